Source: an optimization exercise on an open RTL-to-GDS flow (aim: small area, a short achievable clock period and few clock cycles). Production flows keep margins and buffers that such runs may drop.
Where RTL was checked, it was by simulation tests only, not by an equivalence proof against the original.
Runs are listed by start time; runs that overlapped did not see each other's results, and the first one shown may already differ from the original design.
Some runs may be left out. An edit can pass the tests and still lose a function that they never use.
Only the layout flow was run in runs 1, 7, 10 to 13, 18 to 22, 24, 25, 30, 31, 35, 38, 39, 49 and 50; the RTL was not checked for function there.
In runs 13 to 15, 17, 19 to 21, 24 and 28 to 50 the design's own scripts or RTL, not TritonCTS, make the clock network.
The clock input has no modelled driver; a real chip could not lean on it and would need a root buffer or a full tree.

**flow/config.mk**
```make
export PLATFORM = sky130hd
export DESIGN_NAME = top_axi_lite
export DESIGN_NICKNAME = top_axi_lite
export VERILOG_FILES = /design/flow/design.v
export SDC_FILE = /design/flow/constraint.sdc
export NUM_CORES = 4
export LEC_CHECK = 0
export CAP_MARGIN = 20
export CORE_MARGIN = 2
export CORE_UTILIZATION = 45
export SLEW_MARGIN = 20
```
**flow/constraint.sdc**
```tcl
create_clock -name core_clock -period 3.5 [get_ports {clk}]
set_input_delay 0.7000 -clock core_clock [delete_from_list [all_inputs] [get_ports {clk}]]
set_output_delay 0.7000 -clock core_clock [all_outputs]
set_load 0.01 [all_outputs]
```
**flow/design.v**
```verilog
`timescale 1ns / 1ps
module axi_lite_master (
    input logic clk,
    input logic rstn,
    input logic        start,     
    input logic        mode,      
    input logic [31:0] addr,      
    input logic [31:0] wdata_in,  
    input  logic        arready,   
    output logic        arvalid,   
    output logic [31:0] araddr,    
    input  logic        rvalid,   
    input  logic [31:0] rdata,    
    output logic        rready,   
    input  logic        awready,   
    output logic        awvalid,   
    output logic [31:0] awaddr,    
    input  logic        wready,   
    output logic        wvalid,   
    output logic [31:0] wdata,    
    input  logic bvalid,   
    output logic bready,   
    output logic [31:0] rdata_out,   
    output logic        done         
);
  typedef enum logic [2:0] {
    IDLE,         
    WRITE_ADDR,   
    WRITE_DATA,   
    WRITE_RESP,   
    READ_ADDR,    
    READ_DATA,    
    DONE          
  } state_t;
  state_t state, next_state;
  logic aw_handshake, w_handshake, b_handshake;
  logic ar_handshake, r_handshake;
  assign aw_handshake = awvalid && awready;
  assign w_handshake  = wvalid && wready;
  assign b_handshake  = bvalid && bready;
  assign ar_handshake = arvalid && arready;
  assign r_handshake  = rvalid && rready;
  always_ff @(posedge clk or negedge rstn) begin
    if (!rstn) state <= IDLE;
    else state <= next_state;
  end
  always_comb begin
    next_state = state;
    case (state)
      IDLE: if (start) next_state = (mode) ? WRITE_ADDR : READ_ADDR;
      WRITE_ADDR: if (aw_handshake) next_state = WRITE_DATA;
      WRITE_DATA: if (w_handshake) next_state = WRITE_RESP;
      WRITE_RESP: if (b_handshake) next_state = DONE;
      READ_ADDR: if (ar_handshake) next_state = READ_DATA;
      READ_DATA: if (r_handshake) next_state = DONE;
      DONE:
      if (start) next_state = (mode) ? WRITE_ADDR : READ_ADDR;
      else next_state = IDLE;
    endcase
  end
  assign awvalid = (state == WRITE_ADDR);
  assign awaddr  = addr;
  assign wvalid  = (state == WRITE_DATA);
  assign wdata   = wdata_in;
  assign bready  = (state == WRITE_RESP);
  assign arvalid = (state == READ_ADDR);
  assign araddr  = addr;
  assign rready  = (state == READ_DATA);
  assign done    = (state == DONE);
  always_ff @(posedge clk or negedge rstn) begin
    if (!rstn) rdata_out <= 32'b0;
    else if (state == READ_DATA && rvalid) rdata_out <= rdata;
  end
endmodule
`timescale 1ns / 1ps
module axi_lite_slave (
    input  logic        clk,
    input  logic        rstn,
    input  logic        awvalid,
    input  logic [31:0] awaddr,
    output logic        awready,
    input  logic        wvalid,
    input  logic [31:0] wdata,
    output logic        wready,
    output logic        bvalid,
    input  logic        bready,
    input  logic        arvalid,
    input  logic [31:0] araddr,
    output logic        arready,
    output logic        rvalid,
    output logic [31:0] rdata,
    input  logic        rready
);
    logic [31:0] mem [0:15];
    logic [31:0] awaddr_reg, araddr_reg;
    always_ff @(posedge clk or negedge rstn) begin
        if (!rstn) begin
            awready    <= 0;
            awaddr_reg <= 0;
        end else begin
            if (!awready && awvalid) begin
                awready <= 1;
                awaddr_reg <= awaddr;
            end else begin
                awready <= 0;
            end
        end
    end
    always_ff @(posedge clk or negedge rstn) begin
        if (!rstn) begin
            wready <= 0;
        end else begin
            if (!wready && wvalid) begin
                wready <= 1;
                mem[awaddr_reg[5:2]] <= wdata;  
            end else begin
                wready <= 0;
            end
        end
    end
    always_ff @(posedge clk or negedge rstn) begin
        if (!rstn) begin
            bvalid <= 0;
        end else begin
            if (wvalid && wready)
                bvalid <= 1;
            else if (bvalid && bready)
                bvalid <= 0;
        end
    end
    always_ff @(posedge clk or negedge rstn) begin
        if (!rstn) begin
            arready    <= 0;
            araddr_reg <= 0;
        end else begin
            if (!arready && arvalid) begin
                arready <= 1;
                araddr_reg <= araddr;
            end else begin
                arready <= 0;
            end
        end
    end
    always_ff @(posedge clk or negedge rstn) begin
        if (!rstn) begin
            rvalid <= 0;
            rdata  <= 0;
        end else begin
            if (arvalid && arready) begin
                rdata  <= mem[araddr_reg[5:2]];
                rvalid <= 1;
            end else if (rvalid && rready) begin
                rvalid <= 0;
            end
        end
    end
endmodule
module top_axi_lite (
    input  logic clk,
    input  logic rstn,
    input  logic start,
    input  logic mode,            
    input  logic [31:0] addr,
    input  logic [31:0] wdata_in,
    output logic [31:0] rdata_out,
    output logic done
);
    logic        awvalid, awready;
    logic [31:0] awaddr;
    logic        wvalid, wready;
    logic [31:0] wdata;
    logic        bvalid, bready;
    logic        arvalid, arready;
    logic [31:0] araddr;
    logic        rvalid, rready;
    logic [31:0] rdata;
    logic [1:0]  bresp;   
    axi_lite_master master_inst (
        .clk(clk),
        .rstn(rstn),
        .start(start),
        .mode(mode),
        .addr(addr),
        .wdata_in(wdata_in),
        .arready(arready),
        .rvalid(rvalid),
        .rdata(rdata),
        .arvalid(arvalid),
        .araddr(araddr),
        .rready(rready),
        .awready(awready),
        .wready(wready),
        .bvalid(bvalid),
        .awvalid(awvalid),
        .awaddr(awaddr),
        .wvalid(wvalid),
        .wdata(wdata),
        .bready(bready),
        .rdata_out(rdata_out),
        .done(done)
    );
    axi_lite_slave slave_inst (
        .clk(clk),
        .rstn(rstn),
        .awvalid(awvalid),
        .awaddr(awaddr),
        .awready(awready),
        .wvalid(wvalid),
        .wdata(wdata),
        .wready(wready),
        .bvalid(bvalid),
        .bready(bready),
        .arvalid(arvalid),
        .araddr(araddr),
        .arready(arready),
        .rvalid(rvalid),
        .rdata(rdata),
        .rready(rready)
    );
endmodule
```
**flow/run.sh**
```bash
#!/bin/bash
# synth_recipe.tcl (not shown) runs the flow's synth.tcl, then flattens the netlist and writes it again
# the make line also repeats each setting of config.mk as NAME=value (left out here)
make -C /OpenROAD-flow-scripts/flow DESIGN_CONFIG=/design/flow/config.mk WORK_HOME=/design/flow/orfs CLKGATE_MAP_FILE= SYNTH_SCRIPT=/design/flow/synth_recipe.tcl finish
```
==> results.sh, run 1 <==
export IMPL_status="complete, no violations"
export IMPL_post_place_ws_ps=825
export IMPL_fin_tns_setup_ps=0
export IMPL_synthesis_area_mm2=0.0225
export IMPL_hold_path_class="in -> async"
export IMPL_synth_net_count=1431
export IMPL_synth_async_sr_flop_share_pct=13.5
export IMPL_cts_htree_levels=2
export IMPL_cap_violations=0
export IMPL_ys_seq_area_share_pct=77.1
export IMPL_num_vias=13000
export IMPL_timing_slew_headroom_pct=41.5
export IMPL_yosys_warnings=3
export IMPL_worst_setup_path_type="reg -> out"
export IMPL_firstDrtPassIters=5
export IMPL_wl_per_cell_um=26.1
export IMPL_grt_util_all_layers_pct=22.1
export IMPL_routabilityCongestion=0.748
export IMPL_grt_pass1_vias=13200
export IMPL_largest_reg_flops=512
export IMPL_netlist_top_cells_count="edfxtp_1 (512), a22oi_1 (186), o22ai_1 (93)"
export IMPL_initial_core_util_pct=45.3
export IMPL_insertion_delay_ps=620
export IMPL_avgSynthCellArea_um2=16.5
export IMPL_max_freq_ghz=0.332
export IMPL_cts_root_buf="clkbuf_16"
export IMPL_via_per_inst=5.92
export IMPL_period_share_pct=86.1
export IMPL_chipHeight_um=228
export IMPL_cp_required_ps=2800
export IMPL_syn2layout_area_growth_pct=17.8
export IMPL_drt_iter0_drc=1216
export IMPL_period_minus_slack_ps=3010
export IMPL_critPathMaxStageDelay_ps=590
export IMPL_fin_nets=1535
export IMPL_hold_violations=0
export IMPL_final_area_mm2=0.0266
export IMPL_pin_count=101
export IMPL_finalWorstSetupSlack_ps=487
export IMPL_synthFlopType="edfxtp_1"
export IMPL_clk_pin_slew_worst_paths_ps=60
export IMPL_clkSinkCount=592
export IMPL_cts_tree="built"
export IMPL_tightest_slew_ps=875
export IMPL_drt_wl_total_mm=57.1
export IMPL_ys_top_cells_by_area="edfxtp_1 (68%), dfrtp_1 (8.9%), a22oi_1 (6.2%)"
export IMPL_antenna_found_initial=1
export IMPL_dp_hpwl_mm=32.6
export IMPL_worstSetupEndpointType="output pin"
export IMPL_synth_edf_count=512
export IMPL_clk_path_buf_depth=3
export IMPL_io_buffers=72
export IMPL_netlist_instances=1363
export IMPL_synth_most_common_cell="edfxtp_1"
export IMPL_place_area_mm2=0.0245
export IMPL_dieArea_mm2=0.0519
export IMPL_post_synth_top_area_fraction_pct=68.2
export IMPL_post_route_util_pct=53.4
export IMPL_yosysTopAreaCell="edfxtp_1"
export IMPL_rsz0062_at_grt="false"
export IMPL_grt_max_degree=43
export IMPL_gr_total_overflow=0
export IMPL_cts_hold_buffers=0
export IMPL_fin_skew_ps=16.1
export IMPL_critical_path_slowest_cell="dfrtp_1"
export IMPL_numCtsBuffers=59
export IMPL_yosysUniqueCellTypes=48
export IMPL_num_fill_cells=3944
export IMPL_num_rows=82
export IMPL_core_area_mm2=0.0498
export IMPL_crit_arrival_ps=2310
export IMPL_drc=0
export IMPL_ys_ff_latch=592
export IMPL_ant_nets=0
export IMPL_post_cts_setup_buffers=0
export IMPL_crit_chain="clkinv_1, and3_1, clkdlybuf4s50_1"
export IMPL_cp_start_kind="register"
export IMPL_crit_fanout=11
export IMPL_setup_viol=0
export IMPL_cts_repair_resized=0
export IMPL_grt_pass1_wl_mm=85.3
export IMPL_drive_gt1_share_pct=17.7
export IMPL_drv_slew=0
export IMPL_die_w_um=228
## cell usage in the layout (no fill, tap or decap), drive strengths merged, types with 41 or more instances in the layout
master / count
a21oi: 41
a22oi: 186
buf: 65
clkbuf: 80
clkdlybuf4s50: 71
dfrtp: 80
edfxtp: 512
nor2: 53
nor2b: 41
o22ai: 93
## routing by layer
layer,global-route usage (%),up-vias,share of wire [%]
li1,-,5712,-
met1,30.0,6670,42
met2,36.0,494,48
met3,3.86,96,7.2
met4,7.64,0,2.9
met5,0,-,0
## cells by family after synthesis
kind of cell    count (synthesis)  share of synthesized area (%)
flops                         592                           77.1
compound gates                431                           14.3
simple gates                  168                           4.12
buf+inv                       130                           2.40
mux                            42                           2.08
## layout make-up
| class | instances | area [um^2] | share of cell area, % |
|---|---|---|---|
| multi-input cells | 641 | 4830 | 18.2 |
| clock buffers | 80 | 1680 | 6.31 |
| well taps | 672 | 841 | 3.17 |
| flip-flops and latches | 592 | 17400 | 65.4 |
| diodes | 1 | 2.50 | 0.00942 |
| clock inverters | 32 | 385 | 1.45 |
| inverters | 37 | 139 | 0.523 |
| repair buffers | 136 | 1310 | 4.92 |
## metrics by stage
step | hold WS [ps] | std cells
after floorplan | 404 | 1363
final | 232 | 2191
after global routing | 274 | 2191
after global placement | 470 | 2077
after detailed placement | 477 | 2078
after CTS | 246 | 2190
## critical path: cells and delay by family (launching register included)
kind | cells | cell delay (ps)
DFF | 1 | 590
buffers and inverters | 2 | 850
and+or+nand+nor | 1 | 250
## path summary, 6_finish.rpt
kind / from / endpoint / slack [ps] / depth (start not counted)
max: master_inst.state[0]$_DFFE_PN0P_ / done / 490 / 3
min in group core_clock: slave_inst.awready$_DFF_PN0_ / slave_inst.awready$_DFF_PN0_ / 480 / 1
min: rstn / slave_inst.awaddr_reg[5]$_DFFE_PN0P_ / 230 / 2
max in group asynchronous: rstn / master_inst.rdata_out[10]$_DFFE_PN0P_ / 2230 / 3
min reg2reg: slave_inst.awready$_DFF_PN0_ / slave_inst.awready$_DFF_PN0_ / 480 / 1
max reg2reg: slave_inst.araddr_reg[3]$_DFFE_PN0P_ / slave_inst.rdata[30]$_DFFE_PN0P_ / 770 / 6
Power of run 1 is not shown: the default activity estimate is doubtful for this run.
==> inputs of run 2 (changes only) <==
==> flow/design.v (replaced) <==
module top_axi_lite (
    input  logic        clk,
    input  logic        rstn,
    input  logic        start,
    input  logic        mode,        
    input  logic [31:0] addr,
    input  logic [31:0] wdata_in,
    output logic [31:0] rdata_out,
    output logic        done
);
    logic [31:0] mem [0:15];
    always_ff @(posedge clk) begin
        if (start && mode) mem[addr[5:2]] <= wdata_in;
    end
    always_ff @(posedge clk) begin
        rdata_out <= mem[addr[5:2]];
    end
    always_ff @(posedge clk or negedge rstn) begin
        if (!rstn) done <= 1'b0;
        else       done <= start;
    end
endmodule
==> run 2 against run 1 <==
Against the previous run:
- still clean on timing, DRC and antenna
- synthesized cell count fell by 38%
- clock skew fell by 1.9 ps
- global-route usage down 4.3 points
- via count is 31% lower
- worst setup slack improved by 800 ps
- critical path depth is 2 lower
- highest routed layer is now met5
==> results.sh, run 2 <==
export IMPL_cts_hold_buffers=0
export IMPL_pin_count=101
export IMPL_ys_ff_latch=545
export IMPL_num_fill_cells=3381
export IMPL_layout_cells_non_filler=1612
export IMPL_ant_nets=0
export IMPL_numCtsBuffers=55
export IMPL_cap_violations=0
export IMPL_rsz0062_at_grt="false"
export IMPL_gr_total_overflow=0
export IMPL_chipHeight_um=214
export IMPL_grt_util_all_layers_pct=17.8
export IMPL_post_synth_top_area_fraction_pct=77.2
export IMPL_multiInputGateArea_mm2=0.00378
export IMPL_synth_most_common_cell="edfxtp_1"
export IMPL_synthesis_area_mm2=0.0199
export IMPL_clkSinkCount=545
export IMPL_synth_async_sr_flop_share_pct=0.183
export IMPL_crit_fanout=1
export IMPL_cts_htree_levels=2
export IMPL_dieArea_mm2=0.0460
export IMPL_num_vias=8925
export IMPL_fin_skew_ps=14.3
export IMPL_netlist_top_cells_count="edfxtp_1 (512), mux4_2 (128), a22oi_1 (64)"
export IMPL_critPathMaxStageDelay_ps=550
export IMPL_period_share_pct=63.2
export IMPL_firstDrtPassIters=5
export IMPL_wl_per_cell_um=24.9
export IMPL_grt_pass1_wl_mm=60.1
export IMPL_drc=0
export IMPL_placed_cells_incl_taps=1508
export IMPL_num_rows=77
export IMPL_initial_core_util_pct=45.3
export IMPL_drt_iter0_drc=726
export IMPL_timing_slew_headroom_pct=58.3
export IMPL_cts_repair_resized=0
export IMPL_max_freq_ghz=0.452
export IMPL_core_area_mm2=0.0439
export IMPL_via_per_inst=5.54
export IMPL_cp_start_kind="register"
export IMPL_worstSetupEndpointType="output pin"
export IMPL_die_w_um=214
export IMPL_fin_tns_setup_ps=0
export IMPL_io_buffers=72
export IMPL_syn2layout_area_growth_pct=18.6
export IMPL_post_route_util_pct=53.8
export IMPL_period_minus_slack_ps=2210
export IMPL_drive_gt1_share_pct=27.7
export IMPL_yosys_warnings=1
export IMPL_critPathBufInv=1
export IMPL_ys_seq_area_share_pct=80.5
export IMPL_status="complete, no violations"
export IMPL_cts_tree="built"
export IMPL_insertion_delay_ps=600
export IMPL_clk_pin_slew_worst_paths_ps=60
export IMPL_final_common_cell="edfxtp_1"
export IMPL_dp_hpwl_mm=21.7
export IMPL_clk_path_buf_depth=3
export IMPL_fin_nets=1041
export IMPL_critical_path_slowest_cell="clkdlybuf4s50_1"
export IMPL_final_cell_mix="edfxtp_1 (512), mux4_2 (128), clkdlybuf4s50_1 (70), a22oi_1 (64), clkbuf_16 (56)"
export IMPL_grt_max_degree=65
export IMPL_register_area_mm2=0.0160
export IMPL_netlist_instances=844
export IMPL_yosysUniqueCellTypes=19
export IMPL_setup_viol=0
export IMPL_crit_family="buffers and inverters"
export IMPL_synth_net_count=912
export IMPL_antenna_found_initial=1
export IMPL_crit_arrival_ps=1510
export IMPL_finalWorstSetupSlack_ps=1290
export IMPL_grt_pass1_vias=9436
export IMPL_post_place_ws_ps=705
export IMPL_hold_violations=0
export IMPL_post_cts_setup_buffers=0
export IMPL_largest_reg_flops=512
export IMPL_drv_slew=0
export IMPL_routabilityCongestion=0.691
export IMPL_cp_required_ps=2800
export IMPL_drt_wl_total_mm=40.2
export IMPL_yosysTopAreaCell="edfxtp_1"
export IMPL_ys_top_cells_by_area="edfxtp_1 (77%), mux4_2 (14%), dfxtp_1 (3.2%)"
export IMPL_worst_setup_path_type="reg -> out"
export IMPL_crit_chain="clkdlybuf4s50_1"
export IMPL_cts_root_buf="clkbuf_16"
export IMPL_hold_path_class="in -> async"
export IMPL_tightest_slew_ps=623
export IMPL_synthFlopType="edfxtp_1"
export IMPL_synth_edf_count=512
export IMPL_avgSynthCellArea_um2=23.6
export IMPL_antennaDiodeCount=0
==> run 2: cell types whose count changed after synthesis, sizes merged, moves of 40 or more <==
| cell | before | now |
|---|---|---|
| nor2 | 53 | 13 |
| mux4 | 0 | 128 |
| a21oi | 41 | 0 |
| dfrtp | 80 | 1 |
| a22oi | 186 | 64 |
| o22ai | 93 | 0 |
| clkbuf | 65 | 25 |
==> run 2: worst paths after layout <==
check,end,slack (ps),cells after the start,start
worst min register to register,rdata_out[6]$_DFF_P_,670,3,mem[12][6]$_DFFE_PP_
max in group asynchronous,done$_DFF_PN0_,3170,1,rstn
min in group core_clock,rdata_out[6]$_DFF_P_,670,3,mem[12][6]$_DFFE_PP_
worst min-delay path,done$_DFF_PN0_,230,1,rstn
worst max register to register,rdata_out[15]$_DFF_P_,2100,3,mem[11][15]$_DFFE_PP_
worst max-delay path,rdata_out[31],1290,1,rdata_out[31]$_DFF_P_
==> run 2: cell families (layout without fill, tap and decap cells) <==
family,Yosys count,in the layout,synth area share [%]
compound gates,64,64,2.41
buf+inv,47,223,1.28
flops,545,545,80.5
mux,128,128,14.5
simple gates,60,60,1.29
==> run 2: final cells by class <==
type | count | area share (%)
Sequential cell | 545 | 67.9
Timing Repair Buffer | 119 | 4.99
Clock inverter | 33 | 1.48
Tap cell | 592 | 3.14
Multi-Input combinational cell | 252 | 16.0
Clock buffer | 71 | 6.47
==> run 2: metal layers <==
metal | routed length [um] | global-route usage (%) | up-vias
met5 | 13 | 0 | -
met4 | 654 | 5.14 | 2
met3 | 2020 | 3.05 | 56
met2 | 20700 | 30.3 | 223
met1 | 16800 | 23.9 | 4787
li1 | - | - | 3857
==> run 2: per-stage QoR <==
stage,hold slack [ps],cell area (um^2)
floorplan,404,19900
global placement,651,21700
detailed placement,652,21700
CTS,211,23600
global route,212,23600
finish,234,23600
Testbench counts for the RTL of run 2, summed over its fixed seeds: cycles 8,000.
Power of run 2 is not shown: the default activity estimate is doubtful for this run.
==> inputs of run 3 (changes only) <==
--- a/flow/config.mk
+++ b/flow/config.mk
@@ -7,5 +7,6 @@
 export LEC_CHECK = 0
 export CAP_MARGIN = 20
 export CORE_MARGIN = 2
-export CORE_UTILIZATION = 45
+export CORE_UTILIZATION = 55
+export SETUP_SLACK_MARGIN = 1.9
 export SLEW_MARGIN = 20
==> run 3 against run 2 <==
Against the previous run:
- still clean
- wire length grew 16%
- first-iteration DRC count up 32%
- worst setup slack better by 440 ps
- synthesized cell count is the same
- non-clock buffer count increased by 55
- utilization is 15 points higher
- die area decreased by 18%
- register-to-register slack better by 60 ps
- clock-buffer cell count up 5
- cell count down 5.0%
- sequential share of layout area fell by 2.7 points
- critical endpoint is now mem[12][5]$_DFFE_PP_
- highest routed layer is now met4
==> results.sh, run 3 <==
export IMPL_period_minus_slack_ps=1770
export IMPL_clk_path_buf_depth=3
export IMPL_worst_setup_path_type="in -> reg"
export IMPL_largest_reg_flops=512
export IMPL_post_synth_top_area_fraction_pct=77.2
export IMPL_tightest_slew_ps=536
export IMPL_yosysTopAreaCell="edfxtp_1"
export IMPL_numCtsBuffers=53
export IMPL_grt_util_all_layers_pct=24.9
export IMPL_antennaDiodeCount=0
export IMPL_worstSetupEndpointType="register"
export IMPL_fin_tns_setup_ps=0
export IMPL_num_fill_cells=2153
export IMPL_netlist_instances=844
export IMPL_hold_path_class="in -> async"
export IMPL_multiInputGateArea_mm2=0.00382
export IMPL_ys_ff_latch=545
export IMPL_register_area_mm2=0.0161
export IMPL_fin_skew_ps=14.0
export IMPL_yosysUniqueCellTypes=19
export IMPL_crit_chain="buf_8, nand2_4, or3_4, buf_6, buf_12, buf_6, nor2_4, buf_12, buf_6, buf_16"
export IMPL_cts_tree="built"
export IMPL_core_area_mm2=0.0357
export IMPL_final_cell_mix="edfxtp_1 (512), mux4_2 (128), clkbuf_16 (63), a22oi_1 (61), buf_6 (37)"
export IMPL_die_w_um=194
export IMPL_cp_required_ps=3790
export IMPL_avgSynthCellArea_um2=23.6
export IMPL_num_vias=9586
export IMPL_crit_arrival_ps=2060
export IMPL_yosys_warnings=1
export IMPL_synth_net_count=912
export IMPL_firstDrtPassIters=24
export IMPL_ys_seq_area_share_pct=80.5
export IMPL_clk_pin_slew_worst_paths_ps=60
export IMPL_drive_gt1_share_pct=36.4
export IMPL_antenna_found_initial=0
export IMPL_final_common_cell="edfxtp_1"
export IMPL_initial_core_util_pct=55.9
export IMPL_netlist_top_cells_count="edfxtp_1 (512), mux4_2 (128), a22oi_1 (64)"
export IMPL_period_share_pct=50.5
export IMPL_crit_top_cell="buf_6"
export IMPL_hold_violations=0
export IMPL_dp_hpwl_mm=20.5
export IMPL_drt_iter0_drc=957
export IMPL_critical_path_slowest_cell="or3_4"
export IMPL_dieArea_mm2=0.0378
export IMPL_critPathMaxStageDelay_ps=390
export IMPL_via_per_inst=6.26
export IMPL_ys_top_cells_by_area="edfxtp_1 (77%), mux4_2 (14%), dfxtp_1 (3.2%)"
export IMPL_syn2layout_area_growth_pct=23.6
export IMPL_clkSinkCount=545
export IMPL_insertion_delay_ps=590
export IMPL_cts_htree_levels=2
export IMPL_routabilityCongestion=0.753
export IMPL_timing_rr_start="mem[10][3]$_DFFE_PP_"
export IMPL_fin_hold_ws_ps=259
export IMPL_wl_per_cell_um=30.4
export IMPL_timing_slew_headroom_pct=64.1
export IMPL_cts_hold_buffers=0
export IMPL_num_rows=69
export IMPL_synth_async_sr_flop_share_pct=0.183
export IMPL_post_route_util_pct=69.0
export IMPL_synthesis_area_mm2=0.0199
export IMPL_crit_fanout=8
export IMPL_synthFlopType="edfxtp_1"
export IMPL_chipHeight_um=194
export IMPL_drc=0
export IMPL_pin_count=101
export IMPL_rsz0062_at_grt="true"
export IMPL_gr_total_overflow=0
export IMPL_grt_max_degree=88
export IMPL_cp_start_kind="input port"
export IMPL_io_buffers=72
export IMPL_ant_nets=0
export IMPL_max_freq_ghz=0.565
export IMPL_setup_viol=0
export IMPL_cap_violations=0
export IMPL_drv_slew=0
export IMPL_synth_most_common_cell="edfxtp_1"
export IMPL_fin_nets=1094
export IMPL_grt_pass1_vias=9809
export IMPL_cts_root_buf="clkbuf_16"
export IMPL_drt_wl_total_mm=46.6
export IMPL_synth_edf_count=512
export IMPL_grt_pass1_wl_mm=66.0
export IMPL_cp_startpoint="mode"
export IMPL_r2r_slack_ps=2160
export IMPL_status="complete, no violations"
==> run 3: cell counts after synthesis <==
Identical to the previous run, type by type.
==> run 3: area by class of cell <==
cell class,count,share of cell area (%)
clock buffer,76,6.15
multi-input combinational,252,15.5
timing repair buffer,174,9.67
tap,461,2.34
sequential,545,65.2
clock inverter,24,1.08
==> run 3: worst paths after layout <==
check,end,cells past startpoint
worst max-delay path,mem[12][5]$_DFFE_PP_,10
worst min-delay path,done$_DFF_PN0_,1
worst max register to register,rdata_out[3]$_DFF_P_,3
worst min register to register,rdata_out[24]$_DFF_P_,3
max in group asynchronous,done$_DFF_PN0_,1
min in group core_clock,done$_DFF_PN0_,2
==> run 3: layer usage <==
layer	part of all wire, %	vias to the layer above	routed length (um)	track usage [%]
li1	-	3989	-	-
met1	43	5114	19900	38.4
met2	47	430	22100	37.9
met3	8.3	53	3850	4.79
met4	1.6	0	756	5.73
met5	0	-	0	0
==> run 3: metrics by stage <==
| step | std cells | setup WS, ps | area (um^2) |
|---|---|---|---|
| floorplan | 844 | 685 | 20100 |
| global placement | 1365 | 720 | 21500 |
| detailed placement | 1365 | 651 | 21500 |
| CTS | 1514 | 1710 | 24200 |
| global route | 1532 | 1700 | 24600 |
| finish | 1532 | 1730 | 24600 |
==> run 3: cell families after synthesis <==
| kind of cell | share of synthesized area, % |
|---|---|
| flops | 80.5 |
| mux | 14.5 |
| compound gates | 2.41 |
| simple gates | 1.29 |
| buf+inv | 1.28 |
==> run 3: what timing repair did <==
item,4_1_cts,5_1_grt
pin swaps,9,5
buffers inserted,33,11
cloned,16,7
resized for setup,237,38
setup endpoints to repair,577,217
==> run 3: critical path, delay by kind of cell <==
kind	cells	cell delay (ps)
buffers and inverters	7	820
AND/OR/NAND/NOR	3	520
Power of run 3 is not shown: the default activity estimate is doubtful for this run.
==> inputs of run 4 (changes only) <==
--- a/flow/config.mk
+++ b/flow/config.mk
@@ -8,5 +8,5 @@
 export CAP_MARGIN = 20
 export CORE_MARGIN = 2
 export CORE_UTILIZATION = 55
-export SETUP_SLACK_MARGIN = 1.9
+export SETUP_SLACK_MARGIN = 1.4
 export SLEW_MARGIN = 20
==> run 4 against run 3 <==
Against the previous run:
- sequential cell count did not move
- critical endpoint is now rdata_out[24]$_DFF_P_
- first-iteration DRC count fell by 5.6%
- hold slack improved by 11 ps
- synthesized cell count did not move
- register-to-register slack barely moved
- critical path type unchanged
- wire length fell by 10%
- final area fell by 5.1%
- cell count fell by 3.7%
- clock-buffer cell count rose by 5
- largest cell class unchanged
- maximum frequency fell by 13%
- sequential share of layout area rose by 3.4 points
- via count fell by 5.4%
==> results.sh, run 4 <==
export IMPL_avgSynthCellArea_um2=23.6
export IMPL_setup_viol=0
export IMPL_firstDrtPassIters=7
export IMPL_ys_seq_area_share_pct=80.5
export IMPL_period_share_pct=58.2
export IMPL_cts_hold_buffers=0
export IMPL_ys_ff_latch=545
export IMPL_num_vias=9070
export IMPL_cp_start_kind="input port"
export IMPL_synth_compound_area_share_pct=2.41
export IMPL_status="complete, no violations"
export IMPL_timing_rr_start="mem[11][24]$_DFFE_PP_"
export IMPL_chipHeight_um=194
export IMPL_netlist_instances=844
export IMPL_final_common_cell="edfxtp_1"
export IMPL_pin_count=101
export IMPL_placed_cells_incl_taps=1368
export IMPL_synth_most_common_cell="edfxtp_1"
export IMPL_cts_htree_levels=2
export IMPL_largest_reg_flops=512
export IMPL_fin_skew_ps=10.3
export IMPL_grt_max_degree=129
export IMPL_antennaDiodeCount=0
export IMPL_routabilityCongestion=0.711
export IMPL_hold_violations=0
export IMPL_die_w_um=194
export IMPL_insertion_delay_ps=570
export IMPL_syn2layout_area_growth_pct=17.3
export IMPL_muxShareOfSynthArea_pct=14.5
export IMPL_initial_core_util_pct=55.9
export IMPL_tightest_slew_ps=817
export IMPL_yosys_warnings=1
export IMPL_drive_gt1_share_pct=26.7
export IMPL_worstSetupEndpointType="register"
export IMPL_fin_tns_setup_ps=0
export IMPL_grt_pass1_vias=9563
export IMPL_netlist_top_cells_count="edfxtp_1 (512), mux4_2 (128), a22oi_1 (64)"
export IMPL_synthAdderAreaFrac_pct=0
export IMPL_yosysUniqueCellTypes=19
export IMPL_crit_arrival_ps=2540
export IMPL_gr_total_overflow=0
export IMPL_period_minus_slack_ps=2040
export IMPL_synthXorXnorAreaFrac_pct=0
export IMPL_core_area_mm2=0.0357
export IMPL_num_rows=69
export IMPL_grt_pass1_wl_mm=61.0
export IMPL_synth_net_count=912
export IMPL_grt_util_all_layers_pct=22.5
export IMPL_via_per_inst=6.14
export IMPL_synth_top_family_by_area="multiplexers"
export IMPL_cp_startpoint="addr[5]"
export IMPL_cts_root_buf="clkbuf_16"
export IMPL_synth_simple_gate_area_share_pct=1.29
export IMPL_clkSinkCount=545
export IMPL_post_route_util_pct=65.5
export IMPL_clk_pin_slew_worst_paths_ps=60
export IMPL_fin_nets=1044
export IMPL_cp_required_ps=4000
export IMPL_crit_fanout=32
export IMPL_ant_nets=0
export IMPL_drv_slew=0
export IMPL_wl_per_cell_um=28.3
export IMPL_synthesis_area_mm2=0.0199
export IMPL_rsz0062_at_grt="false"
export IMPL_cts_tree="built"
export IMPL_drc=0
export IMPL_yosysTopAreaCell="edfxtp_1"
export IMPL_timing_slew_headroom_pct=45.5
export IMPL_clk_path_buf_depth=3
export IMPL_io_buffers=72
export IMPL_synthFlopType="edfxtp_1"
export IMPL_antenna_found_initial=0
export IMPL_final_cell_mix="edfxtp_1 (512), mux4_2 (128), a22oi_1 (64), clkbuf_16 (55), clkdlybuf4s50_1 (37)"
export IMPL_ys_top_cells_by_area="edfxtp_1 (77%), mux4_2 (14%), dfxtp_1 (3.2%)"
export IMPL_hold_path_class="in -> async"
export IMPL_dieArea_mm2=0.0378
export IMPL_post_synth_top_area_fraction_pct=77.2
export IMPL_max_freq_ghz=0.491
export IMPL_layout_cells_non_filler=1476
export IMPL_synth_edf_count=512
export IMPL_worst_setup_path_type="in -> reg"
export IMPL_numCtsBuffers=53
export IMPL_drt_iter0_drc=903
export IMPL_synth_async_sr_flop_share_pct=0.183
export IMPL_drt_wl_total_mm=41.8
export IMPL_cap_violations=0
export IMPL_dp_hpwl_mm=21.2
run 4: cell counts after synthesis:
Identical to the previous run, type by type.
run 4: cells by family after synthesis:
group / Yosys count
DFF: 545
muxes: 128
AOI/OAI and AO/OA: 64
and+or+nand+nor: 60
buffers and inverters: 47
run 4: timing repair:
item | 4_1_cts | 5_1_grt
gates resized for setup | 35 | 8
cloned | 0 | 3
setup buffers | 6 | 5
pin swaps | 3 | 3
setup endpoints to repair | 185 | 164
run 4: worst paths after layout:
kind	end	slack, ps	depth (start not counted)
worst max-delay path	rdata_out[24]$_DFF_P_	1460	6
worst min-delay path	done$_DFF_PN0_	270	1
worst max register to register	rdata_out[24]$_DFF_P_	2150	3
worst min register to register	rdata_out[30]$_DFF_P_	670	3
max in group asynchronous	done$_DFF_PN0_	3130	1
min in group core_clock	rdata_out[30]$_DFF_P_	670	3
run 4: area by class of cell:
cell class,instances,area (um^2)
Tap cell,461,577
Sequential cell,545,16000
Multi-Input combinational cell,252,3780
Timing Repair Buffer,124,1370
Fill cell,2340,12300
Clock inverter,13,82.6
Clock buffer,81,1510
run 4: stage by stage:
stage	hold slack (ps)	worst slack [ps]	area [um^2]
2_1_floorplan	404	682	20100
3_3_place_gp	658	652	21600
3_5_place_dp	660	624	21600
4_1_cts	242	1420	23200
5_1_grt	251	1390	23400
6_report	271	1460	23400
run 4: worst max-delay path, cell delays in order:
cell and delay, ps:
clkdlybuf4s50_1 520, buf_4 250, nor2b_4 170, buf_4 500
a22oi_1 230, nand2_1 160
run 4: per-layer routing:
metal	GRT usage, %	share of wire (%)	vias up
met5	0	0	-
met4	6.24	1.6	0
met3	3.56	5.8	53
met2	35.2	48	285
met1	33.7	44	4879
li1	-	-	3853
Power of run 4 is not shown: the default activity estimate is doubtful for this run.
==> inputs of run 5 (changes only) <==
--- a/flow/config.mk
+++ b/flow/config.mk
@@ -7,6 +7,8 @@
 export LEC_CHECK = 0
 export CAP_MARGIN = 20
 export CORE_MARGIN = 2
-export CORE_UTILIZATION = 55
-export SETUP_SLACK_MARGIN = 1.4
+export CORE_UTILIZATION = 65
+export CTS_CLUSTER_DIAMETER = 60
+export CTS_CLUSTER_SIZE = 25
+export SETUP_SLACK_MARGIN = 1.8
 export SLEW_MARGIN = 20
==> run 5 against run 4 <==
Against the previous run:
- via count is 5.1% higher
- hold slack better by 42 ps
- first-iteration DRC count is 54% higher
- synthesized cell count stayed put
- worst setup slack better by 300 ps
- register-to-register slack worse by 30 ps
- sequential cell count stayed put
- critical endpoint is now done
- highest routed layer is now met5
- area after synthesis stayed put
- final area is 1.2% higher
- utilization is 12 points higher
- non-clock buffer count is 34 higher
- largest cell class unchanged
- maximum frequency is 17% higher
==> results.sh, run 5 <==
export IMPL_crit_chain="buf_2"
export IMPL_critPathBufInv=1
export IMPL_fin_tns_setup_ps=0
export IMPL_synth_edf_count=512
export IMPL_cts_root_buf="clkbuf_16"
export IMPL_r2r_slack_ps=2120
export IMPL_ys_ff_latch=545
export IMPL_synthXorXnorAreaFrac_pct=0
export IMPL_crit_family="flip-flops"
export IMPL_tightest_slew_ps=559
export IMPL_firstDrtPassIters=5
export IMPL_layout_cells_non_filler=1415
export IMPL_ant_nets=0
export IMPL_ys_top_cells_by_area="edfxtp_1 (77%), mux4_2 (14%), dfxtp_1 (3.2%)"
export IMPL_synth_async_sr_flop_share_pct=0.183
export IMPL_insertion_delay_ps=540
export IMPL_fin_skew_ps=12.4
export IMPL_avgSynthCellArea_um2=23.6
export IMPL_clk_pin_slew_worst_paths_ps=80
export IMPL_num_vias=9534
export IMPL_dp_hpwl_mm=20.6
export IMPL_timing_slew_headroom_pct=62.6
export IMPL_syn2layout_area_growth_pct=18.8
export IMPL_clkSinkCount=545
export IMPL_cts_htree_levels=2
export IMPL_largest_reg_flops=512
export IMPL_cp_start_kind="register"
export IMPL_synthAdderAreaFrac_pct=0
export IMPL_pin_count=101
export IMPL_num_rows=64
export IMPL_setup_viol=0
export IMPL_r2r_end="rdata_out[30]$_DFF_P_"
export IMPL_finalWorstSetupSlack_ps=1760
export IMPL_yosysUniqueCellTypes=19
export IMPL_placed_cells_incl_taps=1298
export IMPL_yosys_warnings=1
export IMPL_chipHeight_um=179
export IMPL_antenna_found_initial=3
export IMPL_grt_pass1_vias=9696
export IMPL_synthFlopType="edfxtp_1"
export IMPL_netlist_top_cells_count="edfxtp_1 (512), mux4_2 (128), a22oi_1 (64)"
export IMPL_crit_fanout=1
export IMPL_final_cell_mix="edfxtp_1 (512), mux4_2 (128), a22oi_1 (63), clkbuf_16 (44)"
export IMPL_synth_simple_gate_area_share_pct=1.29
export IMPL_initial_core_util_pct=65.6
export IMPL_cts_hold_buffers=0
export IMPL_cap_violations=0
export IMPL_post_route_util_pct=77.9
export IMPL_fin_nets=1061
export IMPL_io_buffers=72
export IMPL_drive_gt1_share_pct=34.3
export IMPL_via_per_inst=6.74
export IMPL_hold_violations=0
export IMPL_routabilityCongestion=0.749
export IMPL_numCtsBuffers=36
export IMPL_grt_pass1_wl_mm=63.1
export IMPL_synth_most_common_cell="edfxtp_1"
export IMPL_max_freq_ghz=0.575
export IMPL_clk_path_buf_depth=3
export IMPL_grt_util_all_layers_pct=28.6
export IMPL_grt_max_degree=65
export IMPL_muxShareOfSynthArea_pct=14.5
export IMPL_critical_path_slowest_cell="dfrtp_1"
export IMPL_crit_arrival_ps=1040
export IMPL_hold_path_class="in -> async"
export IMPL_wl_per_cell_um=32.7
export IMPL_post_place_ws_ps=602
export IMPL_synth_compound_area_share_pct=2.41
export IMPL_dieArea_mm2=0.0321
export IMPL_drc=0
export IMPL_synth_net_count=912
export IMPL_post_synth_top_area_fraction_pct=77.2
export IMPL_core_area_mm2=0.0303
export IMPL_netlist_instances=844
export IMPL_drt_iter0_drc=1388
export IMPL_cp_required_ps=2800
export IMPL_ff2ff_path_depth=3
export IMPL_period_share_pct=49.7
export IMPL_final_common_cell="edfxtp_1"
export IMPL_period_minus_slack_ps=1740
export IMPL_drt_wl_total_mm=46.2
export IMPL_synthesis_area_mm2=0.0199
export IMPL_ys_seq_area_share_pct=80.5
export IMPL_critPathMaxStageDelay_ps=380
export IMPL_gr_total_overflow=0
export IMPL_timing_rr_start="mem[3][30]$_DFFE_PP_"
export IMPL_yosysTopAreaCell="edfxtp_1"
export IMPL_drv_slew=0
export IMPL_synth_top_family_by_area="multiplexers"
export IMPL_rsz0062_at_grt="true"
export IMPL_worst_setup_path_type="reg -> out"
export IMPL_status="complete, no violations"
export IMPL_worstSetupEndpointType="output pin"
export IMPL_cts_tree="built"
export IMPL_die_w_um=179
[run 5: cell counts after synthesis]
No cell type changed its count.
[run 5: per-layer routing]
layer | part of all wire, % | vias up | GRT usage [%]
li1 | - | 3888 | -
met1 | 37 | 5031 | 39.2
met3 | 9.6 | 81 | 5.45
met2 | 51 | 528 | 48.5
met4 | 2.5 | 6 | 7.38
met5 | 0.082 | - | 0
[run 5: metrics by stage]
step | cell area, um^2 | hold WS, ps
final | 23700 | 313
after global routing | 23700 | 307
after CTS | 23400 | 307
after detailed placement | 21500 | 654
after global placement | 21500 | 650
after floorplan | 20100 | 404
[run 5: worst max-delay path by stage]
| stage | startpoint | to | slack, ps | depth (start not counted) |
|---|---|---|---|---|
| 3_3_place_gp | start | mem[3][10]$_DFFE_PP_ | 660 | 4 |
| 2_1_floorplan | addr[2] | mem[3][0]$_DFFE_PP_ | 680 | 5 |
| 6_report | done$_DFF_PN0_ | done | 1760 | 1 |
| 4_1_cts | done$_DFF_PN0_ | done | 1750 | 1 |
| 5_1_grt | done$_DFF_PN0_ | done | 1740 | 1 |
| 3_5_place_dp | start | mem[3][12]$_DFFE_PP_ | 600 | 4 |
[run 5: logic make-up (layout without fill, tap and decap cells)]
| group | after synthesis | count (layout) |
|---|---|---|
| other | 0 | 1 |
| and+or+nand+nor | 60 | 60 |
| AOI/OAI and AO/OA | 64 | 64 |
| DFF | 545 | 545 |
| buffers and inverters | 47 | 221 |
| muxes | 128 | 128 |
[run 5: final cells by class]
class                      instances  area, um^2
antenna                            1        2.50
clock buffer                      44         952
clock inverter                    19         234
fill                            1487        6700
multi-input combinational        252        3810
sequential                       545       16100
tap                              396         495
timing repair buffer             158        2090
[run 5: what timing repair did]
| action | 4_1_cts | 5_1_grt |
|---|---|---|
| pin swaps | 12 | 7 |
| setup endpoints to repair | 577 | 227 |
| resized for setup | 208 | 18 |
| gates cloned | 13 | 9 |
| setup buffers | 28 | 3 |
Power of run 5 is not shown: the default activity estimate is doubtful for this run.
==> inputs of run 6 (changes only) <==
--- a/flow/config.mk
+++ b/flow/config.mk
@@ -7,8 +7,8 @@
 export LEC_CHECK = 0
 export CAP_MARGIN = 20
 export CORE_MARGIN = 2
-export CORE_UTILIZATION = 65
-export CTS_CLUSTER_DIAMETER = 60
-export CTS_CLUSTER_SIZE = 25
+export CORE_UTILIZATION = 55
+export CTS_CLUSTER_DIAMETER = 100
+export CTS_CLUSTER_SIZE = 30
 export SETUP_SLACK_MARGIN = 1.8
 export SLEW_MARGIN = 20
==> run 6 against run 5 <==
Against the previous run:
- still clean
- final area fell by 3.8%
- utilization fell by 14 points
- maximum frequency fell by 0.81%
- hold slack got worse by 38 ps
- die area rose by 18%
- area after synthesis did not move
- first-iteration DRC count fell by 51%
- critical path depth rose by 5
- clock skew rose by 14 ps
- clock-buffer cell count fell by 5
- cell count rose by 0.99%
- sequential share of layout area rose by 2.7 points
- critical path type is now in -> reg
==> results.sh, run 6 <==
export IMPL_yosysTopAreaCell="edfxtp_1"
export IMPL_ys_ff_latch=545
export IMPL_netlist_instances=844
export IMPL_crit_fanout=22
export IMPL_timing_slew_headroom_pct=63.5
export IMPL_crit_arrival_ps=2010
export IMPL_cts_hold_buffers=0
export IMPL_cts_tree="built"
export IMPL_final_cell_mix="edfxtp_1 (512), mux4_2 (128), a22oi_1 (64), nand2_1 (33), clkdlybuf4s50_1 (33)"
export IMPL_io_buffers=72
export IMPL_synth_most_common_cell="edfxtp_1"
export IMPL_dieArea_mm2=0.0378
export IMPL_ys_seq_area_share_pct=80.5
export IMPL_period_share_pct=50.1
export IMPL_crit_chain="clkbuf_16, or3_4, buf_12, nor2_4, buf_4, buf_16"
export IMPL_clk_pin_slew_worst_paths_ps=110
export IMPL_syn2layout_area_growth_pct=14.2
export IMPL_fin_tns_setup_ps=0
export IMPL_placed_cells_incl_taps=1365
export IMPL_period_minus_slack_ps=1750
export IMPL_hold_path_class="in -> async"
export IMPL_antennaDiodeCount=0
export IMPL_wl_per_cell_um=29.7
export IMPL_grt_util_all_layers_pct=22.8
export IMPL_r2r_slack_ps=2180
export IMPL_critPathMaxStageDelay_ps=400
export IMPL_ff2ff_path_depth=3
export IMPL_drt_wl_total_mm=42.4
export IMPL_fin_skew_ps=26.5
export IMPL_cp_start_kind="input port"
export IMPL_crit_family="buffers and inverters"
export IMPL_antenna_found_initial=0
export IMPL_cts_root_buf="clkbuf_16"
export IMPL_max_freq_ghz=0.570
export IMPL_synthesis_area_mm2=0.0199
export IMPL_cp_startpoint="addr[2]"
export IMPL_clk_path_buf_depth=3
export IMPL_netlist_top_cells_count="edfxtp_1 (512), mux4_2 (128), a22oi_1 (64)"
export IMPL_rsz0062_at_grt="true"
export IMPL_synth_edf_count=512
export IMPL_critical_path_slowest_cell="or3_4"
export IMPL_register_area_mm2=0.0161
export IMPL_grt_max_degree=88
export IMPL_grt_pass1_vias=9277
export IMPL_status="complete, no violations"
export IMPL_numCtsBuffers=22
export IMPL_num_fill_cells=2373
export IMPL_via_per_inst=6.27
export IMPL_drive_gt1_share_pct=30.1
export IMPL_drv_slew=0
export IMPL_grt_pass1_wl_mm=61.6
export IMPL_place_area_mm2=0.0215
export IMPL_worstSetupEndpointType="register"
export IMPL_routabilityCongestion=0.753
export IMPL_fin_nets=1020
export IMPL_num_vias=8955
export IMPL_ant_nets=0
export IMPL_cap_violations=0
export IMPL_pin_count=101
export IMPL_cp_required_ps=3760
export IMPL_insertion_delay_ps=540
export IMPL_dp_hpwl_mm=20.5
export IMPL_chipHeight_um=194
export IMPL_core_area_mm2=0.0357
export IMPL_largest_reg_flops=512
export IMPL_timing_rr_start="mem[10][0]$_DFFE_PP_"
export IMPL_worst_setup_path_type="in -> reg"
export IMPL_firstDrtPassIters=15
export IMPL_r2r_end="rdata_out[0]$_DFF_P_"
export IMPL_final_area_mm2=0.0228
export IMPL_die_w_um=194
export IMPL_hold_violations=0
export IMPL_avgSynthCellArea_um2=23.6
export IMPL_clkSinkCount=545
export IMPL_cts_htree_levels=1
export IMPL_num_rows=69
export IMPL_final_common_cell="edfxtp_1"
export IMPL_yosys_warnings=1
export IMPL_tightest_slew_ps=545
export IMPL_yosysUniqueCellTypes=19
export IMPL_multiInputGateArea_mm2=0.00380
export IMPL_drt_iter0_drc=682
export IMPL_synth_net_count=912
export IMPL_gr_total_overflow=0
export IMPL_drc=0
export IMPL_initial_core_util_pct=55.9
export IMPL_setup_viol=0
export IMPL_post_synth_top_area_fraction_pct=77.2
export IMPL_synth_async_sr_flop_share_pct=0.183
export IMPL_critPathBufInv=4
export IMPL_layout_cells_non_filler=1429
export IMPL_ys_top_cells_by_area="edfxtp_1 (77%), mux4_2 (14%), dfxtp_1 (3.2%)"
export IMPL_synthFlopType="edfxtp_1"
[run 6: cell count changes in the layout (fill, tap and decap cells not counted), moves of 7 or more]
cell	previous run	this run
buf_6	20	29
clkbuf_16	44	27
buf_12	25	15
buf_16	15	8
clkbuf_1	7	16
buf_4	28	16
[run 6: how the worst max path moves through the flow]
stage | endpoint | cells past startpoint
4_1_cts | mem[12][26]$_DFFE_PP_ | 5
3_3_place_gp | mem[3][18]$_DFFE_PP_ | 4
3_5_place_dp | mem[1][9]$_DFFE_PP_ | 4
5_1_grt | done | 1
2_1_floorplan | mem[3][0]$_DFFE_PP_ | 5
6_report | mem[12][5]$_DFFE_PP_ | 6
[run 6: repair_timing]
item	CTS	global route
pin swaps	8	2
buffers inserted	12	1
cloned	8	3
setup endpoints to repair	577	73
resized for setup	205	20
[run 6: worst reg2reg max path: cells and delay by family (launching register included)]
family             cells  cell delay (ps)
muxes                  1              470
DFF                    1              400
AOI/OAI and AO/OA      1              240
and+or+nand+nor        1              100
[run 6: cells by family after synthesis]
logic type	Yosys count	synth area share, %
buffers and inverters	47	1.28
AO/OA/AOI/OAI	64	2.41
flip-flops	545	80.5
multiplexers	128	14.5
AND/OR/NAND/NOR	60	1.29
[run 6: layer usage]
metal	share of wire, %	GRT usage, %
met5	0	0
met4	1.1	3.65
met3	6.0	2.69
met2	48	36.3
met1	45	35.6
[run 6: final cells by class]
cell class              count  area share (%)
flip-flops and latches    545            70.6
well taps                 461            2.54
clock inverters             1           0.132
clock buffers              39            2.79
repair buffers            131            7.23
multi-input cells         252            16.7
[run 6: stage by stage]
stage / hold slack, ps / setup WS [ps] / util [%]
after floorplan: 404 / 685 / -
final: 274 / 1750 / 63.8
after global routing: 268 / 1710 / 63.8
after detailed placement: 654 / 651 / 60.4
after global placement: 650 / 720 / 60.4
after CTS: 265 / 1710 / 63.4
Power of run 6 is not shown: the default activity estimate is doubtful for this run.
==> inputs of run 7 (changes only) <==
--- a/flow/design.v
+++ b/flow/design.v
@@ -9,8 +9,18 @@
     output logic        done
 );
     logic [31:0] mem [0:15];
+    logic [3:0] lo, hi;
+    logic [15:0] we;
+    always_comb begin
+        for (int j = 0; j < 4; j++) begin
+            lo[j] = (addr[3:2] == 2'(j));
+            hi[j] = start && mode && (addr[5:4] == 2'(j));
+        end
+        for (int i = 0; i < 16; i++) we[i] = hi[i/4] && lo[i%4];
+    end
     always_ff @(posedge clk) begin
-        if (start && mode) mem[addr[5:2]] <= wdata_in;
+        for (int i = 0; i < 16; i++)
+            if (we[i]) mem[i] <= wdata_in;
     end
     always_ff @(posedge clk) begin
         rdata_out <= mem[addr[5:2]];
==> run 7 against run 6 <==
Against the previous run:
- still clean
- global-route usage grew 5.2 points
- synthesized cell count is 47% higher
- cell count up 33%
- wire length increased by 30%
- maximum frequency fell by 0.60%
- worst setup slack worse by 11 ps
- critical endpoint is now done
- largest cell class unchanged
==> results.sh, run 7 <==
export IMPL_status="complete, no violations"
export IMPL_drt_iter0_drc=1325
export IMPL_setup_viol=0
export IMPL_period_minus_slack_ps=1760
export IMPL_num_fill_cells=2600
export IMPL_synth_edf_count=512
export IMPL_timing_slew_headroom_pct=58.2
export IMPL_worst_setup_path_type="reg -> out"
export IMPL_tightest_slew_ps=625
export IMPL_fin_nets=1436
export IMPL_drv_slew=0
export IMPL_avgSynthCellArea_um2=16.8
export IMPL_final_common_cell="edfxtp_1"
export IMPL_register_area_mm2=0.0161
export IMPL_pin_count=101
export IMPL_drive_gt1_share_pct=22.2
export IMPL_ys_top_cells_by_area="edfxtp_1 (74%), a22oi_1 (4.1%), dfxtp_1 (3.1%)"
export IMPL_dieArea_mm2=0.0396
export IMPL_cp_start_kind="register"
export IMPL_grt_pass1_vias=11900
export IMPL_r2r_end="rdata_out[2]$_DFF_P_"
export IMPL_clk_pin_slew_worst_paths_ps=110
export IMPL_cts_htree_levels=1
export IMPL_hold_violations=0
export IMPL_syn2layout_area_growth_pct=18.1
export IMPL_ff2ff_path_depth=4
export IMPL_initial_core_util_pct=55.6
export IMPL_antenna_found_initial=1
export IMPL_fin_hold_ws_ps=267
export IMPL_largest_reg_flops=512
export IMPL_hold_path_class="in -> async"
export IMPL_ant_nets=0
export IMPL_clkSinkCount=545
export IMPL_die_w_um=199
export IMPL_synth_async_sr_flop_share_pct=0.183
export IMPL_routabilityCongestion=0.747
export IMPL_cap_violations=0
export IMPL_num_rows=71
export IMPL_wl_per_cell_um=29.1
export IMPL_gr_total_overflow=0
export IMPL_fin_skew_ps=28.9
export IMPL_cts_root_buf="clkbuf_16"
export IMPL_netlist_top_cells_count="edfxtp_1 (512), a22oi_1 (113), nand3b_1 (58)"
export IMPL_multiInputGateArea_mm2=0.00487
export IMPL_synthFlopType="edfxtp_1"
export IMPL_drc=0
export IMPL_num_vias=12300
export IMPL_max_freq_ghz=0.567
export IMPL_grt_pass1_wl_mm=79.2
export IMPL_fin_tns_setup_ps=0
export IMPL_numCtsBuffers=22
export IMPL_cp_required_ps=2800
export IMPL_grt_util_all_layers_pct=28.0
export IMPL_crit_fanout=1
export IMPL_dp_hpwl_mm=29.7
export IMPL_yosysTopAreaCell="edfxtp_1"
export IMPL_via_per_inst=6.47
export IMPL_crit_family="flip-flops"
export IMPL_post_synth_top_area_fraction_pct=73.5
export IMPL_r2r_slack_ps=1960
export IMPL_grt_max_degree=35
export IMPL_ys_ff_latch=545
export IMPL_insertion_delay_ps=570
export IMPL_synth_most_common_cell="edfxtp_1"
export IMPL_crit_arrival_ps=1060
export IMPL_timing_rr_start="mem[1][2]$_DFFE_PP_"
export IMPL_io_buffers=72
export IMPL_netlist_instances=1244
export IMPL_synth_net_count=1312
export IMPL_yosysUniqueCellTypes=59
export IMPL_crit_chain="buf_2"
export IMPL_critPathMaxStageDelay_ps=370
export IMPL_chipHeight_um=199
export IMPL_critPathBufInv=1
export IMPL_core_area_mm2=0.0376
export IMPL_place_area_mm2=0.0226
export IMPL_firstDrtPassIters=5
export IMPL_worstSetupEndpointType="output pin"
export IMPL_synthesis_area_mm2=0.0209
export IMPL_period_share_pct=50.4
export IMPL_final_area_mm2=0.0247
export IMPL_critical_path_slowest_cell="dfrtp_1"
export IMPL_final_cell_mix="edfxtp_1 (512), a22oi_1 (99), buf_4 (60), nand3b_1 (58), and3b_1 (43)"
export IMPL_ys_seq_area_share_pct=76.7
export IMPL_drt_wl_total_mm=55.1
export IMPL_yosys_warnings=2
export IMPL_clk_path_buf_depth=3
export IMPL_cts_tree="built"
export IMPL_rsz0062_at_grt="true"
[run 7: what timing repair did]
action,4_1_cts,5_1_grt
endpoints found under the setup margin,577,238
gates resized for setup,293,55
cloned,16,5
pin swaps,20,18
hold buffers,0,0
buffers inserted,28,7
[run 7: area by class of cell]
class                   count  share of cell area [%]
inverters                   9                   0.152
clock inverters             1                   0.122
flip-flops and latches    545                    65.1
well taps                 511                    2.59
diodes                      1                  0.0101
multi-input cells         591                    19.7
clock buffers              37                    2.54
repair buffers            199                    9.79
[run 7: worst max path at each step]
| stage | start | end | cells past startpoint |
|---|---|---|---|
| after floorplan | addr[3] | mem[12][0]$_DFFE_PP_ | 5 |
| after global placement | addr[4] | rdata_out[10]$_DFF_P_ | 6 |
| after detailed placement | addr[4] | rdata_out[7]$_DFF_P_ | 6 |
| after CTS | done$_DFF_PN0_ | done | 1 |
| after global routing | done$_DFF_PN0_ | done | 1 |
| final | done$_DFF_PN0_ | done | 1 |
[run 7: cell families (layout without fill, tap and decap cells)]
logic type             count (synthesis)  in the layout  share of synthesized area (%)
DFF                                  545            545                           76.7
and+or+nand+nor                      241            245                           7.52
other                                  0              1                              0
AOI/OAI and AO/OA                    332            332                           12.2
buffers and inverters                112            246                           2.81
muxes                                 14             14                          0.718
[run 7: stage by stage]
step                      worst slack (ps)  cells  util [%]
after floorplan                        892   1244         -
after global placement                 241   1799      60.1
after detailed placement               194   1799      60.1
after CTS                             1710   1881      64.8
after global routing                  1690   1893      65.7
final                                 1740   1894      65.7
[run 7: per-layer routing]
metal	wire [um]	global-route usage [%]	vias to the layer above
li1	-	-	5319
met1	23100	40.0	6295
met2	26100	45.5	565
met3	4540	4.73	79
met4	1410	6.58	0
met5	0	0	-
Power of run 7 is not shown: the default activity estimate is doubtful for this run.
==> inputs of run 8 (changes only) <==
==> flow/design.v (replaced) <==
module top_axi_lite (
    input  logic        clk,
    input  logic        rstn,
    input  logic        start,
    input  logic        mode,        
    input  logic [31:0] addr,
    input  logic [31:0] wdata_in,
    output logic [31:0] rdata_out,
    output logic        done
);
    logic [31:0] mem [0:15];
    always_ff @(posedge clk) begin
        if (start && mode) mem[addr[5:2]] <= wdata_in;
    end
    always_ff @(posedge clk) begin
        rdata_out <= mem[addr[5:2]];
    end
    always_ff @(posedge clk or negedge rstn) begin
        if (!rstn) done <= 1'b0;
        else       done <= start;
    end
endmodule
==> flow/flow/run.sh (new file) <==
#!/bin/bash
# The standard layout, with the ports buffered by buf_4 cells instead of the
# cell buffer_ports picks by itself. Full output in standard.log.
set -euo pipefail
bash standard.sh "BUFFER_PORTS_ARGS=-buffer_cell sky130_fd_sc_hd__buf_4" finish > standard.log 2>&1
==> flow/standard.sh (new file) <==
#!/bin/bash
# synth_recipe.tcl (not shown) runs the flow's synth.tcl, then flattens the netlist and writes it again
# the make line also repeats each setting of config.mk as NAME=value (left out here)
make -C /OpenROAD-flow-scripts/flow DESIGN_CONFIG=/design/flow/config.mk WORK_HOME=/design/flow/orfs CLKGATE_MAP_FILE= SYNTH_SCRIPT=/design/flow/synth_recipe.tcl "${@:-finish}"
removed: flow/run.sh
==> run 8 against run 7 <==
Against the previous run:
- area after synthesis fell by 4.7%
- die area fell by 4.6%
- hold slack improved by 14 ps
- cell count fell by 26%
- clock skew rose by 0.77 ps
- utilization fell by 2.9 points
- still clean on timing, DRC and antenna
- highest routed layer unchanged
- final area fell by 9.3%
==> results.sh, run 8 <==
export IMPL_status="complete, no violations"
export IMPL_clk_path_buf_depth=3
export IMPL_via_per_inst=6.31
export IMPL_crit_chain="buf_6"
export IMPL_num_fill_cells=2414
export IMPL_grt_util_all_layers_pct=23.4
export IMPL_timing_rr_start="mem[8][29]$_DFFE_PP_"
export IMPL_ff2ff_path_depth=3
export IMPL_critical_path_slowest_cell="dfrtp_1"
export IMPL_multiInputGateArea_mm2=0.00378
export IMPL_yosys_warnings=1
export IMPL_drt_wl_total_mm=43.0
export IMPL_setup_viol=0
export IMPL_grt_max_degree=65
export IMPL_fin_tns_setup_ps=0
export IMPL_io_buffers=72
export IMPL_synth_edf_count=512
export IMPL_avgSynthCellArea_um2=23.6
export IMPL_dieArea_mm2=0.0378
export IMPL_final_cell_mix="edfxtp_1 (512), mux4_2 (128), a22oi_1 (64), buf_4 (54), buf_6 (37)"
export IMPL_routabilityCongestion=0.720
export IMPL_chipHeight_um=194
export IMPL_drt_iter0_drc=831
export IMPL_cp_required_ps=2800
export IMPL_cts_root_buf="clkbuf_16"
export IMPL_rsz0062_at_grt="true"
export IMPL_hold_path_class="in -> reg"
export IMPL_crit_fanout=1
export IMPL_netlist_top_cells_count="edfxtp_1 (512), mux4_2 (128), a22oi_1 (64)"
export IMPL_crit_family="flip-flops"
export IMPL_ys_ff_latch=545
export IMPL_synthesis_area_mm2=0.0199
export IMPL_wl_per_cell_um=30.6
export IMPL_tightest_slew_ps=658
export IMPL_register_area_mm2=0.0161
export IMPL_post_place_ws_ps=707
export IMPL_largest_reg_flops=512
export IMPL_cap_violations=0
export IMPL_syn2layout_area_growth_pct=12.4
export IMPL_insertion_delay_ps=560
export IMPL_timing_slew_headroom_pct=56.2
export IMPL_place_area_mm2=0.0213
export IMPL_finalWorstSetupSlack_ps=1720
export IMPL_dp_hpwl_mm=20.6
export IMPL_ys_seq_area_share_pct=80.5
export IMPL_cp_start_kind="register"
export IMPL_period_minus_slack_ps=1780
export IMPL_fin_hold_ws_ps=281
export IMPL_critPathMaxStageDelay_ps=400
export IMPL_synthFlopType="edfxtp_1"
export IMPL_antenna_found_initial=0
export IMPL_antennaDiodeCount=0
export IMPL_cp_startpoint="done$_DFF_PN0_"
export IMPL_clkSinkCount=545
export IMPL_whs_path_depth=1
export IMPL_critPathBufInv=1
export IMPL_fin_skew_ps=29.7
export IMPL_synth_most_common_cell="edfxtp_1"
export IMPL_final_area_mm2=0.0224
export IMPL_post_synth_top_area_fraction_pct=77.2
export IMPL_cts_htree_levels=1
export IMPL_r2r_slack_ps=2180
export IMPL_max_freq_ghz=0.563
export IMPL_worstSetupEndpointType="output pin"
export IMPL_gr_total_overflow=0
export IMPL_core_area_mm2=0.0357
export IMPL_clk_pin_slew_worst_paths_ps=110
export IMPL_synth_net_count=912
export IMPL_timing_critical_path_to="done"
export IMPL_crit_arrival_ps=1080
export IMPL_drive_gt1_share_pct=33.4
export IMPL_pin_count=101
export IMPL_cts_tree="built"
export IMPL_num_rows=69
export IMPL_drc=0
export IMPL_yosysTopAreaCell="edfxtp_1"
export IMPL_period_share_pct=50.8
export IMPL_num_vias=8869
export IMPL_grt_pass1_vias=9356
export IMPL_initial_core_util_pct=55.9
export IMPL_numCtsBuffers=22
export IMPL_drv_slew=0
export IMPL_r2r_end="rdata_out[29]$_DFF_P_"
export IMPL_ant_nets=0
export IMPL_hold_violations=0
export IMPL_yosysUniqueCellTypes=19
export IMPL_netlist_instances=844
export IMPL_final_common_cell="edfxtp_1"
export IMPL_fin_nets=1002
export IMPL_grt_pass1_wl_mm=62.4
export IMPL_worst_setup_path_type="reg -> out"
export IMPL_die_w_um=194
export IMPL_ys_top_cells_by_area="edfxtp_1 (77%), mux4_2 (14%), dfxtp_1 (3.2%)"
export IMPL_crit_cells=1
export IMPL_firstDrtPassIters=20
export IMPL_synth_async_sr_flop_share_pct=0.183
==> run 8: how the worst min path moves through the flow <==
stage,start,to
2_1_floorplan,rstn,done$_DFF_PN0_
3_3_place_gp,rstn,done$_DFF_PN0_
3_5_place_dp,rstn,done$_DFF_PN0_
4_1_cts,start,done$_DFF_PN0_
5_1_grt,start,done$_DFF_PN0_
6_report,start,done$_DFF_PN0_
==> run 8: timing repair <==
item,in CTS,in global routing
endpoints found under the setup margin,399,53
cloned,5,0
pin swaps,4,0
gates resized for setup,73,5
hold endpoints to repair,1,0
hold buffers,1,0
buffers inserted,6,0
==> run 8: metal layers <==
layer	GRT usage, %	wire length [um]
met5	0	0
met4	3.82	668
met3	2.97	2520
met2	40.0	21900
met1	33.5	18000
==> run 8: logic make-up (layout without fill, tap and decap cells) <==
logic type             count (synthesis)  count (layout)  share of synthesized area (%)
AO/OA/AOI/OAI                         64              64                           2.41
buffers and inverters                 47             148                           1.28
flip-flops                           545             545                           80.5
multiplexers                         128             128                           14.5
AND/OR/NAND/NOR                       60              60                           1.29
==> run 8: layout make-up <==
cell class	instances	share of cell area (%)
Sequential cell	545	71.8
Multi-Input combinational cell	252	16.9
Tap cell	461	2.58
Timing Repair Buffer	113	5.82
Clock buffer	34	2.75
Clock inverter	1	0.134
==> run 8: worst register-to-register path: stages, from the launching register on <==
cell	delay (ps)
edfxtp_1	400
mux4_2	470
a22oi_1	250
nand2_1	90
==> run 8: through the flow <==
step	util [%]	instances
floorplan	-	844
global placement	59.9	1359
detailed placement	59.9	1359
CTS	62.8	1406
global route	62.8	1406
finish	62.8	1406
Testbench counts for the RTL of run 8, summed over its fixed seeds: cycles 8,000.
Power of run 8 is not shown: the default activity estimate is doubtful for this run.
==> inputs of run 9 (changes only) <==
==> flow/flow/run.sh (replaced) <==
#!/bin/bash
# The standard layout, with the ports buffered by buf_2 cells instead of the
# cell buffer_ports picks by itself. Full output in standard.log.
set -euo pipefail
bash standard.sh "BUFFER_PORTS_ARGS=-buffer_cell sky130_fd_sc_hd__buf_2" finish > standard.log 2>&1
==> run 9 against run 8 <==
Against the previous run:
- still clean on timing, DRC and antenna
- maximum frequency is 0.11% higher
- wire length is 0.17% higher
- clock skew increased by 1.5 ps
- final area up 0.93%
- critical path type unchanged
==> results.sh, run 9 <==
export IMPL_min_from="start"
export IMPL_fin_skew_ps=31.2
export IMPL_firstDrtPassIters=20
export IMPL_fin_nets=1020
export IMPL_avgSynthCellArea_um2=23.6
export IMPL_drc=0
export IMPL_netlist_instances=844
export IMPL_drt_wl_total_mm=43.1
export IMPL_critPathMaxStageDelay_ps=380
export IMPL_status="complete, no violations"
export IMPL_ff2ff_path_depth=3
export IMPL_chipHeight_um=194
export IMPL_synth_net_count=912
export IMPL_io_buffers=72
export IMPL_r2r_end="rdata_out[0]$_DFF_P_"
export IMPL_synthFlopType="edfxtp_1"
export IMPL_die_w_um=194
export IMPL_yosysTopAreaCell="edfxtp_1"
export IMPL_tightest_slew_ps=624
export IMPL_cts_htree_levels=1
export IMPL_synthXorXnorAreaFrac_pct=0
export IMPL_drive_gt1_share_pct=33.1
export IMPL_crit_family="flip-flops"
export IMPL_period_share_pct=50.7
export IMPL_whs_endpoint="done$_DFF_PN0_"
export IMPL_cp_required_ps=2800
export IMPL_yosysUniqueCellTypes=19
export IMPL_routabilityCongestion=0.715
export IMPL_crit_arrival_ps=1080
export IMPL_grt_util_all_layers_pct=22.6
export IMPL_hold_violations=0
export IMPL_register_area_mm2=0.0161
export IMPL_clk_pin_slew_worst_paths_ps=120
export IMPL_clkSinkCount=545
export IMPL_crit_chain="buf_2"
export IMPL_hold_path_class="in -> reg"
export IMPL_cap_violations=0
export IMPL_num_rows=69
export IMPL_num_fill_cells=2380
export IMPL_insertion_delay_ps=550
export IMPL_synthesis_area_mm2=0.0199
export IMPL_r2r_slack_ps=2190
export IMPL_post_route_util_pct=63.4
export IMPL_core_area_mm2=0.0357
export IMPL_worst_setup_path_type="reg -> out"
export IMPL_placed_cells_incl_taps=1359
export IMPL_drv_slew=0
export IMPL_muxShareOfSynthArea_pct=14.5
export IMPL_period_minus_slack_ps=1780
export IMPL_timing_rr_start="mem[10][0]$_DFFE_PP_"
export IMPL_critical_path_slowest_cell="dfrtp_1"
export IMPL_largest_reg_flops=512
export IMPL_synth_edf_count=512
export IMPL_max_freq_ghz=0.563
export IMPL_multiInputGateArea_mm2=0.00379
export IMPL_post_synth_top_area_fraction_pct=77.2
export IMPL_synth_top_family_by_area="multiplexers"
export IMPL_yosys_warnings=1
export IMPL_final_cell_mix="edfxtp_1 (512), mux4_2 (128), a22oi_1 (64), buf_2 (55), nand2_1 (33)"
export IMPL_grt_max_degree=65
export IMPL_gr_total_overflow=0
export IMPL_wl_per_cell_um=30.1
export IMPL_grt_pass1_vias=9176
export IMPL_numCtsBuffers=22
export IMPL_setup_viol=0
export IMPL_syn2layout_area_growth_pct=13.5
export IMPL_rsz0062_at_grt="true"
export IMPL_via_per_inst=6.25
export IMPL_crit_fanout=1
export IMPL_critPathBufInv=1
export IMPL_synth_simple_gate_area_share_pct=1.29
export IMPL_initial_core_util_pct=55.9
export IMPL_cts_root_buf="clkbuf_16"
export IMPL_ys_seq_area_share_pct=80.5
export IMPL_grt_pass1_wl_mm=60.9
export IMPL_cts_tree="built"
export IMPL_fin_tns_setup_ps=0
export IMPL_layout_cells_non_filler=1430
export IMPL_ys_ff_latch=545
export IMPL_dp_hpwl_mm=20.3
export IMPL_netlist_top_cells_count="edfxtp_1 (512), mux4_2 (128), a22oi_1 (64)"
export IMPL_whs_path_depth=1
export IMPL_antenna_found_initial=2
export IMPL_ant_nets=0
export IMPL_clk_path_buf_depth=3
export IMPL_synthAdderAreaFrac_pct=0
export IMPL_pin_count=101
export IMPL_synth_compound_area_share_pct=2.41
export IMPL_num_vias=8939
export IMPL_dieArea_mm2=0.0378
export IMPL_drt_iter0_drc=770
export IMPL_ys_top_cells_by_area="edfxtp_1 (77%), mux4_2 (14%), dfxtp_1 (3.2%)"
export IMPL_synth_most_common_cell="edfxtp_1"
export IMPL_cp_start_kind="register"
export IMPL_timing_slew_headroom_pct=58.3
export IMPL_worstSetupEndpointType="output pin"
export IMPL_final_common_cell="edfxtp_1"
export IMPL_synth_async_sr_flop_share_pct=0.183
run 9: cell families after synthesis:
| family | count (synthesis) |
|---|---|
| compound gates | 64 |
| buf+inv | 47 |
| simple gates | 60 |
| flops | 545 |
| mux | 128 |
run 9: metrics by stage:
stage	setup WS, ps	instance area [um^2]	hold slack, ps
floorplan	685	20100	404
global placement	680	21200	476
detailed placement	627	21200	479
CTS	1700	22200	274
global route	1680	22600	279
finish	1720	22600	297
run 9: worst max-delay path by stage:
stage	cells past startpoint	to	startpoint	slack (ps)
2_1_floorplan	5	mem[3][0]$_DFFE_PP_	addr[2]	680
3_3_place_gp	4	mem[1][18]$_DFFE_PP_	addr[2]	680
3_5_place_dp	4	mem[1][18]$_DFFE_PP_	addr[2]	630
4_1_cts	1	done	done$_DFF_PN0_	1700
5_1_grt	1	done	done$_DFF_PN0_	1680
6_report	1	done	done$_DFF_PN0_	1720
run 9: what timing repair did:
item                       in CTS  in global routing
setup endpoints to repair     563                233
hold buffers                    1                  0
resized for setup              28                 23
pin swaps                       4                  5
cloned                          4                  7
buffers inserted                5                 13
hold endpoints to repair        1                  0
run 9: routing by layer:
layer,up-vias,global-route usage [%],share of wire (%)
li1,3782,-,-
met1,4842,32.7,42
met5,-,0,0.030
met2,267,37.9,51
met4,2,4.93,1.7
met3,46,2.67,5.5
run 9: final cells by class:
class / count / share of cell area [%]
well taps: 461 / 2.55
diodes: 1 / 0.0111
clock buffers: 39 / 2.81
flip-flops and latches: 545 / 71.1
repair buffers: 131 / 6.65
clock inverters: 1 / 0.133
multi-input cells: 252 / 16.8
Power of run 9 is not shown: the default activity estimate is doubtful for this run.
==> inputs of run 10 (changes only) <==
==> flow/design.v (replaced) <==
module rf_ao22 (
    input  logic a1, a2, b1, b2,
    output logic y
);
    assign y = (a1 & a2) | (b1 & b2);
endmodule
module rf_aoi222 (
    input  logic a1, a2, b1, b2, c1, c2,
    output logic y
);
    assign y = !((a1 & a2) | (b1 & b2) | (c1 & c2));
endmodule
module top_axi_lite (
    input  logic        clk,
    input  logic        rstn,
    input  logic        start,
    input  logic        mode,        
    input  logic [31:0] addr,
    input  logic [31:0] wdata_in,
    output logic [31:0] rdata_out,
    output logic        done
);
    logic [31:0] mem [0:15];
    logic [31:0] mem_d [0:15];
    logic [15:0] we, hold, sel;
    logic [5:0]  part [0:31];
    logic [31:0] rd;
    always_comb begin
        for (int i = 0; i < 16; i++) begin
            we[i]   = start && mode && (addr[5:2] == 4'(i));
            hold[i] = !we[i];
            sel[i]  = (addr[5:2] == 4'(i));
        end
    end
    for (genvar i = 0; i < 16; i++) begin : g_word
        for (genvar b = 0; b < 32; b++) begin : g_bit
            rf_ao22 u_next (
                .a1(we[i]), .a2(wdata_in[b]), .b1(hold[i]), .b2(mem[i][b]),
                .y(mem_d[i][b])
            );
        end
    end
    always_ff @(posedge clk) begin
        for (int i = 0; i < 16; i++) mem[i] <= mem_d[i];
    end
    for (genvar b = 0; b < 32; b++) begin : g_rd
        for (genvar k = 0; k < 5; k++) begin : g_aoi222
            rf_aoi222 u_part (
                .a1(sel[3*k]),   .a2(mem[3*k][b]),
                .b1(sel[3*k+1]), .b2(mem[3*k+1][b]),
                .c1(sel[3*k+2]), .c2(mem[3*k+2][b]),
                .y(part[b][k])
            );
        end
        assign part[b][5] = !(sel[15] && mem[15][b]);
        assign rd[b] = !(&part[b]);
    end
    always_ff @(posedge clk) begin
        rdata_out <= rd;
    end
    always_ff @(posedge clk or negedge rstn) begin
        if (!rstn) done <= 1'b0;
        else       done <= start;
    end
endmodule
==> flow/run.sh (new file) <==
#!/bin/bash
# synth_recipe.tcl (not shown) runs the flow's synth.tcl, then flattens the netlist and writes it again
# the make line also repeats each setting of config.mk as NAME=value (left out here)
make -C /OpenROAD-flow-scripts/flow DESIGN_CONFIG=/design/flow/config.mk WORK_HOME=/design/flow/orfs CLKGATE_MAP_FILE= SYNTH_SCRIPT=/design/flow/synth_recipe.tcl finish
--- a/flow/config.mk
+++ b/flow/config.mk
@@ -12,3 +12,5 @@
 export CTS_CLUSTER_SIZE = 30
 export SETUP_SLACK_MARGIN = 1.8
 export SLEW_MARGIN = 20
+export SYNTH_HIERARCHICAL = 1
+export SYNTH_MINIMUM_KEEP_SIZE = 0
removed: flow/flow/run.sh
removed: flow/standard.sh
==> run 10 against run 9 <==
Against the previous run:
- still clean on timing, DRC and antenna
- global-route usage grew 18 points
- sequential share of layout area is 22 points lower
- synthesized cell count up 65%
- critical path depth grew 9
- maximum frequency shrank 9.8%
- final area decreased by 1.0%
- sequential cell count did not move
- non-clock buffer count increased by 80
==> results.sh, run 10 <==
export IMPL_status="complete, no violations"
export IMPL_tightest_slew_ps=751
export IMPL_numCtsBuffers=22
export IMPL_antenna_found_initial=2
export IMPL_yosys_warnings=12
export IMPL_drv_slew=0
export IMPL_synthFlopType="dfxtp_1"
export IMPL_synth_net_count=1460
export IMPL_hold_violations=0
export IMPL_place_area_mm2=0.0200
export IMPL_fin_tns_setup_ps=0
export IMPL_fin_skew_ps=26.1
export IMPL_synth_most_common_cell="dfxtp_1"
export IMPL_drt_iter0_drc=2764
export IMPL_critPathMaxStageDelay_ps=530
export IMPL_final_common_cell="dfxtp_1"
export IMPL_cts_root_buf="clkbuf_16"
export IMPL_placed_cells_incl_taps=1943
export IMPL_yosysTopAreaCell="dfxtp_1"
export IMPL_core_area_mm2=0.0324
export IMPL_drive_gt1_share_pct=17.3
export IMPL_io_buffers=72
export IMPL_hold_path_class="in -> async"
export IMPL_initial_core_util_pct=55.5
export IMPL_final_area_mm2=0.0224
export IMPL_netlist_top_cells_count="dfxtp_1 (544), a22o_1 (512), a222oi_1 (160)"
export IMPL_cap_violations=0
export IMPL_wl_per_cell_um=34.0
export IMPL_synth_edf_count=0
export IMPL_final_cell_mix="dfxtp_1 (528), a22o_1 (512), a222oi_1 (160), buf_12 (47), buf_4 (46)"
export IMPL_die_w_um=185
export IMPL_chipHeight_um=185
export IMPL_insertion_delay_ps=580
export IMPL_timing_rr_start="mem[6][0]$_DFF_P_"
export IMPL_ff2ff_path_depth=3
export IMPL_cp_required_ps=3980
export IMPL_post_synth_top_area_fraction_pct=60.6
export IMPL_timing_slew_headroom_pct=49.8
export IMPL_grt_max_degree=34
export IMPL_crit_arrival_ps=2450
export IMPL_clkSinkCount=545
export IMPL_dp_hpwl_mm=30.6
export IMPL_cts_hold_buffers=0
export IMPL_num_vias=15700
export IMPL_period_minus_slack_ps=1970
export IMPL_via_per_inst=7.57
export IMPL_crit_fanout=6
export IMPL_period_share_pct=56.2
export IMPL_pin_count=101
export IMPL_worst_setup_path_type="in -> reg"
export IMPL_finalWorstSetupSlack_ps=1530
export IMPL_setup_viol=0
export IMPL_gr_total_overflow=0
export IMPL_grt_pass1_vias=15100
export IMPL_synth_async_sr_flop_share_pct=0.183
export IMPL_ys_ff_latch=545
export IMPL_routabilityCongestion=0.770
export IMPL_post_place_ws_ps=103
export IMPL_ys_seq_area_share_pct=60.7
export IMPL_critical_path_slowest_cell="a222oi_1"
export IMPL_ant_nets=0
export IMPL_r2r_slack_ps=2080
export IMPL_crit_family="compound AO/OA/AOI/OAI gates"
export IMPL_cp_start_kind="input port"
export IMPL_synthesis_area_mm2=0.0180
export IMPL_yosysUniqueCellTypes=22
export IMPL_critPathBufInv=5
export IMPL_worstSetupEndpointType="register"
export IMPL_dieArea_mm2=0.0341
export IMPL_rsz0062_at_grt="true"
export IMPL_grt_util_all_layers_pct=40.1
export IMPL_fin_nets=1694
export IMPL_clk_path_buf_depth=3
export IMPL_firstDrtPassIters=7
export IMPL_cts_htree_levels=1
export IMPL_netlist_instances=1392
export IMPL_max_freq_ghz=0.508
export IMPL_clk_pin_slew_worst_paths_ps=110
export IMPL_layout_cells_non_filler=2070
export IMPL_largest_reg_flops=512
export IMPL_drt_wl_total_mm=70.4
export IMPL_ys_top_cells_by_area="dfxtp_1 (61%), a22o_1 (25%), a222oi_1 (8.9%)"
export IMPL_drc=0
export IMPL_cts_tree="built"
export IMPL_syn2layout_area_growth_pct=24.5
export IMPL_grt_pass1_wl_mm=101
export IMPL_r2r_end="rdata_out[0]$_DFF_P_"
export IMPL_num_rows=66
export IMPL_crit_chain="buf_6, buf_6, nand2b_4, buf_12, buf_12, nor2_4, buf_4, a222oi_1, nand3_1, a211o_1"
export IMPL_avgSynthCellArea_um2=12.9
-- run 10: cell types whose count changed in the layout (fill, tap and decap cells not counted), moves of 28 or more --
cell and change:
dfxtp_1 +511, edfxtp_1 -512, nand3_1 +34, buf_2 -38, a22oi_1 -64, mux4_2 -128, a222oi_1 +160, clkdlybuf4s50_1 +33
a22o_1 +512, a211o_1 +32, buf_4 +28
-- run 10: logic make-up (layout without fill, tap and decap cells) --
group | after synthesis | after routing | share of synthesized area [%]
other | 0 | 2 | 0
and+or+nand+nor | 130 | 142 | 3.39
DFF | 545 | 545 | 60.7
AOI/OAI and AO/OA | 704 | 704 | 35.4
buffers and inverters | 13 | 235 | 0.473
-- run 10: Yosys stat by module, one instance, submodules excluded --
| module | area [um^2] | flops+latches | cells inside |
|---|---|---|---|
| top_axi_lite | 11900 | 545 | 720 |
| rf_ao22 | 8.76 | 0 | 1 |
| rf_aoi222 | 10.0 | 0 | 1 |
-- run 10: routing by layer --
| metal | routed length, um | global-route usage (%) | vias up |
|---|---|---|---|
| li1 | - | - | 6497 |
| met3 | 8790 | 9.83 | 262 |
| met5 | 0 | 0 | - |
| met4 | 4390 | 20.8 | 0 |
| met2 | 30400 | 61.3 | 1138 |
| met1 | 26800 | 52.9 | 7783 |
-- run 10: worst max-delay path by stage --
| stage | start | to | depth (start not counted) |
|---|---|---|---|
| floorplan | addr[4] | rdata_out[0]$_DFF_P_ | 7 |
| global placement | addr[4] | rdata_out[25]$_DFF_P_ | 6 |
| finish | addr[3] | rdata_out[0]$_DFF_P_ | 10 |
| CTS | addr[3] | rdata_out[2]$_DFF_P_ | 9 |
| global route | addr[3] | rdata_out[0]$_DFF_P_ | 10 |
| detailed placement | addr[4] | rdata_out[26]$_DFF_P_ | 6 |
-- run 10: worst reg2reg max path: cells and delay by family, from the launching register on --
kind	cells	cell delay (ps)
compound gates	2	780
flops	1	380
simple gates	1	160
-- run 10: per-stage QoR --
step           util [%]  hold slack, ps
4_1_cts            68.4             270
3_5_place_dp       61.7             449
6_report           69.1             271
3_3_place_gp       61.3             449
2_1_floorplan         -             404
5_1_grt            69.1             279
-- run 10: cell type report --
class / instances / area [um^2]
antenna: 2 / 5.00
clock buffer: 23 / 576
clock inverter: 1 / 30.0
fill: 2392 / 10000
multi-input combinational: 846 / 7520
sequential: 545 / 10900
tap: 442 / 553
timing repair buffer: 211 / 2750
-- run 10: repair_timing --
item                       in CTS  in global routing
setup endpoints to repair     577                395
buffers inserted               72                  4
gates cloned                   22                  3
pin swaps                      92                 40
resized for setup             266                 43
hold endpoints to repair        0                  0
Power of run 10 is not shown: the default activity estimate is doubtful for this run.
==> inputs of run 11 (changes only) <==
--- a/flow/design.v
+++ b/flow/design.v
@@ -3,12 +3,6 @@
     output logic y
 );
     assign y = (a1 & a2) | (b1 & b2);
-endmodule
-module rf_aoi222 (
-    input  logic a1, a2, b1, b2, c1, c2,
-    output logic y
-);
-    assign y = !((a1 & a2) | (b1 & b2) | (c1 & c2));
 endmodule
 module top_axi_lite (
     input  logic        clk,
@@ -23,7 +17,7 @@
     logic [31:0] mem [0:15];
     logic [31:0] mem_d [0:15];
     logic [15:0] we, hold, sel;
-    logic [5:0]  part [0:31];
+    logic [7:0]  part [0:31];   
     logic [31:0] rd;
     always_comb begin
         for (int i = 0; i < 16; i++) begin
@@ -44,16 +38,14 @@
         for (int i = 0; i < 16; i++) mem[i] <= mem_d[i];
     end
     for (genvar b = 0; b < 32; b++) begin : g_rd
-        for (genvar k = 0; k < 5; k++) begin : g_aoi222
-            rf_aoi222 u_part (
-                .a1(sel[3*k]),   .a2(mem[3*k][b]),
-                .b1(sel[3*k+1]), .b2(mem[3*k+1][b]),
-                .c1(sel[3*k+2]), .c2(mem[3*k+2][b]),
+        for (genvar k = 0; k < 8; k++) begin : g_ao22
+            rf_ao22 u_part (
+                .a1(sel[2*k]),   .a2(mem[2*k][b]),
+                .b1(sel[2*k+1]), .b2(mem[2*k+1][b]),
                 .y(part[b][k])
             );
         end
-        assign part[b][5] = !(sel[15] && mem[15][b]);
-        assign rd[b] = !(&part[b]);
+        assign rd[b] = |part[b];
     end
     always_ff @(posedge clk) begin
         rdata_out <= rd;
==> run 11 against run 10 <==
Against the previous run:
- register-to-register slack gained 200 ps
- area after synthesis grew 3.2%
- utilization grew 0.28 points
- wire length shrank 1.0%
- clock skew shrank 8.5 ps
- die area grew 3.2%
- final area grew 3.5%
- clock-buffer cell count is the same
- hold slack lost 0.80 ps
- sequential cell count is the same
- cell count grew 5.2%
- sequential share of layout area shrank 1.7 points
- highest routed layer unchanged
- still clean
==> results.sh, run 11 <==
export IMPL_cap_violations=0
export IMPL_critical_path_slowest_cell="nor4_2"
export IMPL_grt_max_degree=33
export IMPL_worstSetupEndpointType="register"
export IMPL_ys_seq_area_share_pct=58.8
export IMPL_dp_hpwl_mm=33.1
export IMPL_clk_path_buf_depth=3
export IMPL_num_rows=67
export IMPL_crit_top_cell="buf_6"
export IMPL_num_vias=16100
export IMPL_period_share_pct=52.8
export IMPL_synth_most_common_cell="a22o_1"
export IMPL_setup_viol=0
export IMPL_yosys_warnings=11
export IMPL_crit_arrival_ps=2270
export IMPL_max_freq_ghz=0.542
export IMPL_ys_top_cells_by_area="dfxtp_1 (59%), a22o_1 (36%), nor4_1 (2.2%)"
export IMPL_routabilityCongestion=0.796
export IMPL_final_common_cell="a22o_1"
export IMPL_cts_root_buf="clkbuf_16"
export IMPL_core_area_mm2=0.0334
export IMPL_r2r_slack_ps=2280
export IMPL_crit_fanout=8
export IMPL_period_minus_slack_ps=1850
export IMPL_numCtsBuffers=22
export IMPL_drt_wl_total_mm=69.7
export IMPL_die_w_um=188
export IMPL_final_cell_mix="a22o_1 (766), dfxtp_1 (532), buf_4 (68), nor4_2 (46), buf_12 (42)"
export IMPL_hold_violations=0
export IMPL_avgSynthCellArea_um2=12.5
export IMPL_drc=0
export IMPL_grt_util_all_layers_pct=38.1
export IMPL_hold_path_class="in -> async"
export IMPL_cp_start_kind="input port"
export IMPL_gr_total_overflow=0
export IMPL_ys_ff_latch=545
export IMPL_tightest_slew_ps=665
export IMPL_chipHeight_um=188
export IMPL_insertion_delay_ps=570
export IMPL_netlist_instances=1482
export IMPL_timing_slew_headroom_pct=55.6
export IMPL_ant_nets=0
export IMPL_dieArea_mm2=0.0352
export IMPL_grt_pass1_vias=15500
export IMPL_synth_net_count=1550
export IMPL_synth_edf_count=0
export IMPL_drive_gt1_share_pct=19.8
export IMPL_antenna_found_initial=0
export IMPL_synthesis_area_mm2=0.0186
export IMPL_wl_per_cell_um=32.0
export IMPL_crit_family="simple AND/OR/NAND/NOR gates"
export IMPL_pin_count=101
export IMPL_io_buffers=72
export IMPL_fin_tns_setup_ps=0
export IMPL_fin_nets=1795
export IMPL_largest_reg_flops=512
export IMPL_netlist_top_cells_count="a22o_1 (768), dfxtp_1 (544), nor4_1 (64)"
export IMPL_firstDrtPassIters=5
export IMPL_critPathMaxStageDelay_ps=290
export IMPL_status="complete, no violations"
export IMPL_synth_async_sr_flop_share_pct=0.183
export IMPL_yosysUniqueCellTypes=22
export IMPL_syn2layout_area_growth_pct=24.8
export IMPL_drv_slew=0
export IMPL_critPathBufInv=5
export IMPL_via_per_inst=7.38
export IMPL_synthFlopType="dfxtp_1"
export IMPL_grt_pass1_wl_mm=101
export IMPL_drt_iter0_drc=2081
export IMPL_rsz0062_at_grt="true"
export IMPL_fin_skew_ps=17.6
export IMPL_cts_tree="built"
export IMPL_post_synth_top_area_fraction_pct=58.7
export IMPL_crit_chain="buf_6, buf_6, buf_12, nand2b_4, buf_6, nor2_4, buf_12, a22o_1, nor4_2, nand2_1"
export IMPL_clkSinkCount=545
export IMPL_clk_pin_slew_worst_paths_ps=100
export IMPL_cp_required_ps=3920
export IMPL_worst_setup_path_type="in -> reg"
export IMPL_initial_core_util_pct=55.6
export IMPL_yosysTopAreaCell="dfxtp_1"
export IMPL_cts_htree_levels=1
## run 11: changes by cell type after synthesis, moves of 2 or more
cell      delta
buf_6        -3
clkbuf_1     -4
a222oi_1   -160
buf_4        +2
nand3_1     -32
nor2_1       -5
nor4_1      +64
a211o_1     -32
a22o_1     +256
nor2_2       +7
## run 11: area by class of cell
cell class                 instances  area (um^2)
clock inverter                     2         28.8
multi-input combinational        940         8530
timing repair buffer             218         2530
clock buffer                      23          576
tap                              448          561
fill                            2407        10200
sequential                       545        10900
antenna                            1         2.50
## run 11: worst register-to-register path, cell delays in order (launching register included)
cell	delay, ps
dfxtp_1	340
a22o_1	250
nor4_2	300
nand2_1	180
## run 11: path summary, 6_finish.rpt
kind | from | endpoint | depth (start not counted)
max | addr[4] | rdata_out[29]$_DFF_P_ | 10
min in group core_clock | mem[15][12]$_DFF_P_ | mem[15][12]$_DFF_P_ | 1
min reg2reg | mem[15][12]$_DFF_P_ | mem[15][12]$_DFF_P_ | 1
min | rstn | done$_DFF_PN0_ | 1
max in group asynchronous | rstn | done$_DFF_PN0_ | 1
max reg2reg | mem[0][29]$_DFF_P_ | rdata_out[29]$_DFF_P_ | 3
## run 11: what timing repair did
item	CTS	global route
cloned	12	2
gates resized for setup	282	52
setup endpoints to repair	577	176
buffers inserted	77	3
pin swaps	60	29
hold buffers	0	0
## run 11: per-module statistics from Yosys (local to each module, per instance)
| module | flops+latches | copies in the design |
|---|---|---|
| rf_ao22 | 0 | 768 |
| top_axi_lite | 545 | 1 |
## run 11: kinds of logic after synthesis
group                  Yosys count  share of synthesized area (%)
flip-flops                     545                           58.8
AND/OR/NAND/NOR                162                           4.69
AO/OA/AOI/OAI                  768                           36.2
buffers and inverters            7                          0.249
## run 11: through the flow
step | setup WS [ps] | hold WS, ps | area, um^2 | util [%] | instances
after floorplan | 1270 | 404 | 18800 | - | 1482
after global placement | 251 | 452 | 20700 | 61.9 | 2051
after detailed placement | 250 | 453 | 20800 | 62.3 | 2057
after CTS | 1730 | 267 | 22800 | 68.4 | 2171
after global routing | 1640 | 277 | 23200 | 69.4 | 2176
final | 1650 | 270 | 23200 | 69.4 | 2177
## run 11: metal layers
layer / GRT usage (%) / wire length (um)
met5: 0 / 0
met4: 18.6 / 4280
met3: 7.28 / 7370
met2: 59.0 / 30800
met1: 51.4 / 27200
Power of run 11 is not shown: the default activity estimate is doubtful for this run.
==> inputs of run 12 (changes only) <==
==> flow/flow/run.sh (new file) <==
#!/bin/bash
# The standard layout, with the ports buffered by buf_4 cells instead of the
# cell buffer_ports picks by itself. Full output in standard.log.
set -euo pipefail
bash standard.sh "BUFFER_PORTS_ARGS=-buffer_cell sky130_fd_sc_hd__buf_4" finish > standard.log 2>&1
==> flow/standard.sh (new file) <==
#!/bin/bash
# synth_recipe.tcl (not shown) runs the flow's synth.tcl, then flattens the netlist and writes it again
# the make line also repeats each setting of config.mk as NAME=value (left out here)
make -C /OpenROAD-flow-scripts/flow DESIGN_CONFIG=/design/flow/config.mk WORK_HOME=/design/flow/orfs CLKGATE_MAP_FILE= SYNTH_SCRIPT=/design/flow/synth_recipe.tcl "${@:-finish}"
removed: flow/run.sh
==> run 12 against run 11 <==
Against the previous run:
- sequential share of layout area increased by 1.6 points
- first-iteration DRC count shrank 19%
- highest routed layer unchanged
- critical path depth shrank 9
- global-route usage down 1.7 points
- die area stayed put
- sequential cell count did not move
- clock skew grew 8.0 ps
- area after synthesis is the same
- maximum frequency up 4.6%
- utilization decreased by 2.1 points
==> results.sh, run 12 <==
export IMPL_synth_most_common_cell="a22o_1"
export IMPL_clk_path_buf_depth=3
export IMPL_antennaDiodeCount=0
export IMPL_yosysUniqueCellTypes=22
export IMPL_synth_async_sr_flop_share_pct=0.183
export IMPL_cts_root_buf="clkbuf_16"
export IMPL_crit_fanout=1
export IMPL_status="complete, no violations"
export IMPL_gr_total_overflow=0
export IMPL_grt_max_degree=33
export IMPL_clkSinkCount=545
export IMPL_cts_tree="built"
export IMPL_critPathMaxStageDelay_ps=380
export IMPL_numCtsBuffers=22
export IMPL_crit_chain="buf_6"
export IMPL_synthFlopType="dfxtp_1"
export IMPL_num_rows=67
export IMPL_drv_slew=0
export IMPL_synth_edf_count=0
export IMPL_dp_hpwl_mm=32.4
export IMPL_insertion_delay_ps=580
export IMPL_critical_path_slowest_cell="dfxtp_2"
export IMPL_yosysTopAreaCell="dfxtp_1"
export IMPL_antenna_found_initial=0
export IMPL_ys_top_cells_by_area="dfxtp_1 (59%), a22o_1 (36%), nor4_1 (2.2%)"
export IMPL_synthesis_area_mm2=0.0186
export IMPL_io_buffers=72
export IMPL_synth_net_count=1550
export IMPL_crit_arrival_ps=1070
export IMPL_via_per_inst=7.33
export IMPL_period_minus_slack_ps=1770
export IMPL_grt_util_all_layers_pct=36.5
export IMPL_max_freq_ghz=0.566
export IMPL_netlist_top_cells_count="a22o_1 (768), dfxtp_1 (544), nor4_1 (64)"
export IMPL_cts_htree_levels=1
export IMPL_ys_ff_latch=545
export IMPL_tightest_slew_ps=743
export IMPL_timing_slew_headroom_pct=50.3
export IMPL_grt_pass1_wl_mm=97.6
export IMPL_setup_viol=0
export IMPL_chipHeight_um=188
export IMPL_drive_gt1_share_pct=19.5
export IMPL_hold_path_class="in -> reg"
export IMPL_syn2layout_area_growth_pct=21.0
export IMPL_critPathBufInv=1
export IMPL_rsz0062_at_grt="true"
export IMPL_die_w_um=188
export IMPL_firstDrtPassIters=7
export IMPL_wl_per_cell_um=31.2
export IMPL_dieArea_mm2=0.0352
export IMPL_ant_nets=0
export IMPL_final_cell_mix="a22o_1 (767), dfxtp_1 (514), buf_4 (99), buf_6 (47), nand2_1 (38)"
export IMPL_ys_seq_area_share_pct=58.8
export IMPL_worstSetupEndpointType="output pin"
export IMPL_yosys_warnings=11
export IMPL_netlist_instances=1482
export IMPL_clk_pin_slew_worst_paths_ps=120
export IMPL_initial_core_util_pct=55.6
export IMPL_drt_iter0_drc=1695
export IMPL_crit_family="flip-flops"
export IMPL_hold_violations=0
export IMPL_cp_start_kind="register"
export IMPL_core_area_mm2=0.0334
export IMPL_worst_setup_path_type="reg -> out"
export IMPL_routabilityCongestion=0.782
export IMPL_drt_wl_total_mm=66.7
export IMPL_avgSynthCellArea_um2=12.5
export IMPL_grt_pass1_vias=15500
export IMPL_period_share_pct=50.5
export IMPL_r2r_slack_ps=2320
export IMPL_post_synth_top_area_fraction_pct=58.7
export IMPL_pin_count=101
export IMPL_final_common_cell="a22o_1"
export IMPL_fin_tns_setup_ps=0
export IMPL_fin_nets=1757
export IMPL_drc=0
export IMPL_num_vias=15700
export IMPL_fin_skew_ps=25.6
export IMPL_cap_violations=0
export IMPL_largest_reg_flops=512
export IMPL_cp_required_ps=2800
## run 12: worst paths after layout
path,start,end,depth (start not counted)
worst min register to register,mem[9][5]$_DFF_P_,mem[9][5]$_DFF_P_,1
worst min-delay path,start,done$_DFF_PN0_,1
worst max-delay path,rdata_out[26]$_DFF_P_,rdata_out[26],1
worst max register to register,mem[0][28]$_DFF_P_,rdata_out[28]$_DFF_P_,3
min in group asynchronous,rstn,done$_DFF_PN0_,2
max in group asynchronous,rstn,done$_DFF_PN0_,2
## run 12: through the flow
step | instance area [um^2] | setup slack, ps | hold WS [ps] | util, % | instances
floorplan | 18800 | 1270 | 404 | - | 1482
global placement | 20400 | 624 | 452 | 61.0 | 2041
detailed placement | 20400 | 608 | 453 | 61.2 | 2043
CTS | 22000 | 1590 | 323 | 66.0 | 2122
global route | 22400 | 1720 | 323 | 67.3 | 2137
finish | 22400 | 1730 | 330 | 67.3 | 2137
## run 12: cell families (layout without fill, tap and decap cells)
family          after synthesis  after routing  synth area share, %
buf+inv                       7            208                0.249
flops                       545            545                 58.8
compound gates              768            768                 36.2
simple gates                162            168                 4.69
## run 12: per-layer routing
layer  wire length, um  global-route usage, %
met1             26100                   45.7
met2             30500                   58.4
met5                 0                      0
met3              6480                   8.70
met4              3630                   19.5
## run 12: worst register-to-register path: stages (launching register included)
cell,delay (ps)
dfxtp_1,350
a22o_1,260
nor4_4,300
nand2_1,130
## run 12: Yosys stat by module (local to each module, per instance)
| module | cell area (um^2) | cells inside | flops+latches | times used |
|---|---|---|---|---|
| rf_ao22 | 8.76 | 1 | 0 | 768 |
| top_axi_lite | 11800 | 714 | 545 | 1 |
## run 12: what timing repair did
item,4_1_cts,5_1_grt
pin swaps,24,11
hold buffers,1,0
endpoints found under the setup margin,467,200
buffers inserted,47,14
gates resized for setup,103,57
gates cloned,7,1
endpoints found under the hold margin,1,0
## run 12: cell type report
class,instances,area (um^2)
sequential,545,11000
fill,2609,10900
multi-input combinational,936,8300
timing repair buffer,184,2030
clock buffer,23,576
tap,448,561
clock inverter,1,30.0
Power of run 12 is not shown: the default activity estimate is doubtful for this run.
==> inputs of run 13 (changes only) <==
==> flow/flow/run.sh (replaced) <==
#!/bin/bash
# The standard layout with two changes:
#  - ports are buffered with buf_4 cells instead of the cell buffer_ports picks;
#  - at the end of the CTS step, flow/clock_tree.tcl replaces the clock tree
#    with a two-level one (clock port -> 4 root buffers -> 20 leaf buffers ->
#    flip-flops) and repairs timing again.
# Full output in standard.log (ORFS's per-step logs are under orfs/logs).
set -euo pipefail
export CT_LEAFS=20 CT_ROOTS=4
bash standard.sh "BUFFER_PORTS_ARGS=-buffer_cell sky130_fd_sc_hd__buf_4" \
  "POST_CTS_TCL=$PWD/flow/clock_tree.tcl" finish > standard.log 2>&1
==> flow/flow/clock_tree.tcl (new file) <==
# Runs at the end of ORFS's CTS step (POST_CTS_TCL). Replaces the clock tree
# that clock_tree_synthesis built with a two-level one: the clock port drives
# a few root buffers, each root drives the leaf buffers near it, one leaf
# buffer per cluster of flip-flops, and each leaf buffer drives the clock pins
# of its cluster. All flip-flops get
# the same number of buffers (two) on their clock path, and the tree is not
# skewed on purpose. Then timing is repaired again on the new tree.

set ct_buf   sky130_fd_sc_hd__clkbuf_16
set ct_leafs [expr {[info exists ::env(CT_LEAFS)] ? $::env(CT_LEAFS) : 16}]

set block [ord::get_db_block]
set db    [ord::get_db]
set clk   [$block findNet clk]

# Flip-flop clock pins, as odb iterms.
set sinks {}
foreach pin [all_registers -clock_pins -edge_triggered] {
  lappend sinks [sta::sta_to_db_pin $pin]
}
puts "clock_tree: [llength $sinks] flip-flop clock pins"

# Remove what clock_tree_synthesis built: every instance in the clock tree
# between the clock port and the flip-flops, and the dummy loads.
set doomed {}
foreach inst [$block getInsts] {
  set name [$inst getName]
  if {[string match clkbuf_* $name] || [string match clkload* $name]} {
    lappend doomed $inst
  }
}
foreach inst $doomed { odb::dbInst_destroy $inst }
foreach net [$block getNets] {
  if {[string match clknet_* [$net getName]] && [llength [$net getITerms]] == 0} {
    odb::dbNet_destroy $net
  }
}
puts "clock_tree: removed [llength $doomed] instances of the old tree"

# Cluster the sinks by position, seeded at quantiles of y.
set pts {}
foreach it $sinks {
  set bb [[$it getInst] getBBox]
  lappend pts [list [expr {([$bb xMin] + [$bb xMax]) / 2.0}] [expr {([$bb yMin] + [$bb yMax]) / 2.0}]]
}
set n [llength $pts]
set order [lsort -real -index 1 $pts]
set cent {}
for {set k 0} {$k < $ct_leafs} {incr k} {
  lappend cent [lindex $order [expr {int(($k + 0.5) * $n / $ct_leafs)}]]
}
# Capacitated k-means: each pass assigns the sinks greedily by distance to
# the nearest centre that still has room (at most ct_cap sinks per leaf), then
# moves each centre to the mean of its sinks.
set ct_cap [expr {int(ceil(1.1 * $n / $ct_leafs))}]
for {set iter 0} {$iter < 30} {incr iter} {
  set pairs {}
  set i 0
  foreach p $pts {
    for {set k 0} {$k < $ct_leafs} {incr k} {
      set c [lindex $cent $k]
      lappend pairs [list [expr {abs([lindex $p 0] - [lindex $c 0]) + abs([lindex $p 1] - [lindex $c 1])}] $i $k]
    }
    incr i
  }
  set pairs [lsort -real -index 0 $pairs]
  set assign [lrepeat $n -1]
  set fill [lrepeat $ct_leafs 0]
  set left $n
  foreach pr $pairs {
    lassign $pr d i k
    if {[lindex $assign $i] >= 0 || [lindex $fill $k] >= $ct_cap} { continue }
    lset assign $i $k
    lset fill $k [expr {[lindex $fill $k] + 1}]
    if {[incr left -1] == 0} { break }
  }
  set newc {}
  for {set k 0} {$k < $ct_leafs} {incr k} {
    set sx 0.0; set sy 0.0; set c 0
    foreach p $pts a $assign {
      if {$a == $k} { set sx [expr {$sx + [lindex $p 0]}]; set sy [expr {$sy + [lindex $p 1]}]; incr c }
    }
    if {$c > 0} { lappend newc [list [expr {$sx / $c}] [expr {$sy / $c}]] } else { lappend newc [lindex $cent $k] }
  }
  set cent $newc
}

set master [$db findMaster $ct_buf]
proc ct_place {inst x y} {
  $inst setLocation [expr {int($x)}] [expr {int($y)}]
  $inst setPlacementStatus PLACED
}

set ct_roots [expr {[info exists ::env(CT_ROOTS)] ? $::env(CT_ROOTS) : 4}]
set rorder [lsort -real -index 0 $cent]
set rcent {}
for {set r 0} {$r < $ct_roots} {incr r} {
  lappend rcent [lindex $rorder [expr {int(($r + 0.5) * $ct_leafs / $ct_roots)}]]
}
for {set iter 0} {$iter < 50} {incr iter} {
  set rassign {}
  foreach p $cent {
    set best 0; set bd 1e30
    for {set r 0} {$r < $ct_roots} {incr r} {
      set c [lindex $rcent $r]
      set d [expr {abs([lindex $p 0] - [lindex $c 0]) + abs([lindex $p 1] - [lindex $c 1])}]
      if {$d < $bd} { set bd $d; set best $r }
    }
    lappend rassign $best
  }
  set newc {}
  for {set r 0} {$r < $ct_roots} {incr r} {
    set sx 0.0; set sy 0.0; set c 0
    foreach p $cent a $rassign {
      if {$a == $r} { set sx [expr {$sx + [lindex $p 0]}]; set sy [expr {$sy + [lindex $p 1]}]; incr c }
    }
    if {$c > 0} { lappend newc [list [expr {$sx / $c}] [expr {$sy / $c}]] } else { lappend newc [lindex $rcent $r] }
  }
  set rcent $newc
}
set rootnets {}
for {set r 0} {$r < $ct_roots} {incr r} {
  set root [odb::dbInst_create $block $master ct_root_$r]
  set c [lindex $rcent $r]
  ct_place $root [lindex $c 0] [lindex $c 1]
  set rootnet [odb::dbNet_create $block ct_root_net_$r]
  $rootnet setSigType CLOCK
  [$root findITerm A] connect $clk
  [$root findITerm X] connect $rootnet
  lappend rootnets $rootnet
}

for {set k 0} {$k < $ct_leafs} {incr k} {
  set leaf [odb::dbInst_create $block $master ct_leaf_$k]
  set c [lindex $cent $k]
  ct_place $leaf [lindex $c 0] [lindex $c 1]
  set net [odb::dbNet_create $block ct_leaf_net_$k]
  $net setSigType CLOCK
  [$leaf findITerm A] connect [lindex $rootnets [lindex $rassign $k]]
  [$leaf findITerm X] connect $net
  set cnt 0
  foreach it $sinks a $assign {
    if {$a == $k} {
      $it disconnect
      $it connect $net
      incr cnt
    }
  }
  puts "clock_tree: leaf $k at [lindex $c 0] [lindex $c 1] drives $cnt flip-flops"
}
$clk setSigType CLOCK

detailed_placement
set_propagated_clock [all_clocks]
estimate_parasitics -placement
report_clock_skew
report_clock_latency
repair_timing_helper
detailed_placement
check_placement -verbose
estimate_parasitics -placement
report_worst_slack
report_clock_skew
--- a/flow/config.mk
+++ b/flow/config.mk
@@ -8,9 +8,7 @@
 export CAP_MARGIN = 20
 export CORE_MARGIN = 2
 export CORE_UTILIZATION = 55
-export CTS_CLUSTER_DIAMETER = 100
-export CTS_CLUSTER_SIZE = 30
-export SETUP_SLACK_MARGIN = 1.8
+export SETUP_SLACK_MARGIN = 1.85
 export SLEW_MARGIN = 20
 export SYNTH_HIERARCHICAL = 1
 export SYNTH_MINIMUM_KEEP_SIZE = 0
==> run 13 against run 12 <==
Against the previous run:
- critical path type is now in -> reg
- clock skew increased by 43 ps
- still clean on timing, DRC and antenna
- first-iteration DRC count grew 44%
- register-to-register slack worse by 120 ps
- hold slack better by 150 ps
- utilization is 5.9 points higher
- maximum frequency down 15%
- via count rose by 9.9%
- area after synthesis unchanged
- cell count is 4.5% higher
==> results.sh, run 13 <==
export IMPL_netlist_top_cells_count="a22o_1 (768), dfxtp_1 (544), nor4_1 (64)"
export IMPL_gr_total_overflow=0
export IMPL_drt_iter0_drc=2448
export IMPL_synth_async_sr_flop_share_pct=0.183
export IMPL_period_minus_slack_ps=2070
export IMPL_grt_max_degree=33
export IMPL_via_per_inst=7.70
export IMPL_synthFlopType="dfxtp_1"
export IMPL_wl_per_cell_um=36.3
export IMPL_clk_pin_slew_worst_paths_ps=110
export IMPL_min_from="mem[12][10]$_DFF_P_"
export IMPL_period_share_pct=59.0
export IMPL_register_area_mm2=0.0109
export IMPL_core_area_mm2=0.0334
export IMPL_final_common_cell="a22o_1"
export IMPL_post_place_ws_ps=520
export IMPL_fin_skew_ps=69.0
export IMPL_syn2layout_area_growth_pct=31.6
export IMPL_ys_ff_latch=545
export IMPL_drt_wl_total_mm=81.0
export IMPL_whs_endpoint="mem[12][10]$_DFF_P_"
export IMPL_routed_top_layer="met5"
export IMPL_antenna_found_initial=4
export IMPL_wl_met1_mm=29.3
export IMPL_die_w_um=188
export IMPL_ys_seq_area_share_pct=58.8
export IMPL_cap_violations=0
export IMPL_dp_hpwl_mm=31.5
export IMPL_fin_hold_ws_ps=477
export IMPL_cp_startpoint="addr[4]"
export IMPL_multiInputGateArea_mm2=0.00856
export IMPL_drc=0
export IMPL_timing_rr_start="mem[6][17]$_DFF_P_"
export IMPL_num_rows=67
export IMPL_netlist_instances=1482
export IMPL_largest_reg_flops=512
export IMPL_hold_path_class="reg -> reg"
export IMPL_r2r_slack_ps=2200
export IMPL_yosysUniqueCellTypes=22
export IMPL_io_buffers=72
export IMPL_grt_pass1_wl_mm=108
export IMPL_synth_net_count=1550
export IMPL_cp_required_ps=3750
export IMPL_place_area_mm2=0.0203
export IMPL_ys_top_cells_by_area="dfxtp_1 (59%), a22o_1 (36%), nor4_1 (2.2%)"
export IMPL_grt_util_all_layers_pct=41.1
export IMPL_met3RoutedLength_mm=11.2
export IMPL_worstSetupEndpointType="register"
export IMPL_crit_fanout=8
export IMPL_initial_core_util_pct=55.6
export IMPL_pin_count=101
export IMPL_final_area_mm2=0.0244
export IMPL_synth_edf_count=0
export IMPL_num_vias=17200
export IMPL_rsz0062_at_grt="true"
export IMPL_fin_tns_setup_ps=0
export IMPL_synth_most_common_cell="a22o_1"
export IMPL_routabilityCongestion=0.760
export IMPL_fin_nets=1900
export IMPL_worst_setup_path_type="in -> reg"
export IMPL_setup_viol=0
export IMPL_r2r_end="rdata_out[17]$_DFF_P_"
export IMPL_grt_pass1_vias=16300
export IMPL_route_met2_wl_mm=33.5
export IMPL_timing_slew_headroom_pct=46.1
export IMPL_hold_violations=0
export IMPL_clkSinkCount=545
export IMPL_firstDrtPassIters=6
export IMPL_final_cell_mix="a22o_1 (765), dfxtp_1 (524), buf_4 (103), buf_12 (70), buf_6 (63)"
export IMPL_insertion_delay_ps=390
export IMPL_num_fill_cells=2197
export IMPL_post_synth_top_area_fraction_pct=58.7
export IMPL_chipHeight_um=188
export IMPL_synthesis_area_mm2=0.0186
export IMPL_avgSynthCellArea_um2=12.5
export IMPL_status="complete, no violations"
export IMPL_finalWorstSetupSlack_ps=1430
export IMPL_yosys_warnings=11
export IMPL_ant_nets=0
export IMPL_crit_arrival_ps=2320
export IMPL_ff2ff_path_depth=3
export IMPL_max_freq_ghz=0.484
export IMPL_tightest_slew_ps=806
export IMPL_dieArea_mm2=0.0352
export IMPL_drive_gt1_share_pct=24.5
export IMPL_drv_slew=0
export IMPL_cp_start_kind="input port"
export IMPL_whs_path_depth=1
export IMPL_yosysTopAreaCell="dfxtp_1"
run 13: how the worst max path moves through the flow:
stage                           endpoint  slack, ps  cells past startpoint
finish              rdata_out[8]$_DFF_P_       1430                      8
global route        rdata_out[8]$_DFF_P_       1440                      8
global placement    rdata_out[4]$_DFF_P_        500                      8
detailed placement  rdata_out[4]$_DFF_P_        520                      8
floorplan           rdata_out[0]$_DFF_P_       1270                      7
run 13: layout make-up:
class                      instances  area share, %
tap                              448           2.30
multi-input combinational        940           35.1
timing repair buffer             273           15.3
sequential                       545           44.8
antenna                            4         0.0410
buffer                            24           2.46
run 13: cell families (layout without fill, tap and decap cells):
logic type / Yosys count / in the layout / synth area share (%)
buf+inv: 7 / 297 / 0.249
compound gates: 768 / 768 / 36.2
other cells: 0 / 4 / 0
simple gates: 162 / 172 / 4.69
flops: 545 / 545 / 58.8
run 13: stage by stage:
step	util [%]	instances
2_1_floorplan	-	1482
3_3_place_gp	60.8	2039
3_5_place_dp	60.9	2041
5_1_grt	73.1	2230
6_report	73.2	2234
run 13: modules after synthesis, one instance, submodules excluded:
| module | times used | area [um^2] | flops+latches |
|---|---|---|---|
| rf_ao22 | 768 | 8.76 | 0 |
| top_axi_lite | 1 | 11800 | 545 |
run 13: per-layer routing:
layer / track usage [%] / vias to the layer above
met2: 62.8 / 1411
li1: - / 6823
met4: 24.2 / 2
met3: 9.81 / 469
met1: 53.3 / 8500
met5: 0 / -
run 13: worst max-delay path: stages:
cell	delay (ps)
buf_12	120
nand2b_4	190
buf_12	130
nor2_4	60
bufbuf_16	300
a22o_1	270
nor4_2	440
nand2_1	100
Power of run 13 is not shown: the default activity estimate is doubtful for this run.
==> inputs of run 14 (changes only) <==
==> flow/design.v (replaced) <==
module top_axi_lite (
    input  logic        clk,
    input  logic        rstn,
    input  logic        start,
    input  logic        mode,        
    input  logic [31:0] addr,
    input  logic [31:0] wdata_in,
    output logic [31:0] rdata_out,
    output logic        done
);
    logic [31:0] mem [0:15];
    always_ff @(posedge clk) begin
        if (start && mode) mem[addr[5:2]] <= wdata_in;
    end
    always_ff @(posedge clk) begin
        rdata_out <= mem[addr[5:2]];
    end
    always_ff @(posedge clk or negedge rstn) begin
        if (!rstn) done <= 1'b0;
        else       done <= start;
    end
endmodule
--- a/flow/config.mk
+++ b/flow/config.mk
@@ -10,5 +10,3 @@
 export CORE_UTILIZATION = 55
 export SETUP_SLACK_MARGIN = 1.85
 export SLEW_MARGIN = 20
-export SYNTH_HIERARCHICAL = 1
-export SYNTH_MINIMUM_KEEP_SIZE = 0
==> run 14 against run 13 <==
Against the previous run:
- still clean on timing, DRC and antenna
- hold slack better by 60 ps
- worst setup slack better by 260 ps
- synthesized cell count shrank 43%
- cell count decreased by 33%
- critical path depth fell by 1
- highest routed layer is now met4
==> results.sh, run 14 <==
export IMPL_status="complete, no violations"
export IMPL_drt_wl_total_mm=55.4
export IMPL_dieArea_mm2=0.0378
export IMPL_avgSynthCellArea_um2=23.6
export IMPL_synth_async_sr_flop_share_pct=0.183
export IMPL_ys_ff_latch=545
export IMPL_grt_util_all_layers_pct=28.8
export IMPL_final_common_cell="edfxtp_1"
export IMPL_via_per_inst=6.68
export IMPL_crit_chain="buf_8, nand2_2, or3_4, buf_12, nor2_4, buf_8, clkbuf_16"
export IMPL_largest_reg_flops=512
export IMPL_drive_gt1_share_pct=43.6
export IMPL_critPathMaxStageDelay_ps=420
export IMPL_crit_cells=7
export IMPL_crit_arrival_ps=1860
export IMPL_crit_top_cell="buf_8"
export IMPL_insertion_delay_ps=360
export IMPL_drt_iter0_drc=1410
export IMPL_hold_violations=0
export IMPL_critical_path_slowest_cell="or3_4"
export IMPL_ys_seq_area_share_pct=80.5
export IMPL_synth_net_count=912
export IMPL_synthFlopType="edfxtp_1"
export IMPL_fin_tns_setup_ps=0
export IMPL_hold_path_class="in -> reg"
export IMPL_whs_path_depth=2
export IMPL_timing_slew_headroom_pct=64.6
export IMPL_gr_total_overflow=0
export IMPL_drv_slew=0
export IMPL_r2r_end="rdata_out[24]$_DFF_P_"
export IMPL_core_area_mm2=0.0357
export IMPL_rsz0062_at_grt="true"
export IMPL_io_buffers=72
export IMPL_grt_pass1_vias=9990
export IMPL_clk_pin_slew_worst_paths_ps=100
export IMPL_synthesis_area_mm2=0.0199
export IMPL_routabilityCongestion=0.720
export IMPL_grt_pass1_wl_mm=73.7
export IMPL_num_fill_cells=2126
export IMPL_finalWorstSetupSlack_ps=1690
export IMPL_cap_violations=0
export IMPL_timing_rr_start="mem[11][24]$_DFFE_PP_"
export IMPL_ant_nets=0
export IMPL_post_synth_top_area_fraction_pct=77.2
export IMPL_critPathBufInv=4
export IMPL_yosys_warnings=1
export IMPL_netlist_instances=844
export IMPL_pin_count=101
export IMPL_die_w_um=194
export IMPL_tightest_slew_ps=532
export IMPL_post_place_ws_ps=707
export IMPL_netlist_top_cells_count="edfxtp_1 (512), mux4_2 (128), a22oi_1 (64)"
export IMPL_setup_viol=0
export IMPL_yosysTopAreaCell="edfxtp_1"
export IMPL_drc=0
export IMPL_ys_top_cells_by_area="edfxtp_1 (77%), mux4_2 (14%), dfxtp_1 (3.2%)"
export IMPL_wl_per_cell_um=37.1
export IMPL_num_vias=9999
export IMPL_ff2ff_path_depth=3
export IMPL_chipHeight_um=194
export IMPL_max_freq_ghz=0.553
export IMPL_cp_start_kind="input port"
export IMPL_synth_most_common_cell="edfxtp_1"
export IMPL_r2r_slack_ps=2080
export IMPL_antennaDiodeCount=0
export IMPL_antenna_found_initial=0
export IMPL_crit_fanout=6
export IMPL_period_share_pct=51.7
export IMPL_min_from="start"
export IMPL_syn2layout_area_growth_pct=24.4
export IMPL_worstSetupEndpointType="register"
export IMPL_grt_max_degree=33
export IMPL_clkSinkCount=545
export IMPL_final_cell_mix="edfxtp_1 (512), mux4_2 (128), buf_6 (55), buf_4 (48)"
export IMPL_cp_required_ps=3550
export IMPL_synth_edf_count=512
export IMPL_num_rows=69
export IMPL_fin_nets=1153
export IMPL_worst_setup_path_type="in -> reg"
export IMPL_whs_endpoint="done$_DFF_PN0_"
export IMPL_fin_skew_ps=34.8
export IMPL_dp_hpwl_mm=20.6
export IMPL_period_minus_slack_ps=1810
export IMPL_initial_core_util_pct=55.9
export IMPL_yosysUniqueCellTypes=19
export IMPL_crit_family="buffers and inverters"
export IMPL_firstDrtPassIters=20
-- run 14: layout make-up --
| type | count | area (um^2) | share of cell area, % |
|---|---|---|---|
| plain buffers | 24 | 601 | 2.42 |
| multi-input cells | 252 | 3980 | 16.0 |
| flip-flops and latches | 545 | 16100 | 64.9 |
| well taps | 461 | 577 | 2.33 |
| repair buffers | 214 | 3550 | 14.3 |
-- run 14: worst register-to-register path, stage by stage, from the launching register on --
cell      delay [ps]
edfxtp_1         430
mux4_2           530
a22oi_1          260
nand2_1           90
-- run 14: cell families (layout without fill, tap and decap cells) --
logic type / Yosys count / count (layout) / synth area share (%)
flops: 545 / 545 / 80.5
mux: 128 / 128 / 14.5
compound gates: 64 / 64 / 2.41
simple gates: 60 / 60 / 1.29
buf+inv: 47 / 238 / 1.28
-- run 14: worst max path at each step --
stage	end	from	slack, ps
after floorplan	mem[3][0]$_DFFE_PP_	addr[2]	680
after global placement	mem[5][7]$_DFFE_PP_	addr[2]	780
after detailed placement	mem[5][7]$_DFFE_PP_	addr[2]	710
after global routing	rdata_out[14]$_DFF_P_	addr[2]	1630
final	mem[4][3]$_DFFE_PP_	mode	1690
-- run 14: per-stage QoR --
stage	hold WS, ps	util [%]	cell area, um^2	instances
global route	528	69.5	24800	1496
finish	537	69.5	24800	1496
global placement	476	59.9	21300	1359
detailed placement	477	59.9	21300	1359
floorplan	404	-	20100	844
-- run 14: layer usage --
metal	GRT usage (%)	vias up	share of wire [%]
met5	0	-	0
met4	8.01	0	2.6
met2	47.7	613	49
met1	39.4	5337	38
li1	-	3962	-
met3	6.39	87	10
Testbench counts for the RTL of run 14, summed over its fixed seeds: cycles 8,000.
Power of run 14 is not shown: the default activity estimate is doubtful for this run.
==> inputs of run 15 (changes only) <==
==> flow/design.v (replaced) <==
module rf_ao22 (
    input  logic a1, a2, b1, b2,
    output logic y
);
    assign y = (a1 & a2) | (b1 & b2);
endmodule
module rf_and2 (
    input  logic a, b,
    output logic y
);
    assign y = a & b;
endmodule
module rf_nand2 (
    input  logic a, b,
    output logic y
);
    assign y = !(a & b);
endmodule
module top_axi_lite (
    input  logic        clk,
    input  logic        rstn,
    input  logic        start,
    input  logic        mode,        
    input  logic [31:0] addr,
    input  logic [31:0] wdata_in,
    output logic [31:0] rdata_out,
    output logic        done
);
    logic [31:0] mem [0:15];
    logic [31:0] mem_d [0:15];
    logic [31:0] rd;
    logic [3:0] lo, hi, whi;
    always_comb begin
        for (int j = 0; j < 4; j++) begin
            lo[j]  = (addr[3:2] == 2'(j));
            hi[j]  = (addr[5:4] == 2'(j));
            whi[j] = start && mode && (addr[5:4] == 2'(j));
        end
    end
    logic [15:0] we [0:1];
    logic [15:0] hold [0:1];
    logic [15:0] sel [0:1];
    for (genvar h = 0; h < 2; h++) begin : g_half
        for (genvar i = 0; i < 16; i++) begin : g_word
            rf_and2  u_we   (.a(whi[i/4]), .b(lo[i%4]), .y(we[h][i]));
            rf_nand2 u_hold (.a(whi[i/4]), .b(lo[i%4]), .y(hold[h][i]));
            rf_and2  u_sel  (.a(hi[i/4]),  .b(lo[i%4]), .y(sel[h][i]));
        end
    end
    for (genvar i = 0; i < 16; i++) begin : g_word
        for (genvar b = 0; b < 32; b++) begin : g_bit
            rf_ao22 u_next (
                .a1(we[b/16][i]), .a2(wdata_in[b]), .b1(hold[b/16][i]), .b2(mem[i][b]),
                .y(mem_d[i][b])
            );
        end
    end
    always_ff @(posedge clk) begin
        for (int i = 0; i < 16; i++) mem[i] <= mem_d[i];
    end
    logic [7:0] part [0:31];
    for (genvar b = 0; b < 32; b++) begin : g_rd
        for (genvar k = 0; k < 8; k++) begin : g_ao22
            rf_ao22 u_part (
                .a1(sel[b/16][2*k]),   .a2(mem[2*k][b]),
                .b1(sel[b/16][2*k+1]), .b2(mem[2*k+1][b]),
                .y(part[b][k])
            );
        end
        assign rd[b] = |part[b];
    end
    always_ff @(posedge clk) begin
        rdata_out <= rd;
    end
    always_ff @(posedge clk or negedge rstn) begin
        if (!rstn) done <= 1'b0;
        else       done <= start;
    end
endmodule
--- a/flow/config.mk
+++ b/flow/config.mk
@@ -10,3 +10,5 @@
 export CORE_UTILIZATION = 55
 export SETUP_SLACK_MARGIN = 1.85
 export SLEW_MARGIN = 20
+export SYNTH_HIERARCHICAL = 1
+export SYNTH_MINIMUM_KEEP_SIZE = 0
==> run 15 against run 14 <==
Against the previous run:
- hold slack worse by 60 ps
- first-iteration DRC count up 5.7%
- wire length up 22%
- die area down 5.7%
- clock skew up 13 ps
- critical path type unchanged
- largest cell class unchanged
==> results.sh, run 15 <==
export IMPL_initial_core_util_pct=56.0
export IMPL_synth_async_sr_flop_share_pct=0.183
export IMPL_cap_violations=0
export IMPL_hold_path_class="reg -> reg"
export IMPL_post_place_ws_ps=921
export IMPL_num_vias=16100
export IMPL_fin_nets=1883
export IMPL_final_cell_mix="a22o_1 (754), dfxtp_1 (519), and2_4 (102), buf_4 (91), buf_6 (54)"
export IMPL_drive_gt1_share_pct=25.7
export IMPL_cp_start_kind="input port"
export IMPL_dp_hpwl_mm=33.7
export IMPL_status="complete, no violations"
export IMPL_drv_slew=0
export IMPL_grt_busiest_layer="met2"
export IMPL_worstSetupEndpointType="register"
export IMPL_final_area_mm2=0.0237
export IMPL_wl_per_cell_um=30.6
export IMPL_clkSinkCount=545
export IMPL_yosysUniqueCellTypes=12
export IMPL_drt_wl_total_mm=67.7
export IMPL_synthFlopType="dfxtp_1"
export IMPL_netlist_top_cells_count="a22o_1 (768), dfxtp_1 (544), and2_1 (66)"
export IMPL_synth_most_common_cell="a22o_1"
export IMPL_yosys_warnings=14
export IMPL_crit_fanout=8
export IMPL_finalWorstSetupSlack_ps=1650
export IMPL_final_common_cell="a22o_1"
export IMPL_grt_util_all_layers_pct=35.6
export IMPL_ys_seq_area_share_pct=58.2
export IMPL_largest_reg_flops=512
export IMPL_drc=0
export IMPL_yosysTopAreaCell="dfxtp_1"
export IMPL_use_met3_pct=6.30
export IMPL_r2r_slack_ps=2240
export IMPL_crit_arrival_ps=2070
export IMPL_fin_tns_setup_ps=0
export IMPL_antenna_found_initial=0
export IMPL_worst_setup_path_type="in -> reg"
export IMPL_synth_net_count=1588
export IMPL_timing_slew_headroom_pct=68.4
export IMPL_die_w_um=189
export IMPL_tightest_slew_ps=473
export IMPL_clk_pin_slew_worst_paths_ps=100
export IMPL_synthesis_area_mm2=0.0188
export IMPL_ant_nets=0
export IMPL_num_fill_cells=2378
export IMPL_cp_startpoint="addr[2]"
export IMPL_grt_use_met1_pct=45.3
export IMPL_ff2ff_path_depth=4
export IMPL_drt_iter0_drc=1491
export IMPL_netlist_instances=1520
export IMPL_ys_top_cells_by_area="dfxtp_1 (58%), a22o_1 (36%), and2_1 (2.2%)"
export IMPL_fin_skew_ps=48.1
export IMPL_min_from="mem[5][17]$_DFF_P_"
export IMPL_insertion_delay_ps=370
export IMPL_pin_count=101
export IMPL_period_share_pct=53.0
export IMPL_whs_endpoint="mem[5][17]$_DFF_P_"
export IMPL_grt_pass1_wl_mm=96.8
export IMPL_avgSynthCellArea_um2=12.3
export IMPL_antennaDiodeCount=0
export IMPL_r2r_end="rdata_out[16]$_DFF_P_"
export IMPL_num_rows=67
export IMPL_grt_max_degree=31
export IMPL_whs_path_depth=1
export IMPL_cp_required_ps=3710
export IMPL_place_area_mm2=0.0201
export IMPL_io_buffers=72
export IMPL_ys_ff_latch=545
export IMPL_setup_viol=0
export IMPL_syn2layout_area_growth_pct=26.1
export IMPL_firstDrtPassIters=5
export IMPL_routabilityCongestion=0.792
export IMPL_core_area_mm2=0.0335
export IMPL_synth_edf_count=0
export IMPL_post_route_util_pct=70.6
export IMPL_timing_rr_start="mem[4][16]$_DFF_P_"
export IMPL_max_freq_ghz=0.539
export IMPL_dieArea_mm2=0.0356
export IMPL_chipHeight_um=189
export IMPL_grtUsageMet2_pct=58.6
export IMPL_gr_total_overflow=0
export IMPL_post_synth_top_area_fraction_pct=58.0
export IMPL_via_per_inst=7.26
export IMPL_grt_pass1_vias=15400
export IMPL_hold_violations=0
export IMPL_rsz0062_at_grt="true"
export IMPL_period_minus_slack_ps=1850
==> run 15: critical path, cell delays in order <==
cell and delay, ps:
buf_12 100, nor2_4 80, buf_6 180, and2_4 220, a22o_1 290, nor4_4 370
nand2_1 120
==> run 15: cell type report <==
| class | instances | area (um^2) | share of cell area, % |
|---|---|---|---|
| sequential | 545 | 10900 | 46.2 |
| multi-input combinational | 1020 | 9690 | 41.0 |
| timing repair buffer | 174 | 1860 | 7.84 |
| buffer | 24 | 601 | 2.54 |
| tap | 448 | 561 | 2.37 |
| inverter | 1 | 11.3 | 0.0476 |
==> run 15: per-stage QoR <==
stage          hold slack [ps]  std cells
2_1_floorplan              404       1520
3_3_place_gp               452       2041
6_report                   477       2212
3_5_place_dp               453       2041
5_1_grt                    491       2212
==> run 15: worst max path at each step <==
stage,slack [ps],to
floorplan,1690,mem[2][0]$_DFF_P_
global placement,970,rdata_out[22]$_DFF_P_
detailed placement,920,rdata_out[23]$_DFF_P_
global route,1660,rdata_out[31]$_DFF_P_
finish,1650,rdata_out[23]$_DFF_P_
==> run 15: cells by family after synthesis <==
logic type,Yosys count,synth area share [%]
AOI/OAI and AO/OA,768,35.8
buffers and inverters,1,0.0200
DFF,545,58.2
and+or+nand+nor,206,5.97
==> run 15: per-layer routing <==
metal / routed length (um) / part of all wire (%)
met2: 31600 / 47
met3: 6080 / 9.0
met5: 0 / 0
met1: 26300 / 39
met4: 3700 / 5.5
==> run 15: modules after synthesis (local to each module, per instance) <==
module	copies in the design	area, um^2	cells	flops+latches
rf_and2	64	6.26	1	0
rf_ao22	768	8.76	1	0
rf_nand2	32	3.75	1	0
top_axi_lite	1	11500	656	545
Testbench counts for the RTL of run 15, summed over its fixed seeds: cycles 8,000.
Power of run 15 is not shown: the default activity estimate is doubtful for this run.
==> inputs of run 16 (changes only) <==
--- a/flow/design.v
+++ b/flow/design.v
@@ -15,6 +15,18 @@
     output logic y
 );
     assign y = !(a & b);
+endmodule
+module rf_nor2 (
+    input  logic a, b,
+    output logic y
+);
+    assign y = !(a | b);
+endmodule
+module rf_nand4 (
+    input  logic a, b, c, d,
+    output logic y
+);
+    assign y = !(a & b & c & d);
 endmodule
 module top_axi_lite (
     input  logic        clk,
@@ -59,6 +71,7 @@
         for (int i = 0; i < 16; i++) mem[i] <= mem_d[i];
     end
     logic [7:0] part [0:31];
+    logic [3:0] quad [0:31];
     for (genvar b = 0; b < 32; b++) begin : g_rd
         for (genvar k = 0; k < 8; k++) begin : g_ao22
             rf_ao22 u_part (
@@ -67,7 +80,10 @@
                 .y(part[b][k])
             );
         end
-        assign rd[b] = |part[b];
+        for (genvar k = 0; k < 4; k++) begin : g_nor2
+            rf_nor2 u_quad (.a(part[b][2*k]), .b(part[b][2*k+1]), .y(quad[b][k]));
+        end
+        rf_nand4 u_rd (.a(quad[b][0]), .b(quad[b][1]), .c(quad[b][2]), .d(quad[b][3]), .y(rd[b]));
     end
     always_ff @(posedge clk) begin
         rdata_out <= rd;
==> flow/flow/run.sh (replaced) <==
#!/bin/bash
# The standard layout, with the ports buffered by buf_4 cells instead of the
# cell buffer_ports picks by itself. Full output in standard.log.
set -euo pipefail
bash standard.sh "BUFFER_PORTS_ARGS=-buffer_cell sky130_fd_sc_hd__buf_4" finish > standard.log 2>&1
--- a/flow/config.mk
+++ b/flow/config.mk
@@ -8,7 +8,9 @@
 export CAP_MARGIN = 20
 export CORE_MARGIN = 2
 export CORE_UTILIZATION = 55
-export SETUP_SLACK_MARGIN = 1.85
+export CTS_CLUSTER_DIAMETER = 100
+export CTS_CLUSTER_SIZE = 30
+export SETUP_SLACK_MARGIN = 1.8
 export SLEW_MARGIN = 20
 export SYNTH_HIERARCHICAL = 1
 export SYNTH_MINIMUM_KEEP_SIZE = 0
removed: flow/flow/clock_tree.tcl
==> run 16 against run 15 <==
Against the previous run:
- still clean
- critical path type is now reg -> out
- cell count is 3.5% lower
- hold slack worse by 170 ps
- critical endpoint is now done
- maximum frequency is 4.6% higher
- area after synthesis is 0.88% higher
- die area is 0.86% higher
- highest routed layer unchanged
==> results.sh, run 16 <==
export IMPL_dp_hpwl_mm=35.0
export IMPL_synthFlopType="dfxtp_1"
export IMPL_pin_count=101
export IMPL_cts_root_buf="clkbuf_16"
export IMPL_cap_violations=0
export IMPL_period_share_pct=50.7
export IMPL_place_area_mm2=0.0202
export IMPL_worstSetupEndpointType="output pin"
export IMPL_drc=0
export IMPL_crit_chain="buf_6"
export IMPL_cp_start_kind="register"
export IMPL_final_cell_mix="a22o_1 (768), dfxtp_1 (514), nor2_1 (95), buf_4 (42), and2_2 (40)"
export IMPL_yosys_warnings=15
export IMPL_syn2layout_area_growth_pct=12.2
export IMPL_placed_cells_incl_taps=2101
export IMPL_io_buffers=72
export IMPL_antennaDiodeCount=0
export IMPL_setup_viol=0
export IMPL_dieArea_mm2=0.0359
export IMPL_routabilityCongestion=0.810
export IMPL_clkSinkCount=545
export IMPL_final_common_cell="a22o_1"
export IMPL_whs_endpoint="done$_DFF_PN0_"
export IMPL_cts_htree_levels=1
export IMPL_core_area_mm2=0.0337
export IMPL_clk_pin_slew_worst_paths_ps=110
export IMPL_synth_async_sr_flop_share_pct=0.183
export IMPL_crit_fanout=1
export IMPL_min_from="start"
export IMPL_drv_slew=0
export IMPL_ff2ff_path_depth=3
export IMPL_multiInputGateArea_mm2=0.00837
export IMPL_rsz0062_at_grt="true"
export IMPL_period_minus_slack_ps=1770
export IMPL_timing_slew_headroom_pct=55.6
export IMPL_netlist_top_cells_count="a22o_1 (768), dfxtp_1 (544), nor2_1 (130)"
export IMPL_fin_skew_ps=26.8
export IMPL_ys_top_cells_by_area="dfxtp_1 (58%), a22o_1 (36%), nor2_1 (2.6%)"
export IMPL_wl_per_cell_um=26.6
export IMPL_initial_core_util_pct=56.2
export IMPL_final_area_mm2=0.0212
export IMPL_yosysUniqueCellTypes=12
export IMPL_cp_required_ps=2800
export IMPL_avgSynthCellArea_um2=12.0
export IMPL_drt_iter0_drc=1157
export IMPL_crit_family="flip-flops"
export IMPL_antenna_found_initial=0
export IMPL_hold_path_class="in -> reg"
export IMPL_r2r_slack_ps=2340
export IMPL_grt_util_all_layers_pct=30.5
export IMPL_crit_cells=1
export IMPL_synth_most_common_cell="a22o_1"
export IMPL_drt_wl_total_mm=56.7
export IMPL_whs_path_depth=1
export IMPL_post_synth_top_area_fraction_pct=57.5
export IMPL_firstDrtPassIters=5
export IMPL_critPathBufInv=1
export IMPL_grt_pass1_vias=13500
export IMPL_num_vias=14800
export IMPL_critPathMaxStageDelay_ps=390
export IMPL_hold_violations=0
export IMPL_via_per_inst=6.93
export IMPL_ant_nets=0
export IMPL_largest_reg_flops=512
export IMPL_insertion_delay_ps=570
export IMPL_r2r_end="rdata_out[30]$_DFF_P_"
export IMPL_crit_arrival_ps=1070
export IMPL_worst_setup_path_type="reg -> out"
export IMPL_synth_net_count=1649
export IMPL_die_w_um=190
export IMPL_drive_gt1_share_pct=16.1
export IMPL_critical_path_slowest_cell="dfrtp_1"
export IMPL_numCtsBuffers=22
export IMPL_synthesis_area_mm2=0.0189
export IMPL_chipHeight_um=190
export IMPL_netlist_instances=1581
export IMPL_grt_pass1_wl_mm=84.8
export IMPL_num_rows=67
export IMPL_gr_total_overflow=0
export IMPL_status="complete, no violations"
export IMPL_cts_tree="built"
export IMPL_yosysTopAreaCell="dfxtp_1"
export IMPL_synth_edf_count=0
export IMPL_max_freq_ghz=0.564
export IMPL_tightest_slew_ps=664
export IMPL_timing_rr_start="mem[2][30]$_DFF_P_"
export IMPL_clk_path_buf_depth=3
export IMPL_ys_ff_latch=545
export IMPL_fin_tns_setup_ps=0
export IMPL_num_fill_cells=2696
export IMPL_register_area_mm2=0.0110
export IMPL_grt_max_degree=32
export IMPL_ys_seq_area_share_pct=57.7
export IMPL_fin_nets=1754
export IMPL_layout_cells_non_filler=2135
run 16: cell count changes after synthesis, moves of 2 or more:
cell     previous run  this run
and4b_1             0         2
nor2_1              5       130
nand2_1            65        32
nor4_1             64         0
nand4_1             0        32
run 16: layer usage:
layer / up-vias / global-route usage [%] / wire length (um)
met3: 60 / 5.67 / 5040
met2: 648 / 43.0 / 23400
li1: 6600 / - / -
met1: 7485 / 48.3 / 27200
met5: - / 0 / 0
met4: 0 / 5.84 / 1110
run 16: timing repair:
| item | CTS | global route |
|---|---|---|
| cloned | 3 | 0 |
| setup buffers | 5 | 0 |
| endpoints found under the hold margin | 1 | 0 |
| hold buffers | 1 | 0 |
| endpoints found under the setup margin | 273 | 153 |
| resized for setup | 93 | 36 |
| pin swaps | 2 | 2 |
run 16: cell type report:
class                   count  share of cell area, %
repair buffers             78                   3.47
multi-input cells        1039                   39.4
clock inverters             1                  0.141
well taps                 448                   2.64
flip-flops and latches    545                   51.6
clock buffers              24                   2.73
run 16: worst max path at each step:
| stage | start | end | slack (ps) |
|---|---|---|---|
| 3_5_place_dp | addr[3] | mem[2][20]$_DFF_P_ | 950 |
| 4_1_cts | done$_DFF_PN0_ | done | 1710 |
| 3_3_place_gp | addr[4] | rdata_out[24]$_DFF_P_ | 1030 |
| 6_report | done$_DFF_PN0_ | done | 1730 |
| 2_1_floorplan | addr[4] | mem[9][0]$_DFF_P_ | 1730 |
| 5_1_grt | done$_DFF_PN0_ | done | 1700 |
run 16: cell families (layout without fill, tap and decap cells):
family	after synthesis	in the layout	share of synthesized area (%)
and+or+nand+nor	268	271	6.81
DFF	545	545	57.7
AOI/OAI and AO/OA	768	768	35.5
buffers and inverters	0	103	0
run 16: per-stage QoR:
stage               utilization [%]  setup slack, ps  hold slack, ps
floorplan                         -             1730             404
CTS                            62.8             1710             280
global placement               59.9             1030             452
finish                         63.0             1730             303
global route                   63.0             1700             276
detailed placement             59.9              949             453
run 16: per-module statistics from Yosys (local to each module, per instance):
| module | cells inside | flops+latches |
|---|---|---|
| rf_nor2 | 1 | 0 |
| rf_ao22 | 1 | 0 |
| rf_nand2 | 1 | 0 |
| rf_and2 | 1 | 0 |
| rf_nand4 | 1 | 0 |
| top_axi_lite | 557 | 545 |
Testbench counts for the RTL of run 16, summed over its fixed seeds: cycles 8,000.
Power of run 16 is not shown: the default activity estimate is doubtful for this run.
==> inputs of run 17 (changes only) <==
==> flow/flow/run.sh (replaced) <==
#!/bin/bash
# The standard layout with two changes:
#  - ports are buffered with buf_4 cells instead of the cell buffer_ports picks;
#  - at the end of the CTS step, flow/clock_tree.tcl replaces the clock tree
#    with a two-level one (clock port -> 4 root buffers -> 20 leaf buffers ->
#    flip-flops) and repairs timing again.
# Full output in standard.log (ORFS's per-step logs are under orfs/logs).
set -euo pipefail
export CT_LEAFS=20 CT_ROOTS=4
bash standard.sh "BUFFER_PORTS_ARGS=-buffer_cell sky130_fd_sc_hd__buf_4" \
  "POST_CTS_TCL=$PWD/flow/clock_tree.tcl" finish > standard.log 2>&1
==> flow/flow/clock_tree.tcl: back to that of run 13 <==
--- a/flow/config.mk
+++ b/flow/config.mk
@@ -8,9 +8,7 @@
 export CAP_MARGIN = 20
 export CORE_MARGIN = 2
 export CORE_UTILIZATION = 55
-export CTS_CLUSTER_DIAMETER = 100
-export CTS_CLUSTER_SIZE = 30
-export SETUP_SLACK_MARGIN = 1.8
+export SETUP_SLACK_MARGIN = 1.85
 export SLEW_MARGIN = 20
 export SYNTH_HIERARCHICAL = 1
 export SYNTH_MINIMUM_KEEP_SIZE = 0
==> run 17 against run 16 <==
Against the previous run:
- worst setup slack improved by 45 ps
- via count up 2.6%
- sequential share of layout area is 2.3 points lower
- global-route usage is 0.086 points lower
- wire length up 1.9%
- die area is the same
- synthesized cell count stayed put
- first-iteration DRC count up 3.5%
- final area increased by 4.7%
- cell count up 2.8%
==> results.sh, run 17 <==
export IMPL_netlist_top_cells_count="a22o_1 (768), dfxtp_1 (544), nor2_1 (130)"
export IMPL_cp_start_kind="input port"
export IMPL_synth_edf_count=0
export IMPL_crit_fanout=9
export IMPL_drt_wl_total_mm=57.8
export IMPL_r2r_slack_ps=2400
export IMPL_core_area_mm2=0.0337
export IMPL_routabilityCongestion=0.870
export IMPL_grt_max_degree=31
export IMPL_post_synth_top_area_fraction_pct=57.5
export IMPL_fin_nets=1866
export IMPL_yosysUniqueCellTypes=12
export IMPL_grt_util_all_layers_pct=30.4
export IMPL_cp_required_ps=3690
export IMPL_cap_violations=0
export IMPL_status="complete, no violations"
export IMPL_setup_viol=0
export IMPL_netlist_instances=1581
export IMPL_worst_setup_path_type="in -> reg"
export IMPL_gr_total_overflow=0
export IMPL_dp_hpwl_mm=33.8
export IMPL_antennaDiodeCount=0
export IMPL_synth_net_count=1649
export IMPL_insertion_delay_ps=350
export IMPL_final_common_cell="a22o_1"
export IMPL_place_area_mm2=0.0202
export IMPL_clk_pin_slew_worst_paths_ps=100
export IMPL_final_cell_mix="a22o_1 (768), dfxtp_1 (516), and2_4 (79), buf_4 (73), nor2_1 (59)"
export IMPL_yosys_warnings=15
export IMPL_period_share_pct=49.4
export IMPL_post_route_util_pct=66.0
export IMPL_firstDrtPassIters=6
export IMPL_synthFlopType="dfxtp_1"
export IMPL_ys_seq_area_share_pct=57.7
export IMPL_drive_gt1_share_pct=21.2
export IMPL_pin_count=101
export IMPL_final_area_mm2=0.0222
export IMPL_synthesis_area_mm2=0.0189
export IMPL_drc=0
export IMPL_dieArea_mm2=0.0359
export IMPL_syn2layout_area_growth_pct=17.4
export IMPL_grt_pass1_vias=14400
export IMPL_period_minus_slack_ps=1730
export IMPL_rsz0062_at_grt="true"
export IMPL_largest_reg_flops=512
export IMPL_crit_arrival_ps=1920
export IMPL_fin_tns_setup_ps=0
export IMPL_fin_skew_ps=32.0
export IMPL_tightest_slew_ps=399
export IMPL_grt_pass1_wl_mm=85.3
export IMPL_hold_violations=0
export IMPL_wl_per_cell_um=26.3
export IMPL_clkSinkCount=545
export IMPL_io_buffers=72
export IMPL_die_w_um=190
export IMPL_drt_iter0_drc=1198
export IMPL_ys_ff_latch=545
export IMPL_chipHeight_um=190
export IMPL_ant_nets=0
export IMPL_initial_core_util_pct=56.2
export IMPL_timing_slew_headroom_pct=73.3
export IMPL_max_freq_ghz=0.579
export IMPL_num_vias=15200
export IMPL_synth_async_sr_flop_share_pct=0.183
export IMPL_avgSynthCellArea_um2=12.0
export IMPL_antenna_found_initial=0
export IMPL_ys_top_cells_by_area="dfxtp_1 (58%), a22o_1 (36%), nor2_1 (2.6%)"
export IMPL_synth_most_common_cell="a22o_1"
export IMPL_yosysTopAreaCell="dfxtp_1"
export IMPL_drv_slew=0
export IMPL_hold_path_class="reg -> reg"
export IMPL_via_per_inst=6.92
export IMPL_num_fill_cells=2635
export IMPL_worstSetupEndpointType="register"
export IMPL_num_rows=67
[run 17: cell counts after synthesis]
No cell type changed its count.
[run 17: worst paths after layout]
| check | startpoint | end | cells after the start |
|---|---|---|---|
| setup / recovery | addr[3] | rdata_out[30]$_DFF_P_ | 7 |
| hold / removal | mem[5][23]$_DFF_P_ | mem[5][23]$_DFF_P_ | 1 |
| min in group asynchronous | rstn | done$_DFF_PN0_ | 2 |
| max in group asynchronous | rstn | done$_DFF_PN0_ | 2 |
| hold reg to reg | mem[5][23]$_DFF_P_ | mem[5][23]$_DFF_P_ | 1 |
| setup reg to reg | mem[6][30]$_DFF_P_ | rdata_out[30]$_DFF_P_ | 3 |
[run 17: cell families (layout without fill, tap and decap cells)]
group / Yosys count / after routing / synth area share (%)
flip-flops: 545 / 545 / 57.7
buffers and inverters: 0 / 145 / 0
AND/OR/NAND/NOR: 268 / 289 / 6.81
AO/OA/AOI/OAI: 768 / 768 / 35.5
[run 17: layout make-up]
class	count	area [um^2]	area share, %
tap	448	561	2.52
timing repair buffer	121	1170	5.27
multi-input combinational	1057	8950	40.2
buffer	24	601	2.70
sequential	545	11000	49.3
[run 17: stage by stage]
step,setup WS (ps),cells,hold WS [ps]
floorplan,1750,1581,404
global placement,1060,2101,452
detailed placement,1060,2101,453
global route,1770,2195,489
finish,1770,2195,474
[run 17: routing by layer]
| metal | wire, um | part of all wire (%) | global-route usage [%] | vias to the layer above |
|---|---|---|---|---|
| li1 | - | - | - | 6767 |
| met2 | 28000 | 48 | 51.7 | 606 |
| met4 | 2390 | 4.1 | 11.6 | 0 |
| met5 | 0 | 0 | 0 | - |
| met1 | 24200 | 42 | 39.8 | 7685 |
| met3 | 3190 | 5.5 | 3.43 | 125 |
[run 17: modules after synthesis, one instance, submodules excluded]
module / area, um^2 / copies in the design / cells / flops+latches
rf_nand4: 6.26 / 32 / 1 / 0
rf_nand2: 3.75 / 32 / 1 / 0
rf_nor2: 3.75 / 128 / 1 / 0
rf_and2: 6.26 / 64 / 1 / 0
rf_ao22: 8.76 / 768 / 1 / 0
top_axi_lite: 11000 / 1 / 557 / 545
[run 17: critical path: stages]
cell	delay [ps]
buf_12	120
nor2b_4	150
buf_12	150
and2_4	180
a22o_1	260
nor2_1	140
nand4_1	200
Power of run 17 is not shown: the default activity estimate is doubtful for this run.
==> inputs of run 18 (changes only) <==
--- a/flow/design.v
+++ b/flow/design.v
@@ -1,32 +1,20 @@
-module rf_ao22 (
-    input  logic a1, a2, b1, b2,
-    output logic y
-);
-    assign y = (a1 & a2) | (b1 & b2);
+module rf_inv (input logic a, output logic y);
+    assign y = !a;
 endmodule
-module rf_and2 (
-    input  logic a, b,
-    output logic y
-);
-    assign y = a & b;
-endmodule
-module rf_nand2 (
-    input  logic a, b,
-    output logic y
-);
+module rf_nand2 (input logic a, b, output logic y);
     assign y = !(a & b);
 endmodule
-module rf_nor2 (
-    input  logic a, b,
-    output logic y
-);
+module rf_nor2 (input logic a, b, output logic y);
     assign y = !(a | b);
 endmodule
-module rf_nand4 (
-    input  logic a, b, c, d,
-    output logic y
-);
+module rf_nor3 (input logic a, b, c, output logic y);
+    assign y = !(a | b | c);
+endmodule
+module rf_nand4 (input logic a, b, c, d, output logic y);
     assign y = !(a & b & c & d);
+endmodule
+module rf_ao22 (input logic a1, a2, b1, b2, output logic y);
+    assign y = (a1 & a2) | (b1 & b2);
 endmodule
 module top_axi_lite (
     input  logic        clk,
@@ -41,22 +29,30 @@
     logic [31:0] mem [0:15];
     logic [31:0] mem_d [0:15];
     logic [31:0] rd;
-    logic [3:0] lo, hi, whi;
-    always_comb begin
-        for (int j = 0; j < 4; j++) begin
-            lo[j]  = (addr[3:2] == 2'(j));
-            hi[j]  = (addr[5:4] == 2'(j));
-            whi[j] = start && mode && (addr[5:4] == 2'(j));
-        end
+    logic [5:2] a, an;
+    assign a = addr[5:2];
+    for (genvar n = 2; n < 6; n++) begin : g_an
+        rf_inv u_an (.a(a[n]), .y(an[n]));
+    end
+    logic [3:0] lo, lon, hin, whi, whin;
+    logic       wmn;
+    rf_nand2 u_wmn (.a(start), .b(mode), .y(wmn));
+    for (genvar j = 0; j < 4; j++) begin : g_pre
+        localparam bit B0 = j[0], B1 = j[1];
+        rf_nor2  u_lo   (.a(B1 ? an[3] : a[3]), .b(B0 ? an[2] : a[2]), .y(lo[j]));
+        rf_nand2 u_lon  (.a(B1 ? a[3] : an[3]), .b(B0 ? a[2] : an[2]), .y(lon[j]));
+        rf_nand2 u_hin  (.a(B1 ? a[5] : an[5]), .b(B0 ? a[4] : an[4]), .y(hin[j]));
+        rf_nor3  u_whi  (.a(wmn), .b(B1 ? an[5] : a[5]), .c(B0 ? an[4] : a[4]), .y(whi[j]));
+        rf_nand4 u_whin (.a(start), .b(mode), .c(B1 ? a[5] : an[5]), .d(B0 ? a[4] : an[4]), .y(whin[j]));
     end
     logic [15:0] we [0:1];
     logic [15:0] hold [0:1];
     logic [15:0] sel [0:1];
     for (genvar h = 0; h < 2; h++) begin : g_half
         for (genvar i = 0; i < 16; i++) begin : g_word
-            rf_and2  u_we   (.a(whi[i/4]), .b(lo[i%4]), .y(we[h][i]));
-            rf_nand2 u_hold (.a(whi[i/4]), .b(lo[i%4]), .y(hold[h][i]));
-            rf_and2  u_sel  (.a(hi[i/4]),  .b(lo[i%4]), .y(sel[h][i]));
+            rf_nor2  u_we   (.a(whin[i/4]), .b(lon[i%4]), .y(we[h][i]));
+            rf_nand2 u_hold (.a(whi[i/4]),  .b(lo[i%4]),  .y(hold[h][i]));
+            rf_nor2  u_sel  (.a(hin[i/4]),  .b(lon[i%4]), .y(sel[h][i]));
         end
     end
     for (genvar i = 0; i < 16; i++) begin : g_word
==> flow/flow/run.sh (replaced) <==
#!/bin/bash
# The standard layout, with the ports buffered by buf_4 cells instead of the
# cell buffer_ports picks by itself. Full output in standard.log.
set -euo pipefail
bash standard.sh "BUFFER_PORTS_ARGS=-buffer_cell sky130_fd_sc_hd__buf_4" finish > standard.log 2>&1
--- a/flow/config.mk
+++ b/flow/config.mk
@@ -8,7 +8,9 @@
 export CAP_MARGIN = 20
 export CORE_MARGIN = 2
 export CORE_UTILIZATION = 55
-export SETUP_SLACK_MARGIN = 1.85
+export CTS_CLUSTER_DIAMETER = 100
+export CTS_CLUSTER_SIZE = 30
+export SETUP_SLACK_MARGIN = 1.8
 export SLEW_MARGIN = 20
 export SYNTH_HIERARCHICAL = 1
 export SYNTH_MINIMUM_KEEP_SIZE = 0
removed: flow/flow/clock_tree.tcl
==> run 18 against run 17 <==
Against the previous run:
- first-iteration DRC count up 8.3%
- worst setup slack got worse by 35 ps
- final area is 1.7% higher
- area after synthesis is 0.63% lower
- synthesized cell count is 0.82% higher
==> results.sh, run 18 <==
export IMPL_setup_viol=0
export IMPL_synthesis_area_mm2=0.0188
export IMPL_drt_iter0_drc=1297
export IMPL_synth_async_sr_flop_share_pct=0.183
export IMPL_netlist_instances=1594
export IMPL_fin_nets=1871
export IMPL_crit_chain="buf_6"
export IMPL_ys_top_cells_by_area="dfxtp_1 (58%), a22o_1 (36%), nor2_1 (3.9%)"
export IMPL_drt_wl_total_mm=57.1
export IMPL_synth_most_common_cell="a22o_1"
export IMPL_status="complete, no violations"
export IMPL_yosysUniqueCellTypes=8
export IMPL_period_share_pct=50.4
export IMPL_ys_ff_latch=545
export IMPL_critPathBufInv=1
export IMPL_numCtsBuffers=22
export IMPL_wl_per_cell_um=25.4
export IMPL_dp_hpwl_mm=35.1
export IMPL_cp_required_ps=2800
export IMPL_cap_violations=0
export IMPL_clk_path_buf_depth=3
export IMPL_timing_rr_start="mem[10][11]$_DFF_P_"
export IMPL_multiInputGateArea_mm2=0.00858
export IMPL_yosys_warnings=15
export IMPL_ys_seq_area_share_pct=58.0
export IMPL_synthFlopType="dfxtp_1"
export IMPL_netlist_top_cells_count="a22o_1 (768), dfxtp_1 (544), nor2_1 (196)"
export IMPL_period_minus_slack_ps=1760
export IMPL_clk_pin_slew_worst_paths_ps=110
export IMPL_final_common_cell="a22o_1"
export IMPL_critical_path_slowest_cell="dfrtp_1"
export IMPL_crit_arrival_ps=1060
export IMPL_whs_endpoint="done$_DFF_PN0_"
export IMPL_firstDrtPassIters=5
export IMPL_fin_skew_ps=26.2
export IMPL_syn2layout_area_growth_pct=20.2
export IMPL_min_from="start"
export IMPL_yosysTopAreaCell="dfxtp_1"
export IMPL_chipHeight_um=189
export IMPL_drive_gt1_share_pct=19.7
export IMPL_max_freq_ghz=0.567
export IMPL_die_w_um=189
export IMPL_synth_net_count=1662
export IMPL_num_vias=15300
export IMPL_fin_tns_setup_ps=0
export IMPL_insertion_delay_ps=560
export IMPL_worstSetupEndpointType="output pin"
export IMPL_synth_edf_count=0
export IMPL_cts_tree="built"
export IMPL_critPathMaxStageDelay_ps=390
export IMPL_timing_slew_headroom_pct=51.6
export IMPL_pin_count=101
export IMPL_cp_start_kind="register"
export IMPL_register_area_mm2=0.0110
export IMPL_hold_path_class="in -> reg"
export IMPL_tightest_slew_ps=725
export IMPL_routabilityCongestion=0.843
export IMPL_rsz0062_at_grt="true"
export IMPL_cts_root_buf="clkbuf_16"
export IMPL_core_area_mm2=0.0336
export IMPL_final_cell_mix="a22o_1 (768), dfxtp_1 (514), buf_4 (114), nor2_1 (97), nor2_4 (53)"
export IMPL_whs_path_depth=1
export IMPL_drv_slew=0
export IMPL_io_buffers=72
export IMPL_hold_violations=0
export IMPL_grt_max_degree=32
export IMPL_cts_htree_levels=1
export IMPL_initial_core_util_pct=56.0
export IMPL_ant_nets=0
export IMPL_dieArea_mm2=0.0357
export IMPL_post_synth_top_area_fraction_pct=57.9
export IMPL_ff2ff_path_depth=3
export IMPL_r2r_slack_ps=2400
export IMPL_post_place_ws_ps=665
export IMPL_clkSinkCount=545
export IMPL_num_rows=67
export IMPL_via_per_inst=6.80
export IMPL_grt_pass1_vias=14500
export IMPL_antenna_found_initial=0
export IMPL_drc=0
export IMPL_finalWorstSetupSlack_ps=1740
export IMPL_crit_fanout=1
export IMPL_gr_total_overflow=0
export IMPL_r2r_end="rdata_out[11]$_DFF_P_"
export IMPL_grt_util_all_layers_pct=30.4
export IMPL_worst_setup_path_type="reg -> out"
export IMPL_avgSynthCellArea_um2=11.8
export IMPL_largest_reg_flops=512
export IMPL_num_fill_cells=2545
export IMPL_grt_pass1_wl_mm=86.2
export IMPL_crit_family="flip-flops"
export IMPL_antennaDiodeCount=0
[run 18: cell types whose count changed after synthesis]
| cell | delta |
|---|---|
| nand2_1 | +9 |
| nor2_1 | +66 |
| and4bb_2 | -1 |
| nor2b_1 | -3 |
| inv_1 | +4 |
| nor3_2 | +4 |
| and2b_1 | -1 |
| and2_1 | -66 |
| nand4_1 | +4 |
| and4b_1 | -2 |
| and4_1 | -1 |
[run 18: layout make-up]
| class | instances | area share [%] |
|---|---|---|
| Timing Repair Buffer | 182 | 8.26 |
| Sequential cell | 545 | 48.5 |
| Multi-Input combinational cell | 1048 | 38.0 |
| Tap cell | 448 | 2.48 |
| Clock buffer | 24 | 2.56 |
| Inverter | 4 | 0.133 |
| Clock inverter | 1 | 0.133 |
[run 18: cells by family (layout without fill, tap and decap cells)]
family,Yosys count,count (layout),synth area share (%)
buf+inv,4,211,0.0798
compound gates,768,768,35.8
flops,545,545,58.0
simple gates,277,280,6.14
[run 18: worst max-delay path by stage]
stage                                endpoint  slack [ps]      startpoint  cells after the start
final                                    done        1740  done$_DFF_PN0_                      1
after CTS                 mem[14][11]$_DFF_P_        1620           start                      4
after floorplan             mem[0][0]$_DFF_P_        1540         addr[5]                      4
after detailed placement    mem[0][8]$_DFF_P_         660         addr[5]                      5
after global placement      mem[2][3]$_DFF_P_         730         addr[5]                      5
after global routing                     done        1700  done$_DFF_PN0_                      1
[run 18: repair_timing]
action	4_1_cts	5_1_grt
pin swaps	13	19
cloned	3	1
setup endpoints to repair	466	466
hold buffers	1	0
hold endpoints to repair	1	0
gates resized for setup	140	46
buffers inserted	43	19
[run 18: through the flow]
stage | area (um^2) | utilization (%) | hold WS [ps] | std cells
global placement | 20600 | 61.2 | 452 | 2159
CTS | 22200 | 66.0 | 325 | 2232
detailed placement | 20600 | 61.2 | 453 | 2160
floorplan | 19100 | - | 404 | 1594
global route | 22600 | 67.2 | 321 | 2252
finish | 22600 | 67.2 | 360 | 2252
[run 18: Yosys stat by module, one instance, submodules excluded]
| module | cell area [um^2] | flops+latches | cells inside |
|---|---|---|---|
| rf_nand4 | 6.26 | 0 | 1 |
| top_axi_lite | 10900 | 545 | 545 |
| rf_nand2 | 3.75 | 0 | 1 |
| rf_ao22 | 8.76 | 0 | 1 |
| rf_inv | 3.75 | 0 | 1 |
| rf_nor3 | 10.0 | 0 | 1 |
| rf_nor2 | 3.75 | 0 | 1 |
[run 18: routing by layer]
metal  global-route usage, %  wire length [um]
met5                       0                 0
met4                    15.2              3160
met3                    2.50              3180
met2                    50.3             27400
met1                    40.3             23400
Power of run 18 is not shown: the default activity estimate is doubtful for this run.
==> inputs of run 19 (changes only) <==
==> flow/flow/run.sh (replaced) <==
#!/bin/bash
# The standard layout with two changes:
#  - ports are buffered with buf_4 cells instead of the cell buffer_ports picks;
#  - at the end of the CTS step, flow/clock_tree.tcl replaces the clock tree
#    with a two-level one (clock port -> 4 root buffers -> 20 leaf buffers ->
#    flip-flops) and repairs timing again.
# Full output in standard.log (ORFS's per-step logs are under orfs/logs).
set -euo pipefail
export CT_LEAFS=20 CT_ROOTS=4
bash standard.sh "BUFFER_PORTS_ARGS=-buffer_cell sky130_fd_sc_hd__buf_4" \
  "POST_CTS_TCL=$PWD/flow/clock_tree.tcl" finish > standard.log 2>&1
==> flow/flow/clock_tree.tcl: back to that of run 13 <==
--- a/flow/config.mk
+++ b/flow/config.mk
@@ -8,9 +8,7 @@
 export CAP_MARGIN = 20
 export CORE_MARGIN = 2
 export CORE_UTILIZATION = 55
-export CTS_CLUSTER_DIAMETER = 100
-export CTS_CLUSTER_SIZE = 30
-export SETUP_SLACK_MARGIN = 1.8
+export SETUP_SLACK_MARGIN = 1.95
 export SLEW_MARGIN = 20
 export SYNTH_HIERARCHICAL = 1
 export SYNTH_MINIMUM_KEEP_SIZE = 0
==> run 19 against run 18 <==
Against the previous run:
- cell count is 4.6% higher
- global-route usage is 6.9 points higher
- sequential cell count stayed put
- largest cell class unchanged
- still clean on timing, DRC and antenna
- area after synthesis stayed put
- utilization is 6.7 points higher
- register-to-register slack worse by 80 ps
- die area stayed put
- critical path depth is 9 higher
- hold slack better by 120 ps
- synthesized cell count stayed put
- highest routed layer unchanged
==> results.sh, run 19 <==
export IMPL_status="complete, no violations"
export IMPL_synth_most_common_cell="a22o_1"
export IMPL_dp_hpwl_mm=37.1
export IMPL_period_share_pct=55.5
export IMPL_ant_nets=0
export IMPL_dieArea_mm2=0.0357
export IMPL_yosysUniqueCellTypes=8
export IMPL_antenna_found_initial=1
export IMPL_netlist_instances=1594
export IMPL_grt_pass1_wl_mm=102
export IMPL_setup_viol=0
export IMPL_netlist_top_cells_count="a22o_1 (768), dfxtp_1 (544), nor2_1 (196)"
export IMPL_grt_max_degree=31
export IMPL_drc=0
export IMPL_hold_path_class="reg -> reg"
export IMPL_grt_util_all_layers_pct=37.3
export IMPL_crit_arrival_ps=2100
export IMPL_io_buffers=72
export IMPL_fin_nets=2025
export IMPL_clkSinkCount=545
export IMPL_worst_setup_path_type="in -> reg"
export IMPL_via_per_inst=7.13
export IMPL_insertion_delay_ps=340
export IMPL_crit_fanout=16
export IMPL_initial_core_util_pct=56.0
export IMPL_clk_pin_slew_worst_paths_ps=90
export IMPL_synth_net_count=1662
export IMPL_hold_violations=0
export IMPL_ys_ff_latch=545
export IMPL_ys_seq_area_share_pct=58.0
export IMPL_pin_count=101
export IMPL_gr_total_overflow=0
export IMPL_die_w_um=189
export IMPL_firstDrtPassIters=5
export IMPL_drt_wl_total_mm=71.4
export IMPL_syn2layout_area_growth_pct=32.2
export IMPL_drv_slew=0
export IMPL_num_rows=67
export IMPL_largest_reg_flops=512
export IMPL_final_cell_mix="a22o_1 (768), dfxtp_1 (516), buf_6 (99), nor2_4 (92), buf_4 (87)"
export IMPL_fin_skew_ps=18.2
export IMPL_routabilityCongestion=0.836
export IMPL_core_area_mm2=0.0336
export IMPL_yosys_warnings=15
export IMPL_timing_slew_headroom_pct=66.2
export IMPL_post_synth_top_area_fraction_pct=57.9
export IMPL_synthesis_area_mm2=0.0188
export IMPL_synthFlopType="dfxtp_1"
export IMPL_period_minus_slack_ps=1940
export IMPL_cp_start_kind="input port"
export IMPL_ys_top_cells_by_area="dfxtp_1 (58%), a22o_1 (36%), nor2_1 (3.9%)"
export IMPL_max_freq_ghz=0.515
export IMPL_wl_per_cell_um=30.3
export IMPL_synth_async_sr_flop_share_pct=0.183
export IMPL_chipHeight_um=189
export IMPL_rsz0062_at_grt="true"
export IMPL_tightest_slew_ps=506
export IMPL_fin_tns_setup_ps=0
export IMPL_worstSetupEndpointType="register"
export IMPL_grt_pass1_vias=16000
export IMPL_drt_iter0_drc=1691
export IMPL_drive_gt1_share_pct=27.0
export IMPL_synth_edf_count=0
export IMPL_yosysTopAreaCell="dfxtp_1"
export IMPL_cap_violations=0
export IMPL_final_common_cell="a22o_1"
export IMPL_num_vias=16800
export IMPL_avgSynthCellArea_um2=11.8
export IMPL_cp_required_ps=3660
export IMPL_antennaDiodeCount=0
## run 19: metrics by stage
stage          instances  hold slack [ps]  setup WS [ps]  util (%)  area (um^2)
5_1_grt             2356              488           1570      74.0        24900
2_1_floorplan       1594              404           1540         -        19100
6_report            2356              476           1560      74.0        24900
3_5_place_dp        2177              453            747      61.6        20700
3_3_place_gp        2176              452            762      61.6        20700
## run 19: worst max-delay path, stage by stage
cell and delay, ps:
buf_12 80, clkinvlp_4 110, buf_6 150, nand2_8 110, buf_6 130, nor2_4 40
buf_12 150, a22o_1 250, nor2_2 130, nand4_1 230
## run 19: path summary, 6_finish.rpt
kind / from / end / slack (ps) / depth (start not counted)
worst max-delay path: addr[2] / rdata_out[22]$_DFF_P_ / 1560 / 10
worst min-delay path: mem[0][27]$_DFF_P_ / mem[0][27]$_DFF_P_ / 480 / 1
worst max register to register: mem[0][22]$_DFF_P_ / rdata_out[22]$_DFF_P_ / 2320 / 3
worst min register to register: mem[0][27]$_DFF_P_ / mem[0][27]$_DFF_P_ / 480 / 1
max in group asynchronous: rstn / done$_DFF_PN0_ / 2740 / 2
min in group asynchronous: rstn / done$_DFF_PN0_ / 680 / 2
## run 19: cells by family (layout without fill, tap and decap cells)
logic type / count (synthesis) / in the layout / share of synthesized area [%]
AOI/OAI and AO/OA: 768 / 768 / 35.8
DFF: 545 / 545 / 58.0
and+or+nand+nor: 277 / 295 / 6.14
buffers and inverters: 4 / 300 / 0.0798
## run 19: per-module statistics from Yosys, one instance, submodules excluded
| module | cell area, um^2 | flip-flops and latches | cells | copies in the design |
|---|---|---|---|---|
| rf_ao22 | 8.76 | 0 | 1 | 768 |
| rf_nor3 | 10.0 | 0 | 1 | 4 |
| rf_nand4 | 6.26 | 0 | 1 | 36 |
| rf_nand2 | 3.75 | 0 | 1 | 41 |
| top_axi_lite | 10900 | 545 | 545 | 1 |
| rf_nor2 | 3.75 | 0 | 1 | 196 |
| rf_inv | 3.75 | 0 | 1 | 4 |
## run 19: routing by layer
metal | part of all wire, % | vias up | global-route usage, %
met5 | 0 | - | 0
met4 | 6.9 | 0 | 21.0
met3 | 9.2 | 278 | 4.87
met2 | 46 | 1133 | 61.5
met1 | 38 | 8279 | 47.4
li1 | - | 7108 | -
## run 19: layout make-up
class,count,area (um^2)
plain buffers,24,601
inverters,4,30.0
flip-flops and latches,545,11000
well taps,448,561
repair buffers,272,3470
fillers,2238,8760
multi-input cells,1063,9250
Power of run 19 is not shown: the default activity estimate is doubtful for this run.
==> inputs of run 20 (changes only) <==
==> flow/flow/run.sh (replaced) <==
#!/bin/bash
# The standard layout with these changes:
#  - ports are buffered with buf_4 cells instead of the cell buffer_ports picks;
#  - the low-power clock inverters (clkinvlp) are not used;
#  - timing repair only resizes, swaps pins, clones and removes buffers
#    (no buffer insertion on the setup paths);
#  - at the end of the CTS step, flow/clock_tree.tcl replaces the clock tree
#    with a two-level one (clock port -> 4 root buffers -> 20 leaf buffers ->
#    flip-flops) and repairs timing again.
# Full output in standard.log (ORFS's per-step logs are under orfs/logs).
set -euo pipefail
export CT_LEAFS=20 CT_ROOTS=4
DONT_USE="sky130_fd_sc_hd__probe_p_8 sky130_fd_sc_hd__probec_p_8 sky130_fd_sc_hd__lpflow_bleeder_1 sky130_fd_sc_hd__lpflow_clkbufkapwr_1 sky130_fd_sc_hd__lpflow_clkbufkapwr_16 sky130_fd_sc_hd__lpflow_clkbufkapwr_2 sky130_fd_sc_hd__lpflow_clkbufkapwr_4 sky130_fd_sc_hd__lpflow_clkbufkapwr_8 sky130_fd_sc_hd__lpflow_clkinvkapwr_1 sky130_fd_sc_hd__lpflow_clkinvkapwr_16 sky130_fd_sc_hd__lpflow_clkinvkapwr_2 sky130_fd_sc_hd__lpflow_clkinvkapwr_4 sky130_fd_sc_hd__lpflow_clkinvkapwr_8 sky130_fd_sc_hd__lpflow_decapkapwr_12 sky130_fd_sc_hd__lpflow_decapkapwr_3 sky130_fd_sc_hd__lpflow_decapkapwr_4 sky130_fd_sc_hd__lpflow_decapkapwr_6 sky130_fd_sc_hd__lpflow_decapkapwr_8 sky130_fd_sc_hd__lpflow_inputiso0n_1 sky130_fd_sc_hd__lpflow_inputiso0p_1 sky130_fd_sc_hd__lpflow_inputiso1n_1 sky130_fd_sc_hd__lpflow_inputiso1p_1 sky130_fd_sc_hd__lpflow_inputisolatch_1 sky130_fd_sc_hd__lpflow_isobufsrc_1 sky130_fd_sc_hd__lpflow_isobufsrc_16 sky130_fd_sc_hd__lpflow_isobufsrc_2 sky130_fd_sc_hd__lpflow_isobufsrc_4 sky130_fd_sc_hd__lpflow_isobufsrc_8 sky130_fd_sc_hd__lpflow_isobufsrckapwr_16 sky130_fd_sc_hd__lpflow_lsbuf_lh_hl_isowell_tap_1 sky130_fd_sc_hd__lpflow_lsbuf_lh_hl_isowell_tap_2 sky130_fd_sc_hd__lpflow_lsbuf_lh_hl_isowell_tap_4 sky130_fd_sc_hd__lpflow_lsbuf_lh_isowell_4 sky130_fd_sc_hd__lpflow_lsbuf_lh_isowell_tap_1 sky130_fd_sc_hd__lpflow_lsbuf_lh_isowell_tap_2 sky130_fd_sc_hd__lpflow_lsbuf_lh_isowell_tap_4 sky130_fd_sc_hd__clkinvlp_2 sky130_fd_sc_hd__clkinvlp_4"
bash standard.sh "BUFFER_PORTS_ARGS=-buffer_cell sky130_fd_sc_hd__buf_4" \
  "DONT_USE_CELLS=$DONT_USE" "SETUP_MOVE_SEQUENCE=unbuffer,sizeup,swap,clone" \
  "POST_CTS_TCL=$PWD/flow/clock_tree.tcl" finish > standard.log 2>&1
--- a/flow/config.mk
+++ b/flow/config.mk
@@ -8,7 +8,7 @@
 export CAP_MARGIN = 20
 export CORE_MARGIN = 2
 export CORE_UTILIZATION = 55
-export SETUP_SLACK_MARGIN = 1.95
+export SETUP_SLACK_MARGIN = 1.9
 export SLEW_MARGIN = 20
 export SYNTH_HIERARCHICAL = 1
 export SYNTH_MINIMUM_KEEP_SIZE = 0
==> run 20 against run 19 <==
Against the previous run:
- global-route usage fell by 3.7 points
- via count fell by 5.7%
- highest routed layer unchanged
- sequential share of layout area rose by 3.2 points
- hold slack got worse by 2.1 ps
- critical path depth fell by 3
==> results.sh, run 20 <==
export IMPL_worstSetupEndpointType="register"
export IMPL_num_rows=67
export IMPL_setup_viol=0
export IMPL_initial_core_util_pct=56.0
export IMPL_final_cell_mix="a22o_1 (768), dfxtp_1 (523), nor2_4 (99), nor2_1 (85), buf_6 (60)"
export IMPL_firstDrtPassIters=5
export IMPL_wl_per_cell_um=28.3
export IMPL_ff2ff_path_depth=3
export IMPL_grt_pass1_vias=14800
export IMPL_grt_util_all_layers_pct=33.6
export IMPL_clk_pin_slew_worst_paths_ps=80
export IMPL_insertion_delay_ps=370
export IMPL_num_vias=15800
export IMPL_drv_slew=0
export IMPL_crit_chain="buf_16, clkinv_16, nand2_8, nor2_4, a22o_1, nor2_4, nand4_1"
export IMPL_via_per_inst=7.04
export IMPL_timing_rr_start="mem[10][17]$_DFF_P_"
export IMPL_dieArea_mm2=0.0357
export IMPL_max_freq_ghz=0.554
export IMPL_synth_edf_count=0
export IMPL_drt_wl_total_mm=63.7
export IMPL_ant_nets=0
export IMPL_synthesis_area_mm2=0.0188
export IMPL_cp_required_ps=3670
export IMPL_yosys_warnings=15
export IMPL_io_buffers=72
export IMPL_crit_arrival_ps=1980
export IMPL_core_area_mm2=0.0336
export IMPL_grt_pass1_wl_mm=92.9
export IMPL_crit_family="simple AND/OR/NAND/NOR gates"
export IMPL_drt_iter0_drc=1471
export IMPL_syn2layout_area_growth_pct=23.1
export IMPL_gr_total_overflow=0
export IMPL_hold_violations=0
export IMPL_synth_async_sr_flop_share_pct=0.183
export IMPL_cap_violations=0
export IMPL_drive_gt1_share_pct=20.7
export IMPL_antennaDiodeCount=0
export IMPL_crit_top_cell="nor2_4"
export IMPL_netlist_instances=1594
export IMPL_critPathBufInv=2
export IMPL_largest_reg_flops=512
export IMPL_antenna_found_initial=0
export IMPL_grt_max_degree=31
export IMPL_ys_seq_area_share_pct=58.0
export IMPL_whs_path_depth=1
export IMPL_pin_count=101
export IMPL_drc=0
export IMPL_tightest_slew_ps=533
export IMPL_post_synth_top_area_fraction_pct=57.9
export IMPL_final_common_cell="a22o_1"
export IMPL_timing_slew_headroom_pct=64.4
export IMPL_critical_path_slowest_cell="a22o_1"
export IMPL_yosysTopAreaCell="dfxtp_1"
export IMPL_dp_hpwl_mm=35.2
export IMPL_period_share_pct=51.6
export IMPL_worst_setup_path_type="in -> reg"
export IMPL_fin_nets=1923
export IMPL_rsz0062_at_grt="true"
export IMPL_period_minus_slack_ps=1810
export IMPL_whs_endpoint="mem[9][26]$_DFF_P_"
export IMPL_synth_most_common_cell="a22o_1"
export IMPL_clkSinkCount=545
export IMPL_yosysUniqueCellTypes=8
export IMPL_fin_skew_ps=59.7
export IMPL_ys_top_cells_by_area="dfxtp_1 (58%), a22o_1 (36%), nor2_1 (3.9%)"
export IMPL_min_from="mem[9][26]$_DFF_P_"
export IMPL_cp_start_kind="input port"
export IMPL_chipHeight_um=189
export IMPL_critPathMaxStageDelay_ps=250
export IMPL_hold_path_class="reg -> reg"
export IMPL_fin_tns_setup_ps=0
export IMPL_r2r_end="rdata_out[17]$_DFF_P_"
export IMPL_status="complete, no violations"
export IMPL_die_w_um=189
export IMPL_synthFlopType="dfxtp_1"
export IMPL_r2r_slack_ps=2320
export IMPL_avgSynthCellArea_um2=11.8
export IMPL_routabilityCongestion=0.819
export IMPL_ys_ff_latch=545
export IMPL_synth_net_count=1662
export IMPL_netlist_top_cells_count="a22o_1 (768), dfxtp_1 (544), nor2_1 (196)"
export IMPL_crit_fanout=8
## run 20: changes by cell type in the layout (fill, tap and decap cells not counted), sizes merged
cell and change:
buf -137, nor2 +17, nand2 +12, clkbuf -5, clkinv +4, clkinvlp -4, inv +4, nand4 +4
nor3 +3, bufbuf -2
## run 20: cells by family (layout without fill, tap and decap cells)
| logic type | after synthesis | after routing | synth area share (%) |
|---|---|---|---|
| AO/OA/AOI/OAI | 768 | 768 | 35.8 |
| flip-flops | 545 | 545 | 58.0 |
| AND/OR/NAND/NOR | 277 | 331 | 6.14 |
| buffers and inverters | 4 | 160 | 0.0798 |
## run 20: worst max path at each step
stage                 start                     to  slack [ps]  cells after the start
global route           mode     mem[0][29]$_DFF_P_        1660                      5
finish              addr[2]  rdata_out[17]$_DFF_P_        1690                      7
global placement    addr[5]    mem[14][19]$_DFF_P_         970                      5
floorplan           addr[4]     mem[0][16]$_DFF_P_        1540                      4
detailed placement  addr[5]    mem[14][24]$_DFF_P_         930                      5
## run 20: final cells by class
| class | count | area, um^2 |
|---|---|---|
| buffer | 24 | 601 |
| fill | 2445 | 10500 |
| inverter | 4 | 120 |
| multi-input combinational | 1099 | 9430 |
| sequential | 545 | 10900 |
| tap | 448 | 561 |
| timing repair buffer | 128 | 1470 |
| timing repair inverter | 4 | 42.5 |
## run 20: per-stage QoR
stage / setup slack (ps) / hold WS (ps) / std cells / util (%) / area (um^2)
floorplan: 1540 / 404 / 1594 / - / 19300
global placement: 966 / 452 / 2157 / 61.6 / 20700
detailed placement: 926 / 453 / 2157 / 61.6 / 20700
global route: 1660 / 485 / 2252 / 68.9 / 23200
finish: 1690 / 474 / 2252 / 68.9 / 23200
## run 20: routing by layer
metal  track usage (%)  vias to the layer above  routed length, um
met3              5.75                      100               6240
met2              48.9                      805              27300
li1                  -                     6950                  -
met4              7.60                        0               1570
met5                 0                        -                  0
met1              51.9                     7993              28600
## run 20: per-module statistics from Yosys, one instance, submodules excluded, excerpt
module        area, um^2  flops+latches
rf_nor2             3.75              0
rf_nor3             10.0              0
top_axi_lite       10900            545
rf_nand4            6.26              0
rf_inv              3.75              0
rf_ao22             8.76              0
## run 20: worst reg2reg max path: stages, from the launching register on
cell and delay [ps]:
dfxtp_1 320, a22o_1 250, nor2_4 200, nand4_1 200
Power of run 20 is not shown: the default activity estimate is doubtful for this run.
==> inputs of run 21 (changes only) <==
==> flow/flow/run.sh (replaced) <==
#!/bin/bash
# The standard layout with these changes:
#  - ports are buffered with buf_4 cells instead of the cell buffer_ports picks;
#  - the low-power clock inverters (clkinvlp) are not used;
#  - at the end of the CTS step, flow/clock_tree.tcl replaces the clock tree
#    with a two-level one (clock port -> 4 root buffers -> 20 leaf buffers ->
#    flip-flops) and repairs timing again.
# Full output in standard.log (ORFS's per-step logs are under orfs/logs).
set -euo pipefail
export CT_LEAFS=20 CT_ROOTS=4
DONT_USE="sky130_fd_sc_hd__probe_p_8 sky130_fd_sc_hd__probec_p_8 sky130_fd_sc_hd__lpflow_bleeder_1 sky130_fd_sc_hd__lpflow_clkbufkapwr_1 sky130_fd_sc_hd__lpflow_clkbufkapwr_16 sky130_fd_sc_hd__lpflow_clkbufkapwr_2 sky130_fd_sc_hd__lpflow_clkbufkapwr_4 sky130_fd_sc_hd__lpflow_clkbufkapwr_8 sky130_fd_sc_hd__lpflow_clkinvkapwr_1 sky130_fd_sc_hd__lpflow_clkinvkapwr_16 sky130_fd_sc_hd__lpflow_clkinvkapwr_2 sky130_fd_sc_hd__lpflow_clkinvkapwr_4 sky130_fd_sc_hd__lpflow_clkinvkapwr_8 sky130_fd_sc_hd__lpflow_decapkapwr_12 sky130_fd_sc_hd__lpflow_decapkapwr_3 sky130_fd_sc_hd__lpflow_decapkapwr_4 sky130_fd_sc_hd__lpflow_decapkapwr_6 sky130_fd_sc_hd__lpflow_decapkapwr_8 sky130_fd_sc_hd__lpflow_inputiso0n_1 sky130_fd_sc_hd__lpflow_inputiso0p_1 sky130_fd_sc_hd__lpflow_inputiso1n_1 sky130_fd_sc_hd__lpflow_inputiso1p_1 sky130_fd_sc_hd__lpflow_inputisolatch_1 sky130_fd_sc_hd__lpflow_isobufsrc_1 sky130_fd_sc_hd__lpflow_isobufsrc_16 sky130_fd_sc_hd__lpflow_isobufsrc_2 sky130_fd_sc_hd__lpflow_isobufsrc_4 sky130_fd_sc_hd__lpflow_isobufsrc_8 sky130_fd_sc_hd__lpflow_isobufsrckapwr_16 sky130_fd_sc_hd__lpflow_lsbuf_lh_hl_isowell_tap_1 sky130_fd_sc_hd__lpflow_lsbuf_lh_hl_isowell_tap_2 sky130_fd_sc_hd__lpflow_lsbuf_lh_hl_isowell_tap_4 sky130_fd_sc_hd__lpflow_lsbuf_lh_isowell_4 sky130_fd_sc_hd__lpflow_lsbuf_lh_isowell_tap_1 sky130_fd_sc_hd__lpflow_lsbuf_lh_isowell_tap_2 sky130_fd_sc_hd__lpflow_lsbuf_lh_isowell_tap_4 sky130_fd_sc_hd__clkinvlp_2 sky130_fd_sc_hd__clkinvlp_4"
bash standard.sh "BUFFER_PORTS_ARGS=-buffer_cell sky130_fd_sc_hd__buf_4" \
  "DONT_USE_CELLS=$DONT_USE" \
  "POST_CTS_TCL=$PWD/flow/clock_tree.tcl" finish > standard.log 2>&1
==> run 21 against run 20 <==
Against the previous run:
- critical path depth up 1
- cell count up 2.6%
- die area unchanged
- first-iteration DRC count fell by 2.7%
- register-to-register slack about the same
- final area grew 4.3%
- wire length fell by 3.8%
- via count down 0.21%
- area after synthesis is the same
- synthesized cell count unchanged
- sequential share of layout area decreased by 2.0 points
- worst setup slack improved by 38 ps
==> results.sh, run 21 <==
export IMPL_status="complete, no violations"
export IMPL_grt_util_all_layers_pct=31.7
export IMPL_dp_hpwl_mm=35.2
export IMPL_fin_nets=1981
export IMPL_synth_most_common_cell="a22o_1"
export IMPL_synth_async_sr_flop_share_pct=0.183
export IMPL_firstDrtPassIters=5
export IMPL_io_buffers=72
export IMPL_antennaDiodeCount=0
export IMPL_num_vias=15800
export IMPL_drv_slew=0
export IMPL_routabilityCongestion=0.819
export IMPL_via_per_inst=6.85
export IMPL_largest_reg_flops=512
export IMPL_synthesis_area_mm2=0.0188
export IMPL_worst_setup_path_type="in -> reg"
export IMPL_grt_pass1_vias=14600
export IMPL_fin_tns_setup_ps=0
export IMPL_pin_count=101
export IMPL_final_cell_mix="a22o_1 (767), dfxtp_1 (523), buf_4 (94), nor2_1 (76), buf_6 (67)"
export IMPL_synthAdderAreaFrac_pct=0
export IMPL_cp_start_kind="input port"
export IMPL_netlist_instances=1594
export IMPL_chipHeight_um=189
export IMPL_period_share_pct=50.5
export IMPL_core_area_mm2=0.0336
export IMPL_setup_viol=0
export IMPL_post_place_ws_ps=926
export IMPL_fin_skew_ps=62.4
export IMPL_ys_ff_latch=545
export IMPL_crit_arrival_ps=1940
export IMPL_avgSynthCellArea_um2=11.8
export IMPL_drt_iter0_drc=1431
export IMPL_insertion_delay_ps=370
export IMPL_antenna_found_initial=0
export IMPL_synthFlopType="dfxtp_1"
export IMPL_dieArea_mm2=0.0357
export IMPL_worstSetupEndpointType="register"
export IMPL_synthXorXnorAreaFrac_pct=0
export IMPL_grt_max_degree=31
export IMPL_netlist_top_cells_count="a22o_1 (768), dfxtp_1 (544), nor2_1 (196)"
export IMPL_placed_cells_incl_taps=2157
export IMPL_finalWorstSetupSlack_ps=1730
export IMPL_period_minus_slack_ps=1770
export IMPL_rsz0062_at_grt="true"
export IMPL_hold_path_class="reg -> reg"
export IMPL_clkSinkCount=545
export IMPL_synth_compound_area_share_pct=35.8
export IMPL_synth_top_family_by_area="compound AO/OA/AOI/OAI gates"
export IMPL_drive_gt1_share_pct=24.2
export IMPL_synth_simple_gate_area_share_pct=6.14
export IMPL_cap_violations=0
export IMPL_cp_required_ps=3670
export IMPL_die_w_um=189
export IMPL_hold_violations=0
export IMPL_fin_hold_ws_ps=472
export IMPL_ys_top_cells_by_area="dfxtp_1 (58%), a22o_1 (36%), nor2_1 (3.9%)"
export IMPL_syn2layout_area_growth_pct=28.4
export IMPL_ant_nets=0
export IMPL_tightest_slew_ps=484
export IMPL_num_rows=67
export IMPL_layout_cells_non_filler=2310
export IMPL_yosys_warnings=15
export IMPL_drt_wl_total_mm=61.2
export IMPL_drc=0
export IMPL_ys_seq_area_share_pct=58.0
export IMPL_yosysUniqueCellTypes=8
export IMPL_final_common_cell="a22o_1"
export IMPL_clk_pin_slew_worst_paths_ps=90
export IMPL_crit_fanout=8
export IMPL_grt_pass1_wl_mm=88.8
export IMPL_wl_per_cell_um=26.5
export IMPL_timing_slew_headroom_pct=67.7
export IMPL_gr_total_overflow=0
export IMPL_synth_edf_count=0
export IMPL_yosysTopAreaCell="dfxtp_1"
export IMPL_max_freq_ghz=0.565
export IMPL_post_synth_top_area_fraction_pct=57.9
export IMPL_synth_net_count=1662
export IMPL_initial_core_util_pct=56.0
export IMPL_muxShareOfSynthArea_pct=0
run 21: cell count changes in the layout (fill, tap and decap cells not counted), moves of 6 or more:
cell     before  now
buf_8         3    9
nor2_2       45   59
nor2_4       99   66
buf_4        50   94
nand2_2      11    2
buf_12        2   48
buf_6        60   67
nor2_1       85   76
run 21: critical path: stages:
cell,delay (ps)
buf_16,140
buf_12,130
nand2_8,140
buf_6,140
nor2_4,50
a22o_1,230
nor2_2,210
nand4_1,200
run 21: area by class of cell:
cell class | instances | area (um^2)
fillers | 2288 | 9460
plain buffers | 24 | 601
multi-input cells | 1057 | 9090
repair buffers | 232 | 2890
inverters | 4 | 76.3
flip-flops and latches | 545 | 10900
well taps | 448 | 561
run 21: through the flow:
step	area, um^2	util (%)
detailed placement	20700	61.6
floorplan	19300	-
global route	24200	71.9
finish	24200	71.9
global placement	20700	61.6
run 21: per-module statistics from Yosys, one instance, submodules excluded:
module	flip-flops and latches	times used	cells
top_axi_lite	545	1	545
rf_ao22	0	768	1
rf_nor2	0	196	1
rf_nor3	0	4	1
rf_inv	0	4	1
rf_nand4	0	36	1
rf_nand2	0	41	1
run 21: cells by family (layout without fill, tap and decap cells):
kind of cell           count (synthesis)  in the layout
AOI/OAI and AO/OA                    768            768
DFF                                  545            545
and+or+nand+nor                      277            289
buffers and inverters                  4            260
run 21: path summary, 6_finish.rpt:
check	from	endpoint	slack (ps)	cells after the start
max in group asynchronous	rstn	done$_DFF_PN0_	2760	2
min in group asynchronous	rstn	done$_DFF_PN0_	660	2
setup / recovery	addr[2]	rdata_out[29]$_DFF_P_	1730	8
setup reg to reg	mem[12][29]$_DFF_P_	rdata_out[29]$_DFF_P_	2330	3
hold / removal	mem[9][26]$_DFF_P_	mem[9][26]$_DFF_P_	470	1
hold reg to reg	mem[9][26]$_DFF_P_	mem[9][26]$_DFF_P_	470	1
run 21: metal layers:
metal | wire (um) | up-vias | share of wire, % | track usage, %
met1 | 27700 | 7970 | 45 | 49.9
met2 | 26700 | 760 | 44 | 46.1
met4 | 1200 | 0 | 2.0 | 4.72
met5 | 0 | - | 0 | 0
li1 | - | 7006 | - | -
met3 | 5650 | 78 | 9.2 | 5.32
Power of run 21 is not shown: the default activity estimate is doubtful for this run.
==> inputs of run 22 (changes only) <==
==> flow/flow/run.sh (replaced) <==
#!/bin/bash
# The standard layout, with the ports buffered by buf_4 cells instead of the
# cell buffer_ports picks by itself. Full output in standard.log.
set -euo pipefail
bash standard.sh "BUFFER_PORTS_ARGS=-buffer_cell sky130_fd_sc_hd__buf_4" finish > standard.log 2>&1
--- a/flow/config.mk
+++ b/flow/config.mk
@@ -8,7 +8,9 @@
 export CAP_MARGIN = 20
 export CORE_MARGIN = 2
 export CORE_UTILIZATION = 55
-export SETUP_SLACK_MARGIN = 1.9
+export CTS_CLUSTER_DIAMETER = 100
+export CTS_CLUSTER_SIZE = 30
+export SETUP_SLACK_MARGIN = 1.72
 export SLEW_MARGIN = 20
 export SYNTH_HIERARCHICAL = 1
 export SYNTH_MINIMUM_KEEP_SIZE = 0
removed: flow/flow/clock_tree.tcl
==> run 22 against run 21 <==
Against the previous run:
- via count is 5.9% lower
- wire length decreased by 9.5%
- hold slack lost 120 ps
- synthesized cell count unchanged
- highest routed layer unchanged
==> results.sh, run 22 <==
export IMPL_synth_most_common_cell="a22o_1"
export IMPL_core_area_mm2=0.0336
export IMPL_grtUsageMet2_pct=49.2
export IMPL_ys_top_cells_by_area="dfxtp_1 (58%), a22o_1 (36%), nor2_1 (3.9%)"
export IMPL_num_rows=67
export IMPL_synthFlopType="dfxtp_1"
export IMPL_period_share_pct=55.5
export IMPL_fin_skew_ps=32.0
export IMPL_gr_total_overflow=0
export IMPL_cts_tree="built"
export IMPL_timing_slew_headroom_pct=47.2
export IMPL_synth_edf_count=0
export IMPL_clk_pin_slew_worst_paths_ps=110
export IMPL_netlist_instances=1594
export IMPL_post_synth_top_area_fraction_pct=57.9
export IMPL_grt_pass1_vias=13900
export IMPL_crit_fanout=16
export IMPL_synth_net_count=1662
export IMPL_clk_path_buf_depth=3
export IMPL_netlist_top_cells_count="a22o_1 (768), dfxtp_1 (544), nor2_1 (196)"
export IMPL_use_met3_pct=2.80
export IMPL_drt_iter0_drc=1242
export IMPL_chipHeight_um=189
export IMPL_io_buffers=72
export IMPL_die_w_um=189
export IMPL_yosysUniqueCellTypes=8
export IMPL_pin_count=101
export IMPL_grt_max_degree=32
export IMPL_ys_seq_area_share_pct=58.0
export IMPL_via_per_inst=6.61
export IMPL_hold_violations=0
export IMPL_rsz0062_at_grt="true"
export IMPL_status="complete, no violations"
export IMPL_ys_ff_latch=545
export IMPL_cts_root_buf="clkbuf_16"
export IMPL_wl_per_cell_um=24.6
export IMPL_initial_core_util_pct=56.0
export IMPL_final_common_cell="a22o_1"
export IMPL_cp_start_kind="input port"
export IMPL_fin_nets=1869
export IMPL_cp_required_ps=4030
export IMPL_num_vias=14900
export IMPL_clkSinkCount=545
export IMPL_synthesis_area_mm2=0.0188
export IMPL_antenna_found_initial=0
export IMPL_syn2layout_area_growth_pct=17.8
export IMPL_r2r_slack_ps=2280
export IMPL_grt_busiest_layer="met2"
export IMPL_synth_async_sr_flop_share_pct=0.183
export IMPL_crit_arrival_ps=2470
export IMPL_routabilityCongestion=0.868
export IMPL_setup_viol=0
export IMPL_worstSetupEndpointType="register"
export IMPL_antennaDiodeCount=0
export IMPL_period_minus_slack_ps=1940
export IMPL_fin_tns_setup_ps=0
export IMPL_avgSynthCellArea_um2=11.8
export IMPL_numCtsBuffers=22
export IMPL_yosysTopAreaCell="dfxtp_1"
export IMPL_firstDrtPassIters=5
export IMPL_grt_util_all_layers_pct=29.4
export IMPL_largest_reg_flops=512
export IMPL_hold_path_class="in -> reg"
export IMPL_insertion_delay_ps=580
export IMPL_drive_gt1_share_pct=16.1
export IMPL_max_freq_ghz=0.515
export IMPL_grt_use_met1_pct=39.4
export IMPL_yosys_warnings=15
export IMPL_dp_hpwl_mm=34.6
export IMPL_ant_nets=0
export IMPL_drc=0
export IMPL_grt_pass1_wl_mm=83.0
export IMPL_drv_slew=0
export IMPL_dieArea_mm2=0.0357
export IMPL_final_cell_mix="a22o_1 (768), dfxtp_1 (533), buf_4 (141), nor2_1 (140), nor2_4 (40)"
export IMPL_worst_setup_path_type="in -> reg"
export IMPL_cts_htree_levels=1
export IMPL_tightest_slew_ps=790
export IMPL_cap_violations=0
export IMPL_drt_wl_total_mm=55.4
-- run 22: changes by cell type in the layout (fill, tap and decap cells not counted), sizes merged, moves of 3 or more --
cell,delta
buf,-49
clkbuf,-6
nor2,-4
nand2,-3
-- run 22: layout make-up --
class                      instances  area [um^2]
clock inverter                     2         46.3
tap                              448          561
timing repair buffer             178         1680
inverter                           4         22.5
multi-input combinational       1050         8370
clock buffer                      23          554
sequential                       545        10900
fill                            2587        11500
-- run 22: what timing repair did --
item                       CTS  global route
hold endpoints to repair     1             0
pin swaps                    6            24
gates resized for setup     24            36
hold buffers                 1             0
cloned                       0             5
setup endpoints to repair  182           126
setup buffers                6            46
-- run 22: per-stage QoR --
stage	util, %	hold WS, ps	std cells	cell area [um^2]	worst slack (ps)
2_1_floorplan	-	404	1594	19100	1490
3_3_place_gp	61.3	452	2167	20600	852
3_5_place_dp	61.3	453	2167	20600	785
4_1_cts	63.6	326	2199	21400	1390
5_1_grt	65.9	319	2250	22200	1500
6_report	65.9	349	2250	22200	1560
-- run 22: path summary, 6_finish.rpt --
path                                     start               endpoint  depth (start not counted)
max                                    addr[5]      mem[3][8]$_DFF_P_                          5
min                                      start         done$_DFF_PN0_                          1
max reg2reg                 mem[6][12]$_DFF_P_  rdata_out[12]$_DFF_P_                          3
min reg2reg                mem[13][13]$_DFF_P_    mem[13][13]$_DFF_P_                          1
max in group asynchronous                 rstn         done$_DFF_PN0_                          2
min in group asynchronous                 rstn         done$_DFF_PN0_                          2
-- run 22: modules after synthesis, one instance, submodules excluded --
module        cell area [um^2]  flip-flops and latches
rf_ao22                   8.76                       0
rf_inv                    3.75                       0
rf_nor3                   10.0                       0
rf_nand2                  3.75                       0
rf_nand4                  6.26                       0
rf_nor2                   3.75                       0
top_axi_lite             10900                     545
-- run 22: logic make-up after synthesis --
logic type             share of synthesized area, %
buffers and inverters                        0.0798
flip-flops                                     58.0
AO/OA/AOI/OAI                                  35.8
AND/OR/NAND/NOR                                6.14
-- run 22: critical path, cell delays in order --
cell     delay (ps)
buf_4           150
inv_1           230
nand4_1         370
nor2_2          730
a22o_1          260
-- run 22: layer usage --
metal	wire, um	vias up	part of all wire (%)
met4	2450	0	4.4
met1	23200	7373	42
li1	-	6865	-
met5	0	-	0
met3	2910	111	5.2
met2	26900	533	48
Power of run 22 is not shown: the default activity estimate is doubtful for this run.
==> inputs of run 23 (changes only) <==
==> flow/design.v (replaced) <==
module rf_ao22 (
    input  logic a1, a2, b1, b2,
    output logic y
);
    assign y = (a1 & a2) | (b1 & b2);
endmodule
module rf_and2 (
    input  logic a, b,
    output logic y
);
    assign y = a & b;
endmodule
module rf_nand2 (
    input  logic a, b,
    output logic y
);
    assign y = !(a & b);
endmodule
module top_axi_lite (
    input  logic        clk,
    input  logic        rstn,
    input  logic        start,
    input  logic        mode,        
    input  logic [31:0] addr,
    input  logic [31:0] wdata_in,
    output logic [31:0] rdata_out,
    output logic        done
);
    logic [31:0] mem [0:15];
    logic [31:0] mem_d [0:15];
    logic [31:0] rd;
    logic [3:0] lo, hi, whi;
    always_comb begin
        for (int j = 0; j < 4; j++) begin
            lo[j]  = (addr[3:2] == 2'(j));
            hi[j]  = (addr[5:4] == 2'(j));
            whi[j] = start && mode && (addr[5:4] == 2'(j));
        end
    end
    logic [15:0] we [0:1];
    logic [15:0] hold [0:1];
    logic [15:0] sel [0:1];
    for (genvar h = 0; h < 2; h++) begin : g_half
        for (genvar i = 0; i < 16; i++) begin : g_word
            rf_and2  u_we   (.a(whi[i/4]), .b(lo[i%4]), .y(we[h][i]));
            rf_nand2 u_hold (.a(whi[i/4]), .b(lo[i%4]), .y(hold[h][i]));
            rf_and2  u_sel  (.a(hi[i/4]),  .b(lo[i%4]), .y(sel[h][i]));
        end
    end
    for (genvar i = 0; i < 16; i++) begin : g_word
        for (genvar b = 0; b < 32; b++) begin : g_bit
            rf_ao22 u_next (
                .a1(we[b/16][i]), .a2(wdata_in[b]), .b1(hold[b/16][i]), .b2(mem[i][b]),
                .y(mem_d[i][b])
            );
        end
    end
    always_ff @(posedge clk) begin
        for (int i = 0; i < 16; i++) mem[i] <= mem_d[i];
    end
    logic [7:0] part [0:31];
    for (genvar b = 0; b < 32; b++) begin : g_rd
        for (genvar k = 0; k < 8; k++) begin : g_ao22
            rf_ao22 u_part (
                .a1(sel[b/16][2*k]),   .a2(mem[2*k][b]),
                .b1(sel[b/16][2*k+1]), .b2(mem[2*k+1][b]),
                .y(part[b][k])
            );
        end
        assign rd[b] = |part[b];
    end
    always_ff @(posedge clk) begin
        rdata_out <= rd;
    end
    always_ff @(posedge clk or negedge rstn) begin
        if (!rstn) done <= 1'b0;
        else       done <= start;
    end
endmodule
--- a/flow/config.mk
+++ b/flow/config.mk
@@ -10,7 +10,7 @@
 export CORE_UTILIZATION = 55
 export CTS_CLUSTER_DIAMETER = 100
 export CTS_CLUSTER_SIZE = 30
-export SETUP_SLACK_MARGIN = 1.72
+export SETUP_SLACK_MARGIN = 1.8
 export SLEW_MARGIN = 20
 export SYNTH_HIERARCHICAL = 1
 export SYNTH_MINIMUM_KEEP_SIZE = 0
==> run 23 against run 22 <==
Against the previous run:
- sequential share of layout area up 1.9 points
- synthesized cell count down 4.6%
- non-clock buffer count down 102
- register-to-register slack worse by 20 ps
- first-iteration DRC count up 3.9%
- critical path depth down 4
- global-route usage up 1.9 points
- clock-buffer cell count up 1
- highest routed layer unchanged
==> results.sh, run 23 <==
export IMPL_yosysUniqueCellTypes=12
export IMPL_insertion_delay_ps=570
export IMPL_num_vias=14800
export IMPL_core_area_mm2=0.0335
export IMPL_clk_path_buf_depth=3
export IMPL_clk_pin_slew_worst_paths_ps=110
export IMPL_cts_htree_levels=1
export IMPL_hold_violations=0
export IMPL_chipHeight_um=189
export IMPL_synthesis_area_mm2=0.0188
export IMPL_synth_net_count=1588
export IMPL_syn2layout_area_growth_pct=14.1
export IMPL_muxShareOfSynthArea_pct=0
export IMPL_timing_slew_headroom_pct=65.6
export IMPL_final_common_cell="a22o_1"
export IMPL_cts_tree="built"
export IMPL_cp_startpoint="rdata_out[22]$_DFF_P_"
export IMPL_clkSinkCount=545
export IMPL_antennaDiodeCount=0
export IMPL_crit_fanout=1
export IMPL_timing_rr_start="mem[12][2]$_DFF_P_"
export IMPL_firstDrtPassIters=5
export IMPL_synth_edf_count=0
export IMPL_yosysTopAreaCell="dfxtp_1"
export IMPL_period_share_pct=50.6
export IMPL_synthAdderAreaFrac_pct=0
export IMPL_routabilityCongestion=0.764
export IMPL_timing_critical_path_to="rdata_out[22]"
export IMPL_fin_nets=1695
export IMPL_wl_per_cell_um=28.0
export IMPL_largest_reg_flops=512
export IMPL_hold_path_class="in -> reg"
export IMPL_synth_most_common_cell="a22o_1"
export IMPL_critPathBufInv=1
export IMPL_dp_hpwl_mm=33.6
export IMPL_avgSynthCellArea_um2=12.3
export IMPL_fin_tns_setup_ps=0
export IMPL_cp_start_kind="register"
export IMPL_via_per_inst=7.11
export IMPL_synth_compound_area_share_pct=35.8
export IMPL_setup_viol=0
export IMPL_r2r_end="rdata_out[2]$_DFF_P_"
export IMPL_ys_seq_area_share_pct=58.2
export IMPL_synth_simple_gate_area_share_pct=5.97
export IMPL_ys_ff_latch=545
export IMPL_antenna_found_initial=0
export IMPL_gr_total_overflow=0
export IMPL_yosys_warnings=14
export IMPL_tightest_slew_ps=514
export IMPL_crit_cells=1
export IMPL_pin_count=101
export IMPL_grt_pass1_wl_mm=86.8
export IMPL_min_from="start"
export IMPL_worstSetupEndpointType="output pin"
export IMPL_max_freq_ghz=0.564
export IMPL_netlist_instances=1520
export IMPL_critical_path_slowest_cell="dfxtp_4"
export IMPL_drt_iter0_drc=1290
export IMPL_cap_violations=0
export IMPL_grt_util_all_layers_pct=31.3
export IMPL_netlist_top_cells_count="a22o_1 (768), dfxtp_1 (544), and2_1 (66)"
export IMPL_synth_async_sr_flop_share_pct=0.183
export IMPL_drc=0
export IMPL_num_fill_cells=2636
export IMPL_synthFlopType="dfxtp_1"
export IMPL_synthXorXnorAreaFrac_pct=0
export IMPL_ant_nets=0
export IMPL_cp_required_ps=2800
export IMPL_critPathMaxStageDelay_ps=380
export IMPL_grt_max_degree=32
export IMPL_cts_root_buf="clkbuf_16"
export IMPL_ff2ff_path_depth=3
export IMPL_drive_gt1_share_pct=17.6
export IMPL_num_rows=67
export IMPL_worst_setup_path_type="reg -> out"
export IMPL_grt_pass1_vias=14400
export IMPL_die_w_um=189
export IMPL_crit_family="flip-flops"
export IMPL_synth_top_family_by_area="compound AO/OA/AOI/OAI gates"
export IMPL_rsz0062_at_grt="true"
export IMPL_fin_skew_ps=31.9
export IMPL_crit_arrival_ps=1070
export IMPL_io_buffers=72
export IMPL_drv_slew=0
export IMPL_dieArea_mm2=0.0356
export IMPL_final_cell_mix="a22o_1 (768), dfxtp_1 (512), buf_4 (40), and2_4 (35), and2_2 (34)"
export IMPL_numCtsBuffers=22
export IMPL_period_minus_slack_ps=1770
export IMPL_r2r_slack_ps=2260
export IMPL_status="complete, no violations"
export IMPL_initial_core_util_pct=56.0
export IMPL_crit_chain="buf_6"
export IMPL_ys_top_cells_by_area="dfxtp_1 (58%), a22o_1 (36%), and2_1 (2.2%)"
export IMPL_drt_wl_total_mm=58.2
export IMPL_post_synth_top_area_fraction_pct=58.0
[run 23: metrics by stage]
stage               std cells  worst slack (ps)  utilization, %  instance area [um^2]  hold slack, ps
detailed placement       2041               900            59.7                 20000             453
floorplan                1520              1690               -                 18900             404
global route             2076              1700            63.9                 21400             280
global placement         2041               910            59.7                 20000             452
finish                   2076              1730            63.9                 21400             304
CTS                      2067              1540            63.0                 21100             276
[run 23: routing by layer]
layer,global-route usage (%),wire (um)
met1,41.5,24600
met2,52.2,27800
met3,4.00,3860
met4,12.3,1920
met5,0,0
[run 23: worst min-delay path by stage]
stage	cells past startpoint	slack [ps]	endpoint
after floorplan	0	400	done$_DFF_PN0_
after global routing	1	280	done$_DFF_PN0_
final	1	300	done$_DFF_PN0_
after CTS	1	280	done$_DFF_PN0_
after global placement	1	450	mem[4][29]$_DFF_P_
after detailed placement	1	450	mem[12][24]$_DFF_P_
[run 23: cell type report]
cell class                 count  area [um^2]  area share (%)
sequential                   545        11000            51.2
multi-input combinational    981         8560            39.9
timing repair buffer          76          722            3.37
clock buffer                  24          579            2.70
tap                          448          561            2.62
clock inverter                 1         30.0           0.140
inverter                       1         6.26          0.0292
[run 23: modules after synthesis (local to each module, per instance)]
module / flip-flops and latches / times used / cells / area [um^2]
top_axi_lite: 545 / 1 / 656 / 11500
rf_nand2: 0 / 32 / 1 / 3.75
rf_ao22: 0 / 768 / 1 / 8.76
rf_and2: 0 / 64 / 1 / 6.26
[run 23: cell families (layout without fill, tap and decap cells)]
family                 Yosys count  after routing
and+or+nand+nor                206            213
AOI/OAI and AO/OA              768            768
buffers and inverters            1            102
DFF                            545            545
[run 23: repair_timing]
item | 4_1_cts | 5_1_grt
gates resized for setup | 130 | 65
hold buffers | 1 | 0
setup endpoints to repair | 512 | 563
pin swaps | 0 | 8
setup buffers | 0 | 2
hold endpoints to repair | 1 | 0
gates cloned | 0 | 7
Testbench counts for the RTL of run 23, summed over its fixed seeds: cycles 8,000.
Power of run 23 is not shown: the default activity estimate is doubtful for this run.
==> inputs of run 24 (changes only) <==
==> flow/design.v: back to that of run 18 <==
==> flow/flow/run.sh (replaced) <==
#!/bin/bash
# The standard layout with these changes:
#  - ports are buffered with buf_4 cells instead of the cell buffer_ports picks;
#  - the low-power clock inverters (clkinvlp) are not used;
#  - at the end of the CTS step, flow/clock_tree.tcl replaces the clock tree
#    with a two-level one (clock port -> 4 root buffers -> 20 leaf buffers ->
#    flip-flops), sizes up the address decode and repairs timing again.
# Full output in standard.log (ORFS's per-step logs are under orfs/logs).
set -euo pipefail
export CT_LEAFS=20 CT_ROOTS=4
# Drive strengths for the address decode (see flow/clock_tree.tcl).
export CT_SIZE="*.u_sel.y sky130_fd_sc_hd__nor2_4 *.u_we.y sky130_fd_sc_hd__nor2_4
  *.u_hold.y sky130_fd_sc_hd__nand2_4 *.u_lon.y sky130_fd_sc_hd__nand2_4
  *.u_hin.y sky130_fd_sc_hd__nand2_4 *.u_lo.y sky130_fd_sc_hd__nor2_4
  *.u_whin.y sky130_fd_sc_hd__nand4_4 *.u_whi.y sky130_fd_sc_hd__nor3_4
  *.u_an.y sky130_fd_sc_hd__inv_4"
DONT_USE="sky130_fd_sc_hd__probe_p_8 sky130_fd_sc_hd__probec_p_8 sky130_fd_sc_hd__lpflow_bleeder_1 sky130_fd_sc_hd__lpflow_clkbufkapwr_1 sky130_fd_sc_hd__lpflow_clkbufkapwr_16 sky130_fd_sc_hd__lpflow_clkbufkapwr_2 sky130_fd_sc_hd__lpflow_clkbufkapwr_4 sky130_fd_sc_hd__lpflow_clkbufkapwr_8 sky130_fd_sc_hd__lpflow_clkinvkapwr_1 sky130_fd_sc_hd__lpflow_clkinvkapwr_16 sky130_fd_sc_hd__lpflow_clkinvkapwr_2 sky130_fd_sc_hd__lpflow_clkinvkapwr_4 sky130_fd_sc_hd__lpflow_clkinvkapwr_8 sky130_fd_sc_hd__lpflow_decapkapwr_12 sky130_fd_sc_hd__lpflow_decapkapwr_3 sky130_fd_sc_hd__lpflow_decapkapwr_4 sky130_fd_sc_hd__lpflow_decapkapwr_6 sky130_fd_sc_hd__lpflow_decapkapwr_8 sky130_fd_sc_hd__lpflow_inputiso0n_1 sky130_fd_sc_hd__lpflow_inputiso0p_1 sky130_fd_sc_hd__lpflow_inputiso1n_1 sky130_fd_sc_hd__lpflow_inputiso1p_1 sky130_fd_sc_hd__lpflow_inputisolatch_1 sky130_fd_sc_hd__lpflow_isobufsrc_1 sky130_fd_sc_hd__lpflow_isobufsrc_16 sky130_fd_sc_hd__lpflow_isobufsrc_2 sky130_fd_sc_hd__lpflow_isobufsrc_4 sky130_fd_sc_hd__lpflow_isobufsrc_8 sky130_fd_sc_hd__lpflow_isobufsrckapwr_16 sky130_fd_sc_hd__lpflow_lsbuf_lh_hl_isowell_tap_1 sky130_fd_sc_hd__lpflow_lsbuf_lh_hl_isowell_tap_2 sky130_fd_sc_hd__lpflow_lsbuf_lh_hl_isowell_tap_4 sky130_fd_sc_hd__lpflow_lsbuf_lh_isowell_4 sky130_fd_sc_hd__lpflow_lsbuf_lh_isowell_tap_1 sky130_fd_sc_hd__lpflow_lsbuf_lh_isowell_tap_2 sky130_fd_sc_hd__lpflow_lsbuf_lh_isowell_tap_4 sky130_fd_sc_hd__clkinvlp_2 sky130_fd_sc_hd__clkinvlp_4"
bash standard.sh "BUFFER_PORTS_ARGS=-buffer_cell sky130_fd_sc_hd__buf_4" \
  "DONT_USE_CELLS=$DONT_USE" \
  "POST_CTS_TCL=$PWD/flow/clock_tree.tcl" finish > standard.log 2>&1
==> flow/flow/clock_tree.tcl (new file) <==
# Runs at the end of ORFS's CTS step (POST_CTS_TCL). Replaces the clock tree
# that clock_tree_synthesis built with a two-level one: the clock port drives
# a few root buffers, each root drives the leaf buffers near it, one leaf
# buffer per cluster of flip-flops, and each leaf buffer drives the clock pins
# of its cluster. All flip-flops get
# the same number of buffers (two) on their clock path, and the tree is not
# skewed on purpose. Then timing is repaired again on the new tree.

set ct_buf   sky130_fd_sc_hd__clkbuf_16
set ct_leafs [expr {[info exists ::env(CT_LEAFS)] ? $::env(CT_LEAFS) : 16}]

set block [ord::get_db_block]
set db    [ord::get_db]
set clk   [$block findNet clk]

# Flip-flop clock pins, as odb iterms.
set sinks {}
foreach pin [all_registers -clock_pins -edge_triggered] {
  lappend sinks [sta::sta_to_db_pin $pin]
}
puts "clock_tree: [llength $sinks] flip-flop clock pins"

# Remove what clock_tree_synthesis built: every instance in the clock tree
# between the clock port and the flip-flops, and the dummy loads.
set doomed {}
foreach inst [$block getInsts] {
  set name [$inst getName]
  if {[string match clkbuf_* $name] || [string match clkload* $name]} {
    lappend doomed $inst
  }
}
foreach inst $doomed { odb::dbInst_destroy $inst }
foreach net [$block getNets] {
  if {[string match clknet_* [$net getName]] && [llength [$net getITerms]] == 0} {
    odb::dbNet_destroy $net
  }
}
puts "clock_tree: removed [llength $doomed] instances of the old tree"

# Cluster the sinks by position, seeded at quantiles of y.
set pts {}
foreach it $sinks {
  set bb [[$it getInst] getBBox]
  lappend pts [list [expr {([$bb xMin] + [$bb xMax]) / 2.0}] [expr {([$bb yMin] + [$bb yMax]) / 2.0}]]
}
set n [llength $pts]
set order [lsort -real -index 1 $pts]
set cent {}
for {set k 0} {$k < $ct_leafs} {incr k} {
  lappend cent [lindex $order [expr {int(($k + 0.5) * $n / $ct_leafs)}]]
}
# Capacitated k-means: each pass assigns the sinks greedily by distance to
# the nearest centre that still has room (at most ct_cap sinks per leaf), then
# moves each centre to the mean of its sinks.
set ct_cap [expr {int(ceil(1.1 * $n / $ct_leafs))}]
for {set iter 0} {$iter < 30} {incr iter} {
  set pairs {}
  set i 0
  foreach p $pts {
    for {set k 0} {$k < $ct_leafs} {incr k} {
      set c [lindex $cent $k]
      lappend pairs [list [expr {abs([lindex $p 0] - [lindex $c 0]) + abs([lindex $p 1] - [lindex $c 1])}] $i $k]
    }
    incr i
  }
  set pairs [lsort -real -index 0 $pairs]
  set assign [lrepeat $n -1]
  set fill [lrepeat $ct_leafs 0]
  set left $n
  foreach pr $pairs {
    lassign $pr d i k
    if {[lindex $assign $i] >= 0 || [lindex $fill $k] >= $ct_cap} { continue }
    lset assign $i $k
    lset fill $k [expr {[lindex $fill $k] + 1}]
    if {[incr left -1] == 0} { break }
  }
  set newc {}
  for {set k 0} {$k < $ct_leafs} {incr k} {
    set sx 0.0; set sy 0.0; set c 0
    foreach p $pts a $assign {
      if {$a == $k} { set sx [expr {$sx + [lindex $p 0]}]; set sy [expr {$sy + [lindex $p 1]}]; incr c }
    }
    if {$c > 0} { lappend newc [list [expr {$sx / $c}] [expr {$sy / $c}]] } else { lappend newc [lindex $cent $k] }
  }
  set cent $newc
}

set master [$db findMaster $ct_buf]
proc ct_place {inst x y} {
  $inst setLocation [expr {int($x)}] [expr {int($y)}]
  $inst setPlacementStatus PLACED
}

set ct_roots [expr {[info exists ::env(CT_ROOTS)] ? $::env(CT_ROOTS) : 4}]
set rorder [lsort -real -index 0 $cent]
set rcent {}
for {set r 0} {$r < $ct_roots} {incr r} {
  lappend rcent [lindex $rorder [expr {int(($r + 0.5) * $ct_leafs / $ct_roots)}]]
}
for {set iter 0} {$iter < 50} {incr iter} {
  set rassign {}
  foreach p $cent {
    set best 0; set bd 1e30
    for {set r 0} {$r < $ct_roots} {incr r} {
      set c [lindex $rcent $r]
      set d [expr {abs([lindex $p 0] - [lindex $c 0]) + abs([lindex $p 1] - [lindex $c 1])}]
      if {$d < $bd} { set bd $d; set best $r }
    }
    lappend rassign $best
  }
  set newc {}
  for {set r 0} {$r < $ct_roots} {incr r} {
    set sx 0.0; set sy 0.0; set c 0
    foreach p $cent a $rassign {
      if {$a == $r} { set sx [expr {$sx + [lindex $p 0]}]; set sy [expr {$sy + [lindex $p 1]}]; incr c }
    }
    if {$c > 0} { lappend newc [list [expr {$sx / $c}] [expr {$sy / $c}]] } else { lappend newc [lindex $rcent $r] }
  }
  set rcent $newc
}
set rootnets {}
for {set r 0} {$r < $ct_roots} {incr r} {
  set root [odb::dbInst_create $block $master ct_root_$r]
  set c [lindex $rcent $r]
  ct_place $root [lindex $c 0] [lindex $c 1]
  set rootnet [odb::dbNet_create $block ct_root_net_$r]
  $rootnet setSigType CLOCK
  [$root findITerm A] connect $clk
  [$root findITerm X] connect $rootnet
  lappend rootnets $rootnet
}

for {set k 0} {$k < $ct_leafs} {incr k} {
  set leaf [odb::dbInst_create $block $master ct_leaf_$k]
  set c [lindex $cent $k]
  ct_place $leaf [lindex $c 0] [lindex $c 1]
  set net [odb::dbNet_create $block ct_leaf_net_$k]
  $net setSigType CLOCK
  [$leaf findITerm A] connect [lindex $rootnets [lindex $rassign $k]]
  [$leaf findITerm X] connect $net
  set cnt 0
  foreach it $sinks a $assign {
    if {$a == $k} {
      $it disconnect
      $it connect $net
      incr cnt
    }
  }
  puts "clock_tree: leaf $k at [lindex $c 0] [lindex $c 1] drives $cnt flip-flops"
}
$clk setSigType CLOCK

# Optional: give the address decode's gates (found by the names of the nets
# they drive, from the RTL's gate modules) a strong drive before repair, as
# each drives many loads. CT_SIZE holds pairs of net-name pattern and cell.
if {[info exists ::env(CT_SIZE)]} {
  foreach {pattern cell} $::env(CT_SIZE) {
    set m [$db findMaster $cell]
    set c 0
    foreach net [$block getNets] {
      if {![string match $pattern [$net getName]]} { continue }
      foreach it [$net getITerms] {
        if {[$it isOutputSignal]} { [$it getInst] swapMaster $m; incr c }
      }
    }
    puts "clock_tree: $c drivers of $pattern made $cell"
  }
}

detailed_placement
set_propagated_clock [all_clocks]
estimate_parasitics -placement
report_clock_skew
report_clock_latency
repair_timing_helper
detailed_placement
check_placement -verbose
estimate_parasitics -placement
report_worst_slack
report_clock_skew
--- a/flow/config.mk
+++ b/flow/config.mk
@@ -8,9 +8,7 @@
 export CAP_MARGIN = 20
 export CORE_MARGIN = 2
 export CORE_UTILIZATION = 55
-export CTS_CLUSTER_DIAMETER = 100
-export CTS_CLUSTER_SIZE = 30
-export SETUP_SLACK_MARGIN = 1.8
+export SETUP_SLACK_MARGIN = 1.85
 export SLEW_MARGIN = 20
 export SYNTH_HIERARCHICAL = 1
 export SYNTH_MINIMUM_KEEP_SIZE = 0
==> run 24 against run 23 <==
Against the previous run:
- still clean
- via count rose by 6.2%
- utilization up 6.6 points
- hold slack improved by 170 ps
- highest routed layer unchanged
==> results.sh, run 24 <==
export IMPL_status="complete, no violations"
export IMPL_ys_seq_area_share_pct=58.0
export IMPL_drt_iter0_drc=1309
export IMPL_io_buffers=72
export IMPL_yosysUniqueCellTypes=8
export IMPL_fin_nets=1974
export IMPL_num_rows=67
export IMPL_chipHeight_um=189
export IMPL_setup_viol=0
export IMPL_avgSynthCellArea_um2=11.8
export IMPL_rsz0062_at_grt="true"
export IMPL_clkSinkCount=545
export IMPL_grt_pass1_wl_mm=90.7
export IMPL_synth_net_count=1662
export IMPL_r2r_end="rdata_out[4]$_DFF_P_"
export IMPL_max_freq_ghz=0.540
export IMPL_min_from="mem[4][22]$_DFF_P_"
export IMPL_ys_top_cells_by_area="dfxtp_1 (58%), a22o_1 (36%), nor2_1 (3.9%)"
export IMPL_drc=0
export IMPL_tightest_slew_ps=506
export IMPL_via_per_inst=6.80
export IMPL_grt_pass1_vias=15500
export IMPL_core_area_mm2=0.0336
export IMPL_synthesis_area_mm2=0.0188
export IMPL_final_area_mm2=0.0237
export IMPL_period_share_pct=52.9
export IMPL_synth_edf_count=0
export IMPL_hold_path_class="reg -> reg"
export IMPL_fin_tns_setup_ps=0
export IMPL_clk_pin_slew_worst_paths_ps=100
export IMPL_worstSetupEndpointType="register"
export IMPL_firstDrtPassIters=5
export IMPL_antenna_found_initial=0
export IMPL_crit_fanout=16
export IMPL_dp_hpwl_mm=35.1
export IMPL_die_w_um=189
export IMPL_whs_endpoint="mem[4][22]$_DFF_P_"
export IMPL_netlist_instances=1594
export IMPL_insertion_delay_ps=350
export IMPL_num_fill_cells=2375
export IMPL_syn2layout_area_growth_pct=25.9
export IMPL_synth_most_common_cell="a22o_1"
export IMPL_post_route_util_pct=70.5
export IMPL_yosysTopAreaCell="dfxtp_1"
export IMPL_period_minus_slack_ps=1850
export IMPL_whs_path_depth=1
export IMPL_cp_startpoint="addr[2]"
export IMPL_ff2ff_path_depth=3
export IMPL_num_vias=15700
export IMPL_drv_slew=0
export IMPL_largest_reg_flops=512
export IMPL_ys_ff_latch=545
export IMPL_grt_max_degree=31
export IMPL_place_area_mm2=0.0207
export IMPL_wl_per_cell_um=25.9
export IMPL_initial_core_util_pct=56.0
export IMPL_timing_slew_headroom_pct=66.2
export IMPL_cp_start_kind="input port"
export IMPL_worst_setup_path_type="in -> reg"
export IMPL_synth_async_sr_flop_share_pct=0.183
export IMPL_routabilityCongestion=0.869
export IMPL_fin_hold_ws_ps=477
export IMPL_synthFlopType="dfxtp_1"
export IMPL_antennaDiodeCount=0
export IMPL_timing_rr_start="mem[14][4]$_DFF_P_"
export IMPL_post_synth_top_area_fraction_pct=57.9
export IMPL_ant_nets=0
export IMPL_r2r_slack_ps=2290
export IMPL_gr_total_overflow=0
export IMPL_cap_violations=0
export IMPL_drive_gt1_share_pct=24.5
export IMPL_yosys_warnings=15
export IMPL_crit_arrival_ps=2010
export IMPL_final_common_cell="a22o_1"
export IMPL_grt_util_all_layers_pct=32.2
export IMPL_dieArea_mm2=0.0357
export IMPL_cp_required_ps=3660
export IMPL_fin_skew_ps=18.5
export IMPL_hold_violations=0
export IMPL_netlist_top_cells_count="a22o_1 (768), dfxtp_1 (544), nor2_1 (196)"
export IMPL_drt_wl_total_mm=59.6
export IMPL_pin_count=101
export IMPL_final_cell_mix="a22o_1 (767), dfxtp_1 (516), buf_4 (124), nor2_1 (80), nor2_4 (72)"
-- run 24: worst max-delay path by stage --
stage                                       to  slack, ps  cells past startpoint
after floorplan              mem[0][0]$_DFF_P_       1530                      4
after global placement      mem[7][14]$_DFF_P_       1060                      6
after detailed placement    mem[7][11]$_DFF_P_       1030                      6
after global routing      rdata_out[4]$_DFF_P_       1680                      8
final                     rdata_out[4]$_DFF_P_       1650                      8
-- run 24: cell type report --
class                           instances  area, um^2  area share (%)
Tap cell                              448         561            2.37
Sequential cell                       545       11000            46.2
Multi-Input combinational cell       1051        9010            38.0
Timing Repair Buffer                  232        2500            10.6
Inverter                                4        65.1           0.275
Buffer                                 24         601            2.54
-- run 24: per-module statistics from Yosys, one instance, submodules excluded --
module / copies in the design / cells
rf_nor2: 196 / 1
top_axi_lite: 1 / 545
rf_nor3: 4 / 1
rf_nand2: 41 / 1
rf_inv: 4 / 1
rf_ao22: 768 / 1
rf_nand4: 36 / 1
-- run 24: cells by family (layout without fill, tap and decap cells) --
logic type | Yosys count | count (layout) | share of synthesized area, %
compound gates | 768 | 768 | 35.8
flops | 545 | 545 | 58.0
simple gates | 277 | 283 | 6.14
buf+inv | 4 | 260 | 0.0798
-- run 24: stage by stage --
stage                     setup slack [ps]  std cells
after detailed placement              1030       2175
final                                 1650       2304
after floorplan                       1530       1594
after global routing                  1680       2304
after global placement                1060       2175
-- run 24: critical path, cell delays in order --
cell,delay [ps]
buf_16,140
inv_16,70
nand2_8,150
nor2_4,70
buf_12,150
a22o_1,230
nor2_2,210
nand4_1,260
-- run 24: routing by layer --
| metal | wire length [um] | share of wire [%] | global-route usage [%] |
|---|---|---|---|
| met3 | 3340 | 5.6 | 2.63 |
| met4 | 3510 | 5.9 | 17.9 |
| met1 | 23800 | 40 | 41.4 |
| met2 | 28900 | 49 | 53.7 |
| met5 | 0 | 0 | 0 |
Power of run 24 is not shown: the default activity estimate is doubtful for this run.
==> inputs of run 25 (changes only) <==
--- a/flow/design.v
+++ b/flow/design.v
@@ -12,6 +12,12 @@
 endmodule
 module rf_nand4 (input logic a, b, c, d, output logic y);
     assign y = !(a & b & c & d);
+endmodule
+module rf_aoi22 (input logic a1, a2, b1, b2, output logic y);
+    assign y = !((a1 & a2) | (b1 & b2));
+endmodule
+module rf_or2 (input logic a, b, output logic y);
+    assign y = a | b;
 endmodule
 module rf_ao22 (input logic a1, a2, b1, b2, output logic y);
     assign y = (a1 & a2) | (b1 & b2);
@@ -66,20 +72,21 @@
     always_ff @(posedge clk) begin
         for (int i = 0; i < 16; i++) mem[i] <= mem_d[i];
     end
-    logic [7:0] part [0:31];
-    logic [3:0] quad [0:31];
+    logic [7:0] part_n [0:31];
+    logic [1:0] half [0:31];
     for (genvar b = 0; b < 32; b++) begin : g_rd
-        for (genvar k = 0; k < 8; k++) begin : g_ao22
-            rf_ao22 u_part (
+        for (genvar k = 0; k < 8; k++) begin : g_aoi22
+            rf_aoi22 u_part (
                 .a1(sel[b/16][2*k]),   .a2(mem[2*k][b]),
                 .b1(sel[b/16][2*k+1]), .b2(mem[2*k+1][b]),
-                .y(part[b][k])
+                .y(part_n[b][k])
             );
         end
-        for (genvar k = 0; k < 4; k++) begin : g_nor2
-            rf_nor2 u_quad (.a(part[b][2*k]), .b(part[b][2*k+1]), .y(quad[b][k]));
+        for (genvar k = 0; k < 2; k++) begin : g_nand4
+            rf_nand4 u_half (.a(part_n[b][4*k]), .b(part_n[b][4*k+1]), .c(part_n[b][4*k+2]),
+                             .d(part_n[b][4*k+3]), .y(half[b][k]));
         end
-        rf_nand4 u_rd (.a(quad[b][0]), .b(quad[b][1]), .c(quad[b][2]), .d(quad[b][3]), .y(rd[b]));
+        rf_or2 u_rd (.a(half[b][0]), .b(half[b][1]), .y(rd[b]));
     end
     always_ff @(posedge clk) begin
         rdata_out <= rd;
==> flow/flow/run.sh (replaced) <==
#!/bin/bash
# The standard layout with two changes:
#  - ports are buffered with buf_4 cells instead of the cell buffer_ports picks;
#  - synthesis maps each gate module for a 1 fF load (ABC_LOAD_IN_FF=1), so
#    the gates come out at their smallest size; timing repair then sizes up
#    the ones that need it.
# Full output in standard.log (ORFS's per-step logs are under orfs/logs).
set -euo pipefail
bash standard.sh "BUFFER_PORTS_ARGS=-buffer_cell sky130_fd_sc_hd__buf_4" ABC_LOAD_IN_FF=1 \
  finish > standard.log 2>&1
--- a/flow/config.mk
+++ b/flow/config.mk
@@ -8,7 +8,9 @@
 export CAP_MARGIN = 20
 export CORE_MARGIN = 2
 export CORE_UTILIZATION = 55
-export SETUP_SLACK_MARGIN = 1.85
+export CTS_CLUSTER_DIAMETER = 100
+export CTS_CLUSTER_SIZE = 30
+export SETUP_SLACK_MARGIN = 1.8
 export SLEW_MARGIN = 20
 export SYNTH_HIERARCHICAL = 1
 export SYNTH_MINIMUM_KEEP_SIZE = 0
removed: flow/flow/clock_tree.tcl
==> run 25 against run 24 <==
Against the previous run:
- synthesized cell count decreased by 4.0%
- still clean
- global-route usage grew 1.3 points
- hold slack worse by 140 ps
- sequential cell count unchanged
- highest routed layer unchanged
- worst setup slack improved by 48 ps
- first-iteration DRC count shrank 0.38%
==> results.sh, run 25 <==
export IMPL_min_from="start"
export IMPL_drc=0
export IMPL_pin_count=101
export IMPL_cp_start_kind="input port"
export IMPL_whs_path_depth=1
export IMPL_clk_pin_slew_worst_paths_ps=110
export IMPL_cts_root_buf="clkbuf_16"
export IMPL_ant_nets=0
export IMPL_max_freq_ghz=0.554
export IMPL_timing_slew_headroom_pct=61.6
export IMPL_dp_hpwl_mm=35.6
export IMPL_largest_reg_flops=512
export IMPL_tightest_slew_ps=575
export IMPL_num_fill_cells=2404
export IMPL_grt_max_degree=32
export IMPL_ys_ff_latch=545
export IMPL_cp_required_ps=3970
export IMPL_clk_path_buf_depth=3
export IMPL_grt_pass1_wl_mm=91.9
export IMPL_timing_rr_start="mem[0][29]$_DFF_P_"
export IMPL_cts_tree="built"
export IMPL_fin_skew_ps=31.8
export IMPL_yosysTopAreaCell="dfxtp_1"
export IMPL_numCtsBuffers=22
export IMPL_drt_iter0_drc=1304
export IMPL_period_share_pct=51.5
export IMPL_synth_edf_count=0
export IMPL_dieArea_mm2=0.0349
export IMPL_synth_most_common_cell="dfxtp_1"
export IMPL_synth_simple_gate_area_share_pct=5.74
export IMPL_cts_htree_levels=1
export IMPL_worst_setup_path_type="in -> reg"
export IMPL_yosysUniqueCellTypes=10
export IMPL_fin_nets=1836
export IMPL_num_vias=15600
export IMPL_synthAdderAreaFrac_pct=0
export IMPL_muxShareOfSynthArea_pct=0
export IMPL_drv_slew=0
export IMPL_core_area_mm2=0.0327
export IMPL_num_rows=66
export IMPL_ff2ff_path_depth=3
export IMPL_period_minus_slack_ps=1800
export IMPL_post_synth_top_area_fraction_pct=59.2
export IMPL_synth_top_family_by_area="compound AO/OA/AOI/OAI gates"
export IMPL_ys_top_cells_by_area="dfxtp_1 (59%), a22o_1 (24%), a22oi_1 (10%)"
export IMPL_hold_violations=0
export IMPL_yosys_warnings=15
export IMPL_wl_per_cell_um=28.3
export IMPL_synth_async_sr_flop_share_pct=0.183
export IMPL_gr_total_overflow=0
export IMPL_final_cell_mix="a22o_1 (512), dfxtp_1 (512), a22oi_1 (187), buf_4 (119), a22oi_2 (69)"
export IMPL_firstDrtPassIters=5
export IMPL_grt_pass1_vias=14900
export IMPL_drive_gt1_share_pct=25.2
export IMPL_chipHeight_um=187
export IMPL_synthFlopType="dfxtp_1"
export IMPL_avgSynthCellArea_um2=12.0
export IMPL_crit_fanout=8
export IMPL_io_buffers=72
export IMPL_synth_net_count=1598
export IMPL_insertion_delay_ps=570
export IMPL_routabilityCongestion=0.811
export IMPL_grt_util_all_layers_pct=33.5
export IMPL_crit_arrival_ps=2270
export IMPL_fin_tns_setup_ps=0
export IMPL_setup_viol=0
export IMPL_cap_violations=0
export IMPL_netlist_top_cells_count="dfxtp_1 (544), a22o_1 (512), a22oi_1 (256)"
export IMPL_drt_wl_total_mm=62.6
export IMPL_r2r_slack_ps=2310
export IMPL_rsz0062_at_grt="true"
export IMPL_status="complete, no violations"
export IMPL_r2r_end="rdata_out[29]$_DFF_P_"
export IMPL_syn2layout_area_growth_pct=24.1
export IMPL_antennaDiodeCount=0
export IMPL_antenna_found_initial=1
export IMPL_netlist_instances=1530
export IMPL_via_per_inst=7.07
export IMPL_hold_path_class="in -> reg"
export IMPL_cp_startpoint="addr[5]"
export IMPL_ys_seq_area_share_pct=59.4
export IMPL_worstSetupEndpointType="register"
export IMPL_synth_compound_area_share_pct=34.8
export IMPL_synthesis_area_mm2=0.0184
export IMPL_synthXorXnorAreaFrac_pct=0
export IMPL_whs_endpoint="done$_DFF_PN0_"
export IMPL_clkSinkCount=545
export IMPL_initial_core_util_pct=56.2
export IMPL_die_w_um=187
## run 25: metrics by stage
| step | instance area (um^2) | cells | setup slack (ps) | hold WS (ps) | utilization, % |
|---|---|---|---|---|---|
| global route | 22800 | 2211 | 1650 | 316 | 69.8 |
| floorplan | 18600 | 1530 | 1550 | 404 | - |
| finish | 22800 | 2211 | 1700 | 339 | 69.8 |
| global placement | 20200 | 2113 | 857 | 452 | 61.9 |
| detailed placement | 20200 | 2113 | 839 | 453 | 61.9 |
| CTS | 22000 | 2188 | 1690 | 294 | 67.3 |
## run 25: timing repair
action	4_1_cts	5_1_grt
cloned	5	8
endpoints found under the hold margin	1	0
gates resized for setup	184	130
endpoints found under the setup margin	473	473
hold buffers	1	0
setup buffers	44	15
pin swaps	31	80
## run 25: worst max-delay path, cell delays in order
cell and delay, ps:
buf_12 130, clkinvlp_4 120, buf_12 150, nand2_8 140
nor2_4 80, buf_12 150, a22oi_2 200, nand4_1 280
or2_0 290
## run 25: cells by family (layout without fill, tap and decap cells)
group,after synthesis,count (layout)
compound gates,768,768
buf+inv,4,235
flops,545,545
simple gates,213,221
## run 25: area by class of cell
cell class	count	area [um^2]	share of cell area, %
Clock inverter	1	30.0	0.132
Sequential cell	545	11000	48.0
Multi-Input combinational cell	989	8580	37.6
Clock buffer	24	579	2.54
Tap cell	442	553	2.42
Timing Repair Buffer	206	2090	9.14
Inverter	4	30.0	0.132
## run 25: modules after synthesis (local to each module, per instance), a selection
module	times used	cell area, um^2	cells	flip-flops and latches
top_axi_lite	1	10900	545	545
rf_ao22	512	8.76	1	0
rf_aoi22	256	7.51	1	0
rf_nand4	68	6.26	1	0
rf_nor3	4	5.00	1	0
rf_nand2	41	3.75	1	0
rf_inv	4	3.75	1	0
## run 25: how the worst max path moves through the flow
stage | to | slack [ps] | cells after the start
final | rdata_out[29]$_DFF_P_ | 1700 | 9
after global routing | rdata_out[29]$_DFF_P_ | 1650 | 9
after CTS | mem[4][14]$_DFF_P_ | 1690 | 6
after detailed placement | mem[14][8]$_DFF_P_ | 840 | 5
after global placement | mem[9][18]$_DFF_P_ | 860 | 5
after floorplan | rdata_out[0]$_DFF_P_ | 1550 | 6
## run 25: metal layers
layer,vias up,track usage [%],routed length (um)
li1,6793,-,-
met1,7807,45.2,25200
met2,826,54.6,29500
met3,197,3.58,4720
met4,0,15.4,3120
met5,-,0,0
Power of run 25 is not shown: the default activity estimate is doubtful for this run.
==> inputs of run 26 (changes only) <==
==> flow/design.v: back to that of run 16 <==
==> flow/flow/run.sh (replaced) <==
#!/bin/bash
# The standard layout, with the ports buffered by buf_4 cells instead of the
# cell buffer_ports picks by itself. Full output in standard.log.
set -euo pipefail
bash standard.sh "BUFFER_PORTS_ARGS=-buffer_cell sky130_fd_sc_hd__buf_4" finish > standard.log 2>&1
--- a/flow/config.mk
+++ b/flow/config.mk
@@ -10,7 +10,7 @@
 export CORE_UTILIZATION = 55
 export CTS_CLUSTER_DIAMETER = 100
 export CTS_CLUSTER_SIZE = 30
-export SETUP_SLACK_MARGIN = 1.8
+export SETUP_SLACK_MARGIN = 1.75
 export SLEW_MARGIN = 20
 export SYNTH_HIERARCHICAL = 1
 export SYNTH_MINIMUM_KEEP_SIZE = 0
==> run 26 against run 25 <==
Against the previous run:
- area after synthesis up 2.9%
- die area up 2.9%
- critical path depth down 8
- critical path type is now reg -> out
==> results.sh, run 26 <==
export IMPL_status="complete, no violations"
export IMPL_hold_path_class="in -> reg"
export IMPL_worstSetupEndpointType="output pin"
export IMPL_chipHeight_um=190
export IMPL_yosysTopAreaCell="dfxtp_1"
export IMPL_max_freq_ghz=0.530
export IMPL_numCtsBuffers=22
export IMPL_fin_hold_ws_ps=293
export IMPL_period_share_pct=53.9
export IMPL_cap_violations=0
export IMPL_worst_setup_path_type="reg -> out"
export IMPL_netlist_instances=1581
export IMPL_yosysUniqueCellTypes=12
export IMPL_ant_nets=0
export IMPL_ys_ff_latch=545
export IMPL_grt_pass1_wl_mm=86.5
export IMPL_critPathMaxStageDelay_ps=480
export IMPL_synthAdderAreaFrac_pct=0
export IMPL_tightest_slew_ps=680
export IMPL_pin_count=101
export IMPL_hold_violations=0
export IMPL_synthXorXnorAreaFrac_pct=0
export IMPL_clkSinkCount=545
export IMPL_via_per_inst=6.99
export IMPL_netlist_top_cells_count="a22o_1 (768), dfxtp_1 (544), nor2_1 (130)"
export IMPL_post_synth_top_area_fraction_pct=57.5
export IMPL_die_w_um=190
export IMPL_cp_start_kind="register"
export IMPL_cts_htree_levels=1
export IMPL_final_area_mm2=0.0211
export IMPL_crit_chain="buf_6"
export IMPL_drt_iter0_drc=1229
export IMPL_cts_tree="built"
export IMPL_crit_arrival_ps=1190
export IMPL_drc=0
export IMPL_clk_path_buf_depth=3
export IMPL_post_route_util_pct=62.7
export IMPL_ys_top_cells_by_area="dfxtp_1 (58%), a22o_1 (36%), nor2_1 (2.6%)"
export IMPL_period_minus_slack_ps=1890
export IMPL_synth_top_family_by_area="compound AO/OA/AOI/OAI gates"
export IMPL_gr_total_overflow=0
export IMPL_yosys_warnings=15
export IMPL_fin_nets=1758
export IMPL_avgSynthCellArea_um2=12.0
export IMPL_synthesis_area_mm2=0.0189
export IMPL_grt_pass1_vias=13800
export IMPL_synth_most_common_cell="a22o_1"
export IMPL_cp_required_ps=2800
export IMPL_core_area_mm2=0.0337
export IMPL_antennaDiodeCount=0
export IMPL_fin_tns_setup_ps=0
export IMPL_cts_root_buf="clkbuf_16"
export IMPL_drt_wl_total_mm=57.2
export IMPL_io_buffers=72
export IMPL_crit_family="flip-flops"
export IMPL_syn2layout_area_growth_pct=11.5
export IMPL_grt_max_degree=32
export IMPL_drive_gt1_share_pct=13.9
export IMPL_final_cell_mix="a22o_1 (768), dfxtp_1 (532), nor2_1 (117), buf_4 (65), and2_2 (36)"
export IMPL_dp_hpwl_mm=35.3
export IMPL_drv_slew=0
export IMPL_initial_core_util_pct=56.2
export IMPL_largest_reg_flops=512
export IMPL_num_rows=67
export IMPL_synth_compound_area_share_pct=35.5
export IMPL_timing_slew_headroom_pct=54.6
export IMPL_routabilityCongestion=0.825
export IMPL_num_fill_cells=2746
export IMPL_num_vias=14900
export IMPL_synth_simple_gate_area_share_pct=6.81
export IMPL_final_common_cell="a22o_1"
export IMPL_grt_util_all_layers_pct=31.0
export IMPL_rsz0062_at_grt="true"
export IMPL_muxShareOfSynthArea_pct=0
export IMPL_setup_viol=0
export IMPL_ys_seq_area_share_pct=57.7
export IMPL_insertion_delay_ps=560
export IMPL_critPathBufInv=1
export IMPL_synth_async_sr_flop_share_pct=0.183
export IMPL_synth_net_count=1649
export IMPL_clk_pin_slew_worst_paths_ps=120
export IMPL_fin_skew_ps=31.1
export IMPL_crit_fanout=1
export IMPL_critical_path_slowest_cell="dfrtp_2"
export IMPL_wl_per_cell_um=26.7
export IMPL_firstDrtPassIters=5
export IMPL_dieArea_mm2=0.0359
export IMPL_place_area_mm2=0.0202
export IMPL_synthFlopType="dfxtp_1"
export IMPL_synth_edf_count=0
export IMPL_antenna_found_initial=0
==> run 26: cell types whose count changed after synthesis, moves of 9 or more <==
| cell | delta |
|---|---|
| nand2_1 | -9 |
| nor2_1 | +62 |
| or2_0 | -32 |
| a22oi_1 | -256 |
| nand4_1 | -36 |
| and2_1 | +66 |
| a22o_1 | +256 |
==> run 26: timing repair <==
item	in CTS	in global routing
gates cloned	3	0
endpoints found under the hold margin	1	0
setup buffers	2	7
gates resized for setup	32	57
pin swaps	1	0
endpoints found under the setup margin	409	329
hold buffers	1	0
==> run 26: layer usage <==
metal / track usage (%) / wire, um / up-vias
met5: 0 / 0 / -
met4: 5.66 / 1040 / 0
met3: 5.02 / 5130 / 52
met2: 43.6 / 23800 / 686
met1: 49.7 / 27200 / 7577
li1: - / - / 6626
==> run 26: kinds of logic (layout without fill, tap and decap cells) <==
logic type             after synthesis  in the layout
AOI/OAI and AO/OA                  768            768
buffers and inverters                0            107
DFF                                545            545
and+or+nand+nor                    268            271
==> run 26: cell type report <==
cell class / instances / area (um^2) / share of cell area [%]
Tap cell: 448 / 561 / 2.65
Sequential cell: 545 / 10900 / 51.8
Clock buffer: 24 / 579 / 2.74
Clock inverter: 1 / 30.0 / 0.142
Multi-Input combinational cell: 1039 / 8310 / 39.3
Timing Repair Buffer: 82 / 704 / 3.34
==> run 26: modules after synthesis (local to each module, per instance) <==
module / cells inside / cell area (um^2)
rf_nand2: 1 / 3.75
top_axi_lite: 557 / 11000
rf_nand4: 1 / 6.26
rf_nor2: 1 / 3.75
rf_ao22: 1 / 8.76
rf_and2: 1 / 6.26
==> run 26: path summary, 6_finish.rpt <==
path | start | to | slack [ps] | cells past startpoint
hold reg to reg | mem[11][21]$_DFF_P_ | mem[11][21]$_DFF_P_ | 480 | 1
max in group asynchronous | rstn | done$_DFF_PN0_ | 2990 | 2
min in group asynchronous | rstn | done$_DFF_PN0_ | 430 | 2
hold / removal | start | done$_DFF_PN0_ | 290 | 1
setup reg to reg | mem[2][16]$_DFF_P_ | rdata_out[16]$_DFF_P_ | 2260 | 3
setup / recovery | done$_DFF_PN0_ | done | 1610 | 1
==> run 26: metrics by stage <==
step | setup WS, ps | instances
finish | 1610 | 2139
global route | 1580 | 2139
CTS | 1580 | 2132
detailed placement | 974 | 2101
global placement | 1050 | 2101
floorplan | 1690 | 1581
Testbench counts for the RTL of run 26, summed over its fixed seeds: cycles 8,000.
Power of run 26 is not shown: the default activity estimate is doubtful for this run.
==> inputs of run 27 (changes only) <==
--- a/flow/design.v
+++ b/flow/design.v
@@ -15,18 +15,6 @@
     output logic y
 );
     assign y = !(a & b);
-endmodule
-module rf_nor2 (
-    input  logic a, b,
-    output logic y
-);
-    assign y = !(a | b);
-endmodule
-module rf_nand4 (
-    input  logic a, b, c, d,
-    output logic y
-);
-    assign y = !(a & b & c & d);
 endmodule
 module top_axi_lite (
     input  logic        clk,
@@ -71,7 +59,6 @@
         for (int i = 0; i < 16; i++) mem[i] <= mem_d[i];
     end
     logic [7:0] part [0:31];
-    logic [3:0] quad [0:31];
     for (genvar b = 0; b < 32; b++) begin : g_rd
         for (genvar k = 0; k < 8; k++) begin : g_ao22
             rf_ao22 u_part (
@@ -80,10 +67,7 @@
                 .y(part[b][k])
             );
         end
-        for (genvar k = 0; k < 4; k++) begin : g_nor2
-            rf_nor2 u_quad (.a(part[b][2*k]), .b(part[b][2*k+1]), .y(quad[b][k]));
-        end
-        rf_nand4 u_rd (.a(quad[b][0]), .b(quad[b][1]), .c(quad[b][2]), .d(quad[b][3]), .y(rd[b]));
+        assign rd[b] = |part[b];
     end
     always_ff @(posedge clk) begin
         rdata_out <= rd;
--- a/flow/config.mk
+++ b/flow/config.mk
@@ -7,10 +7,10 @@
 export LEC_CHECK = 0
 export CAP_MARGIN = 20
 export CORE_MARGIN = 2
-export CORE_UTILIZATION = 55
+export CORE_UTILIZATION = 65
 export CTS_CLUSTER_DIAMETER = 100
 export CTS_CLUSTER_SIZE = 30
-export SETUP_SLACK_MARGIN = 1.75
+export SETUP_SLACK_MARGIN = 1.8
 export SLEW_MARGIN = 20
 export SYNTH_HIERARCHICAL = 1
 export SYNTH_MINIMUM_KEEP_SIZE = 0
==> run 27 against run 26 <==
Against the previous run:
- still clean
- maximum frequency shrank 2.3%
- non-clock buffer count fell by 6
- clock skew fell by 2.7 ps
- hold slack better by 5.3 ps
- synthesized cell count decreased by 3.9%
- register-to-register slack got worse by 50 ps
- die area fell by 16%
- via count is 0.58% higher
- global-route usage rose by 4.3 points
- sequential cell count did not move
- utilization rose by 12 points
==> results.sh, run 27 <==
export IMPL_core_area_mm2=0.0285
export IMPL_drt_wl_total_mm=55.9
export IMPL_hold_path_class="in -> reg"
export IMPL_ant_nets=0
export IMPL_synthesis_area_mm2=0.0188
export IMPL_grt_pass1_vias=14200
export IMPL_avgSynthCellArea_um2=12.3
export IMPL_crit_arrival_ps=2380
export IMPL_worst_setup_path_type="in -> reg"
export IMPL_antenna_found_initial=0
export IMPL_timing_rr_start="mem[4][11]$_DFF_P_"
export IMPL_synth_edf_count=0
export IMPL_insertion_delay_ps=570
export IMPL_syn2layout_area_growth_pct=13.0
export IMPL_whs_path_depth=1
export IMPL_ys_seq_area_share_pct=58.2
export IMPL_io_buffers=72
export IMPL_r2r_slack_ps=2210
export IMPL_worstSetupEndpointType="register"
export IMPL_timing_slew_headroom_pct=49.9
export IMPL_grt_max_degree=32
export IMPL_hold_violations=0
export IMPL_min_from="start"
export IMPL_firstDrtPassIters=6
export IMPL_whs_endpoint="done$_DFF_PN0_"
export IMPL_rsz0062_at_grt="true"
export IMPL_cts_root_buf="clkbuf_16"
export IMPL_yosysTopAreaCell="dfxtp_1"
export IMPL_dp_hpwl_mm=32.6
export IMPL_fin_nets=1692
export IMPL_clk_path_buf_depth=3
export IMPL_dieArea_mm2=0.0302
export IMPL_fin_tns_setup_ps=0
export IMPL_cts_htree_levels=1
export IMPL_cp_startpoint="addr[5]"
export IMPL_fin_skew_ps=28.4
export IMPL_largest_reg_flops=512
export IMPL_grtUsageMet2_pct=56.0
export IMPL_netlist_top_cells_count="a22o_1 (768), dfxtp_1 (544), and2_1 (66)"
export IMPL_layout_cells_non_filler=2009
export IMPL_chipHeight_um=174
export IMPL_num_rows=62
export IMPL_initial_core_util_pct=65.7
export IMPL_post_synth_top_area_fraction_pct=58.0
export IMPL_synth_net_count=1588
export IMPL_crit_fanout=16
export IMPL_routabilityCongestion=0.827
export IMPL_num_vias=15000
export IMPL_max_freq_ghz=0.518
export IMPL_period_minus_slack_ps=1930
export IMPL_clkSinkCount=545
export IMPL_cp_required_ps=3950
export IMPL_pin_count=101
export IMPL_setup_viol=0
export IMPL_drive_gt1_share_pct=17.1
export IMPL_final_cell_mix="a22o_1 (768), dfxtp_1 (512), buf_4 (40), and2_4 (34)"
export IMPL_ys_ff_latch=545
export IMPL_drc=0
export IMPL_placed_cells_incl_taps=1977
export IMPL_synth_most_common_cell="a22o_1"
export IMPL_drt_iter0_drc=1760
export IMPL_clk_pin_slew_worst_paths_ps=110
export IMPL_yosysUniqueCellTypes=12
export IMPL_use_met3_pct=3.24
export IMPL_fin_hold_ws_ps=298
export IMPL_grt_use_met1_pct=48.7
export IMPL_final_area_mm2=0.0212
export IMPL_netlist_instances=1520
export IMPL_via_per_inst=7.48
export IMPL_cap_violations=0
export IMPL_ff2ff_path_depth=3
export IMPL_grt_busiest_layer="met2"
export IMPL_wl_per_cell_um=27.8
export IMPL_yosys_warnings=14
export IMPL_cp_start_kind="input port"
export IMPL_synth_async_sr_flop_share_pct=0.183
export IMPL_final_common_cell="a22o_1"
export IMPL_r2r_end="rdata_out[11]$_DFF_P_"
export IMPL_place_area_mm2=0.0199
export IMPL_grt_util_all_layers_pct=35.3
export IMPL_cts_tree="built"
export IMPL_period_share_pct=55.1
export IMPL_tightest_slew_ps=751
export IMPL_gr_total_overflow=0
export IMPL_status="complete, no violations"
export IMPL_antennaDiodeCount=0
export IMPL_numCtsBuffers=22
export IMPL_synthFlopType="dfxtp_1"
export IMPL_die_w_um=174
export IMPL_drv_slew=0
export IMPL_grt_pass1_wl_mm=84.5
export IMPL_ys_top_cells_by_area="dfxtp_1 (58%), a22o_1 (36%), and2_1 (2.2%)"
[run 27: cell count changes in the layout (fill, tap and decap cells not counted), moves of 20 or more]
cell and delta:
nand2_1 +33, nor4_2 +26, buf_6 +20, nor2_1 -116, nor4_1 +30, nand4_1 -32
dfxtp_1 -20, buf_4 -25
[run 27: what timing repair did]
| action | CTS | global route |
|---|---|---|
| buffers inserted | 1 | 1 |
| hold endpoints to repair | 1 | 0 |
| hold buffers | 1 | 0 |
| endpoints found under the setup margin | 510 | 512 |
| cloned | 0 | 4 |
| pin swaps | 1 | 2 |
| resized for setup | 138 | 41 |
[run 27: layout make-up]
type | count | area (um^2)
flip-flops and latches | 545 | 11000
multi-input cells | 978 | 8440
fillers | 2030 | 7330
repair buffers | 76 | 722
clock buffers | 24 | 579
well taps | 384 | 480
clock inverters | 1 | 30.0
inverters | 1 | 6.26
[run 27: metal layers]
metal  routed length (um)  vias up
met5                    0        -
met4                 2870        0
met3                 4080      156
met2                26000      851
met1                23000     7546
li1                     -     6474
[run 27: worst max-delay path by stage]
stage	cells past startpoint	slack (ps)	endpoint
2_1_floorplan	4	1690	mem[2][0]$_DFF_P_
3_3_place_gp	6	930	rdata_out[20]$_DFF_P_
3_5_place_dp	5	910	mem[9][12]$_DFF_P_
4_1_cts	4	1640	mem[1][2]$_DFF_P_
5_1_grt	5	1510	mem[11][20]$_DFF_P_
6_report	5	1570	mem[9][12]$_DFF_P_
[run 27: cell families (layout without fill, tap and decap cells)]
kind of cell	Yosys count	count (layout)	share of synthesized area (%)
and+or+nand+nor	206	210	5.97
buffers and inverters	1	102	0.0200
AOI/OAI and AO/OA	768	768	35.8
DFF	545	545	58.2
[run 27: per-module statistics from Yosys, one instance, submodules excluded]
module | copies in the design | cells
rf_nand2 | 32 | 1
top_axi_lite | 1 | 656
rf_ao22 | 768 | 1
rf_and2 | 64 | 1
[run 27: through the flow]
stage	worst slack, ps	util [%]
final	1570	74.3
after global routing	1510	74.3
after CTS	1640	73.7
after detailed placement	913	69.8
after global placement	925	69.8
after floorplan	1690	-
[run 27: worst max-delay path: stages]
cell	delay [ps]
buf_4	180
nand3_2	110
nor2_2	590
nand2_2	450
a22o_1	340
Testbench counts for the RTL of run 27, summed over its fixed seeds: cycles 8,000.
Power of run 27 is not shown: the default activity estimate is doubtful for this run.
==> inputs of run 28 (changes only) <==
--- a/flow/design.v
+++ b/flow/design.v
@@ -15,6 +15,18 @@
     output logic y
 );
     assign y = !(a & b);
+endmodule
+module rf_nor2 (
+    input  logic a, b,
+    output logic y
+);
+    assign y = !(a | b);
+endmodule
+module rf_nand4 (
+    input  logic a, b, c, d,
+    output logic y
+);
+    assign y = !(a & b & c & d);
 endmodule
 module top_axi_lite (
     input  logic        clk,
@@ -59,6 +71,7 @@
         for (int i = 0; i < 16; i++) mem[i] <= mem_d[i];
     end
     logic [7:0] part [0:31];
+    logic [3:0] quad [0:31];
     for (genvar b = 0; b < 32; b++) begin : g_rd
         for (genvar k = 0; k < 8; k++) begin : g_ao22
             rf_ao22 u_part (
@@ -67,7 +80,10 @@
                 .y(part[b][k])
             );
         end
-        assign rd[b] = |part[b];
+        for (genvar k = 0; k < 4; k++) begin : g_nor2
+            rf_nor2 u_quad (.a(part[b][2*k]), .b(part[b][2*k+1]), .y(quad[b][k]));
+        end
+        rf_nand4 u_rd (.a(quad[b][0]), .b(quad[b][1]), .c(quad[b][2]), .d(quad[b][3]), .y(rd[b]));
     end
     always_ff @(posedge clk) begin
         rdata_out <= rd;
==> flow/flow/run.sh (replaced) <==
#!/bin/bash
# The standard layout with two changes:
#  - ports are buffered with buf_4 cells instead of the cell buffer_ports picks;
#  - at the end of the CTS step, flow/clock_tree.tcl replaces the clock tree
#    with a two-level one (clock port -> 3 root buffers -> 20 leaf buffers ->
#    flip-flops) and repairs timing again.
# Full output in standard.log (ORFS's per-step logs are under orfs/logs).
set -euo pipefail
export CT_LEAFS=20 CT_ROOTS=3
bash standard.sh "BUFFER_PORTS_ARGS=-buffer_cell sky130_fd_sc_hd__buf_4" \
  "POST_CTS_TCL=$PWD/flow/clock_tree.tcl" finish > standard.log 2>&1
==> flow/flow/clock_tree.tcl: back to that of run 24 <==
--- a/flow/config.mk
+++ b/flow/config.mk
@@ -7,10 +7,8 @@
 export LEC_CHECK = 0
 export CAP_MARGIN = 20
 export CORE_MARGIN = 2
-export CORE_UTILIZATION = 65
-export CTS_CLUSTER_DIAMETER = 100
-export CTS_CLUSTER_SIZE = 30
-export SETUP_SLACK_MARGIN = 1.8
+export CORE_UTILIZATION = 55
+export SETUP_SLACK_MARGIN = 1.85
 export SLEW_MARGIN = 20
 export SYNTH_HIERARCHICAL = 1
 export SYNTH_MINIMUM_KEEP_SIZE = 0
==> run 28 against run 27 <==
Against the previous run:
- sequential share of layout area down 2.3 points
- still clean on timing, DRC and antenna
- via count up 1.2%
- final area up 4.5%
- maximum frequency up 11%
- largest cell class unchanged
- critical path type unchanged
- hold slack better by 180 ps
- first-iteration DRC count down 32%
- clock skew up 55 ps
- die area up 19%
- area after synthesis up 0.88%
- sequential cell count unchanged
- cell count up 9.1%
==> results.sh, run 28 <==
export IMPL_netlist_top_cells_count="a22o_1 (768), dfxtp_1 (544), nor2_1 (130)"
export IMPL_synthesis_area_mm2=0.0189
export IMPL_insertion_delay_ps=410
export IMPL_num_vias=15200
export IMPL_post_synth_top_area_fraction_pct=57.5
export IMPL_crit_chain="buf_12, nor2b_4, buf_12, and2_4, a22o_1, nor2_4, nand4_1"
export IMPL_gr_total_overflow=0
export IMPL_fin_skew_ps=83.0
export IMPL_dieArea_mm2=0.0359
export IMPL_ys_seq_area_share_pct=57.7
export IMPL_post_route_util_pct=65.8
export IMPL_io_buffers=72
export IMPL_critPathBufInv=2
export IMPL_worstSetupEndpointType="register"
export IMPL_clk_pin_slew_worst_paths_ps=80
export IMPL_worst_setup_path_type="in -> reg"
export IMPL_rsz0062_at_grt="true"
export IMPL_die_w_um=190
export IMPL_ys_ff_latch=545
export IMPL_critPathMaxStageDelay_ps=270
export IMPL_cap_violations=0
export IMPL_synth_edf_count=0
export IMPL_syn2layout_area_growth_pct=17.1
export IMPL_crit_fanout=8
export IMPL_chipHeight_um=190
export IMPL_final_common_cell="a22o_1"
export IMPL_yosysUniqueCellTypes=12
export IMPL_initial_core_util_pct=56.2
export IMPL_fin_tns_setup_ps=0
export IMPL_firstDrtPassIters=5
export IMPL_grt_pass1_wl_mm=86.5
export IMPL_grt_max_degree=31
export IMPL_tightest_slew_ps=443
export IMPL_hold_violations=0
export IMPL_synth_most_common_cell="a22o_1"
export IMPL_drive_gt1_share_pct=21.1
export IMPL_synth_async_sr_flop_share_pct=0.183
export IMPL_yosys_warnings=15
export IMPL_drt_iter0_drc=1191
export IMPL_crit_top_cell="buf_12"
export IMPL_cp_start_kind="input port"
export IMPL_ys_top_cells_by_area="dfxtp_1 (58%), a22o_1 (36%), nor2_1 (2.6%)"
export IMPL_via_per_inst=6.94
export IMPL_num_rows=67
export IMPL_final_cell_mix="a22o_1 (766), dfxtp_1 (516), and2_4 (74), buf_4 (62), nor2_1 (59)"
export IMPL_drc=0
export IMPL_ant_nets=0
export IMPL_synth_net_count=1649
export IMPL_synthFlopType="dfxtp_1"
export IMPL_period_minus_slack_ps=1730
export IMPL_largest_reg_flops=512
export IMPL_status="complete, no violations"
export IMPL_drv_slew=0
export IMPL_pin_count=101
export IMPL_grt_util_all_layers_pct=30.8
export IMPL_setup_viol=0
export IMPL_wl_per_cell_um=26.4
export IMPL_yosysTopAreaCell="dfxtp_1"
export IMPL_drt_wl_total_mm=57.9
export IMPL_cp_required_ps=3670
export IMPL_grt_pass1_vias=14400
export IMPL_routabilityCongestion=0.870
export IMPL_period_share_pct=49.5
export IMPL_antenna_found_initial=0
export IMPL_max_freq_ghz=0.577
export IMPL_antennaDiodeCount=0
export IMPL_dp_hpwl_mm=33.8
export IMPL_critical_path_slowest_cell="a22o_1"
export IMPL_crit_arrival_ps=1900
export IMPL_netlist_instances=1581
export IMPL_timing_slew_headroom_pct=70.4
export IMPL_core_area_mm2=0.0337
export IMPL_crit_family="simple AND/OR/NAND/NOR gates"
export IMPL_hold_path_class="reg -> reg"
export IMPL_fin_nets=1862
export IMPL_avgSynthCellArea_um2=12.0
export IMPL_clkSinkCount=545
-- run 28: changes by cell type in the layout (fill, tap and decap cells not counted), moves of 26 or more --
cell	change
and2_4	+40
nand2_1	-33
nand4_1	+32
nor2_1	+58
nor2_2	+50
nor4_1	-30
nor4_2	-26
-- run 28: per-layer routing --
layer	GRT usage [%]	up-vias	wire length [um]
li1	-	6768	-
met1	40.8	7753	24100
met2	52.9	578	28400
met3	2.41	107	3230
met4	11.0	0	2150
met5	0	-	0
-- run 28: per-module statistics from Yosys (local to each module, per instance) --
module / area, um^2 / cells inside
rf_nand4: 6.26 / 1
rf_nand2: 3.75 / 1
rf_and2: 6.26 / 1
rf_nor2: 3.75 / 1
rf_ao22: 8.76 / 1
top_axi_lite: 11000 / 557
-- run 28: layout make-up --
cell class / count / area, um^2
Fill cell: 2645 / 11500
Sequential cell: 545 / 11000
Multi-Input combinational cell: 1060 / 8870
Timing Repair Buffer: 115 / 1210
Buffer: 23 / 576
Tap cell: 448 / 561
-- run 28: worst reg2reg max path, delay by kind of cell (launching register included) --
kind,cells,cell delay [ps]
simple gates,2,350
flops,1,320
compound gates,1,240
-- run 28: final timing paths --
| path | endpoint | startpoint | cells past startpoint | slack [ps] |
|---|---|---|---|---|
| max | rdata_out[23]$_DFF_P_ | addr[3] | 7 | 1770 |
| min | mem[5][23]$_DFF_P_ | mem[5][23]$_DFF_P_ | 1 | 470 |
| max reg2reg | rdata_out[23]$_DFF_P_ | mem[4][23]$_DFF_P_ | 3 | 2440 |
| min reg2reg | mem[5][23]$_DFF_P_ | mem[5][23]$_DFF_P_ | 1 | 470 |
| max in group asynchronous | done$_DFF_PN0_ | rstn | 2 | 2830 |
| min in group asynchronous | done$_DFF_PN0_ | rstn | 2 | 590 |
-- run 28: cell families (layout without fill, tap and decap cells) --
kind of cell    count (synthesis)  count (layout)  synth area share [%]
compound gates                768             768                  35.5
flops                         545             545                  57.7
simple gates                  268             292                  6.81
buf+inv                         0             138                     0
-- run 28: through the flow --
stage | hold slack (ps) | area [um^2] | cells | setup WS, ps
2_1_floorplan | 404 | 19100 | 1581 | 1750
3_3_place_gp | 452 | 20200 | 2101 | 1060
3_5_place_dp | 453 | 20200 | 2101 | 1060
5_1_grt | 477 | 22200 | 2191 | 1790
6_report | 474 | 22200 | 2191 | 1770
Testbench counts for the RTL of run 28, summed over its fixed seeds: cycles 8,000.
Power of run 28 is not shown: the default activity estimate is doubtful for this run.
==> inputs of run 29 (changes only) <==
==> flow/flow/run.sh (replaced) <==
#!/bin/bash
# The standard layout with two changes:
#  - ports are buffered with buf_4 cells instead of the cell buffer_ports picks;
#  - at the end of the CTS step, flow/clock_tree.tcl replaces the clock tree
#    with a two-level one (clock port -> 2 root buffers -> 20 leaf buffers ->
#    flip-flops) and repairs timing again.
# Full output in standard.log (ORFS's per-step logs are under orfs/logs).
set -euo pipefail
export CT_LEAFS=20 CT_ROOTS=2
bash standard.sh "BUFFER_PORTS_ARGS=-buffer_cell sky130_fd_sc_hd__buf_4" \
  "POST_CTS_TCL=$PWD/flow/clock_tree.tcl" finish > standard.log 2>&1
--- a/flow/config.mk
+++ b/flow/config.mk
@@ -8,7 +8,7 @@
 export CAP_MARGIN = 20
 export CORE_MARGIN = 2
 export CORE_UTILIZATION = 55
-export SETUP_SLACK_MARGIN = 1.85
+export SETUP_SLACK_MARGIN = 1.9
 export SLEW_MARGIN = 20
 export SYNTH_HIERARCHICAL = 1
 export SYNTH_MINIMUM_KEEP_SIZE = 0
==> run 29 against run 28 <==
Against the previous run:
- cell count down 1.1%
- synthesized cell count stayed put
- highest routed layer unchanged
- worst setup slack better by 7.2 ps
- first-iteration DRC count fell by 7.2%
==> results.sh, run 29 <==
export IMPL_core_area_mm2=0.0337
export IMPL_largest_reg_flops=512
export IMPL_rsz0062_at_grt="true"
export IMPL_firstDrtPassIters=5
export IMPL_synthFlopType="dfxtp_1"
export IMPL_crit_arrival_ps=2020
export IMPL_tightest_slew_ps=389
export IMPL_post_synth_top_area_fraction_pct=57.5
export IMPL_cp_start_kind="input port"
export IMPL_chipHeight_um=190
export IMPL_wl_per_cell_um=26.2
export IMPL_via_per_inst=6.91
export IMPL_num_vias=15000
export IMPL_cp_startpoint="addr[3]"
export IMPL_timing_critical_path_to="rdata_out[21]$_DFF_P_"
export IMPL_worstSetupEndpointType="register"
export IMPL_synthesis_area_mm2=0.0189
export IMPL_synth_edf_count=0
export IMPL_num_rows=67
export IMPL_gr_total_overflow=0
export IMPL_syn2layout_area_growth_pct=16.2
export IMPL_grt_util_all_layers_pct=30.5
export IMPL_ff2ff_path_depth=3
export IMPL_yosysUniqueCellTypes=12
export IMPL_drc=0
export IMPL_drv_slew=0
export IMPL_crit_chain="buf_12, nor2b_4, buf_12, and2_4, a22o_1, nor2_4, nand4_1"
export IMPL_antenna_found_initial=0
export IMPL_fin_tns_setup_ps=0
export IMPL_status="complete, no violations"
export IMPL_ys_seq_area_share_pct=57.7
export IMPL_synth_async_sr_flop_share_pct=0.183
export IMPL_period_share_pct=49.3
export IMPL_cp_required_ps=3800
export IMPL_synth_most_common_cell="a22o_1"
export IMPL_fin_nets=1837
export IMPL_r2r_end="rdata_out[21]$_DFF_P_"
export IMPL_yosysTopAreaCell="dfxtp_1"
export IMPL_clkSinkCount=545
export IMPL_netlist_top_cells_count="a22o_1 (768), dfxtp_1 (544), nor2_1 (130)"
export IMPL_insertion_delay_ps=470
export IMPL_io_buffers=72
export IMPL_ant_nets=0
export IMPL_dieArea_mm2=0.0359
export IMPL_drt_wl_total_mm=56.7
export IMPL_crit_fanout=13
export IMPL_ys_ff_latch=545
export IMPL_timing_slew_headroom_pct=74.1
export IMPL_initial_core_util_pct=56.2
export IMPL_r2r_slack_ps=2360
export IMPL_critical_path_slowest_cell="a22o_1"
export IMPL_drt_iter0_drc=1105
export IMPL_routabilityCongestion=0.790
export IMPL_final_common_cell="a22o_1"
export IMPL_hold_path_class="in -> reg"
export IMPL_antennaDiodeCount=0
export IMPL_period_minus_slack_ps=1730
export IMPL_grt_max_degree=31
export IMPL_fin_skew_ps=81.6
export IMPL_dp_hpwl_mm=33.9
export IMPL_crit_top_cell="buf_12"
export IMPL_ys_top_cells_by_area="dfxtp_1 (58%), a22o_1 (36%), nor2_1 (2.6%)"
export IMPL_synth_net_count=1649
export IMPL_drive_gt1_share_pct=19.8
export IMPL_pin_count=101
export IMPL_hold_violations=0
export IMPL_max_freq_ghz=0.579
export IMPL_yosys_warnings=15
export IMPL_setup_viol=0
export IMPL_worst_setup_path_type="in -> reg"
export IMPL_final_cell_mix="a22o_1 (766), dfxtp_1 (519), and2_4 (63), nor2_1 (59), buf_4 (54)"
export IMPL_critPathMaxStageDelay_ps=270
export IMPL_cap_violations=0
export IMPL_die_w_um=190
export IMPL_grt_pass1_wl_mm=85.9
export IMPL_grt_pass1_vias=14100
export IMPL_avgSynthCellArea_um2=12.0
export IMPL_timing_rr_start="mem[10][21]$_DFF_P_"
export IMPL_clk_pin_slew_worst_paths_ps=110
export IMPL_netlist_instances=1581
==> run 29: how the worst min path moves through the flow <==
stage	startpoint	end	slack (ps)	cells after the start
2_1_floorplan	rstn	done$_DFF_PN0_	400	0
3_3_place_gp	mem[8][14]$_DFF_P_	mem[8][14]$_DFF_P_	450	1
3_5_place_dp	mem[0][22]$_DFF_P_	mem[0][22]$_DFF_P_	450	1
5_1_grt	start	done$_DFF_PN0_	420	1
6_report	start	done$_DFF_PN0_	450	1
==> run 29: stage by stage <==
| stage | area [um^2] | worst slack, ps | utilization, % | cells | hold WS [ps] |
|---|---|---|---|---|---|
| 5_1_grt | 22000 | 1800 | 65.3 | 2167 | 416 |
| 2_1_floorplan | 19200 | 1820 | - | 1581 | 404 |
| 6_report | 22000 | 1770 | 65.3 | 2167 | 452 |
| 3_3_place_gp | 20300 | 1150 | 60.2 | 2101 | 452 |
| 3_5_place_dp | 20300 | 1140 | 60.2 | 2101 | 453 |
==> run 29: layout make-up <==
type,instances,area [um^2]
Multi-Input combinational cell,1049,8870
Sequential cell,545,10900
Timing Repair Buffer,103,1070
Fill cell,2672,11700
Buffer,22,551
Tap cell,448,561
==> run 29: per-module statistics from Yosys, one instance, submodules excluded <==
module	cells	times used
rf_and2	1	64
rf_nor2	1	128
rf_ao22	1	768
top_axi_lite	557	1
rf_nand4	1	32
rf_nand2	1	32
==> run 29: cell families after synthesis <==
family,after synthesis,share of synthesized area [%]
AND/OR/NAND/NOR,268,6.81
AO/OA/AOI/OAI,768,35.5
flip-flops,545,57.7
==> run 29: metal layers <==
| layer | track usage (%) | vias up | part of all wire (%) |
|---|---|---|---|
| li1 | - | 6693 | - |
| met1 | 47.7 | 7567 | 47 |
| met2 | 42.6 | 668 | 42 |
| met3 | 7.49 | 56 | 9.8 |
| met4 | 5.28 | 0 | 1.3 |
| met5 | 0 | - | 0 |
==> run 29: worst max-delay path: cells and delay by family <==
kind                   cells  cell delay (ps)
AND/OR/NAND/NOR            4              770
buffers and inverters      2              280
AO/OA/AOI/OAI              1              270
Power of run 29 is not shown: the default activity estimate is doubtful for this run.
==> inputs of run 30 (changes only) <==
--- a/flow/design.v
+++ b/flow/design.v
@@ -3,12 +3,6 @@
     output logic y
 );
     assign y = (a1 & a2) | (b1 & b2);
-endmodule
-module rf_and2 (
-    input  logic a, b,
-    output logic y
-);
-    assign y = a & b;
 endmodule
 module rf_nand2 (
     input  logic a, b,
@@ -41,12 +35,15 @@
     logic [31:0] mem [0:15];
     logic [31:0] mem_d [0:15];
     logic [31:0] rd;
-    logic [3:0] lo, hi, whi;
+    logic [3:0] lo, lon, hi, hin, wlo, wlon;
     always_comb begin
         for (int j = 0; j < 4; j++) begin
-            lo[j]  = (addr[3:2] == 2'(j));
-            hi[j]  = (addr[5:4] == 2'(j));
-            whi[j] = start && mode && (addr[5:4] == 2'(j));
+            lo[j]   =  (addr[3:2] == 2'(j));
+            lon[j]  = !(addr[3:2] == 2'(j));
+            hi[j]   =  (addr[5:4] == 2'(j));
+            hin[j]  = !(addr[5:4] == 2'(j));
+            wlo[j]  =  (start && mode && addr[3:2] == 2'(j));
+            wlon[j] = !(start && mode && addr[3:2] == 2'(j));
         end
     end
     logic [15:0] we [0:1];
@@ -54,9 +51,9 @@
     logic [15:0] sel [0:1];
     for (genvar h = 0; h < 2; h++) begin : g_half
         for (genvar i = 0; i < 16; i++) begin : g_word
-            rf_and2  u_we   (.a(whi[i/4]), .b(lo[i%4]), .y(we[h][i]));
-            rf_nand2 u_hold (.a(whi[i/4]), .b(lo[i%4]), .y(hold[h][i]));
-            rf_and2  u_sel  (.a(hi[i/4]),  .b(lo[i%4]), .y(sel[h][i]));
+            rf_nor2  u_we   (.a(hin[i/4]), .b(wlon[i%4]), .y(we[h][i]));
+            rf_nand2 u_hold (.a(hi[i/4]),  .b(wlo[i%4]),  .y(hold[h][i]));
+            rf_nor2  u_sel  (.a(hin[i/4]), .b(lon[i%4]),  .y(sel[h][i]));
         end
     end
     for (genvar i = 0; i < 16; i++) begin : g_word
==> run 30 against run 29 <==
Against the previous run:
- wire length decreased by 0.13%
- hold slack improved by 26 ps
- utilization up 2.5 points
- maximum frequency rose by 3.9%
- worst setup slack better by 65 ps
- sequential share of layout area decreased by 1.7 points
- critical path depth increased by 1
- global-route usage is 0.40 points higher
- highest routed layer unchanged
- sequential cell count did not move
==> results.sh, run 30 <==
export IMPL_crit_fanout=8
export IMPL_antenna_found_initial=0
export IMPL_dieArea_mm2=0.0358
export IMPL_worst_setup_path_type="in -> reg"
export IMPL_status="complete, no violations"
export IMPL_drt_iter0_drc=1062
export IMPL_die_w_um=189
export IMPL_netlist_top_cells_count="a22o_1 (768), dfxtp_1 (544), nor2_1 (193)"
export IMPL_tightest_slew_ps=486
export IMPL_io_buffers=72
export IMPL_drt_wl_total_mm=56.6
export IMPL_chipHeight_um=189
export IMPL_fin_nets=1903
export IMPL_synth_async_sr_flop_share_pct=0.183
export IMPL_period_minus_slack_ps=1660
export IMPL_max_freq_ghz=0.602
export IMPL_hold_violations=0
export IMPL_num_vias=15100
export IMPL_cp_required_ps=3770
export IMPL_ys_ff_latch=545
export IMPL_largest_reg_flops=512
export IMPL_setup_viol=0
export IMPL_crit_arrival_ps=1940
export IMPL_ys_top_cells_by_area="dfxtp_1 (58%), a22o_1 (36%), nor2_1 (3.8%)"
export IMPL_pin_count=101
export IMPL_timing_slew_headroom_pct=67.5
export IMPL_yosysTopAreaCell="dfxtp_1"
export IMPL_antennaDiodeCount=0
export IMPL_gr_total_overflow=0
export IMPL_post_route_util_pct=67.7
export IMPL_period_share_pct=47.5
export IMPL_core_area_mm2=0.0336
export IMPL_avgSynthCellArea_um2=11.8
export IMPL_rsz0062_at_grt="true"
export IMPL_synthesis_area_mm2=0.0188
export IMPL_fin_tns_setup_ps=0
export IMPL_post_synth_top_area_fraction_pct=57.8
export IMPL_cap_violations=0
export IMPL_clk_pin_slew_worst_paths_ps=110
export IMPL_dp_hpwl_mm=34.8
export IMPL_grt_pass1_vias=14700
export IMPL_yosysUniqueCellTypes=17
export IMPL_initial_core_util_pct=56.1
export IMPL_syn2layout_area_growth_pct=20.8
export IMPL_synth_edf_count=0
export IMPL_netlist_instances=1591
export IMPL_clkSinkCount=545
export IMPL_grt_util_all_layers_pct=30.9
export IMPL_synthFlopType="dfxtp_1"
export IMPL_fin_skew_ps=21.3
export IMPL_final_common_cell="a22o_1"
export IMPL_yosys_warnings=15
export IMPL_ant_nets=0
export IMPL_ys_seq_area_share_pct=57.9
export IMPL_final_cell_mix="a22o_1 (768), dfxtp_1 (519), buf_4 (88), nor2_1 (71), nor2_2 (67)"
export IMPL_cp_start_kind="input port"
export IMPL_drv_slew=0
export IMPL_grt_max_degree=31
export IMPL_drc=0
export IMPL_hold_path_class="reg -> reg"
export IMPL_firstDrtPassIters=7
export IMPL_num_rows=67
export IMPL_wl_per_cell_um=25.4
export IMPL_synth_most_common_cell="a22o_1"
export IMPL_worstSetupEndpointType="register"
export IMPL_drive_gt1_share_pct=21.8
export IMPL_num_fill_cells=2511
export IMPL_synth_net_count=1659
export IMPL_grt_pass1_wl_mm=87.1
export IMPL_insertion_delay_ps=430
export IMPL_via_per_inst=6.78
export IMPL_routabilityCongestion=0.889
==> run 30: cell types whose count changed in the layout (fill, tap and decap cells not counted), moves of 3 or more <==
cell,delta
nor2_4,+20
nor2_2,+31
and2_2,-12
nor2_1,+12
nand2b_4,+4
buf_6,+5
buf_4,+34
nand2_2,+11
clkbuf_16,+3
nand2_4,-10
buf_12,+27
and2_4,-62
==> run 30: final cells by class <==
type | count | area (um^2) | area share [%]
well taps | 448 | 561 | 2.46
repair buffers | 171 | 1970 | 8.64
multi-input cells | 1046 | 8740 | 38.4
plain buffers | 22 | 551 | 2.42
flip-flops and latches | 545 | 10900 | 48.1
==> run 30: kinds of logic after synthesis <==
logic type	Yosys count	share of synthesized area, %
AO/OA/AOI/OAI	768	35.7
flip-flops	545	57.9
AND/OR/NAND/NOR	276	6.29
buffers and inverters	2	0.119
==> run 30: stage by stage <==
stage | std cells | hold WS, ps | worst slack, ps | instance area, um^2
global placement | 2127 | 452 | 780 | 20300
global route | 2232 | 484 | 1830 | 22800
floorplan | 1591 | 404 | 1500 | 19100
finish | 2232 | 478 | 1840 | 22800
detailed placement | 2127 | 453 | 753 | 20300
==> run 30: per-layer routing <==
layer	wire, um	part of all wire [%]	vias up	track usage (%)
met1	23400	41	7529	40.8
met3	3140	5.5	133	2.54
met5	0	0	-	0
met4	2820	5.0	0	15.6
li1	-	-	6843	-
met2	27200	48	630	51.0
==> run 30: final timing paths <==
check	endpoint	startpoint	depth (start not counted)	slack, ps
hold reg to reg	mem[13][30]$_DFF_P_	mem[13][30]$_DFF_P_	1	480
min in group asynchronous	done$_DFF_PN0_	rstn	2	580
hold / removal	mem[13][30]$_DFF_P_	mem[13][30]$_DFF_P_	1	480
max in group asynchronous	done$_DFF_PN0_	rstn	2	2840
setup / recovery	rdata_out[4]$_DFF_P_	addr[3]	8	1840
setup reg to reg	rdata_out[4]$_DFF_P_	mem[14][4]$_DFF_P_	3	2410
==> run 30: per-module statistics from Yosys (local to each module, per instance) <==
module        copies in the design  flops+latches  cell area, um^2
rf_nor2                        192              0             3.75
rf_ao22                        768              0             8.76
rf_nand2                        32              0             3.75
rf_nand4                        32              0             6.26
top_axi_lite                     1            545            11100
==> run 30: worst max-delay path, stage by stage <==
cell and delay (ps):
buf_12 100, or2_4 280, buf_6 150, nor2_4 40, buf_4 130, a22o_1 230, nor2_2 130, nand4_1 180
Power of run 30 is not shown: the default activity estimate is doubtful for this run.
==> inputs of run 31 (changes only) <==
--- a/flow/config.mk
+++ b/flow/config.mk
@@ -8,7 +8,7 @@
 export CAP_MARGIN = 20
 export CORE_MARGIN = 2
 export CORE_UTILIZATION = 55
-export SETUP_SLACK_MARGIN = 1.9
+export SETUP_SLACK_MARGIN = 1.85
 export SLEW_MARGIN = 20
 export SYNTH_HIERARCHICAL = 1
 export SYNTH_MINIMUM_KEEP_SIZE = 0
==> run 31 against run 30 <==
Against the previous run:
- still clean on timing, DRC and antenna
- first-iteration DRC count about the same
- synthesized cell count did not move
- maximum frequency fell by 1.6%
- wire length rose by 0.15%
- cell count is 0.45% lower
- sequential share of layout area is 0.75 points higher
- via count down 0.63%
- sequential cell count unchanged
- hold slack got worse by 0.70 ps
- critical path type unchanged
==> results.sh, run 31 <==
export IMPL_post_route_util_pct=66.7
export IMPL_synthFlopType="dfxtp_1"
export IMPL_pin_count=101
export IMPL_worstSetupEndpointType="register"
export IMPL_grt_max_degree=31
export IMPL_avgSynthCellArea_um2=11.8
export IMPL_firstDrtPassIters=5
export IMPL_grt_pass1_vias=14700
export IMPL_ff2ff_path_depth=3
export IMPL_core_area_mm2=0.0336
export IMPL_cp_required_ps=3780
export IMPL_synthesis_area_mm2=0.0188
export IMPL_timing_critical_path_to="rdata_out[0]$_DFF_P_"
export IMPL_fin_skew_ps=27.3
export IMPL_chipHeight_um=189
export IMPL_synth_simple_gate_area_share_pct=6.29
export IMPL_netlist_instances=1591
export IMPL_fin_tns_setup_ps=0
export IMPL_yosysTopAreaCell="dfxtp_1"
export IMPL_yosysUniqueCellTypes=17
export IMPL_timing_rr_start="mem[14][4]$_DFF_P_"
export IMPL_io_buffers=72
export IMPL_initial_core_util_pct=56.1
export IMPL_synthAdderAreaFrac_pct=0
export IMPL_fin_hold_ws_ps=477
export IMPL_status="complete, no violations"
export IMPL_wl_per_cell_um=25.5
export IMPL_crit_fanout=12
export IMPL_grt_pass1_wl_mm=87.0
export IMPL_num_vias=15000
export IMPL_fin_nets=1894
export IMPL_synth_compound_area_share_pct=35.7
export IMPL_place_area_mm2=0.0204
export IMPL_ys_seq_area_share_pct=57.9
export IMPL_synth_top_family_by_area="compound AO/OA/AOI/OAI gates"
export IMPL_cp_startpoint="addr[2]"
export IMPL_hold_path_class="reg -> reg"
export IMPL_ys_top_cells_by_area="dfxtp_1 (58%), a22o_1 (36%), nor2_1 (3.8%)"
export IMPL_via_per_inst=6.77
export IMPL_muxShareOfSynthArea_pct=0
export IMPL_post_synth_top_area_fraction_pct=57.8
export IMPL_tightest_slew_ps=499
export IMPL_cap_violations=0
export IMPL_cp_start_kind="input port"
export IMPL_r2r_end="rdata_out[4]$_DFF_P_"
export IMPL_num_rows=67
export IMPL_drv_slew=0
export IMPL_yosys_warnings=15
export IMPL_grt_util_all_layers_pct=30.8
export IMPL_final_area_mm2=0.0224
export IMPL_clk_pin_slew_worst_paths_ps=120
export IMPL_ys_ff_latch=545
export IMPL_timing_slew_headroom_pct=66.7
export IMPL_largest_reg_flops=512
export IMPL_r2r_slack_ps=2390
export IMPL_dp_hpwl_mm=35.2
export IMPL_max_freq_ghz=0.592
export IMPL_drc=0
export IMPL_clkSinkCount=545
export IMPL_hold_violations=0
export IMPL_rsz0062_at_grt="true"
export IMPL_synth_async_sr_flop_share_pct=0.183
export IMPL_worst_setup_path_type="in -> reg"
export IMPL_antennaDiodeCount=0
export IMPL_drt_iter0_drc=1063
export IMPL_final_common_cell="a22o_1"
export IMPL_netlist_top_cells_count="a22o_1 (768), dfxtp_1 (544), nor2_1 (193)"
export IMPL_final_cell_mix="a22o_1 (768), dfxtp_1 (518), nor2_1 (96), buf_4 (88), nor2_2 (51)"
export IMPL_crit_arrival_ps=1970
export IMPL_insertion_delay_ps=430
export IMPL_synth_net_count=1659
export IMPL_setup_viol=0
export IMPL_drt_wl_total_mm=56.7
export IMPL_synthXorXnorAreaFrac_pct=0
export IMPL_synth_most_common_cell="a22o_1"
export IMPL_antenna_found_initial=2
export IMPL_synth_edf_count=0
export IMPL_period_share_pct=48.3
export IMPL_syn2layout_area_growth_pct=18.9
export IMPL_dieArea_mm2=0.0358
export IMPL_die_w_um=189
export IMPL_drive_gt1_share_pct=20.0
export IMPL_period_minus_slack_ps=1690
export IMPL_gr_total_overflow=0
export IMPL_ant_nets=0
export IMPL_routabilityCongestion=0.869
[run 31: cell types whose count changed in the layout (fill, tap and decap cells not counted), moves of 3 or more]
cell     previous run  this run
nand2_4             9         2
nor2_4             56        48
nand2_2            24        31
nor2_2             67        51
buf_6              41        38
nor2_1             71        96
buf_12             38        29
[run 31: critical path: stages]
cell     delay, ps
buf_12         110
or2_4          280
buf_6          170
nor2_4          50
buf_12         130
a22o_1         210
nor2_2         120
nand4_1        180
[run 31: cell families (layout without fill, tap and decap cells)]
family,Yosys count,after routing
DFF,545,545
and+or+nand+nor,276,280
AOI/OAI and AO/OA,768,768
buffers and inverters,2,181
[run 31: through the flow]
stage / worst slack [ps] / std cells
6_report: 1810 / 2222
2_1_floorplan: 1500 / 1591
5_1_grt: 1820 / 2222
3_3_place_gp: 763 / 2135
3_5_place_dp: 754 / 2135
[run 31: final cells by class]
cell class | count | area [um^2]
Timing Repair Buffer | 159 | 1740
Multi-Input combinational cell | 1048 | 8610
Fill cell | 2567 | 11200
Buffer | 22 | 551
Tap cell | 448 | 561
Sequential cell | 545 | 10900
[run 31: worst min-delay path by stage]
stage	from	end	slack [ps]	cells after the start
finish	mem[15][21]$_DFF_P_	mem[15][21]$_DFF_P_	480	1
global route	mem[8][20]$_DFF_P_	mem[8][20]$_DFF_P_	490	1
detailed placement	mem[11][26]$_DFF_P_	mem[11][26]$_DFF_P_	450	1
global placement	mem[6][3]$_DFF_P_	mem[6][3]$_DFF_P_	450	1
floorplan	rstn	done$_DFF_PN0_	400	0
[run 31: layer usage]
layer / part of all wire [%] / track usage (%)
met5: 0.042 / 0
met4: 4.9 / 14.6
met3: 6.1 / 3.21
met2: 48 / 51.0
met1: 41 / 40.6
[run 31: modules after synthesis (local to each module, per instance)]
| module | copies in the design | cells inside |
|---|---|---|
| rf_ao22 | 768 | 1 |
| top_axi_lite | 1 | 567 |
| rf_nor2 | 192 | 1 |
| rf_nand2 | 32 | 1 |
| rf_nand4 | 32 | 1 |
Power of run 31 is not shown: the default activity estimate is doubtful for this run.
==> inputs of run 32 (changes only) <==
--- a/flow/design.v
+++ b/flow/design.v
@@ -3,6 +3,12 @@
     output logic y
 );
     assign y = (a1 & a2) | (b1 & b2);
+endmodule
+module rf_and2 (
+    input  logic a, b,
+    output logic y
+);
+    assign y = a & b;
 endmodule
 module rf_nand2 (
     input  logic a, b,
@@ -35,15 +41,12 @@
     logic [31:0] mem [0:15];
     logic [31:0] mem_d [0:15];
     logic [31:0] rd;
-    logic [3:0] lo, lon, hi, hin, wlo, wlon;
+    logic [3:0] lo, hi, whi;
     always_comb begin
         for (int j = 0; j < 4; j++) begin
-            lo[j]   =  (addr[3:2] == 2'(j));
-            lon[j]  = !(addr[3:2] == 2'(j));
-            hi[j]   =  (addr[5:4] == 2'(j));
-            hin[j]  = !(addr[5:4] == 2'(j));
-            wlo[j]  =  (start && mode && addr[3:2] == 2'(j));
-            wlon[j] = !(start && mode && addr[3:2] == 2'(j));
+            lo[j]  = (addr[3:2] == 2'(j));
+            hi[j]  = (addr[5:4] == 2'(j));
+            whi[j] = start && mode && (addr[5:4] == 2'(j));
         end
     end
     logic [15:0] we [0:1];
@@ -51,9 +54,9 @@
     logic [15:0] sel [0:1];
     for (genvar h = 0; h < 2; h++) begin : g_half
         for (genvar i = 0; i < 16; i++) begin : g_word
-            rf_nor2  u_we   (.a(hin[i/4]), .b(wlon[i%4]), .y(we[h][i]));
-            rf_nand2 u_hold (.a(hi[i/4]),  .b(wlo[i%4]),  .y(hold[h][i]));
-            rf_nor2  u_sel  (.a(hin[i/4]), .b(lon[i%4]),  .y(sel[h][i]));
+            rf_and2  u_we   (.a(whi[i/4]), .b(lo[i%4]), .y(we[h][i]));
+            rf_nand2 u_hold (.a(whi[i/4]), .b(lo[i%4]), .y(hold[h][i]));
+            rf_and2  u_sel  (.a(hi[i/4]),  .b(lo[i%4]), .y(sel[h][i]));
         end
     end
     for (genvar i = 0; i < 16; i++) begin : g_word
==> run 32 against run 31 <==
Against the previous run:
- hold slack lost 1.0 ps
- first-iteration DRC count grew 5.6%
- critical path depth shrank 4
- maximum frequency shrank 1.7%
- cell count shrank 2.8%
- global-route usage shrank 1.1 points
- sequential share of layout area grew 1.8 points
- critical endpoint is now mem[7][15]$_DFF_P_
==> results.sh, run 32 <==
export IMPL_ant_nets=0
export IMPL_drive_gt1_share_pct=18.7
export IMPL_yosys_warnings=15
export IMPL_gr_total_overflow=0
export IMPL_fin_tns_setup_ps=0
export IMPL_worstSetupEndpointType="register"
export IMPL_crit_family="simple AND/OR/NAND/NOR gates"
export IMPL_period_minus_slack_ps=1720
export IMPL_netlist_top_cells_count="a22o_1 (768), dfxtp_1 (544), nor2_1 (130)"
export IMPL_ys_top_cells_by_area="dfxtp_1 (58%), a22o_1 (36%), nor2_1 (2.6%)"
export IMPL_synth_most_common_cell="a22o_1"
export IMPL_avgSynthCellArea_um2=12.0
export IMPL_io_buffers=72
export IMPL_synthesis_area_mm2=0.0189
export IMPL_yosysTopAreaCell="dfxtp_1"
export IMPL_via_per_inst=6.91
export IMPL_rsz0062_at_grt="true"
export IMPL_fin_nets=1830
export IMPL_num_vias=14900
export IMPL_dieArea_mm2=0.0359
export IMPL_crit_arrival_ps=2070
export IMPL_post_synth_top_area_fraction_pct=57.5
export IMPL_ff2ff_path_depth=3
export IMPL_cp_required_ps=3850
export IMPL_pin_count=101
export IMPL_min_from="mem[5][23]$_DFF_P_"
export IMPL_hold_violations=0
export IMPL_grt_pass1_wl_mm=84.0
export IMPL_insertion_delay_ps=430
export IMPL_dp_hpwl_mm=33.8
export IMPL_multiInputGateArea_mm2=0.00865
export IMPL_antenna_found_initial=1
export IMPL_drc=0
export IMPL_critical_path_slowest_cell="and4b_4"
export IMPL_cap_violations=0
export IMPL_grt_max_degree=31
export IMPL_status="complete, no violations"
export IMPL_syn2layout_area_growth_pct=14.3
export IMPL_crit_fanout=16
export IMPL_largest_reg_flops=512
export IMPL_synth_compound_area_share_pct=35.5
export IMPL_synthAdderAreaFrac_pct=0
export IMPL_core_area_mm2=0.0337
export IMPL_synth_simple_gate_area_share_pct=6.81
export IMPL_num_fill_cells=2694
export IMPL_period_share_pct=49.1
export IMPL_setup_viol=0
export IMPL_r2r_end="rdata_out[30]$_DFF_P_"
export IMPL_drv_slew=0
export IMPL_fin_skew_ps=23.9
export IMPL_chipHeight_um=190
export IMPL_initial_core_util_pct=56.2
export IMPL_timing_rr_start="mem[6][30]$_DFF_P_"
export IMPL_synthFlopType="dfxtp_1"
export IMPL_timing_slew_headroom_pct=65.8
export IMPL_clkSinkCount=545
export IMPL_synth_top_family_by_area="compound AO/OA/AOI/OAI gates"
export IMPL_clk_pin_slew_worst_paths_ps=100
export IMPL_ys_seq_area_share_pct=57.7
export IMPL_final_common_cell="a22o_1"
export IMPL_firstDrtPassIters=5
export IMPL_grt_util_all_layers_pct=29.7
export IMPL_netlist_instances=1581
export IMPL_crit_chain="buf_4, and4b_4, and2_2, a22o_1"
export IMPL_critPathMaxStageDelay_ps=520
export IMPL_register_area_mm2=0.0110
export IMPL_drt_wl_total_mm=56.1
export IMPL_grt_pass1_vias=14300
export IMPL_synth_net_count=1649
export IMPL_synthXorXnorAreaFrac_pct=0
export IMPL_synth_edf_count=0
export IMPL_num_rows=67
export IMPL_critPathBufInv=1
export IMPL_ys_ff_latch=545
export IMPL_routabilityCongestion=0.870
export IMPL_hold_path_class="reg -> reg"
export IMPL_die_w_um=190
export IMPL_max_freq_ghz=0.582
export IMPL_final_cell_mix="a22o_1 (768), dfxtp_1 (516), nor2_1 (73), and2_4 (58), buf_4 (55)"
export IMPL_cp_start_kind="input port"
export IMPL_drt_iter0_drc=1122
export IMPL_whs_endpoint="mem[5][23]$_DFF_P_"
export IMPL_worst_setup_path_type="in -> reg"
export IMPL_tightest_slew_ps=511
export IMPL_muxShareOfSynthArea_pct=0
export IMPL_synth_async_sr_flop_share_pct=0.183
export IMPL_yosysUniqueCellTypes=12
export IMPL_cp_startpoint="addr[5]"
export IMPL_r2r_slack_ps=2420
export IMPL_wl_per_cell_um=26.0
export IMPL_whs_path_depth=1
-- run 32: worst reg2reg max path, cell delays in order, from the launching register on --
cell	delay, ps
dfxtp_1	330
a22o_1	260
nor2_4	140
nand4_1	190
-- run 32: kinds of logic after synthesis --
group	Yosys count
AO/OA/AOI/OAI	768
AND/OR/NAND/NOR	268
flip-flops	545
-- run 32: layer usage --
layer,GRT usage (%),part of all wire [%]
met1,39.0,41
met4,10.7,3.4
met2,51.1,50
met3,2.97,5.7
met5,0,0
-- run 32: how the worst max path moves through the flow --
stage	slack [ps]	cells after the start	endpoint
after floorplan	1750	3	mem[0][0]$_DFF_P_
after global placement	1060	6	rdata_out[21]$_DFF_P_
after detailed placement	1060	4	mem[14][0]$_DFF_P_
after global routing	1760	4	mem[6][3]$_DFF_P_
final	1780	4	mem[7][15]$_DFF_P_
-- run 32: cell type report --
| type | instances | share of cell area [%] |
|---|---|---|
| Timing Repair Buffer | 96 | 4.30 |
| Tap cell | 448 | 2.59 |
| Multi-Input combinational cell | 1048 | 40.0 |
| Sequential cell | 545 | 50.6 |
| Antenna cell | 1 | 0.0116 |
| Buffer | 22 | 2.54 |
-- run 32: metrics by stage --
| step | instance area [um^2] | cells | setup WS (ps) | hold WS, ps | util, % |
|---|---|---|---|---|---|
| floorplan | 19100 | 1581 | 1750 | 404 | - |
| global placement | 20200 | 2101 | 1060 | 452 | 60.0 |
| detailed placement | 20200 | 2101 | 1060 | 453 | 60.0 |
| global route | 21600 | 2159 | 1760 | 474 | 64.2 |
| finish | 21600 | 2160 | 1780 | 476 | 64.2 |
-- run 32: per-module statistics from Yosys, one instance, submodules excluded --
module,cell area [um^2],times used
rf_and2,6.26,64
rf_ao22,8.76,768
rf_nand2,3.75,32
rf_nand4,6.26,32
rf_nor2,3.75,128
top_axi_lite,11000,1
Testbench counts for the RTL of run 32, summed over its fixed seeds: cycles 8,000.
Power of run 32 is not shown: the default activity estimate is doubtful for this run.
==> inputs of run 33 (changes only) <==
==> flow/flow/run.sh (replaced) <==
#!/bin/bash
# The standard layout with two changes:
#  - ports are buffered with buf_4 cells instead of the cell buffer_ports picks;
#  - at the end of the CTS step, flow/clock_tree.tcl replaces the clock tree
#    with a two-level one (clock port -> 2 root buffers -> 32 clkbuf_8 leaf buffers ->
#    flip-flops) and repairs timing again.
# Full output in standard.log (ORFS's per-step logs are under orfs/logs).
set -euo pipefail
export CT_LEAFS=32 CT_ROOTS=2 CT_LEAF_BUF=sky130_fd_sc_hd__clkbuf_8
bash standard.sh "BUFFER_PORTS_ARGS=-buffer_cell sky130_fd_sc_hd__buf_4" \
  "POST_CTS_TCL=$PWD/flow/clock_tree.tcl" finish > standard.log 2>&1
--- a/flow/flow/clock_tree.tcl
+++ b/flow/flow/clock_tree.tcl
@@ -7,6 +7,7 @@
 # skewed on purpose. Then timing is repaired again on the new tree.
 
 set ct_buf   sky130_fd_sc_hd__clkbuf_16
+set ct_leaf_buf [expr {[info exists ::env(CT_LEAF_BUF)] ? $::env(CT_LEAF_BUF) : $ct_buf}]
 set ct_leafs [expr {[info exists ::env(CT_LEAFS)] ? $::env(CT_LEAFS) : 16}]
 
 set block [ord::get_db_block]
@@ -131,7 +132,7 @@
 }
 
 for {set k 0} {$k < $ct_leafs} {incr k} {
-  set leaf [odb::dbInst_create $block $master ct_leaf_$k]
+  set leaf [odb::dbInst_create $block [$db findMaster $ct_leaf_buf] ct_leaf_$k]
   set c [lindex $cent $k]
   ct_place $leaf [lindex $c 0] [lindex $c 1]
   set net [odb::dbNet_create $block ct_leaf_net_$k]
==> run 33 against run 32 <==
Against the previous run:
- still clean on timing, DRC and antenna
- utilization down 0.71 points
- clock skew up 40 ps
- register-to-register slack worse by 30 ps
- cell count about the same
- critical path depth up 3
==> results.sh, run 33 <==
export IMPL_antennaDiodeCount=0
export IMPL_met3RoutedLength_mm=3.59
export IMPL_routed_top_layer="met4"
export IMPL_clk_pin_slew_worst_paths_ps=90
export IMPL_timing_slew_headroom_pct=65.3
export IMPL_yosysTopAreaCell="dfxtp_1"
export IMPL_drive_gt1_share_pct=18.5
export IMPL_die_w_um=190
export IMPL_grt_util_all_layers_pct=29.8
export IMPL_core_area_mm2=0.0337
export IMPL_layout_cells_non_filler=2159
export IMPL_ys_seq_area_share_pct=57.7
export IMPL_period_share_pct=48.4
export IMPL_period_minus_slack_ps=1690
export IMPL_io_buffers=72
export IMPL_cp_required_ps=3750
export IMPL_synth_edf_count=0
export IMPL_fin_hold_ws_ps=474
export IMPL_max_freq_ghz=0.590
export IMPL_drv_slew=0
export IMPL_grt_pass1_vias=14200
export IMPL_pin_count=101
export IMPL_synthFlopType="dfxtp_1"
export IMPL_worstSetupEndpointType="register"
export IMPL_clkSinkCount=545
export IMPL_grt_pass1_wl_mm=84.1
export IMPL_firstDrtPassIters=5
export IMPL_crit_chain="buf_6, nor2b_4, buf_12, and2_4, a22o_1, nor2_4, nand4_1"
export IMPL_post_synth_top_area_fraction_pct=57.5
export IMPL_chipHeight_um=190
export IMPL_ys_ff_latch=545
export IMPL_synth_async_sr_flop_share_pct=0.183
export IMPL_status="complete, no violations"
export IMPL_yosysUniqueCellTypes=12
export IMPL_dp_hpwl_mm=33.8
export IMPL_final_cell_mix="a22o_1 (768), dfxtp_1 (516), nor2_1 (76), and2_4 (51)"
export IMPL_drt_wl_total_mm=55.7
export IMPL_insertion_delay_ps=450
export IMPL_initial_core_util_pct=56.2
export IMPL_largest_reg_flops=512
export IMPL_synth_most_common_cell="a22o_1"
export IMPL_tightest_slew_ps=519
export IMPL_syn2layout_area_growth_pct=13.1
export IMPL_grt_max_degree=20
export IMPL_critPathMaxStageDelay_ps=270
export IMPL_avgSynthCellArea_um2=12.0
export IMPL_crit_fanout=14
export IMPL_hold_path_class="reg -> reg"
export IMPL_synthesis_area_mm2=0.0189
export IMPL_drt_iter0_drc=1147
export IMPL_routabilityCongestion=0.870
export IMPL_netlist_top_cells_count="a22o_1 (768), dfxtp_1 (544), nor2_1 (130)"
export IMPL_rsz0062_at_grt="true"
export IMPL_wl_met1_mm=22.7
export IMPL_placed_cells_incl_taps=2101
export IMPL_via_per_inst=6.90
export IMPL_drc=0
export IMPL_fin_nets=1830
export IMPL_crit_arrival_ps=1940
export IMPL_route_met2_wl_mm=27.3
export IMPL_worst_setup_path_type="in -> reg"
export IMPL_dieArea_mm2=0.0359
export IMPL_critPathBufInv=2
export IMPL_crit_family="simple AND/OR/NAND/NOR gates"
export IMPL_wl_per_cell_um=25.8
export IMPL_gr_total_overflow=0
export IMPL_fin_tns_setup_ps=0
export IMPL_synth_net_count=1649
export IMPL_num_vias=14900
export IMPL_final_common_cell="a22o_1"
export IMPL_ant_nets=0
export IMPL_num_rows=67
export IMPL_cp_start_kind="input port"
export IMPL_antenna_found_initial=0
export IMPL_critical_path_slowest_cell="a22o_1"
export IMPL_cap_violations=0
export IMPL_hold_violations=0
export IMPL_ys_top_cells_by_area="dfxtp_1 (58%), a22o_1 (36%), nor2_1 (2.6%)"
export IMPL_yosys_warnings=15
export IMPL_fin_skew_ps=64.3
export IMPL_setup_viol=0
export IMPL_netlist_instances=1581
run 33: changes by cell type in the layout (fill, tap and decap cells not counted), moves of 3 or more:
cell,before,now
clkbuf_8,0,32
clkbuf_16,23,2
buf_4,55,44
and2_2,17,24
and2_4,58,51
nor2_4,17,11
nand2_2,26,29
nand2_4,6,3
nor2_1,73,76
nor2_2,41,44
run 33: kinds of logic (layout without fill, tap and decap cells):
logic type             Yosys count  count (layout)  share of synthesized area (%)
buffers and inverters            0             118                              0
AND/OR/NAND/NOR                268             280                           6.81
flip-flops                     545             545                           57.7
AO/OA/AOI/OAI                  768             768                           35.5
run 33: worst reg2reg max path, cell delays in order (launching register included):
cell	delay, ps
dfxtp_1	330
a22o_1	260
nor2_4	150
nand4_1	180
run 33: metal layers:
metal,up-vias,track usage (%)
met5,-,0
met4,0,11.4
met3,110,3.13
met2,598,50.8
met1,7516,39.0
li1,6682,-
run 33: final cells by class:
cell class	instances	area (um^2)
flip-flops and latches	545	11000
fillers	2720	12300
multi-input cells	1048	8590
plain buffers	34	490
well taps	448	561
repair buffers	84	815
run 33: through the flow:
| step | worst slack [ps] | util, % | instance area, um^2 |
|---|---|---|---|
| 2_1_floorplan | 1750 | - | 19100 |
| 3_3_place_gp | 1060 | 60.0 | 20200 |
| 3_5_place_dp | 1060 | 60.0 | 20200 |
| 5_1_grt | 1790 | 63.5 | 21400 |
| 6_report | 1810 | 63.5 | 21400 |
run 33: final timing paths:
check                                        end           startpoint  cells after the start  slack [ps]
max                        rdata_out[23]$_DFF_P_              addr[3]                      7        1810
min                          mem[12][15]$_DFF_P_  mem[12][15]$_DFF_P_                      1         470
max reg2reg                rdata_out[30]$_DFF_P_   mem[6][30]$_DFF_P_                      3        2390
min reg2reg                  mem[12][15]$_DFF_P_  mem[12][15]$_DFF_P_                      1         470
max in group asynchronous         done$_DFF_PN0_                 rstn                      2        2810
min in group asynchronous         done$_DFF_PN0_                 rstn                      2         610
run 33: modules after synthesis, one instance, submodules excluded:
module,copies in the design,cells
rf_nand4,32,1
rf_and2,64,1
rf_ao22,768,1
top_axi_lite,1,557
rf_nand2,32,1
rf_nor2,128,1
Power of run 33 is not shown: the default activity estimate is doubtful for this run.
==> inputs of run 34 (changes only) <==
==> flow/flow/run.sh (replaced) <==
#!/bin/bash
# The standard layout with two changes:
#  - ports are buffered with buf_4 cells instead of the cell buffer_ports picks;
#  - at the end of the CTS step, flow/clock_tree.tcl replaces the clock tree
#    with a two-level one (clock port -> 2 root buffers -> 36 clkbuf_8 leaf buffers ->
#    flip-flops) and repairs timing again.
# Full output in standard.log (ORFS's per-step logs are under orfs/logs).
set -euo pipefail
export CT_LEAFS=36 CT_ROOTS=2 CT_LEAF_BUF=sky130_fd_sc_hd__clkbuf_8
bash standard.sh "BUFFER_PORTS_ARGS=-buffer_cell sky130_fd_sc_hd__buf_4" \
  "POST_CTS_TCL=$PWD/flow/clock_tree.tcl" finish > standard.log 2>&1
--- a/flow/config.mk
+++ b/flow/config.mk
@@ -8,7 +8,7 @@
 export CAP_MARGIN = 20
 export CORE_MARGIN = 2
 export CORE_UTILIZATION = 55
-export SETUP_SLACK_MARGIN = 1.85
+export SETUP_SLACK_MARGIN = 1.9
 export SLEW_MARGIN = 20
 export SYNTH_HIERARCHICAL = 1
 export SYNTH_MINIMUM_KEEP_SIZE = 0
==> run 34 against run 33 <==
Against the previous run:
- sequential cell count is the same
- synthesized cell count did not move
- worst setup slack got worse by 35 ps
- die area did not move
- largest cell class unchanged
==> results.sh, run 34 <==
export IMPL_drv_slew=0
export IMPL_worstSetupEndpointType="register"
export IMPL_r2r_slack_ps=2370
export IMPL_rsz0062_at_grt="true"
export IMPL_grt_pass1_vias=14200
export IMPL_crit_cells=6
export IMPL_yosysTopAreaCell="dfxtp_1"
export IMPL_num_vias=15200
export IMPL_grt_util_all_layers_pct=30.5
export IMPL_ys_top_cells_by_area="dfxtp_1 (58%), a22o_1 (36%), nor2_1 (2.6%)"
export IMPL_timing_rr_start="mem[10][21]$_DFF_P_"
export IMPL_synth_compound_area_share_pct=35.5
export IMPL_fin_hold_ws_ps=471
export IMPL_pin_count=101
export IMPL_period_minus_slack_ps=1730
export IMPL_die_w_um=190
export IMPL_setup_viol=0
export IMPL_post_route_util_pct=64.8
export IMPL_insertion_delay_ps=450
export IMPL_netlist_instances=1581
export IMPL_ys_seq_area_share_pct=57.7
export IMPL_synthAdderAreaFrac_pct=0
export IMPL_synth_simple_gate_area_share_pct=6.81
export IMPL_clk_pin_slew_worst_paths_ps=100
export IMPL_drt_wl_total_mm=57.4
export IMPL_drt_iter0_drc=1130
export IMPL_drc=0
export IMPL_hold_path_class="in -> reg"
export IMPL_crit_arrival_ps=2010
export IMPL_critical_path_slowest_cell="and2_2"
export IMPL_netlist_top_cells_count="a22o_1 (768), dfxtp_1 (544), nor2_1 (130)"
export IMPL_yosys_warnings=15
export IMPL_chipHeight_um=190
export IMPL_hold_violations=0
export IMPL_largest_reg_flops=512
export IMPL_synthXorXnorAreaFrac_pct=0
export IMPL_timing_slew_headroom_pct=66.6
export IMPL_crit_chain="buf_4, and2_2, and2_4, a22o_1, nor2_2, nand4_1"
export IMPL_clkSinkCount=545
export IMPL_avgSynthCellArea_um2=12.0
export IMPL_final_cell_mix="a22o_1 (768), dfxtp_1 (516), nor2_1 (66), buf_4 (62), and2_4 (61)"
export IMPL_post_synth_top_area_fraction_pct=57.5
export IMPL_initial_core_util_pct=56.2
export IMPL_max_freq_ghz=0.578
export IMPL_num_rows=67
export IMPL_synth_most_common_cell="a22o_1"
export IMPL_critPathBufInv=1
export IMPL_ff2ff_path_depth=3
export IMPL_r2r_end="rdata_out[21]$_DFF_P_"
export IMPL_cp_start_kind="input port"
export IMPL_antennaDiodeCount=0
export IMPL_dp_hpwl_mm=33.9
export IMPL_fin_skew_ps=27.7
export IMPL_drive_gt1_share_pct=20.5
export IMPL_synthFlopType="dfxtp_1"
export IMPL_finalWorstSetupSlack_ps=1770
export IMPL_io_buffers=72
export IMPL_dieArea_mm2=0.0359
export IMPL_tightest_slew_ps=499
export IMPL_routabilityCongestion=0.790
export IMPL_fin_tns_setup_ps=0
export IMPL_grt_pass1_wl_mm=86.1
export IMPL_synth_top_family_by_area="compound AO/OA/AOI/OAI gates"
export IMPL_final_common_cell="a22o_1"
export IMPL_grt_max_degree=19
export IMPL_min_from="start"
export IMPL_yosysUniqueCellTypes=12
export IMPL_fin_nets=1859
export IMPL_critPathMaxStageDelay_ps=270
export IMPL_synth_edf_count=0
export IMPL_crit_family="simple AND/OR/NAND/NOR gates"
export IMPL_post_place_ws_ps=1140
export IMPL_crit_fanout=13
export IMPL_core_area_mm2=0.0337
export IMPL_worst_setup_path_type="in -> reg"
export IMPL_muxShareOfSynthArea_pct=0
export IMPL_syn2layout_area_growth_pct=15.4
export IMPL_wl_per_cell_um=26.2
export IMPL_synth_net_count=1649
export IMPL_antenna_found_initial=0
export IMPL_ant_nets=0
export IMPL_cap_violations=0
export IMPL_synth_async_sr_flop_share_pct=0.183
export IMPL_cp_required_ps=3780
export IMPL_gr_total_overflow=0
export IMPL_via_per_inst=6.93
export IMPL_ys_ff_latch=545
export IMPL_period_share_pct=49.4
export IMPL_status="complete, no violations"
export IMPL_cp_startpoint="addr[4]"
export IMPL_timing_critical_path_to="rdata_out[21]$_DFF_P_"
export IMPL_firstDrtPassIters=5
export IMPL_synthesis_area_mm2=0.0189
==> run 34: kinds of logic (layout without fill, tap and decap cells) <==
family	count (synthesis)	after routing
DFF	545	545
AOI/OAI and AO/OA	768	768
and+or+nand+nor	268	286
buffers and inverters	0	142
==> run 34: per-layer routing <==
metal	GRT usage, %	part of all wire [%]	vias to the layer above
li1	-	-	6727
met1	48.8	48	7722
met2	42.6	42	645
met3	5.60	8.4	66
met4	6.02	1.7	0
met5	0	0	-
==> run 34: area by class of cell <==
cell class | count | area (um^2)
buffer | 38 | 546
fill | 2691 | 11900
timing repair buffer | 104 | 1010
sequential | 545 | 11000
tap | 448 | 561
multi-input combinational | 1054 | 8790
==> run 34: worst min path at each step <==
stage	to	slack (ps)	cells after the start
6_report	done$_DFF_PN0_	470	1
5_1_grt	done$_DFF_PN0_	440	1
3_5_place_dp	mem[0][22]$_DFF_P_	450	1
3_3_place_gp	mem[8][14]$_DFF_P_	450	1
2_1_floorplan	done$_DFF_PN0_	400	0
==> run 34: Yosys stat by module (local to each module, per instance) <==
| module | copies in the design | cells inside |
|---|---|---|
| rf_ao22 | 768 | 1 |
| rf_and2 | 64 | 1 |
| rf_nand4 | 32 | 1 |
| rf_nand2 | 32 | 1 |
| rf_nor2 | 128 | 1 |
| top_axi_lite | 1 | 557 |
==> run 34: metrics by stage <==
stage                     instance area [um^2]  std cells
after floorplan                          19200       1581
final                                    21800       2189
after global placement                   20300       2101
after global routing                     21800       2189
after detailed placement                 20300       2101
==> run 34: worst register-to-register path, stage by stage, from the launching register on <==
cell and delay (ps):
dfxtp_1 330, a22o_1 270, nor2_4 170, nand4_1 200
Power of run 34 is not shown: the default activity estimate is doubtful for this run.
==> inputs of run 35 (changes only) <==
--- a/flow/design.v
+++ b/flow/design.v
@@ -15,6 +15,12 @@
     output logic y
 );
     assign y = !(a & b);
+endmodule
+module rf_and4 (
+    input  logic a, b, c, d,
+    output logic y
+);
+    assign y = a & b & c & d;
 endmodule
 module rf_nor2 (
     input  logic a, b,
@@ -41,12 +47,23 @@
     logic [31:0] mem [0:15];
     logic [31:0] mem_d [0:15];
     logic [31:0] rd;
-    logic [3:0] lo, hi, whi;
+    logic [3:0] lo, hi;
+    logic [5:4] an;
     always_comb begin
         for (int j = 0; j < 4; j++) begin
             lo[j]  = (addr[3:2] == 2'(j));
             hi[j]  = (addr[5:4] == 2'(j));
-            whi[j] = start && mode && (addr[5:4] == 2'(j));
+        end
+        an = ~addr[5:4];
+    end
+    logic [3:0] whi [0:1];
+    for (genvar h = 0; h < 2; h++) begin : g_whi
+        for (genvar k = 0; k < 4; k++) begin : g_k
+            rf_and4 u_whi (
+                .a(start), .b(mode),
+                .c(k[1] ? addr[5] : an[5]), .d(k[0] ? addr[4] : an[4]),
+                .y(whi[h][k])
+            );
         end
     end
     logic [15:0] we [0:1];
@@ -54,8 +71,8 @@
     logic [15:0] sel [0:1];
     for (genvar h = 0; h < 2; h++) begin : g_half
         for (genvar i = 0; i < 16; i++) begin : g_word
-            rf_and2  u_we   (.a(whi[i/4]), .b(lo[i%4]), .y(we[h][i]));
-            rf_nand2 u_hold (.a(whi[i/4]), .b(lo[i%4]), .y(hold[h][i]));
+            rf_and2  u_we   (.a(whi[h][i/4]), .b(lo[i%4]), .y(we[h][i]));
+            rf_nand2 u_hold (.a(whi[h][i/4]), .b(lo[i%4]), .y(hold[h][i]));
             rf_and2  u_sel  (.a(hi[i/4]),  .b(lo[i%4]), .y(sel[h][i]));
         end
     end
==> flow/flow/run.sh (replaced) <==
#!/bin/bash
# The standard layout with two changes:
#  - ports are buffered with buf_4 cells instead of the cell buffer_ports picks;
#  - at the end of the CTS step, flow/clock_tree.tcl replaces the clock tree
#    with a two-level one (clock port -> 2 root buffers -> 32 clkbuf_8 leaf buffers ->
#    flip-flops) and repairs timing again.
# Full output in standard.log (ORFS's per-step logs are under orfs/logs).
set -euo pipefail
export CT_LEAFS=32 CT_ROOTS=2 CT_LEAF_BUF=sky130_fd_sc_hd__clkbuf_8
bash standard.sh "BUFFER_PORTS_ARGS=-buffer_cell sky130_fd_sc_hd__buf_4" \
  "POST_CTS_TCL=$PWD/flow/clock_tree.tcl" finish > standard.log 2>&1
--- a/flow/config.mk
+++ b/flow/config.mk
@@ -8,7 +8,7 @@
 export CAP_MARGIN = 20
 export CORE_MARGIN = 2
 export CORE_UTILIZATION = 55
-export SETUP_SLACK_MARGIN = 1.9
+export SETUP_SLACK_MARGIN = 1.85
 export SLEW_MARGIN = 20
 export SYNTH_HIERARCHICAL = 1
 export SYNTH_MINIMUM_KEEP_SIZE = 0
==> run 35 against run 34 <==
Against the previous run:
- final area grew 0.13%
- first-iteration DRC count grew 1.5%
- clock skew grew 3.3 ps
- global-route usage grew 1.2 points
==> results.sh, run 35 <==
export IMPL_status="complete, no violations"
export IMPL_via_per_inst=6.95
export IMPL_antenna_found_initial=0
export IMPL_firstDrtPassIters=5
export IMPL_layout_cells_non_filler=2188
export IMPL_worstSetupEndpointType="register"
export IMPL_dp_hpwl_mm=35.6
export IMPL_synth_edf_count=0
export IMPL_io_buffers=72
export IMPL_synth_most_common_cell="a22o_1"
export IMPL_wl_per_cell_um=27.6
export IMPL_synthFlopType="dfxtp_1"
export IMPL_ys_top_cells_by_area="dfxtp_1 (57%), a22o_1 (35%), nor2_1 (2.6%)"
export IMPL_placed_cells_incl_taps=2115
export IMPL_synth_net_count=1655
export IMPL_drt_iter0_drc=1147
export IMPL_netlist_top_cells_count="a22o_1 (768), dfxtp_1 (544), nor2_1 (130)"
export IMPL_yosysTopAreaCell="dfxtp_1"
export IMPL_yosys_warnings=16
export IMPL_period_share_pct=49.6
export IMPL_worst_setup_path_type="in -> reg"
export IMPL_grt_util_all_layers_pct=31.7
export IMPL_period_minus_slack_ps=1740
export IMPL_fin_skew_ps=31.0
export IMPL_routabilityCongestion=0.853
export IMPL_clk_pin_slew_worst_paths_ps=100
export IMPL_grt_pass1_vias=14200
export IMPL_drive_gt1_share_pct=20.1
export IMPL_avgSynthCellArea_um2=12.0
export IMPL_tightest_slew_ps=407
export IMPL_num_fill_cells=2723
export IMPL_crit_fanout=7
export IMPL_rsz0062_at_grt="true"
export IMPL_insertion_delay_ps=430
export IMPL_pin_count=101
export IMPL_yosysUniqueCellTypes=12
export IMPL_multiInputGateArea_mm2=0.00877
export IMPL_wl_met1_mm=24.8
export IMPL_synth_async_sr_flop_share_pct=0.183
export IMPL_netlist_instances=1587
export IMPL_gr_total_overflow=0
export IMPL_chipHeight_um=190
export IMPL_drc=0
export IMPL_fin_tns_setup_ps=0
export IMPL_initial_core_util_pct=55.3
export IMPL_num_rows=68
export IMPL_cp_start_kind="input port"
export IMPL_place_area_mm2=0.0202
export IMPL_grt_pass1_wl_mm=88.2
export IMPL_ys_seq_area_share_pct=57.5
export IMPL_dieArea_mm2=0.0360
export IMPL_hold_path_class="reg -> reg"
export IMPL_ys_ff_latch=545
export IMPL_met3RoutedLength_mm=4.05
export IMPL_cp_required_ps=3780
export IMPL_post_synth_top_area_fraction_pct=57.4
export IMPL_drv_slew=0
export IMPL_final_common_cell="a22o_1"
export IMPL_route_met2_wl_mm=28.6
export IMPL_num_vias=15200
export IMPL_drt_wl_total_mm=60.3
export IMPL_register_area_mm2=0.0109
export IMPL_synthesis_area_mm2=0.0190
export IMPL_routed_top_layer="met4"
export IMPL_crit_arrival_ps=2020
export IMPL_fin_nets=1851
export IMPL_setup_viol=0
export IMPL_timing_slew_headroom_pct=72.8
export IMPL_final_cell_mix="a22o_1 (766), dfxtp_1 (519), nor2_1 (60), and2_4 (55)"
export IMPL_core_area_mm2=0.0343
export IMPL_grt_max_degree=20
export IMPL_clkSinkCount=545
export IMPL_max_freq_ghz=0.576
export IMPL_cap_violations=0
export IMPL_syn2layout_area_growth_pct=15.3
export IMPL_antennaDiodeCount=0
export IMPL_hold_violations=0
export IMPL_final_area_mm2=0.0219
export IMPL_largest_reg_flops=512
export IMPL_ant_nets=0
export IMPL_die_w_um=190
## run 35: path summary, 6_finish.rpt
kind | from | cells after the start | end | slack (ps)
max | addr[3] | 8 | rdata_out[17]$_DFF_P_ | 1760
min | mem[6][28]$_DFF_P_ | 1 | mem[6][28]$_DFF_P_ | 480
max reg2reg | mem[4][26]$_DFF_P_ | 3 | rdata_out[26]$_DFF_P_ | 2350
min reg2reg | mem[6][28]$_DFF_P_ | 1 | mem[6][28]$_DFF_P_ | 480
max in group asynchronous | rstn | 2 | done$_DFF_PN0_ | 2860
min in group asynchronous | rstn | 2 | done$_DFF_PN0_ | 570
## run 35: layer usage
layer | global-route usage (%) | vias up
met2 | 52.0 | 673
met3 | 3.49 | 130
met1 | 42.3 | 7661
li1 | - | 6736
met4 | 14.6 | 0
met5 | 0 | -
## run 35: area by class of cell
type | count | area share [%]
tap | 455 | 2.60
inverter | 2 | 0.0343
multi-input combinational | 1051 | 40.1
timing repair buffer | 101 | 5.00
sequential | 545 | 50.0
buffer | 34 | 2.24
## run 35: metrics by stage
| stage | utilization, % | hold slack [ps] | setup WS, ps |
|---|---|---|---|
| after floorplan | - | 404 | 1800 |
| after global placement | 59.0 | 452 | 1010 |
| after detailed placement | 59.0 | 453 | 993 |
| after global routing | 63.8 | 468 | 1780 |
| final | 63.8 | 477 | 1760 |
## run 35: worst max-delay path, stage by stage
cell,delay (ps)
buf_12,120
nor2b_4,150
buf_12,150
and2_4,160
buf_6,140
a22o_1,240
nor2_4,160
nand4_1,180
## run 35: per-module statistics from Yosys, one instance, submodules excluded
module        cell area, um^2  cells  times used
rf_and4                  8.76      1           8
rf_ao22                  8.76      1         768
rf_nor2                  3.75      1         128
rf_and2                  6.26      1          64
rf_nand2                 3.75      1          32
top_axi_lite            11000    555           1
rf_nand4                 6.26      1          32
## run 35: logic make-up (layout without fill, tap and decap cells)
kind of cell / after synthesis / in the layout / synth area share (%)
compound gates: 768 / 768 / 35.5
flops: 545 / 545 / 57.5
simple gates: 272 / 283 / 6.96
buf+inv: 2 / 137 / 0.0396
Power of run 35 is not shown: the default activity estimate is doubtful for this run.
==> inputs of run 36 (changes only) <==
--- a/flow/design.v
+++ b/flow/design.v
@@ -15,12 +15,6 @@
     output logic y
 );
     assign y = !(a & b);
-endmodule
-module rf_and4 (
-    input  logic a, b, c, d,
-    output logic y
-);
-    assign y = a & b & c & d;
 endmodule
 module rf_nor2 (
     input  logic a, b,
@@ -47,23 +41,12 @@
     logic [31:0] mem [0:15];
     logic [31:0] mem_d [0:15];
     logic [31:0] rd;
-    logic [3:0] lo, hi;
-    logic [5:4] an;
+    logic [3:0] lo, hi, whi;
     always_comb begin
         for (int j = 0; j < 4; j++) begin
             lo[j]  = (addr[3:2] == 2'(j));
             hi[j]  = (addr[5:4] == 2'(j));
-        end
-        an = ~addr[5:4];
-    end
-    logic [3:0] whi [0:1];
-    for (genvar h = 0; h < 2; h++) begin : g_whi
-        for (genvar k = 0; k < 4; k++) begin : g_k
-            rf_and4 u_whi (
-                .a(start), .b(mode),
-                .c(k[1] ? addr[5] : an[5]), .d(k[0] ? addr[4] : an[4]),
-                .y(whi[h][k])
-            );
+            whi[j] = start && mode && (addr[5:4] == 2'(j));
         end
     end
     logic [15:0] we [0:1];
@@ -71,8 +54,8 @@
     logic [15:0] sel [0:1];
     for (genvar h = 0; h < 2; h++) begin : g_half
         for (genvar i = 0; i < 16; i++) begin : g_word
-            rf_and2  u_we   (.a(whi[h][i/4]), .b(lo[i%4]), .y(we[h][i]));
-            rf_nand2 u_hold (.a(whi[h][i/4]), .b(lo[i%4]), .y(hold[h][i]));
+            rf_and2  u_we   (.a(whi[i/4]), .b(lo[i%4]), .y(we[h][i]));
+            rf_nand2 u_hold (.a(whi[i/4]), .b(lo[i%4]), .y(hold[h][i]));
             rf_and2  u_sel  (.a(hi[i/4]),  .b(lo[i%4]), .y(sel[h][i]));
         end
     end
--- a/flow/config.mk
+++ b/flow/config.mk
@@ -7,7 +7,7 @@
 export LEC_CHECK = 0
 export CAP_MARGIN = 20
 export CORE_MARGIN = 2
-export CORE_UTILIZATION = 55
+export CORE_UTILIZATION = 60
 export SETUP_SLACK_MARGIN = 1.85
 export SLEW_MARGIN = 20
 export SYNTH_HIERARCHICAL = 1
==> run 36 against run 35 <==
Against the previous run:
- sequential share of layout area increased by 1.2 points
- largest cell class unchanged
- worst setup slack got worse by 3.6 ps
- utilization grew 4.5 points
- synthesized cell count fell by 0.38%
- hold slack got worse by 1.6 ps
- final area fell by 2.3%
- critical endpoint is now rdata_out[23]$_DFF_P_
- highest routed layer unchanged
- cell count is 3.4% lower
- still clean
- wire length decreased by 7.7%
==> results.sh, run 36 <==
export IMPL_critical_path_slowest_cell="a22o_4"
export IMPL_num_rows=65
export IMPL_gr_total_overflow=0
export IMPL_num_fill_cells=2387
export IMPL_post_place_ws_ps=1050
export IMPL_worst_setup_path_type="in -> reg"
export IMPL_die_w_um=182
export IMPL_register_area_mm2=0.0110
export IMPL_initial_core_util_pct=60.5
export IMPL_avgSynthCellArea_um2=12.0
export IMPL_dp_hpwl_mm=33.3
export IMPL_synth_async_sr_flop_share_pct=0.183
export IMPL_period_minus_slack_ps=1740
export IMPL_grt_util_all_layers_pct=32.1
export IMPL_status="complete, no violations"
export IMPL_crit_fanout=8
export IMPL_ys_ff_latch=545
export IMPL_insertion_delay_ps=440
export IMPL_cp_start_kind="input port"
export IMPL_num_vias=14900
export IMPL_hold_path_class="reg -> reg"
export IMPL_multiInputGateArea_mm2=0.00857
export IMPL_hold_violations=0
export IMPL_tightest_slew_ps=461
export IMPL_grt_pass1_wl_mm=83.6
export IMPL_finalWorstSetupSlack_ps=1760
export IMPL_netlist_top_cells_count="a22o_1 (768), dfxtp_1 (544), nor2_1 (130)"
export IMPL_core_area_mm2=0.0313
export IMPL_synth_edf_count=0
export IMPL_largest_reg_flops=512
export IMPL_synthFlopType="dfxtp_1"
export IMPL_yosysTopAreaCell="dfxtp_1"
export IMPL_critPathMaxStageDelay_ps=270
export IMPL_crit_chain="buf_6, nor2_4, buf_12, buf_12, and2_4, a22o_4, nor2_4, nand4_1"
export IMPL_antenna_found_initial=0
export IMPL_worstSetupEndpointType="register"
export IMPL_firstDrtPassIters=5
export IMPL_yosys_warnings=15
export IMPL_fin_tns_setup_ps=0
export IMPL_cp_required_ps=3760
export IMPL_wl_per_cell_um=26.4
export IMPL_pin_count=101
export IMPL_ys_seq_area_share_pct=57.7
export IMPL_synth_net_count=1649
export IMPL_grt_pass1_vias=14400
export IMPL_drc=0
export IMPL_drt_iter0_drc=1257
export IMPL_yosysUniqueCellTypes=12
export IMPL_drive_gt1_share_pct=18.1
export IMPL_setup_viol=0
export IMPL_dieArea_mm2=0.0330
export IMPL_crit_arrival_ps=2000
export IMPL_post_synth_top_area_fraction_pct=57.5
export IMPL_drv_slew=0
export IMPL_fin_skew_ps=28.6
export IMPL_via_per_inst=7.07
export IMPL_timing_slew_headroom_pct=69.2
export IMPL_fin_nets=1830
export IMPL_io_buffers=72
export IMPL_ant_nets=0
export IMPL_final_common_cell="a22o_1"
export IMPL_max_freq_ghz=0.575
export IMPL_grt_max_degree=20
export IMPL_rsz0062_at_grt="true"
export IMPL_final_cell_mix="a22o_1 (766), dfxtp_1 (522), nor2_1 (80), and2_4 (48), buf_4 (44)"
export IMPL_clkSinkCount=545
export IMPL_synthesis_area_mm2=0.0189
export IMPL_clk_pin_slew_worst_paths_ps=100
export IMPL_cap_violations=0
export IMPL_netlist_instances=1581
export IMPL_antennaDiodeCount=0
export IMPL_drt_wl_total_mm=55.7
export IMPL_ys_top_cells_by_area="dfxtp_1 (58%), a22o_1 (36%), nor2_1 (2.6%)"
export IMPL_period_share_pct=49.7
export IMPL_synth_most_common_cell="a22o_1"
export IMPL_syn2layout_area_growth_pct=12.9
export IMPL_routabilityCongestion=0.856
export IMPL_chipHeight_um=182
==> run 36: cell count changes in the layout (fill, tap and decap cells not counted), moves of 7 or more <==
| cell | delta |
|---|---|
| and2_2 | +8 |
| nor2_4 | -14 |
| nand2_4 | -10 |
| and2_4 | -7 |
| nand2_2 | +10 |
| nor2_1 | +20 |
==> run 36: area by class of cell <==
class	instances	area share, %
multi-input cells	1047	40.1
repair buffers	86	4.02
plain buffers	34	2.29
flip-flops and latches	545	51.2
well taps	402	2.35
==> run 36: layer usage <==
| layer | global-route usage, % | share of wire [%] | wire [um] | up-vias |
|---|---|---|---|---|
| met5 | 0 | 0 | 0 | - |
| met4 | 16.3 | 5.1 | 2860 | 0 |
| met3 | 2.87 | 5.2 | 2880 | 143 |
| met2 | 53.9 | 48 | 27000 | 596 |
| met1 | 41.5 | 41 | 23000 | 7524 |
| li1 | - | - | - | 6680 |
==> run 36: critical path: cells and delay by family <==
| family | cells | cell delay [ps] |
|---|---|---|
| compound gates | 1 | 270 |
| simple gates | 4 | 620 |
| buf+inv | 3 | 410 |
==> run 36: worst paths after layout <==
check | from | to | slack, ps | cells past startpoint
worst max-delay path | addr[3] | rdata_out[23]$_DFF_P_ | 1760 | 8
worst min-delay path | mem[4][24]$_DFF_P_ | mem[4][24]$_DFF_P_ | 480 | 1
worst max register to register | mem[12][23]$_DFF_P_ | rdata_out[23]$_DFF_P_ | 2320 | 3
worst min register to register | mem[4][24]$_DFF_P_ | mem[4][24]$_DFF_P_ | 480 | 1
max in group asynchronous | rstn | done$_DFF_PN0_ | 2840 | 2
min in group asynchronous | rstn | done$_DFF_PN0_ | 580 | 2
==> run 36: logic make-up after synthesis <==
group,share of synthesized area (%)
flip-flops,57.7
AO/OA/AOI/OAI,35.5
AND/OR/NAND/NOR,6.81
==> run 36: metrics by stage <==
| stage | std cells | utilization (%) | hold WS, ps | instance area (um^2) |
|---|---|---|---|---|
| final | 2114 | 68.3 | 475 | 21400 |
| after global routing | 2114 | 68.3 | 448 | 21400 |
| after detailed placement | 2055 | 64.4 | 453 | 20200 |
| after global placement | 2055 | 64.4 | 452 | 20200 |
| after floorplan | 1581 | - | 404 | 19100 |
==> run 36: modules after synthesis, one instance, submodules excluded <==
module / times used / cell area, um^2
rf_and2: 64 / 6.26
rf_ao22: 768 / 8.76
top_axi_lite: 1 / 11000
rf_nor2: 128 / 3.75
rf_nand4: 32 / 6.26
rf_nand2: 32 / 3.75
Testbench counts for the RTL of run 36, summed over its fixed seeds: cycles 8,000.
Power of run 36 is not shown: the default activity estimate is doubtful for this run.
==> inputs of run 37 (changes only) <==
--- a/flow/config.mk
+++ b/flow/config.mk
@@ -7,8 +7,8 @@
 export LEC_CHECK = 0
 export CAP_MARGIN = 20
 export CORE_MARGIN = 2
-export CORE_UTILIZATION = 60
-export SETUP_SLACK_MARGIN = 1.85
+export CORE_UTILIZATION = 55
+export SETUP_SLACK_MARGIN = 1.8
 export SLEW_MARGIN = 20
 export SYNTH_HIERARCHICAL = 1
 export SYNTH_MINIMUM_KEEP_SIZE = 0
==> run 37 against run 36 <==
Against the previous run:
- worst setup slack lost 25 ps
- maximum frequency down 1.4%
- first-iteration DRC count up 11%
- critical path depth unchanged
- hold slack worse by 38 ps
- final area increased by 1.2%
- die area up 8.9%
- critical endpoint is now rdata_out[24]$_DFF_P_
- cell count is 2.6% higher
- wire length rose by 5.0%
==> results.sh, run 37 <==
export IMPL_status="complete, no violations"
export IMPL_synth_edf_count=0
export IMPL_r2r_end="rdata_out[26]$_DFF_P_"
export IMPL_critPathMaxStageDelay_ps=220
export IMPL_antenna_found_initial=0
export IMPL_drt_wl_total_mm=58.5
export IMPL_grt_util_all_layers_pct=31.2
export IMPL_tightest_slew_ps=542
export IMPL_insertion_delay_ps=450
export IMPL_ff2ff_path_depth=3
export IMPL_ys_seq_area_share_pct=57.7
export IMPL_ys_ff_latch=545
export IMPL_synth_async_sr_flop_share_pct=0.183
export IMPL_synthesis_area_mm2=0.0189
export IMPL_max_freq_ghz=0.566
export IMPL_chipHeight_um=190
export IMPL_whs_path_depth=1
export IMPL_die_w_um=190
export IMPL_io_buffers=72
export IMPL_rsz0062_at_grt="true"
export IMPL_grt_pass1_vias=13900
export IMPL_worstSetupEndpointType="register"
export IMPL_critical_path_slowest_cell="a22o_1"
export IMPL_synthXorXnorAreaFrac_pct=0
export IMPL_num_fill_cells=2664
export IMPL_synthFlopType="dfxtp_1"
export IMPL_num_rows=67
export IMPL_cp_start_kind="input port"
export IMPL_grt_pass1_wl_mm=86.5
export IMPL_final_common_cell="a22o_1"
export IMPL_timing_rr_start="mem[0][26]$_DFF_P_"
export IMPL_synth_compound_area_share_pct=35.5
export IMPL_synth_top_family_by_area="compound AO/OA/AOI/OAI gates"
export IMPL_whs_endpoint="done$_DFF_PN0_"
export IMPL_num_vias=15000
export IMPL_netlist_top_cells_count="a22o_1 (768), dfxtp_1 (544), nor2_1 (130)"
export IMPL_min_from="start"
export IMPL_ys_top_cells_by_area="dfxtp_1 (58%), a22o_1 (36%), nor2_1 (2.6%)"
export IMPL_synth_most_common_cell="a22o_1"
export IMPL_antennaDiodeCount=0
export IMPL_cp_required_ps=3780
export IMPL_fin_tns_setup_ps=0
export IMPL_ant_nets=0
export IMPL_via_per_inst=6.91
export IMPL_largest_reg_flops=512
export IMPL_crit_arrival_ps=2050
export IMPL_period_minus_slack_ps=1770
export IMPL_period_share_pct=50.4
export IMPL_gr_total_overflow=0
export IMPL_synthAdderAreaFrac_pct=0
export IMPL_critPathBufInv=3
export IMPL_timing_slew_headroom_pct=63.8
export IMPL_netlist_instances=1581
export IMPL_hold_violations=0
export IMPL_yosys_warnings=15
export IMPL_crit_family="simple AND/OR/NAND/NOR gates"
export IMPL_routabilityCongestion=0.810
export IMPL_pin_count=101
export IMPL_clk_pin_slew_worst_paths_ps=110
export IMPL_dp_hpwl_mm=35.0
export IMPL_avgSynthCellArea_um2=12.0
export IMPL_clkSinkCount=545
export IMPL_firstDrtPassIters=5
export IMPL_grt_max_degree=20
export IMPL_setup_viol=0
export IMPL_synth_net_count=1649
export IMPL_post_synth_top_area_fraction_pct=57.5
export IMPL_initial_core_util_pct=56.2
export IMPL_synth_simple_gate_area_share_pct=6.81
export IMPL_wl_per_cell_um=27.0
export IMPL_final_cell_mix="a22o_1 (768), dfxtp_1 (520), nor2_2 (57), nor2_1 (57), buf_4 (49)"
export IMPL_hold_path_class="in -> reg"
export IMPL_yosysUniqueCellTypes=12
export IMPL_worst_setup_path_type="in -> reg"
export IMPL_drv_slew=0
export IMPL_cap_violations=0
export IMPL_crit_chain="buf_12, nor2b_4, buf_12, and2_4, buf_8, a22o_1, nor2_2, nand4_1"
export IMPL_muxShareOfSynthArea_pct=0
export IMPL_r2r_slack_ps=2320
export IMPL_yosysTopAreaCell="dfxtp_1"
export IMPL_core_area_mm2=0.0337
export IMPL_dieArea_mm2=0.0359
export IMPL_syn2layout_area_growth_pct=14.3
export IMPL_crit_top_cell="buf_12"
export IMPL_drt_iter0_drc=1400
export IMPL_fin_skew_ps=61.3
export IMPL_drive_gt1_share_pct=19.9
export IMPL_crit_fanout=8
export IMPL_drc=0
export IMPL_fin_nets=1840
run 37: final cells by class:
type	instances	area (um^2)	area share, %
flip-flops and latches	545	10900	50.6
multi-input cells	1046	8640	39.9
repair buffers	97	1000	4.63
well taps	448	561	2.59
plain buffers	34	490	2.27
run 37: worst max path at each step:
stage,startpoint,end,slack (ps),cells after the start
finish,addr[3],rdata_out[24]$_DFF_P_,1730,8
global route,addr[4],rdata_out[26]$_DFF_P_,1750,6
detailed placement,addr[3],mem[2][20]$_DFF_P_,950,4
global placement,addr[4],rdata_out[24]$_DFF_P_,1030,6
floorplan,addr[4],mem[9][0]$_DFF_P_,1730,3
run 37: logic make-up after synthesis:
group | count (synthesis)
DFF | 545
and+or+nand+nor | 268
AOI/OAI and AO/OA | 768
run 37: Yosys stat by module (local to each module, per instance):
module	area, um^2	flip-flops and latches
rf_nor2	3.75	0
rf_nand2	3.75	0
rf_ao22	8.76	0
rf_nand4	6.26	0
top_axi_lite	11000	545
rf_and2	6.26	0
run 37: worst reg2reg max path, delay by kind of cell, from the launching register on:
kind / cells / cell delay, ps
compound gates: 1 / 210
flops: 1 / 330
simple gates: 2 / 450
run 37: through the flow:
| step | instances | hold WS (ps) | cell area [um^2] | setup slack (ps) | utilization, % |
|---|---|---|---|---|---|
| floorplan | 1581 | 404 | 19100 | 1730 | - |
| global placement | 2101 | 452 | 20200 | 1030 | 59.9 |
| detailed placement | 2101 | 453 | 20200 | 949 | 59.9 |
| global route | 2170 | 408 | 21600 | 1750 | 64.2 |
| finish | 2170 | 437 | 21600 | 1730 | 64.2 |
run 37: layer usage:
layer  share of wire [%]  wire, um  global-route usage (%)
met4                 1.8      1060                    6.53
met1                  47     27500                    49.2
met5                   0         0                       0
met2                  42     24600                    44.6
met3                 9.1      5350                    5.17
Power of run 37 is not shown: the default activity estimate is doubtful for this run.
==> inputs of run 38 (changes only) <==
--- a/flow/design.v
+++ b/flow/design.v
@@ -16,17 +16,17 @@
 );
     assign y = !(a & b);
 endmodule
-module rf_nor2 (
+module rf_oct (
+    input  logic [7:0] s, m,
+    output logic y
+);
+    assign y = |(s & m);
+endmodule
+module rf_or2 (
     input  logic a, b,
     output logic y
 );
-    assign y = !(a | b);
-endmodule
-module rf_nand4 (
-    input  logic a, b, c, d,
-    output logic y
-);
-    assign y = !(a & b & c & d);
+    assign y = a | b;
 endmodule
 module top_axi_lite (
     input  logic        clk,
@@ -70,20 +70,16 @@
     always_ff @(posedge clk) begin
         for (int i = 0; i < 16; i++) mem[i] <= mem_d[i];
     end
-    logic [7:0] part [0:31];
-    logic [3:0] quad [0:31];
+    logic [1:0] oct [0:31];
     for (genvar b = 0; b < 32; b++) begin : g_rd
-        for (genvar k = 0; k < 8; k++) begin : g_ao22
-            rf_ao22 u_part (
-                .a1(sel[b/16][2*k]),   .a2(mem[2*k][b]),
-                .b1(sel[b/16][2*k+1]), .b2(mem[2*k+1][b]),
-                .y(part[b][k])
-            );
+        for (genvar k = 0; k < 2; k++) begin : g_oct
+            logic [7:0] m;
+            for (genvar w = 0; w < 8; w++) begin : g_m
+                assign m[w] = mem[8*k+w][b];
+            end
+            rf_oct u_oct (.s(sel[b/16][8*k +: 8]), .m(m), .y(oct[b][k]));
         end
-        for (genvar k = 0; k < 4; k++) begin : g_nor2
-            rf_nor2 u_quad (.a(part[b][2*k]), .b(part[b][2*k+1]), .y(quad[b][k]));
-        end
-        rf_nand4 u_rd (.a(quad[b][0]), .b(quad[b][1]), .c(quad[b][2]), .d(quad[b][3]), .y(rd[b]));
+        rf_or2 u_rd (.a(oct[b][0]), .b(oct[b][1]), .y(rd[b]));
     end
     always_ff @(posedge clk) begin
         rdata_out <= rd;
--- a/flow/config.mk
+++ b/flow/config.mk
@@ -7,8 +7,8 @@
 export LEC_CHECK = 0
 export CAP_MARGIN = 20
 export CORE_MARGIN = 2
-export CORE_UTILIZATION = 55
-export SETUP_SLACK_MARGIN = 1.8
+export CORE_UTILIZATION = 60
+export SETUP_SLACK_MARGIN = 1.85
 export SLEW_MARGIN = 20
 export SYNTH_HIERARCHICAL = 1
 export SYNTH_MINIMUM_KEEP_SIZE = 0
==> run 38 against run 37 <==
Against the previous run:
- still clean on timing, DRC and antenna
- first-iteration DRC count grew 29%
- critical path type unchanged
- worst setup slack got worse by 21 ps
- maximum frequency down 1.2%
- hold slack gained 11 ps
- critical path depth down 3
- sequential share of layout area down 0.65 points
==> results.sh, run 38 <==
export IMPL_synthFlopType="dfxtp_1"
export IMPL_yosysUniqueCellTypes=14
export IMPL_route_met2_wl_mm=29.2
export IMPL_insertion_delay_ps=450
export IMPL_ys_top_cells_by_area="dfxtp_1 (59%), a22o_1 (24%), a22oi_1 (10%)"
export IMPL_routabilityCongestion=0.814
export IMPL_rsz0062_at_grt="true"
export IMPL_num_vias=15600
export IMPL_io_buffers=72
export IMPL_worstSetupEndpointType="register"
export IMPL_grt_pass1_wl_mm=91.3
export IMPL_crit_fanout=16
export IMPL_drc=0
export IMPL_routed_top_layer="met4"
export IMPL_initial_core_util_pct=60.7
export IMPL_largest_reg_flops=512
export IMPL_final_common_cell="dfxtp_1"
export IMPL_max_freq_ghz=0.560
export IMPL_hold_violations=0
export IMPL_worst_setup_path_type="in -> reg"
export IMPL_cap_violations=0
export IMPL_avgSynthCellArea_um2=12.2
export IMPL_grt_util_all_layers_pct=35.9
export IMPL_wl_met1_mm=24.8
export IMPL_hold_path_class="in -> reg"
export IMPL_grt_pass1_vias=15100
export IMPL_timing_slew_headroom_pct=62.6
export IMPL_synthesis_area_mm2=0.0185
export IMPL_wl_per_cell_um=29.8
export IMPL_status="complete, no violations"
export IMPL_firstDrtPassIters=9
export IMPL_period_share_pct=51.0
export IMPL_post_synth_top_area_fraction_pct=58.8
export IMPL_tightest_slew_ps=561
export IMPL_die_w_um=180
export IMPL_chipHeight_um=180
export IMPL_core_area_mm2=0.0305
export IMPL_num_rows=64
export IMPL_dp_hpwl_mm=33.0
export IMPL_drt_iter0_drc=1800
export IMPL_cp_start_kind="input port"
export IMPL_syn2layout_area_growth_pct=18.4
export IMPL_antenna_found_initial=0
export IMPL_setup_viol=0
export IMPL_synth_async_sr_flop_share_pct=0.183
export IMPL_period_minus_slack_ps=1790
export IMPL_synth_edf_count=0
export IMPL_clkSinkCount=545
export IMPL_synth_net_count=1585
export IMPL_ant_nets=0
export IMPL_netlist_instances=1517
export IMPL_grt_max_degree=20
export IMPL_yosysTopAreaCell="dfxtp_1"
export IMPL_drv_slew=0
export IMPL_clk_pin_slew_worst_paths_ps=100
export IMPL_via_per_inst=7.38
export IMPL_drive_gt1_share_pct=23.4
export IMPL_met3RoutedLength_mm=5.88
export IMPL_final_cell_mix="dfxtp_1 (516), a22o_1 (512), a22oi_1 (191), and2_4 (79), buf_4 (72)"
export IMPL_ys_ff_latch=545
export IMPL_fin_nets=1836
export IMPL_crit_arrival_ps=2120
export IMPL_fin_tns_setup_ps=0
export IMPL_netlist_top_cells_count="dfxtp_1 (544), a22o_1 (512), a22oi_1 (256)"
export IMPL_dieArea_mm2=0.0323
export IMPL_ys_seq_area_share_pct=58.9
export IMPL_drt_wl_total_mm=63.0
export IMPL_gr_total_overflow=0
export IMPL_synth_most_common_cell="dfxtp_1"
export IMPL_cp_required_ps=3840
export IMPL_yosys_warnings=14
export IMPL_pin_count=101
export IMPL_fin_skew_ps=42.7
export IMPL_antennaDiodeCount=0
## run 38: area by class of cell
class,count,area (um^2)
multi-input cells,1013,8690
flip-flops and latches,545,11000
repair buffers,127,1310
plain buffers,34,490
well taps,396,495
fillers,2174,8580
## run 38: per-module statistics from Yosys, one instance, submodules excluded
module        flip-flops and latches  cells  cell area (um^2)  copies in the design
top_axi_lite                     545    557             11000                     1
rf_ao22                            0      1              8.76                   512
rf_or2                             0      1              6.26                    32
rf_nand2                           0      1              3.75                    32
rf_oct                             0      5              36.3                    64
rf_and2                            0      1              6.26                    64
## run 38: through the flow
stage | util (%) | cells | worst slack (ps) | hold slack [ps] | area (um^2)
3_5_place_dp | 64.8 | 1985 | 1020 | 453 | 19800
6_report | 71.9 | 2115 | 1710 | 448 | 21900
3_3_place_gp | 64.8 | 1985 | 1060 | 452 | 19800
5_1_grt | 71.9 | 2115 | 1720 | 430 | 21900
2_1_floorplan | - | 1517 | 1750 | 404 | 18700
## run 38: path summary, 6_finish.rpt
check | start | end | slack (ps) | cells after the start
max | addr[2] | mem[6][21]$_DFF_P_ | 1710 | 5
min | start | done$_DFF_PN0_ | 450 | 1
min in group asynchronous | rstn | done$_DFF_PN0_ | 580 | 2
max in group asynchronous | rstn | done$_DFF_PN0_ | 2830 | 2
max reg2reg | mem[0][27]$_DFF_P_ | rdata_out[27]$_DFF_P_ | 2300 | 3
min reg2reg | mem[5][22]$_DFF_P_ | mem[5][22]$_DFF_P_ | 480 | 1
## run 38: cell families after synthesis
kind of cell / after synthesis / synth area share (%)
flip-flops: 545 / 58.9
AO/OA/AOI/OAI: 768 / 34.6
AND/OR/NAND/NOR: 204 / 6.52
## run 38: critical path, cell delays in order
cell and delay, ps:
buf_12 130, buf_12 140, nor2b_4 420, nand2_2 400, a22o_1 320
## run 38: metal layers
metal / vias to the layer above / track usage (%)
li1: 6702 / -
met1: 7765 / 47.5
met2: 941 / 57.8
met3: 203 / 6.08
met4: 0 / 16.8
met5: - / 0
Power of run 38 is not shown: the default activity estimate is doubtful for this run.
==> inputs of run 39 (changes only) <==
--- a/flow/config.mk
+++ b/flow/config.mk
@@ -7,7 +7,7 @@
 export LEC_CHECK = 0
 export CAP_MARGIN = 20
 export CORE_MARGIN = 2
-export CORE_UTILIZATION = 60
+export CORE_UTILIZATION = 55
 export SETUP_SLACK_MARGIN = 1.85
 export SLEW_MARGIN = 20
 export SYNTH_HIERARCHICAL = 1
==> run 39 against run 38 <==
Against the previous run:
- via count shrank 2.1%
- global-route usage shrank 2.9 points
- maximum frequency grew 3.3%
- still clean on timing, DRC and antenna
- worst setup slack gained 57 ps
- utilization shrank 6.6 points
- clock skew shrank 13 ps
- final area shrank 0.67%
- synthesized cell count is the same
- sequential share of layout area grew 0.36 points
- register-to-register slack gained 30 ps
==> results.sh, run 39 <==
export IMPL_fin_skew_ps=30.0
export IMPL_synth_edf_count=0
export IMPL_grt_util_all_layers_pct=33.0
export IMPL_fin_nets=1801
export IMPL_cp_required_ps=3810
export IMPL_grt_max_degree=20
export IMPL_pin_count=101
export IMPL_routabilityCongestion=0.776
export IMPL_drt_iter0_drc=1356
export IMPL_largest_reg_flops=512
export IMPL_ys_ff_latch=545
export IMPL_drive_gt1_share_pct=23.9
export IMPL_max_freq_ghz=0.578
export IMPL_via_per_inst=7.17
export IMPL_avgSynthCellArea_um2=12.2
export IMPL_synthXorXnorAreaFrac_pct=0
export IMPL_die_w_um=188
export IMPL_num_rows=67
export IMPL_synth_compound_area_share_pct=34.6
export IMPL_final_cell_mix="dfxtp_1 (514), a22o_1 (512), a22oi_1 (156), a22oi_2 (100), and2_4 (82)"
export IMPL_tightest_slew_ps=477
export IMPL_rsz0062_at_grt="true"
export IMPL_worst_setup_path_type="in -> reg"
export IMPL_synth_simple_gate_area_share_pct=6.52
export IMPL_grt_pass1_wl_mm=90.7
export IMPL_cap_violations=0
export IMPL_synth_net_count=1585
export IMPL_ys_top_cells_by_area="dfxtp_1 (59%), a22o_1 (24%), a22oi_1 (10%)"
export IMPL_synth_async_sr_flop_share_pct=0.183
export IMPL_cp_start_kind="input port"
export IMPL_hold_path_class="in -> reg"
export IMPL_chipHeight_um=188
export IMPL_netlist_top_cells_count="dfxtp_1 (544), a22o_1 (512), a22oi_1 (256)"
export IMPL_synth_most_common_cell="dfxtp_1"
export IMPL_drc=0
export IMPL_insertion_delay_ps=440
export IMPL_synth_top_family_by_area="compound AO/OA/AOI/OAI gates"
export IMPL_dp_hpwl_mm=33.4
export IMPL_ys_seq_area_share_pct=58.9
export IMPL_setup_viol=0
export IMPL_dieArea_mm2=0.0352
export IMPL_synthAdderAreaFrac_pct=0
export IMPL_firstDrtPassIters=7
export IMPL_antenna_found_initial=1
export IMPL_period_minus_slack_ps=1730
export IMPL_yosys_warnings=14
export IMPL_grt_pass1_vias=14700
export IMPL_gr_total_overflow=0
export IMPL_post_synth_top_area_fraction_pct=58.8
export IMPL_crit_fanout=16
export IMPL_netlist_instances=1517
export IMPL_drv_slew=0
export IMPL_ant_nets=0
export IMPL_io_buffers=72
export IMPL_status="complete, no violations"
export IMPL_clkSinkCount=545
export IMPL_synthFlopType="dfxtp_1"
export IMPL_hold_violations=0
export IMPL_final_common_cell="dfxtp_1"
export IMPL_syn2layout_area_growth_pct=17.6
export IMPL_clk_pin_slew_worst_paths_ps=120
export IMPL_synthesis_area_mm2=0.0185
export IMPL_drt_wl_total_mm=61.4
export IMPL_whs_path_depth=1
export IMPL_period_share_pct=49.4
export IMPL_initial_core_util_pct=55.5
export IMPL_crit_arrival_ps=2040
export IMPL_yosysTopAreaCell="dfxtp_1"
export IMPL_ff2ff_path_depth=3
export IMPL_muxShareOfSynthArea_pct=0
export IMPL_worstSetupEndpointType="register"
export IMPL_fin_tns_setup_ps=0
export IMPL_core_area_mm2=0.0334
export IMPL_yosysUniqueCellTypes=14
export IMPL_wl_per_cell_um=28.8
export IMPL_timing_slew_headroom_pct=68.1
export IMPL_num_vias=15300
-- run 39: final timing paths --
kind | slack (ps) | from | endpoint
max in group asynchronous | 2880 | rstn | done$_DFF_PN0_
hold / removal | 440 | start | done$_DFF_PN0_
min in group asynchronous | 550 | rstn | done$_DFF_PN0_
hold reg to reg | 480 | mem[3][26]$_DFF_P_ | mem[3][26]$_DFF_P_
setup reg to reg | 2330 | mem[8][24]$_DFF_P_ | rdata_out[24]$_DFF_P_
setup / recovery | 1770 | addr[5] | mem[4][0]$_DFF_P_
-- run 39: worst max-delay path, stage by stage --
cell	delay (ps)
buf_8	130
and4b_4	520
nand2_2	360
a22o_1	310
-- run 39: layer usage --
| layer | part of all wire, % | track usage [%] |
|---|---|---|
| met3 | 8.1 | 4.75 |
| met4 | 5.2 | 15.3 |
| met2 | 46 | 52.4 |
| met1 | 41 | 44.8 |
| met5 | 0 | 0 |
-- run 39: through the flow --
step	setup slack (ps)	instance area [um^2]	cells	hold slack, ps	util, %
global route	1750	21800	2130	428	65.3
floorplan	1750	18700	1517	404	-
finish	1770	21800	2131	440	65.3
detailed placement	1050	19800	2037	453	59.4
global placement	1090	19800	2037	452	59.4
-- run 39: cells by family (layout without fill, tap and decap cells) --
group / after synthesis / in the layout
other cells: 0 / 1
compound gates: 768 / 768
buf+inv: 0 / 128
flops: 545 / 545
simple gates: 204 / 241
-- run 39: final cells by class --
class / count / area (um^2)
Sequential cell: 545 / 11000
Timing Repair Buffer: 94 / 1000
Multi-Input combinational cell: 1009 / 8770
Fill cell: 2663 / 11600
Tap cell: 448 / 561
Antenna cell: 1 / 2.50
Buffer: 34 / 490
-- run 39: modules after synthesis (local to each module, per instance) --
module | cells inside | times used | flip-flops and latches
rf_nand2 | 1 | 32 | 0
rf_ao22 | 1 | 512 | 0
rf_or2 | 1 | 32 | 0
rf_and2 | 1 | 64 | 0
top_axi_lite | 557 | 1 | 545
rf_oct | 5 | 64 | 0
Power of run 39 is not shown: the default activity estimate is doubtful for this run.
==> inputs of run 40 (changes only) <==
--- a/flow/design.v
+++ b/flow/design.v
@@ -16,17 +16,17 @@
 );
     assign y = !(a & b);
 endmodule
-module rf_oct (
-    input  logic [7:0] s, m,
-    output logic y
-);
-    assign y = |(s & m);
-endmodule
-module rf_or2 (
+module rf_nor2 (
     input  logic a, b,
     output logic y
 );
-    assign y = a | b;
+    assign y = !(a | b);
+endmodule
+module rf_nand4 (
+    input  logic a, b, c, d,
+    output logic y
+);
+    assign y = !(a & b & c & d);
 endmodule
 module top_axi_lite (
     input  logic        clk,
@@ -70,16 +70,20 @@
     always_ff @(posedge clk) begin
         for (int i = 0; i < 16; i++) mem[i] <= mem_d[i];
     end
-    logic [1:0] oct [0:31];
+    logic [7:0] part [0:31];
+    logic [3:0] quad [0:31];
     for (genvar b = 0; b < 32; b++) begin : g_rd
-        for (genvar k = 0; k < 2; k++) begin : g_oct
-            logic [7:0] m;
-            for (genvar w = 0; w < 8; w++) begin : g_m
-                assign m[w] = mem[8*k+w][b];
-            end
-            rf_oct u_oct (.s(sel[b/16][8*k +: 8]), .m(m), .y(oct[b][k]));
+        for (genvar k = 0; k < 8; k++) begin : g_ao22
+            rf_ao22 u_part (
+                .a1(sel[b/16][2*k]),   .a2(mem[2*k][b]),
+                .b1(sel[b/16][2*k+1]), .b2(mem[2*k+1][b]),
+                .y(part[b][k])
+            );
         end
-        rf_or2 u_rd (.a(oct[b][0]), .b(oct[b][1]), .y(rd[b]));
+        for (genvar k = 0; k < 4; k++) begin : g_nor2
+            rf_nor2 u_quad (.a(part[b][2*k]), .b(part[b][2*k+1]), .y(quad[b][k]));
+        end
+        rf_nand4 u_rd (.a(quad[b][0]), .b(quad[b][1]), .c(quad[b][2]), .d(quad[b][3]), .y(rd[b]));
     end
     always_ff @(posedge clk) begin
         rdata_out <= rd;
--- a/flow/config.mk
+++ b/flow/config.mk
@@ -8,7 +8,7 @@
 export CAP_MARGIN = 20
 export CORE_MARGIN = 2
 export CORE_UTILIZATION = 55
-export SETUP_SLACK_MARGIN = 1.85
+export SETUP_SLACK_MARGIN = 1.87
 export SLEW_MARGIN = 20
 export SYNTH_HIERARCHICAL = 1
 export SYNTH_MINIMUM_KEEP_SIZE = 0
==> run 40 against run 39 <==
Against the previous run:
- wire length down 7.9%
- first-iteration DRC count down 17%
- hold slack better by 35 ps
- final area about the same
- register-to-register slack better by 70 ps
- critical endpoint is now rdata_out[11]$_DFF_P_
- die area up 2.1%
- still clean
==> results.sh, run 40 <==
export IMPL_drive_gt1_share_pct=20.1
export IMPL_core_area_mm2=0.0337
export IMPL_crit_fanout=8
export IMPL_grt_util_all_layers_pct=29.4
export IMPL_clk_pin_slew_worst_paths_ps=110
export IMPL_register_area_mm2=0.0109
export IMPL_crit_cells=7
export IMPL_final_common_cell="a22o_1"
export IMPL_drv_slew=0
export IMPL_io_buffers=72
export IMPL_netlist_instances=1581
export IMPL_antenna_found_initial=0
export IMPL_r2r_slack_ps=2400
export IMPL_finalWorstSetupSlack_ps=1790
export IMPL_clkSinkCount=545
export IMPL_crit_chain="buf_6, nor2b_4, buf_4, and2_4, a22o_1, nor2_4, nand4_1"
export IMPL_insertion_delay_ps=440
export IMPL_final_area_mm2=0.0218
export IMPL_routabilityCongestion=0.794
export IMPL_ff2ff_path_depth=3
export IMPL_ys_seq_area_share_pct=57.7
export IMPL_critPathBufInv=2
export IMPL_timing_rr_start="mem[10][11]$_DFF_P_"
export IMPL_firstDrtPassIters=5
export IMPL_cap_violations=0
export IMPL_multiInputGateArea_mm2=0.00885
export IMPL_dp_hpwl_mm=33.8
export IMPL_synthesis_area_mm2=0.0189
export IMPL_die_w_um=190
export IMPL_post_synth_top_area_fraction_pct=57.5
export IMPL_synthFlopType="dfxtp_1"
export IMPL_ys_ff_latch=545
export IMPL_r2r_end="rdata_out[11]$_DFF_P_"
export IMPL_num_vias=15000
export IMPL_fin_tns_setup_ps=0
export IMPL_num_rows=67
export IMPL_dieArea_mm2=0.0359
export IMPL_fin_hold_ws_ps=475
export IMPL_critical_path_slowest_cell="a22o_1"
export IMPL_pin_count=101
export IMPL_final_cell_mix="a22o_1 (766), dfxtp_1 (519), and2_4 (64), nor2_1 (62), buf_4 (52)"
export IMPL_num_fill_cells=2682
export IMPL_critPathMaxStageDelay_ps=220
export IMPL_initial_core_util_pct=56.2
export IMPL_hold_violations=0
export IMPL_crit_arrival_ps=1970
export IMPL_setup_viol=0
export IMPL_ys_top_cells_by_area="dfxtp_1 (58%), a22o_1 (36%), nor2_1 (2.6%)"
export IMPL_ant_nets=0
export IMPL_tightest_slew_ps=397
export IMPL_syn2layout_area_growth_pct=15.2
export IMPL_drt_iter0_drc=1130
export IMPL_drc=0
export IMPL_status="complete, no violations"
export IMPL_synth_most_common_cell="a22o_1"
export IMPL_timing_slew_headroom_pct=73.4
export IMPL_antennaDiodeCount=0
export IMPL_largest_reg_flops=512
export IMPL_yosys_warnings=15
export IMPL_gr_total_overflow=0
export IMPL_wl_per_cell_um=26.0
export IMPL_hold_path_class="reg -> reg"
export IMPL_worstSetupEndpointType="register"
export IMPL_cp_start_kind="input port"
export IMPL_synth_async_sr_flop_share_pct=0.183
export IMPL_drt_wl_total_mm=56.5
export IMPL_netlist_top_cells_count="a22o_1 (768), dfxtp_1 (544), nor2_1 (130)"
export IMPL_grt_pass1_wl_mm=83.4
export IMPL_worst_setup_path_type="in -> reg"
export IMPL_via_per_inst=6.90
export IMPL_max_freq_ghz=0.586
export IMPL_post_place_ws_ps=1140
export IMPL_place_area_mm2=0.0203
export IMPL_chipHeight_um=190
export IMPL_avgSynthCellArea_um2=12.0
export IMPL_yosysTopAreaCell="dfxtp_1"
export IMPL_fin_nets=1847
export IMPL_yosysUniqueCellTypes=12
export IMPL_period_minus_slack_ps=1710
export IMPL_timing_critical_path_to="rdata_out[11]$_DFF_P_"
export IMPL_synth_edf_count=0
export IMPL_rsz0062_at_grt="true"
export IMPL_grt_max_degree=20
export IMPL_grt_pass1_vias=13900
export IMPL_synth_net_count=1649
export IMPL_cp_required_ps=3770
export IMPL_crit_family="simple AND/OR/NAND/NOR gates"
export IMPL_cp_startpoint="addr[2]"
export IMPL_period_share_pct=48.7
export IMPL_fin_skew_ps=18.2
run 40: cell count changes in the layout (fill, tap and decap cells not counted), moves of 38 or more:
cell and delta:
a22oi_2 -100, a22o_1 +254, a22oi_1 -156, nor2_2 +38, nor2_1 +62
run 40: area by class of cell:
class / count / area share, %
plain buffers: 34 / 2.25
multi-input cells: 1053 / 40.6
flip-flops and latches: 545 / 50.2
well taps: 448 / 2.57
repair buffers: 97 / 4.39
run 40: logic make-up (layout without fill, tap and decap cells):
family | Yosys count | in the layout | synth area share [%]
buffers and inverters | 0 | 131 | 0
flip-flops | 545 | 545 | 57.7
AO/OA/AOI/OAI | 768 | 768 | 35.5
AND/OR/NAND/NOR | 268 | 285 | 6.81
run 40: worst register-to-register path: cells and delay by family, from the launching register on:
kind	cells	cell delay [ps]
compound gates	1	250
flops	1	320
simple gates	2	360
run 40: Yosys stat by module (local to each module, per instance):
module	cell area [um^2]	flops+latches	times used	cells
rf_ao22	8.76	0	768	1
rf_and2	6.26	0	64	1
rf_nand4	6.26	0	32	1
rf_nor2	3.75	0	128	1
rf_nand2	3.75	0	32	1
top_axi_lite	11000	545	1	557
run 40: worst min path at each step:
stage | startpoint | endpoint | cells after the start | slack [ps]
2_1_floorplan | rstn | done$_DFF_PN0_ | 0 | 400
3_3_place_gp | mem[4][2]$_DFF_P_ | mem[4][2]$_DFF_P_ | 1 | 450
3_5_place_dp | mem[4][4]$_DFF_P_ | mem[4][4]$_DFF_P_ | 1 | 450
5_1_grt | start | done$_DFF_PN0_ | 1 | 460
6_report | mem[11][16]$_DFF_P_ | mem[11][16]$_DFF_P_ | 1 | 480
run 40: per-layer routing:
metal | up-vias | track usage (%) | wire (um)
li1 | 6708 | - | -
met1 | 7629 | 47.4 | 27100
met2 | 630 | 41.1 | 23900
met3 | 50 | 4.99 | 4670
met4 | 0 | 5.28 | 802
met5 | - | 0 | 0
run 40: through the flow:
| step | instances | util, % |
|---|---|---|
| 3_3_place_gp | 2101 | 60.2 |
| 2_1_floorplan | 1581 | - |
| 3_5_place_dp | 2101 | 60.2 |
| 6_report | 2177 | 64.7 |
| 5_1_grt | 2177 | 64.7 |
Testbench counts for the RTL of run 40, summed over its fixed seeds: cycles 8,000.
Power of run 40 is not shown: the default activity estimate is doubtful for this run.
==> inputs of run 41 (changes only) <==
--- a/flow/config.mk
+++ b/flow/config.mk
@@ -7,8 +7,8 @@
 export LEC_CHECK = 0
 export CAP_MARGIN = 20
 export CORE_MARGIN = 2
-export CORE_UTILIZATION = 55
-export SETUP_SLACK_MARGIN = 1.87
+export CORE_UTILIZATION = 58
+export SETUP_SLACK_MARGIN = 1.83
 export SLEW_MARGIN = 20
 export SYNTH_HIERARCHICAL = 1
 export SYNTH_MINIMUM_KEEP_SIZE = 0
==> run 41 against run 40 <==
Against the previous run:
- final area is 0.63% lower
- global-route usage up 2.0 points
- utilization up 2.2 points
- sequential cell count stayed put
- first-iteration DRC count grew 13%
- critical endpoint is now done
- largest cell class unchanged
==> results.sh, run 41 <==
export IMPL_tightest_slew_ps=514
export IMPL_yosysTopAreaCell="dfxtp_1"
export IMPL_netlist_top_cells_count="a22o_1 (768), dfxtp_1 (544), nor2_1 (130)"
export IMPL_crit_family="flip-flops"
export IMPL_clkSinkCount=545
export IMPL_num_rows=66
export IMPL_chipHeight_um=185
export IMPL_fin_nets=1853
export IMPL_yosysUniqueCellTypes=12
export IMPL_largest_reg_flops=512
export IMPL_critPathBufInv=1
export IMPL_cp_startpoint="done$_DFF_PN0_"
export IMPL_via_per_inst=6.89
export IMPL_syn2layout_area_growth_pct=14.5
export IMPL_ys_top_cells_by_area="dfxtp_1 (58%), a22o_1 (36%), nor2_1 (2.6%)"
export IMPL_drt_iter0_drc=1275
export IMPL_pin_count=101
export IMPL_initial_core_util_pct=58.5
export IMPL_wl_per_cell_um=25.7
export IMPL_crit_fanout=1
export IMPL_hold_violations=0
export IMPL_ys_seq_area_share_pct=57.7
export IMPL_synthesis_area_mm2=0.0189
export IMPL_crit_cells=1
export IMPL_drc=0
export IMPL_core_area_mm2=0.0324
export IMPL_dieArea_mm2=0.0341
export IMPL_timing_slew_headroom_pct=65.6
export IMPL_r2r_slack_ps=2330
export IMPL_ff2ff_path_depth=3
export IMPL_crit_arrival_ps=1040
export IMPL_die_w_um=185
export IMPL_grt_pass1_wl_mm=83.9
export IMPL_post_synth_top_area_fraction_pct=57.5
export IMPL_hold_path_class="in -> reg"
export IMPL_avgSynthCellArea_um2=12.0
export IMPL_drt_wl_total_mm=56.0
export IMPL_critPathMaxStageDelay_ps=480
export IMPL_worstSetupEndpointType="output pin"
export IMPL_synthFlopType="dfxtp_1"
export IMPL_setup_viol=0
export IMPL_cap_violations=0
export IMPL_period_share_pct=49.9
export IMPL_dp_hpwl_mm=33.3
export IMPL_crit_chain="buf_6"
export IMPL_rsz0062_at_grt="true"
export IMPL_period_minus_slack_ps=1740
export IMPL_netlist_instances=1581
export IMPL_ys_ff_latch=545
export IMPL_io_buffers=72
export IMPL_routabilityCongestion=0.845
export IMPL_synth_edf_count=0
export IMPL_num_vias=15000
export IMPL_r2r_end="rdata_out[24]$_DFF_P_"
export IMPL_fin_tns_setup_ps=0
export IMPL_num_fill_cells=2550
export IMPL_antennaDiodeCount=0
export IMPL_worst_setup_path_type="reg -> out"
export IMPL_synth_async_sr_flop_share_pct=0.183
export IMPL_synth_net_count=1649
export IMPL_insertion_delay_ps=430
export IMPL_grt_util_all_layers_pct=31.4
export IMPL_timing_rr_start="mem[4][24]$_DFF_P_"
export IMPL_timing_critical_path_to="done"
export IMPL_status="complete, no violations"
export IMPL_gr_total_overflow=0
export IMPL_fin_skew_ps=19.8
export IMPL_max_freq_ghz=0.573
export IMPL_firstDrtPassIters=5
export IMPL_critical_path_slowest_cell="dfrtp_2"
export IMPL_final_cell_mix="a22o_1 (768), dfxtp_1 (519), nor2_1 (80), buf_4 (58), and2_4 (55)"
export IMPL_clk_pin_slew_worst_paths_ps=100
export IMPL_grt_pass1_vias=14400
export IMPL_drive_gt1_share_pct=19.3
export IMPL_final_common_cell="a22o_1"
export IMPL_cp_required_ps=2800
export IMPL_drv_slew=0
export IMPL_synth_most_common_cell="a22o_1"
export IMPL_cp_start_kind="register"
export IMPL_yosys_warnings=15
export IMPL_grt_max_degree=20
export IMPL_ant_nets=0
export IMPL_whs_path_depth=1
export IMPL_antenna_found_initial=0
-- run 41: stage by stage --
step	setup WS [ps]	hold WS, ps	util (%)	instances	area [um^2]
after global placement	1090	452	62.5	2095	20200
after detailed placement	1020	453	62.5	2095	20200
after global routing	1730	423	66.9	2177	21700
after floorplan	1720	404	-	1581	19100
final	1760	450	66.9	2177	21700
-- run 41: worst min-delay path by stage --
stage	endpoint	startpoint	slack [ps]
after floorplan	done$_DFF_PN0_	rstn	400
after global placement	mem[6][18]$_DFF_P_	mem[6][18]$_DFF_P_	450
after detailed placement	mem[0][24]$_DFF_P_	mem[0][24]$_DFF_P_	450
after global routing	done$_DFF_PN0_	start	420
final	done$_DFF_PN0_	start	450
-- run 41: logic make-up (layout without fill, tap and decap cells) --
family,Yosys count,after routing,synth area share (%)
simple gates,268,284,6.81
compound gates,768,768,35.5
buf+inv,0,138,0
flops,545,545,57.7
-- run 41: routing by layer --
layer / global-route usage [%] / vias to the layer above / share of wire (%)
met2: 51.2 / 593 / 48
li1: - / 6728 / -
met3: 3.06 / 141 / 5.6
met5: 0 / - / 0
met1: 41.6 / 7537 / 42
met4: 16.5 / 0 / 5.0
-- run 41: area by class of cell --
class,instances,area (um^2),share of cell area [%]
Tap cell,442,553,2.55
Sequential cell,545,10900,50.5
Buffer,34,490,2.26
Multi-Input combinational cell,1052,8630,39.8
Timing Repair Buffer,104,1040,4.82
-- run 41: per-module statistics from Yosys, one instance, submodules excluded --
module / area (um^2) / cells
rf_nand4: 6.26 / 1
rf_nand2: 3.75 / 1
rf_ao22: 8.76 / 1
top_axi_lite: 11000 / 557
rf_nor2: 3.75 / 1
rf_and2: 6.26 / 1
Power of run 41 is not shown: the default activity estimate is doubtful for this run.
==> inputs of run 42 (changes only) <==
==> flow/flow/run.sh (replaced) <==
#!/bin/bash
# The standard layout with two changes:
#  - ports are buffered with buf_2 cells instead of the cell buffer_ports picks;
#  - at the end of the CTS step, flow/clock_tree.tcl replaces the clock tree
#    with a two-level one (clock port -> 2 root buffers -> 32 clkbuf_8 leaf buffers ->
#    flip-flops) and repairs timing again.
# Full output in standard.log (ORFS's per-step logs are under orfs/logs).
set -euo pipefail
export CT_LEAFS=32 CT_ROOTS=2 CT_LEAF_BUF=sky130_fd_sc_hd__clkbuf_8
bash standard.sh "BUFFER_PORTS_ARGS=-buffer_cell sky130_fd_sc_hd__buf_2" \
  "POST_CTS_TCL=$PWD/flow/clock_tree.tcl" finish > standard.log 2>&1
--- a/flow/config.mk
+++ b/flow/config.mk
@@ -7,8 +7,8 @@
 export LEC_CHECK = 0
 export CAP_MARGIN = 20
 export CORE_MARGIN = 2
-export CORE_UTILIZATION = 58
-export SETUP_SLACK_MARGIN = 1.83
+export CORE_UTILIZATION = 55
+export SETUP_SLACK_MARGIN = 1.85
 export SLEW_MARGIN = 20
 export SYNTH_HIERARCHICAL = 1
 export SYNTH_MINIMUM_KEEP_SIZE = 0
==> run 42 against run 41 <==
Against the previous run:
- still clean
- maximum frequency increased by 2.4%
- synthesized cell count unchanged
- final area decreased by 1.0%
==> results.sh, run 42 <==
export IMPL_crit_fanout=16
export IMPL_syn2layout_area_growth_pct=13.3
export IMPL_synthFlopType="dfxtp_1"
export IMPL_hold_violations=0
export IMPL_wl_per_cell_um=26.1
export IMPL_netlist_top_cells_count="a22o_1 (768), dfxtp_1 (544), nor2_1 (130)"
export IMPL_ys_seq_area_share_pct=57.7
export IMPL_ant_nets=0
export IMPL_via_per_inst=6.85
export IMPL_drive_gt1_share_pct=19.0
export IMPL_period_share_pct=48.7
export IMPL_synthAdderAreaFrac_pct=0
export IMPL_yosys_warnings=15
export IMPL_synthXorXnorAreaFrac_pct=0
export IMPL_finalWorstSetupSlack_ps=1800
export IMPL_synth_top_family_by_area="compound AO/OA/AOI/OAI gates"
export IMPL_crit_arrival_ps=2010
export IMPL_gr_total_overflow=0
export IMPL_grt_use_met1_pct=39.4
export IMPL_synth_edf_count=0
export IMPL_cp_required_ps=3810
export IMPL_register_area_mm2=0.0109
export IMPL_grt_pass1_vias=14300
export IMPL_clkSinkCount=545
export IMPL_ys_ff_latch=545
export IMPL_drt_wl_total_mm=56.8
export IMPL_largest_reg_flops=512
export IMPL_worstSetupEndpointType="register"
export IMPL_hold_path_class="reg -> reg"
export IMPL_clk_pin_slew_worst_paths_ps=80
export IMPL_pin_count=101
export IMPL_synth_most_common_cell="a22o_1"
export IMPL_initial_core_util_pct=56.2
export IMPL_tightest_slew_ps=437
export IMPL_final_cell_mix="a22o_1 (768), dfxtp_1 (525), nor2_1 (73), and2_4 (65), buf_2 (49)"
export IMPL_grt_busiest_layer="met2"
export IMPL_max_freq_ghz=0.587
export IMPL_multiInputGateArea_mm2=0.00870
export IMPL_avgSynthCellArea_um2=12.0
export IMPL_use_met3_pct=2.48
export IMPL_final_area_mm2=0.0214
export IMPL_place_area_mm2=0.0200
export IMPL_insertion_delay_ps=440
export IMPL_rsz0062_at_grt="true"
export IMPL_worst_setup_path_type="in -> reg"
export IMPL_post_place_ws_ps=993
export IMPL_fin_tns_setup_ps=0
export IMPL_chipHeight_um=190
export IMPL_fin_skew_ps=28.3
export IMPL_drc=0
export IMPL_grt_util_all_layers_pct=29.9
export IMPL_num_vias=14900
export IMPL_setup_viol=0
export IMPL_fin_nets=1848
export IMPL_netlist_instances=1581
export IMPL_ys_top_cells_by_area="dfxtp_1 (58%), a22o_1 (36%), nor2_1 (2.6%)"
export IMPL_routabilityCongestion=0.873
export IMPL_final_common_cell="a22o_1"
export IMPL_cp_start_kind="input port"
export IMPL_synth_compound_area_share_pct=35.5
export IMPL_num_rows=67
export IMPL_synth_net_count=1649
export IMPL_antenna_found_initial=1
export IMPL_drv_slew=0
export IMPL_synth_simple_gate_area_share_pct=6.81
export IMPL_status="complete, no violations"
export IMPL_grt_pass1_wl_mm=84.3
export IMPL_synthesis_area_mm2=0.0189
export IMPL_timing_slew_headroom_pct=70.8
export IMPL_muxShareOfSynthArea_pct=0
export IMPL_io_buffers=72
export IMPL_synth_async_sr_flop_share_pct=0.183
export IMPL_core_area_mm2=0.0337
export IMPL_post_synth_top_area_fraction_pct=57.5
export IMPL_dieArea_mm2=0.0359
export IMPL_firstDrtPassIters=5
export IMPL_drt_iter0_drc=1109
export IMPL_dp_hpwl_mm=33.9
export IMPL_period_minus_slack_ps=1700
export IMPL_yosysUniqueCellTypes=12
export IMPL_grtUsageMet2_pct=50.1
export IMPL_yosysTopAreaCell="dfxtp_1"
export IMPL_num_fill_cells=2710
export IMPL_die_w_um=190
export IMPL_cap_violations=0
export IMPL_grt_max_degree=20
[run 42: worst paths after layout]
| kind | startpoint | to | slack (ps) | cells after the start |
|---|---|---|---|---|
| min | mem[13][17]$_DFF_P_ | mem[13][17]$_DFF_P_ | 470 | 1 |
| max in group asynchronous | rstn | done$_DFF_PN0_ | 2810 | 2 |
| max | addr[4] | mem[2][20]$_DFF_P_ | 1800 | 4 |
| min reg2reg | mem[13][17]$_DFF_P_ | mem[13][17]$_DFF_P_ | 470 | 1 |
| max reg2reg | mem[12][20]$_DFF_P_ | rdata_out[20]$_DFF_P_ | 2420 | 3 |
| min in group asynchronous | rstn | done$_DFF_PN0_ | 610 | 2 |
[run 42: critical path, cell delays in order]
cell,delay [ps]
buf_4,160
and4bb_4,560
nand2_2,290
a22o_1,300
[run 42: layer usage]
layer	vias up	share of wire, %
met5	-	0
met4	0	4.2
met3	115	5.2
met2	541	49
met1	7556	42
li1	6709	-
[run 42: layout make-up]
class / count / share of cell area (%)
Sequential cell: 545 / 51.0
Tap cell: 448 / 2.61
Timing Repair Buffer: 96 / 3.54
Multi-Input combinational cell: 1053 / 40.5
Buffer: 34 / 2.29
Antenna cell: 1 / 0.0117
[run 42: metrics by stage]
step                      instances  hold WS (ps)  util, %
final                          2177           472     63.6
after global routing           2177           485     63.6
after detailed placement       2101           453     59.5
after global placement         2101           452     59.5
after floorplan                1581           404        -
[run 42: logic make-up (layout without fill, tap and decap cells)]
group           after synthesis  in the layout
compound gates              768            768
buf+inv                       0            130
flops                       545            545
simple gates                268            285
other cells                   0              1
[run 42: per-module statistics from Yosys, one instance, submodules excluded]
module / copies in the design / flops+latches / cells / area (um^2)
rf_and2: 64 / 0 / 1 / 6.26
rf_ao22: 768 / 0 / 1 / 8.76
rf_nand2: 32 / 0 / 1 / 3.75
rf_nand4: 32 / 0 / 1 / 6.26
rf_nor2: 128 / 0 / 1 / 3.75
top_axi_lite: 1 / 545 / 557 / 11000
Power of run 42 is not shown: the default activity estimate is doubtful for this run.
==> inputs of run 43 (changes only) <==
==> flow/flow/run.sh (replaced) <==
#!/bin/bash
# The standard layout with two changes:
#  - ports are buffered with buf_1 cells instead of the cell buffer_ports picks;
#  - at the end of the CTS step, flow/clock_tree.tcl replaces the clock tree
#    with a two-level one (clock port -> 2 root buffers -> 32 clkbuf_8 leaf buffers ->
#    flip-flops) and repairs timing again.
# Full output in standard.log (ORFS's per-step logs are under orfs/logs).
set -euo pipefail
export CT_LEAFS=32 CT_ROOTS=2 CT_LEAF_BUF=sky130_fd_sc_hd__clkbuf_8
bash standard.sh "BUFFER_PORTS_ARGS=-buffer_cell sky130_fd_sc_hd__buf_1" \
  "POST_CTS_TCL=$PWD/flow/clock_tree.tcl" finish > standard.log 2>&1
==> run 43 against run 42 <==
Against the previous run:
- first-iteration DRC count increased by 0.99%
- global-route usage about the same
- area after synthesis unchanged
- register-to-register slack lost 40 ps
- synthesized cell count is the same
- critical path type unchanged
- hold slack better by 2.5 ps
- sequential cell count unchanged
- still clean
- utilization decreased by 0.47 points
==> results.sh, run 43 <==
export IMPL_status="complete, no violations"
export IMPL_synth_edf_count=0
export IMPL_core_area_mm2=0.0337
export IMPL_period_minus_slack_ps=1730
export IMPL_netlist_top_cells_count="a22o_1 (768), dfxtp_1 (544), nor2_1 (130)"
export IMPL_worst_setup_path_type="in -> reg"
export IMPL_synthesis_area_mm2=0.0189
export IMPL_final_cell_mix="a22o_1 (768), dfxtp_1 (524), nor2_1 (82), and2_4 (60), nor2_2 (41)"
export IMPL_wl_per_cell_um=26.1
export IMPL_grt_max_degree=20
export IMPL_clk_pin_slew_worst_paths_ps=120
export IMPL_antennaDiodeCount=0
export IMPL_synth_net_count=1649
export IMPL_timing_rr_start="mem[10][23]$_DFF_P_"
export IMPL_drv_slew=0
export IMPL_drive_gt1_share_pct=16.4
export IMPL_avgSynthCellArea_um2=12.0
export IMPL_gr_total_overflow=0
export IMPL_synth_most_common_cell="a22o_1"
export IMPL_critPathMaxStageDelay_ps=260
export IMPL_synthFlopType="dfxtp_1"
export IMPL_fin_tns_setup_ps=0
export IMPL_setup_viol=0
export IMPL_clkSinkCount=545
export IMPL_cap_violations=0
export IMPL_drt_iter0_drc=1120
export IMPL_io_buffers=72
export IMPL_tightest_slew_ps=989
export IMPL_num_vias=14900
export IMPL_worstSetupEndpointType="register"
export IMPL_yosysTopAreaCell="dfxtp_1"
export IMPL_crit_fanout=15
export IMPL_ys_top_cells_by_area="dfxtp_1 (58%), a22o_1 (36%), nor2_1 (2.6%)"
export IMPL_hold_violations=0
export IMPL_crit_chain="buf_6, nor2b_4, buf_12, and2_4, a22o_1, nor2_1, nand4_1"
export IMPL_ant_nets=0
export IMPL_fin_skew_ps=42.3
export IMPL_grt_util_all_layers_pct=29.9
export IMPL_dp_hpwl_mm=33.8
export IMPL_dieArea_mm2=0.0359
export IMPL_post_synth_top_area_fraction_pct=57.5
export IMPL_num_rows=67
export IMPL_fin_hold_ws_ps=474
export IMPL_yosys_warnings=15
export IMPL_critical_path_slowest_cell="a22o_1"
export IMPL_final_common_cell="a22o_1"
export IMPL_chipHeight_um=190
export IMPL_yosysUniqueCellTypes=12
export IMPL_rsz0062_at_grt="true"
export IMPL_pin_count=101
export IMPL_hold_path_class="reg -> reg"
export IMPL_insertion_delay_ps=450
export IMPL_fin_nets=1842
export IMPL_max_freq_ghz=0.577
export IMPL_antenna_found_initial=0
export IMPL_drt_wl_total_mm=56.7
export IMPL_grt_pass1_vias=14200
export IMPL_syn2layout_area_growth_pct=12.5
export IMPL_period_share_pct=49.6
export IMPL_netlist_instances=1581
export IMPL_ys_ff_latch=545
export IMPL_firstDrtPassIters=5
export IMPL_crit_arrival_ps=2030
export IMPL_min_from="mem[6][8]$_DFF_P_"
export IMPL_largest_reg_flops=512
export IMPL_cp_start_kind="input port"
export IMPL_initial_core_util_pct=56.2
export IMPL_synth_async_sr_flop_share_pct=0.183
export IMPL_drc=0
export IMPL_die_w_um=190
export IMPL_via_per_inst=6.87
export IMPL_timing_slew_headroom_pct=34.0
export IMPL_ys_seq_area_share_pct=57.7
export IMPL_cp_required_ps=3800
export IMPL_cp_startpoint="addr[3]"
export IMPL_grt_pass1_wl_mm=84.2
export IMPL_routabilityCongestion=0.863
## run 43: cell counts after synthesis
Identical to the previous run, type by type.
## run 43: critical path, delay by kind of cell
kind                   cells  cell delay [ps]
AOI/OAI and AO/OA          1              260
buffers and inverters      2              290
and+or+nand+nor            4              770
## run 43: kinds of logic after synthesis
family | count (synthesis) | synth area share, %
flops | 545 | 57.7
simple gates | 268 | 6.81
compound gates | 768 | 35.5
## run 43: through the flow
stage / util (%) / area (um^2) / instances / setup slack (ps)
floorplan: - / 19100 / 1581 / 1750
global placement: 59.2 / 19900 / 2101 / 904
detailed placement: 59.2 / 19900 / 2101 / 854
global route: 63.2 / 21300 / 2171 / 1800
finish: 63.2 / 21300 / 2171 / 1770
## run 43: area by class of cell
cell class,instances,area (um^2)
timing repair buffer,92,668
buffer,34,490
tap,448,561
sequential,545,10900
multi-input combinational,1052,8630
fill,2755,12400
## run 43: final timing paths
| path | end | slack (ps) | cells after the start |
|---|---|---|---|
| min in group asynchronous | done$_DFF_PN0_ | 550 | 2 |
| hold reg to reg | mem[6][8]$_DFF_P_ | 470 | 1 |
| setup reg to reg | rdata_out[23]$_DFF_P_ | 2380 | 3 |
| hold / removal | mem[6][8]$_DFF_P_ | 470 | 1 |
| max in group asynchronous | done$_DFF_PN0_ | 2850 | 2 |
| setup / recovery | rdata_out[23]$_DFF_P_ | 1770 | 7 |
## run 43: routing by layer
layer | global-route usage, % | up-vias | part of all wire (%)
met3 | 2.48 | 130 | 5.0
met1 | 39.3 | 7540 | 42
li1 | - | 6710 | -
met5 | 0 | - | 0
met2 | 49.5 | 529 | 48
met4 | 15.2 | 0 | 4.8
## run 43: modules after synthesis (local to each module, per instance)
| module | cell area (um^2) | times used |
|---|---|---|
| top_axi_lite | 11000 | 1 |
| rf_ao22 | 8.76 | 768 |
| rf_and2 | 6.26 | 64 |
| rf_nand4 | 6.26 | 32 |
| rf_nand2 | 3.75 | 32 |
| rf_nor2 | 3.75 | 128 |
Power of run 43 is not shown: the default activity estimate is doubtful for this run.
==> inputs of run 44 (changes only) <==
==> flow/flow/run.sh (replaced) <==
#!/bin/bash
# The standard layout with two changes:
#  - ports are buffered with buf_1 cells instead of the cell buffer_ports picks;
#  - at the end of the CTS step, flow/clock_tree.tcl replaces the clock tree
#    with a two-level one (clock port -> 2 root buffers -> 34 clkbuf_8 leaf buffers ->
#    flip-flops) and repairs timing again.
# Full output in standard.log (ORFS's per-step logs are under orfs/logs).
set -euo pipefail
export CT_LEAFS=34 CT_ROOTS=2 CT_LEAF_BUF=sky130_fd_sc_hd__clkbuf_8
bash standard.sh "BUFFER_PORTS_ARGS=-buffer_cell sky130_fd_sc_hd__buf_1" \
  "POST_CTS_TCL=$PWD/flow/clock_tree.tcl" finish > standard.log 2>&1
==> run 44 against run 43 <==
Against the previous run:
- critical path depth shrank 3
- clock skew shrank 13 ps
- register-to-register slack better by 30 ps
- global-route usage grew 0.065 points
- maximum frequency grew 0.32%
- utilization increased by 0.23 points
- die area did not move
- worst setup slack better by 5.5 ps
- highest routed layer unchanged
==> results.sh, run 44 <==
export IMPL_status="complete, no violations"
export IMPL_synthesis_area_mm2=0.0189
export IMPL_final_common_cell="a22o_1"
export IMPL_routabilityCongestion=0.863
export IMPL_clk_pin_slew_worst_paths_ps=100
export IMPL_tightest_slew_ps=969
export IMPL_cp_startpoint="addr[5]"
export IMPL_r2r_slack_ps=2410
export IMPL_grt_max_degree=19
export IMPL_via_per_inst=6.87
export IMPL_syn2layout_area_growth_pct=12.9
export IMPL_period_minus_slack_ps=1730
export IMPL_die_w_um=190
export IMPL_chipHeight_um=190
export IMPL_netlist_top_cells_count="a22o_1 (768), dfxtp_1 (544), nor2_1 (130)"
export IMPL_dp_hpwl_mm=33.8
export IMPL_timing_rr_start="mem[6][23]$_DFF_P_"
export IMPL_fin_tns_setup_ps=0
export IMPL_insertion_delay_ps=450
export IMPL_cap_violations=0
export IMPL_final_cell_mix="a22o_1 (768), dfxtp_1 (524), nor2_1 (74), and2_4 (61), nor2_2 (47)"
export IMPL_hold_violations=0
export IMPL_setup_viol=0
export IMPL_ant_nets=0
export IMPL_ff2ff_path_depth=3
export IMPL_cp_start_kind="input port"
export IMPL_worst_setup_path_type="in -> reg"
export IMPL_worstSetupEndpointType="register"
export IMPL_wl_per_cell_um=25.8
export IMPL_num_vias=14900
export IMPL_synthFlopType="dfxtp_1"
export IMPL_finalWorstSetupSlack_ps=1770
export IMPL_drt_wl_total_mm=55.9
export IMPL_synth_edf_count=0
export IMPL_wl_met1_mm=23.2
export IMPL_drc=0
export IMPL_hold_path_class="reg -> reg"
export IMPL_grt_pass1_wl_mm=84.5
export IMPL_ys_seq_area_share_pct=57.7
export IMPL_grt_util_all_layers_pct=29.9
export IMPL_routed_top_layer="met4"
export IMPL_timing_slew_headroom_pct=35.4
export IMPL_rsz0062_at_grt="true"
export IMPL_antenna_found_initial=0
export IMPL_synth_net_count=1649
export IMPL_firstDrtPassIters=5
export IMPL_netlist_instances=1581
export IMPL_fin_skew_ps=29.1
export IMPL_crit_arrival_ps=2120
export IMPL_gr_total_overflow=0
export IMPL_cp_required_ps=3890
export IMPL_max_freq_ghz=0.578
export IMPL_initial_core_util_pct=56.2
export IMPL_post_place_ws_ps=854
export IMPL_avgSynthCellArea_um2=12.0
export IMPL_io_buffers=72
export IMPL_crit_fanout=16
export IMPL_route_met2_wl_mm=27.1
export IMPL_r2r_end="rdata_out[23]$_DFF_P_"
export IMPL_dieArea_mm2=0.0359
export IMPL_ys_ff_latch=545
export IMPL_antennaDiodeCount=0
export IMPL_yosysUniqueCellTypes=12
export IMPL_timing_critical_path_to="mem[4][19]$_DFF_P_"
export IMPL_yosys_warnings=15
export IMPL_largest_reg_flops=512
export IMPL_fin_nets=1839
export IMPL_core_area_mm2=0.0337
export IMPL_synth_async_sr_flop_share_pct=0.183
export IMPL_min_from="mem[0][9]$_DFF_P_"
export IMPL_num_rows=67
export IMPL_pin_count=101
export IMPL_period_share_pct=49.4
export IMPL_met3RoutedLength_mm=2.78
export IMPL_clkSinkCount=545
export IMPL_grt_pass1_vias=14300
export IMPL_post_synth_top_area_fraction_pct=57.5
export IMPL_synth_most_common_cell="a22o_1"
export IMPL_drt_iter0_drc=1061
export IMPL_drv_slew=0
export IMPL_yosysTopAreaCell="dfxtp_1"
export IMPL_ys_top_cells_by_area="dfxtp_1 (58%), a22o_1 (36%), nor2_1 (2.6%)"
export IMPL_drive_gt1_share_pct=16.6
## run 44: cell counts after synthesis
Identical to the previous run, type by type.
## run 44: critical path, cell delays in order
cell and delay [ps]:
buf_2 170, and4b_4 540, and2_2 460, a22o_1 220
## run 44: per-layer routing
layer / track usage (%) / vias up
li1: - / 6686
met1: 39.1 / 7551
met2: 50.1 / 523
met3: 2.82 / 125
met4: 14.4 / 0
met5: 0 / -
## run 44: worst min-delay path by stage
| stage | to | slack [ps] | depth (start not counted) |
|---|---|---|---|
| detailed placement | mem[13][6]$_DFF_P_ | 450 | 1 |
| global placement | mem[6][20]$_DFF_P_ | 450 | 1 |
| finish | mem[0][9]$_DFF_P_ | 480 | 1 |
| global route | mem[8][15]$_DFF_P_ | 480 | 1 |
| floorplan | done$_DFF_PN0_ | 400 | 0 |
## run 44: per-stage QoR
stage	std cells	util (%)	area, um^2	hold WS [ps]
after detailed placement	2101	59.2	19900	453
after global routing	2168	63.4	21400	485
after floorplan	1581	-	19100	404
after global placement	2101	59.2	19900	452
final	2168	63.4	21400	476
## run 44: cell type report
cell class | instances | area (um^2)
multi-input cells | 1042 | 8600
flip-flops and latches | 545 | 10900
plain buffers | 36 | 518
well taps | 448 | 561
repair buffers | 97 | 748
fillers | 2750 | 12300
## run 44: kinds of logic (layout without fill, tap and decap cells)
family,count (synthesis),count (layout),share of synthesized area (%)
AOI/OAI and AO/OA,768,768,35.5
and+or+nand+nor,268,274,6.81
buffers and inverters,0,133,0
DFF,545,545,57.7
## run 44: per-module statistics from Yosys (local to each module, per instance)
module,area (um^2),times used
rf_nor2,3.75,128
rf_ao22,8.76,768
top_axi_lite,11000,1
rf_nand4,6.26,32
rf_nand2,3.75,32
rf_and2,6.26,64
Power of run 44 is not shown: the default activity estimate is doubtful for this run.
==> inputs of run 45 (changes only) <==
==> flow/flow/run.sh (replaced) <==
#!/bin/bash
# The standard layout with two changes:
#  - ports are buffered with buf_1 cells instead of the cell buffer_ports picks;
#  - at the end of the CTS step, flow/clock_tree.tcl replaces the clock tree
#    with a two-level one (clock port -> 2 root buffers -> 36 clkbuf_8 leaf buffers ->
#    flip-flops) and repairs timing again.
# Full output in standard.log (ORFS's per-step logs are under orfs/logs).
set -euo pipefail
export CT_LEAFS=36 CT_ROOTS=2 CT_LEAF_BUF=sky130_fd_sc_hd__clkbuf_8
bash standard.sh "BUFFER_PORTS_ARGS=-buffer_cell sky130_fd_sc_hd__buf_1" \
  "POST_CTS_TCL=$PWD/flow/clock_tree.tcl" finish > standard.log 2>&1
==> run 45 against run 44 <==
Against the previous run:
- still clean on timing, DRC and antenna
- first-iteration DRC count increased by 5.3%
- global-route usage about the same
- hold slack improved by 0.83 ps
- area after synthesis unchanged
- worst setup slack improved by 42 ps
- critical path depth unchanged
- sequential cell count unchanged
- maximum frequency increased by 2.5%
- synthesized cell count unchanged
- via count decreased by 0.40%
- register-to-register slack about the same
- critical endpoint is now mem[0][24]$_DFF_P_
- largest cell class unchanged
==> results.sh, run 45 <==
export IMPL_dieArea_mm2=0.0359
export IMPL_worst_setup_path_type="in -> reg"
export IMPL_synth_most_common_cell="a22o_1"
export IMPL_num_vias=14800
export IMPL_synth_edf_count=0
export IMPL_wl_per_cell_um=25.9
export IMPL_grt_util_all_layers_pct=30.0
export IMPL_grt_use_met1_pct=39.1
export IMPL_grtUsageMet2_pct=50.3
export IMPL_clk_pin_slew_worst_paths_ps=90
export IMPL_use_met3_pct=2.50
export IMPL_tightest_slew_ps=992
export IMPL_dp_hpwl_mm=33.8
export IMPL_status="complete, no violations"
export IMPL_num_fill_cells=2756
export IMPL_fin_skew_ps=46.6
export IMPL_pin_count=101
export IMPL_grt_max_degree=21
export IMPL_avgSynthCellArea_um2=12.0
export IMPL_die_w_um=190
export IMPL_cp_required_ps=3810
export IMPL_post_synth_top_area_fraction_pct=57.5
export IMPL_io_buffers=72
export IMPL_post_place_ws_ps=854
export IMPL_netlist_top_cells_count="a22o_1 (768), dfxtp_1 (544), nor2_1 (130)"
export IMPL_worstSetupEndpointType="register"
export IMPL_clkSinkCount=545
export IMPL_syn2layout_area_growth_pct=12.5
export IMPL_synthesis_area_mm2=0.0189
export IMPL_gr_total_overflow=0
export IMPL_core_area_mm2=0.0337
export IMPL_post_route_util_pct=63.2
export IMPL_finalWorstSetupSlack_ps=1810
export IMPL_netlist_instances=1581
export IMPL_synthFlopType="dfxtp_1"
export IMPL_firstDrtPassIters=5
export IMPL_chipHeight_um=190
export IMPL_final_cell_mix="a22o_1 (768), dfxtp_1 (524), nor2_1 (81), and2_4 (59), nor2_2 (41)"
export IMPL_crit_fanout=16
export IMPL_drc=0
export IMPL_fin_tns_setup_ps=0
export IMPL_initial_core_util_pct=56.2
export IMPL_synth_net_count=1649
export IMPL_num_rows=67
export IMPL_timing_slew_headroom_pct=33.8
export IMPL_synth_async_sr_flop_share_pct=0.183
export IMPL_insertion_delay_ps=450
export IMPL_period_share_pct=48.2
export IMPL_drv_slew=0
export IMPL_fin_nets=1839
export IMPL_ant_nets=0
export IMPL_yosysUniqueCellTypes=12
export IMPL_period_minus_slack_ps=1690
export IMPL_final_common_cell="a22o_1"
export IMPL_antenna_found_initial=1
export IMPL_cap_violations=0
export IMPL_setup_viol=0
export IMPL_largest_reg_flops=512
export IMPL_ys_top_cells_by_area="dfxtp_1 (58%), a22o_1 (36%), nor2_1 (2.6%)"
export IMPL_drt_wl_total_mm=56.2
export IMPL_drt_iter0_drc=1117
export IMPL_rsz0062_at_grt="true"
export IMPL_yosys_warnings=15
export IMPL_ys_ff_latch=545
export IMPL_grt_busiest_layer="met2"
export IMPL_max_freq_ghz=0.593
export IMPL_hold_violations=0
export IMPL_via_per_inst=6.83
export IMPL_crit_arrival_ps=1990
export IMPL_grt_pass1_vias=14200
export IMPL_grt_pass1_wl_mm=84.5
export IMPL_multiInputGateArea_mm2=0.00858
export IMPL_drive_gt1_share_pct=16.3
export IMPL_yosysTopAreaCell="dfxtp_1"
export IMPL_cp_start_kind="input port"
export IMPL_register_area_mm2=0.0109
export IMPL_ys_seq_area_share_pct=57.7
export IMPL_routabilityCongestion=0.863
export IMPL_hold_path_class="reg -> reg"
[run 45: cell counts after synthesis]
No cell type changed its count.
[run 45: kinds of logic (layout without fill, tap and decap cells)]
| kind of cell | Yosys count | in the layout | share of synthesized area (%) |
|---|---|---|---|
| buf+inv | 0 | 128 | 0 |
| flops | 545 | 545 | 57.7 |
| simple gates | 268 | 279 | 6.81 |
| compound gates | 768 | 768 | 35.5 |
| other cells | 0 | 1 | 0 |
[run 45: worst paths after layout]
path	slack, ps	from	cells after the start	endpoint
worst min-delay path	480	mem[5][20]$_DFF_P_	1	mem[5][20]$_DFF_P_
max in group asynchronous	2840	rstn	2	done$_DFF_PN0_
worst min register to register	480	mem[5][20]$_DFF_P_	1	mem[5][20]$_DFF_P_
min in group asynchronous	560	rstn	2	done$_DFF_PN0_
worst max register to register	2400	mem[6][23]$_DFF_P_	3	rdata_out[23]$_DFF_P_
worst max-delay path	1810	start	4	mem[0][24]$_DFF_P_
[run 45: layer usage]
layer / vias up / routed length (um) / share of wire, %
met5: - / 0 / 0
met3: 127 / 2760 / 4.9
met4: 0 / 2620 / 4.7
met2: 509 / 27500 / 49
met1: 7516 / 23300 / 41
li1: 6673 / - / -
[run 45: layout make-up]
class / instances / area share, %
well taps: 448 / 2.63
flip-flops and latches: 545 / 51.4
plain buffers: 38 / 2.56
diodes: 1 / 0.0118
multi-input cells: 1047 / 40.3
repair buffers: 90 / 3.11
[run 45: critical path: stages]
cell and delay (ps):
buf_2 250, and4bb_4 450, nand2_2 290, a22o_1 290
[run 45: modules after synthesis (local to each module, per instance)]
| module | copies in the design | cell area, um^2 | flops+latches |
|---|---|---|---|
| rf_ao22 | 768 | 8.76 | 0 |
| rf_nand2 | 32 | 3.75 | 0 |
| rf_nor2 | 128 | 3.75 | 0 |
| top_axi_lite | 1 | 11000 | 545 |
| rf_and2 | 64 | 6.26 | 0 |
| rf_nand4 | 32 | 6.26 | 0 |
[run 45: per-stage QoR]
stage               instance area [um^2]  instances  hold slack [ps]
detailed placement                 19900       2101              453
floorplan                          19100       1581              404
global placement                   19900       2101              452
finish                             21300       2169              477
global route                       21300       2169              486
Power of run 45 is not shown: the default activity estimate is doubtful for this run.
==> inputs of run 46 (changes only) <==
--- a/flow/config.mk
+++ b/flow/config.mk
@@ -8,6 +8,7 @@
 export CAP_MARGIN = 20
 export CORE_MARGIN = 2
 export CORE_UTILIZATION = 55
+export PLACE_DENSITY = 0.7
 export SETUP_SLACK_MARGIN = 1.85
 export SLEW_MARGIN = 20
 export SYNTH_HIERARCHICAL = 1
==> run 46 against run 45 <==
Against the previous run:
- hold slack lost 3.0 ps
- wire length grew 1.4%
- maximum frequency shrank 2.9%
- worst setup slack lost 50 ps
- critical endpoint is now rdata_out[29]$_DFF_P_
==> results.sh, run 46 <==
export IMPL_final_common_cell="a22o_1"
export IMPL_num_rows=67
export IMPL_synth_async_sr_flop_share_pct=0.183
export IMPL_rsz0062_at_grt="true"
export IMPL_grt_util_all_layers_pct=30.2
export IMPL_clk_pin_slew_worst_paths_ps=100
export IMPL_post_place_ws_ps=878
export IMPL_grt_pass1_wl_mm=85.9
export IMPL_netlist_top_cells_count="a22o_1 (768), dfxtp_1 (544), nor2_1 (130)"
export IMPL_timing_critical_path_to="rdata_out[29]$_DFF_P_"
export IMPL_fin_tns_setup_ps=0
export IMPL_grt_pass1_vias=14500
export IMPL_cap_violations=0
export IMPL_setup_viol=0
export IMPL_timing_rr_start="mem[12][16]$_DFF_P_"
export IMPL_dieArea_mm2=0.0359
export IMPL_r2r_slack_ps=2330
export IMPL_finalWorstSetupSlack_ps=1760
export IMPL_ys_seq_area_share_pct=57.7
export IMPL_antenna_found_initial=1
export IMPL_chipHeight_um=190
export IMPL_drt_wl_total_mm=57.0
export IMPL_netlist_instances=1581
export IMPL_synth_net_count=1649
export IMPL_ys_top_cells_by_area="dfxtp_1 (58%), a22o_1 (36%), nor2_1 (2.6%)"
export IMPL_crit_arrival_ps=2030
export IMPL_worst_setup_path_type="in -> reg"
export IMPL_core_area_mm2=0.0337
export IMPL_avgSynthCellArea_um2=12.0
export IMPL_synthFlopType="dfxtp_1"
export IMPL_routabilityCongestion=0.875
export IMPL_worstSetupEndpointType="register"
export IMPL_synth_edf_count=0
export IMPL_ant_nets=0
export IMPL_via_per_inst=6.89
export IMPL_pin_count=101
export IMPL_synth_simple_gate_area_share_pct=6.81
export IMPL_wl_per_cell_um=26.1
export IMPL_syn2layout_area_growth_pct=13.4
export IMPL_yosysUniqueCellTypes=12
export IMPL_insertion_delay_ps=450
export IMPL_die_w_um=190
export IMPL_dp_hpwl_mm=33.5
export IMPL_drt_iter0_drc=1213
export IMPL_synth_compound_area_share_pct=35.5
export IMPL_cp_start_kind="input port"
export IMPL_status="complete, no violations"
export IMPL_period_minus_slack_ps=1740
export IMPL_hold_violations=0
export IMPL_ff2ff_path_depth=3
export IMPL_fin_skew_ps=38.9
export IMPL_firstDrtPassIters=7
export IMPL_max_freq_ghz=0.576
export IMPL_synth_most_common_cell="a22o_1"
export IMPL_drive_gt1_share_pct=16.9
export IMPL_drc=0
export IMPL_antennaDiodeCount=0
export IMPL_period_share_pct=49.6
export IMPL_synthAdderAreaFrac_pct=0
export IMPL_largest_reg_flops=512
export IMPL_yosysTopAreaCell="dfxtp_1"
export IMPL_fin_nets=1851
export IMPL_final_cell_mix="a22o_1 (768), dfxtp_1 (536), and2_4 (69), nor2_1 (68), nor2_2 (47)"
export IMPL_initial_core_util_pct=56.2
export IMPL_cp_required_ps=3800
export IMPL_synthesis_area_mm2=0.0189
export IMPL_io_buffers=72
export IMPL_muxShareOfSynthArea_pct=0
export IMPL_crit_fanout=8
export IMPL_timing_slew_headroom_pct=34.3
export IMPL_gr_total_overflow=0
export IMPL_clkSinkCount=545
export IMPL_synthXorXnorAreaFrac_pct=0
export IMPL_r2r_end="rdata_out[16]$_DFF_P_"
export IMPL_synth_top_family_by_area="compound AO/OA/AOI/OAI gates"
export IMPL_cp_startpoint="addr[3]"
export IMPL_tightest_slew_ps=985
export IMPL_hold_path_class="reg -> reg"
export IMPL_yosys_warnings=15
export IMPL_num_vias=15000
export IMPL_post_synth_top_area_fraction_pct=57.5
export IMPL_ys_ff_latch=545
export IMPL_grt_max_degree=21
export IMPL_drv_slew=0
[run 46: cell types whose count changed in the layout (fill, tap and decap cells not counted), sizes merged]
cell,previous run,this run
diode,1,0
and2b,1,2
and4,1,2
and4bb,1,2
buf,87,92
and2,73,78
[run 46: logic make-up (layout without fill, tap and decap cells)]
family / after synthesis / count (layout)
AOI/OAI and AO/OA: 768 / 768
DFF: 545 / 545
and+or+nand+nor: 268 / 287
buffers and inverters: 0 / 133
[run 46: layout make-up]
cell class              instances  area [um^2]
flip-flops and latches        545        10900
plain buffers                  38          546
multi-input cells            1055         8770
well taps                     448          561
repair buffers                 95          662
fillers                      2719        12200
[run 46: per-layer routing]
metal | vias up | track usage (%) | routed length [um] | part of all wire [%]
met4 | 0 | 11.2 | 2070 | 3.6
li1 | 6722 | - | - | -
met1 | 7583 | 39.8 | 24000 | 42
met5 | - | 0 | 0 | 0
met2 | 607 | 51.1 | 27500 | 48
met3 | 117 | 3.63 | 3440 | 6.0
[run 46: how the worst min path moves through the flow]
stage	to	from	slack, ps	cells past startpoint
after global placement	mem[4][8]$_DFF_P_	mem[4][8]$_DFF_P_	450	1
after floorplan	done$_DFF_PN0_	rstn	400	0
after detailed placement	mem[8][6]$_DFF_P_	mem[8][6]$_DFF_P_	450	1
final	mem[13][14]$_DFF_P_	mem[13][14]$_DFF_P_	470	1
after global routing	mem[4][6]$_DFF_P_	mem[4][6]$_DFF_P_	490	1
[run 46: per-module statistics from Yosys, one instance, submodules excluded]
| module | flip-flops and latches | cells | times used |
|---|---|---|---|
| rf_and2 | 0 | 1 | 64 |
| rf_ao22 | 0 | 1 | 768 |
| rf_nand2 | 0 | 1 | 32 |
| rf_nand4 | 0 | 1 | 32 |
| rf_nor2 | 0 | 1 | 128 |
| top_axi_lite | 545 | 557 | 1 |
[run 46: per-stage QoR]
stage / instance area (um^2) / hold WS [ps] / std cells / utilization, %
floorplan: 19100 / 404 / 1581 / -
global placement: 19900 / 452 / 2101 / 59.2
detailed placement: 19900 / 453 / 2101 / 59.2
global route: 21500 / 491 / 2181 / 63.7
finish: 21500 / 474 / 2181 / 63.7
[run 46: critical path, stage by stage]
cell and delay (ps):
buf_12 130, nor2b_4 160, buf_12 150, and2_2 250
a22o_1 290, nor2_4 170, nand4_1 170
Power of run 46 is not shown: the default activity estimate is doubtful for this run.
==> inputs of run 47 (changes only) <==
--- a/flow/config.mk
+++ b/flow/config.mk
@@ -7,8 +7,7 @@
 export LEC_CHECK = 0
 export CAP_MARGIN = 20
 export CORE_MARGIN = 2
-export CORE_UTILIZATION = 55
-export PLACE_DENSITY = 0.7
+export CORE_UTILIZATION = 60
 export SETUP_SLACK_MARGIN = 1.85
 export SLEW_MARGIN = 20
 export SYNTH_HIERARCHICAL = 1
==> run 47 against run 46 <==
Against the previous run:
- still clean
- global-route usage grew 1.6 points
- die area shrank 8.2%
- first-iteration DRC count grew 9.3%
- sequential share of layout area grew 0.57 points
- via count shrank 0.90%
- wire length shrank 3.2%
- maximum frequency shrank 0.31%
- largest cell class unchanged
- highest routed layer unchanged
==> results.sh, run 47 <==
export IMPL_status="complete, no violations"
export IMPL_ys_seq_area_share_pct=57.7
export IMPL_antennaDiodeCount=0
export IMPL_gr_total_overflow=0
export IMPL_ant_nets=0
export IMPL_ys_top_cells_by_area="dfxtp_1 (58%), a22o_1 (36%), nor2_1 (2.6%)"
export IMPL_hold_violations=0
export IMPL_yosysUniqueCellTypes=12
export IMPL_cp_required_ps=3770
export IMPL_insertion_delay_ps=440
export IMPL_period_minus_slack_ps=1740
export IMPL_post_synth_top_area_fraction_pct=57.5
export IMPL_rsz0062_at_grt="true"
export IMPL_antenna_found_initial=1
export IMPL_syn2layout_area_growth_pct=12.2
export IMPL_wl_per_cell_um=25.9
export IMPL_firstDrtPassIters=6
export IMPL_num_vias=14900
export IMPL_period_share_pct=49.8
export IMPL_final_cell_mix="a22o_1 (768), dfxtp_1 (531), nor2_1 (80), and2_4 (57), nor2_2 (37)"
export IMPL_ys_ff_latch=545
export IMPL_dp_hpwl_mm=32.9
export IMPL_crit_arrival_ps=2020
export IMPL_layout_cells_non_filler=2130
export IMPL_drv_slew=0
export IMPL_r2r_slack_ps=2380
export IMPL_avgSynthCellArea_um2=12.0
export IMPL_finalWorstSetupSlack_ps=1760
export IMPL_clkSinkCount=545
export IMPL_die_w_um=182
export IMPL_drt_iter0_drc=1326
export IMPL_worst_setup_path_type="in -> reg"
export IMPL_via_per_inst=6.99
export IMPL_yosysTopAreaCell="dfxtp_1"
export IMPL_timing_slew_headroom_pct=33.0
export IMPL_placed_cells_incl_taps=2055
export IMPL_cap_violations=0
export IMPL_yosys_warnings=15
export IMPL_grt_pass1_vias=14300
export IMPL_setup_viol=0
export IMPL_fin_tns_setup_ps=0
export IMPL_dieArea_mm2=0.0330
export IMPL_drive_gt1_share_pct=16.3
export IMPL_grt_max_degree=20
export IMPL_core_area_mm2=0.0313
export IMPL_synth_most_common_cell="a22o_1"
export IMPL_synth_edf_count=0
export IMPL_num_fill_cells=2357
export IMPL_tightest_slew_ps=1010
export IMPL_synthFlopType="dfxtp_1"
export IMPL_netlist_top_cells_count="a22o_1 (768), dfxtp_1 (544), nor2_1 (130)"
export IMPL_pin_count=101
export IMPL_num_rows=65
export IMPL_clk_pin_slew_worst_paths_ps=100
export IMPL_crit_fanout=16
export IMPL_synth_net_count=1649
export IMPL_initial_core_util_pct=60.5
export IMPL_grt_pass1_wl_mm=83.4
export IMPL_max_freq_ghz=0.574
export IMPL_netlist_instances=1581
export IMPL_register_area_mm2=0.0109
export IMPL_final_common_cell="a22o_1"
export IMPL_fin_hold_ws_ps=474
export IMPL_cp_start_kind="input port"
export IMPL_drc=0
export IMPL_grt_util_all_layers_pct=31.8
export IMPL_fin_nets=1846
export IMPL_chipHeight_um=182
export IMPL_synthesis_area_mm2=0.0189
export IMPL_drt_wl_total_mm=55.1
export IMPL_routabilityCongestion=0.893
export IMPL_post_place_ws_ps=878
export IMPL_fin_skew_ps=28.1
export IMPL_multiInputGateArea_mm2=0.00861
export IMPL_largest_reg_flops=512
export IMPL_io_buffers=72
export IMPL_hold_path_class="reg -> reg"
export IMPL_synth_async_sr_flop_share_pct=0.183
export IMPL_worstSetupEndpointType="register"
run 47: path summary, 6_finish.rpt:
kind	start	to	depth (start not counted)
worst max-delay path	addr[5]	rdata_out[23]$_DFF_P_	6
worst min-delay path	mem[13][18]$_DFF_P_	mem[13][18]$_DFF_P_	1
worst max register to register	mem[14][23]$_DFF_P_	rdata_out[23]$_DFF_P_	3
worst min register to register	mem[13][18]$_DFF_P_	mem[13][18]$_DFF_P_	1
max in group asynchronous	rstn	done$_DFF_PN0_	2
min in group asynchronous	rstn	done$_DFF_PN0_	2
run 47: per-module statistics from Yosys (local to each module, per instance):
module        copies in the design  cells  flops+latches
top_axi_lite                     1    557            545
rf_nand2                        32      1              0
rf_nand4                        32      1              0
rf_and2                         64      1              0
rf_nor2                        128      1              0
rf_ao22                        768      1              0
run 47: cell type report:
cell class                 count  share of cell area, %
sequential                   545                   51.5
multi-input combinational   1049                   40.5
timing repair buffer          96                   3.06
buffer                        38                   2.57
tap                          402                   2.37
run 47: cells by family (layout without fill, tap and decap cells):
family / Yosys count / in the layout / synth area share, %
AO/OA/AOI/OAI: 768 / 768 / 35.5
AND/OR/NAND/NOR: 268 / 281 / 6.81
flip-flops: 545 / 545 / 57.7
buffers and inverters: 0 / 134 / 0
run 47: stage by stage:
step | cell area, um^2 | util, %
final | 21200 | 67.8
after global routing | 21200 | 67.8
after detailed placement | 19900 | 63.5
after global placement | 19900 | 63.5
after floorplan | 19100 | -
run 47: critical path: stages:
cell	delay (ps)
clkbuf_4	190
and2_4	230
and2_4	230
a22o_1	280
nor2_4	180
nand4_1	210
run 47: routing by layer:
metal  global-route usage (%)  up-vias  part of all wire, %  wire length (um)
met1                     41.3     7444                   40             22300
met3                     3.43      113                  6.4              3550
met4                     13.2        0                  4.1              2290
met2                     54.5      632                   49             27000
met5                        0        -                    0                 0
li1                         -     6705                    -                 -
Power of run 47 is not shown: the default activity estimate is doubtful for this run.
==> inputs of run 48 (changes only) <==
--- a/flow/config.mk
+++ b/flow/config.mk
@@ -7,7 +7,7 @@
 export LEC_CHECK = 0
 export CAP_MARGIN = 20
 export CORE_MARGIN = 2
-export CORE_UTILIZATION = 60
+export CORE_UTILIZATION = 50
 export SETUP_SLACK_MARGIN = 1.85
 export SLEW_MARGIN = 20
 export SYNTH_HIERARCHICAL = 1
==> run 48 against run 47 <==
Against the previous run:
- global-route usage fell by 3.8 points
- maximum frequency hardly changed
- first-iteration DRC count decreased by 17%
- final area increased by 1.7%
==> results.sh, run 48 <==
export IMPL_status="complete, no violations"
export IMPL_yosys_warnings=15
export IMPL_final_area_mm2=0.0216
export IMPL_register_area_mm2=0.0109
export IMPL_dp_hpwl_mm=34.7
export IMPL_grt_pass1_wl_mm=85.6
export IMPL_drive_gt1_share_pct=17.4
export IMPL_num_fill_cells=3201
export IMPL_critPathMaxStageDelay_ps=410
export IMPL_chipHeight_um=199
export IMPL_ant_nets=0
export IMPL_cp_required_ps=3800
export IMPL_worst_setup_path_type="in -> reg"
export IMPL_grt_util_all_layers_pct=28.1
export IMPL_ys_top_cells_by_area="dfxtp_1 (58%), a22o_1 (36%), nor2_1 (2.6%)"
export IMPL_drv_slew=0
export IMPL_r2r_end="rdata_out[22]$_DFF_P_"
export IMPL_via_per_inst=6.55
export IMPL_routabilityCongestion=0.836
export IMPL_post_synth_top_area_fraction_pct=57.5
export IMPL_crit_fanout=16
export IMPL_final_cell_mix="a22o_1 (768), dfxtp_1 (525), nor2_1 (75), and2_4 (59), nor2_2 (42)"
export IMPL_firstDrtPassIters=5
export IMPL_largest_reg_flops=512
export IMPL_synth_most_common_cell="a22o_1"
export IMPL_clk_pin_slew_worst_paths_ps=80
export IMPL_place_area_mm2=0.0200
export IMPL_pin_count=101
export IMPL_io_buffers=72
export IMPL_ys_seq_area_share_pct=57.7
export IMPL_setup_viol=0
export IMPL_min_from="mem[4][8]$_DFF_P_"
export IMPL_crit_chain="buf_12, buf_4, nor2_4, nand2_2, a22o_1"
export IMPL_multiInputGateArea_mm2=0.00870
export IMPL_clkSinkCount=545
export IMPL_drc=0
export IMPL_synth_edf_count=0
export IMPL_fin_skew_ps=48.0
export IMPL_die_w_um=199
export IMPL_avgSynthCellArea_um2=12.0
export IMPL_timing_rr_start="mem[14][22]$_DFF_P_"
export IMPL_grt_max_degree=21
export IMPL_final_common_cell="a22o_1"
export IMPL_netlist_instances=1581
export IMPL_period_minus_slack_ps=1740
export IMPL_ff2ff_path_depth=3
export IMPL_grt_pass1_vias=13900
export IMPL_insertion_delay_ps=470
export IMPL_wl_per_cell_um=25.8
export IMPL_tightest_slew_ps=978
export IMPL_whs_endpoint="mem[4][8]$_DFF_P_"
export IMPL_ys_ff_latch=545
export IMPL_num_vias=14700
export IMPL_period_share_pct=49.8
export IMPL_hold_path_class="reg -> reg"
export IMPL_drt_wl_total_mm=58.0
export IMPL_yosysTopAreaCell="dfxtp_1"
export IMPL_drt_iter0_drc=1101
export IMPL_synthFlopType="dfxtp_1"
export IMPL_synthesis_area_mm2=0.0189
export IMPL_fin_tns_setup_ps=0
export IMPL_cp_startpoint="addr[3]"
export IMPL_whs_path_depth=1
export IMPL_dieArea_mm2=0.0394
export IMPL_netlist_top_cells_count="a22o_1 (768), dfxtp_1 (544), nor2_1 (130)"
export IMPL_gr_total_overflow=0
export IMPL_cap_violations=0
export IMPL_hold_violations=0
export IMPL_crit_arrival_ps=2040
export IMPL_antenna_found_initial=0
export IMPL_syn2layout_area_growth_pct=14.0
export IMPL_fin_nets=1858
export IMPL_max_freq_ghz=0.574
export IMPL_rsz0062_at_grt="true"
export IMPL_r2r_slack_ps=2350
export IMPL_num_rows=71
export IMPL_initial_core_util_pct=50.5
export IMPL_cp_start_kind="input port"
export IMPL_core_area_mm2=0.0375
export IMPL_synth_async_sr_flop_share_pct=0.183
export IMPL_synth_net_count=1649
export IMPL_antennaDiodeCount=0
export IMPL_timing_slew_headroom_pct=34.8
export IMPL_worstSetupEndpointType="register"
export IMPL_critical_path_slowest_cell="nor2_4"
export IMPL_yosysUniqueCellTypes=12
run 48: cell types whose count changed in the layout (fill, tap and decap cells not counted), sizes merged:
cell | previous run | this run
and4 | 2 | 1
and4b | 2 | 3
and2b | 1 | 2
buf | 92 | 100
and2 | 75 | 78
clkbuf | 41 | 39
run 48: cell families after synthesis:
logic type	share of synthesized area [%]
AOI/OAI and AO/OA	35.5
DFF	57.7
and+or+nand+nor	6.81
run 48: stage by stage:
step | hold WS [ps] | cells | utilization, % | setup slack, ps
global placement | 452 | 2164 | 53.4 | 867
finish | 472 | 2249 | 57.6 | 1760
global route | 479 | 2249 | 57.6 | 1770
floorplan | 404 | 1581 | - | 1750
detailed placement | 453 | 2164 | 53.4 | 848
run 48: modules after synthesis, one instance, submodules excluded:
module	cells	cell area, um^2	times used	flip-flops and latches
rf_nand4	1	6.26	32	0
rf_ao22	1	8.76	768	0
top_axi_lite	557	11000	1	545
rf_and2	1	6.26	64	0
rf_nand2	1	3.75	32	0
rf_nor2	1	3.75	128	0
run 48: layout make-up:
class	count	share of cell area, %
Sequential cell	545	50.7
Multi-Input combinational cell	1053	40.3
Timing Repair Buffer	102	3.54
Tap cell	511	2.96
Buffer	38	2.53
run 48: per-layer routing:
layer | vias to the layer above | global-route usage (%) | share of wire (%)
met1 | 7476 | 37.2 | 43
met3 | 101 | 2.73 | 4.6
met5 | - | 0 | 0
met4 | 0 | 9.92 | 3.7
li1 | 6729 | - | -
met2 | 436 | 47.8 | 49
run 48: worst max-delay path by stage:
| stage | endpoint | cells past startpoint |
|---|---|---|
| finish | mem[8][9]$_DFF_P_ | 5 |
| global route | mem[5][0]$_DFF_P_ | 5 |
| detailed placement | rdata_out[22]$_DFF_P_ | 6 |
| global placement | rdata_out[22]$_DFF_P_ | 6 |
| floorplan | mem[0][0]$_DFF_P_ | 3 |
run 48: critical path: cells and delay by family:
family / cells / cell delay, ps
compound gates: 1 / 310
buf+inv: 2 / 250
simple gates: 2 / 770
Power of run 48 is not shown: the default activity estimate is doubtful for this run.
==> inputs of run 49 (changes only) <==
--- a/flow/design.v
+++ b/flow/design.v
@@ -49,20 +49,24 @@
             whi[j] = start && mode && (addr[5:4] == 2'(j));
         end
     end
-    logic [15:0] we [0:1];
-    logic [15:0] hold [0:1];
+    logic [15:0] we [0:3];
+    logic [15:0] hold [0:3];
     logic [15:0] sel [0:1];
+    for (genvar q = 0; q < 4; q++) begin : g_quarter
+        for (genvar i = 0; i < 16; i++) begin : g_word
+            rf_and2  u_we   (.a(whi[i/4]), .b(lo[i%4]), .y(we[q][i]));
+            rf_nand2 u_hold (.a(whi[i/4]), .b(lo[i%4]), .y(hold[q][i]));
+        end
+    end
     for (genvar h = 0; h < 2; h++) begin : g_half
         for (genvar i = 0; i < 16; i++) begin : g_word
-            rf_and2  u_we   (.a(whi[i/4]), .b(lo[i%4]), .y(we[h][i]));
-            rf_nand2 u_hold (.a(whi[i/4]), .b(lo[i%4]), .y(hold[h][i]));
             rf_and2  u_sel  (.a(hi[i/4]),  .b(lo[i%4]), .y(sel[h][i]));
         end
     end
     for (genvar i = 0; i < 16; i++) begin : g_word
         for (genvar b = 0; b < 32; b++) begin : g_bit
             rf_ao22 u_next (
-                .a1(we[b/16][i]), .a2(wdata_in[b]), .b1(hold[b/16][i]), .b2(mem[i][b]),
+                .a1(we[b/8][i]), .a2(wdata_in[b]), .b1(hold[b/8][i]), .b2(mem[i][b]),
                 .y(mem_d[i][b])
             );
         end
--- a/flow/config.mk
+++ b/flow/config.mk
@@ -7,7 +7,7 @@
 export LEC_CHECK = 0
 export CAP_MARGIN = 20
 export CORE_MARGIN = 2
-export CORE_UTILIZATION = 50
+export CORE_UTILIZATION = 55
 export SETUP_SLACK_MARGIN = 1.85
 export SLEW_MARGIN = 20
 export SYNTH_HIERARCHICAL = 1
==> run 49 against run 48 <==
Against the previous run:
- worst setup slack better by 8.1 ps
- area after synthesis is 1.7% higher
- synthesized cell count up 4.0%
- critical endpoint is now rdata_out[15]$_DFF_P_
- die area decreased by 7.4%
- still clean on timing, DRC and antenna
- utilization is 5.6 points higher
- critical path depth grew 3
- maximum frequency is 0.47% higher
- sequential share of layout area shrank 0.70 points
- highest routed layer unchanged
==> results.sh, run 49 <==
export IMPL_fin_nets=1942
export IMPL_netlist_instances=1645
export IMPL_cap_violations=0
export IMPL_yosysUniqueCellTypes=12
export IMPL_timing_slew_headroom_pct=28.5
export IMPL_syn2layout_area_growth_pct=13.5
export IMPL_die_w_um=191
export IMPL_critPathBufInv=3
export IMPL_fin_skew_ps=49.3
export IMPL_ys_ff_latch=545
export IMPL_fin_hold_ws_ps=470
export IMPL_dp_hpwl_mm=34.3
export IMPL_cp_startpoint="addr[3]"
export IMPL_chipHeight_um=191
export IMPL_final_common_cell="a22o_1"
export IMPL_insertion_delay_ps=470
export IMPL_drt_wl_total_mm=60.5
export IMPL_wl_per_cell_um=26.6
export IMPL_clkSinkCount=545
export IMPL_dieArea_mm2=0.0365
export IMPL_largest_reg_flops=512
export IMPL_drv_slew=0
export IMPL_ys_seq_area_share_pct=56.7
export IMPL_via_per_inst=6.81
export IMPL_crit_arrival_ps=2020
export IMPL_post_route_util_pct=63.2
export IMPL_num_rows=68
export IMPL_crit_family="simple AND/OR/NAND/NOR gates"
export IMPL_synthesis_area_mm2=0.0193
export IMPL_max_freq_ghz=0.577
export IMPL_period_share_pct=49.5
export IMPL_hold_path_class="reg -> reg"
export IMPL_crit_fanout=8
export IMPL_critPathMaxStageDelay_ps=260
export IMPL_yosysTopAreaCell="dfxtp_1"
export IMPL_post_synth_top_area_fraction_pct=56.6
export IMPL_placed_cells_incl_taps=2181
export IMPL_synth_most_common_cell="a22o_1"
export IMPL_synth_net_count=1713
export IMPL_crit_top_cell="buf_12"
export IMPL_initial_core_util_pct=55.7
export IMPL_num_vias=15500
export IMPL_gr_total_overflow=0
export IMPL_r2r_slack_ps=2440
export IMPL_final_cell_mix="a22o_1 (766), dfxtp_1 (542), nor2_1 (73), nand2_1 (58)"
export IMPL_drive_gt1_share_pct=14.7
export IMPL_avgSynthCellArea_um2=11.7
export IMPL_cp_start_kind="input port"
export IMPL_antennaDiodeCount=0
export IMPL_clk_pin_slew_worst_paths_ps=100
export IMPL_layout_cells_non_filler=2278
export IMPL_setup_viol=0
export IMPL_synth_edf_count=0
export IMPL_drc=0
export IMPL_timing_rr_start="mem[6][27]$_DFF_P_"
export IMPL_min_from="mem[6][7]$_DFF_P_"
export IMPL_fin_tns_setup_ps=0
export IMPL_worstSetupEndpointType="register"
export IMPL_crit_chain="buf_12, nor2b_4, buf_12, buf_8, and2_4, a22o_1, nor2_2, nand4_1"
export IMPL_antenna_found_initial=0
export IMPL_rsz0062_at_grt="true"
export IMPL_num_fill_cells=2852
export IMPL_critical_path_slowest_cell="a22o_1"
export IMPL_tightest_slew_ps=1070
export IMPL_yosys_warnings=15
export IMPL_hold_violations=0
export IMPL_ant_nets=0
export IMPL_cp_required_ps=3780
export IMPL_ys_top_cells_by_area="dfxtp_1 (57%), a22o_1 (35%), and2_1 (3.2%)"
export IMPL_drt_iter0_drc=1233
export IMPL_grt_max_degree=21
export IMPL_routabilityCongestion=0.803
export IMPL_grt_pass1_vias=14700
export IMPL_grt_util_all_layers_pct=31.8
export IMPL_firstDrtPassIters=5
export IMPL_worst_setup_path_type="in -> reg"
export IMPL_synthFlopType="dfxtp_1"
export IMPL_pin_count=101
export IMPL_synth_async_sr_flop_share_pct=0.183
export IMPL_status="complete, no violations"
export IMPL_core_area_mm2=0.0345
export IMPL_grt_pass1_wl_mm=89.7
export IMPL_io_buffers=72
export IMPL_period_minus_slack_ps=1730
export IMPL_netlist_top_cells_count="a22o_1 (768), dfxtp_1 (544), nor2_1 (130)"
run 49: changes by cell type after synthesis, sizes merged:
cell   change
nand2     +32
and2      +32
run 49: cell type report:
| type | instances | area [um^2] | area share [%] |
|---|---|---|---|
| plain buffers | 38 | 546 | 2.50 |
| multi-input cells | 1124 | 8930 | 40.9 |
| flip-flops and latches | 545 | 10900 | 50.0 |
| well taps | 455 | 569 | 2.61 |
| repair buffers | 116 | 873 | 4.00 |
run 49: cells by family (layout without fill, tap and decap cells):
kind of cell	Yosys count	in the layout	share of synthesized area (%)
DFF	545	545	56.7
buffers and inverters	0	154	0
AOI/OAI and AO/OA	768	768	34.9
and+or+nand+nor	332	356	8.36
run 49: routing by layer:
metal / GRT usage [%] / routed length [um] / up-vias
li1: - / - / 6997
met1: 47.6 / 27400 / 7662
met2: 47.4 / 25900 / 774
met3: 6.24 / 5790 / 89
met4: 7.07 / 1370 / 0
met5: 0 / 0 / -
run 49: through the flow:
stage	instance area, um^2	worst slack [ps]
2_1_floorplan	19400	1750
3_3_place_gp	20300	859
3_5_place_dp	20300	810
5_1_grt	21800	1780
6_report	21800	1770
run 49: Yosys stat by module, one instance, submodules excluded:
module	cell area (um^2)	times used	cells	flops+latches
rf_and2	6.26	96	1	0
rf_ao22	8.76	768	1	0
rf_nand2	3.75	64	1	0
rf_nand4	6.26	32	1	0
rf_nor2	3.75	128	1	0
top_axi_lite	11000	1	557	545
run 49: worst paths after layout:
check                                              to  cells after the start
worst max-delay path            rdata_out[15]$_DFF_P_                      8
worst min-delay path                mem[6][7]$_DFF_P_                      1
worst max register to register  rdata_out[27]$_DFF_P_                      3
worst min register to register      mem[6][7]$_DFF_P_                      1
max in group asynchronous              done$_DFF_PN0_                      2
min in group asynchronous              done$_DFF_PN0_                      2
Power of run 49 is not shown: the default activity estimate is doubtful for this run.
==> inputs of run 50 (changes only) <==
--- a/flow/config.mk
+++ b/flow/config.mk
@@ -8,7 +8,7 @@
 export CAP_MARGIN = 20
 export CORE_MARGIN = 2
 export CORE_UTILIZATION = 55
-export SETUP_SLACK_MARGIN = 1.85
+export SETUP_SLACK_MARGIN = 1.9
 export SLEW_MARGIN = 20
 export SYNTH_HIERARCHICAL = 1
 export SYNTH_MINIMUM_KEEP_SIZE = 0
==> run 50 against run 49 <==
Against the previous run:
- sequential share of layout area down 1.1 points
- utilization up 1.4 points
- via count increased by 0.12%
- critical endpoint is now rdata_out[23]$_DFF_P_
- global-route usage down 0.51 points
- die area did not move
- first-iteration DRC count fell by 7.1%
- maximum frequency rose by 5.3%
- still clean on timing, DRC and antenna
==> results.sh, run 50 <==
export IMPL_die_w_um=191
export IMPL_core_area_mm2=0.0345
export IMPL_place_area_mm2=0.0204
export IMPL_period_share_pct=47.0
export IMPL_drt_iter0_drc=1146
export IMPL_num_fill_cells=2790
export IMPL_syn2layout_area_growth_pct=16.0
export IMPL_insertion_delay_ps=450
export IMPL_post_synth_top_area_fraction_pct=56.6
export IMPL_io_buffers=72
export IMPL_crit_family="simple AND/OR/NAND/NOR gates"
export IMPL_crit_chain="buf_12, nor2b_4, buf_8, and2_4, a22o_1, nor2_1, nand4_1"
export IMPL_ys_ff_latch=545
export IMPL_synth_edf_count=0
export IMPL_drc=0
export IMPL_yosys_warnings=15
export IMPL_dieArea_mm2=0.0365
export IMPL_gr_total_overflow=0
export IMPL_crit_fanout=11
export IMPL_ys_top_cells_by_area="dfxtp_1 (57%), a22o_1 (35%), and2_1 (3.2%)"
export IMPL_fin_nets=1945
export IMPL_drive_gt1_share_pct=17.6
export IMPL_num_rows=68
export IMPL_yosysTopAreaCell="dfxtp_1"
export IMPL_r2r_end="rdata_out[14]$_DFF_P_"
export IMPL_grt_util_all_layers_pct=31.3
export IMPL_drt_wl_total_mm=61.0
export IMPL_r2r_slack_ps=2440
export IMPL_tightest_slew_ps=1110
export IMPL_worst_setup_path_type="in -> reg"
export IMPL_cap_violations=0
export IMPL_firstDrtPassIters=6
export IMPL_fin_hold_ws_ps=476
export IMPL_num_vias=15500
export IMPL_avgSynthCellArea_um2=11.7
export IMPL_status="complete, no violations"
export IMPL_synthesis_area_mm2=0.0193
export IMPL_clkSinkCount=545
export IMPL_hold_path_class="reg -> reg"
export IMPL_period_minus_slack_ps=1650
export IMPL_layout_cells_non_filler=2281
export IMPL_final_area_mm2=0.0223
export IMPL_hold_violations=0
export IMPL_grt_pass1_vias=14600
export IMPL_crit_cells=7
export IMPL_synth_async_sr_flop_share_pct=0.183
export IMPL_fin_tns_setup_ps=0
export IMPL_netlist_top_cells_count="a22o_1 (768), dfxtp_1 (544), nor2_1 (130)"
export IMPL_drv_slew=0
export IMPL_synth_net_count=1713
export IMPL_cp_start_kind="input port"
export IMPL_pin_count=101
export IMPL_timing_rr_start="mem[2][14]$_DFF_P_"
export IMPL_synthFlopType="dfxtp_1"
export IMPL_initial_core_util_pct=55.7
export IMPL_ys_seq_area_share_pct=56.7
export IMPL_timing_slew_headroom_pct=25.8
export IMPL_dp_hpwl_mm=34.6
export IMPL_worstSetupEndpointType="register"
export IMPL_cp_required_ps=3870
export IMPL_max_freq_ghz=0.608
export IMPL_yosysUniqueCellTypes=12
export IMPL_antenna_found_initial=2
export IMPL_via_per_inst=6.81
export IMPL_placed_cells_incl_taps=2180
export IMPL_clk_pin_slew_worst_paths_ps=90
export IMPL_rsz0062_at_grt="true"
export IMPL_grt_pass1_wl_mm=87.9
export IMPL_chipHeight_um=191
export IMPL_final_cell_mix="a22o_1 (764), dfxtp_1 (531), nor2_1 (69), and2_4 (55), nor2_2 (53)"
export IMPL_wl_per_cell_um=26.8
export IMPL_netlist_instances=1645
export IMPL_critical_path_slowest_cell="nor2b_4"
export IMPL_largest_reg_flops=512
export IMPL_antennaDiodeCount=0
export IMPL_ff2ff_path_depth=3
export IMPL_grt_max_degree=19
export IMPL_crit_arrival_ps=2010
export IMPL_final_common_cell="a22o_1"
export IMPL_critPathMaxStageDelay_ps=370
export IMPL_synth_most_common_cell="a22o_1"
export IMPL_ant_nets=0
export IMPL_timing_critical_path_to="rdata_out[23]$_DFF_P_"
export IMPL_setup_viol=0
export IMPL_critPathBufInv=2
export IMPL_fin_skew_ps=28.4
export IMPL_routabilityCongestion=0.843
export IMPL_cp_startpoint="addr[3]"
==> run 50: cell count changes in the layout (fill, tap and decap cells not counted), moves of 3 or more <==
cell     delta
buf_6      +14
nand2_1    -27
and2_4      +6
nand2_4    +13
nand2_2    +14
dfxtp_2    +11
buf_12     +11
buf_2      -13
and2_2      -3
nor2_2      +4
nor2_1      -4
and2_1      -6
buf_4      -11
dfxtp_1    -11
==> run 50: cell families (layout without fill, tap and decap cells) <==
logic type             count (synthesis)  in the layout  share of synthesized area (%)
buffers and inverters                  0            158                              0
AO/OA/AOI/OAI                        768            768                           34.9
flip-flops                           545            545                           56.7
AND/OR/NAND/NOR                      332            355                           8.36
==> run 50: cell type report <==
cell class,instances,area (um^2),share of cell area [%]
plain buffers,38,546,2.44
well taps,455,569,2.55
repair buffers,120,1180,5.29
multi-input cells,1123,9110,40.8
flip-flops and latches,545,10900,48.9
==> run 50: metrics by stage <==
step | util [%] | setup slack [ps]
3_5_place_dp | 59.0 | 912
2_1_floorplan | - | 1750
3_3_place_gp | 59.0 | 953
6_report | 64.7 | 1850
5_1_grt | 64.7 | 1830
==> run 50: per-layer routing <==
| layer | track usage (%) | up-vias | share of wire (%) |
|---|---|---|---|
| met5 | 0 | - | 0 |
| met4 | 11.1 | 0 | 2.6 |
| met3 | 5.64 | 112 | 7.8 |
| met2 | 49.3 | 686 | 47 |
| met1 | 43.3 | 7738 | 43 |
| li1 | - | 7005 | - |
==> run 50: Yosys stat by module, one instance, submodules excluded <==
module,times used,flops+latches
rf_nand4,32,0
rf_and2,96,0
rf_nor2,128,0
top_axi_lite,1,545
rf_ao22,768,0
rf_nand2,64,0
==> run 50: how the worst min path moves through the flow <==
stage | start | end | slack, ps | cells past startpoint
after floorplan | rstn | done$_DFF_PN0_ | 400 | 0
after global placement | mem[0][4]$_DFF_P_ | mem[0][4]$_DFF_P_ | 450 | 1
after detailed placement | mem[0][5]$_DFF_P_ | mem[0][5]$_DFF_P_ | 450 | 1
after global routing | start | done$_DFF_PN0_ | 480 | 1
final | mem[9][11]$_DFF_P_ | mem[9][11]$_DFF_P_ | 480 | 1
Power of run 50 is not shown: the default activity estimate is doubtful for this run.

-- re-timing with driven ports --
In the flow no input, the clock included, has a driving cell. The finished layouts below were timed again as built, in two steps. Step 1 (the two cells are an assumption about what drives the block):
set clk [get_ports {clk}]
set_driving_cell -lib_cell sky130_fd_sc_hd__clkbuf_16 $clk
set_driving_cell -lib_cell sky130_fd_sc_hd__buf_2 [delete_from_list [all_inputs] $clk]
Step 2 moves the port delays by t, midway between the first and last clock arrival at a register: inputs arrive t later, outputs are due t later. That takes back most of the time a late clock gives input paths. Three values: ideal, step 1, step 2; two values: the first two.
run | t (ns) | setup slack, ns | worst data-port slew with drivers (ns) | cell pins on the clock port's net
run 1 | 0.666 | 0.487 / 0.433 / 0.768 | 0.12 | 1
run 2 | 0.644 | 1.289 / 1.237 / 0.689 | 0.07 | 1
run 3 | 0.633 | 1.731 / 1.687 / 1.064 | 0.18 | 1
run 4 | 0.623 | 1.461 / 1.492 / 0.870 | 0.06 | 1
run 5 | 0.579 | 1.761 / 1.647 / 1.068 | 0.26 | 1
run 6 | 0.584 | 1.746 / 1.699 / 1.118 | 0.14 | 1
run 7 | 0.607 | 1.736 / 1.632 / 1.026 | 0.30 | 1
run 8 | 0.592 | 1.723 / 1.673 / 1.157 | 0.14 | 1
run 9 | 0.594 | 1.725 / 1.670 / 1.081 | 0.19 | 1
run 10 | 0.621 | 1.532 / 1.557 / 0.936 | 0.09 | 1
run 11 | 0.614 | 1.654 / 1.674 / 1.060 | 0.07 | 1
run 12 | 0.621 | 1.734 / 1.676 / 1.149 | 0.07 | 1
run 13 | 0.453 | 1.434 / 1.454 / 1.001 | 0.11 | 4
run 14 | 0.454 | 1.692 / 1.535 / 1.081 | 0.28 | 4
run 15 | 0.473 | 1.646 / 1.561 / 1.089 | 0.21 | 4
run 16 | 0.613 | 1.727 / 1.671 / 1.158 | 0.09 | 1
run 17 | 0.454 | 1.772 / 1.838 / 1.384 | 0.06 | 4
run 18 | 0.605 | 1.737 / 1.680 / 1.104 | 0.09 | 1
run 19 | 0.461 | 1.559 / 1.605 / 1.144 | 0.11 | 4
run 20 | 0.454 | 1.693 / 1.600 / 1.146 | 0.22 | 4
run 21 | 0.453 | 1.731 / 1.742 / 1.289 | 0.12 | 4
run 22 | 0.624 | 1.558 / 1.591 / 0.967 | 0.07 | 1
run 23 | 0.610 | 1.728 / 1.670 / 1.155 | 0.06 | 1
run 24 | 0.443 | 1.649 / 1.662 / 1.219 | 0.10 | 4
run 25 | 0.615 | 1.697 / 1.626 / 1.011 | 0.12 | 1
run 26 | 0.605 | 1.615 / 1.559 / 1.128 | 0.09 | 1
run 27 | 0.611 | 1.570 / 1.603 / 0.992 | 0.04 | 1
run 28 | 0.457 | 1.767 / 1.804 / 1.347 | 0.06 | 3
run 29 | 0.500 | 1.774 / 1.760 / 1.298 | 0.07 | 2
run 30 | 0.496 | 1.838 / 1.790 / 1.306 | 0.12 | 2
run 31 | 0.491 | 1.811 / 1.728 / 1.237 | 0.17 | 2
run 32 | 0.489 | 1.782 / 1.803 / 1.341 | 0.06 | 2
run 33 | 0.496 | 1.806 / 1.783 / 1.352 | 0.06 | 2
run 34 | 0.514 | 1.771 / 1.782 / 1.305 | 0.07 | 2
run 35 | 0.497 | 1.763 / 1.766 / 1.269 | 0.13 | 2
run 36 | 0.497 | 1.760 / 1.780 / 1.288 | 0.05 | 2
run 37 | 0.496 | 1.735 / 1.760 / 1.264 | 0.09 | 2
run 38 | 0.506 | 1.714 / 1.687 / 1.181 | 0.16 | 2
run 39 | 0.497 | 1.770 / 1.762 / 1.266 | 0.14 | 2
run 40 | 0.495 | 1.795 / 1.802 / 1.336 | 0.09 | 2
run 41 | 0.497 | 1.755 / 1.681 / 1.301 | 0.08 | 2
run 42 | 0.498 | 1.795 / 1.818 / 1.344 | 0.06 | 2
run 43 | 0.503 | 1.766 / 1.784 / 1.305 | 0.06 | 2
run 44 | 0.497 | 1.771 / 1.775 / 1.318 | 0.06 | 2
run 45 | 0.507 | 1.813 / 1.773 / 1.355 | 0.06 | 2
run 46 | 0.495 | 1.764 / 1.781 / 1.286 | 0.07 | 2
run 47 | 0.491 | 1.758 / 1.792 / 1.317 | 0.06 | 2
run 48 | 0.506 | 1.758 / 1.778 / 1.272 | 0.10 | 2
run 49 | 0.509 | 1.766 / 1.788 / 1.279 | 0.07 | 2
run 50 | 0.512 | 1.854 / 1.809 / 1.305 | 0.13 | 2
After both steps setup and hold are still met in every run listed. For run 7, which loses most, drivers alone change the setup slack by -0.104 ns; drivers and shift together by -0.710 ns.
